Context: an optimization exercise on an open-source flow, tuned for small area. The choices shown serve that exercise and are no tape-out recipe.
Only simulation tests tie the RTL to the original design; equivalence was not proved.
Runs are listed by start time; runs that overlapped did not see each other's results, and the first one shown may already differ from the original design.
The series may have gaps, and a smaller design here may also do less where the tests do not look.
Power figures rest on the tool's default switching activity, not on a simulated workload.

--- run.sh ---
#!/bin/bash
# synth_recipe.tcl (not shown) runs the flow's synth.tcl, then flattens the netlist and writes it again
# the make line also repeats each setting of config.mk as NAME=value (left out here)
make -C /OpenROAD-flow-scripts/flow DESIGN_CONFIG=/design/flow/config.mk WORK_HOME=/design/flow/orfs CLKGATE_MAP_FILE= SYNTH_SCRIPT=/design/flow/synth_recipe.tcl finish
--- config.mk ---
export PLATFORM = sky130hd
export DESIGN_NAME = sprite_bank
export DESIGN_NICKNAME = sprite_bank
export VERILOG_FILES = /design/flow/design.v
export SDC_FILE = /design/flow/constraint.sdc
export NUM_CORES = 4
export LEC_CHECK = 0
export ABC_AREA = 1
export CAP_MARGIN = 20
export CORE_MARGIN = 2
export CORE_UTILIZATION = 55
export SLEW_MARGIN = 20
export SYNTH_MEMORY_MAX_BITS = 65536
--- constraint.sdc ---
create_clock -name core_clock -period 12.0 [get_ports {clock}]
set_input_delay 2.4000 -clock core_clock [delete_from_list [all_inputs] [get_ports {clock}]]
set_output_delay 2.4000 -clock core_clock [all_outputs]
set_load 0.01 [all_outputs]
--- design.v ---
`timescale 1ns / 1ps
module Logo (
input enable,
input clock,
input [9:0] X, Y,
input [9:0] hcount,
input [9:0] vcount,
output reg[2:0] red,
output reg[2:0] green,
output reg[1:0] blue,
output reg imagen);
wire [10:0] dx = {1'b0, hcount} - {1'b0, X};
wire [10:0] dy = {1'b0, vcount} - {1'b0, Y};
wire inbox = ~dx[10] & ~dy[10] & (dx[9:0] < 10'd70) & (dy[9:0] < 10'd40);
wire op;
wire [7:0] col;
Logo_op u_op (.a({dy[5:0], dx[6:0]}), .q(op));
Logo_col u_col (.a({dy[5:0], dx[6:0]}), .q(col));
always @(posedge clock)
	if (enable) begin
		imagen <= inbox & op;
		{red, green, blue} <= col;
	end
endmodule
module Logo_op (input [12:0] a, output [0:0] q);
wire n0, n1, n2, n3, n4, n5, n6, n7, n8, n9, n10, n11, n12, n13, n14, n15, n16, n17, n18, n19, n20, n21, n22, n23, n24, n25, n26, n27, n28, n29, n30, n31, n32, n33, n34, n35, n36, n37, n38, n39, n40, n41, n42, n43, n44, n45, n46, n47, n48, n49, n50, n51, n52, n53, n54, n55, n56, n57, n58, n59, n60, n61, n62, n63, n64, n65, n66, n67, n68, n69, n70, n71, n72, n73, n74, n75, n76, n77, n78, n79, n80, n81, n82, n83, n84, n85, n86, n87, n88, n89, n90, n91, n92, n93, n94, n95, n96, n97, n98, n99, n100, n101, n102, n103, n104, n105, n106, n107, n108, n109, n110, n111, n112, n113, n114, n115, n116, n117, n118, n119, n120, n121, n122, n123, n124, n125, n126, n127, n128, n129, n130, n131, n132, n133, n134, n135, n136, n137, n138, n139, n140, n141, n142, n143, n144, n145, n146, n147, n148, n149, n150, n151, n152, n153, n154, n155, n156, n157, n158, n159, n160, n161, n162, n163, n164, n165, n166, n167, n168, n169, n170, n171, n172, n173, n174, n175, n176, n177, n178, n179, n180, n181, n182, n183, n184, n185, n186, n187, n188, n189;
assign n0 = (a[8] & a[10]);
assign n1 = (a[9] & a[10]);
assign n2 = (~n0 & ~n1);
assign n3 = (~a[11] & n2);
assign n4 = (a[9] & a[11]);
assign n5 = (n0 & n4);
assign n6 = (~a[3] & ~n5);
assign n7 = (~n3 & n6);
assign n8 = (~a[7] & ~a[9]);
assign n9 = (~n2 & ~n8);
assign n10 = (a[11] & ~n9);
assign n11 = (a[9] & ~a[11]);
assign n12 = (n0 & n11);
assign n13 = (a[7] & n12);
assign n14 = (~n10 & ~n13);
assign n15 = (~n7 & n14);
assign n16 = (~a[11] & ~n15);
assign n17 = (~a[1] & ~n16);
assign n18 = (a[11] & n2);
assign n19 = (~a[9] & a[10]);
assign n20 = (~a[7] & ~a[8]);
assign n21 = (a[7] & a[8]);
assign n22 = (~n20 & ~n21);
assign n23 = (n19 & n22);
assign n24 = (~a[3] & ~a[8]);
assign n25 = (n23 & n24);
assign n26 = (n18 & ~n25);
assign n27 = (~n18 & n25);
assign n28 = (~n26 & ~n27);
assign n29 = (n17 & n28);
assign n30 = (a[1] & ~n18);
assign n31 = (~n12 & n30);
assign n32 = (~a[11] & n9);
assign n33 = (~n23 & ~n32);
assign n34 = (a[0] & ~n7);
assign n35 = (~a[0] & ~a[3]);
assign n36 = (~a[11] & n35);
assign n37 = (n22 & n36);
assign n38 = (~n34 & ~n37);
assign n39 = (~n33 & ~n38);
assign n40 = (n31 & ~n39);
assign n41 = (a[2] & ~n40);
assign n42 = (~n29 & n41);
assign n43 = (a[4] & ~n42);
assign n44 = (~a[9] & n21);
assign n45 = (a[9] & ~n21);
assign n46 = (a[1] & ~n45);
assign n47 = (~n44 & n46);
assign n48 = (n10 & ~n47);
assign n49 = (~a[10] & n20);
assign n50 = (n18 & ~n49);
assign n51 = (~a[9] & a[11]);
assign n52 = (n14 & ~n51);
assign n53 = (~a[1] & ~n52);
assign n54 = (~n50 & ~n53);
assign n55 = (~n35 & ~n54);
assign n56 = (a[0] & ~a[7]);
assign n57 = (~n51 & ~n56);
assign n58 = (~n11 & ~n57);
assign n59 = (~n8 & n58);
assign n60 = (a[0] & ~a[11]);
assign n61 = (n8 & n60);
assign n62 = (a[3] & ~n61);
assign n63 = (~n59 & n62);
assign n64 = (~n55 & ~n63);
assign n65 = (~n48 & n64);
assign n66 = (~a[8] & a[11]);
assign n67 = (n1 & n66);
assign n68 = (~a[0] & a[10]);
assign n69 = (a[8] & ~a[9]);
assign n70 = (n68 & n69);
assign n71 = (a[1] & ~n70);
assign n72 = (~n67 & n71);
assign n73 = (~n3 & n72);
assign n74 = (~n65 & n73);
assign n75 = (n1 & ~n21);
assign n76 = (n52 & ~n75);
assign n77 = (a[3] & ~n23);
assign n78 = (~n76 & n77);
assign n79 = (a[10] & n20);
assign n80 = (~n4 & n79);
assign n81 = (a[9] & ~n20);
assign n82 = (n68 & ~n81);
assign n83 = (~n80 & ~n82);
assign n84 = (~a[0] & n80);
assign n85 = (~n83 & ~n84);
assign n86 = (a[10] & ~n81);
assign n87 = (~n85 & n86);
assign n88 = (~a[1] & ~n87);
assign n89 = (n78 & n88);
assign n90 = (~a[2] & ~n89);
assign n91 = (~n74 & n90);
assign n92 = (~n43 & ~n91);
assign n93 = (a[3] & n60);
assign n94 = (a[11] & ~n81);
assign n95 = (a[0] & ~a[3]);
assign n96 = (a[7] & ~a[8]);
assign n97 = (n95 & n96);
assign n98 = (n11 & ~n24);
assign n99 = (~n97 & ~n98);
assign n100 = (~n94 & n99);
assign n101 = (~n93 & n100);
assign n102 = (~n24 & ~n35);
assign n103 = (n32 & ~n102);
assign n104 = (~a[0] & a[3]);
assign n105 = (n66 & n104);
assign n106 = (n31 & ~n105);
assign n107 = (~n103 & n106);
assign n108 = (~n101 & n107);
assign n109 = (~a[2] & a[4]);
assign n110 = (~a[0] & ~a[11]);
assign n111 = (~a[1] & n8);
assign n112 = (n110 & n111);
assign n113 = (n109 & ~n112);
assign n114 = (~n15 & n113);
assign n115 = (~n108 & n114);
assign n116 = (~a[5] & ~n115);
assign n117 = (~n92 & n116);
assign n118 = (~n19 & ~n68);
assign n119 = (~a[3] & ~n118);
assign n120 = (~n100 & n119);
assign n121 = (~n10 & ~n120);
assign n122 = (n17 & n121);
assign n123 = (n22 & n93);
assign n124 = (~n35 & ~n123);
assign n125 = (~n33 & ~n124);
assign n126 = (n31 & ~n125);
assign n127 = (~a[4] & ~n126);
assign n128 = (~n122 & n127);
assign n129 = (~a[1] & ~n7);
assign n130 = (~n61 & ~n129);
assign n131 = (n78 & ~n85);
assign n132 = (~n130 & ~n131);
assign n133 = (~n94 & n107);
assign n134 = (a[4] & ~n133);
assign n135 = (~n132 & n134);
assign n136 = (~n128 & ~n135);
assign n137 = (a[2] & ~n136);
assign n138 = (~a[9] & a[12]);
assign n139 = (n49 & n138);
assign n140 = (~n9 & ~n139);
assign n141 = (~a[11] & n140);
assign n142 = (a[3] & ~n141);
assign n143 = (~n18 & ~n142);
assign n144 = (~n101 & ~n143);
assign n145 = (n68 & n78);
assign n146 = (~n29 & ~n145);
assign n147 = (~n144 & ~n146);
assign n148 = (a[9] & ~n66);
assign n149 = (~n110 & ~n148);
assign n150 = (~n140 & n149);
assign n151 = (n142 & ~n150);
assign n152 = (n75 & n95);
assign n153 = (n30 & ~n152);
assign n154 = (~n16 & n153);
assign n155 = (~n151 & n154);
assign n156 = (n56 & n67);
assign n157 = (n109 & ~n156);
assign n158 = (~n155 & n157);
assign n159 = (~n147 & n158);
assign n160 = (~a[3] & n58);
assign n161 = (n29 & ~n160);
assign n162 = (a[0] & ~n14);
assign n163 = (~a[0] & ~n30);
assign n164 = (~n7 & ~n163);
assign n165 = (~n162 & n164);
assign n166 = (~a[2] & ~a[4]);
assign n167 = (~n165 & n166);
assign n168 = (~n161 & n167);
assign n169 = (a[5] & ~n168);
assign n170 = (~n159 & n169);
assign n171 = (~n137 & n170);
assign n172 = (~n117 & ~n171);
assign n173 = (~a[6] & ~n172);
assign n174 = (~a[1] & ~n4);
assign n175 = (~n140 & n174);
assign n176 = (~n64 & n175);
assign n177 = (a[1] & n9);
assign n178 = (~n101 & n177);
assign n179 = (~n10 & ~n178);
assign n180 = (~n176 & n179);
assign n181 = (~a[6] & ~n180);
assign n182 = (~a[0] & ~n54);
assign n183 = (~a[3] & ~n48);
assign n184 = (~n182 & n183);
assign n185 = (~a[2] & ~n184);
assign n186 = (~a[4] & ~a[5]);
assign n187 = (~n185 & n186);
assign n188 = (~n181 & n187);
assign n189 = (~n173 & ~n188);
assign q[0] = n189;
endmodule
module Logo_col (input [12:0] a, output [7:0] q);
wire n0, n1, n2, n3, n4, n5, n6, n7, n8, n9, n10, n11, n12, n13, n14, n15, n16, n17, n18, n19, n20, n21, n22, n23, n24, n25, n26, n27, n28, n29, n30, n31, n32, n33, n34, n35, n36, n37, n38, n39, n40, n41, n42, n43, n44, n45, n46, n47, n48, n49, n50, n51, n52, n53, n54, n55, n56, n57, n58, n59, n60, n61, n62, n63, n64, n65, n66, n67, n68, n69, n70, n71, n72, n73, n74, n75, n76, n77, n78, n79, n80, n81, n82, n83, n84, n85, n86, n87, n88, n89, n90, n91, n92, n93, n94, n95, n96, n97, n98, n99, n100, n101, n102, n103, n104, n105, n106, n107, n108, n109, n110, n111, n112, n113, n114, n115, n116, n117, n118, n119, n120, n121, n122, n123, n124, n125, n126, n127, n128, n129, n130, n131, n132, n133, n134, n135, n136, n137, n138, n139, n140, n141, n142, n143, n144, n145, n146, n147, n148, n149, n150, n151, n152, n153, n154, n155, n156, n157, n158, n159, n160, n161, n162, n163, n164, n165, n166, n167, n168, n169, n170, n171, n172, n173, n174, n175, n176, n177, n178, n179, n180, n181, n182, n183, n184, n185, n186, n187, n188, n189, n190, n191, n192, n193, n194, n195, n196, n197, n198, n199, n200, n201, n202, n203, n204, n205, n206, n207, n208, n209, n210, n211, n212, n213, n214, n215, n216, n217, n218, n219, n220, n221, n222, n223, n224, n225, n226, n227, n228, n229, n230, n231, n232, n233, n234, n235, n236, n237, n238, n239, n240, n241, n242, n243, n244, n245, n246, n247, n248, n249, n250, n251, n252, n253, n254, n255, n256, n257, n258, n259, n260, n261, n262, n263, n264, n265, n266, n267, n268, n269, n270, n271, n272, n273, n274, n275, n276, n277, n278, n279, n280, n281, n282, n283, n284, n285, n286, n287, n288, n289, n290, n291, n292, n293, n294, n295, n296, n297, n298, n299, n300, n301, n302, n303, n304, n305, n306, n307, n308, n309, n310, n311, n312, n313, n314, n315, n316, n317, n318, n319, n320, n321, n322, n323, n324, n325, n326, n327, n328, n329, n330, n331, n332, n333, n334, n335, n336, n337, n338, n339, n340, n341, n342, n343, n344, n345, n346, n347, n348, n349, n350, n351, n352, n353, n354, n355, n356, n357, n358, n359, n360, n361, n362, n363, n364, n365, n366, n367, n368, n369, n370, n371, n372, n373, n374, n375, n376, n377, n378, n379, n380, n381, n382, n383, n384, n385, n386, n387, n388, n389, n390, n391, n392, n393, n394, n395, n396, n397, n398, n399, n400, n401, n402, n403, n404, n405, n406, n407, n408, n409, n410, n411, n412, n413, n414, n415, n416, n417, n418, n419, n420, n421, n422, n423, n424, n425, n426;
assign n0 = (a[10] & a[11]);
assign n1 = (a[8] & n0);
assign n2 = (~a[0] & ~a[5]);
assign n3 = (a[0] & a[5]);
assign n4 = (~n2 & ~n3);
assign n5 = (~a[4] & ~a[5]);
assign n6 = (a[4] & a[5]);
assign n7 = (~n5 & ~n6);
assign n8 = (~a[3] & a[5]);
assign n9 = (a[2] & ~n8);
assign n10 = (n7 & n9);
assign n11 = (~n4 & n10);
assign n12 = (a[1] & n11);
assign n13 = (~a[2] & a[5]);
assign n14 = (a[2] & ~a[5]);
assign n15 = (~n13 & ~n14);
assign n16 = (a[3] & ~a[5]);
assign n17 = (~n8 & ~n16);
assign n18 = (~a[0] & ~n17);
assign n19 = (n15 & n18);
assign n20 = (~a[1] & n19);
assign n21 = (a[1] & ~a[3]);
assign n22 = (~n15 & n21);
assign n23 = (~a[3] & ~a[5]);
assign n24 = (a[0] & n23);
assign n25 = (~a[2] & n24);
assign n26 = (~n22 & ~n25);
assign n27 = (~n20 & n26);
assign n28 = (a[4] & ~n27);
assign n29 = (~n12 & ~n28);
assign n30 = (a[1] & a[7]);
assign n31 = (n29 & ~n30);
assign n32 = (~a[1] & a[7]);
assign n33 = (a[0] & a[2]);
assign n34 = (~a[5] & n33);
assign n35 = (~a[0] & n13);
assign n36 = (~n34 & ~n35);
assign n37 = (~a[3] & ~n5);
assign n38 = (a[4] & n13);
assign n39 = (~n24 & ~n38);
assign n40 = (n37 & ~n39);
assign n41 = (~n11 & ~n40);
assign n42 = (~a[1] & a[4]);
assign n43 = (~n41 & n42);
assign n44 = (~n36 & n43);
assign n45 = (a[3] & a[4]);
assign n46 = (~a[0] & ~a[2]);
assign n47 = (~n33 & ~n46);
assign n48 = (~n4 & n47);
assign n49 = (n45 & n48);
assign n50 = (~n12 & ~n49);
assign n51 = (~n44 & n50);
assign n52 = (a[7] & ~n51);
assign n53 = (~n32 & ~n52);
assign n54 = (~n31 & ~n53);
assign n55 = (~a[9] & ~n54);
assign n56 = (~a[1] & n48);
assign n57 = (~n37 & n56);
assign n58 = (~n44 & ~n57);
assign n59 = (~a[7] & ~n58);
assign n60 = (~a[3] & n34);
assign n61 = (a[4] & n60);
assign n62 = (~a[0] & a[2]);
assign n63 = (n45 & n62);
assign n64 = (~n61 & ~n63);
assign n65 = (a[1] & ~n64);
assign n66 = (~a[1] & a[3]);
assign n67 = (~n36 & n66);
assign n68 = (~n65 & ~n67);
assign n69 = (a[7] & ~n68);
assign n70 = (a[9] & ~n69);
assign n71 = (~n59 & n70);
assign n72 = (~n55 & ~n71);
assign n73 = (n1 & n72);
assign n74 = (~a[3] & ~a[4]);
assign n75 = (~a[1] & a[5]);
assign n76 = (n74 & n75);
assign n77 = (n47 & n76);
assign n78 = (a[7] & n77);
assign n79 = (~n29 & ~n32);
assign n80 = (~n78 & ~n79);
assign n81 = (~a[8] & a[9]);
assign n82 = (n0 & n81);
assign n83 = (~n80 & n82);
assign n84 = (~n15 & n66);
assign n85 = (n50 & ~n84);
assign n86 = (~a[7] & ~n85);
assign n87 = (~n69 & ~n86);
assign n88 = (~a[9] & ~a[11]);
assign n89 = (~n87 & n88);
assign n90 = (~n83 & ~n89);
assign n91 = (~n73 & n90);
assign n92 = (~a[12] & ~n91);
assign n93 = (a[10] & ~a[11]);
assign n94 = (~a[8] & n93);
assign n95 = (~n72 & n94);
assign n96 = (a[8] & a[9]);
assign n97 = (~n80 & n96);
assign n98 = (n0 & ~n97);
assign n99 = (n54 & n81);
assign n100 = (a[1] & ~a[7]);
assign n101 = (a[1] & a[2]);
assign n102 = (n7 & n101);
assign n103 = (~n17 & n102);
assign n104 = (n4 & n103);
assign n105 = (a[4] & ~n104);
assign n106 = (n100 & ~n105);
assign n107 = (~n32 & ~n106);
assign n108 = (~n5 & ~n107);
assign n109 = (a[0] & ~a[2]);
assign n110 = (n74 & ~n109);
assign n111 = (~n103 & ~n110);
assign n112 = (a[2] & ~n3);
assign n113 = (~n32 & ~n112);
assign n114 = (~a[8] & ~a[9]);
assign n115 = (~n2 & n114);
assign n116 = (~n113 & n115);
assign n117 = (~n111 & n116);
assign n118 = (n108 & n117);
assign n119 = (a[3] & n20);
assign n120 = (a[1] & ~n60);
assign n121 = (n33 & n74);
assign n122 = (~n63 & ~n121);
assign n123 = (~a[2] & ~n8);
assign n124 = (~a[4] & ~n16);
assign n125 = (n123 & n124);
assign n126 = (n122 & ~n125);
assign n127 = (n120 & n126);
assign n128 = (~a[7] & ~n127);
assign n129 = (a[4] & n66);
assign n130 = (~n13 & n129);
assign n131 = (a[4] & ~n33);
assign n132 = (~a[1] & ~n123);
assign n133 = (n131 & n132);
assign n134 = (~n130 & ~n133);
assign n135 = (~n128 & n134);
assign n136 = (~n119 & n135);
assign n137 = (~a[1] & ~a[7]);
assign n138 = (~n77 & n137);
assign n139 = (~n43 & n138);
assign n140 = (a[8] & ~a[9]);
assign n141 = (~n139 & n140);
assign n142 = (~n136 & n141);
assign n143 = (~n118 & ~n142);
assign n144 = (~n99 & n143);
assign n145 = (n98 & n144);
assign n146 = (n66 & ~n131);
assign n147 = (a[2] & n2);
assign n148 = (n146 & n147);
assign n149 = (~n59 & ~n148);
assign n150 = (~a[9] & ~n149);
assign n151 = (a[9] & n78);
assign n152 = (a[8] & n93);
assign n153 = (~n151 & n152);
assign n154 = (~n150 & n153);
assign n155 = (~a[4] & ~n46);
assign n156 = (n146 & ~n155);
assign n157 = (n30 & ~n122);
assign n158 = (~n156 & ~n157);
assign n159 = (n96 & ~n158);
assign n160 = (~n7 & n159);
assign n161 = (n2 & n157);
assign n162 = (~a[7] & n76);
assign n163 = (n47 & n162);
assign n164 = (~n161 & ~n163);
assign n165 = (n114 & ~n164);
assign n166 = (~a[10] & a[11]);
assign n167 = (~a[7] & n7);
assign n168 = (n140 & n167);
assign n169 = (n156 & n168);
assign n170 = (n166 & ~n169);
assign n171 = (~n165 & n170);
assign n172 = (~n160 & n171);
assign n173 = (~a[12] & ~n172);
assign n174 = (~n154 & n173);
assign n175 = (~n145 & n174);
assign n176 = (~n95 & n175);
assign n177 = (~a[8] & a[11]);
assign n178 = (~n54 & ~n177);
assign n179 = (~a[3] & ~n177);
assign n180 = (n17 & ~n122);
assign n181 = (a[1] & n180);
assign n182 = (~n156 & ~n181);
assign n183 = (~n179 & n182);
assign n184 = (~n7 & ~n183);
assign n185 = (~n178 & n184);
assign n186 = (a[8] & ~a[11]);
assign n187 = (~a[9] & ~n186);
assign n188 = (~n185 & n187);
assign n189 = (~n52 & n186);
assign n190 = (n31 & n177);
assign n191 = (n68 & ~n177);
assign n192 = (~n3 & ~n23);
assign n193 = (~n25 & ~n192);
assign n194 = (n17 & n46);
assign n195 = (~n193 & ~n194);
assign n196 = (a[4] & ~n195);
assign n197 = (~n19 & ~n25);
assign n198 = (~a[4] & ~n197);
assign n199 = (~n196 & ~n198);
assign n200 = (n177 & ~n199);
assign n201 = (a[7] & ~n200);
assign n202 = (~n191 & ~n201);
assign n203 = (~n190 & n202);
assign n204 = (a[9] & ~n203);
assign n205 = (~n189 & ~n204);
assign n206 = (~n188 & n205);
assign n207 = (a[10] & ~n206);
assign n208 = (~n47 & n76);
assign n209 = (a[7] & n104);
assign n210 = (~n208 & ~n209);
assign n211 = (n114 & ~n210);
assign n212 = (n103 & n168);
assign n213 = (n166 & ~n212);
assign n214 = (~n211 & n213);
assign n215 = (~a[12] & ~n214);
assign n216 = (~n207 & n215);
assign n217 = (n5 & ~n68);
assign n218 = (a[1] & n63);
assign n219 = (~a[7] & ~n218);
assign n220 = (a[1] & ~a[4]);
assign n221 = (n193 & n220);
assign n222 = (~n61 & ~n221);
assign n223 = (n45 & n147);
assign n224 = (a[3] & n220);
assign n225 = (~n42 & ~n224);
assign n226 = (~n66 & n225);
assign n227 = (n35 & ~n226);
assign n228 = (~n223 & ~n227);
assign n229 = (n222 & n228);
assign n230 = (n219 & n229);
assign n231 = (a[7] & ~n77);
assign n232 = (n147 & n224);
assign n233 = (a[9] & ~n232);
assign n234 = (n231 & n233);
assign n235 = (~n230 & ~n234);
assign n236 = (~n217 & ~n235);
assign n237 = (a[7] & ~n41);
assign n238 = (~a[9] & ~n237);
assign n239 = (~n236 & ~n238);
assign n240 = (n1 & n239);
assign n241 = (~n89 & ~n240);
assign n242 = (~a[12] & ~n241);
assign n243 = (a[12] & ~n91);
assign n244 = (a[2] & n8);
assign n245 = (~n38 & ~n244);
assign n246 = (n108 & n245);
assign n247 = (~a[3] & n41);
assign n248 = (n246 & n247);
assign n249 = (~n36 & n220);
assign n250 = (~n244 & ~n249);
assign n251 = (n33 & ~n74);
assign n252 = (n100 & n251);
assign n253 = (n30 & n131);
assign n254 = (~a[4] & a[7]);
assign n255 = (~n21 & n254);
assign n256 = (~n253 & ~n255);
assign n257 = (~n252 & n256);
assign n258 = (~n250 & ~n257);
assign n259 = (~n77 & n96);
assign n260 = (~n258 & n259);
assign n261 = (~n248 & n260);
assign n262 = (~a[8] & ~n239);
assign n263 = (n32 & ~n229);
assign n264 = (n84 & n254);
assign n265 = (n140 & ~n264);
assign n266 = (~n86 & n265);
assign n267 = (~n263 & n266);
assign n268 = (~n262 & ~n267);
assign n269 = (~n261 & n268);
assign n270 = (a[10] & ~n269);
assign n271 = (~a[11] & ~n270);
assign n272 = (~n32 & ~n182);
assign n273 = (a[0] & n157);
assign n274 = (n84 & n167);
assign n275 = (a[8] & ~n274);
assign n276 = (~n273 & n275);
assign n277 = (~n272 & n276);
assign n278 = (~a[3] & n137);
assign n279 = (n7 & n278);
assign n280 = (a[7] & n156);
assign n281 = (~n279 & ~n280);
assign n282 = (n199 & ~n281);
assign n283 = (~a[7] & ~n34);
assign n284 = (n103 & ~n283);
assign n285 = (~a[9] & ~n284);
assign n286 = (~n282 & n285);
assign n287 = (~n277 & ~n286);
assign n288 = (~a[7] & ~n7);
assign n289 = (~a[3] & ~n33);
assign n290 = (~a[9] & ~n289);
assign n291 = (~n288 & n290);
assign n292 = (n277 & n291);
assign n293 = (~n287 & ~n292);
assign n294 = (n109 & n220);
assign n295 = (~n100 & ~n294);
assign n296 = (n17 & ~n35);
assign n297 = (~n295 & ~n296);
assign n298 = (n265 & ~n297);
assign n299 = (n3 & n156);
assign n300 = (a[7] & n299);
assign n301 = (n81 & ~n300);
assign n302 = (~n298 & ~n301);
assign n303 = (~n9 & ~n24);
assign n304 = (~n18 & n303);
assign n305 = (n4 & n288);
assign n306 = (n304 & n305);
assign n307 = (n229 & n306);
assign n308 = (~n302 & ~n307);
assign n309 = (~a[10] & ~n308);
assign n310 = (~n293 & n309);
assign n311 = (n33 & n162);
assign n312 = (n6 & n47);
assign n313 = (n278 & n312);
assign n314 = (n140 & ~n313);
assign n315 = (~n311 & n314);
assign n316 = (~n246 & n315);
assign n317 = (n87 & n96);
assign n318 = (~a[1] & n198);
assign n319 = (n42 & n193);
assign n320 = (n13 & ~n225);
assign n321 = (a[0] & n129);
assign n322 = (a[7] & ~n63);
assign n323 = (~n321 & n322);
assign n324 = (~n320 & n323);
assign n325 = (~n319 & n324);
assign n326 = (n222 & n325);
assign n327 = (~n318 & n326);
assign n328 = (n137 & ~n304);
assign n329 = (n81 & ~n328);
assign n330 = (~n327 & n329);
assign n331 = (n32 & n64);
assign n332 = (n46 & n76);
assign n333 = (n219 & ~n332);
assign n334 = (a[1] & ~n180);
assign n335 = (~n333 & ~n334);
assign n336 = (~n331 & n335);
assign n337 = (n114 & ~n336);
assign n338 = (n0 & ~n337);
assign n339 = (~n330 & n338);
assign n340 = (~n317 & n339);
assign n341 = (~n316 & n340);
assign n342 = (~n310 & ~n341);
assign n343 = (~n271 & n342);
assign n344 = (~a[12] & ~n343);
assign n345 = ~((~n243 & ~n344));
assign n346 = (~n119 & ~n137);
assign n347 = (n29 & n346);
assign n348 = (~n138 & ~n347);
assign n349 = (~a[9] & ~n348);
assign n350 = (~a[1] & ~n87);
assign n351 = (n7 & n21);
assign n352 = (n41 & n351);
assign n353 = (~n3 & n15);
assign n354 = (~a[2] & n100);
assign n355 = (~n4 & n354);
assign n356 = (~n353 & ~n355);
assign n357 = (n352 & n356);
assign n358 = (a[9] & ~n357);
assign n359 = (~n350 & n358);
assign n360 = (~n349 & ~n359);
assign n361 = (~a[8] & ~n360);
assign n362 = (n76 & ~n138);
assign n363 = (~a[7] & n232);
assign n364 = (n96 & ~n363);
assign n365 = (~n362 & n364);
assign n366 = (~n30 & ~n51);
assign n367 = (n265 & ~n366);
assign n368 = (~n365 & ~n367);
assign n369 = (~n361 & n368);
assign n370 = (n93 & ~n369);
assign n371 = (~a[1] & n199);
assign n372 = (~a[7] & ~n352);
assign n373 = (~n371 & n372);
assign n374 = (n30 & ~n304);
assign n375 = (n81 & ~n374);
assign n376 = (~n331 & n375);
assign n377 = (~n373 & n376);
assign n378 = (n41 & ~n333);
assign n379 = (~n43 & ~n181);
assign n380 = (~n378 & n379);
assign n381 = (n231 & ~n299);
assign n382 = (~n352 & n381);
assign n383 = (n140 & ~n382);
assign n384 = (~n380 & n383);
assign n385 = (~n104 & n231);
assign n386 = (~n181 & n385);
assign n387 = (a[5] & n121);
assign n388 = (n219 & ~n387);
assign n389 = (n114 & ~n388);
assign n390 = (~n386 & n389);
assign n391 = (~n384 & ~n390);
assign n392 = (~n377 & n391);
assign n393 = (n98 & n392);
assign n394 = (~n109 & n162);
assign n395 = (n103 & ~n128);
assign n396 = (~n394 & ~n395);
assign n397 = (n114 & ~n396);
assign n398 = (a[1] & n34);
assign n399 = (~n56 & ~n398);
assign n400 = (n168 & ~n399);
assign n401 = (~n32 & ~n355);
assign n402 = (~n7 & n81);
assign n403 = (~n356 & n402);
assign n404 = (~n401 & n403);
assign n405 = (~n400 & ~n404);
assign n406 = (a[3] & ~n405);
assign n407 = (n159 & ~n167);
assign n408 = (n166 & ~n407);
assign n409 = (~n406 & n408);
assign n410 = (~n397 & n409);
assign n411 = (~a[12] & ~n410);
assign n412 = (~n393 & n411);
assign n413 = (~n370 & n412);
assign n414 = (n1 & n360);
assign n415 = (~n34 & n212);
assign n416 = (~n169 & ~n415);
assign n417 = (~n211 & n416);
assign n418 = (n166 & ~n417);
assign n419 = (~n100 & n112);
assign n420 = (n0 & ~n419);
assign n421 = (n117 & n420);
assign n422 = (~n89 & ~n421);
assign n423 = (~n418 & n422);
assign n424 = (~n414 & n423);
assign n425 = (~a[12] & ~n424);
assign n426 = ~(1'b1);
assign q[0] = n92;
assign q[1] = n426;
assign q[2] = n176;
assign q[3] = n216;
assign q[4] = n242;
assign q[5] = n345;
assign q[6] = n413;
assign q[7] = n425;
endmodule
`timescale 1ns / 1ps
module Obs (
input enable,
input clock,
input [9:0] X, Y,
input [9:0] hcount,
input [9:0] vcount,
output reg[2:0] red,
output reg[2:0] green,
output reg[1:0] blue,
output reg imagen);
wire [10:0] dx = {1'b0, hcount} - {1'b0, X};
wire [10:0] dy = {1'b0, vcount} - {1'b0, Y};
wire inbox = ~dx[10] & ~dy[10] & (dx[9:0] < 10'd32) & (dy[9:0] < 10'd15);
wire op;
wire [7:0] col;
Obs_op u_op (.a({dy[3:0], dx[4:0]}), .q(op));
Obs_col u_col (.a({dy[3:0], dx[4:0]}), .q(col));
always @(posedge clock)
	if (enable) begin
		imagen <= inbox & op;
		{red, green, blue} <= col;
	end
endmodule
module Obs_op (input [8:0] a, output [0:0] q);
wire n0, n1, n2, n3, n4, n5, n6, n7, n8, n9, n10, n11, n12, n13, n14, n15, n16, n17, n18, n19, n20, n21, n22, n23, n24, n25, n26, n27, n28, n29, n30, n31, n32, n33, n34, n35, n36, n37, n38, n39, n40, n41, n42, n43, n44, n45, n46, n47, n48, n49, n50, n51, n52, n53, n54, n55, n56;
assign n0 = (~a[1] & ~a[6]);
assign n1 = (a[7] & ~n0);
assign n2 = (~a[0] & ~a[1]);
assign n3 = (a[6] & ~n2);
assign n4 = (a[0] & a[1]);
assign n5 = (~a[5] & ~n4);
assign n6 = (~n3 & n5);
assign n7 = (n1 & ~n6);
assign n8 = (a[5] & a[6]);
assign n9 = (~n4 & n8);
assign n10 = (~a[5] & ~a[6]);
assign n11 = (a[4] & ~n10);
assign n12 = (~a[7] & ~n11);
assign n13 = (~n9 & n12);
assign n14 = (a[3] & ~n13);
assign n15 = (~n7 & ~n14);
assign n16 = (a[8] & ~n15);
assign n17 = (~a[0] & a[6]);
assign n18 = (a[1] & ~n17);
assign n19 = (a[7] & ~n18);
assign n20 = (~n8 & ~n10);
assign n21 = (n2 & ~n20);
assign n22 = (a[0] & ~a[6]);
assign n23 = (a[5] & a[7]);
assign n24 = (~n22 & n23);
assign n25 = (~a[4] & ~a[8]);
assign n26 = (~n24 & n25);
assign n27 = (~n21 & n26);
assign n28 = (~n19 & n27);
assign n29 = (~a[7] & ~a[8]);
assign n30 = (n10 & n29);
assign n31 = (a[4] & ~n30);
assign n32 = (~a[3] & ~n31);
assign n33 = (~n28 & n32);
assign n34 = (~n16 & ~n33);
assign n35 = (~a[2] & ~n34);
assign n36 = (n3 & ~n5);
assign n37 = (~a[7] & ~n36);
assign n38 = (~a[3] & ~n37);
assign n39 = (a[3] & ~n19);
assign n40 = (~n2 & n10);
assign n41 = (~a[4] & ~n40);
assign n42 = (~n39 & n41);
assign n43 = (~n38 & ~n42);
assign n44 = (a[8] & ~n43);
assign n45 = (~n1 & ~n23);
assign n46 = (~n2 & ~n45);
assign n47 = (n4 & ~n20);
assign n48 = (a[4] & ~a[8]);
assign n49 = (~n47 & n48);
assign n50 = (~n46 & n49);
assign n51 = (~a[4] & ~n30);
assign n52 = (a[3] & ~n51);
assign n53 = (~n50 & n52);
assign n54 = (~n44 & ~n53);
assign n55 = (a[2] & ~n54);
assign n56 = (~n35 & ~n55);
assign q[0] = n56;
endmodule
module Obs_col (input [8:0] a, output [7:0] q);
wire n0, n1, n2, n3, n4, n5, n6, n7, n8, n9, n10, n11, n12, n13, n14, n15, n16, n17, n18, n19, n20, n21, n22, n23, n24, n25, n26, n27, n28, n29, n30, n31, n32, n33, n34, n35, n36, n37, n38, n39, n40, n41, n42, n43, n44, n45, n46, n47, n48, n49, n50, n51, n52, n53, n54, n55, n56, n57, n58, n59, n60, n61, n62, n63, n64, n65, n66, n67, n68, n69, n70, n71, n72, n73, n74, n75, n76, n77, n78, n79, n80, n81, n82, n83, n84, n85, n86, n87, n88, n89, n90, n91, n92, n93, n94, n95, n96, n97, n98, n99, n100, n101, n102, n103, n104, n105, n106, n107, n108, n109, n110, n111, n112, n113, n114, n115, n116, n117, n118, n119, n120, n121, n122, n123, n124, n125, n126, n127, n128, n129, n130, n131, n132, n133, n134, n135, n136, n137, n138, n139, n140, n141, n142, n143, n144, n145, n146, n147, n148, n149, n150, n151, n152, n153, n154, n155, n156, n157, n158, n159, n160, n161, n162, n163, n164, n165, n166, n167, n168, n169, n170, n171, n172, n173, n174, n175, n176, n177, n178, n179, n180, n181, n182, n183, n184, n185, n186, n187, n188, n189, n190, n191, n192, n193, n194, n195, n196, n197, n198, n199, n200, n201, n202, n203, n204, n205, n206, n207, n208, n209, n210, n211, n212, n213, n214, n215, n216, n217, n218, n219, n220, n221, n222, n223, n224, n225, n226, n227, n228, n229, n230, n231, n232, n233, n234, n235, n236, n237, n238, n239, n240, n241, n242, n243, n244, n245, n246, n247, n248, n249, n250, n251, n252, n253, n254, n255, n256, n257, n258, n259, n260, n261, n262, n263, n264, n265, n266, n267, n268, n269, n270, n271, n272, n273, n274, n275, n276, n277, n278, n279, n280, n281, n282, n283, n284, n285, n286, n287, n288, n289, n290, n291, n292, n293, n294, n295, n296, n297, n298, n299, n300, n301, n302, n303, n304, n305, n306, n307, n308, n309, n310, n311, n312, n313, n314, n315, n316, n317, n318, n319, n320, n321, n322, n323, n324, n325, n326, n327, n328, n329, n330, n331, n332, n333, n334, n335, n336, n337, n338, n339, n340, n341, n342, n343, n344, n345, n346, n347, n348, n349, n350, n351, n352, n353, n354, n355, n356, n357, n358, n359, n360, n361, n362, n363, n364, n365, n366, n367, n368, n369, n370, n371, n372, n373, n374, n375, n376, n377, n378, n379, n380, n381, n382, n383, n384, n385, n386, n387, n388, n389, n390;
assign n0 = (a[3] & a[8]);
assign n1 = (a[2] & ~a[3]);
assign n2 = (a[1] & ~n1);
assign n3 = (~n0 & n2);
assign n4 = (a[2] & a[3]);
assign n5 = (a[8] & ~n4);
assign n6 = (~a[1] & n5);
assign n7 = (~n3 & ~n6);
assign n8 = (~a[4] & n7);
assign n9 = (~a[3] & ~a[8]);
assign n10 = (~a[2] & n9);
assign n11 = (~a[1] & ~n10);
assign n12 = (~n0 & ~n9);
assign n13 = (~a[2] & n12);
assign n14 = (a[2] & ~n12);
assign n15 = (~n13 & ~n14);
assign n16 = (a[1] & ~a[3]);
assign n17 = (a[2] & ~a[8]);
assign n18 = (n16 & ~n17);
assign n19 = (~a[1] & ~n17);
assign n20 = (~n13 & n19);
assign n21 = (~n18 & ~n20);
assign n22 = (~n15 & n21);
assign n23 = (a[3] & ~n22);
assign n24 = (n11 & n23);
assign n25 = (a[4] & ~n3);
assign n26 = (~n24 & n25);
assign n27 = (a[0] & ~n26);
assign n28 = (~n8 & n27);
assign n29 = (a[2] & a[8]);
assign n30 = (n16 & n29);
assign n31 = (~a[1] & a[2]);
assign n32 = (~a[2] & ~a[3]);
assign n33 = (~n4 & ~n32);
assign n34 = (~a[1] & ~n33);
assign n35 = (~n31 & ~n34);
assign n36 = (~n5 & ~n35);
assign n37 = (~n30 & ~n36);
assign n38 = (~a[0] & ~n37);
assign n39 = (~a[5] & ~n38);
assign n40 = (~n28 & n39);
assign n41 = (~a[4] & ~n37);
assign n42 = (a[1] & ~a[2]);
assign n43 = (n15 & ~n42);
assign n44 = (a[3] & n42);
assign n45 = (~n43 & ~n44);
assign n46 = (a[4] & ~n45);
assign n47 = (~n41 & ~n46);
assign n48 = (a[0] & ~n47);
assign n49 = (a[4] & n7);
assign n50 = (~a[0] & ~n49);
assign n51 = (~n4 & ~n13);
assign n52 = (~a[1] & n51);
assign n53 = (a[1] & n15);
assign n54 = (~a[4] & ~n53);
assign n55 = (~n52 & n54);
assign n56 = (n50 & ~n55);
assign n57 = (a[5] & ~n56);
assign n58 = (~n48 & n57);
assign n59 = (~a[6] & ~n58);
assign n60 = (~n40 & n59);
assign n61 = (a[1] & ~n51);
assign n62 = (a[4] & ~n6);
assign n63 = (~n61 & n62);
assign n64 = (a[0] & ~n63);
assign n65 = (~a[4] & n21);
assign n66 = (n64 & ~n65);
assign n67 = (a[5] & ~n66);
assign n68 = (a[3] & ~a[8]);
assign n69 = (~n29 & ~n68);
assign n70 = (a[1] & ~n12);
assign n71 = (n69 & ~n70);
assign n72 = (a[8] & n33);
assign n73 = (~n31 & n72);
assign n74 = (~n71 & ~n73);
assign n75 = (~a[4] & ~n74);
assign n76 = (~a[0] & n75);
assign n77 = (n67 & ~n76);
assign n78 = (a[6] & ~n77);
assign n79 = (a[1] & n0);
assign n80 = (~a[4] & ~n79);
assign n81 = (~n52 & n80);
assign n82 = (~n63 & ~n81);
assign n83 = (~a[5] & ~n82);
assign n84 = (n78 & ~n83);
assign n85 = (~n60 & ~n84);
assign n86 = (a[7] & ~n85);
assign n87 = (~a[1] & ~n72);
assign n88 = (a[1] & n33);
assign n89 = (~n87 & ~n88);
assign n90 = (~n9 & ~n29);
assign n91 = (n89 & n90);
assign n92 = (~n24 & ~n91);
assign n93 = (~a[4] & ~n92);
assign n94 = (~n52 & ~n53);
assign n95 = (a[4] & ~n94);
assign n96 = (~a[0] & ~n95);
assign n97 = (~n93 & n96);
assign n98 = (a[4] & ~n10);
assign n99 = (~a[8] & ~n15);
assign n100 = (a[1] & ~n99);
assign n101 = (n98 & ~n100);
assign n102 = (a[0] & n101);
assign n103 = (a[0] & ~a[4]);
assign n104 = (n45 & n103);
assign n105 = (~a[6] & ~n104);
assign n106 = (~n102 & n105);
assign n107 = (~n97 & n106);
assign n108 = (~n34 & ~n73);
assign n109 = (a[4] & ~n108);
assign n110 = (~a[0] & ~n109);
assign n111 = (~n75 & n110);
assign n112 = (a[1] & ~n69);
assign n113 = (n0 & ~n42);
assign n114 = (~n112 & ~n113);
assign n115 = (a[4] & ~n114);
assign n116 = (~a[4] & n89);
assign n117 = (a[0] & ~n116);
assign n118 = (~n115 & n117);
assign n119 = (a[6] & ~n118);
assign n120 = (~n111 & n119);
assign n121 = (a[5] & ~n120);
assign n122 = (~n107 & n121);
assign n123 = (~n68 & n87);
assign n124 = (n101 & ~n123);
assign n125 = (~n9 & n31);
assign n126 = (~a[4] & ~n125);
assign n127 = (~n18 & n126);
assign n128 = (~a[0] & ~n127);
assign n129 = (~n124 & n128);
assign n130 = (~n9 & ~n33);
assign n131 = (~n70 & n130);
assign n132 = (~a[4] & ~n131);
assign n133 = (~a[1] & n15);
assign n134 = (~n61 & ~n133);
assign n135 = (n132 & n134);
assign n136 = (a[4] & ~n18);
assign n137 = (~n125 & n136);
assign n138 = (a[0] & ~n137);
assign n139 = (~n135 & n138);
assign n140 = (a[6] & ~n139);
assign n141 = (~n129 & n140);
assign n142 = (n5 & ~n42);
assign n143 = (~a[4] & ~n142);
assign n144 = (a[0] & ~n143);
assign n145 = (a[4] & ~n72);
assign n146 = (n144 & ~n145);
assign n147 = (a[4] & n74);
assign n148 = (~n72 & ~n147);
assign n149 = (~n53 & n98);
assign n150 = (~a[0] & ~n149);
assign n151 = (~n148 & n150);
assign n152 = (~n146 & ~n151);
assign n153 = (~a[6] & ~n152);
assign n154 = (~a[5] & ~n153);
assign n155 = (~n141 & n154);
assign n156 = (~a[7] & ~n155);
assign n157 = (~n122 & n156);
assign n158 = (~n86 & ~n157);
assign n159 = (~n37 & ~n114);
assign n160 = (a[4] & ~n159);
assign n161 = (~a[0] & ~n160);
assign n162 = (~n7 & n161);
assign n163 = (a[0] & a[4]);
assign n164 = (~n37 & n163);
assign n165 = (~a[6] & ~n164);
assign n166 = (~n162 & n165);
assign n167 = (a[4] & n21);
assign n168 = (~a[4] & ~n43);
assign n169 = (a[0] & ~n168);
assign n170 = (~n167 & n169);
assign n171 = (~n132 & n150);
assign n172 = (a[6] & ~n171);
assign n173 = (~n170 & n172);
assign n174 = (~a[5] & ~n173);
assign n175 = (~n166 & n174);
assign n176 = (n15 & n74);
assign n177 = (~a[4] & ~n22);
assign n178 = (~n176 & ~n177);
assign n179 = (a[0] & ~n178);
assign n180 = (~n133 & n136);
assign n181 = (n128 & ~n180);
assign n182 = (a[6] & ~n181);
assign n183 = (~n179 & n182);
assign n184 = (~a[4] & n114);
assign n185 = (n72 & n184);
assign n186 = (~a[1] & n12);
assign n187 = (a[4] & ~n16);
assign n188 = (~n13 & n187);
assign n189 = (~n186 & n188);
assign n190 = (~n185 & ~n189);
assign n191 = (~a[0] & ~n190);
assign n192 = (n72 & n114);
assign n193 = (a[4] & ~n192);
assign n194 = (~n11 & ~n70);
assign n195 = (~a[4] & ~n194);
assign n196 = (a[0] & ~n195);
assign n197 = (~n193 & n196);
assign n198 = (~a[6] & ~n197);
assign n199 = (~n191 & n198);
assign n200 = (a[5] & ~n199);
assign n201 = (~n183 & n200);
assign n202 = (~a[7] & ~n201);
assign n203 = (~n175 & n202);
assign n204 = (~n23 & ~n99);
assign n205 = (~a[4] & n204);
assign n206 = (a[4] & n142);
assign n207 = (~n205 & ~n206);
assign n208 = (a[5] & n207);
assign n209 = (a[4] & ~n89);
assign n210 = (~a[0] & ~n81);
assign n211 = (~n209 & n210);
assign n212 = (~a[4] & n108);
assign n213 = (n64 & ~n212);
assign n214 = (~a[5] & ~n213);
assign n215 = (~n211 & n214);
assign n216 = (~a[6] & ~n215);
assign n217 = (~n208 & n216);
assign n218 = (a[4] & n92);
assign n219 = (~n65 & ~n218);
assign n220 = (a[6] & n219);
assign n221 = (a[7] & ~n220);
assign n222 = (~n217 & n221);
assign n223 = (~n203 & ~n222);
assign n224 = (n210 & ~n218);
assign n225 = (n67 & ~n224);
assign n226 = (~n115 & ~n205);
assign n227 = (a[0] & ~n226);
assign n228 = (~a[0] & a[4]);
assign n229 = (n131 & n228);
assign n230 = (~n76 & ~n229);
assign n231 = (~n227 & n230);
assign n232 = (a[6] & ~n231);
assign n233 = (~a[6] & n219);
assign n234 = (~a[5] & ~n233);
assign n235 = (~n232 & n234);
assign n236 = (~n225 & ~n235);
assign n237 = (a[7] & ~n236);
assign n238 = (n161 & ~n168);
assign n239 = (n144 & ~n149);
assign n240 = (a[5] & ~n239);
assign n241 = (~n238 & n240);
assign n242 = (a[4] & ~n204);
assign n243 = (a[8] & ~n30);
assign n244 = (~n186 & n243);
assign n245 = (~a[4] & ~n244);
assign n246 = (~a[5] & ~n245);
assign n247 = (~n242 & n246);
assign n248 = (~a[6] & ~n247);
assign n249 = (~n241 & n248);
assign n250 = (~a[7] & ~n249);
assign n251 = (n81 & ~n186);
assign n252 = (~n15 & n65);
assign n253 = (~n251 & ~n252);
assign n254 = (~a[0] & n253);
assign n255 = (~n145 & n254);
assign n256 = (a[0] & ~n149);
assign n257 = (~n148 & n256);
assign n258 = (~a[5] & ~n257);
assign n259 = (~n255 & n258);
assign n260 = (a[4] & ~n244);
assign n261 = (a[0] & n253);
assign n262 = (~n260 & n261);
assign n263 = (~n53 & n193);
assign n264 = (~a[0] & ~n263);
assign n265 = (~a[4] & ~n159);
assign n266 = (n264 & ~n265);
assign n267 = (a[5] & ~n266);
assign n268 = (~n262 & n267);
assign n269 = (a[6] & ~n268);
assign n270 = (~n259 & n269);
assign n271 = (n250 & ~n270);
assign n272 = (~n237 & ~n271);
assign n273 = (~a[0] & ~n226);
assign n274 = (a[0] & n75);
assign n275 = (~a[5] & ~n274);
assign n276 = (~n273 & n275);
assign n277 = (n78 & ~n276);
assign n278 = (n27 & ~n54);
assign n279 = (~a[0] & ~n42);
assign n280 = (~n47 & n279);
assign n281 = (~a[5] & ~n280);
assign n282 = (~n278 & n281);
assign n283 = (~n37 & n103);
assign n284 = (~n3 & ~n113);
assign n285 = (n228 & ~n284);
assign n286 = (a[5] & ~n285);
assign n287 = (~n283 & n286);
assign n288 = (~a[6] & ~n287);
assign n289 = (~n282 & n288);
assign n290 = (a[7] & ~n289);
assign n291 = (~n277 & n290);
assign n292 = (~n160 & n254);
assign n293 = (~a[4] & ~n91);
assign n294 = (a[0] & ~n263);
assign n295 = (~n293 & n294);
assign n296 = (~n292 & ~n295);
assign n297 = (~a[6] & ~n296);
assign n298 = (~n184 & n256);
assign n299 = (~a[0] & ~n147);
assign n300 = (~n168 & n299);
assign n301 = (a[6] & ~n300);
assign n302 = (~n298 & n301);
assign n303 = (~n297 & ~n302);
assign n304 = (~a[5] & ~n303);
assign n305 = (~a[8] & ~n33);
assign n306 = (n35 & n163);
assign n307 = (~a[0] & ~a[4]);
assign n308 = (~n2 & n307);
assign n309 = (~n306 & ~n308);
assign n310 = (~n305 & ~n309);
assign n311 = (a[8] & ~n192);
assign n312 = (~n163 & ~n307);
assign n313 = (~n311 & n312);
assign n314 = (~n310 & ~n313);
assign n315 = (~a[6] & ~n314);
assign n316 = (~a[4] & ~n94);
assign n317 = (n110 & ~n316);
assign n318 = (~n46 & n117);
assign n319 = (a[6] & ~n318);
assign n320 = (~n317 & n319);
assign n321 = (~n315 & ~n320);
assign n322 = (a[5] & ~n321);
assign n323 = (~a[7] & ~n322);
assign n324 = (~n304 & n323);
assign n325 = ~((~n291 & ~n324));
assign n326 = (~n207 & ~n228);
assign n327 = (a[5] & ~n229);
assign n328 = (~n326 & n327);
assign n329 = (~a[0] & ~n131);
assign n330 = (n205 & n329);
assign n331 = (n215 & ~n330);
assign n332 = (~a[6] & ~n331);
assign n333 = (~n328 & n332);
assign n334 = (~n220 & ~n333);
assign n335 = (a[7] & ~n334);
assign n336 = (a[4] & ~n22);
assign n337 = (~a[0] & ~n336);
assign n338 = (n92 & n337);
assign n339 = (a[5] & ~n252);
assign n340 = (~n102 & n339);
assign n341 = (~n338 & n340);
assign n342 = (~a[1] & n305);
assign n343 = (n98 & ~n342);
assign n344 = (~n293 & ~n343);
assign n345 = (a[0] & ~n344);
assign n346 = (~n101 & n209);
assign n347 = (~a[4] & n176);
assign n348 = (~a[0] & ~n347);
assign n349 = (~n346 & n348);
assign n350 = (~a[5] & ~n349);
assign n351 = (~n345 & n350);
assign n352 = (a[6] & ~n351);
assign n353 = (~n341 & n352);
assign n354 = (n33 & n124);
assign n355 = (~n79 & n126);
assign n356 = (a[0] & ~n355);
assign n357 = (~n354 & n356);
assign n358 = (~n136 & ~n284);
assign n359 = (~a[1] & a[4]);
assign n360 = (~n358 & ~n359);
assign n361 = (n50 & ~n360);
assign n362 = (a[5] & ~n361);
assign n363 = (~n357 & n362);
assign n364 = (~n9 & n100);
assign n365 = (~a[1] & n32);
assign n366 = (~n29 & ~n365);
assign n367 = (~n364 & n366);
assign n368 = (~a[0] & ~n367);
assign n369 = (a[0] & n243);
assign n370 = (~a[5] & ~n369);
assign n371 = (~n368 & n370);
assign n372 = (~a[6] & ~n371);
assign n373 = (~n363 & n372);
assign n374 = (~a[7] & ~n373);
assign n375 = (~n353 & n374);
assign n376 = ~((~n335 & ~n375));
assign n377 = (a[5] & n218);
assign n378 = (~a[5] & n209);
assign n379 = (n261 & ~n378);
assign n380 = (~n377 & n379);
assign n381 = (~a[5] & n212);
assign n382 = (a[5] & n65);
assign n383 = (~n381 & ~n382);
assign n384 = (n264 & n383);
assign n385 = (~n380 & ~n384);
assign n386 = (a[6] & ~n385);
assign n387 = (n250 & ~n386);
assign n388 = (~n237 & ~n387);
assign n389 = ~(1'b1);
assign n390 = ~(1'b1);
assign q[0] = n389;
assign q[1] = n390;
assign q[2] = n158;
assign q[3] = n223;
assign q[4] = n272;
assign q[5] = n325;
assign q[6] = n376;
assign q[7] = n388;
endmodule
`timescale 1ns / 1ps
module Obs2 (
input enable,
input clock,
input [9:0] X, Y,
input [9:0] hcount,
input [9:0] vcount,
output reg[2:0] red,
output reg[2:0] green,
output reg[1:0] blue,
output reg imagen);
wire [10:0] dx = {1'b0, hcount} - {1'b0, X};
wire [10:0] dy = {1'b0, vcount} - {1'b0, Y};
wire inbox = ~dx[10] & ~dy[10] & (dx[9:0] < 10'd20) & (dy[9:0] < 10'd32);
wire op;
wire [7:0] col;
Obs2_op u_op (.a({dy[4:0], dx[4:0]}), .q(op));
Obs2_col u_col (.a({dy[4:0], dx[4:0]}), .q(col));
always @(posedge clock)
	if (enable) begin
		imagen <= inbox & op;
		{red, green, blue} <= col;
	end
endmodule
module Obs2_op (input [9:0] a, output [0:0] q);
wire n0, n1, n2, n3, n4, n5, n6, n7, n8, n9, n10, n11, n12, n13, n14, n15, n16, n17, n18, n19, n20, n21, n22, n23, n24, n25, n26, n27, n28, n29, n30, n31, n32, n33, n34, n35, n36, n37, n38, n39, n40, n41, n42, n43, n44, n45, n46, n47, n48, n49, n50, n51, n52, n53, n54, n55, n56, n57, n58, n59, n60, n61, n62, n63, n64, n65, n66, n67, n68, n69, n70, n71, n72, n73, n74, n75, n76, n77, n78, n79;
assign n0 = (~a[5] & ~a[9]);
assign n1 = (a[3] & a[9]);
assign n2 = (a[2] & n1);
assign n3 = (~a[2] & ~a[3]);
assign n4 = (~a[1] & n3);
assign n5 = (~a[0] & n4);
assign n6 = (~a[3] & a[9]);
assign n7 = (~a[1] & n6);
assign n8 = (a[8] & ~n7);
assign n9 = (~n5 & n8);
assign n10 = (~a[0] & n6);
assign n11 = (a[0] & a[1]);
assign n12 = (n1 & n11);
assign n13 = (~n4 & ~n12);
assign n14 = (~n10 & n13);
assign n15 = (a[5] & ~n14);
assign n16 = (n9 & ~n15);
assign n17 = (~a[6] & a[8]);
assign n18 = (~n16 & ~n17);
assign n19 = (~n2 & ~n18);
assign n20 = (~a[8] & ~n5);
assign n21 = (~a[2] & a[3]);
assign n22 = (a[6] & n21);
assign n23 = (~a[0] & a[1]);
assign n24 = (n0 & n23);
assign n25 = (n22 & n24);
assign n26 = (n20 & ~n25);
assign n27 = (~n19 & ~n26);
assign n28 = (n0 & n27);
assign n29 = (~a[0] & ~a[1]);
assign n30 = (a[2] & ~n29);
assign n31 = (a[3] & n30);
assign n32 = (~a[3] & ~n30);
assign n33 = (~n31 & ~n32);
assign n34 = (a[9] & ~n33);
assign n35 = (~n2 & ~n34);
assign n36 = (~a[5] & ~a[6]);
assign n37 = (~a[8] & ~n36);
assign n38 = (~n17 & ~n37);
assign n39 = (n11 & n31);
assign n40 = (~n4 & ~n39);
assign n41 = (~a[6] & n40);
assign n42 = (~n38 & ~n41);
assign n43 = (n35 & n42);
assign n44 = (~n28 & ~n43);
assign n45 = (a[4] & ~n44);
assign n46 = (~a[4] & ~n34);
assign n47 = (~n27 & n46);
assign n48 = (~n45 & ~n47);
assign n49 = (a[7] & ~n48);
assign n50 = (n3 & ~n11);
assign n51 = (~n12 & ~n50);
assign n52 = (~a[8] & ~n51);
assign n53 = (~a[6] & ~n9);
assign n54 = (~n52 & ~n53);
assign n55 = (~a[4] & ~n54);
assign n56 = (n35 & ~n55);
assign n57 = (a[5] & a[6]);
assign n58 = (~n34 & n57);
assign n59 = (a[1] & a[5]);
assign n60 = (n2 & n59);
assign n61 = (~a[9] & n3);
assign n62 = (~a[6] & ~n61);
assign n63 = (~n60 & n62);
assign n64 = (~n58 & ~n63);
assign n65 = (n0 & ~n33);
assign n66 = (~a[8] & n40);
assign n67 = (~n65 & n66);
assign n68 = (~n64 & n67);
assign n69 = (~n56 & ~n68);
assign n70 = (~n20 & n57);
assign n71 = (~n40 & n70);
assign n72 = (~n36 & ~n50);
assign n73 = (a[8] & ~n57);
assign n74 = (~n72 & n73);
assign n75 = (a[4] & ~n74);
assign n76 = (~n71 & n75);
assign n77 = (~a[7] & ~n76);
assign n78 = (~n69 & n77);
assign n79 = ~((~n49 & ~n78));
assign q[0] = n79;
endmodule
module Obs2_col (input [9:0] a, output [7:0] q);
wire n0, n1, n2, n3, n4, n5, n6, n7, n8, n9, n10, n11, n12, n13, n14, n15, n16, n17, n18, n19, n20, n21, n22, n23, n24, n25, n26, n27, n28, n29, n30, n31, n32, n33, n34, n35, n36, n37, n38, n39, n40, n41, n42, n43, n44, n45, n46, n47, n48, n49, n50, n51, n52, n53, n54, n55, n56, n57, n58, n59, n60, n61, n62, n63, n64, n65, n66, n67, n68, n69, n70, n71, n72, n73, n74, n75, n76, n77, n78, n79, n80, n81, n82, n83, n84, n85, n86, n87, n88, n89, n90, n91, n92, n93, n94, n95, n96, n97, n98, n99, n100, n101, n102, n103, n104, n105, n106, n107, n108, n109, n110, n111, n112, n113, n114, n115, n116, n117, n118, n119, n120, n121, n122, n123, n124, n125, n126, n127, n128, n129, n130, n131, n132, n133, n134, n135, n136, n137, n138, n139, n140, n141, n142, n143, n144, n145, n146, n147, n148, n149, n150, n151, n152, n153, n154, n155, n156, n157, n158, n159, n160, n161, n162, n163, n164, n165, n166, n167, n168, n169, n170, n171, n172, n173, n174, n175, n176, n177, n178, n179, n180, n181, n182, n183, n184, n185, n186, n187, n188, n189, n190, n191, n192, n193, n194, n195, n196, n197, n198, n199, n200, n201, n202, n203, n204, n205, n206, n207, n208, n209, n210, n211, n212, n213, n214, n215, n216, n217, n218, n219, n220, n221, n222, n223, n224, n225, n226, n227, n228, n229, n230, n231, n232, n233, n234, n235, n236, n237, n238, n239, n240, n241, n242, n243, n244, n245, n246, n247, n248, n249, n250, n251, n252, n253, n254, n255, n256, n257, n258, n259, n260, n261, n262, n263, n264, n265, n266, n267, n268, n269, n270, n271, n272, n273, n274, n275, n276, n277, n278, n279, n280, n281, n282, n283, n284, n285, n286, n287, n288, n289, n290, n291, n292, n293, n294, n295, n296, n297, n298, n299, n300, n301, n302, n303, n304, n305, n306, n307, n308, n309, n310, n311, n312, n313, n314, n315, n316, n317, n318, n319, n320, n321, n322, n323, n324, n325, n326, n327, n328, n329, n330, n331, n332, n333, n334, n335, n336, n337, n338, n339, n340, n341, n342, n343, n344, n345, n346, n347, n348, n349, n350, n351, n352, n353, n354, n355, n356, n357, n358, n359, n360, n361, n362, n363, n364, n365, n366, n367, n368, n369, n370, n371, n372, n373, n374, n375, n376, n377, n378, n379, n380, n381, n382, n383, n384, n385, n386, n387, n388, n389, n390, n391, n392, n393, n394, n395, n396, n397, n398, n399, n400, n401, n402, n403, n404, n405, n406, n407, n408, n409, n410, n411, n412, n413, n414, n415, n416, n417, n418, n419, n420, n421, n422, n423, n424, n425, n426, n427, n428, n429, n430, n431, n432, n433, n434, n435, n436, n437, n438, n439, n440, n441, n442, n443, n444, n445, n446, n447, n448, n449, n450, n451, n452, n453, n454, n455, n456, n457, n458, n459, n460, n461, n462, n463, n464, n465, n466, n467, n468, n469, n470, n471, n472, n473, n474, n475, n476, n477, n478, n479, n480, n481, n482, n483, n484, n485, n486, n487, n488, n489, n490, n491, n492, n493, n494, n495, n496, n497, n498, n499, n500, n501, n502, n503, n504, n505, n506, n507, n508, n509, n510, n511, n512, n513, n514, n515, n516, n517, n518, n519, n520, n521, n522, n523, n524, n525, n526, n527, n528, n529, n530, n531, n532, n533, n534;
assign n0 = (~a[7] & ~a[8]);
assign n1 = (a[9] & n0);
assign n2 = (~a[3] & ~a[6]);
assign n3 = (a[2] & a[3]);
assign n4 = (a[5] & n3);
assign n5 = (~n2 & ~n4);
assign n6 = (a[1] & a[5]);
assign n7 = (~a[0] & n6);
assign n8 = (~a[6] & ~n7);
assign n9 = (~a[2] & a[4]);
assign n10 = (~a[0] & n9);
assign n11 = (a[5] & n10);
assign n12 = (n8 & n11);
assign n13 = (~a[0] & a[2]);
assign n14 = (~a[2] & ~a[4]);
assign n15 = (a[0] & n14);
assign n16 = (~n13 & ~n15);
assign n17 = (~a[1] & ~a[5]);
assign n18 = (a[2] & n17);
assign n19 = (a[1] & ~a[5]);
assign n20 = (n14 & n19);
assign n21 = (~n18 & ~n20);
assign n22 = (~n16 & ~n21);
assign n23 = (a[0] & n17);
assign n24 = (~n6 & ~n23);
assign n25 = (a[6] & ~n24);
assign n26 = (~n22 & ~n25);
assign n27 = (~n12 & n26);
assign n28 = (~n5 & ~n27);
assign n29 = (~a[3] & a[6]);
assign n30 = (~a[1] & n15);
assign n31 = (a[1] & ~n14);
assign n32 = (~n30 & ~n31);
assign n33 = (n29 & ~n32);
assign n34 = (a[0] & a[1]);
assign n35 = (a[2] & n34);
assign n36 = (~a[1] & n9);
assign n37 = (~a[0] & n36);
assign n38 = (~n35 & ~n37);
assign n39 = (a[3] & a[5]);
assign n40 = (a[6] & ~n39);
assign n41 = (~n38 & n40);
assign n42 = (~n33 & n41);
assign n43 = (~n28 & ~n42);
assign n44 = (n1 & ~n43);
assign n45 = (a[7] & ~a[8]);
assign n46 = (a[3] & ~a[6]);
assign n47 = (~a[1] & a[5]);
assign n48 = (a[2] & n47);
assign n49 = (n46 & n48);
assign n50 = (~a[5] & n15);
assign n51 = (n13 & ~n47);
assign n52 = (a[0] & a[2]);
assign n53 = (a[5] & n52);
assign n54 = (a[3] & ~n53);
assign n55 = (~n51 & n54);
assign n56 = (~n50 & n55);
assign n57 = (n49 & n56);
assign n58 = (a[5] & ~n38);
assign n59 = (~a[0] & ~a[2]);
assign n60 = (n17 & n59);
assign n61 = (~n58 & ~n60);
assign n62 = (~a[3] & n61);
assign n63 = (a[6] & ~n56);
assign n64 = (~n62 & n63);
assign n65 = (~n57 & ~n64);
assign n66 = (n45 & ~n65);
assign n67 = (a[7] & a[8]);
assign n68 = (~a[6] & n67);
assign n69 = (~a[2] & ~a[5]);
assign n70 = (a[3] & ~n69);
assign n71 = (n68 & ~n70);
assign n72 = (~a[2] & n6);
assign n73 = (~n17 & ~n72);
assign n74 = (~a[4] & ~n73);
assign n75 = (~n6 & ~n14);
assign n76 = (~n36 & n75);
assign n77 = (~n74 & ~n76);
assign n78 = (a[0] & ~n77);
assign n79 = (n19 & n59);
assign n80 = (~a[3] & ~n79);
assign n81 = (~n78 & n80);
assign n82 = (n71 & ~n81);
assign n83 = (a[5] & n15);
assign n84 = (~a[1] & ~a[2]);
assign n85 = (a[0] & n47);
assign n86 = (~n79 & ~n85);
assign n87 = (~n84 & n86);
assign n88 = (~n83 & ~n87);
assign n89 = (n29 & n88);
assign n90 = (~a[0] & n19);
assign n91 = (~n14 & n90);
assign n92 = (n6 & n13);
assign n93 = (~n91 & ~n92);
assign n94 = (n2 & n93);
assign n95 = (~a[2] & a[5]);
assign n96 = (~n18 & ~n95);
assign n97 = (~n52 & ~n96);
assign n98 = (a[3] & a[6]);
assign n99 = (~n47 & n98);
assign n100 = (~n30 & n99);
assign n101 = (~n97 & n100);
assign n102 = (~a[7] & a[8]);
assign n103 = (a[2] & n19);
assign n104 = (n46 & ~n103);
assign n105 = (~n52 & n104);
assign n106 = (n102 & ~n105);
assign n107 = (~n101 & n106);
assign n108 = (~n94 & n107);
assign n109 = (~n89 & n108);
assign n110 = (~a[1] & n52);
assign n111 = (~n47 & ~n110);
assign n112 = (n29 & n67);
assign n113 = (~n111 & n112);
assign n114 = (~n109 & ~n113);
assign n115 = (~n82 & n114);
assign n116 = (~n66 & n115);
assign n117 = (~a[9] & ~n116);
assign n118 = ~((~n44 & ~n117));
assign n119 = (a[4] & a[6]);
assign n120 = (~a[5] & ~n119);
assign n121 = (n9 & ~n34);
assign n122 = (~a[0] & n84);
assign n123 = (~n121 & ~n122);
assign n124 = (~n120 & ~n123);
assign n125 = (~a[9] & n45);
assign n126 = (a[5] & n29);
assign n127 = (n125 & n126);
assign n128 = (n124 & n127);
assign n129 = (~a[5] & n9);
assign n130 = (~a[3] & n129);
assign n131 = (~n3 & ~n130);
assign n132 = (~a[1] & ~n131);
assign n133 = (~a[5] & n35);
assign n134 = (~a[3] & n60);
assign n135 = (~n133 & ~n134);
assign n136 = (~n132 & n135);
assign n137 = (a[3] & n13);
assign n138 = (n136 & ~n137);
assign n139 = (~a[6] & ~n138);
assign n140 = (~n30 & ~n52);
assign n141 = (a[5] & n140);
assign n142 = (~a[1] & n141);
assign n143 = (~n69 & ~n92);
assign n144 = (~n17 & n143);
assign n145 = (a[0] & n19);
assign n146 = (~n15 & ~n145);
assign n147 = (n144 & n146);
assign n148 = (~n142 & n147);
assign n149 = (n29 & n148);
assign n150 = (n14 & n34);
assign n151 = (n96 & ~n150);
assign n152 = (n98 & ~n151);
assign n153 = (~a[7] & ~n152);
assign n154 = (~n149 & n153);
assign n155 = (~n139 & n154);
assign n156 = (~a[1] & n13);
assign n157 = (~n150 & ~n156);
assign n158 = (n29 & ~n157);
assign n159 = (a[1] & n2);
assign n160 = (n59 & n159);
assign n161 = (a[7] & ~n160);
assign n162 = (~n158 & n161);
assign n163 = (a[8] & ~a[9]);
assign n164 = (~n162 & n163);
assign n165 = (~n155 & n164);
assign n166 = (~n72 & ~n83);
assign n167 = (n98 & n125);
assign n168 = (~n91 & n167);
assign n169 = (n166 & n168);
assign n170 = (~n165 & ~n169);
assign n171 = ~((~n128 & n170));
assign n172 = (~a[2] & n17);
assign n173 = (n6 & n15);
assign n174 = (~n103 & ~n156);
assign n175 = (~n173 & n174);
assign n176 = (~n172 & n175);
assign n177 = (n10 & n17);
assign n178 = (n21 & ~n177);
assign n179 = (~n176 & n178);
assign n180 = (~n110 & ~n179);
assign n181 = (n98 & ~n180);
assign n182 = (n46 & n176);
assign n183 = (n2 & ~n111);
assign n184 = (n45 & ~n183);
assign n185 = (~n182 & n184);
assign n186 = (~n149 & n185);
assign n187 = (~n181 & n186);
assign n188 = (~a[1] & ~n13);
assign n189 = (~n9 & n188);
assign n190 = (~a[5] & n189);
assign n191 = (n6 & n52);
assign n192 = (~n91 & ~n191);
assign n193 = (~n190 & n192);
assign n194 = (~n142 & n193);
assign n195 = (n46 & ~n194);
assign n196 = (n16 & ~n36);
assign n197 = (n9 & n47);
assign n198 = (~n90 & ~n197);
assign n199 = (~n196 & n198);
assign n200 = (n98 & ~n199);
assign n201 = (a[2] & ~n85);
assign n202 = (~n90 & n201);
assign n203 = (n29 & n202);
assign n204 = (n2 & ~n47);
assign n205 = (~n9 & n145);
assign n206 = (n204 & ~n205);
assign n207 = (~n203 & ~n206);
assign n208 = (~n200 & n207);
assign n209 = (~n195 & n208);
assign n210 = (n0 & ~n209);
assign n211 = (a[3] & n27);
assign n212 = (n2 & ~n176);
assign n213 = (~n211 & ~n212);
assign n214 = (n67 & ~n213);
assign n215 = (a[3] & ~n48);
assign n216 = (n175 & n215);
assign n217 = (a[6] & ~n216);
assign n218 = (~n81 & n217);
assign n219 = (n46 & ~n88);
assign n220 = (n2 & ~n93);
assign n221 = (n102 & ~n220);
assign n222 = (~n219 & n221);
assign n223 = (~n218 & n222);
assign n224 = (~n214 & ~n223);
assign n225 = (~n210 & n224);
assign n226 = (~n187 & n225);
assign n227 = (a[9] & ~n226);
assign n228 = (a[5] & n13);
assign n229 = (~a[1] & a[2]);
assign n230 = (~n228 & ~n229);
assign n231 = (~n22 & n230);
assign n232 = (~n11 & n231);
assign n233 = (~n47 & ~n232);
assign n234 = (n46 & ~n233);
assign n235 = (a[5] & n34);
assign n236 = (n17 & n52);
assign n237 = (~n95 & ~n236);
assign n238 = (~n235 & n237);
assign n239 = (n98 & ~n238);
assign n240 = (n45 & ~n239);
assign n241 = (n84 & ~n129);
assign n242 = (n29 & ~n236);
assign n243 = (~n241 & n242);
assign n244 = (n93 & n243);
assign n245 = (n86 & ~n189);
assign n246 = (n2 & n245);
assign n247 = (~n244 & ~n246);
assign n248 = (n240 & n247);
assign n249 = (~n234 & n248);
assign n250 = (~a[6] & ~n202);
assign n251 = (n0 & ~n204);
assign n252 = (~n250 & n251);
assign n253 = (~n249 & ~n252);
assign n254 = (~a[3] & n27);
assign n255 = (n13 & n19);
assign n256 = (a[3] & ~n255);
assign n257 = (n237 & n256);
assign n258 = (~n254 & ~n257);
assign n259 = (a[6] & ~a[7]);
assign n260 = (~n258 & n259);
assign n261 = (~n253 & ~n260);
assign n262 = (a[0] & ~n31);
assign n263 = (~n84 & n262);
assign n264 = (~n13 & n166);
assign n265 = (~n263 & n264);
assign n266 = (n98 & n265);
assign n267 = (n29 & n199);
assign n268 = (~n266 & ~n267);
assign n269 = (n67 & ~n268);
assign n270 = (~n7 & n98);
assign n271 = (~n205 & n270);
assign n272 = (~n97 & n271);
assign n273 = (~n15 & n143);
assign n274 = (n46 & ~n273);
assign n275 = (n102 & ~n274);
assign n276 = (~n272 & n275);
assign n277 = (~n13 & ~n235);
assign n278 = (n21 & n277);
assign n279 = (n198 & n278);
assign n280 = (n2 & ~n279);
assign n281 = (n14 & n47);
assign n282 = (~n228 & ~n281);
assign n283 = (n146 & n282);
assign n284 = (n178 & n283);
assign n285 = (n29 & ~n284);
assign n286 = (~n280 & ~n285);
assign n287 = (n276 & n286);
assign n288 = (a[3] & ~n17);
assign n289 = (~n131 & ~n288);
assign n290 = (a[3] & ~a[5]);
assign n291 = (~a[3] & ~a[4]);
assign n292 = (n84 & ~n291);
assign n293 = (a[1] & n59);
assign n294 = (~n90 & ~n293);
assign n295 = (~n292 & n294);
assign n296 = (~n290 & ~n295);
assign n297 = (~n289 & ~n296);
assign n298 = (n68 & ~n297);
assign n299 = (~a[9] & ~n298);
assign n300 = (~n287 & n299);
assign n301 = (~n269 & n300);
assign n302 = (~n261 & n301);
assign n303 = ~((~n227 & ~n302));
assign n304 = (n23 & n81);
assign n305 = (~n150 & ~n235);
assign n306 = (~n97 & n305);
assign n307 = (n98 & ~n306);
assign n308 = (n31 & ~n52);
assign n309 = (~a[3] & ~n53);
assign n310 = (~n308 & n309);
assign n311 = (~n3 & ~n310);
assign n312 = (n8 & ~n30);
assign n313 = (~n311 & n312);
assign n314 = (~n307 & ~n313);
assign n315 = (~n149 & n314);
assign n316 = (~n304 & n315);
assign n317 = (n102 & ~n316);
assign n318 = (n2 & ~n180);
assign n319 = (n144 & ~n263);
assign n320 = (n46 & ~n319);
assign n321 = (n0 & ~n320);
assign n322 = (n29 & n176);
assign n323 = (~n34 & ~n237);
assign n324 = (~n205 & ~n323);
assign n325 = (n98 & ~n324);
assign n326 = (~n322 & ~n325);
assign n327 = (n321 & n326);
assign n328 = (~n318 & n327);
assign n329 = (~a[5] & n13);
assign n330 = (n46 & ~n329);
assign n331 = (~n58 & n330);
assign n332 = (n2 & ~n293);
assign n333 = (~n11 & n332);
assign n334 = (a[5] & n156);
assign n335 = (~n72 & ~n334);
assign n336 = (n333 & n335);
assign n337 = (~n33 & ~n336);
assign n338 = (n240 & n337);
assign n339 = (~n331 & n338);
assign n340 = (~n35 & ~n121);
assign n341 = (~n30 & n340);
assign n342 = (~a[5] & n341);
assign n343 = (~n53 & n99);
assign n344 = (~n342 & n343);
assign n345 = (~n158 & ~n344);
assign n346 = (n67 & ~n345);
assign n347 = (n68 & ~n333);
assign n348 = (~n216 & n347);
assign n349 = (~a[9] & ~n348);
assign n350 = (~n346 & n349);
assign n351 = (~n339 & n350);
assign n352 = (~n328 & n351);
assign n353 = (~n317 & n352);
assign n354 = (n29 & n180);
assign n355 = (n99 & ~n205);
assign n356 = (~n354 & ~n355);
assign n357 = (~a[7] & ~n356);
assign n358 = (a[8] & ~n357);
assign n359 = (n29 & n194);
assign n360 = (~n61 & n98);
assign n361 = (n46 & ~n47);
assign n362 = (n279 & n361);
assign n363 = (a[2] & a[5]);
assign n364 = (~n50 & ~n363);
assign n365 = (n159 & ~n364);
assign n366 = (n0 & ~n365);
assign n367 = (~n362 & n366);
assign n368 = (~n360 & n367);
assign n369 = (~n359 & n368);
assign n370 = (n39 & n263);
assign n371 = (a[6] & ~n370);
assign n372 = (a[5] & n9);
assign n373 = (~n7 & ~n372);
assign n374 = (n19 & ~n59);
assign n375 = (n46 & ~n374);
assign n376 = (n373 & n375);
assign n377 = (~n371 & ~n376);
assign n378 = (~a[3] & ~n136);
assign n379 = (a[7] & ~n378);
assign n380 = (~n377 & n379);
assign n381 = (~n369 & ~n380);
assign n382 = (~n358 & n381);
assign n383 = (n141 & ~n148);
assign n384 = (n288 & ~n383);
assign n385 = (~a[3] & ~n373);
assign n386 = (~a[6] & ~n374);
assign n387 = (~n385 & n386);
assign n388 = (~n384 & n387);
assign n389 = (a[6] & n138);
assign n390 = (n67 & ~n389);
assign n391 = (~n388 & n390);
assign n392 = (a[9] & ~n391);
assign n393 = (~n382 & n392);
assign n394 = (~n353 & ~n393);
assign n395 = (~a[6] & ~n257);
assign n396 = (~n62 & n395);
assign n397 = (n98 & ~n231);
assign n398 = (n17 & n29);
assign n399 = (n16 & n398);
assign n400 = (n126 & n156);
assign n401 = (n0 & ~n400);
assign n402 = (~n399 & n401);
assign n403 = (~n397 & n402);
assign n404 = (~n396 & n403);
assign n405 = (n43 & n102);
assign n406 = (a[6] & ~n95);
assign n407 = (~n20 & ~n229);
assign n408 = (n406 & n407);
assign n409 = (~n91 & n408);
assign n410 = (n105 & ~n363);
assign n411 = (a[3] & ~n410);
assign n412 = (~n409 & n411);
assign n413 = (n10 & n333);
assign n414 = (n67 & ~n413);
assign n415 = (~n412 & n414);
assign n416 = (~a[6] & n150);
assign n417 = (~n361 & ~n416);
assign n418 = (~n410 & ~n417);
assign n419 = (n45 & ~n158);
assign n420 = (~n418 & n419);
assign n421 = (~a[9] & ~n420);
assign n422 = (~n415 & n421);
assign n423 = (~n405 & n422);
assign n424 = (~n404 & n423);
assign n425 = (n29 & n265);
assign n426 = (n98 & n279);
assign n427 = (n46 & ~n111);
assign n428 = (~n426 & ~n427);
assign n429 = (~n425 & n428);
assign n430 = (a[8] & ~n429);
assign n431 = (~a[7] & ~n430);
assign n432 = (n29 & n319);
assign n433 = (~a[8] & ~n220);
assign n434 = (~n432 & n433);
assign n435 = (~a[6] & n370);
assign n436 = (a[6] & n216);
assign n437 = (~n435 & ~n436);
assign n438 = (n434 & n437);
assign n439 = (n2 & n265);
assign n440 = (n98 & ~n176);
assign n441 = (n46 & ~n245);
assign n442 = (n67 & ~n441);
assign n443 = (~n440 & n442);
assign n444 = (~n439 & n443);
assign n445 = (a[9] & ~n444);
assign n446 = (~n438 & n445);
assign n447 = (~n431 & n446);
assign n448 = (n2 & ~n38);
assign n449 = (n105 & n335);
assign n450 = (n29 & n111);
assign n451 = (~n449 & ~n450);
assign n452 = (~n448 & n451);
assign n453 = (n1 & ~n452);
assign n454 = (~n447 & ~n453);
assign n455 = ~((~n424 & n454));
assign n456 = (~n53 & n70);
assign n457 = (~n6 & n98);
assign n458 = (~n456 & ~n457);
assign n459 = (~n173 & ~n458);
assign n460 = (~a[6] & ~n20);
assign n461 = (~n51 & n460);
assign n462 = (~n23 & n406);
assign n463 = (n335 & n462);
assign n464 = (~n461 & ~n463);
assign n465 = (~a[3] & ~n255);
assign n466 = (~n124 & n465);
assign n467 = (~n464 & n466);
assign n468 = (~n459 & ~n467);
assign n469 = (~a[7] & ~n468);
assign n470 = (n2 & ~n17);
assign n471 = (~n69 & n470);
assign n472 = (~n36 & n471);
assign n473 = (~n262 & n472);
assign n474 = (~n15 & ~n95);
assign n475 = (~n51 & n474);
assign n476 = (n29 & ~n475);
assign n477 = (~n410 & ~n476);
assign n478 = (~n473 & n477);
assign n479 = (a[7] & ~n478);
assign n480 = (~n469 & ~n479);
assign n481 = (~n52 & n98);
assign n482 = (~n92 & n481);
assign n483 = (~n50 & n482);
assign n484 = (n163 & ~n483);
assign n485 = (~n480 & n484);
assign n486 = (n39 & n88);
assign n487 = (n126 & ~n341);
assign n488 = (n51 & n104);
assign n489 = (n98 & ~n329);
assign n490 = (n474 & n489);
assign n491 = (~n488 & ~n490);
assign n492 = (~n487 & n491);
assign n493 = (~n486 & n492);
assign n494 = (n125 & ~n493);
assign n495 = (n105 & n493);
assign n496 = (a[6] & ~n156);
assign n497 = (~n34 & n69);
assign n498 = (~n4 & ~n497);
assign n499 = (n1 & ~n498);
assign n500 = (~n496 & n499);
assign n501 = (~n495 & n500);
assign n502 = (~n494 & ~n501);
assign n503 = (~n485 & n502);
assign n504 = (a[5] & n121);
assign n505 = (n46 & ~n504);
assign n506 = (~n94 & ~n505);
assign n507 = (~n191 & ~n506);
assign n508 = (a[5] & n16);
assign n509 = (~n10 & ~n172);
assign n510 = (~n508 & n509);
assign n511 = (n29 & ~n510);
assign n512 = (~a[1] & ~n364);
assign n513 = (n98 & ~n512);
assign n514 = (n102 & ~n513);
assign n515 = (~n511 & n514);
assign n516 = (~n507 & n515);
assign n517 = (~a[5] & ~n140);
assign n518 = (~a[3] & ~n48);
assign n519 = (~n173 & n518);
assign n520 = (~n517 & n519);
assign n521 = (n71 & ~n520);
assign n522 = (n16 & n113);
assign n523 = (n91 & n98);
assign n524 = (n10 & n398);
assign n525 = (~n49 & ~n524);
assign n526 = (~n523 & n525);
assign n527 = (n45 & ~n526);
assign n528 = (~n522 & ~n527);
assign n529 = (~n521 & n528);
assign n530 = (~n516 & n529);
assign n531 = (~a[9] & ~n530);
assign n532 = ~((~n44 & ~n531));
assign n533 = (n127 & ~n340);
assign n534 = ~((n170 & ~n533));
assign q[0] = n118;
assign q[1] = n171;
assign q[2] = n303;
assign q[3] = n394;
assign q[4] = n455;
assign q[5] = n503;
assign q[6] = n532;
assign q[7] = n534;
endmodule
`timescale 1ns / 1ps
module Over (
input enable,
input clock,
input [9:0] X, Y,
input [9:0] hcount,
input [9:0] vcount,
output reg[2:0] red,
output reg[2:0] green,
output reg[1:0] blue,
output reg imagen);
wire [10:0] dx = {1'b0, hcount} - {1'b0, X};
wire [10:0] dy = {1'b0, vcount} - {1'b0, Y};
wire inbox = ~dx[10] & ~dy[10] & (dx[9:0] < 10'd70) & (dy[9:0] < 10'd40);
wire op;
wire [7:0] col;
Over_op u_op (.a({dy[5:0], dx[6:0]}), .q(op));
Over_col u_col (.a({dy[5:0], dx[6:0]}), .q(col));
always @(posedge clock)
	if (enable) begin
		imagen <= inbox & op;
		{red, green, blue} <= col;
	end
endmodule
module Over_op (input [12:0] a, output [0:0] q);
wire n0, n1, n2, n3, n4, n5, n6, n7, n8, n9, n10, n11, n12, n13, n14, n15, n16, n17, n18, n19, n20, n21, n22, n23, n24, n25, n26, n27, n28, n29, n30, n31, n32, n33, n34, n35, n36, n37, n38, n39, n40, n41, n42, n43, n44, n45, n46, n47, n48, n49, n50, n51, n52, n53, n54, n55, n56, n57, n58, n59, n60, n61, n62, n63, n64, n65, n66, n67, n68, n69, n70, n71, n72, n73, n74, n75, n76, n77, n78, n79, n80, n81, n82, n83, n84, n85, n86, n87, n88, n89, n90, n91, n92, n93, n94, n95, n96, n97, n98, n99, n100, n101, n102, n103, n104, n105, n106, n107, n108, n109, n110, n111, n112, n113, n114, n115, n116, n117, n118, n119, n120, n121, n122, n123, n124, n125, n126, n127, n128, n129, n130, n131, n132, n133, n134, n135, n136, n137, n138, n139, n140, n141, n142, n143, n144, n145, n146, n147, n148, n149, n150, n151, n152, n153, n154, n155, n156, n157, n158, n159, n160, n161, n162, n163, n164, n165, n166, n167, n168, n169, n170, n171, n172, n173, n174, n175, n176, n177, n178, n179, n180, n181, n182, n183, n184, n185, n186, n187, n188, n189;
assign n0 = (~a[3] & a[5]);
assign n1 = (~a[0] & ~a[1]);
assign n2 = (a[2] & ~n1);
assign n3 = (a[0] & a[1]);
assign n4 = (~a[1] & ~a[7]);
assign n5 = (a[8] & ~n4);
assign n6 = (~n3 & ~n5);
assign n7 = (n2 & ~n6);
assign n8 = (n0 & ~n7);
assign n9 = (~a[2] & ~a[8]);
assign n10 = (~a[1] & ~a[3]);
assign n11 = (~n9 & n10);
assign n12 = (~n8 & ~n11);
assign n13 = (~a[1] & ~a[2]);
assign n14 = (a[0] & n13);
assign n15 = (~a[8] & n14);
assign n16 = (~a[0] & a[1]);
assign n17 = (n9 & n16);
assign n18 = (~a[7] & ~a[8]);
assign n19 = (a[9] & ~n18);
assign n20 = (~n17 & n19);
assign n21 = (~n15 & n20);
assign n22 = (~n12 & ~n21);
assign n23 = (a[1] & ~a[8]);
assign n24 = (~a[0] & ~n18);
assign n25 = (n23 & ~n24);
assign n26 = (a[9] & ~n25);
assign n27 = (~a[2] & ~a[3]);
assign n28 = (a[7] & a[8]);
assign n29 = (a[2] & a[3]);
assign n30 = (~n28 & n29);
assign n31 = (~n27 & ~n30);
assign n32 = (~n26 & ~n31);
assign n33 = (a[1] & a[2]);
assign n34 = (a[3] & n23);
assign n35 = (a[9] & ~n34);
assign n36 = (n33 & ~n35);
assign n37 = (~a[2] & a[3]);
assign n38 = (a[1] & n37);
assign n39 = (~a[0] & ~n37);
assign n40 = (~n19 & ~n39);
assign n41 = (~n38 & n40);
assign n42 = (~n36 & ~n41);
assign n43 = (~n32 & n42);
assign n44 = (~a[5] & ~n43);
assign n45 = (~n22 & ~n44);
assign n46 = (a[1] & a[7]);
assign n47 = (~n3 & ~n46);
assign n48 = (a[3] & ~n47);
assign n49 = (~a[9] & n18);
assign n50 = (n48 & n49);
assign n51 = (~a[4] & ~n50);
assign n52 = (~n45 & ~n51);
assign n53 = (a[3] & a[8]);
assign n54 = (n1 & n53);
assign n55 = (~a[9] & ~n54);
assign n56 = (~a[8] & n1);
assign n57 = (n35 & ~n56);
assign n58 = (~n55 & ~n57);
assign n59 = (a[3] & n3);
assign n60 = (n28 & n59);
assign n61 = (n19 & ~n23);
assign n62 = (~n27 & ~n61);
assign n63 = (~n60 & n62);
assign n64 = (~n58 & ~n63);
assign n65 = (~a[4] & a[5]);
assign n66 = (~a[2] & ~n3);
assign n67 = (~n13 & ~n18);
assign n68 = (n66 & ~n67);
assign n69 = (n58 & ~n68);
assign n70 = (n65 & ~n69);
assign n71 = (~n64 & n70);
assign n72 = (~a[10] & ~a[11]);
assign n73 = (a[12] & n72);
assign n74 = (~n71 & n73);
assign n75 = (~n52 & n74);
assign n76 = (~n19 & ~n26);
assign n77 = (a[2] & n3);
assign n78 = (~n66 & ~n77);
assign n79 = (~n5 & n78);
assign n80 = (n0 & ~n2);
assign n81 = (~n79 & n80);
assign n82 = (~n28 & n48);
assign n83 = (~a[5] & ~n29);
assign n84 = (~n82 & n83);
assign n85 = (~n10 & n28);
assign n86 = (~n54 & n66);
assign n87 = (~n85 & n86);
assign n88 = (n84 & ~n87);
assign n89 = (~n81 & ~n88);
assign n90 = (~n76 & ~n89);
assign n91 = (~a[5] & ~n90);
assign n92 = (~n3 & n90);
assign n93 = (~a[0] & a[8]);
assign n94 = (n36 & ~n93);
assign n95 = (~a[3] & ~n94);
assign n96 = (~n92 & ~n95);
assign n97 = (~n91 & n96);
assign n98 = (a[3] & ~n33);
assign n99 = (~n93 & n98);
assign n100 = (~n67 & ~n81);
assign n101 = (~n99 & ~n100);
assign n102 = (~a[9] & ~n28);
assign n103 = (a[0] & a[8]);
assign n104 = (~a[2] & n103);
assign n105 = (n102 & ~n104);
assign n106 = (~n101 & n105);
assign n107 = (~n97 & ~n106);
assign n108 = (~n2 & n18);
assign n109 = (a[1] & ~n28);
assign n110 = (~n78 & ~n109);
assign n111 = (~n108 & ~n110);
assign n112 = (a[3] & ~n21);
assign n113 = (~n111 & ~n112);
assign n114 = (a[5] & ~n113);
assign n115 = (~a[2] & ~n46);
assign n116 = (a[8] & ~n115);
assign n117 = (n98 & ~n116);
assign n118 = (~n14 & ~n16);
assign n119 = (n18 & ~n118);
assign n120 = (~n117 & ~n119);
assign n121 = (n13 & n18);
assign n122 = (n120 & n121);
assign n123 = (n3 & n29);
assign n124 = (~a[11] & ~n123);
assign n125 = (~n122 & n124);
assign n126 = (~n114 & n125);
assign n127 = (a[4] & ~n126);
assign n128 = (~n107 & n127);
assign n129 = (~n3 & n19);
assign n130 = (~n1 & ~n19);
assign n131 = (~n129 & ~n130);
assign n132 = (n27 & ~n102);
assign n133 = (~n131 & n132);
assign n134 = (a[7] & ~n43);
assign n135 = (~a[8] & ~a[9]);
assign n136 = (~n113 & n135);
assign n137 = (~n134 & n136);
assign n138 = (~n133 & ~n137);
assign n139 = (a[11] & ~n58);
assign n140 = (~n138 & n139);
assign n141 = (a[5] & ~n140);
assign n142 = (~a[9] & ~n103);
assign n143 = (a[1] & ~n142);
assign n144 = (~n64 & ~n143);
assign n145 = (a[11] & ~n131);
assign n146 = (n29 & ~n145);
assign n147 = (~n144 & n146);
assign n148 = (~a[4] & ~n147);
assign n149 = (~n141 & n148);
assign n150 = (~n128 & ~n149);
assign n151 = (a[10] & ~n150);
assign n152 = (a[4] & ~n132);
assign n153 = (~a[2] & n3);
assign n154 = (a[5] & n18);
assign n155 = (~n153 & n154);
assign n156 = (a[9] & ~n155);
assign n157 = (~n8 & n156);
assign n158 = (~n84 & ~n157);
assign n159 = (~n152 & ~n158);
assign n160 = (a[2] & n25);
assign n161 = (a[9] & ~n160);
assign n162 = (n91 & ~n161);
assign n163 = (~n2 & n116);
assign n164 = (~n29 & ~n163);
assign n165 = (~a[5] & n121);
assign n166 = (a[9] & ~n165);
assign n167 = (~a[3] & ~n28);
assign n168 = (n78 & ~n167);
assign n169 = (~n166 & ~n168);
assign n170 = (n164 & n169);
assign n171 = (a[4] & ~n170);
assign n172 = (~n162 & n171);
assign n173 = (~n159 & ~n172);
assign n174 = (~a[10] & ~n173);
assign n175 = (~n72 & ~n174);
assign n176 = (~n151 & n175);
assign n177 = (~a[3] & n33);
assign n178 = (a[9] & ~n177);
assign n179 = (~n14 & ~n178);
assign n180 = (n120 & ~n179);
assign n181 = (n11 & n24);
assign n182 = (~n180 & ~n181);
assign n183 = (n65 & ~n182);
assign n184 = (a[4] & n90);
assign n185 = (~n183 & ~n184);
assign n186 = (~a[11] & ~n185);
assign n187 = (~a[12] & ~n186);
assign n188 = (~n176 & n187);
assign n189 = (~n75 & ~n188);
assign q[0] = n189;
endmodule
module Over_col (input [12:0] a, output [7:0] q);
wire n0, n1, n2, n3, n4, n5, n6, n7, n8, n9, n10, n11, n12, n13, n14, n15, n16, n17, n18, n19, n20, n21, n22, n23, n24, n25, n26, n27, n28, n29, n30, n31, n32, n33, n34, n35, n36, n37, n38, n39, n40, n41, n42, n43, n44, n45, n46, n47, n48, n49, n50, n51, n52, n53, n54, n55, n56, n57, n58, n59, n60, n61, n62, n63, n64, n65, n66, n67, n68, n69, n70, n71, n72, n73, n74, n75, n76, n77, n78, n79, n80, n81, n82, n83, n84, n85, n86, n87, n88, n89, n90, n91, n92, n93, n94, n95, n96, n97, n98, n99, n100, n101, n102, n103, n104, n105, n106, n107, n108, n109, n110, n111, n112, n113, n114, n115, n116, n117, n118, n119, n120, n121, n122, n123, n124, n125, n126, n127, n128, n129, n130, n131, n132, n133, n134, n135, n136, n137, n138, n139, n140, n141, n142, n143, n144, n145, n146, n147, n148, n149, n150, n151, n152, n153, n154, n155, n156, n157, n158, n159, n160, n161, n162, n163, n164, n165, n166, n167, n168, n169, n170, n171, n172, n173, n174, n175, n176, n177, n178, n179, n180, n181, n182, n183, n184, n185, n186, n187, n188, n189, n190, n191, n192, n193, n194, n195, n196, n197, n198, n199, n200, n201, n202, n203, n204, n205, n206, n207, n208, n209, n210, n211, n212, n213, n214, n215, n216, n217, n218, n219, n220, n221, n222, n223, n224, n225, n226, n227, n228, n229, n230, n231, n232, n233, n234, n235, n236, n237, n238, n239, n240, n241, n242, n243, n244, n245, n246, n247, n248, n249, n250, n251, n252, n253, n254, n255, n256, n257, n258, n259, n260, n261, n262, n263, n264, n265, n266, n267, n268, n269, n270, n271, n272, n273, n274, n275, n276, n277, n278, n279, n280, n281, n282, n283, n284, n285, n286, n287, n288, n289, n290, n291, n292, n293, n294, n295, n296, n297, n298, n299, n300, n301, n302, n303, n304, n305, n306, n307, n308, n309, n310, n311, n312, n313, n314, n315, n316, n317, n318, n319, n320, n321, n322, n323, n324, n325, n326, n327, n328, n329, n330, n331, n332, n333, n334, n335, n336, n337, n338, n339, n340, n341, n342, n343, n344, n345, n346, n347, n348, n349, n350, n351, n352, n353, n354, n355, n356, n357, n358, n359, n360, n361, n362, n363, n364, n365, n366, n367, n368, n369, n370, n371, n372, n373, n374, n375, n376, n377, n378, n379, n380, n381, n382, n383, n384, n385, n386, n387, n388, n389, n390, n391, n392, n393, n394, n395, n396, n397, n398, n399, n400, n401, n402, n403, n404, n405, n406, n407, n408, n409, n410, n411, n412, n413, n414, n415, n416, n417, n418, n419, n420, n421, n422, n423, n424, n425, n426, n427, n428, n429, n430, n431, n432, n433, n434, n435, n436, n437, n438, n439, n440, n441, n442, n443, n444, n445, n446, n447, n448, n449, n450, n451, n452, n453, n454, n455, n456, n457, n458, n459, n460, n461, n462, n463, n464, n465, n466, n467, n468, n469, n470, n471, n472, n473, n474, n475, n476, n477, n478, n479, n480, n481, n482, n483, n484, n485, n486, n487, n488, n489, n490, n491, n492, n493, n494, n495, n496, n497, n498, n499, n500, n501, n502, n503, n504, n505, n506, n507, n508, n509, n510, n511, n512, n513, n514, n515, n516, n517, n518, n519, n520, n521, n522, n523, n524, n525, n526, n527, n528, n529, n530, n531, n532, n533, n534, n535, n536, n537, n538, n539, n540, n541, n542, n543, n544, n545, n546, n547, n548, n549, n550, n551, n552, n553, n554, n555, n556, n557, n558, n559, n560, n561, n562, n563, n564, n565, n566, n567, n568, n569, n570, n571, n572, n573, n574, n575, n576, n577, n578, n579, n580, n581, n582, n583, n584, n585, n586, n587, n588, n589, n590, n591, n592, n593, n594, n595, n596, n597, n598, n599, n600, n601, n602, n603, n604, n605, n606, n607, n608, n609, n610, n611, n612, n613, n614, n615, n616, n617, n618, n619, n620, n621, n622, n623, n624, n625, n626, n627, n628, n629, n630, n631, n632, n633, n634, n635, n636, n637, n638, n639, n640, n641, n642, n643, n644, n645, n646, n647, n648, n649, n650, n651, n652, n653, n654, n655, n656, n657, n658, n659, n660, n661, n662, n663, n664, n665, n666, n667, n668, n669, n670, n671, n672, n673, n674, n675, n676, n677, n678, n679, n680, n681, n682, n683, n684, n685, n686, n687, n688, n689, n690, n691, n692, n693, n694, n695, n696, n697, n698, n699, n700, n701, n702, n703, n704, n705, n706, n707, n708, n709, n710, n711, n712, n713, n714, n715, n716, n717, n718, n719, n720, n721, n722, n723, n724, n725, n726, n727, n728, n729, n730, n731, n732, n733, n734, n735, n736, n737, n738, n739, n740, n741, n742, n743, n744, n745, n746, n747, n748, n749, n750, n751, n752, n753, n754, n755, n756, n757, n758, n759, n760, n761, n762, n763, n764, n765, n766, n767, n768, n769, n770, n771, n772, n773, n774, n775, n776, n777, n778, n779, n780, n781, n782, n783, n784, n785, n786, n787, n788, n789, n790, n791, n792, n793, n794, n795, n796, n797, n798, n799, n800, n801, n802, n803, n804, n805, n806, n807, n808, n809, n810, n811, n812, n813, n814, n815, n816, n817, n818, n819, n820, n821, n822, n823, n824, n825, n826, n827, n828, n829, n830, n831, n832, n833, n834, n835, n836, n837, n838, n839, n840, n841, n842, n843, n844, n845, n846, n847, n848, n849, n850, n851, n852, n853, n854, n855, n856, n857, n858, n859, n860, n861, n862, n863, n864, n865, n866, n867, n868, n869, n870, n871, n872, n873, n874, n875, n876, n877, n878, n879, n880, n881, n882, n883, n884, n885, n886, n887, n888, n889, n890, n891, n892, n893, n894, n895, n896, n897, n898, n899, n900, n901, n902, n903, n904, n905, n906, n907, n908, n909, n910, n911, n912, n913, n914, n915, n916, n917, n918, n919, n920, n921, n922, n923, n924, n925, n926, n927, n928, n929, n930, n931, n932, n933, n934, n935, n936, n937, n938, n939, n940, n941, n942, n943, n944, n945, n946, n947, n948, n949, n950, n951, n952, n953, n954, n955, n956, n957, n958, n959, n960, n961, n962, n963, n964, n965, n966, n967, n968, n969, n970, n971, n972, n973, n974, n975, n976, n977, n978, n979, n980, n981, n982, n983, n984, n985, n986, n987, n988, n989, n990, n991, n992, n993, n994, n995, n996, n997, n998, n999, n1000, n1001, n1002, n1003, n1004, n1005, n1006, n1007, n1008, n1009, n1010, n1011, n1012, n1013, n1014, n1015, n1016, n1017, n1018, n1019, n1020, n1021, n1022, n1023, n1024, n1025, n1026, n1027, n1028, n1029, n1030, n1031, n1032, n1033, n1034, n1035, n1036, n1037, n1038, n1039, n1040, n1041, n1042, n1043, n1044, n1045, n1046, n1047, n1048, n1049, n1050, n1051, n1052, n1053, n1054, n1055, n1056, n1057, n1058, n1059, n1060, n1061, n1062, n1063, n1064, n1065, n1066, n1067, n1068, n1069, n1070, n1071, n1072, n1073, n1074, n1075, n1076, n1077, n1078, n1079, n1080, n1081, n1082, n1083, n1084, n1085, n1086, n1087, n1088, n1089, n1090, n1091, n1092, n1093, n1094, n1095, n1096, n1097, n1098, n1099, n1100, n1101, n1102, n1103, n1104, n1105, n1106, n1107, n1108, n1109, n1110, n1111, n1112, n1113, n1114, n1115, n1116, n1117, n1118, n1119, n1120, n1121, n1122, n1123, n1124, n1125, n1126, n1127, n1128, n1129, n1130, n1131, n1132, n1133, n1134, n1135, n1136, n1137, n1138, n1139, n1140, n1141, n1142, n1143, n1144, n1145, n1146, n1147, n1148, n1149, n1150, n1151, n1152, n1153, n1154, n1155, n1156, n1157, n1158, n1159, n1160, n1161, n1162, n1163, n1164, n1165, n1166, n1167, n1168, n1169, n1170, n1171, n1172, n1173, n1174, n1175, n1176, n1177, n1178, n1179, n1180, n1181, n1182, n1183, n1184, n1185, n1186, n1187, n1188, n1189, n1190, n1191, n1192, n1193, n1194, n1195, n1196, n1197, n1198, n1199, n1200, n1201, n1202, n1203, n1204, n1205, n1206, n1207, n1208, n1209, n1210, n1211, n1212, n1213, n1214, n1215, n1216, n1217, n1218, n1219, n1220, n1221, n1222, n1223, n1224, n1225, n1226, n1227, n1228, n1229, n1230, n1231, n1232, n1233, n1234, n1235, n1236, n1237, n1238, n1239, n1240, n1241, n1242, n1243, n1244, n1245, n1246, n1247, n1248, n1249, n1250, n1251, n1252, n1253, n1254, n1255, n1256, n1257, n1258, n1259, n1260, n1261, n1262, n1263, n1264, n1265, n1266, n1267, n1268, n1269, n1270, n1271, n1272, n1273, n1274, n1275, n1276, n1277, n1278, n1279, n1280, n1281, n1282, n1283, n1284, n1285, n1286, n1287, n1288, n1289, n1290, n1291, n1292, n1293, n1294, n1295, n1296, n1297, n1298, n1299, n1300, n1301, n1302, n1303, n1304, n1305, n1306, n1307, n1308, n1309, n1310, n1311, n1312, n1313, n1314, n1315, n1316, n1317, n1318, n1319, n1320, n1321, n1322, n1323, n1324, n1325, n1326, n1327, n1328, n1329, n1330, n1331, n1332, n1333, n1334, n1335, n1336, n1337, n1338, n1339, n1340, n1341, n1342, n1343, n1344, n1345, n1346, n1347, n1348, n1349, n1350, n1351, n1352, n1353, n1354, n1355, n1356, n1357, n1358, n1359, n1360, n1361, n1362, n1363, n1364, n1365, n1366, n1367, n1368, n1369, n1370, n1371, n1372, n1373, n1374, n1375, n1376, n1377, n1378, n1379, n1380, n1381, n1382, n1383, n1384, n1385, n1386, n1387, n1388, n1389, n1390, n1391, n1392, n1393, n1394, n1395, n1396, n1397, n1398, n1399, n1400, n1401, n1402, n1403, n1404, n1405, n1406, n1407, n1408, n1409, n1410, n1411, n1412, n1413, n1414, n1415, n1416, n1417, n1418, n1419, n1420, n1421, n1422, n1423, n1424, n1425, n1426, n1427, n1428, n1429, n1430, n1431, n1432, n1433, n1434, n1435, n1436, n1437, n1438, n1439, n1440, n1441, n1442, n1443, n1444, n1445, n1446, n1447, n1448, n1449, n1450, n1451, n1452, n1453, n1454, n1455, n1456, n1457, n1458, n1459, n1460, n1461, n1462, n1463, n1464, n1465, n1466, n1467, n1468, n1469, n1470, n1471, n1472, n1473, n1474, n1475, n1476, n1477, n1478, n1479, n1480, n1481, n1482, n1483, n1484, n1485, n1486, n1487, n1488, n1489, n1490, n1491, n1492, n1493, n1494, n1495, n1496, n1497, n1498, n1499, n1500, n1501, n1502, n1503, n1504, n1505, n1506, n1507, n1508, n1509, n1510, n1511, n1512, n1513, n1514, n1515, n1516, n1517, n1518, n1519, n1520, n1521, n1522, n1523, n1524, n1525, n1526, n1527, n1528, n1529, n1530, n1531, n1532;
assign n0 = (~a[2] & ~a[4]);
assign n1 = (~a[4] & a[5]);
assign n2 = (a[4] & ~a[5]);
assign n3 = (~n1 & ~n2);
assign n4 = (a[2] & ~n3);
assign n5 = (~n0 & ~n4);
assign n6 = (a[7] & n5);
assign n7 = (~a[2] & ~n3);
assign n8 = (~a[7] & n7);
assign n9 = (~n6 & ~n8);
assign n10 = (a[0] & ~n9);
assign n11 = (~a[2] & a[4]);
assign n12 = (a[7] & n11);
assign n13 = (a[2] & a[7]);
assign n14 = (~n3 & n13);
assign n15 = (~n12 & ~n14);
assign n16 = (~a[0] & ~n15);
assign n17 = (~n10 & ~n16);
assign n18 = (~a[8] & ~n17);
assign n19 = (~a[7] & n0);
assign n20 = (a[5] & n13);
assign n21 = (~a[0] & ~n20);
assign n22 = (~n19 & n21);
assign n23 = (a[2] & a[5]);
assign n24 = (a[7] & ~n23);
assign n25 = (~a[5] & n11);
assign n26 = (a[8] & ~n25);
assign n27 = (~n24 & n26);
assign n28 = (~n22 & n27);
assign n29 = (~a[10] & ~n28);
assign n30 = (~n18 & n29);
assign n31 = (~a[2] & n3);
assign n32 = (~a[5] & ~a[7]);
assign n33 = (n31 & ~n32);
assign n34 = (a[4] & a[7]);
assign n35 = (a[5] & n34);
assign n36 = (~n33 & ~n35);
assign n37 = (n3 & n36);
assign n38 = (~a[0] & n37);
assign n39 = (~a[7] & ~n23);
assign n40 = (n3 & n39);
assign n41 = (n36 & ~n40);
assign n42 = (~n38 & ~n41);
assign n43 = (a[8] & n42);
assign n44 = (a[2] & ~a[4]);
assign n45 = (~a[5] & n44);
assign n46 = (~a[7] & n45);
assign n47 = (~a[8] & n46);
assign n48 = (~n43 & ~n47);
assign n49 = (a[10] & n48);
assign n50 = (~n30 & ~n49);
assign n51 = (~a[3] & ~n50);
assign n52 = (~a[0] & ~a[8]);
assign n53 = (a[4] & ~a[7]);
assign n54 = (~n1 & n24);
assign n55 = (~n53 & ~n54);
assign n56 = (~a[4] & a[7]);
assign n57 = (~n11 & ~n44);
assign n58 = (a[5] & ~n57);
assign n59 = (~n56 & ~n58);
assign n60 = (~n55 & ~n59);
assign n61 = (n52 & n60);
assign n62 = (a[10] & n61);
assign n63 = (a[3] & ~n62);
assign n64 = (a[7] & n3);
assign n65 = (~n11 & n64);
assign n66 = (~n39 & ~n65);
assign n67 = (~a[0] & n66);
assign n68 = (~a[8] & ~n67);
assign n69 = (~n13 & ~n34);
assign n70 = (~n39 & n69);
assign n71 = (a[0] & ~n70);
assign n72 = (n68 & ~n71);
assign n73 = (a[2] & n2);
assign n74 = (a[7] & ~n73);
assign n75 = (a[2] & ~n1);
assign n76 = (~n2 & ~n75);
assign n77 = (n74 & ~n76);
assign n78 = (a[0] & a[7]);
assign n79 = (~n77 & ~n78);
assign n80 = (n5 & ~n79);
assign n81 = (a[8] & ~n80);
assign n82 = (~a[10] & ~n81);
assign n83 = (~n72 & n82);
assign n84 = (n63 & ~n83);
assign n85 = (a[9] & ~n84);
assign n86 = (~n51 & n85);
assign n87 = (~a[7] & n44);
assign n88 = (a[0] & a[8]);
assign n89 = (n87 & n88);
assign n90 = (~a[10] & ~n89);
assign n91 = (a[2] & n3);
assign n92 = (~n25 & ~n91);
assign n93 = (a[0] & n92);
assign n94 = (~n44 & n93);
assign n95 = (~a[0] & ~n0);
assign n96 = (~a[8] & ~n95);
assign n97 = (~n75 & n96);
assign n98 = (~n94 & n97);
assign n99 = (n90 & ~n98);
assign n100 = (n3 & ~n11);
assign n101 = (~n19 & ~n100);
assign n102 = (a[0] & n101);
assign n103 = (n68 & ~n102);
assign n104 = (~n46 & ~n103);
assign n105 = (a[10] & n104);
assign n106 = (a[3] & ~n105);
assign n107 = (~n99 & n106);
assign n108 = (~n4 & ~n31);
assign n109 = (a[7] & n108);
assign n110 = (n22 & ~n109);
assign n111 = (a[8] & n110);
assign n112 = (~a[7] & ~n57);
assign n113 = (n15 & ~n112);
assign n114 = (n52 & ~n113);
assign n115 = (a[0] & n44);
assign n116 = (~a[10] & ~n115);
assign n117 = (~n114 & n116);
assign n118 = (~n111 & n117);
assign n119 = (~a[8] & n87);
assign n120 = (a[10] & ~n119);
assign n121 = (a[2] & ~a[5]);
assign n122 = (a[0] & ~n121);
assign n123 = (a[8] & ~n122);
assign n124 = (n65 & n123);
assign n125 = (n120 & ~n124);
assign n126 = (~a[3] & ~n125);
assign n127 = (~n118 & n126);
assign n128 = (~n107 & ~n127);
assign n129 = (~a[9] & ~n128);
assign n130 = (a[1] & ~n129);
assign n131 = (~n86 & n130);
assign n132 = (a[12] & ~n131);
assign n133 = (a[3] & a[10]);
assign n134 = (a[2] & n1);
assign n135 = (~n25 & ~n134);
assign n136 = (~a[7] & n135);
assign n137 = (~n75 & ~n136);
assign n138 = (~a[0] & ~n137);
assign n139 = (a[0] & ~n66);
assign n140 = (~n138 & ~n139);
assign n141 = (~a[8] & ~n140);
assign n142 = (~a[0] & a[7]);
assign n143 = (~n53 & ~n56);
assign n144 = (~a[0] & ~n143);
assign n145 = (~n142 & ~n144);
assign n146 = (n45 & n145);
assign n147 = (~n141 & ~n146);
assign n148 = (n133 & n147);
assign n149 = (~a[3] & ~a[10]);
assign n150 = (~a[0] & a[8]);
assign n151 = (~a[5] & n12);
assign n152 = (~n19 & ~n151);
assign n153 = (n150 & ~n152);
assign n154 = (n149 & ~n153);
assign n155 = (~n98 & n154);
assign n156 = (~n2 & ~n34);
assign n157 = (a[0] & n156);
assign n158 = (~a[0] & ~n87);
assign n159 = (n92 & n158);
assign n160 = (~n157 & ~n159);
assign n161 = (~a[8] & ~n160);
assign n162 = (a[3] & ~a[10]);
assign n163 = (a[7] & ~n11);
assign n164 = (~n2 & ~n163);
assign n165 = (a[0] & ~n164);
assign n166 = (a[8] & ~n165);
assign n167 = (~n95 & n166);
assign n168 = (n162 & ~n167);
assign n169 = (~n161 & n168);
assign n170 = (~a[3] & n120);
assign n171 = (~n169 & ~n170);
assign n172 = (~n155 & n171);
assign n173 = (~n148 & n172);
assign n174 = (~a[9] & ~n173);
assign n175 = (a[7] & n57);
assign n176 = (a[0] & ~n175);
assign n177 = (a[2] & ~a[7]);
assign n178 = (n176 & ~n177);
assign n179 = (~a[0] & n70);
assign n180 = (~a[0] & n135);
assign n181 = (a[7] & n180);
assign n182 = (~n179 & ~n181);
assign n183 = (~n178 & n182);
assign n184 = (~a[8] & ~n183);
assign n185 = (~a[7] & ~n7);
assign n186 = (~a[2] & n35);
assign n187 = (a[0] & ~n186);
assign n188 = (~n185 & n187);
assign n189 = (~n112 & n180);
assign n190 = (a[8] & ~n189);
assign n191 = (~n188 & n190);
assign n192 = (~a[10] & ~n191);
assign n193 = (~n184 & n192);
assign n194 = (~a[3] & ~n193);
assign n195 = (~n49 & n194);
assign n196 = (n31 & ~n143);
assign n197 = (~a[8] & n196);
assign n198 = (~n124 & ~n197);
assign n199 = (~n61 & n198);
assign n200 = (a[10] & ~n199);
assign n201 = (~n3 & ~n13);
assign n202 = (~n24 & ~n201);
assign n203 = (~n77 & ~n202);
assign n204 = (a[0] & ~n203);
assign n205 = (~a[0] & n44);
assign n206 = (~a[8] & ~n205);
assign n207 = (~n204 & n206);
assign n208 = (n82 & ~n207);
assign n209 = (~n200 & ~n208);
assign n210 = (a[3] & ~n209);
assign n211 = (a[9] & ~n210);
assign n212 = (~n195 & n211);
assign n213 = (~n174 & ~n212);
assign n214 = (~a[1] & ~n213);
assign n215 = (n132 & ~n214);
assign n216 = (~a[2] & n53);
assign n217 = (a[0] & ~n20);
assign n218 = (~n216 & n217);
assign n219 = (~n32 & ~n163);
assign n220 = (n218 & n219);
assign n221 = (~n22 & ~n220);
assign n222 = (a[8] & ~n221);
assign n223 = (~n56 & ~n216);
assign n224 = (a[0] & ~n223);
assign n225 = (~a[0] & ~n37);
assign n226 = (~n224 & ~n225);
assign n227 = (~a[8] & ~n226);
assign n228 = (~n222 & ~n227);
assign n229 = (~a[10] & ~n228);
assign n230 = (a[0] & n137);
assign n231 = (~a[8] & a[10]);
assign n232 = (~a[5] & a[7]);
assign n233 = (~n163 & ~n232);
assign n234 = (~n112 & n233);
assign n235 = (~a[0] & ~n234);
assign n236 = (n231 & ~n235);
assign n237 = (~n230 & n236);
assign n238 = (a[3] & ~n237);
assign n239 = (~n229 & n238);
assign n240 = (~n4 & ~n64);
assign n241 = (~n216 & n240);
assign n242 = (a[0] & ~n25);
assign n243 = (~a[8] & ~n242);
assign n244 = (n241 & n243);
assign n245 = (~a[3] & a[10]);
assign n246 = (~a[7] & n25);
assign n247 = (n150 & n246);
assign n248 = (n245 & ~n247);
assign n249 = (~n244 & n248);
assign n250 = (~a[7] & ~n2);
assign n251 = (n57 & ~n250);
assign n252 = (~a[0] & ~n251);
assign n253 = (~n242 & ~n252);
assign n254 = (~a[8] & ~n253);
assign n255 = (~a[0] & ~n25);
assign n256 = (~n250 & n255);
assign n257 = (a[0] & ~n13);
assign n258 = (~n250 & n257);
assign n259 = (~n223 & n258);
assign n260 = (~n256 & ~n259);
assign n261 = (a[8] & n260);
assign n262 = (n149 & ~n261);
assign n263 = (~n254 & n262);
assign n264 = (~n249 & ~n263);
assign n265 = (~n239 & n264);
assign n266 = (~a[9] & ~n265);
assign n267 = (n2 & n177);
assign n268 = (~a[0] & ~n267);
assign n269 = (~n74 & n268);
assign n270 = (a[0] & ~n234);
assign n271 = (~n269 & ~n270);
assign n272 = (a[8] & ~n271);
assign n273 = (~n31 & ~n73);
assign n274 = (~a[7] & n273);
assign n275 = (n176 & ~n274);
assign n276 = (~a[0] & n5);
assign n277 = (~n275 & ~n276);
assign n278 = (~a[8] & ~n277);
assign n279 = (~a[10] & ~n278);
assign n280 = (~n272 & n279);
assign n281 = (a[3] & ~n280);
assign n282 = (a[8] & n38);
assign n283 = (~n146 & ~n282);
assign n284 = (a[10] & n283);
assign n285 = (n281 & ~n284);
assign n286 = (a[8] & a[10]);
assign n287 = (n80 & n286);
assign n288 = (~a[8] & n230);
assign n289 = (n52 & ~n164);
assign n290 = (~n89 & ~n289);
assign n291 = (~n288 & n290);
assign n292 = (~a[10] & ~n291);
assign n293 = (~n287 & ~n292);
assign n294 = (~a[3] & ~n293);
assign n295 = (a[9] & ~n294);
assign n296 = (~n285 & n295);
assign n297 = (~a[1] & ~n296);
assign n298 = (~n266 & n297);
assign n299 = (~a[12] & ~n298);
assign n300 = (~n215 & ~n299);
assign n301 = (a[1] & n213);
assign n302 = (~n132 & n301);
assign n303 = (~a[11] & ~n302);
assign n304 = (~n300 & n303);
assign n305 = (a[7] & n58);
assign n306 = (a[0] & ~n305);
assign n307 = (~a[0] & ~n151);
assign n308 = (~n306 & ~n307);
assign n309 = (a[8] & ~n308);
assign n310 = (~a[7] & n100);
assign n311 = (n122 & n310);
assign n312 = (~a[8] & ~n311);
assign n313 = (~a[10] & ~n312);
assign n314 = (~n309 & n313);
assign n315 = (~n305 & ~n310);
assign n316 = (~a[0] & n315);
assign n317 = (~n19 & n217);
assign n318 = (~n109 & n317);
assign n319 = (a[8] & ~n318);
assign n320 = (~n316 & n319);
assign n321 = (a[10] & ~n72);
assign n322 = (~n320 & n321);
assign n323 = (~n314 & ~n322);
assign n324 = (~a[3] & ~n323);
assign n325 = (n26 & ~n230);
assign n326 = (~n3 & n39);
assign n327 = (~n13 & ~n326);
assign n328 = (~n66 & n327);
assign n329 = (~a[0] & n328);
assign n330 = (~a[8] & ~n329);
assign n331 = (~n325 & ~n330);
assign n332 = (~a[10] & ~n331);
assign n333 = (~a[8] & ~n271);
assign n334 = (a[10] & ~n333);
assign n335 = (~n102 & ~n158);
assign n336 = (a[8] & ~n335);
assign n337 = (n334 & ~n336);
assign n338 = (a[3] & ~n337);
assign n339 = (~n332 & n338);
assign n340 = (~a[9] & ~n339);
assign n341 = (~n324 & n340);
assign n342 = (a[2] & ~n64);
assign n343 = (~a[0] & n342);
assign n344 = (a[10] & ~n343);
assign n345 = (~n76 & ~n175);
assign n346 = (a[0] & ~n345);
assign n347 = (a[8] & ~n0);
assign n348 = (~n346 & ~n347);
assign n349 = (n344 & n348);
assign n350 = (~a[10] & ~n147);
assign n351 = (a[3] & ~n350);
assign n352 = (~n349 & n351);
assign n353 = (~a[8] & ~n115);
assign n354 = (n135 & n353);
assign n355 = (~a[0] & n75);
assign n356 = (~n44 & ~n56);
assign n357 = (a[0] & n356);
assign n358 = (a[10] & ~n357);
assign n359 = (~n355 & n358);
assign n360 = (~n354 & n359);
assign n361 = (~a[3] & ~n360);
assign n362 = (~n118 & n361);
assign n363 = (a[9] & ~n362);
assign n364 = (~n352 & n363);
assign n365 = (a[1] & ~n364);
assign n366 = (~n341 & n365);
assign n367 = (a[11] & ~a[12]);
assign n368 = (a[0] & n164);
assign n369 = (a[8] & ~n368);
assign n370 = (~n22 & n369);
assign n371 = (~n44 & n327);
assign n372 = (~a[0] & ~n371);
assign n373 = (~n34 & ~n87);
assign n374 = (n242 & n373);
assign n375 = (~a[8] & ~n374);
assign n376 = (~n372 & n375);
assign n377 = (~n370 & ~n376);
assign n378 = (~a[10] & ~n377);
assign n379 = (a[3] & ~n378);
assign n380 = (a[10] & ~n0);
assign n381 = (n379 & ~n380);
assign n382 = (~n19 & ~n109);
assign n383 = (~n23 & ~n185);
assign n384 = (n382 & n383);
assign n385 = (a[0] & ~n384);
assign n386 = (~a[0] & n100);
assign n387 = (~a[8] & ~n386);
assign n388 = (~n385 & n387);
assign n389 = (~a[0] & n101);
assign n390 = (a[0] & ~n273);
assign n391 = (~n389 & ~n390);
assign n392 = (a[8] & ~n391);
assign n393 = (a[10] & ~n392);
assign n394 = (~n388 & n393);
assign n395 = (~n280 & ~n394);
assign n396 = (~a[3] & ~n395);
assign n397 = (~n381 & ~n396);
assign n398 = (a[9] & ~n397);
assign n399 = (~n2 & ~n134);
assign n400 = (~a[7] & ~n399);
assign n401 = (~n109 & ~n400);
assign n402 = (~a[0] & n401);
assign n403 = (a[0] & ~n0);
assign n404 = (a[8] & ~n403);
assign n405 = (~n402 & n404);
assign n406 = (~n333 & ~n405);
assign n407 = (a[10] & ~n406);
assign n408 = (~a[10] & n199);
assign n409 = (~a[3] & ~n408);
assign n410 = (~n407 & n409);
assign n411 = (a[0] & ~n401);
assign n412 = (n68 & ~n411);
assign n413 = (a[8] & ~n372);
assign n414 = (~n10 & n413);
assign n415 = (~n412 & ~n414);
assign n416 = (n133 & n415);
assign n417 = (~n151 & ~n267);
assign n418 = (n150 & ~n417);
assign n419 = (~a[8] & n328);
assign n420 = (~n418 & ~n419);
assign n421 = (n162 & ~n420);
assign n422 = (~a[9] & ~n421);
assign n423 = (~n416 & n422);
assign n424 = (~n410 & n423);
assign n425 = (~a[1] & ~n424);
assign n426 = (~n398 & n425);
assign n427 = (n367 & ~n426);
assign n428 = (~n366 & n427);
assign n429 = (~n304 & ~n428);
assign n430 = (a[0] & ~a[8]);
assign n431 = (n0 & n32);
assign n432 = (n430 & n431);
assign n433 = (~a[10] & ~n432);
assign n434 = (~n120 & ~n433);
assign n435 = (~a[3] & ~n434);
assign n436 = (a[0] & n53);
assign n437 = (~n25 & ~n436);
assign n438 = (n231 & ~n437);
assign n439 = (~a[10] & n88);
assign n440 = (n151 & n439);
assign n441 = (a[3] & ~n440);
assign n442 = (~n438 & n441);
assign n443 = (~n435 & ~n442);
assign n444 = (~a[9] & ~n443);
assign n445 = (~a[0] & ~n203);
assign n446 = (a[0] & n305);
assign n447 = (a[0] & ~a[7]);
assign n448 = (~n135 & n447);
assign n449 = (~n446 & ~n448);
assign n450 = (~n445 & n449);
assign n451 = (a[8] & ~n450);
assign n452 = (~n142 & ~n447);
assign n453 = (n25 & ~n452);
assign n454 = (~n451 & ~n453);
assign n455 = (n149 & ~n454);
assign n456 = (n69 & ~n274);
assign n457 = (~a[8] & ~n456);
assign n458 = (a[0] & n245);
assign n459 = (~n347 & n458);
assign n460 = (~n457 & n459);
assign n461 = (a[9] & ~n460);
assign n462 = (~n455 & n461);
assign n463 = (~n285 & n462);
assign n464 = (~n444 & ~n463);
assign n465 = (a[1] & n464);
assign n466 = (a[0] & n13);
assign n467 = (~a[4] & n466);
assign n468 = (a[5] & n11);
assign n469 = (~a[7] & n468);
assign n470 = (n430 & ~n469);
assign n471 = (~n467 & n470);
assign n472 = (~n25 & n52);
assign n473 = (n373 & n472);
assign n474 = (~n471 & ~n473);
assign n475 = (~n451 & n474);
assign n476 = (~a[10] & ~n475);
assign n477 = (~a[3] & ~n476);
assign n478 = (n257 & ~n400);
assign n479 = (~n108 & ~n274);
assign n480 = (~a[0] & ~n479);
assign n481 = (~n478 & ~n480);
assign n482 = (a[8] & n481);
assign n483 = (~a[10] & ~n482);
assign n484 = (n52 & n328);
assign n485 = (~n124 & ~n484);
assign n486 = (a[10] & ~n485);
assign n487 = (a[3] & ~n486);
assign n488 = (~n483 & n487);
assign n489 = (a[9] & ~n488);
assign n490 = (~n477 & n489);
assign n491 = (a[8] & n146);
assign n492 = (~a[0] & ~n73);
assign n493 = (~n31 & n492);
assign n494 = (~a[8] & ~n493);
assign n495 = (~n385 & n494);
assign n496 = (~n491 & ~n495);
assign n497 = (a[10] & ~n496);
assign n498 = (a[7] & ~n58);
assign n499 = (a[0] & ~n39);
assign n500 = (~n498 & n499);
assign n501 = (~n355 & ~n500);
assign n502 = (~a[8] & ~n501);
assign n503 = (n90 & ~n502);
assign n504 = (a[3] & ~n503);
assign n505 = (~n497 & n504);
assign n506 = (~a[10] & n283);
assign n507 = (~a[3] & ~n506);
assign n508 = (~a[9] & ~n507);
assign n509 = (~n505 & n508);
assign n510 = (~n490 & ~n509);
assign n511 = (~a[1] & n510);
assign n512 = (a[12] & ~n511);
assign n513 = (~n465 & n512);
assign n514 = (a[0] & n327);
assign n515 = (~n343 & ~n514);
assign n516 = (~n110 & n515);
assign n517 = (a[8] & n516);
assign n518 = (a[0] & n371);
assign n519 = (n96 & ~n518);
assign n520 = (~n517 & ~n519);
assign n521 = (~a[10] & ~n520);
assign n522 = (~a[8] & n146);
assign n523 = (a[10] & ~n522);
assign n524 = (n45 & n150);
assign n525 = (n523 & ~n524);
assign n526 = (~n521 & ~n525);
assign n527 = (~a[3] & n526);
assign n528 = (a[0] & n273);
assign n529 = (~a[8] & ~n528);
assign n530 = (~n180 & n529);
assign n531 = (~a[0] & ~n468);
assign n532 = (~n185 & n531);
assign n533 = (a[8] & ~n176);
assign n534 = (~n532 & n533);
assign n535 = (~n530 & ~n534);
assign n536 = (~a[10] & ~n535);
assign n537 = (n2 & n13);
assign n538 = (a[0] & ~n537);
assign n539 = (~n469 & n538);
assign n540 = (~a[8] & ~n539);
assign n541 = (~n268 & n540);
assign n542 = (~a[0] & ~n196);
assign n543 = (~n122 & n166);
assign n544 = (~n542 & n543);
assign n545 = (~n541 & ~n544);
assign n546 = (a[10] & ~n545);
assign n547 = (~n536 & ~n546);
assign n548 = (a[3] & ~n547);
assign n549 = (~a[9] & ~n548);
assign n550 = (~n527 & n549);
assign n551 = (a[7] & ~n25);
assign n552 = (~a[0] & ~n551);
assign n553 = (~n3 & n112);
assign n554 = (n552 & ~n553);
assign n555 = (~n218 & ~n554);
assign n556 = (~a[8] & n555);
assign n557 = (~n24 & ~n136);
assign n558 = (~n466 & n557);
assign n559 = (a[8] & ~n558);
assign n560 = (~n556 & ~n559);
assign n561 = (~a[10] & ~n560);
assign n562 = (n32 & n205);
assign n563 = (n523 & ~n562);
assign n564 = (~n561 & ~n563);
assign n565 = (~a[3] & n564);
assign n566 = (~n46 & ~n186);
assign n567 = (n52 & ~n566);
assign n568 = (n52 & ~n152);
assign n569 = (n29 & ~n568);
assign n570 = (~n567 & ~n569);
assign n571 = (a[3] & ~n570);
assign n572 = (a[9] & ~n571);
assign n573 = (~n565 & n572);
assign n574 = (~n550 & ~n573);
assign n575 = (a[1] & n574);
assign n576 = (n231 & n267);
assign n577 = (a[3] & ~n576);
assign n578 = (~a[10] & ~n415);
assign n579 = (n577 & ~n578);
assign n580 = (a[8] & ~n87);
assign n581 = (~n278 & ~n580);
assign n582 = (~a[10] & ~n581);
assign n583 = (n231 & n453);
assign n584 = (~a[3] & ~n583);
assign n585 = (~n582 & n584);
assign n586 = (~n579 & ~n585);
assign n587 = (~a[9] & ~n586);
assign n588 = (a[3] & n564);
assign n589 = (n241 & ~n242);
assign n590 = (a[8] & n589);
assign n591 = (a[0] & n417);
assign n592 = (~a[8] & ~n591);
assign n593 = (~n16 & n592);
assign n594 = (~n590 & ~n593);
assign n595 = (n149 & ~n594);
assign n596 = (a[9] & ~n595);
assign n597 = (~n588 & n596);
assign n598 = (~a[1] & ~n597);
assign n599 = (~n587 & n598);
assign n600 = (~a[12] & ~n599);
assign n601 = (~n575 & n600);
assign n602 = (~n513 & ~n601);
assign n603 = (~a[11] & ~n602);
assign n604 = (~a[8] & ~n390);
assign n605 = (~n38 & n604);
assign n606 = (~n56 & ~n274);
assign n607 = (a[0] & n606);
assign n608 = (a[8] & ~n151);
assign n609 = (~n607 & n608);
assign n610 = (~n605 & ~n609);
assign n611 = (~a[10] & ~n610);
assign n612 = (a[7] & n0);
assign n613 = (n88 & n612);
assign n614 = (a[10] & ~n613);
assign n615 = (~n611 & ~n614);
assign n616 = (~a[3] & ~n615);
assign n617 = (~n442 & ~n616);
assign n618 = (a[9] & ~n617);
assign n619 = (a[3] & n434);
assign n620 = (~a[9] & ~n619);
assign n621 = (~n460 & n620);
assign n622 = (a[1] & ~n621);
assign n623 = (~n618 & n622);
assign n624 = (~a[1] & n464);
assign n625 = (n367 & ~n624);
assign n626 = (~n623 & n625);
assign n627 = (~n603 & ~n626);
assign n628 = (~n76 & n142);
assign n629 = (n532 & ~n628);
assign n630 = (a[8] & ~n220);
assign n631 = (~n629 & n630);
assign n632 = (a[0] & n315);
assign n633 = (~n542 & ~n632);
assign n634 = (~a[8] & ~n633);
assign n635 = (n162 & ~n634);
assign n636 = (~n631 & n635);
assign n637 = (~n39 & n492);
assign n638 = (~n139 & ~n637);
assign n639 = (a[8] & ~n638);
assign n640 = (n133 & ~n278);
assign n641 = (~n639 & n640);
assign n642 = (~a[0] & ~n326);
assign n643 = (~n12 & n642);
assign n644 = (~n258 & ~n643);
assign n645 = (a[8] & ~n644);
assign n646 = (n474 & ~n645);
assign n647 = (n245 & ~n646);
assign n648 = (a[0] & n15);
assign n649 = (a[7] & ~n57);
assign n650 = (n268 & ~n649);
assign n651 = (~n648 & ~n650);
assign n652 = (a[8] & ~n651);
assign n653 = (~a[0] & n186);
assign n654 = (~a[8] & ~n246);
assign n655 = (a[0] & n25);
assign n656 = (n654 & ~n655);
assign n657 = (~n653 & n656);
assign n658 = (n149 & ~n657);
assign n659 = (~n652 & n658);
assign n660 = (~a[9] & ~n659);
assign n661 = (~n647 & n660);
assign n662 = (~n641 & n661);
assign n663 = (~n636 & n662);
assign n664 = (~n273 & n447);
assign n665 = (~n445 & ~n664);
assign n666 = (~a[8] & n665);
assign n667 = (~n167 & ~n666);
assign n668 = (~a[10] & ~n667);
assign n669 = (a[0] & ~n382);
assign n670 = (n231 & ~n276);
assign n671 = (~n669 & n670);
assign n672 = (n5 & n142);
assign n673 = (n92 & n286);
assign n674 = (~n672 & n673);
assign n675 = (~a[3] & ~n674);
assign n676 = (~n671 & n675);
assign n677 = (~n668 & n676);
assign n678 = (~a[2] & ~n34);
assign n679 = (a[8] & ~n678);
assign n680 = (~n357 & n679);
assign n681 = (~a[8] & n356);
assign n682 = (n133 & ~n681);
assign n683 = (~n680 & n682);
assign n684 = (a[9] & ~n683);
assign n685 = (~n677 & n684);
assign n686 = (~n663 & ~n685);
assign n687 = (a[1] & ~n686);
assign n688 = (a[8] & ~n255);
assign n689 = (~n539 & n688);
assign n690 = (~n250 & n430);
assign n691 = (~n57 & n690);
assign n692 = (a[10] & ~n691);
assign n693 = (~n689 & n692);
assign n694 = (~n9 & n604);
assign n695 = (n217 & ~n246);
assign n696 = (~a[0] & ~n678);
assign n697 = (a[8] & ~n696);
assign n698 = (~n695 & n697);
assign n699 = (~a[10] & ~n698);
assign n700 = (~n694 & n699);
assign n701 = (~n693 & ~n700);
assign n702 = (a[3] & ~n701);
assign n703 = (~a[7] & ~n76);
assign n704 = (~a[0] & ~n703);
assign n705 = (~n14 & n704);
assign n706 = (~n165 & ~n705);
assign n707 = (a[8] & ~n706);
assign n708 = (~n254 & ~n707);
assign n709 = (n149 & ~n708);
assign n710 = (~n87 & n93);
assign n711 = (~a[8] & ~n710);
assign n712 = (~a[0] & ~n44);
assign n713 = (~n201 & n712);
assign n714 = (n711 & ~n713);
assign n715 = (a[0] & n5);
assign n716 = (~n389 & ~n715);
assign n717 = (a[8] & ~n716);
assign n718 = (n245 & ~n717);
assign n719 = (~n714 & n718);
assign n720 = (a[9] & ~n719);
assign n721 = (~n709 & n720);
assign n722 = (~n702 & n721);
assign n723 = (~n58 & ~n612);
assign n724 = (a[0] & n723);
assign n725 = (~a[8] & ~n724);
assign n726 = (n58 & n142);
assign n727 = (n725 & ~n726);
assign n728 = (~n240 & n538);
assign n729 = (~a[0] & ~n723);
assign n730 = (~n728 & ~n729);
assign n731 = (a[8] & ~n730);
assign n732 = (a[10] & ~n731);
assign n733 = (~n727 & n732);
assign n734 = (~a[7] & n75);
assign n735 = (a[0] & ~n734);
assign n736 = (~a[8] & ~n735);
assign n737 = (~a[0] & ~n537);
assign n738 = (~a[7] & ~n92);
assign n739 = (n737 & ~n738);
assign n740 = (n736 & ~n739);
assign n741 = (n75 & n165);
assign n742 = (a[8] & n741);
assign n743 = (~a[10] & ~n742);
assign n744 = (~n740 & n743);
assign n745 = (~n733 & ~n744);
assign n746 = (~a[3] & ~n745);
assign n747 = (~n240 & n737);
assign n748 = (~n317 & ~n747);
assign n749 = (a[8] & ~n748);
assign n750 = (~n333 & ~n749);
assign n751 = (a[10] & ~n750);
assign n752 = (~n36 & n430);
assign n753 = (~n19 & n737);
assign n754 = (~n3 & ~n87);
assign n755 = (a[0] & ~n754);
assign n756 = (a[8] & ~n755);
assign n757 = (~n753 & n756);
assign n758 = (~n752 & ~n757);
assign n759 = (~a[10] & ~n758);
assign n760 = (a[3] & ~n759);
assign n761 = (~n751 & n760);
assign n762 = (~a[9] & ~n761);
assign n763 = (~n746 & n762);
assign n764 = (~a[1] & ~n763);
assign n765 = (~n722 & n764);
assign n766 = (~n687 & ~n765);
assign n767 = (n367 & ~n766);
assign n768 = (~a[8] & ~n252);
assign n769 = (~n188 & n768);
assign n770 = (n82 & ~n769);
assign n771 = (n63 & ~n770);
assign n772 = (a[8] & ~n665);
assign n773 = (n9 & n57);
assign n774 = (~n468 & ~n773);
assign n775 = (a[0] & ~n774);
assign n776 = (~a[7] & n5);
assign n777 = (~n20 & ~n776);
assign n778 = (~a[0] & ~n777);
assign n779 = (~a[8] & ~n778);
assign n780 = (~n775 & n779);
assign n781 = (~n772 & ~n780);
assign n782 = (~a[10] & ~n781);
assign n783 = (a[10] & ~n48);
assign n784 = (~a[3] & ~n783);
assign n785 = (~n782 & n784);
assign n786 = (~n771 & ~n785);
assign n787 = (a[9] & ~n786);
assign n788 = (~a[8] & ~n516);
assign n789 = (~a[10] & ~n222);
assign n790 = (~n788 & n789);
assign n791 = (n106 & ~n790);
assign n792 = (n243 & ~n342);
assign n793 = (~a[3] & ~n120);
assign n794 = (~n698 & n793);
assign n795 = (~n792 & n794);
assign n796 = (~a[9] & ~n795);
assign n797 = (~n791 & n796);
assign n798 = (~n787 & ~n797);
assign n799 = (a[1] & ~n798);
assign n800 = (a[8] & ~n65);
assign n801 = (~n386 & n800);
assign n802 = (n21 & n654);
assign n803 = (a[10] & ~n802);
assign n804 = (~n471 & n803);
assign n805 = (~n801 & n804);
assign n806 = (~n229 & ~n805);
assign n807 = (~a[3] & ~n806);
assign n808 = (~n235 & n529);
assign n809 = (a[8] & n46);
assign n810 = (a[10] & ~n809);
assign n811 = (~n808 & n810);
assign n812 = (a[3] & ~n811);
assign n813 = (a[0] & ~n479);
assign n814 = (~a[8] & ~n159);
assign n815 = (~n813 & n814);
assign n816 = (a[8] & ~n252);
assign n817 = (~n539 & n816);
assign n818 = (~a[10] & ~n817);
assign n819 = (~n815 & n818);
assign n820 = (n812 & ~n819);
assign n821 = (~n807 & ~n820);
assign n822 = (~a[9] & ~n821);
assign n823 = (a[10] & n42);
assign n824 = (a[8] & n555);
assign n825 = (~a[10] & ~n824);
assign n826 = (~n244 & n825);
assign n827 = (a[3] & ~n826);
assign n828 = (~n823 & n827);
assign n829 = (~n12 & n26);
assign n830 = (~n672 & n829);
assign n831 = (a[0] & ~n11);
assign n832 = (n3 & n831);
assign n833 = (~a[8] & ~n832);
assign n834 = (a[10] & ~n833);
assign n835 = (~n830 & n834);
assign n836 = (~a[3] & ~n835);
assign n837 = (~n216 & ~n551);
assign n838 = (a[0] & n837);
assign n839 = (n816 & ~n838);
assign n840 = (~a[0] & ~n305);
assign n841 = (~n734 & n840);
assign n842 = (~n87 & n187);
assign n843 = (~a[8] & ~n842);
assign n844 = (~n841 & n843);
assign n845 = (~a[10] & ~n844);
assign n846 = (~n839 & n845);
assign n847 = (n836 & ~n846);
assign n848 = (a[9] & ~n847);
assign n849 = (~n828 & n848);
assign n850 = (~n822 & ~n849);
assign n851 = (~a[1] & ~n850);
assign n852 = (~n799 & ~n851);
assign n853 = (a[12] & ~n852);
assign n854 = (~a[10] & ~n707);
assign n855 = (~a[8] & n481);
assign n856 = (n854 & ~n855);
assign n857 = (~n166 & ~n801);
assign n858 = (~n38 & ~n857);
assign n859 = (~a[7] & ~n58);
assign n860 = (~n24 & ~n859);
assign n861 = (n430 & ~n860);
assign n862 = (n803 & ~n861);
assign n863 = (~n858 & n862);
assign n864 = (~n856 & ~n863);
assign n865 = (~a[3] & ~n864);
assign n866 = (n52 & n557);
assign n867 = (~a[10] & ~n613);
assign n868 = (~n866 & n867);
assign n869 = (n812 & ~n868);
assign n870 = (~n865 & ~n869);
assign n871 = (~a[9] & ~n870);
assign n872 = (~n103 & n825);
assign n873 = (a[3] & ~n872);
assign n874 = (~n783 & n873);
assign n875 = (a[0] & ~n777);
assign n876 = (n142 & n399);
assign n877 = (~a[8] & ~n876);
assign n878 = (~n875 & n877);
assign n879 = (a[8] & ~n591);
assign n880 = (~n841 & n879);
assign n881 = (~n878 & ~n880);
assign n882 = (~a[10] & ~n881);
assign n883 = (n836 & ~n882);
assign n884 = (a[9] & ~n883);
assign n885 = (~n874 & n884);
assign n886 = (~n871 & ~n885);
assign n887 = (a[1] & n886);
assign n888 = (a[3] & ~n193);
assign n889 = (a[0] & n3);
assign n890 = (a[10] & ~n889);
assign n891 = (n41 & n890);
assign n892 = (n888 & ~n891);
assign n893 = (~n6 & ~n310);
assign n894 = (a[0] & ~n893);
assign n895 = (~a[0] & ~n92);
assign n896 = (~n894 & ~n895);
assign n897 = (~n672 & n896);
assign n898 = (a[8] & n245);
assign n899 = (~n897 & n898);
assign n900 = (~n77 & n158);
assign n901 = (~n8 & n900);
assign n902 = (~n318 & ~n901);
assign n903 = (a[8] & ~n902);
assign n904 = (~n205 & n903);
assign n905 = (~a[8] & ~n466);
assign n906 = (~n144 & n905);
assign n907 = (n149 & ~n906);
assign n908 = (~n904 & n907);
assign n909 = (~n899 & ~n908);
assign n910 = (~n892 & n909);
assign n911 = (a[9] & ~n910);
assign n912 = (~a[0] & n109);
assign n913 = (n353 & ~n912);
assign n914 = (~a[0] & n246);
assign n915 = (a[8] & ~n914);
assign n916 = (a[10] & ~n915);
assign n917 = (~n913 & n916);
assign n918 = (~n101 & n150);
assign n919 = (~n163 & ~n326);
assign n920 = (n88 & ~n919);
assign n921 = (~n741 & ~n920);
assign n922 = (~n918 & n921);
assign n923 = (~a[10] & ~n922);
assign n924 = (~a[3] & ~n923);
assign n925 = (~n917 & n924);
assign n926 = (~n134 & n250);
assign n927 = (n176 & ~n926);
assign n928 = (n26 & ~n927);
assign n929 = (~a[0] & ~n273);
assign n930 = (a[0] & ~n135);
assign n931 = (~a[8] & ~n930);
assign n932 = (~n929 & n931);
assign n933 = (~a[10] & ~n932);
assign n934 = (~n928 & n933);
assign n935 = (n180 & n231);
assign n936 = (n577 & ~n935);
assign n937 = (~n934 & n936);
assign n938 = (~a[9] & ~n937);
assign n939 = (~n925 & n938);
assign n940 = (~a[1] & ~n939);
assign n941 = (~n911 & n940);
assign n942 = (~a[12] & ~n941);
assign n943 = (~n887 & n942);
assign n944 = (~a[11] & ~n943);
assign n945 = (~n853 & n944);
assign n946 = (~n767 & ~n945);
assign n947 = (a[0] & ~n15);
assign n948 = (~a[0] & ~n152);
assign n949 = (~a[8] & ~n948);
assign n950 = (~n947 & n949);
assign n951 = (~n222 & ~n950);
assign n952 = (~a[10] & ~n951);
assign n953 = (~n811 & ~n952);
assign n954 = (a[3] & ~n953);
assign n955 = (~a[9] & ~n954);
assign n956 = (a[0] & n37);
assign n957 = (n915 & ~n956);
assign n958 = (a[10] & ~n957);
assign n959 = (a[0] & ~n77);
assign n960 = (~a[8] & n959);
assign n961 = (a[7] & n7);
assign n962 = (n52 & ~n310);
assign n963 = (~n961 & n962);
assign n964 = (~n960 & ~n963);
assign n965 = (n958 & n964);
assign n966 = (~a[10] & n646);
assign n967 = (~a[3] & ~n966);
assign n968 = (~n965 & n967);
assign n969 = (n955 & ~n968);
assign n970 = (a[10] & n146);
assign n971 = (a[8] & ~n553);
assign n972 = (~n446 & n971);
assign n973 = (~a[10] & ~n972);
assign n974 = (~n556 & n973);
assign n975 = (~n970 & ~n974);
assign n976 = (a[3] & n975);
assign n977 = (a[9] & ~n976);
assign n978 = (n286 & n628);
assign n979 = (n977 & n978);
assign n980 = (~n80 & ~n655);
assign n981 = (n286 & ~n980);
assign n982 = (~n74 & n831);
assign n983 = (~a[8] & ~n269);
assign n984 = (~n982 & n983);
assign n985 = (~n89 & ~n984);
assign n986 = (~a[10] & ~n985);
assign n987 = (~a[3] & ~n986);
assign n988 = (~n981 & n987);
assign n989 = (n977 & ~n988);
assign n990 = (~a[1] & ~n989);
assign n991 = (~n979 & n990);
assign n992 = (~n969 & n991);
assign n993 = (~n131 & ~n992);
assign n994 = (~a[12] & ~n993);
assign n995 = (a[9] & n586);
assign n996 = (~n266 & ~n995);
assign n997 = (a[1] & ~n996);
assign n998 = (~a[1] & n574);
assign n999 = (a[12] & ~n998);
assign n1000 = (~n997 & n999);
assign n1001 = (~n994 & ~n1000);
assign n1002 = (~a[11] & ~n1001);
assign n1003 = (a[8] & n17);
assign n1004 = (~a[10] & n1003);
assign n1005 = (~n60 & n88);
assign n1006 = (~n33 & n737);
assign n1007 = (~a[8] & ~n259);
assign n1008 = (~n1006 & n1007);
assign n1009 = (a[10] & ~n1008);
assign n1010 = (~n1005 & n1009);
assign n1011 = (~a[3] & ~n1010);
assign n1012 = (~n1004 & n1011);
assign n1013 = (~a[10] & n104);
assign n1014 = (~n255 & ~n528);
assign n1015 = (a[8] & ~n1014);
assign n1016 = (a[10] & ~n1015);
assign n1017 = (~a[8] & ~n25);
assign n1018 = (~n403 & n1017);
assign n1019 = (n1016 & ~n1018);
assign n1020 = (a[3] & ~n1019);
assign n1021 = (~n1013 & n1020);
assign n1022 = (~n1012 & ~n1021);
assign n1023 = (a[9] & ~n1022);
assign n1024 = (n26 & ~n649);
assign n1025 = (~n552 & n1024);
assign n1026 = (n133 & ~n1025);
assign n1027 = (~n98 & n1026);
assign n1028 = (~a[7] & ~n73);
assign n1029 = (~n54 & n150);
assign n1030 = (~n1028 & n1029);
assign n1031 = (~n197 & ~n1030);
assign n1032 = (n162 & ~n1031);
assign n1033 = (~a[9] & ~n1032);
assign n1034 = (~n1027 & n1033);
assign n1035 = (~a[10] & n545);
assign n1036 = (~a[8] & ~n224);
assign n1037 = (~n269 & n1036);
assign n1038 = (a[10] & ~n1037);
assign n1039 = (a[5] & ~a[7]);
assign n1040 = (~n232 & ~n1039);
assign n1041 = (a[4] & ~n1040);
assign n1042 = (~n926 & ~n1041);
assign n1043 = (a[0] & ~n1042);
assign n1044 = (a[8] & ~n1043);
assign n1045 = (~n179 & n1044);
assign n1046 = (n1038 & ~n1045);
assign n1047 = (~a[3] & ~n1046);
assign n1048 = (~n1035 & n1047);
assign n1049 = (n1034 & ~n1048);
assign n1050 = (~n1023 & ~n1049);
assign n1051 = (~a[1] & ~n1050);
assign n1052 = (~n41 & ~n956);
assign n1053 = (~a[8] & ~n1052);
assign n1054 = (n110 & ~n185);
assign n1055 = (a[7] & ~n7);
assign n1056 = (n499 & ~n1055);
assign n1057 = (a[8] & ~n1056);
assign n1058 = (~n1054 & n1057);
assign n1059 = (~n1053 & ~n1058);
assign n1060 = (~a[10] & ~n1059);
assign n1061 = (~a[0] & n371);
assign n1062 = (a[8] & ~n1061);
assign n1063 = (n73 & n447);
assign n1064 = (n1062 & ~n1063);
assign n1065 = (n334 & ~n1064);
assign n1066 = (a[3] & ~n1065);
assign n1067 = (~n1060 & n1066);
assign n1068 = (~a[8] & ~n37);
assign n1069 = (~n467 & ~n628);
assign n1070 = (a[8] & n1069);
assign n1071 = (~n1068 & ~n1070);
assign n1072 = (~a[10] & ~n1071);
assign n1073 = (~n56 & ~n859);
assign n1074 = (~a[0] & ~n1073);
assign n1075 = (n187 & ~n400);
assign n1076 = (a[8] & ~n1075);
assign n1077 = (~n1074 & n1076);
assign n1078 = (n1038 & ~n1077);
assign n1079 = (~a[3] & ~n1078);
assign n1080 = (~n1072 & n1079);
assign n1081 = (~n1067 & ~n1080);
assign n1082 = (~a[9] & ~n1081);
assign n1083 = (a[0] & ~n92);
assign n1084 = (a[10] & ~n1083);
assign n1085 = (a[8] & ~n138);
assign n1086 = (n1084 & n1085);
assign n1087 = (n93 & ~n961);
assign n1088 = (~a[0] & ~n3);
assign n1089 = (~n1087 & ~n1088);
assign n1090 = (n231 & ~n1089);
assign n1091 = (~n845 & ~n1090);
assign n1092 = (~n1086 & n1091);
assign n1093 = (~a[3] & ~n1092);
assign n1094 = (~n20 & ~n145);
assign n1095 = (n725 & ~n1094);
assign n1096 = (a[10] & ~n688);
assign n1097 = (~n1095 & n1096);
assign n1098 = (n52 & n606);
assign n1099 = (~n0 & ~n52);
assign n1100 = (~a[10] & ~n1099);
assign n1101 = (~n1098 & n1100);
assign n1102 = (~n1097 & ~n1101);
assign n1103 = (a[3] & ~n1102);
assign n1104 = (a[9] & ~n1103);
assign n1105 = (~n1093 & n1104);
assign n1106 = (a[1] & ~n1105);
assign n1107 = (~n1082 & n1106);
assign n1108 = (~n1051 & ~n1107);
assign n1109 = (n367 & ~n1108);
assign n1110 = (~n1002 & ~n1109);
assign n1111 = (a[1] & ~n510);
assign n1112 = (a[3] & n526);
assign n1113 = (~n837 & ~n840);
assign n1114 = (~a[8] & ~n1113);
assign n1115 = (~n589 & ~n1114);
assign n1116 = (n149 & ~n1115);
assign n1117 = (a[9] & ~n1116);
assign n1118 = (~n1112 & n1117);
assign n1119 = (~n453 & ~n948);
assign n1120 = (~a[8] & ~n1119);
assign n1121 = (~a[3] & ~n1120);
assign n1122 = (~n149 & ~n1121);
assign n1123 = (~n611 & ~n1122);
assign n1124 = (a[0] & n241);
assign n1125 = (a[8] & ~n22);
assign n1126 = (~n1124 & n1125);
assign n1127 = (~n519 & ~n1126);
assign n1128 = (~a[10] & ~n1127);
assign n1129 = (a[0] & n234);
assign n1130 = (n231 & n1129);
assign n1131 = (n577 & ~n1130);
assign n1132 = (~n1128 & n1131);
assign n1133 = (~n1123 & ~n1132);
assign n1134 = (~a[9] & ~n1133);
assign n1135 = (~a[1] & ~n1134);
assign n1136 = (~n1118 & n1135);
assign n1137 = (~n1111 & ~n1136);
assign n1138 = (~a[12] & ~n1137);
assign n1139 = (~n180 & ~n234);
assign n1140 = (~a[8] & ~n1139);
assign n1141 = (a[10] & ~n1140);
assign n1142 = (n281 & ~n1141);
assign n1143 = (~a[0] & n87);
assign n1144 = (~a[8] & ~n1143);
assign n1145 = (~n448 & n1144);
assign n1146 = (n149 & ~n1145);
assign n1147 = (~n392 & n1146);
assign n1148 = (~a[3] & ~n913);
assign n1149 = (n958 & n1148);
assign n1150 = (~n1147 & ~n1149);
assign n1151 = (~n1142 & n1150);
assign n1152 = (a[9] & ~n1151);
assign n1153 = (a[1] & ~n1152);
assign n1154 = (~n1134 & n1153);
assign n1155 = (a[9] & ~n954);
assign n1156 = (~n968 & n1155);
assign n1157 = (n940 & ~n1156);
assign n1158 = (a[12] & ~n1157);
assign n1159 = (~n1154 & n1158);
assign n1160 = (~a[11] & ~n1159);
assign n1161 = (~n1138 & n1160);
assign n1162 = (n88 & ~n135);
assign n1163 = (n344 & ~n1162);
assign n1164 = (n281 & ~n1163);
assign n1165 = (a[9] & ~n1164);
assign n1166 = (n279 & ~n451);
assign n1167 = (a[0] & n73);
assign n1168 = (a[10] & ~n1167);
assign n1169 = (n529 & ~n1006);
assign n1170 = (n1168 & ~n1169);
assign n1171 = (~a[3] & ~n1170);
assign n1172 = (~n1166 & n1171);
assign n1173 = (n1165 & ~n1172);
assign n1174 = (a[8] & ~n1129);
assign n1175 = (~n1054 & n1174);
assign n1176 = (n133 & ~n254);
assign n1177 = (~n1175 & n1176);
assign n1178 = (a[8] & n151);
assign n1179 = (~n47 & ~n1178);
assign n1180 = (n162 & ~n1179);
assign n1181 = (~a[9] & ~n1180);
assign n1182 = (~n1177 & n1181);
assign n1183 = (a[0] & ~n431);
assign n1184 = (~n1041 & n1183);
assign n1185 = (a[8] & ~n1184);
assign n1186 = (~n225 & n1185);
assign n1187 = (~n158 & n592);
assign n1188 = (~n1186 & ~n1187);
assign n1189 = (a[10] & n1188);
assign n1190 = (~a[10] & ~n61);
assign n1191 = (~a[3] & ~n1190);
assign n1192 = (~n1189 & n1191);
assign n1193 = (n1182 & ~n1192);
assign n1194 = (~a[1] & ~n1193);
assign n1195 = (~n1173 & n1194);
assign n1196 = (~a[10] & n1188);
assign n1197 = (~a[3] & ~n1196);
assign n1198 = (a[10] & ~n94);
assign n1199 = (~n231 & ~n1198);
assign n1200 = (~n492 & n529);
assign n1201 = (~n1199 & ~n1200);
assign n1202 = (n1197 & ~n1201);
assign n1203 = (a[8] & n343);
assign n1204 = (n59 & n430);
assign n1205 = (n52 & ~n156);
assign n1206 = (a[10] & ~n1205);
assign n1207 = (~n1204 & n1206);
assign n1208 = (~n1203 & n1207);
assign n1209 = (n888 & ~n1208);
assign n1210 = (a[9] & ~n1209);
assign n1211 = (~n1202 & n1210);
assign n1212 = (~n218 & ~n307);
assign n1213 = (a[8] & ~n1212);
assign n1214 = (n313 & ~n1213);
assign n1215 = (n286 & ~n1064);
assign n1216 = (~n1214 & ~n1215);
assign n1217 = (a[3] & ~n1216);
assign n1218 = (~n355 & n1036);
assign n1219 = (n245 & ~n1218);
assign n1220 = (~n642 & ~n927);
assign n1221 = (a[8] & ~n1220);
assign n1222 = (n1219 & ~n1221);
assign n1223 = (~a[9] & ~n1222);
assign n1224 = (~n1217 & n1223);
assign n1225 = (a[1] & ~n1224);
assign n1226 = (~n1211 & n1225);
assign n1227 = (n367 & ~n1226);
assign n1228 = (~n1195 & n1227);
assign n1229 = (~n1161 & ~n1228);
assign n1230 = (a[8] & ~n70);
assign n1231 = (n182 & n1230);
assign n1232 = (~n110 & n353);
assign n1233 = (~a[10] & ~n1232);
assign n1234 = (~n1231 & n1233);
assign n1235 = (n238 & ~n1234);
assign n1236 = (~n216 & n306);
assign n1237 = (~a[8] & ~n901);
assign n1238 = (~n1236 & n1237);
assign n1239 = (~n2 & n704);
assign n1240 = (n166 & ~n1239);
assign n1241 = (n149 & ~n1240);
assign n1242 = (~n1238 & n1241);
assign n1243 = (~a[0] & ~n612);
assign n1244 = (~n310 & n1243);
assign n1245 = (~a[8] & ~n959);
assign n1246 = (~n1244 & n1245);
assign n1247 = (n248 & ~n1246);
assign n1248 = (~a[9] & ~n1247);
assign n1249 = (~n1242 & n1248);
assign n1250 = (~n1235 & n1249);
assign n1251 = (~a[1] & ~n1250);
assign n1252 = (~n503 & n1121);
assign n1253 = (n577 & ~n1013);
assign n1254 = (~n1252 & ~n1253);
assign n1255 = (a[9] & n1254);
assign n1256 = (n1251 & ~n1255);
assign n1257 = (~a[3] & ~n701);
assign n1258 = (n955 & ~n1257);
assign n1259 = (a[1] & ~n1258);
assign n1260 = (~n787 & n1259);
assign n1261 = (~n1256 & ~n1260);
assign n1262 = (a[12] & ~n1261);
assign n1263 = (a[1] & ~n850);
assign n1264 = (n379 & ~n891);
assign n1265 = (~n628 & n896);
assign n1266 = (n898 & ~n1265);
assign n1267 = (~a[0] & n456);
assign n1268 = (n905 & ~n1267);
assign n1269 = (n149 & ~n903);
assign n1270 = (~n1268 & n1269);
assign n1271 = (~n1266 & ~n1270);
assign n1272 = (~n1264 & n1271);
assign n1273 = (a[9] & ~n1272);
assign n1274 = (~a[9] & ~n1151);
assign n1275 = (~n1273 & ~n1274);
assign n1276 = (~a[1] & ~n1275);
assign n1277 = (~a[12] & ~n1276);
assign n1278 = (~n1263 & n1277);
assign n1279 = (~n1262 & ~n1278);
assign n1280 = (~a[11] & ~n1279);
assign n1281 = (~a[0] & ~n629);
assign n1282 = (n711 & ~n1281);
assign n1283 = (~n57 & n1088);
assign n1284 = (~n715 & ~n1283);
assign n1285 = (a[8] & ~n1284);
assign n1286 = (~n1282 & ~n1285);
assign n1287 = (n245 & ~n1286);
assign n1288 = (~a[3] & ~n878);
assign n1289 = (n854 & n1288);
assign n1290 = (~n119 & n162);
assign n1291 = (n430 & ~n557);
assign n1292 = (n52 & ~n151);
assign n1293 = (n133 & ~n1292);
assign n1294 = (~n1291 & n1293);
assign n1295 = (~n1015 & n1294);
assign n1296 = (~n1290 & ~n1295);
assign n1297 = (~n1289 & n1296);
assign n1298 = (~n1287 & n1297);
assign n1299 = (a[9] & ~n1298);
assign n1300 = (~n53 & n492);
assign n1301 = (n736 & ~n1300);
assign n1302 = (~n742 & ~n1301);
assign n1303 = (~a[10] & ~n1302);
assign n1304 = (~a[0] & ~n356);
assign n1305 = (a[8] & ~n1304);
assign n1306 = (~n728 & n1305);
assign n1307 = (n1207 & ~n1306);
assign n1308 = (~a[3] & ~n1307);
assign n1309 = (~n1303 & n1308);
assign n1310 = (n762 & ~n1309);
assign n1311 = (~n1299 & ~n1310);
assign n1312 = (~a[1] & ~n1311);
assign n1313 = (~a[0] & ~n345);
assign n1314 = (a[8] & ~n1313);
assign n1315 = (~n1087 & n1314);
assign n1316 = (a[10] & ~n694);
assign n1317 = (~n1315 & n1316);
assign n1318 = (~n668 & ~n1317);
assign n1319 = (~a[3] & ~n1318);
assign n1320 = (~n204 & ~n696);
assign n1321 = (a[8] & ~n1320);
assign n1322 = (~a[8] & ~n179);
assign n1323 = (~n204 & n1322);
assign n1324 = (a[10] & ~n1323);
assign n1325 = (~n1321 & n1324);
assign n1326 = (a[0] & n113);
assign n1327 = (~a[0] & ~n241);
assign n1328 = (~a[8] & ~n1327);
assign n1329 = (~n1326 & n1328);
assign n1330 = (~a[10] & ~n1126);
assign n1331 = (~n1329 & n1330);
assign n1332 = (a[3] & ~n1331);
assign n1333 = (~n1325 & n1332);
assign n1334 = (~n1319 & ~n1333);
assign n1335 = (a[9] & ~n1334);
assign n1336 = (n533 & ~n637);
assign n1337 = (~a[8] & ~n260);
assign n1338 = (~n1336 & ~n1337);
assign n1339 = (a[10] & ~n1338);
assign n1340 = (a[3] & ~n1339);
assign n1341 = (~n186 & ~n738);
assign n1342 = (~a[0] & ~n1341);
assign n1343 = (n654 & ~n1342);
assign n1344 = (~a[10] & ~n652);
assign n1345 = (~n1343 & n1344);
assign n1346 = (~a[0] & ~n12);
assign n1347 = (~n859 & n1346);
assign n1348 = (a[8] & ~n655);
assign n1349 = (~n1347 & n1348);
assign n1350 = (~a[8] & ~n1069);
assign n1351 = (a[10] & ~n1350);
assign n1352 = (~n1349 & n1351);
assign n1353 = (~a[3] & ~n1352);
assign n1354 = (~n1345 & n1353);
assign n1355 = (~n1340 & ~n1354);
assign n1356 = (n55 & n158);
assign n1357 = (a[8] & ~n448);
assign n1358 = (~n1356 & n1357);
assign n1359 = (n635 & ~n1358);
assign n1360 = (~a[9] & ~n1359);
assign n1361 = (~n1355 & n1360);
assign n1362 = (a[1] & ~n1361);
assign n1363 = (~n1335 & n1362);
assign n1364 = (n367 & ~n1363);
assign n1365 = (~n1312 & n1364);
assign n1366 = (~n1280 & ~n1365);
assign n1367 = (~n989 & n1251);
assign n1368 = (~n799 & ~n1367);
assign n1369 = (~a[12] & ~n1368);
assign n1370 = (~a[1] & ~n886);
assign n1371 = (~a[0] & ~n649);
assign n1372 = (~n274 & n1371);
assign n1373 = (~a[8] & ~n655);
assign n1374 = (~n1372 & n1373);
assign n1375 = (~n261 & ~n1374);
assign n1376 = (n149 & ~n1375);
assign n1377 = (~a[9] & ~n1376);
assign n1378 = (~n381 & n1377);
assign n1379 = (~n995 & ~n1378);
assign n1380 = (a[1] & ~n1379);
assign n1381 = (a[12] & ~n1380);
assign n1382 = (~n1370 & n1381);
assign n1383 = (~n1369 & ~n1382);
assign n1384 = (~a[11] & ~n1383);
assign n1385 = (a[8] & n774);
assign n1386 = (~n88 & ~n877);
assign n1387 = (~n1385 & n1386);
assign n1388 = (n1084 & ~n1387);
assign n1389 = (~a[3] & ~n845);
assign n1390 = (~n1388 & n1389);
assign n1391 = (n52 & n164);
assign n1392 = (~n446 & ~n1391);
assign n1393 = (n1096 & n1392);
assign n1394 = (n351 & ~n1393);
assign n1395 = (a[9] & ~n1394);
assign n1396 = (~n1390 & n1395);
assign n1397 = (~n961 & n971);
assign n1398 = (~n150 & ~n1397);
assign n1399 = (~n1054 & ~n1398);
assign n1400 = (~n1053 & ~n1399);
assign n1401 = (n162 & ~n1400);
assign n1402 = (~n642 & ~n930);
assign n1403 = (a[8] & ~n1402);
assign n1404 = (~n56 & ~n78);
assign n1405 = (n1403 & n1404);
assign n1406 = (~n1037 & ~n1405);
assign n1407 = (a[10] & ~n1406);
assign n1408 = (n313 & ~n1070);
assign n1409 = (~a[3] & ~n1408);
assign n1410 = (~n1407 & n1409);
assign n1411 = (~n8 & n176);
assign n1412 = (n1062 & ~n1411);
assign n1413 = (a[10] & ~n1412);
assign n1414 = (a[3] & ~n184);
assign n1415 = (n1413 & n1414);
assign n1416 = (~n1410 & ~n1415);
assign n1417 = (~n1401 & n1416);
assign n1418 = (~a[9] & ~n1417);
assign n1419 = (a[1] & ~n1418);
assign n1420 = (~n1396 & n1419);
assign n1421 = (~n255 & ~n1124);
assign n1422 = (~a[8] & ~n1421);
assign n1423 = (n1016 & ~n1422);
assign n1424 = (~n1013 & ~n1423);
assign n1425 = (a[3] & ~n1424);
assign n1426 = (n279 & ~n1003);
assign n1427 = (a[5] & ~n919);
assign n1428 = (~n738 & ~n1427);
assign n1429 = (n52 & ~n1428);
assign n1430 = (a[0] & ~n60);
assign n1431 = (a[8] & ~n929);
assign n1432 = (~n1430 & n1431);
assign n1433 = (n678 & n690);
assign n1434 = (a[10] & ~n1433);
assign n1435 = (~n1432 & n1434);
assign n1436 = (~n1429 & n1435);
assign n1437 = (~a[3] & ~n1436);
assign n1438 = (~n1426 & n1437);
assign n1439 = (a[9] & ~n1438);
assign n1440 = (~n1425 & n1439);
assign n1441 = (n307 & n327);
assign n1442 = (n1044 & ~n1441);
assign n1443 = (~a[0] & ~n66);
assign n1444 = (n1036 & ~n1443);
assign n1445 = (a[10] & ~n1444);
assign n1446 = (~n1442 & n1445);
assign n1447 = (n150 & n328);
assign n1448 = (n540 & ~n542);
assign n1449 = (~a[10] & ~n1448);
assign n1450 = (~n1447 & n1449);
assign n1451 = (~a[3] & ~n1450);
assign n1452 = (~n1446 & n1451);
assign n1453 = (n1034 & ~n1452);
assign n1454 = (~a[1] & ~n1453);
assign n1455 = (~n1440 & n1454);
assign n1456 = (n367 & ~n1455);
assign n1457 = (~n1420 & n1456);
assign n1458 = (~n1384 & ~n1457);
assign n1459 = (~a[9] & ~n1254);
assign n1460 = (~n1118 & ~n1459);
assign n1461 = (~a[1] & ~n1460);
assign n1462 = (~a[3] & n975);
assign n1463 = (n489 & ~n1462);
assign n1464 = (a[1] & ~n509);
assign n1465 = (~n1463 & n1464);
assign n1466 = (~a[12] & ~n1465);
assign n1467 = (~n1461 & n1466);
assign n1468 = (~a[9] & ~n1333);
assign n1469 = (~n616 & n1468);
assign n1470 = (n1153 & ~n1469);
assign n1471 = (~a[3] & n209);
assign n1472 = (a[9] & ~n579);
assign n1473 = (~n1471 & n1472);
assign n1474 = (a[0] & n251);
assign n1475 = (~n159 & ~n1474);
assign n1476 = (~a[8] & ~n1475);
assign n1477 = (~n3 & n158);
assign n1478 = (n369 & ~n1477);
assign n1479 = (n149 & ~n1478);
assign n1480 = (~n1476 & n1479);
assign n1481 = (~a[9] & ~n1480);
assign n1482 = (~n1103 & n1481);
assign n1483 = (~a[1] & ~n1482);
assign n1484 = (~n1473 & n1483);
assign n1485 = (a[12] & ~n1484);
assign n1486 = (~n1470 & n1485);
assign n1487 = (~a[11] & ~n1486);
assign n1488 = (~n1467 & n1487);
assign n1489 = (~a[8] & ~n73);
assign n1490 = (~n136 & n1489);
assign n1491 = (~a[0] & ~n800);
assign n1492 = (~n1490 & n1491);
assign n1493 = (n1198 & ~n1492);
assign n1494 = (n1197 & ~n1493);
assign n1495 = (n95 & n1144);
assign n1496 = (~n471 & ~n1495);
assign n1497 = (~n1203 & n1496);
assign n1498 = (n133 & ~n1497);
assign n1499 = (a[9] & ~n1498);
assign n1500 = (~n1494 & n1499);
assign n1501 = (~n309 & ~n312);
assign n1502 = (~n227 & n1413);
assign n1503 = (~n1501 & ~n1502);
assign n1504 = (a[3] & ~n1503);
assign n1505 = (n1219 & ~n1403);
assign n1506 = (~a[9] & ~n1505);
assign n1507 = (~n1504 & n1506);
assign n1508 = (a[1] & ~n1507);
assign n1509 = (~n1500 & n1508);
assign n1510 = (n529 & n1428);
assign n1511 = (~n929 & n1168);
assign n1512 = (~n1510 & n1511);
assign n1513 = (~a[3] & ~n1512);
assign n1514 = (~n483 & n1513);
assign n1515 = (a[7] & n655);
assign n1516 = (n281 & n1515);
assign n1517 = (~n1514 & ~n1516);
assign n1518 = (n1165 & n1517);
assign n1519 = (n531 & ~n776);
assign n1520 = (n1185 & ~n1519);
assign n1521 = (~a[8] & n558);
assign n1522 = (a[10] & ~n1521);
assign n1523 = (~n1520 & n1522);
assign n1524 = (~a[10] & ~n567);
assign n1525 = (~a[3] & ~n1524);
assign n1526 = (~n1523 & n1525);
assign n1527 = (n1182 & ~n1526);
assign n1528 = (~a[1] & ~n1527);
assign n1529 = (~n1518 & n1528);
assign n1530 = (n367 & ~n1529);
assign n1531 = (~n1509 & n1530);
assign n1532 = (~n1488 & ~n1531);
assign q[0] = n429;
assign q[1] = n627;
assign q[2] = n946;
assign q[3] = n1110;
assign q[4] = n1229;
assign q[5] = n1366;
assign q[6] = n1458;
assign q[7] = n1532;
endmodule
`timescale 1ns / 1ps
module Personaje (
input enable,
input clock,
input [9:0] X, Y,
input [9:0] hcount,
input [9:0] vcount,
output reg[2:0] red,
output reg[2:0] green,
output reg[1:0] blue,
output reg imagen);
wire [10:0] dx = {1'b0, hcount} - {1'b0, X};
wire [10:0] dy = {1'b0, vcount} - {1'b0, Y};
wire inbox = ~dx[10] & ~dy[10] & (dx[9:0] < 10'd40) & (dy[9:0] < 10'd40);
wire op;
wire [7:0] col;
Personaje_op u_op (.a({dy[5:0], dx[5:0]}), .q(op));
Personaje_col u_col (.a({dy[5:0], dx[5:0]}), .q(col));
always @(posedge clock)
	if (enable) begin
		imagen <= inbox & op;
		{red, green, blue} <= col;
	end
endmodule
module Personaje_op (input [11:0] a, output [0:0] q);
wire n0, n1, n2, n3, n4, n5, n6, n7, n8, n9, n10, n11, n12, n13, n14, n15, n16, n17, n18, n19, n20, n21, n22, n23, n24, n25, n26, n27, n28, n29, n30, n31, n32, n33, n34, n35, n36, n37, n38, n39, n40, n41, n42, n43, n44, n45, n46, n47, n48, n49, n50, n51, n52, n53, n54, n55, n56, n57, n58, n59, n60, n61, n62, n63, n64, n65, n66, n67, n68, n69, n70, n71, n72, n73, n74, n75, n76, n77, n78, n79, n80, n81, n82, n83, n84, n85, n86, n87, n88, n89, n90, n91, n92, n93, n94, n95, n96, n97, n98, n99, n100, n101, n102, n103, n104, n105, n106, n107, n108, n109, n110, n111, n112, n113, n114, n115, n116, n117, n118, n119, n120, n121, n122, n123, n124, n125, n126, n127, n128, n129, n130, n131, n132, n133, n134, n135, n136, n137, n138, n139, n140, n141, n142, n143, n144, n145, n146, n147, n148, n149;
assign n0 = (~a[7] & ~a[8]);
assign n1 = (~a[9] & n0);
assign n2 = (a[7] & a[8]);
assign n3 = (~n0 & ~n2);
assign n4 = (~a[1] & ~n3);
assign n5 = (~a[2] & ~n4);
assign n6 = (a[1] & n3);
assign n7 = (~a[8] & ~a[9]);
assign n8 = (a[6] & a[7]);
assign n9 = (~a[8] & ~n8);
assign n10 = (a[7] & ~a[9]);
assign n11 = (~n9 & ~n10);
assign n12 = (~n7 & ~n11);
assign n13 = (n6 & n12);
assign n14 = (~n5 & ~n13);
assign n15 = (~a[0] & ~n14);
assign n16 = (~n1 & ~n15);
assign n17 = (a[0] & a[1]);
assign n18 = (~a[2] & ~n17);
assign n19 = (a[1] & n18);
assign n20 = (a[9] & n2);
assign n21 = (~a[0] & ~n8);
assign n22 = (n20 & ~n21);
assign n23 = (n19 & ~n22);
assign n24 = (~a[3] & ~n23);
assign n25 = (~n16 & n24);
assign n26 = (~a[6] & ~a[7]);
assign n27 = (~a[0] & ~a[1]);
assign n28 = (n9 & n27);
assign n29 = (~n26 & ~n28);
assign n30 = (n7 & ~n29);
assign n31 = (a[0] & ~a[1]);
assign n32 = (a[6] & n31);
assign n33 = (n0 & n32);
assign n34 = (~a[3] & ~n33);
assign n35 = (~n8 & ~n27);
assign n36 = (~n6 & ~n35);
assign n37 = (n20 & ~n36);
assign n38 = (~n12 & n17);
assign n39 = (~a[7] & a[9]);
assign n40 = (a[6] & n39);
assign n41 = (n6 & n40);
assign n42 = (~a[2] & ~n41);
assign n43 = (~n38 & n42);
assign n44 = (~n37 & n43);
assign n45 = (~n34 & ~n44);
assign n46 = (~n30 & ~n45);
assign n47 = (~n25 & n46);
assign n48 = (a[4] & n47);
assign n49 = (~n5 & n22);
assign n50 = (a[1] & ~a[4]);
assign n51 = (n49 & n50);
assign n52 = (~n47 & n51);
assign n53 = (~n48 & ~n52);
assign n54 = (~a[10] & ~a[11]);
assign n55 = (~n53 & n54);
assign n56 = (a[8] & n17);
assign n57 = (n39 & n56);
assign n58 = (~n10 & ~n39);
assign n59 = (~n2 & n27);
assign n60 = (n58 & n59);
assign n61 = (~n57 & ~n60);
assign n62 = (~a[6] & ~n61);
assign n63 = (~n5 & n62);
assign n64 = (n9 & n10);
assign n65 = (~n20 & ~n64);
assign n66 = (n19 & ~n65);
assign n67 = (~a[3] & ~n66);
assign n68 = (~n63 & n67);
assign n69 = (a[8] & ~n17);
assign n70 = (n62 & n69);
assign n71 = (a[1] & ~n21);
assign n72 = (~a[9] & ~n71);
assign n73 = (~a[1] & ~a[6]);
assign n74 = (n0 & n73);
assign n75 = (a[9] & ~n27);
assign n76 = (a[8] & ~n26);
assign n77 = (~n75 & ~n76);
assign n78 = (~n74 & ~n77);
assign n79 = (~n72 & n78);
assign n80 = (n31 & ~n40);
assign n81 = (n79 & n80);
assign n82 = (n1 & n17);
assign n83 = (~a[2] & a[3]);
assign n84 = (~n82 & n83);
assign n85 = (~n49 & n84);
assign n86 = (~n81 & n85);
assign n87 = (~n70 & n86);
assign n88 = (~n68 & ~n87);
assign n89 = (a[4] & ~n88);
assign n90 = (~a[0] & a[2]);
assign n91 = (n40 & n90);
assign n92 = (~a[4] & ~n28);
assign n93 = (~n91 & n92);
assign n94 = (~n36 & ~n69);
assign n95 = (a[2] & a[9]);
assign n96 = (~n94 & n95);
assign n97 = (~n93 & ~n96);
assign n98 = (a[2] & ~n56);
assign n99 = (~n79 & ~n98);
assign n100 = (a[3] & ~n99);
assign n101 = (~n97 & n100);
assign n102 = (~n89 & ~n101);
assign n103 = (a[10] & ~n102);
assign n104 = (n72 & n94);
assign n105 = (a[3] & ~n60);
assign n106 = (~a[1] & ~n9);
assign n107 = (n7 & ~n106);
assign n108 = (~a[3] & ~n18);
assign n109 = (~n107 & n108);
assign n110 = (~n99 & n109);
assign n111 = (~n105 & ~n110);
assign n112 = (~n104 & ~n111);
assign n113 = (~n17 & ~n27);
assign n114 = (~n30 & n113);
assign n115 = (~a[9] & n27);
assign n116 = (n9 & n17);
assign n117 = (~n115 & ~n116);
assign n118 = (~n114 & n117);
assign n119 = (~n7 & ~n73);
assign n120 = (~n3 & n119);
assign n121 = (~n118 & ~n120);
assign n122 = (~a[2] & ~n121);
assign n123 = (a[4] & ~n122);
assign n124 = (~n112 & n123);
assign n125 = (~a[9] & ~n106);
assign n126 = (~n31 & ~n125);
assign n127 = (~a[4] & ~n126);
assign n128 = (~n5 & ~n127);
assign n129 = (~a[6] & n17);
assign n130 = (~n32 & ~n129);
assign n131 = (a[4] & ~n58);
assign n132 = (~n130 & n131);
assign n133 = (a[7] & n17);
assign n134 = (n7 & ~n133);
assign n135 = (~a[2] & ~a[4]);
assign n136 = (~n134 & n135);
assign n137 = (~a[6] & n50);
assign n138 = (n2 & ~n137);
assign n139 = (~a[8] & n39);
assign n140 = (a[3] & ~n139);
assign n141 = (~n138 & n140);
assign n142 = (~n136 & n141);
assign n143 = (~n132 & n142);
assign n144 = (~n128 & n143);
assign n145 = (~a[10] & ~n144);
assign n146 = (~n124 & n145);
assign n147 = (a[11] & ~n146);
assign n148 = (~n103 & ~n147);
assign n149 = ~((~n55 & n148));
assign q[0] = n149;
endmodule
module Personaje_col (input [11:0] a, output [7:0] q);
wire n0, n1, n2, n3, n4, n5, n6, n7, n8, n9, n10, n11, n12, n13, n14, n15, n16, n17, n18, n19, n20, n21, n22, n23, n24, n25, n26, n27, n28, n29, n30, n31, n32, n33, n34, n35, n36, n37, n38, n39, n40, n41, n42, n43, n44, n45, n46, n47, n48, n49, n50, n51, n52, n53, n54, n55, n56, n57, n58, n59, n60, n61, n62, n63, n64, n65, n66, n67, n68, n69, n70, n71, n72, n73, n74, n75, n76, n77, n78, n79, n80, n81, n82, n83, n84, n85, n86, n87, n88, n89, n90, n91, n92, n93, n94, n95, n96, n97, n98, n99, n100, n101, n102, n103, n104, n105, n106, n107, n108, n109, n110, n111, n112, n113, n114, n115, n116, n117, n118, n119, n120, n121, n122, n123, n124, n125, n126, n127, n128, n129, n130, n131, n132, n133, n134, n135, n136, n137, n138, n139, n140, n141, n142, n143, n144, n145, n146, n147, n148, n149, n150, n151, n152, n153, n154, n155, n156, n157, n158, n159, n160, n161, n162, n163, n164, n165, n166, n167, n168, n169, n170, n171, n172, n173, n174, n175, n176, n177, n178, n179, n180, n181, n182, n183, n184, n185, n186, n187, n188, n189, n190, n191, n192, n193, n194, n195, n196, n197, n198, n199, n200, n201, n202, n203, n204, n205, n206, n207, n208, n209, n210, n211, n212, n213, n214, n215, n216, n217, n218, n219, n220, n221, n222, n223, n224, n225, n226, n227, n228, n229, n230, n231, n232, n233, n234, n235, n236, n237, n238, n239, n240, n241, n242, n243, n244, n245, n246, n247, n248, n249, n250, n251, n252, n253, n254, n255, n256, n257, n258, n259, n260, n261, n262, n263, n264, n265, n266, n267, n268, n269, n270, n271, n272, n273, n274, n275, n276, n277, n278, n279, n280, n281, n282, n283, n284, n285, n286, n287, n288, n289, n290, n291, n292, n293, n294, n295, n296, n297, n298, n299, n300, n301, n302, n303, n304, n305, n306, n307, n308, n309, n310, n311, n312, n313, n314, n315, n316, n317, n318, n319, n320, n321, n322, n323, n324, n325, n326, n327, n328, n329, n330, n331, n332, n333, n334, n335, n336, n337, n338, n339, n340, n341, n342, n343, n344, n345, n346, n347, n348, n349, n350, n351, n352, n353, n354, n355, n356, n357, n358, n359, n360, n361, n362, n363, n364, n365, n366, n367, n368, n369, n370, n371, n372, n373, n374, n375, n376, n377, n378, n379, n380, n381, n382, n383, n384, n385, n386, n387, n388, n389, n390, n391, n392, n393, n394, n395, n396, n397, n398, n399, n400, n401, n402, n403, n404, n405, n406, n407, n408, n409, n410, n411, n412, n413, n414, n415, n416, n417, n418, n419, n420, n421, n422, n423, n424, n425, n426, n427, n428, n429, n430, n431, n432, n433, n434, n435, n436, n437, n438, n439, n440, n441, n442, n443, n444, n445, n446, n447, n448, n449, n450, n451, n452, n453, n454, n455, n456, n457, n458, n459, n460, n461, n462, n463, n464, n465, n466;
assign n0 = (a[3] & ~a[11]);
assign n1 = (a[0] & ~n0);
assign n2 = (~a[2] & n0);
assign n3 = (a[3] & ~a[4]);
assign n4 = (~a[4] & ~a[11]);
assign n5 = (a[4] & a[11]);
assign n6 = (~n4 & ~n5);
assign n7 = (~a[3] & ~n6);
assign n8 = (a[2] & ~n7);
assign n9 = (~n3 & n8);
assign n10 = (~n2 & ~n9);
assign n11 = (~a[2] & n7);
assign n12 = (~n8 & ~n11);
assign n13 = (n10 & n12);
assign n14 = (a[0] & n13);
assign n15 = (~a[0] & a[3]);
assign n16 = (n6 & ~n15);
assign n17 = (~n14 & n16);
assign n18 = (a[11] & n7);
assign n19 = (~n4 & ~n18);
assign n20 = (a[0] & ~n19);
assign n21 = (~a[2] & n20);
assign n22 = (~n6 & n15);
assign n23 = (~n21 & ~n22);
assign n24 = (~n17 & n23);
assign n25 = (~a[0] & a[2]);
assign n26 = (n0 & n25);
assign n27 = (n24 & ~n26);
assign n28 = (~n1 & n27);
assign n29 = (~a[1] & ~n28);
assign n30 = (~a[6] & ~a[7]);
assign n31 = (a[2] & ~a[3]);
assign n32 = (n6 & n31);
assign n33 = (a[1] & ~n26);
assign n34 = (~n32 & n33);
assign n35 = (n30 & ~n34);
assign n36 = (~n29 & n35);
assign n37 = (~a[9] & ~n36);
assign n38 = (~a[0] & n13);
assign n39 = (~a[2] & ~n3);
assign n40 = (a[2] & n0);
assign n41 = (~n39 & ~n40);
assign n42 = (a[0] & ~n41);
assign n43 = (~n38 & ~n42);
assign n44 = (a[6] & a[7]);
assign n45 = (n43 & n44);
assign n46 = (~n30 & ~n34);
assign n47 = (~n45 & ~n46);
assign n48 = (~n10 & ~n25);
assign n49 = (~a[1] & ~n48);
assign n50 = (~n47 & ~n49);
assign n51 = (n37 & ~n50);
assign n52 = (a[8] & ~a[10]);
assign n53 = (~n51 & n52);
assign n54 = (a[0] & ~a[1]);
assign n55 = (~a[4] & n0);
assign n56 = (n6 & n9);
assign n57 = (~n55 & ~n56);
assign n58 = (a[0] & ~n57);
assign n59 = (a[6] & ~n58);
assign n60 = (~a[6] & n49);
assign n61 = (~n59 & ~n60);
assign n62 = (n54 & n61);
assign n63 = (a[1] & ~n48);
assign n64 = (~n57 & n63);
assign n65 = (~a[0] & ~a[1]);
assign n66 = (~n41 & n65);
assign n67 = (~a[6] & n66);
assign n68 = (~n64 & ~n67);
assign n69 = (~n62 & n68);
assign n70 = (~a[7] & ~n69);
assign n71 = (~a[1] & ~n14);
assign n72 = (n7 & ~n25);
assign n73 = (a[0] & a[1]);
assign n74 = (~n65 & ~n73);
assign n75 = (n72 & n74);
assign n76 = (a[1] & ~n75);
assign n77 = (~n71 & ~n76);
assign n78 = (n44 & n77);
assign n79 = (~a[6] & a[7]);
assign n80 = (~a[2] & a[3]);
assign n81 = (~n4 & ~n80);
assign n82 = (n3 & n81);
assign n83 = (~n3 & ~n81);
assign n84 = (~n82 & ~n83);
assign n85 = (~n18 & n84);
assign n86 = (~a[0] & ~n82);
assign n87 = (~n73 & ~n86);
assign n88 = (~n85 & n87);
assign n89 = (n79 & n88);
assign n90 = (~n78 & ~n89);
assign n91 = (a[9] & n90);
assign n92 = (~n70 & n91);
assign n93 = (n53 & ~n92);
assign n94 = (~a[8] & a[9]);
assign n95 = (~a[1] & ~n44);
assign n96 = (~n27 & n95);
assign n97 = (a[1] & a[7]);
assign n98 = (~n14 & n97);
assign n99 = (n25 & n55);
assign n100 = (n98 & ~n99);
assign n101 = (~a[1] & n44);
assign n102 = (n43 & n101);
assign n103 = (~n1 & n10);
assign n104 = (a[6] & ~a[7]);
assign n105 = (a[1] & n104);
assign n106 = (~n103 & n105);
assign n107 = (~n0 & n39);
assign n108 = (a[1] & n107);
assign n109 = (n30 & ~n108);
assign n110 = (a[9] & ~n109);
assign n111 = (~n106 & n110);
assign n112 = (~n102 & n111);
assign n113 = (~n100 & n112);
assign n114 = (~n96 & n113);
assign n115 = (~n94 & ~n114);
assign n116 = (~a[0] & a[1]);
assign n117 = (n13 & n116);
assign n118 = (~n30 & n117);
assign n119 = (~n2 & ~n32);
assign n120 = (~a[0] & ~n119);
assign n121 = (n101 & n120);
assign n122 = (~a[8] & ~n121);
assign n123 = (~n118 & n122);
assign n124 = (~n115 & ~n123);
assign n125 = (n54 & n55);
assign n126 = (~n64 & ~n125);
assign n127 = (a[8] & n30);
assign n128 = (~n126 & n127);
assign n129 = (n1 & n80);
assign n130 = (a[4] & n15);
assign n131 = (~n40 & n130);
assign n132 = (~n129 & ~n131);
assign n133 = (~n11 & n132);
assign n134 = (n101 & ~n133);
assign n135 = (~a[1] & ~n104);
assign n136 = (n38 & ~n135);
assign n137 = (a[1] & a[6]);
assign n138 = (a[0] & n137);
assign n139 = (n10 & n138);
assign n140 = (~a[1] & n31);
assign n141 = (~a[2] & ~a[3]);
assign n142 = (n116 & n141);
assign n143 = (~n26 & ~n142);
assign n144 = (~n140 & n143);
assign n145 = (n79 & ~n144);
assign n146 = (~n13 & n145);
assign n147 = (~n139 & ~n146);
assign n148 = (~n136 & n147);
assign n149 = (n123 & ~n148);
assign n150 = (~n134 & ~n149);
assign n151 = (~n128 & n150);
assign n152 = (~a[9] & ~n151);
assign n153 = (~n124 & ~n152);
assign n154 = (a[10] & ~n153);
assign n155 = (n28 & n137);
assign n156 = (~a[1] & ~n85);
assign n157 = (~n155 & ~n156);
assign n158 = (~a[7] & ~n157);
assign n159 = (a[1] & n30);
assign n160 = (n43 & n159);
assign n161 = (a[9] & ~n88);
assign n162 = (~n160 & n161);
assign n163 = (~n158 & n162);
assign n164 = (~n44 & n163);
assign n165 = (~a[8] & ~a[9]);
assign n166 = (~n30 & ~n101);
assign n167 = (a[0] & n55);
assign n168 = (a[1] & ~n167);
assign n169 = (~a[2] & ~n6);
assign n170 = (~n15 & n169);
assign n171 = (~a[1] & ~n170);
assign n172 = (~n168 & ~n171);
assign n173 = (~n166 & n172);
assign n174 = (n165 & ~n173);
assign n175 = (~a[8] & ~a[10]);
assign n176 = (~a[1] & ~n129);
assign n177 = (~n33 & ~n176);
assign n178 = (~n75 & ~n177);
assign n179 = (a[7] & a[9]);
assign n180 = (a[6] & n179);
assign n181 = (n178 & n180);
assign n182 = (n175 & ~n181);
assign n183 = (~n174 & n182);
assign n184 = (~n164 & n183);
assign n185 = (~n154 & ~n184);
assign n186 = ~((~n93 & n185));
assign n187 = (n14 & n137);
assign n188 = (~n85 & n101);
assign n189 = (a[1] & n79);
assign n190 = (n107 & n189);
assign n191 = (n94 & ~n190);
assign n192 = (~n188 & n191);
assign n193 = (~n187 & n192);
assign n194 = (a[10] & ~n193);
assign n195 = (~n174 & n194);
assign n196 = (a[9] & ~n90);
assign n197 = (a[8] & ~n196);
assign n198 = (n195 & ~n197);
assign n199 = (~n40 & n54);
assign n200 = (~n11 & n199);
assign n201 = (~a[0] & n169);
assign n202 = (n79 & ~n201);
assign n203 = (~n200 & n202);
assign n204 = (~a[0] & ~n24);
assign n205 = (~n8 & ~n204);
assign n206 = (~n25 & ~n205);
assign n207 = (~a[1] & n206);
assign n208 = (~n34 & n104);
assign n209 = (~n207 & n208);
assign n210 = (~n203 & ~n209);
assign n211 = (a[0] & n85);
assign n212 = (a[1] & ~n55);
assign n213 = (~n211 & n212);
assign n214 = (~n210 & ~n213);
assign n215 = (n49 & ~n57);
assign n216 = (n14 & ~n49);
assign n217 = (~n215 & ~n216);
assign n218 = (n30 & ~n217);
assign n219 = (~a[0] & n32);
assign n220 = (n0 & ~n25);
assign n221 = (n101 & ~n220);
assign n222 = (~n219 & n221);
assign n223 = (~n20 & n222);
assign n224 = (a[1] & n44);
assign n225 = (n170 & n224);
assign n226 = (a[9] & ~n225);
assign n227 = (~n223 & n226);
assign n228 = (~n218 & n227);
assign n229 = (~n214 & n228);
assign n230 = (a[8] & ~n229);
assign n231 = (~n41 & n74);
assign n232 = (n65 & n85);
assign n233 = (~n231 & ~n232);
assign n234 = (~n10 & n73);
assign n235 = (n233 & ~n234);
assign n236 = (n30 & n235);
assign n237 = (n74 & n104);
assign n238 = (n10 & n237);
assign n239 = (~a[9] & a[10]);
assign n240 = (~n238 & n239);
assign n241 = (~n236 & n240);
assign n242 = (n230 & n241);
assign n243 = (~n0 & ~n7);
assign n244 = (a[0] & ~n31);
assign n245 = (~a[6] & n244);
assign n246 = (n243 & ~n245);
assign n247 = (~n34 & n44);
assign n248 = (a[1] & ~n247);
assign n249 = (~n246 & n248);
assign n250 = (n41 & n54);
assign n251 = (n247 & ~n250);
assign n252 = (a[6] & ~n73);
assign n253 = (a[7] & ~n252);
assign n254 = (~n167 & n253);
assign n255 = (~n251 & ~n254);
assign n256 = (~n66 & ~n255);
assign n257 = (~n249 & n256);
assign n258 = (n242 & ~n257);
assign n259 = (~n29 & n58);
assign n260 = (n13 & n65);
assign n261 = (~n259 & ~n260);
assign n262 = (n104 & n261);
assign n263 = (~n13 & ~n22);
assign n264 = (~a[2] & n131);
assign n265 = (~a[6] & ~n264);
assign n266 = (~n263 & n265);
assign n267 = (n65 & ~n119);
assign n268 = (~n32 & ~n267);
assign n269 = (~a[1] & ~n268);
assign n270 = (a[7] & ~n269);
assign n271 = (~n266 & n270);
assign n272 = (~a[6] & ~n97);
assign n273 = (~n167 & n272);
assign n274 = (n94 & ~n273);
assign n275 = (~n271 & n274);
assign n276 = (~n262 & n275);
assign n277 = (~n74 & n243);
assign n278 = (~n88 & ~n277);
assign n279 = (n116 & n119);
assign n280 = (n278 & ~n279);
assign n281 = (n44 & ~n280);
assign n282 = (~a[1] & ~n10);
assign n283 = (~n65 & ~n108);
assign n284 = (~n282 & n283);
assign n285 = (n79 & ~n284);
assign n286 = (~n32 & n73);
assign n287 = (a[6] & ~n286);
assign n288 = (n178 & ~n287);
assign n289 = (~n107 & n252);
assign n290 = (~a[7] & ~n289);
assign n291 = (~n288 & n290);
assign n292 = (~n285 & ~n291);
assign n293 = (~n281 & n292);
assign n294 = (~a[9] & ~n293);
assign n295 = (a[10] & ~n294);
assign n296 = (~n276 & n295);
assign n297 = (~n230 & n296);
assign n298 = (n57 & n137);
assign n299 = (~n73 & n85);
assign n300 = (~n41 & n73);
assign n301 = (~a[6] & n300);
assign n302 = (~a[7] & a[9]);
assign n303 = (~n301 & n302);
assign n304 = (~n299 & n303);
assign n305 = (~n298 & n304);
assign n306 = (n175 & ~n305);
assign n307 = (~n0 & ~n25);
assign n308 = (~n244 & n307);
assign n309 = (n101 & ~n308);
assign n310 = (a[6] & ~n27);
assign n311 = (~a[1] & ~n133);
assign n312 = (a[7] & ~n311);
assign n313 = (~n310 & n312);
assign n314 = (~n309 & ~n313);
assign n315 = (~a[9] & ~n314);
assign n316 = (n30 & ~n88);
assign n317 = (~a[6] & n28);
assign n318 = (~n85 & n97);
assign n319 = (~n215 & ~n318);
assign n320 = (a[6] & ~n319);
assign n321 = (a[9] & ~n320);
assign n322 = (~n317 & n321);
assign n323 = (~n316 & ~n322);
assign n324 = (~n315 & n323);
assign n325 = (n306 & ~n324);
assign n326 = (n159 & ~n206);
assign n327 = (a[1] & n85);
assign n328 = (n104 & ~n327);
assign n329 = (~n223 & ~n328);
assign n330 = (~n267 & ~n329);
assign n331 = (~n86 & n318);
assign n332 = (~a[1] & n79);
assign n333 = (n107 & n332);
assign n334 = (~a[9] & ~n333);
assign n335 = (~n331 & n334);
assign n336 = (~n82 & ~n141);
assign n337 = (a[0] & ~n336);
assign n338 = (~n72 & ~n131);
assign n339 = (~n337 & n338);
assign n340 = (n35 & ~n339);
assign n341 = (n44 & n86);
assign n342 = (n10 & n341);
assign n343 = (~n340 & ~n342);
assign n344 = (n335 & n343);
assign n345 = (~n330 & n344);
assign n346 = (~n326 & n345);
assign n347 = (n52 & ~n346);
assign n348 = (~a[1] & n278);
assign n349 = (n79 & ~n117);
assign n350 = (~n348 & n349);
assign n351 = (n44 & ~n172);
assign n352 = (a[9] & ~n351);
assign n353 = (~n350 & n352);
assign n354 = (n347 & ~n353);
assign n355 = (~n325 & ~n354);
assign n356 = (~n297 & n355);
assign n357 = (n104 & n306);
assign n358 = (n178 & n357);
assign n359 = (~n63 & n104);
assign n360 = (n30 & ~n120);
assign n361 = (~n359 & ~n360);
assign n362 = (~n71 & ~n361);
assign n363 = (n347 & n362);
assign n364 = (~n358 & ~n363);
assign n365 = (n356 & n364);
assign n366 = (~n258 & n365);
assign n367 = (a[8] & a[9]);
assign n368 = (~a[7] & n367);
assign n369 = (~n103 & n189);
assign n370 = (a[6] & n331);
assign n371 = (n101 & n107);
assign n372 = (a[9] & ~n371);
assign n373 = (~n370 & n372);
assign n374 = (~n369 & n373);
assign n375 = (n53 & ~n374);
assign n376 = (n101 & n170);
assign n377 = (~n70 & ~n376);
assign n378 = (~a[9] & n377);
assign n379 = (~a[8] & ~n378);
assign n380 = (~n163 & n379);
assign n381 = (~a[10] & ~n380);
assign n382 = (~n375 & n381);
assign n383 = (~n368 & n382);
assign n384 = (n54 & n243);
assign n385 = (~n26 & n79);
assign n386 = (~n219 & n385);
assign n387 = (~n384 & n386);
assign n388 = (~n64 & n387);
assign n389 = (n44 & ~n235);
assign n390 = (~n2 & n65);
assign n391 = (n55 & n116);
assign n392 = (n104 & ~n391);
assign n393 = (~n390 & n392);
assign n394 = (~n300 & n393);
assign n395 = (~n109 & n165);
assign n396 = (~n394 & n395);
assign n397 = (~n389 & n396);
assign n398 = (~n388 & n397);
assign n399 = (a[10] & ~n398);
assign n400 = (~a[6] & n29);
assign n401 = (n114 & ~n400);
assign n402 = (n10 & n105);
assign n403 = (~n340 & n367);
assign n404 = (~n402 & n403);
assign n405 = (~n401 & n404);
assign n406 = (n30 & ~n178);
assign n407 = (n104 & n116);
assign n408 = (~n80 & n407);
assign n409 = (~n406 & ~n408);
assign n410 = (n123 & n409);
assign n411 = (~n165 & ~n410);
assign n412 = (~n405 & n411);
assign n413 = (n399 & ~n412);
assign n414 = (~n383 & ~n413);
assign n415 = (n37 & n399);
assign n416 = (n41 & n251);
assign n417 = (n79 & n311);
assign n418 = (~n416 & ~n417);
assign n419 = (n415 & n418);
assign n420 = (n43 & n137);
assign n421 = (~n34 & n61);
assign n422 = (~n420 & ~n421);
assign n423 = (n382 & n422);
assign n424 = (~n419 & ~n423);
assign n425 = (n414 & n424);
assign n426 = (n77 & n179);
assign n427 = (a[8] & ~n426);
assign n428 = (~a[9] & n44);
assign n429 = (~a[1] & n428);
assign n430 = (n233 & n429);
assign n431 = (n427 & ~n430);
assign n432 = (n195 & ~n431);
assign n433 = (~n199 & ~n390);
assign n434 = (~n9 & ~n433);
assign n435 = (n247 & ~n434);
assign n436 = (~n117 & ~n156);
assign n437 = (~a[6] & ~n436);
assign n438 = (n85 & n199);
assign n439 = (n268 & n438);
assign n440 = (~n437 & ~n439);
assign n441 = (a[7] & ~n440);
assign n442 = (~n435 & ~n441);
assign n443 = (n242 & n442);
assign n444 = (n104 & n284);
assign n445 = (~n63 & ~n348);
assign n446 = (n30 & ~n445);
assign n447 = (~n444 & ~n446);
assign n448 = (n347 & ~n447);
assign n449 = (~n77 & n357);
assign n450 = (~n448 & ~n449);
assign n451 = (n356 & n450);
assign n452 = (~n443 & n451);
assign n453 = (n261 & n382);
assign n454 = (n44 & ~n49);
assign n455 = (~n98 & n454);
assign n456 = (n79 & ~n268);
assign n457 = (~n455 & ~n456);
assign n458 = (n415 & n457);
assign n459 = (~n453 & ~n458);
assign n460 = (n414 & n459);
assign n461 = (~n268 & n428);
assign n462 = (n427 & ~n461);
assign n463 = (n195 & ~n462);
assign n464 = (~n194 & n367);
assign n465 = (~n377 & n464);
assign n466 = ~((~n463 & ~n465));
assign q[0] = n186;
assign q[1] = n198;
assign q[2] = n366;
assign q[3] = n425;
assign q[4] = n432;
assign q[5] = n452;
assign q[6] = n460;
assign q[7] = n466;
endmodule
`timescale 1ns / 1ps
module User (
input enable,
input clock,
input [9:0] X, Y,
input [9:0] hcount,
input [9:0] vcount,
output reg[2:0] red,
output reg[2:0] green,
output reg[1:0] blue,
output reg imagen);
wire [10:0] dx = {1'b0, hcount} - {1'b0, X};
wire [10:0] dy = {1'b0, vcount} - {1'b0, Y};
wire inbox = ~dx[10] & ~dy[10] & (dx[9:0] < 10'd72) & (dy[9:0] < 10'd25);
wire op;
wire [7:0] col;
User_op u_op (.a({dy[4:0], dx[6:0]}), .q(op));
User_col u_col (.a({dy[4:0], dx[6:0]}), .q(col));
always @(posedge clock)
	if (enable) begin
		imagen <= inbox & op;
		{red, green, blue} <= col;
	end
endmodule
module User_op (input [11:0] a, output [0:0] q);
wire n0;
assign n0 = 1'b1;
assign q[0] = n0;
endmodule
module User_col (input [11:0] a, output [7:0] q);
wire n0, n1, n2, n3, n4, n5, n6, n7, n8, n9, n10, n11, n12, n13, n14, n15, n16, n17, n18, n19, n20, n21, n22, n23, n24, n25, n26, n27, n28, n29, n30, n31, n32, n33, n34, n35, n36, n37, n38, n39, n40, n41, n42, n43, n44, n45, n46, n47, n48, n49, n50, n51, n52, n53, n54, n55, n56, n57, n58, n59, n60, n61, n62, n63, n64, n65, n66, n67, n68, n69, n70, n71, n72, n73, n74, n75, n76, n77, n78, n79, n80, n81, n82, n83, n84, n85, n86, n87, n88, n89, n90, n91, n92, n93, n94, n95, n96, n97, n98, n99, n100, n101, n102, n103, n104, n105, n106, n107, n108, n109, n110, n111, n112, n113, n114, n115, n116, n117, n118, n119, n120, n121, n122, n123, n124, n125, n126, n127, n128, n129, n130, n131, n132, n133, n134, n135, n136, n137, n138, n139, n140, n141, n142, n143, n144, n145, n146, n147, n148, n149, n150, n151, n152, n153, n154, n155, n156, n157, n158, n159, n160, n161, n162, n163, n164, n165, n166, n167, n168, n169, n170, n171, n172, n173, n174, n175, n176, n177, n178, n179, n180, n181, n182, n183, n184, n185, n186, n187, n188, n189, n190, n191, n192, n193, n194, n195, n196, n197, n198, n199, n200, n201, n202, n203, n204, n205, n206, n207, n208, n209, n210, n211, n212, n213, n214, n215, n216, n217, n218, n219, n220, n221, n222, n223, n224, n225, n226, n227, n228, n229, n230, n231, n232, n233, n234, n235, n236, n237, n238, n239, n240, n241, n242, n243, n244, n245, n246, n247, n248, n249, n250, n251, n252, n253, n254, n255, n256, n257, n258, n259, n260, n261, n262, n263, n264, n265, n266, n267, n268, n269, n270, n271, n272, n273, n274, n275, n276, n277, n278, n279, n280, n281, n282, n283, n284, n285, n286, n287, n288, n289, n290, n291, n292, n293, n294, n295, n296, n297, n298, n299, n300, n301, n302, n303, n304, n305, n306, n307, n308, n309, n310, n311, n312, n313, n314, n315, n316, n317, n318, n319, n320, n321, n322, n323, n324, n325, n326, n327, n328, n329, n330, n331, n332, n333, n334, n335, n336, n337, n338, n339, n340, n341, n342, n343, n344, n345, n346, n347, n348, n349, n350, n351, n352, n353, n354, n355, n356, n357, n358, n359, n360, n361, n362, n363, n364, n365, n366, n367, n368, n369, n370, n371, n372, n373, n374, n375, n376, n377, n378, n379, n380, n381, n382, n383, n384, n385, n386, n387, n388, n389, n390, n391, n392, n393, n394, n395, n396, n397, n398, n399, n400, n401, n402, n403, n404, n405, n406, n407, n408, n409, n410, n411, n412, n413, n414, n415, n416, n417, n418, n419, n420, n421, n422, n423, n424, n425, n426, n427, n428, n429, n430, n431, n432, n433, n434, n435, n436, n437, n438, n439, n440, n441, n442, n443, n444, n445, n446, n447, n448, n449, n450, n451, n452, n453, n454, n455, n456, n457, n458, n459, n460, n461, n462, n463, n464, n465, n466, n467, n468, n469, n470, n471, n472, n473, n474, n475, n476, n477, n478, n479, n480, n481, n482, n483, n484, n485, n486, n487, n488, n489, n490, n491, n492, n493, n494, n495, n496, n497, n498, n499, n500, n501, n502, n503, n504, n505, n506, n507, n508, n509, n510, n511, n512, n513, n514, n515, n516, n517, n518, n519, n520, n521, n522, n523, n524, n525, n526, n527, n528, n529, n530, n531, n532, n533, n534, n535, n536, n537, n538, n539, n540, n541, n542, n543, n544, n545, n546, n547, n548, n549, n550, n551, n552, n553, n554, n555, n556, n557, n558, n559, n560, n561, n562, n563, n564, n565, n566, n567, n568, n569, n570, n571, n572, n573, n574, n575, n576, n577, n578, n579, n580, n581, n582, n583, n584, n585, n586, n587, n588, n589, n590, n591, n592, n593, n594, n595, n596, n597, n598, n599, n600, n601, n602, n603, n604, n605, n606, n607, n608, n609, n610, n611, n612, n613, n614, n615, n616, n617, n618, n619, n620, n621, n622, n623, n624, n625, n626, n627, n628, n629, n630, n631, n632, n633, n634, n635, n636, n637, n638, n639, n640, n641, n642, n643, n644, n645, n646, n647, n648, n649, n650, n651, n652, n653, n654, n655, n656, n657, n658, n659, n660, n661, n662, n663, n664, n665, n666, n667, n668, n669, n670, n671, n672, n673, n674, n675, n676, n677, n678, n679, n680, n681, n682, n683, n684, n685, n686, n687, n688, n689, n690, n691, n692, n693, n694, n695, n696, n697, n698, n699, n700, n701, n702, n703, n704, n705, n706, n707, n708, n709, n710, n711, n712, n713, n714, n715, n716, n717, n718, n719, n720, n721, n722, n723, n724, n725, n726, n727, n728, n729, n730, n731, n732, n733, n734, n735, n736, n737, n738, n739, n740, n741, n742, n743, n744, n745, n746, n747, n748, n749, n750, n751, n752, n753, n754, n755, n756, n757, n758, n759, n760, n761, n762, n763, n764, n765, n766, n767, n768, n769, n770, n771, n772, n773, n774, n775, n776, n777, n778, n779, n780, n781, n782, n783, n784, n785, n786, n787, n788, n789, n790, n791, n792, n793, n794, n795, n796, n797, n798, n799, n800, n801, n802, n803, n804, n805, n806, n807, n808, n809, n810, n811, n812, n813, n814, n815, n816, n817, n818, n819, n820, n821, n822, n823, n824, n825, n826, n827, n828, n829, n830, n831, n832, n833, n834, n835, n836, n837, n838, n839, n840, n841, n842, n843, n844, n845, n846, n847, n848, n849, n850, n851, n852, n853, n854, n855, n856, n857, n858, n859, n860, n861, n862, n863, n864, n865, n866, n867, n868, n869, n870, n871, n872, n873, n874, n875, n876, n877, n878, n879, n880, n881, n882, n883, n884, n885, n886, n887, n888, n889, n890, n891, n892, n893, n894, n895, n896, n897, n898, n899, n900, n901, n902, n903, n904, n905, n906, n907, n908, n909, n910, n911, n912, n913, n914, n915, n916, n917, n918, n919, n920, n921, n922, n923, n924, n925, n926, n927, n928, n929, n930, n931, n932, n933, n934, n935, n936, n937, n938, n939, n940, n941, n942, n943, n944, n945, n946, n947, n948, n949;
assign n0 = (a[8] & a[9]);
assign n1 = (a[7] & n0);
assign n2 = (~a[2] & ~a[4]);
assign n3 = (a[6] & n2);
assign n4 = (a[3] & ~a[6]);
assign n5 = (a[4] & n4);
assign n6 = (a[2] & n5);
assign n7 = (~n3 & ~n6);
assign n8 = (~a[1] & ~n7);
assign n9 = (~a[0] & ~n8);
assign n10 = (~a[1] & ~a[4]);
assign n11 = (~a[2] & n10);
assign n12 = (a[6] & n11);
assign n13 = (~a[0] & n12);
assign n14 = (~a[2] & n4);
assign n15 = (a[1] & a[4]);
assign n16 = (n14 & n15);
assign n17 = (~n13 & ~n16);
assign n18 = (~a[1] & n6);
assign n19 = (n17 & ~n18);
assign n20 = (~a[5] & ~n19);
assign n21 = (~n9 & n20);
assign n22 = (~a[2] & a[4]);
assign n23 = (~a[2] & ~n4);
assign n24 = (~a[1] & ~n23);
assign n25 = (~n22 & n24);
assign n26 = (~a[4] & n4);
assign n27 = (~a[1] & ~n26);
assign n28 = (n4 & n22);
assign n29 = (~n3 & ~n28);
assign n30 = (a[4] & ~n4);
assign n31 = (~a[6] & ~n30);
assign n32 = (a[2] & n31);
assign n33 = (a[1] & ~n32);
assign n34 = (n29 & n33);
assign n35 = (~n27 & ~n34);
assign n36 = (~n25 & ~n35);
assign n37 = (~a[0] & ~n36);
assign n38 = (~a[3] & n31);
assign n39 = (a[2] & ~n38);
assign n40 = (~a[1] & ~n4);
assign n41 = (~n39 & n40);
assign n42 = (a[0] & ~n41);
assign n43 = (a[2] & a[4]);
assign n44 = (a[1] & n43);
assign n45 = (~n4 & n44);
assign n46 = (n42 & ~n45);
assign n47 = (a[5] & ~n46);
assign n48 = (~n37 & n47);
assign n49 = (~n21 & ~n48);
assign n50 = (n1 & ~n49);
assign n51 = (~a[0] & ~n35);
assign n52 = (a[1] & ~a[2]);
assign n53 = (n4 & n52);
assign n54 = (a[0] & ~n53);
assign n55 = (a[2] & ~a[4]);
assign n56 = (a[1] & n4);
assign n57 = (n55 & n56);
assign n58 = (n54 & ~n57);
assign n59 = (a[2] & ~n5);
assign n60 = (~a[1] & n59);
assign n61 = (~a[2] & ~n38);
assign n62 = (~a[1] & n61);
assign n63 = (~n60 & ~n62);
assign n64 = (~n5 & ~n55);
assign n65 = (~n63 & n64);
assign n66 = (n58 & ~n65);
assign n67 = (~n51 & ~n66);
assign n68 = (~a[5] & ~n67);
assign n69 = (a[0] & a[5]);
assign n70 = (~a[6] & n55);
assign n71 = (a[3] & n70);
assign n72 = (n24 & ~n71);
assign n73 = (a[1] & ~n4);
assign n74 = (~n70 & n73);
assign n75 = (a[5] & ~n74);
assign n76 = (~n72 & n75);
assign n77 = (~n69 & ~n76);
assign n78 = (a[2] & n27);
assign n79 = (~n62 & ~n78);
assign n80 = (a[2] & n56);
assign n81 = (a[0] & ~n80);
assign n82 = (a[2] & n38);
assign n83 = (~a[2] & ~n31);
assign n84 = (a[1] & n83);
assign n85 = (~n82 & ~n84);
assign n86 = (n81 & n85);
assign n87 = (n79 & n86);
assign n88 = (~n77 & ~n87);
assign n89 = (~n68 & ~n88);
assign n90 = (~a[7] & ~n89);
assign n91 = (a[1] & ~a[4]);
assign n92 = (~n70 & n91);
assign n93 = (a[0] & ~n92);
assign n94 = (a[5] & ~n93);
assign n95 = (a[1] & ~a[5]);
assign n96 = (n70 & n95);
assign n97 = (~n8 & ~n96);
assign n98 = (~n94 & n97);
assign n99 = (~a[1] & n71);
assign n100 = (~a[0] & ~n99);
assign n101 = (~n45 & n100);
assign n102 = (~n98 & ~n101);
assign n103 = (a[7] & ~n102);
assign n104 = (~a[8] & ~a[9]);
assign n105 = (~n103 & n104);
assign n106 = (~n90 & n105);
assign n107 = (~n50 & ~n106);
assign n108 = (a[10] & ~a[11]);
assign n109 = (~n107 & n108);
assign n110 = (a[1] & ~n38);
assign n111 = (~n59 & n110);
assign n112 = (a[2] & ~n4);
assign n113 = (~a[1] & ~n112);
assign n114 = (~n5 & n113);
assign n115 = (~n111 & ~n114);
assign n116 = (a[0] & ~n115);
assign n117 = (a[5] & ~n116);
assign n118 = (n29 & ~n30);
assign n119 = (a[1] & n118);
assign n120 = (~a[0] & ~n119);
assign n121 = (n79 & n120);
assign n122 = (n117 & ~n121);
assign n123 = (a[7] & ~n122);
assign n124 = (~n43 & ~n70);
assign n125 = (~n4 & ~n124);
assign n126 = (~n26 & ~n30);
assign n127 = (~a[2] & ~n126);
assign n128 = (~n125 & ~n127);
assign n129 = (~n43 & n128);
assign n130 = (a[1] & ~n14);
assign n131 = (a[0] & a[1]);
assign n132 = (~n130 & ~n131);
assign n133 = (~n129 & ~n132);
assign n134 = (~n3 & ~n125);
assign n135 = (~n26 & n134);
assign n136 = (~n14 & n135);
assign n137 = (~a[6] & n2);
assign n138 = (~a[1] & ~n137);
assign n139 = (~n100 & n138);
assign n140 = (~n136 & n139);
assign n141 = (~n133 & ~n140);
assign n142 = (~a[5] & ~n141);
assign n143 = (~a[1] & ~n2);
assign n144 = (~n129 & n143);
assign n145 = (~n57 & ~n73);
assign n146 = (~n144 & n145);
assign n147 = (a[0] & ~n146);
assign n148 = (~a[1] & n14);
assign n149 = (~a[0] & ~n148);
assign n150 = (~a[2] & n31);
assign n151 = (n110 & ~n150);
assign n152 = (n149 & ~n151);
assign n153 = (a[5] & ~n152);
assign n154 = (~n147 & n153);
assign n155 = (~n142 & ~n154);
assign n156 = (~a[7] & ~n155);
assign n157 = (~n123 & ~n156);
assign n158 = (a[1] & n29);
assign n159 = (~n125 & n158);
assign n160 = (~a[0] & ~n159);
assign n161 = (~n40 & ~n143);
assign n162 = (n160 & n161);
assign n163 = (~a[5] & a[7]);
assign n164 = (~n15 & ~n130);
assign n165 = (~n4 & n43);
assign n166 = (~n164 & ~n165);
assign n167 = (a[0] & ~n166);
assign n168 = (~a[1] & ~n83);
assign n169 = (~n125 & n168);
assign n170 = (n167 & ~n169);
assign n171 = (n163 & ~n170);
assign n172 = (~n162 & n171);
assign n173 = (~n157 & ~n172);
assign n174 = (a[8] & ~n173);
assign n175 = (~a[1] & ~n150);
assign n176 = (~n32 & ~n61);
assign n177 = (n175 & ~n176);
assign n178 = (~a[4] & ~n177);
assign n179 = (n29 & ~n32);
assign n180 = (~a[1] & a[4]);
assign n181 = (~n179 & n180);
assign n182 = (a[0] & ~n181);
assign n183 = (~n178 & n182);
assign n184 = (n30 & n52);
assign n185 = (n183 & ~n184);
assign n186 = (~a[1] & ~n22);
assign n187 = (~a[0] & ~n186);
assign n188 = (a[2] & n126);
assign n189 = (~n127 & ~n188);
assign n190 = (~n2 & n189);
assign n191 = (n187 & n190);
assign n192 = (~a[5] & ~n191);
assign n193 = (~n185 & n192);
assign n194 = (a[0] & ~n73);
assign n195 = (~n43 & n113);
assign n196 = (~n2 & n195);
assign n197 = (~n91 & ~n196);
assign n198 = (n194 & ~n197);
assign n199 = (~a[1] & ~n124);
assign n200 = (~a[0] & ~n199);
assign n201 = (~a[4] & ~n4);
assign n202 = (n195 & ~n201);
assign n203 = (n200 & ~n202);
assign n204 = (~n119 & n203);
assign n205 = (a[5] & ~n204);
assign n206 = (~n198 & n205);
assign n207 = (a[7] & ~n206);
assign n208 = (~n193 & n207);
assign n209 = (n138 & ~n188);
assign n210 = (~n14 & n209);
assign n211 = (n26 & n52);
assign n212 = (n43 & n56);
assign n213 = (a[0] & ~n212);
assign n214 = (~n211 & n213);
assign n215 = (~n210 & n214);
assign n216 = (a[1] & n38);
assign n217 = (a[2] & n216);
assign n218 = (~a[0] & ~n217);
assign n219 = (~n196 & n218);
assign n220 = (~n215 & ~n219);
assign n221 = (~a[5] & ~n220);
assign n222 = (~n10 & n23);
assign n223 = (a[0] & ~n222);
assign n224 = (n189 & n223);
assign n225 = (a[5] & ~n224);
assign n226 = (a[1] & ~n22);
assign n227 = (~n190 & n226);
assign n228 = (~a[0] & ~n24);
assign n229 = (~n227 & n228);
assign n230 = (n225 & ~n229);
assign n231 = (~a[7] & ~n230);
assign n232 = (~n221 & n231);
assign n233 = (~a[8] & ~n232);
assign n234 = (~n208 & n233);
assign n235 = (a[9] & ~n234);
assign n236 = (~n174 & n235);
assign n237 = (~a[11] & ~n236);
assign n238 = (a[8] & ~a[9]);
assign n239 = (~a[5] & ~n17);
assign n240 = (~a[0] & ~n45);
assign n241 = (n126 & n143);
assign n242 = (n240 & ~n241);
assign n243 = (a[0] & ~n16);
assign n244 = (~n78 & n243);
assign n245 = (a[5] & ~n244);
assign n246 = (~n242 & n245);
assign n247 = (~n239 & ~n246);
assign n248 = (a[7] & ~n247);
assign n249 = (n41 & ~n137);
assign n250 = (n15 & ~n112);
assign n251 = (~n249 & ~n250);
assign n252 = (a[0] & ~n251);
assign n253 = (~n6 & n168);
assign n254 = (~a[0] & ~n253);
assign n255 = (~n70 & n201);
assign n256 = (a[1] & ~n255);
assign n257 = (n254 & ~n256);
assign n258 = (a[5] & ~n257);
assign n259 = (~n252 & n258);
assign n260 = (a[1] & ~n7);
assign n261 = (~a[0] & n260);
assign n262 = (~a[5] & ~n261);
assign n263 = (~n12 & ~n212);
assign n264 = (n262 & n263);
assign n265 = (~a[7] & ~n264);
assign n266 = (~n259 & n265);
assign n267 = (~n248 & ~n266);
assign n268 = (n238 & ~n267);
assign n269 = (a[0] & ~a[1]);
assign n270 = (n82 & n269);
assign n271 = (n179 & n187);
assign n272 = (~n270 & ~n271);
assign n273 = (a[5] & ~n272);
assign n274 = (n4 & n15);
assign n275 = (a[0] & ~n274);
assign n276 = (~n12 & n275);
assign n277 = (~a[5] & ~n276);
assign n278 = (~a[0] & ~n260);
assign n279 = (n277 & ~n278);
assign n280 = (a[7] & ~n279);
assign n281 = (~n273 & n280);
assign n282 = (~a[5] & ~n16);
assign n283 = (~n166 & n200);
assign n284 = (n125 & n269);
assign n285 = (a[5] & ~n284);
assign n286 = (~n283 & n285);
assign n287 = (~n282 & ~n286);
assign n288 = (a[0] & ~a[5]);
assign n289 = (a[1] & ~n5);
assign n290 = (~a[1] & ~n3);
assign n291 = (~n6 & n290);
assign n292 = (~n289 & ~n291);
assign n293 = (n288 & n292);
assign n294 = (~a[7] & ~n293);
assign n295 = (~n287 & n294);
assign n296 = (n104 & ~n295);
assign n297 = (~n281 & n296);
assign n298 = (~a[8] & a[9]);
assign n299 = (n13 & n163);
assign n300 = (a[0] & ~n211);
assign n301 = (~a[0] & ~n82);
assign n302 = (~n300 & ~n301);
assign n303 = (a[5] & ~n302);
assign n304 = (a[0] & n12);
assign n305 = (~a[5] & ~n304);
assign n306 = (~a[7] & ~n305);
assign n307 = (~n303 & n306);
assign n308 = (~n299 & ~n307);
assign n309 = (n298 & ~n308);
assign n310 = (a[11] & ~n309);
assign n311 = (~n297 & n310);
assign n312 = (~n268 & n311);
assign n313 = (~a[10] & ~n312);
assign n314 = (~n237 & n313);
assign n315 = (~n109 & ~n314);
assign n316 = (~n136 & n195);
assign n317 = (~a[0] & ~n256);
assign n318 = (~n316 & n317);
assign n319 = (~n30 & ~n70);
assign n320 = (~n82 & n269);
assign n321 = (~n127 & n320);
assign n322 = (n319 & n321);
assign n323 = (a[0] & ~n43);
assign n324 = (~n164 & n323);
assign n325 = (~a[5] & ~n324);
assign n326 = (~n322 & n325);
assign n327 = (~n318 & n326);
assign n328 = (n79 & n160);
assign n329 = (~a[1] & n7);
assign n330 = (~n82 & n329);
assign n331 = (n81 & ~n274);
assign n332 = (~n330 & n331);
assign n333 = (a[5] & ~n332);
assign n334 = (~n328 & n333);
assign n335 = (a[7] & ~n334);
assign n336 = (~n327 & n335);
assign n337 = (~a[1] & ~n14);
assign n338 = (~n55 & n337);
assign n339 = (~n2 & ~n112);
assign n340 = (~a[1] & ~n339);
assign n341 = (~n338 & ~n340);
assign n342 = (~n14 & ~n341);
assign n343 = (~a[0] & ~n92);
assign n344 = (~n342 & n343);
assign n345 = (n126 & n134);
assign n346 = (~a[1] & n345);
assign n347 = (a[0] & ~n324);
assign n348 = (~n346 & n347);
assign n349 = (~n344 & ~n348);
assign n350 = (~a[5] & ~n349);
assign n351 = (~n82 & n130);
assign n352 = (n203 & ~n351);
assign n353 = (a[5] & ~n352);
assign n354 = (a[0] & ~n56);
assign n355 = (~n84 & n354);
assign n356 = (~n330 & n355);
assign n357 = (n353 & ~n356);
assign n358 = (~a[7] & ~n357);
assign n359 = (~n350 & n358);
assign n360 = (n104 & ~n359);
assign n361 = (~n336 & n360);
assign n362 = (~a[0] & n16);
assign n363 = (n305 & ~n362);
assign n364 = (~n9 & ~n275);
assign n365 = (n363 & ~n364);
assign n366 = (~a[0] & n211);
assign n367 = (~a[7] & ~n366);
assign n368 = (n0 & ~n367);
assign n369 = (~n365 & n368);
assign n370 = (~n55 & n110);
assign n371 = (n4 & n143);
assign n372 = (~a[1] & ~n371);
assign n373 = (~n370 & ~n372);
assign n374 = (a[0] & ~n373);
assign n375 = (~a[1] & n38);
assign n376 = (a[5] & ~n375);
assign n377 = (n33 & ~n201);
assign n378 = (n376 & ~n377);
assign n379 = (~n374 & n378);
assign n380 = (n369 & ~n379);
assign n381 = (~n361 & ~n380);
assign n382 = (n108 & ~n381);
assign n383 = (n40 & n43);
assign n384 = (~a[0] & ~n383);
assign n385 = (a[0] & ~n184);
assign n386 = (a[8] & n163);
assign n387 = (~n385 & n386);
assign n388 = (~n384 & n387);
assign n389 = (~a[9] & ~n388);
assign n390 = (~n38 & n195);
assign n391 = (~a[0] & ~n390);
assign n392 = (~n28 & ~n82);
assign n393 = (a[1] & ~n392);
assign n394 = (n391 & ~n393);
assign n395 = (n187 & ~n393);
assign n396 = (~n394 & ~n395);
assign n397 = (~n184 & ~n396);
assign n398 = (~a[5] & ~n397);
assign n399 = (n119 & ~n129);
assign n400 = (a[0] & ~n209);
assign n401 = (~n399 & n400);
assign n402 = (n398 & ~n401);
assign n403 = (~n62 & ~n82);
assign n404 = (~n260 & n403);
assign n405 = (~a[0] & ~n404);
assign n406 = (~a[1] & n129);
assign n407 = (n54 & ~n406);
assign n408 = (a[5] & ~n407);
assign n409 = (~n405 & n408);
assign n410 = (a[7] & ~n409);
assign n411 = (~n402 & n410);
assign n412 = (~n60 & n404);
assign n413 = (n100 & ~n412);
assign n414 = (~n195 & n331);
assign n415 = (a[5] & ~n414);
assign n416 = (~n413 & n415);
assign n417 = (n305 & ~n394);
assign n418 = (~n401 & n417);
assign n419 = (~a[7] & ~n418);
assign n420 = (~n416 & n419);
assign n421 = (a[8] & ~n420);
assign n422 = (~n411 & n421);
assign n423 = (~a[1] & ~n190);
assign n424 = (~n10 & n164);
assign n425 = (~n423 & n424);
assign n426 = (~n184 & n300);
assign n427 = (~n425 & n426);
assign n428 = (~n202 & n218);
assign n429 = (~a[5] & ~n428);
assign n430 = (~n427 & n429);
assign n431 = (~a[4] & n113);
assign n432 = (n275 & ~n431);
assign n433 = (~n10 & ~n15);
assign n434 = (~n70 & ~n433);
assign n435 = (~a[0] & ~n434);
assign n436 = (a[5] & ~n435);
assign n437 = (~n432 & n436);
assign n438 = (a[7] & ~n437);
assign n439 = (~n430 & n438);
assign n440 = (~a[1] & ~n136);
assign n441 = (a[1] & ~n6);
assign n442 = (~n201 & n441);
assign n443 = (a[0] & ~n442);
assign n444 = (~n440 & n443);
assign n445 = (~n6 & ~n127);
assign n446 = (n256 & n445);
assign n447 = (n391 & ~n446);
assign n448 = (~n165 & n447);
assign n449 = (~a[5] & ~n448);
assign n450 = (~n444 & n449);
assign n451 = (~n126 & n195);
assign n452 = (~n80 & n214);
assign n453 = (~n451 & n452);
assign n454 = (~a[0] & ~n431);
assign n455 = (~n110 & n454);
assign n456 = (a[5] & ~n455);
assign n457 = (~n453 & n456);
assign n458 = (~a[7] & ~n457);
assign n459 = (~n450 & n458);
assign n460 = (~a[8] & ~n459);
assign n461 = (~n439 & n460);
assign n462 = (a[9] & ~n461);
assign n463 = (~n422 & n462);
assign n464 = (~n389 & ~n463);
assign n465 = (~a[11] & ~n464);
assign n466 = (a[1] & n189);
assign n467 = (~a[0] & ~n18);
assign n468 = (~n451 & n467);
assign n469 = (~n466 & n468);
assign n470 = (~n74 & n469);
assign n471 = (~a[0] & ~n470);
assign n472 = (n69 & ~n338);
assign n473 = (~n216 & n472);
assign n474 = (~n277 & ~n473);
assign n475 = (~n471 & n474);
assign n476 = (~a[5] & n9);
assign n477 = (a[8] & ~n476);
assign n478 = (~n475 & n477);
assign n479 = (~n82 & ~n187);
assign n480 = (a[1] & ~n135);
assign n481 = (~n479 & ~n480);
assign n482 = (a[5] & ~n481);
assign n483 = (~n374 & n482);
assign n484 = (n282 & n467);
assign n485 = (~a[8] & ~n484);
assign n486 = (~a[5] & n12);
assign n487 = (n6 & n288);
assign n488 = (~n486 & ~n487);
assign n489 = (n288 & n488);
assign n490 = (n485 & ~n489);
assign n491 = (~n483 & n490);
assign n492 = (~n478 & ~n491);
assign n493 = (~a[7] & ~n492);
assign n494 = (~n216 & ~n346);
assign n495 = (a[0] & ~n494);
assign n496 = (a[1] & n392);
assign n497 = (~n112 & n180);
assign n498 = (~a[0] & ~n497);
assign n499 = (~n496 & n498);
assign n500 = (~a[8] & ~n499);
assign n501 = (~n495 & n500);
assign n502 = (a[0] & ~n377);
assign n503 = (~n372 & n502);
assign n504 = (~a[0] & ~n74);
assign n505 = (~a[1] & ~n125);
assign n506 = (n504 & ~n505);
assign n507 = (a[8] & ~n506);
assign n508 = (~n503 & n507);
assign n509 = (a[5] & ~n508);
assign n510 = (~n501 & n509);
assign n511 = (~a[5] & ~n292);
assign n512 = (~n484 & ~n511);
assign n513 = (a[7] & n512);
assign n514 = (~n510 & n513);
assign n515 = (~n493 & ~n514);
assign n516 = (~a[9] & ~n515);
assign n517 = (n69 & n260);
assign n518 = (a[7] & ~n517);
assign n519 = (n298 & ~n518);
assign n520 = (~n5 & n370);
assign n521 = (~a[0] & ~n346);
assign n522 = (~n520 & n521);
assign n523 = (n289 & n323);
assign n524 = (a[5] & ~n523);
assign n525 = (a[0] & n371);
assign n526 = (n524 & ~n525);
assign n527 = (~n522 & n526);
assign n528 = (~a[7] & ~n20);
assign n529 = (~n527 & n528);
assign n530 = (n519 & ~n529);
assign n531 = (a[11] & ~n530);
assign n532 = (~n516 & n531);
assign n533 = (~a[10] & ~n532);
assign n534 = (~n465 & n533);
assign n535 = (~n382 & ~n534);
assign n536 = (~a[0] & n28);
assign n537 = (~n59 & n131);
assign n538 = (~n150 & n537);
assign n539 = (~n536 & ~n538);
assign n540 = (a[5] & ~n539);
assign n541 = (n18 & n288);
assign n542 = (~n540 & ~n541);
assign n543 = (n1 & ~n542);
assign n544 = (~a[0] & ~n211);
assign n545 = (n61 & ~n433);
assign n546 = (n544 & ~n545);
assign n547 = (~a[5] & ~n546);
assign n548 = (n213 & ~n270);
assign n549 = (n547 & ~n548);
assign n550 = (n93 & ~n497);
assign n551 = (a[5] & ~n550);
assign n552 = (~n60 & n544);
assign n553 = (n194 & ~n339);
assign n554 = (~n552 & ~n553);
assign n555 = (n551 & n554);
assign n556 = (a[7] & ~n555);
assign n557 = (~n549 & n556);
assign n558 = (~a[1] & n189);
assign n559 = (n58 & ~n558);
assign n560 = (n278 & ~n451);
assign n561 = (a[5] & ~n560);
assign n562 = (~n559 & n561);
assign n563 = (~a[0] & n184);
assign n564 = (~n161 & ~n165);
assign n565 = (a[0] & ~n441);
assign n566 = (~n564 & n565);
assign n567 = (~n563 & ~n566);
assign n568 = (~a[5] & ~n567);
assign n569 = (~a[7] & ~n568);
assign n570 = (~n562 & n569);
assign n571 = (n104 & ~n570);
assign n572 = (~n557 & n571);
assign n573 = (~n543 & ~n572);
assign n574 = (n108 & ~n573);
assign n575 = (~n149 & ~n187);
assign n576 = (~a[1] & ~n59);
assign n577 = (~n38 & n576);
assign n578 = (~n351 & ~n577);
assign n579 = (~n61 & ~n578);
assign n580 = (~n575 & ~n579);
assign n581 = (~a[1] & n22);
assign n582 = (a[0] & ~n581);
assign n583 = (~n57 & n582);
assign n584 = (~n580 & ~n583);
assign n585 = (a[5] & ~n584);
assign n586 = (n73 & ~n124);
assign n587 = (n100 & ~n586);
assign n588 = (~n581 & n587);
assign n589 = (~a[1] & n70);
assign n590 = (n213 & ~n589);
assign n591 = (~n588 & ~n590);
assign n592 = (~a[5] & ~n591);
assign n593 = (a[8] & ~n592);
assign n594 = (~n585 & n593);
assign n595 = (a[0] & n145);
assign n596 = (~n177 & n595);
assign n597 = (~a[1] & n127);
assign n598 = (~n44 & ~n597);
assign n599 = (~a[0] & ~n598);
assign n600 = (a[5] & ~n599);
assign n601 = (~n596 & n600);
assign n602 = (~a[1] & ~n29);
assign n603 = (n452 & ~n602);
assign n604 = (~n57 & ~n383);
assign n605 = (n149 & n604);
assign n606 = (~n603 & ~n605);
assign n607 = (~a[5] & ~n606);
assign n608 = (~a[8] & ~n607);
assign n609 = (~n601 & n608);
assign n610 = (~a[7] & ~n609);
assign n611 = (~n594 & n610);
assign n612 = (~n23 & n226);
assign n613 = (~a[0] & ~n612);
assign n614 = (n63 & n613);
assign n615 = (n222 & n269);
assign n616 = (a[5] & ~n615);
assign n617 = (~n614 & n616);
assign n618 = (~n110 & ~n319);
assign n619 = (a[0] & ~n618);
assign n620 = (~n587 & ~n619);
assign n621 = (~a[5] & ~n620);
assign n622 = (a[8] & ~n621);
assign n623 = (~n617 & n622);
assign n624 = (~n44 & ~n575);
assign n625 = (n415 & ~n624);
assign n626 = (~a[5] & ~n320);
assign n627 = (~a[0] & ~n586);
assign n628 = (~n597 & n627);
assign n629 = (n131 & n445);
assign n630 = (~n628 & ~n629);
assign n631 = (n626 & n630);
assign n632 = (~n625 & ~n631);
assign n633 = (~a[8] & ~n632);
assign n634 = (a[7] & ~n633);
assign n635 = (~n623 & n634);
assign n636 = (a[9] & ~n635);
assign n637 = (~n611 & n636);
assign n638 = (~a[0] & n238);
assign n639 = (n163 & n638);
assign n640 = (n383 & n639);
assign n641 = (~a[11] & ~n640);
assign n642 = (~n637 & n641);
assign n643 = (a[0] & ~n249);
assign n644 = (~n78 & ~n161);
assign n645 = (~a[0] & ~n644);
assign n646 = (a[5] & ~n645);
assign n647 = (~n643 & n646);
assign n648 = (n488 & ~n647);
assign n649 = (a[7] & ~n648);
assign n650 = (~n71 & n226);
assign n651 = (~a[0] & ~n291);
assign n652 = (~n650 & n651);
assign n653 = (a[0] & ~n27);
assign n654 = (~n119 & n653);
assign n655 = (a[5] & ~n654);
assign n656 = (~n652 & n655);
assign n657 = (~n213 & ~n467);
assign n658 = (~a[5] & ~n657);
assign n659 = (~a[7] & ~n658);
assign n660 = (~n656 & n659);
assign n661 = (a[8] & ~n660);
assign n662 = (~n649 & n661);
assign n663 = (~n70 & n340);
assign n664 = (n385 & ~n663);
assign n665 = (n504 & ~n597);
assign n666 = (~n664 & ~n665);
assign n667 = (a[5] & ~n666);
assign n668 = (~a[7] & ~n282);
assign n669 = (~n667 & n668);
assign n670 = (~n6 & n262);
assign n671 = (~a[0] & ~n55);
assign n672 = (~n40 & n671);
assign n673 = (~n53 & n672);
assign n674 = (n22 & n673);
assign n675 = (a[0] & ~n126);
assign n676 = (~n337 & n675);
assign n677 = (a[5] & ~n676);
assign n678 = (~n674 & n677);
assign n679 = (a[7] & ~n678);
assign n680 = (~n670 & n679);
assign n681 = (~a[8] & ~n680);
assign n682 = (~n669 & n681);
assign n683 = (~a[9] & ~n682);
assign n684 = (~n662 & n683);
assign n685 = (n403 & n553);
assign n686 = (a[5] & ~n685);
assign n687 = (~n563 & n686);
assign n688 = (~a[5] & ~n13);
assign n689 = (~n362 & n688);
assign n690 = (~a[7] & n298);
assign n691 = (~n689 & n690);
assign n692 = (~n687 & n691);
assign n693 = (a[11] & ~n692);
assign n694 = (~n684 & n693);
assign n695 = (~a[10] & ~n694);
assign n696 = (~n642 & n695);
assign n697 = (~n574 & ~n696);
assign n698 = (~n30 & ~n83);
assign n699 = (a[1] & ~n698);
assign n700 = (n42 & ~n699);
assign n701 = (~n25 & ~n32);
assign n702 = (~a[0] & ~n701);
assign n703 = (a[5] & ~n702);
assign n704 = (~n700 & n703);
assign n705 = (~n21 & ~n704);
assign n706 = (n1 & ~n705);
assign n707 = (~a[1] & ~n698);
assign n708 = (n354 & ~n707);
assign n709 = (~n51 & ~n708);
assign n710 = (~a[5] & ~n709);
assign n711 = (n2 & n75);
assign n712 = (n77 & ~n711);
assign n713 = (a[1] & ~n176);
assign n714 = (a[0] & ~n423);
assign n715 = (~n713 & n714);
assign n716 = (~n712 & ~n715);
assign n717 = (~n710 & ~n716);
assign n718 = (~a[7] & ~n717);
assign n719 = (~n33 & ~n330);
assign n720 = (a[0] & ~n719);
assign n721 = (n547 & ~n720);
assign n722 = (~n45 & n552);
assign n723 = (n551 & ~n722);
assign n724 = (a[7] & ~n723);
assign n725 = (~n721 & n724);
assign n726 = (n104 & ~n725);
assign n727 = (~n718 & n726);
assign n728 = (~n706 & ~n727);
assign n729 = (n108 & ~n728);
assign n730 = (~n144 & n243);
assign n731 = (~n30 & n337);
assign n732 = (n240 & ~n731);
assign n733 = (a[5] & ~n732);
assign n734 = (~n730 & n733);
assign n735 = (a[7] & ~n239);
assign n736 = (~n734 & n735);
assign n737 = (a[2] & ~n433);
assign n738 = (~n451 & ~n737);
assign n739 = (n69 & ~n738);
assign n740 = (~a[7] & ~n486);
assign n741 = (~a[5] & n7);
assign n742 = (a[5] & ~n222);
assign n743 = (~a[0] & ~n742);
assign n744 = (~n741 & n743);
assign n745 = (n740 & ~n744);
assign n746 = (~n739 & n745);
assign n747 = (~a[9] & ~n746);
assign n748 = (~n736 & n747);
assign n749 = (~a[0] & ~n85);
assign n750 = (n686 & ~n749);
assign n751 = (~a[7] & ~n363);
assign n752 = (~n750 & n751);
assign n753 = (a[9] & ~n299);
assign n754 = (~n752 & n753);
assign n755 = (~a[8] & ~n754);
assign n756 = (~n748 & ~n755);
assign n757 = (~n355 & ~n595);
assign n758 = (~n270 & ~n757);
assign n759 = (~a[0] & ~n581);
assign n760 = (~n32 & n226);
assign n761 = (n759 & ~n760);
assign n762 = (~n758 & ~n761);
assign n763 = (a[5] & ~n762);
assign n764 = (n81 & n292);
assign n765 = (n262 & ~n764);
assign n766 = (a[7] & ~n765);
assign n767 = (~n763 & n766);
assign n768 = (~n166 & ~n175);
assign n769 = (~a[0] & ~n768);
assign n770 = (~n375 & n385);
assign n771 = (a[5] & ~n770);
assign n772 = (~n769 & n771);
assign n773 = (~n293 & ~n772);
assign n774 = (~a[7] & ~n773);
assign n775 = (n104 & ~n774);
assign n776 = (~n767 & n775);
assign n777 = (~n756 & ~n776);
assign n778 = (a[11] & ~n777);
assign n779 = (a[1] & ~n190);
assign n780 = (~a[0] & ~n337);
assign n781 = (~n779 & n780);
assign n782 = (~a[5] & ~n781);
assign n783 = (~n183 & n782);
assign n784 = (n194 & ~n199);
assign n785 = (n205 & ~n784);
assign n786 = (a[7] & ~n785);
assign n787 = (~n783 & n786);
assign n788 = (~n110 & ~n222);
assign n789 = (~n2 & ~n788);
assign n790 = (~n11 & ~n789);
assign n791 = (~a[0] & ~n790);
assign n792 = (n225 & ~n791);
assign n793 = (~n81 & ~n218);
assign n794 = (n143 & ~n188);
assign n795 = (~a[5] & ~n794);
assign n796 = (~n793 & n795);
assign n797 = (~a[7] & ~n796);
assign n798 = (~n792 & n797);
assign n799 = (~a[8] & ~n798);
assign n800 = (~n787 & n799);
assign n801 = (~n40 & n149);
assign n802 = (~n713 & n801);
assign n803 = (n117 & ~n802);
assign n804 = (n161 & ~n184);
assign n805 = (n120 & n804);
assign n806 = (~n125 & ~n164);
assign n807 = (~n70 & n290);
assign n808 = (a[0] & ~n807);
assign n809 = (~n806 & n808);
assign n810 = (~a[5] & ~n809);
assign n811 = (~n805 & n810);
assign n812 = (a[7] & ~n811);
assign n813 = (~n803 & n812);
assign n814 = (a[4] & n130);
assign n815 = (n759 & ~n814);
assign n816 = (~n125 & ~n602);
assign n817 = (n426 & n816);
assign n818 = (~n815 & ~n817);
assign n819 = (~a[5] & ~n818);
assign n820 = (~n56 & ~n114);
assign n821 = (a[0] & ~n820);
assign n822 = (a[5] & ~n673);
assign n823 = (~n821 & n822);
assign n824 = (~a[7] & ~n823);
assign n825 = (~n819 & n824);
assign n826 = (a[8] & ~n825);
assign n827 = (~n813 & n826);
assign n828 = (a[9] & ~n827);
assign n829 = (~n800 & n828);
assign n830 = (~a[11] & ~n829);
assign n831 = (~a[10] & ~n830);
assign n832 = (~n778 & n831);
assign n833 = (~n729 & ~n832);
assign n834 = (~n43 & n130);
assign n835 = (a[0] & ~n834);
assign n836 = (~n371 & n835);
assign n837 = (n376 & ~n520);
assign n838 = (~n69 & ~n837);
assign n839 = (~n836 & ~n838);
assign n840 = (n369 & ~n839);
assign n841 = (~n114 & n355);
assign n842 = (n353 & ~n841);
assign n843 = (n167 & ~n345);
assign n844 = (~n344 & ~n843);
assign n845 = (~a[5] & ~n844);
assign n846 = (~a[7] & ~n845);
assign n847 = (~n842 & n846);
assign n848 = (~n126 & n167);
assign n849 = (~n52 & n343);
assign n850 = (n341 & n849);
assign n851 = (~n848 & ~n850);
assign n852 = (~a[5] & ~n851);
assign n853 = (n186 & ~n188);
assign n854 = (n331 & ~n853);
assign n855 = (~n112 & n130);
assign n856 = (~a[0] & ~n855);
assign n857 = (~n577 & n856);
assign n858 = (a[5] & ~n857);
assign n859 = (~n854 & n858);
assign n860 = (a[7] & ~n859);
assign n861 = (~n852 & n860);
assign n862 = (n104 & ~n861);
assign n863 = (~n847 & n862);
assign n864 = (~n840 & ~n863);
assign n865 = (n108 & ~n864);
assign n866 = (~a[1] & ~n118);
assign n867 = (n214 & ~n866);
assign n868 = (n398 & ~n867);
assign n869 = (~n188 & ~n216);
assign n870 = (n79 & n869);
assign n871 = (n384 & ~n870);
assign n872 = (n408 & ~n871);
assign n873 = (a[7] & ~n872);
assign n874 = (~n868 & n873);
assign n875 = (~a[0] & ~n870);
assign n876 = (a[5] & ~n875);
assign n877 = (~n144 & ~n289);
assign n878 = (a[0] & ~n877);
assign n879 = (n876 & ~n878);
assign n880 = (~n395 & n418);
assign n881 = (~a[7] & ~n880);
assign n882 = (~n879 & n881);
assign n883 = (a[8] & ~n882);
assign n884 = (~n874 & n883);
assign n885 = (~n453 & n876);
assign n886 = (~a[1] & ~n135);
assign n887 = (n502 & ~n886);
assign n888 = (~a[5] & ~n447);
assign n889 = (~n887 & n888);
assign n890 = (~a[7] & ~n889);
assign n891 = (~n885 & n890);
assign n892 = (a[0] & ~n425);
assign n893 = (~a[5] & ~n219);
assign n894 = (~n892 & n893);
assign n895 = (a[0] & ~n99);
assign n896 = (n436 & ~n895);
assign n897 = (a[7] & ~n896);
assign n898 = (~n894 & n897);
assign n899 = (~a[8] & ~n898);
assign n900 = (~n891 & n899);
assign n901 = (a[9] & ~n900);
assign n902 = (~n884 & n901);
assign n903 = (~n389 & ~n902);
assign n904 = (~a[11] & ~n903);
assign n905 = (a[5] & n835);
assign n906 = (~n346 & n905);
assign n907 = (n254 & n392);
assign n908 = (~n277 & ~n907);
assign n909 = (~n906 & n908);
assign n910 = (a[7] & ~n909);
assign n911 = (~a[1] & n128);
assign n912 = (n835 & ~n911);
assign n913 = (n482 & ~n912);
assign n914 = (~a[7] & ~n489);
assign n915 = (~n913 & n914);
assign n916 = (~n910 & ~n915);
assign n917 = (n485 & ~n916);
assign n918 = (n504 & ~n577);
assign n919 = (~n340 & n502);
assign n920 = (~n918 & ~n919);
assign n921 = (a[5] & ~n920);
assign n922 = (n512 & ~n921);
assign n923 = (a[7] & ~n922);
assign n924 = (~a[1] & ~n392);
assign n925 = (n355 & ~n924);
assign n926 = (a[5] & ~n469);
assign n927 = (~n925 & n926);
assign n928 = (n274 & n288);
assign n929 = (n740 & ~n928);
assign n930 = (~n927 & n929);
assign n931 = (a[8] & ~n930);
assign n932 = (~n923 & n931);
assign n933 = (~n917 & ~n932);
assign n934 = (~a[9] & ~n933);
assign n935 = (~n211 & n240);
assign n936 = (~n346 & n935);
assign n937 = (~n321 & n524);
assign n938 = (~n936 & n937);
assign n939 = (~a[7] & ~n21);
assign n940 = (~n938 & n939);
assign n941 = (n519 & ~n940);
assign n942 = (a[11] & ~n941);
assign n943 = (~n934 & n942);
assign n944 = (~a[10] & ~n943);
assign n945 = (~n904 & n944);
assign n946 = (~n865 & ~n945);
assign n947 = (n697);
assign n948 = (n833);
assign n949 = (n946);
assign q[0] = n315;
assign q[1] = n535;
assign q[2] = n697;
assign q[3] = n833;
assign q[4] = n946;
assign q[5] = n947;
assign q[6] = n948;
assign q[7] = n949;
endmodule
`timescale 1ns / 1ps
module Boton_Start (
input enable,
input clock,
input [9:0] posx, posy,
input [9:0] hcount,
input [9:0] vcount,
output reg[2:0] red,
output reg[2:0] green,
output reg[1:0] blue,
output reg data);
wire [10:0] dx = {1'b0, hcount} - {1'b0, posx};
wire [10:0] dy = {1'b0, vcount} - {1'b0, posy};
wire inbox = ~dx[10] & ~dy[10] & (dx[9:0] < 10'd50) & (dy[9:0] < 10'd50);
wire op;
wire [7:0] col;
Boton_Start_op u_op (.a({dy[5:0], dx[5:0]}), .q(op));
Boton_Start_col u_col (.a({dy[5:0], dx[5:0]}), .q(col));
always @(posedge clock)
	if (enable) begin
		data <= inbox & op;
		{red, green, blue} <= col;
	end
endmodule
module Boton_Start_op (input [11:0] a, output [0:0] q);
wire n0, n1, n2, n3, n4, n5, n6, n7, n8, n9, n10, n11, n12, n13, n14, n15, n16, n17, n18, n19, n20, n21, n22, n23, n24, n25, n26, n27, n28, n29, n30, n31, n32, n33, n34, n35, n36, n37, n38, n39, n40, n41, n42, n43, n44, n45, n46, n47, n48, n49, n50, n51, n52, n53, n54, n55, n56, n57, n58, n59, n60, n61, n62, n63, n64, n65, n66, n67, n68, n69, n70, n71, n72, n73, n74, n75, n76, n77, n78, n79, n80, n81, n82, n83, n84, n85, n86, n87, n88, n89, n90, n91, n92, n93, n94, n95, n96, n97, n98, n99, n100, n101, n102, n103, n104;
assign n0 = (a[6] & a[7]);
assign n1 = (a[8] & ~n0);
assign n2 = (a[6] & ~a[7]);
assign n3 = (~a[1] & ~n2);
assign n4 = (~n1 & ~n3);
assign n5 = (a[7] & a[11]);
assign n6 = (~a[7] & ~a[11]);
assign n7 = (~n5 & ~n6);
assign n8 = (~a[6] & ~n7);
assign n9 = (~a[0] & ~n8);
assign n10 = (~n4 & n9);
assign n11 = (~a[7] & a[9]);
assign n12 = (~a[6] & ~a[7]);
assign n13 = (a[8] & a[9]);
assign n14 = (~a[8] & ~a[9]);
assign n15 = (~n13 & ~n14);
assign n16 = (~n12 & n15);
assign n17 = (~n11 & ~n16);
assign n18 = (~a[3] & ~n2);
assign n19 = (~n17 & n18);
assign n20 = (a[11] & n0);
assign n21 = (a[8] & ~n20);
assign n22 = (a[1] & ~n0);
assign n23 = (n21 & ~n22);
assign n24 = (a[11] & n14);
assign n25 = (~a[10] & ~n24);
assign n26 = (~n23 & n25);
assign n27 = (~n19 & n26);
assign n28 = (~n10 & n27);
assign n29 = (~a[9] & ~a[10]);
assign n30 = (~a[11] & ~n29);
assign n31 = (~a[10] & a[11]);
assign n32 = (~n13 & n31);
assign n33 = (~n30 & ~n32);
assign n34 = (~a[0] & ~n0);
assign n35 = (a[9] & n5);
assign n36 = (~n34 & n35);
assign n37 = (~n33 & ~n36);
assign n38 = (a[3] & ~n37);
assign n39 = (~a[2] & ~n38);
assign n40 = (~n28 & n39);
assign n41 = (~a[8] & ~a[10]);
assign n42 = (~a[7] & n41);
assign n43 = (~a[6] & n42);
assign n44 = (~a[9] & n43);
assign n45 = (~a[7] & n14);
assign n46 = (a[10] & ~a[11]);
assign n47 = (~n45 & n46);
assign n48 = (~n44 & ~n47);
assign n49 = (~n19 & n48);
assign n50 = (~n1 & n15);
assign n51 = (a[0] & ~n50);
assign n52 = (~a[1] & ~n51);
assign n53 = (~n49 & n52);
assign n54 = (~a[11] & n43);
assign n55 = (a[0] & n54);
assign n56 = (~a[3] & n37);
assign n57 = (~n55 & n56);
assign n58 = (~n53 & ~n57);
assign n59 = (~n40 & n58);
assign n60 = (~a[4] & ~n59);
assign n61 = (a[5] & ~n60);
assign n62 = (a[2] & a[3]);
assign n63 = (a[0] & a[1]);
assign n64 = (a[6] & ~n63);
assign n65 = (n62 & ~n64);
assign n66 = (a[1] & a[6]);
assign n67 = (~a[2] & ~n66);
assign n68 = (~a[1] & ~a[6]);
assign n69 = (~n67 & ~n68);
assign n70 = (~a[3] & ~n69);
assign n71 = (~n65 & ~n70);
assign n72 = (~a[10] & n21);
assign n73 = (~n71 & ~n72);
assign n74 = (a[0] & ~a[6]);
assign n75 = (~a[1] & ~n74);
assign n76 = (n1 & n75);
assign n77 = (n62 & ~n76);
assign n78 = (~n17 & n77);
assign n79 = (~a[4] & ~a[5]);
assign n80 = (~n78 & n79);
assign n81 = (a[6] & a[10]);
assign n82 = (~n42 & ~n81);
assign n83 = (~n80 & n82);
assign n84 = (~n73 & n83);
assign n85 = (n33 & ~n84);
assign n86 = (~n17 & ~n51);
assign n87 = (a[1] & ~n86);
assign n88 = (~n0 & n14);
assign n89 = (a[0] & n88);
assign n90 = (a[10] & ~n88);
assign n91 = (~n89 & ~n90);
assign n92 = (~n87 & n91);
assign n93 = (a[2] & ~n92);
assign n94 = (n7 & ~n34);
assign n95 = (a[9] & n41);
assign n96 = (~n22 & n95);
assign n97 = (~n94 & n96);
assign n98 = (~n54 & ~n97);
assign n99 = (~n63 & ~n98);
assign n100 = (a[3] & ~n99);
assign n101 = (n80 & ~n100);
assign n102 = (~n93 & n101);
assign n103 = (~n85 & ~n102);
assign n104 = (~n61 & n103);
assign q[0] = n104;
endmodule
module Boton_Start_col (input [11:0] a, output [7:0] q);
wire n0, n1, n2, n3, n4, n5, n6, n7, n8, n9, n10, n11, n12, n13, n14, n15, n16, n17, n18, n19, n20, n21, n22, n23, n24, n25, n26, n27, n28, n29, n30, n31, n32, n33, n34, n35, n36, n37, n38, n39, n40, n41, n42, n43, n44, n45, n46, n47, n48, n49, n50, n51, n52, n53, n54, n55, n56, n57, n58, n59, n60, n61, n62, n63, n64, n65, n66, n67, n68, n69, n70, n71, n72, n73, n74, n75, n76, n77, n78, n79, n80, n81, n82, n83, n84, n85, n86, n87, n88, n89, n90, n91, n92, n93, n94, n95, n96, n97, n98, n99, n100, n101, n102, n103, n104, n105, n106, n107, n108, n109, n110, n111, n112, n113, n114, n115, n116, n117, n118, n119, n120, n121, n122, n123, n124, n125, n126, n127, n128, n129, n130, n131, n132, n133, n134, n135, n136, n137, n138, n139, n140, n141, n142, n143, n144, n145, n146, n147, n148, n149, n150, n151, n152, n153, n154, n155, n156, n157, n158, n159, n160, n161, n162, n163, n164, n165, n166, n167, n168, n169, n170, n171, n172, n173, n174, n175, n176, n177, n178, n179, n180, n181, n182, n183, n184, n185, n186, n187, n188, n189, n190, n191, n192, n193, n194, n195, n196, n197, n198, n199, n200, n201, n202, n203, n204, n205, n206, n207, n208, n209, n210, n211, n212, n213, n214, n215, n216, n217, n218, n219, n220, n221, n222, n223, n224, n225, n226, n227, n228, n229, n230, n231, n232, n233, n234, n235, n236, n237, n238, n239, n240, n241, n242, n243, n244, n245, n246, n247, n248, n249, n250, n251, n252, n253, n254, n255, n256, n257, n258, n259, n260, n261, n262, n263, n264, n265, n266, n267, n268, n269, n270, n271, n272, n273, n274, n275, n276, n277, n278, n279, n280, n281, n282, n283, n284, n285, n286, n287, n288, n289, n290, n291, n292, n293, n294, n295, n296, n297, n298, n299, n300, n301, n302, n303, n304, n305, n306, n307, n308, n309, n310, n311, n312, n313, n314, n315, n316, n317, n318, n319, n320, n321, n322, n323, n324, n325, n326, n327, n328, n329, n330, n331, n332, n333, n334, n335, n336, n337, n338, n339, n340, n341, n342, n343, n344, n345, n346, n347, n348, n349, n350, n351, n352, n353, n354, n355, n356, n357, n358, n359, n360, n361, n362, n363, n364, n365, n366, n367, n368, n369, n370, n371, n372, n373, n374, n375, n376, n377, n378, n379, n380, n381, n382, n383, n384, n385, n386, n387, n388, n389, n390, n391, n392, n393, n394, n395, n396, n397, n398, n399, n400, n401, n402, n403, n404, n405, n406, n407, n408, n409, n410, n411, n412, n413, n414, n415, n416, n417, n418, n419, n420, n421, n422, n423, n424, n425, n426, n427, n428, n429, n430, n431, n432, n433, n434, n435, n436, n437, n438, n439, n440, n441, n442, n443, n444, n445, n446, n447, n448, n449, n450, n451, n452, n453, n454, n455, n456, n457, n458, n459, n460, n461, n462, n463, n464, n465, n466, n467, n468, n469, n470, n471, n472, n473, n474, n475, n476, n477, n478, n479, n480, n481, n482, n483, n484, n485, n486, n487, n488, n489, n490, n491, n492, n493, n494, n495, n496, n497, n498, n499, n500, n501, n502, n503, n504, n505, n506, n507, n508, n509, n510, n511, n512, n513, n514, n515, n516, n517, n518, n519, n520, n521, n522, n523, n524, n525, n526, n527, n528, n529, n530, n531, n532, n533, n534, n535, n536, n537, n538, n539, n540, n541, n542, n543, n544, n545, n546, n547, n548, n549, n550, n551, n552, n553, n554, n555, n556, n557, n558, n559, n560, n561, n562, n563, n564, n565, n566, n567, n568, n569, n570, n571, n572, n573, n574, n575, n576, n577, n578, n579, n580, n581, n582, n583, n584, n585, n586, n587, n588, n589, n590, n591, n592, n593, n594, n595, n596, n597, n598, n599, n600, n601, n602, n603, n604, n605, n606, n607, n608, n609, n610, n611, n612, n613, n614, n615, n616, n617, n618, n619, n620, n621, n622, n623, n624, n625, n626, n627, n628, n629, n630, n631, n632, n633, n634, n635, n636, n637, n638, n639, n640, n641, n642, n643, n644, n645, n646, n647, n648, n649, n650, n651, n652, n653, n654, n655, n656, n657, n658, n659, n660, n661, n662, n663, n664, n665, n666, n667, n668, n669, n670, n671, n672, n673, n674, n675, n676, n677, n678, n679, n680, n681, n682, n683, n684, n685, n686, n687, n688, n689, n690, n691, n692, n693, n694, n695, n696, n697, n698, n699, n700, n701, n702, n703, n704, n705, n706, n707, n708, n709, n710, n711, n712, n713, n714, n715, n716, n717, n718, n719, n720, n721, n722, n723, n724, n725, n726, n727, n728, n729, n730, n731, n732, n733, n734, n735, n736, n737, n738, n739, n740, n741, n742, n743, n744, n745, n746, n747, n748, n749, n750, n751, n752, n753, n754, n755, n756, n757, n758, n759, n760, n761, n762, n763, n764, n765, n766, n767, n768, n769, n770, n771, n772, n773, n774, n775, n776, n777, n778, n779, n780, n781, n782, n783, n784, n785, n786, n787, n788, n789, n790, n791, n792, n793, n794, n795, n796, n797, n798, n799, n800, n801, n802, n803, n804, n805, n806, n807, n808, n809, n810, n811, n812, n813, n814, n815, n816, n817, n818, n819, n820, n821, n822, n823, n824, n825, n826, n827, n828, n829, n830, n831, n832, n833, n834, n835, n836, n837, n838, n839, n840, n841, n842, n843, n844, n845, n846, n847, n848, n849, n850, n851, n852, n853, n854, n855, n856, n857, n858, n859, n860, n861, n862, n863, n864, n865, n866, n867, n868, n869, n870, n871, n872, n873, n874, n875, n876, n877, n878, n879, n880, n881, n882, n883, n884, n885, n886, n887, n888, n889, n890, n891, n892, n893, n894, n895, n896, n897, n898, n899, n900, n901, n902, n903, n904, n905, n906, n907, n908, n909, n910, n911, n912, n913, n914, n915, n916, n917, n918, n919, n920, n921, n922, n923, n924, n925, n926, n927, n928, n929, n930, n931, n932, n933, n934, n935, n936, n937, n938, n939, n940, n941, n942, n943, n944, n945, n946, n947, n948, n949, n950, n951, n952, n953, n954, n955, n956, n957, n958, n959, n960, n961, n962, n963, n964, n965, n966, n967, n968, n969, n970, n971, n972, n973, n974, n975, n976, n977, n978, n979, n980, n981, n982, n983, n984, n985, n986, n987, n988, n989, n990, n991, n992, n993, n994, n995, n996, n997, n998, n999, n1000, n1001, n1002, n1003, n1004, n1005, n1006, n1007, n1008, n1009, n1010, n1011, n1012, n1013, n1014, n1015, n1016, n1017, n1018, n1019, n1020, n1021, n1022, n1023, n1024, n1025, n1026, n1027, n1028, n1029, n1030, n1031, n1032, n1033, n1034, n1035, n1036, n1037, n1038, n1039, n1040, n1041, n1042, n1043, n1044, n1045, n1046, n1047, n1048, n1049, n1050, n1051, n1052, n1053, n1054, n1055, n1056, n1057, n1058, n1059, n1060, n1061, n1062, n1063, n1064, n1065, n1066, n1067, n1068, n1069, n1070, n1071, n1072, n1073, n1074, n1075, n1076, n1077, n1078, n1079, n1080, n1081, n1082, n1083, n1084, n1085, n1086, n1087, n1088, n1089, n1090, n1091, n1092, n1093, n1094, n1095, n1096, n1097, n1098, n1099, n1100, n1101, n1102, n1103, n1104, n1105, n1106, n1107, n1108, n1109, n1110, n1111, n1112, n1113, n1114, n1115, n1116, n1117, n1118, n1119, n1120, n1121, n1122, n1123, n1124, n1125, n1126, n1127, n1128, n1129, n1130, n1131, n1132, n1133, n1134, n1135, n1136, n1137, n1138, n1139, n1140, n1141, n1142, n1143, n1144, n1145, n1146, n1147, n1148, n1149, n1150, n1151, n1152, n1153, n1154, n1155, n1156, n1157, n1158, n1159, n1160, n1161, n1162, n1163, n1164, n1165, n1166, n1167, n1168, n1169, n1170, n1171, n1172, n1173, n1174, n1175, n1176, n1177, n1178, n1179, n1180, n1181, n1182, n1183, n1184, n1185, n1186, n1187, n1188, n1189, n1190, n1191, n1192, n1193, n1194, n1195, n1196, n1197, n1198, n1199, n1200, n1201, n1202, n1203, n1204, n1205, n1206, n1207, n1208, n1209, n1210, n1211, n1212, n1213, n1214, n1215, n1216, n1217, n1218, n1219, n1220, n1221, n1222, n1223, n1224, n1225, n1226, n1227, n1228, n1229, n1230, n1231, n1232, n1233, n1234, n1235, n1236, n1237, n1238, n1239, n1240, n1241, n1242, n1243, n1244, n1245, n1246, n1247, n1248, n1249, n1250, n1251, n1252, n1253, n1254, n1255, n1256, n1257, n1258, n1259, n1260, n1261, n1262, n1263, n1264, n1265, n1266, n1267, n1268, n1269, n1270, n1271, n1272, n1273, n1274, n1275, n1276, n1277, n1278, n1279, n1280, n1281, n1282, n1283, n1284, n1285, n1286, n1287, n1288, n1289, n1290, n1291, n1292, n1293, n1294, n1295, n1296, n1297, n1298, n1299, n1300, n1301, n1302, n1303, n1304, n1305, n1306, n1307, n1308, n1309, n1310, n1311, n1312, n1313, n1314, n1315, n1316, n1317, n1318, n1319, n1320, n1321, n1322, n1323, n1324, n1325, n1326, n1327, n1328, n1329, n1330, n1331, n1332, n1333, n1334, n1335, n1336, n1337, n1338, n1339, n1340, n1341, n1342, n1343, n1344, n1345, n1346, n1347, n1348, n1349, n1350, n1351, n1352, n1353, n1354, n1355, n1356, n1357, n1358, n1359, n1360, n1361, n1362, n1363, n1364, n1365, n1366, n1367, n1368, n1369, n1370, n1371, n1372, n1373, n1374, n1375, n1376, n1377, n1378, n1379, n1380, n1381, n1382, n1383, n1384, n1385, n1386, n1387, n1388, n1389, n1390, n1391, n1392, n1393, n1394, n1395, n1396, n1397, n1398, n1399, n1400, n1401, n1402, n1403, n1404, n1405, n1406, n1407, n1408, n1409, n1410, n1411, n1412, n1413, n1414, n1415, n1416, n1417, n1418, n1419, n1420, n1421, n1422, n1423, n1424, n1425, n1426, n1427, n1428, n1429, n1430, n1431, n1432, n1433, n1434, n1435, n1436, n1437, n1438, n1439, n1440, n1441, n1442, n1443, n1444, n1445, n1446, n1447, n1448, n1449, n1450, n1451, n1452, n1453, n1454, n1455, n1456, n1457, n1458, n1459, n1460, n1461, n1462, n1463, n1464, n1465, n1466, n1467, n1468, n1469, n1470, n1471, n1472, n1473, n1474, n1475, n1476, n1477, n1478, n1479, n1480, n1481, n1482, n1483, n1484, n1485, n1486, n1487, n1488, n1489, n1490, n1491, n1492, n1493, n1494, n1495, n1496, n1497, n1498, n1499, n1500, n1501, n1502, n1503, n1504, n1505, n1506, n1507, n1508, n1509, n1510, n1511, n1512, n1513, n1514, n1515, n1516, n1517, n1518, n1519, n1520, n1521, n1522, n1523, n1524, n1525, n1526, n1527, n1528, n1529, n1530, n1531, n1532, n1533, n1534, n1535, n1536, n1537, n1538, n1539, n1540, n1541, n1542, n1543, n1544, n1545, n1546, n1547, n1548, n1549, n1550, n1551, n1552, n1553, n1554, n1555, n1556, n1557, n1558, n1559, n1560, n1561, n1562, n1563, n1564, n1565, n1566, n1567, n1568, n1569, n1570, n1571, n1572, n1573, n1574, n1575, n1576, n1577, n1578, n1579, n1580, n1581, n1582, n1583, n1584, n1585, n1586, n1587, n1588, n1589, n1590, n1591, n1592, n1593, n1594, n1595, n1596, n1597, n1598, n1599, n1600, n1601, n1602, n1603, n1604, n1605, n1606, n1607, n1608, n1609, n1610, n1611, n1612, n1613, n1614, n1615, n1616, n1617, n1618, n1619, n1620, n1621, n1622, n1623, n1624, n1625, n1626, n1627, n1628, n1629, n1630, n1631, n1632, n1633, n1634, n1635, n1636, n1637, n1638, n1639, n1640, n1641, n1642, n1643, n1644, n1645, n1646, n1647, n1648, n1649, n1650, n1651, n1652, n1653, n1654, n1655, n1656, n1657, n1658, n1659, n1660, n1661, n1662, n1663, n1664, n1665, n1666, n1667, n1668, n1669, n1670, n1671, n1672, n1673, n1674, n1675, n1676, n1677, n1678, n1679, n1680, n1681, n1682, n1683, n1684, n1685, n1686, n1687, n1688, n1689, n1690, n1691, n1692, n1693, n1694, n1695, n1696, n1697, n1698, n1699, n1700, n1701, n1702, n1703, n1704, n1705, n1706, n1707, n1708, n1709, n1710, n1711, n1712, n1713, n1714, n1715, n1716, n1717, n1718, n1719, n1720, n1721, n1722, n1723, n1724, n1725, n1726, n1727, n1728, n1729, n1730, n1731, n1732, n1733, n1734, n1735, n1736, n1737, n1738, n1739, n1740, n1741, n1742, n1743, n1744, n1745, n1746, n1747, n1748, n1749, n1750, n1751, n1752, n1753, n1754, n1755, n1756, n1757, n1758, n1759, n1760, n1761, n1762, n1763, n1764, n1765, n1766, n1767, n1768, n1769, n1770, n1771, n1772, n1773, n1774, n1775, n1776, n1777, n1778, n1779, n1780, n1781, n1782, n1783, n1784, n1785, n1786, n1787, n1788, n1789, n1790, n1791, n1792, n1793, n1794, n1795, n1796, n1797, n1798, n1799, n1800, n1801, n1802, n1803, n1804, n1805, n1806, n1807, n1808, n1809, n1810, n1811, n1812, n1813, n1814, n1815, n1816, n1817, n1818, n1819, n1820, n1821, n1822, n1823, n1824, n1825, n1826, n1827, n1828, n1829, n1830, n1831, n1832, n1833, n1834, n1835, n1836, n1837, n1838, n1839, n1840, n1841, n1842, n1843, n1844, n1845, n1846, n1847, n1848, n1849, n1850, n1851, n1852, n1853, n1854, n1855, n1856, n1857, n1858, n1859, n1860, n1861, n1862, n1863, n1864, n1865, n1866, n1867, n1868, n1869, n1870, n1871, n1872, n1873, n1874, n1875, n1876, n1877, n1878, n1879, n1880, n1881, n1882, n1883, n1884, n1885, n1886, n1887, n1888, n1889, n1890, n1891, n1892, n1893, n1894, n1895, n1896, n1897, n1898, n1899, n1900, n1901, n1902, n1903, n1904, n1905, n1906, n1907, n1908, n1909, n1910, n1911, n1912, n1913, n1914, n1915, n1916, n1917, n1918;
assign n0 = (a[5] & ~a[11]);
assign n1 = (~a[5] & a[11]);
assign n2 = (~n0 & ~n1);
assign n3 = (~a[2] & ~a[3]);
assign n4 = (a[1] & ~a[7]);
assign n5 = (~a[6] & n4);
assign n6 = (~a[8] & ~n5);
assign n7 = (~a[0] & ~a[6]);
assign n8 = (~a[1] & a[7]);
assign n9 = (n7 & n8);
assign n10 = (a[8] & ~n9);
assign n11 = (~a[1] & a[6]);
assign n12 = (a[0] & a[7]);
assign n13 = (n11 & n12);
assign n14 = (n10 & ~n13);
assign n15 = (~a[9] & ~n14);
assign n16 = (~n6 & n15);
assign n17 = (a[0] & a[1]);
assign n18 = (a[6] & n17);
assign n19 = (a[8] & ~n5);
assign n20 = (~n18 & n19);
assign n21 = (~a[7] & ~a[8]);
assign n22 = (~n11 & n21);
assign n23 = (a[9] & ~n22);
assign n24 = (~n20 & n23);
assign n25 = (~n16 & ~n24);
assign n26 = (n3 & ~n25);
assign n27 = (~a[1] & a[8]);
assign n28 = (a[6] & ~a[7]);
assign n29 = (a[8] & ~n28);
assign n30 = (~n27 & ~n29);
assign n31 = (~a[6] & a[7]);
assign n32 = (a[1] & ~a[6]);
assign n33 = (a[0] & n32);
assign n34 = (~n31 & ~n33);
assign n35 = (~n30 & n34);
assign n36 = (~a[0] & a[7]);
assign n37 = (~a[1] & n36);
assign n38 = (a[6] & a[7]);
assign n39 = (~n17 & n38);
assign n40 = (~n37 & ~n39);
assign n41 = (~a[8] & ~n40);
assign n42 = (a[9] & ~n41);
assign n43 = (~n35 & n42);
assign n44 = (a[2] & ~a[3]);
assign n45 = (~a[6] & ~a[7]);
assign n46 = (~a[0] & ~a[1]);
assign n47 = (n45 & n46);
assign n48 = (~a[9] & ~n47);
assign n49 = (n44 & ~n48);
assign n50 = (a[8] & ~a[9]);
assign n51 = (n49 & ~n50);
assign n52 = (~n43 & n51);
assign n53 = (a[8] & a[9]);
assign n54 = (a[2] & n17);
assign n55 = (n38 & ~n54);
assign n56 = (a[7] & n32);
assign n57 = (a[2] & n56);
assign n58 = (~n55 & ~n57);
assign n59 = (n53 & ~n58);
assign n60 = (~a[8] & ~a[9]);
assign n61 = (~n17 & n45);
assign n62 = (n60 & n61);
assign n63 = (~n59 & ~n62);
assign n64 = (a[3] & ~n63);
assign n65 = (a[4] & ~a[10]);
assign n66 = (~n64 & n65);
assign n67 = (~n52 & n66);
assign n68 = (~n26 & n67);
assign n69 = (a[0] & ~a[1]);
assign n70 = (~a[0] & a[1]);
assign n71 = (~n69 & ~n70);
assign n72 = (~a[7] & ~n32);
assign n73 = (n71 & n72);
assign n74 = (~a[8] & n73);
assign n75 = (a[7] & a[8]);
assign n76 = (~n32 & n75);
assign n77 = (~n74 & ~n76);
assign n78 = (~a[9] & ~n77);
assign n79 = (a[0] & ~a[7]);
assign n80 = (a[1] & ~n36);
assign n81 = (~n79 & ~n80);
assign n82 = (n28 & n69);
assign n83 = (~n38 & ~n82);
assign n84 = (~a[8] & a[9]);
assign n85 = (n83 & n84);
assign n86 = (~n81 & n85);
assign n87 = (~n78 & ~n86);
assign n88 = (~a[2] & ~a[9]);
assign n89 = (n87 & n88);
assign n90 = (a[2] & ~n87);
assign n91 = (~a[3] & ~n90);
assign n92 = (~n89 & n91);
assign n93 = (~a[8] & ~n46);
assign n94 = (a[6] & ~n79);
assign n95 = (~n70 & n94);
assign n96 = (n93 & ~n95);
assign n97 = (~n38 & ~n45);
assign n98 = (n17 & ~n97);
assign n99 = (n28 & n70);
assign n100 = (~n98 & ~n99);
assign n101 = (a[8] & ~n100);
assign n102 = (~n96 & ~n101);
assign n103 = (~a[9] & ~n102);
assign n104 = (a[2] & ~n103);
assign n105 = (n45 & ~n46);
assign n106 = (~n9 & ~n105);
assign n107 = (a[6] & n80);
assign n108 = (a[8] & ~n107);
assign n109 = (n106 & n108);
assign n110 = (~a[6] & ~n8);
assign n111 = (n81 & ~n110);
assign n112 = (a[0] & n5);
assign n113 = (~a[8] & ~n112);
assign n114 = (~n111 & n113);
assign n115 = (~n109 & ~n114);
assign n116 = (a[9] & n115);
assign n117 = (n104 & ~n116);
assign n118 = (~a[1] & n94);
assign n119 = (a[8] & ~n118);
assign n120 = (~a[0] & ~a[7]);
assign n121 = (~a[6] & n71);
assign n122 = (~n120 & n121);
assign n123 = (n119 & ~n122);
assign n124 = (~a[0] & n38);
assign n125 = (n12 & n32);
assign n126 = (~n124 & ~n125);
assign n127 = (~a[8] & ~n126);
assign n128 = (a[9] & ~n127);
assign n129 = (~n123 & n128);
assign n130 = (a[8] & ~n111);
assign n131 = (a[6] & ~a[8]);
assign n132 = (n45 & n93);
assign n133 = (~n131 & ~n132);
assign n134 = (~a[9] & n133);
assign n135 = (~n130 & n134);
assign n136 = (~a[2] & ~n135);
assign n137 = (~n129 & n136);
assign n138 = (a[3] & ~n137);
assign n139 = (~n117 & n138);
assign n140 = (~n92 & ~n139);
assign n141 = (~a[10] & ~n140);
assign n142 = (a[1] & a[7]);
assign n143 = (a[6] & a[8]);
assign n144 = (n142 & n143);
assign n145 = (a[0] & n144);
assign n146 = (a[9] & ~n145);
assign n147 = (~a[6] & ~a[8]);
assign n148 = (~a[7] & n147);
assign n149 = (~a[8] & n46);
assign n150 = (~n148 & ~n149);
assign n151 = (~n38 & ~n150);
assign n152 = (n17 & n143);
assign n153 = (~n151 & ~n152);
assign n154 = (~n146 & ~n153);
assign n155 = (~a[2] & ~n154);
assign n156 = (~a[1] & n75);
assign n157 = (~a[6] & ~n37);
assign n158 = (n156 & ~n157);
assign n159 = (a[0] & n142);
assign n160 = (a[9] & ~n159);
assign n161 = (~n53 & ~n160);
assign n162 = (~n158 & ~n161);
assign n163 = (~a[0] & a[8]);
assign n164 = (n11 & n163);
assign n165 = (~a[9] & ~n164);
assign n166 = (~n156 & n165);
assign n167 = (~n22 & n166);
assign n168 = (~n162 & ~n167);
assign n169 = (a[2] & ~n168);
assign n170 = (~n155 & ~n169);
assign n171 = (~a[3] & ~n170);
assign n172 = (a[8] & ~n46);
assign n173 = (n38 & n163);
assign n174 = (~n172 & ~n173);
assign n175 = (n6 & ~n17);
assign n176 = (n174 & ~n175);
assign n177 = (~a[9] & ~n176);
assign n178 = (n8 & n163);
assign n179 = (a[9] & ~n178);
assign n180 = (n28 & n46);
assign n181 = (~a[8] & n180);
assign n182 = (n179 & ~n181);
assign n183 = (~a[2] & ~n182);
assign n184 = (~n177 & n183);
assign n185 = (~a[0] & n142);
assign n186 = (~a[8] & ~n185);
assign n187 = (~n131 & ~n186);
assign n188 = (n17 & n28);
assign n189 = (~n187 & ~n188);
assign n190 = (a[8] & ~n159);
assign n191 = (a[9] & ~n190);
assign n192 = (~n189 & n191);
assign n193 = (~a[9] & n17);
assign n194 = (~n21 & n193);
assign n195 = (~n29 & n194);
assign n196 = (a[2] & ~n195);
assign n197 = (~n192 & n196);
assign n198 = (~n184 & ~n197);
assign n199 = (a[3] & ~n198);
assign n200 = (a[10] & ~n199);
assign n201 = (~n171 & n200);
assign n202 = (~n141 & ~n201);
assign n203 = (~a[4] & ~n202);
assign n204 = (~n68 & ~n203);
assign n205 = (~n2 & ~n204);
assign n206 = (~n11 & ~n28);
assign n207 = (~a[6] & ~n17);
assign n208 = (~a[8] & ~n207);
assign n209 = (n206 & n208);
assign n210 = (~a[9] & ~n209);
assign n211 = (~a[1] & ~n12);
assign n212 = (a[8] & ~n211);
assign n213 = (~n22 & ~n212);
assign n214 = (n210 & n213);
assign n215 = (n71 & ~n98);
assign n216 = (a[8] & n71);
assign n217 = (~n215 & ~n216);
assign n218 = (a[9] & ~n217);
assign n219 = (a[2] & ~n218);
assign n220 = (~n214 & n219);
assign n221 = (~n148 & n166);
assign n222 = (a[1] & a[9]);
assign n223 = (~a[2] & ~n222);
assign n224 = (~n221 & n223);
assign n225 = (~a[3] & ~n224);
assign n226 = (~n220 & n225);
assign n227 = (a[0] & n4);
assign n228 = (n131 & n227);
assign n229 = (a[9] & ~n228);
assign n230 = (~a[6] & ~n159);
assign n231 = (a[8] & ~n230);
assign n232 = (n142 & n231);
assign n233 = (n229 & ~n232);
assign n234 = (n48 & n150);
assign n235 = (~a[2] & ~n234);
assign n236 = (~n233 & n235);
assign n237 = (~a[6] & ~n142);
assign n238 = (~a[8] & ~n237);
assign n239 = (n17 & ~n38);
assign n240 = (~n238 & ~n239);
assign n241 = (a[6] & ~n80);
assign n242 = (~n240 & ~n241);
assign n243 = (a[9] & ~n242);
assign n244 = (a[8] & ~n80);
assign n245 = (a[2] & ~n244);
assign n246 = (~n45 & n46);
assign n247 = (n245 & ~n246);
assign n248 = (~n243 & n247);
assign n249 = (a[3] & ~n248);
assign n250 = (~n236 & n249);
assign n251 = (~n226 & ~n250);
assign n252 = (a[10] & ~n251);
assign n253 = (a[2] & ~n60);
assign n254 = (n7 & ~n142);
assign n255 = (~a[1] & ~a[7]);
assign n256 = (~a[8] & ~n255);
assign n257 = (~n254 & n256);
assign n258 = (a[8] & n45);
assign n259 = (~n17 & n258);
assign n260 = (~n257 & ~n259);
assign n261 = (~a[9] & ~n260);
assign n262 = (~a[2] & ~n261);
assign n263 = (~n253 & ~n262);
assign n264 = (~a[3] & ~n263);
assign n265 = (a[3] & a[9]);
assign n266 = (~a[9] & n19);
assign n267 = (a[9] & ~n144);
assign n268 = (a[2] & ~n267);
assign n269 = (~n266 & n268);
assign n270 = (a[3] & ~n60);
assign n271 = (~n269 & n270);
assign n272 = (~a[10] & ~n271);
assign n273 = (~n265 & n272);
assign n274 = (~n264 & n273);
assign n275 = (a[4] & ~n274);
assign n276 = (~n252 & n275);
assign n277 = (~a[1] & n60);
assign n278 = (n45 & n277);
assign n279 = (~a[2] & n278);
assign n280 = (a[8] & ~n73);
assign n281 = (~n120 & n211);
assign n282 = (~a[8] & ~n281);
assign n283 = (~n159 & n282);
assign n284 = (~n280 & ~n283);
assign n285 = (~a[9] & ~n284);
assign n286 = (n33 & n75);
assign n287 = (n229 & ~n286);
assign n288 = (~n285 & ~n287);
assign n289 = (n279 & ~n288);
assign n290 = (a[2] & n288);
assign n291 = (~n289 & ~n290);
assign n292 = (~a[3] & ~n291);
assign n293 = (a[7] & n69);
assign n294 = (n147 & n293);
assign n295 = (~a[0] & a[6]);
assign n296 = (a[0] & ~a[6]);
assign n297 = (~n295 & ~n296);
assign n298 = (~a[8] & n211);
assign n299 = (n297 & n298);
assign n300 = (~n294 & ~n299);
assign n301 = (~n47 & ~n227);
assign n302 = (a[8] & ~n301);
assign n303 = (n300 & ~n302);
assign n304 = (a[9] & ~n303);
assign n305 = (~a[8] & ~n11);
assign n306 = (n46 & ~n97);
assign n307 = (a[8] & n306);
assign n308 = (~n305 & ~n307);
assign n309 = (~n12 & ~n70);
assign n310 = (~a[9] & n309);
assign n311 = (~n308 & n310);
assign n312 = (~n304 & ~n311);
assign n313 = (~a[2] & ~n312);
assign n314 = (a[6] & ~n17);
assign n315 = (a[1] & n21);
assign n316 = (~n314 & n315);
assign n317 = (a[9] & ~n316);
assign n318 = (~n115 & n317);
assign n319 = (~n8 & n186);
assign n320 = (~n11 & n319);
assign n321 = (~n120 & n212);
assign n322 = (~n320 & ~n321);
assign n323 = (a[2] & ~n322);
assign n324 = (~n318 & n323);
assign n325 = (a[3] & ~n324);
assign n326 = (~n313 & n325);
assign n327 = (~n292 & ~n326);
assign n328 = (a[10] & ~n327);
assign n329 = (~n142 & ~n255);
assign n330 = (a[0] & n329);
assign n331 = (a[6] & n330);
assign n332 = (a[0] & n28);
assign n333 = (n255 & ~n332);
assign n334 = (n38 & n70);
assign n335 = (~n333 & ~n334);
assign n336 = (~n331 & n335);
assign n337 = (n53 & n336);
assign n338 = (~a[2] & ~n62);
assign n339 = (~n337 & n338);
assign n340 = (n53 & ~n159);
assign n341 = (~n281 & n340);
assign n342 = (a[2] & ~n341);
assign n343 = (n60 & n105);
assign n344 = (a[9] & n257);
assign n345 = (~n343 & ~n344);
assign n346 = (n342 & n345);
assign n347 = (~a[3] & ~n346);
assign n348 = (~n339 & n347);
assign n349 = (a[8] & ~n336);
assign n350 = (~a[8] & ~n17);
assign n351 = (a[6] & n142);
assign n352 = (n350 & ~n351);
assign n353 = (~n349 & ~n352);
assign n354 = (~a[9] & ~n353);
assign n355 = (~n120 & ~n293);
assign n356 = (~a[6] & ~n355);
assign n357 = (~n188 & ~n356);
assign n358 = (a[8] & ~n357);
assign n359 = (a[6] & ~n255);
assign n360 = (~n142 & n359);
assign n361 = (a[0] & ~n110);
assign n362 = (~n360 & n361);
assign n363 = (n45 & ~n69);
assign n364 = (~n99 & ~n363);
assign n365 = (n8 & n295);
assign n366 = (n364 & ~n365);
assign n367 = (~n362 & n366);
assign n368 = (~a[8] & ~n367);
assign n369 = (a[9] & ~n368);
assign n370 = (~n358 & n369);
assign n371 = (~n354 & ~n370);
assign n372 = (~a[2] & ~n371);
assign n373 = (~a[8] & ~n98);
assign n374 = (~n12 & ~n142);
assign n375 = (~n207 & ~n374);
assign n376 = (~a[1] & n120);
assign n377 = (a[8] & ~n376);
assign n378 = (~n375 & n377);
assign n379 = (~n373 & ~n378);
assign n380 = (~a[9] & ~n379);
assign n381 = (n37 & n147);
assign n382 = (a[2] & ~n381);
assign n383 = (~n380 & n382);
assign n384 = (a[3] & ~n383);
assign n385 = (~n372 & n384);
assign n386 = (~n348 & ~n385);
assign n387 = (~a[10] & ~n386);
assign n388 = (~a[4] & ~n387);
assign n389 = (~n328 & n388);
assign n390 = (~n276 & ~n389);
assign n391 = (n2 & ~n390);
assign n392 = (~n205 & ~n391);
assign n393 = (~a[3] & n343);
assign n394 = (n291 & ~n393);
assign n395 = (~n292 & ~n394);
assign n396 = (~a[10] & ~n395);
assign n397 = (a[8] & n246);
assign n398 = (~a[9] & ~n397);
assign n399 = (~a[8] & ~n8);
assign n400 = (~n38 & n399);
assign n401 = (~n185 & n400);
assign n402 = (n398 & ~n401);
assign n403 = (n131 & n159);
assign n404 = (a[6] & a[9]);
assign n405 = (n21 & n46);
assign n406 = (a[9] & ~n405);
assign n407 = (~n404 & ~n406);
assign n408 = (~n403 & ~n407);
assign n409 = (a[6] & ~n46);
assign n410 = (n157 & ~n227);
assign n411 = (a[8] & ~n410);
assign n412 = (~n409 & n411);
assign n413 = (n408 & ~n412);
assign n414 = (~n402 & ~n413);
assign n415 = (a[2] & ~n414);
assign n416 = (a[9] & ~n93);
assign n417 = (n215 & n416);
assign n418 = (~n125 & n172);
assign n419 = (a[6] & n46);
assign n420 = (a[7] & ~a[8]);
assign n421 = (~n419 & n420);
assign n422 = (~a[9] & ~n421);
assign n423 = (~n418 & n422);
assign n424 = (~a[2] & ~n423);
assign n425 = (~n417 & n424);
assign n426 = (~n415 & ~n425);
assign n427 = (~a[3] & ~n426);
assign n428 = (~a[9] & ~n27);
assign n429 = (~a[6] & ~n4);
assign n430 = (~n36 & ~n69);
assign n431 = (n429 & n430);
assign n432 = (~n18 & ~n431);
assign n433 = (~a[8] & n432);
assign n434 = (n428 & ~n433);
assign n435 = (~n173 & n222);
assign n436 = (a[2] & ~n435);
assign n437 = (~n434 & n436);
assign n438 = (n47 & n84);
assign n439 = (a[8] & n365);
assign n440 = (~a[2] & ~n439);
assign n441 = (~n438 & n440);
assign n442 = (~n437 & ~n441);
assign n443 = (a[3] & n442);
assign n444 = (a[10] & ~n443);
assign n445 = (~n427 & n444);
assign n446 = (~n396 & ~n445);
assign n447 = (a[5] & ~n446);
assign n448 = (~n21 & ~n147);
assign n449 = (~n46 & n448);
assign n450 = (~n56 & ~n449);
assign n451 = (~a[9] & n450);
assign n452 = (~n45 & n172);
assign n453 = (n80 & n147);
assign n454 = (a[9] & ~n315);
assign n455 = (~n453 & n454);
assign n456 = (~n452 & n455);
assign n457 = (~a[2] & ~n456);
assign n458 = (~n451 & n457);
assign n459 = (~a[9] & ~n439);
assign n460 = (a[8] & ~n61);
assign n461 = (~n319 & ~n460);
assign n462 = (n459 & ~n461);
assign n463 = (a[9] & ~n175);
assign n464 = (~n47 & n190);
assign n465 = (n463 & ~n464);
assign n466 = (a[2] & ~n465);
assign n467 = (~n462 & n466);
assign n468 = (~n458 & ~n467);
assign n469 = (a[3] & a[10]);
assign n470 = (~n468 & n469);
assign n471 = (~a[2] & ~n343);
assign n472 = (a[2] & ~n278);
assign n473 = (a[3] & ~a[10]);
assign n474 = (~n472 & n473);
assign n475 = (~n471 & n474);
assign n476 = (~a[5] & ~n475);
assign n477 = (~n470 & n476);
assign n478 = (~n447 & ~n477);
assign n479 = (~a[4] & ~n478);
assign n480 = (~n143 & ~n321);
assign n481 = (~n46 & ~n480);
assign n482 = (~n319 & ~n481);
assign n483 = (~a[9] & ~n482);
assign n484 = (a[9] & ~n46);
assign n485 = (~n145 & n484);
assign n486 = (~n483 & ~n485);
assign n487 = (a[2] & ~n486);
assign n488 = (n27 & ~n45);
assign n489 = (~a[9] & ~n488);
assign n490 = (~n21 & n489);
assign n491 = (n223 & ~n490);
assign n492 = (~a[3] & ~n491);
assign n493 = (~n487 & n492);
assign n494 = (~n17 & ~n428);
assign n495 = (~n453 & n494);
assign n496 = (a[2] & ~n495);
assign n497 = (~n8 & n496);
assign n498 = (~a[8] & n239);
assign n499 = (~n145 & ~n498);
assign n500 = (a[9] & ~n499);
assign n501 = (a[3] & ~n500);
assign n502 = (n88 & ~n172);
assign n503 = (n374 & n502);
assign n504 = (n501 & ~n503);
assign n505 = (~n497 & n504);
assign n506 = (~n493 & ~n505);
assign n507 = (a[10] & ~n506);
assign n508 = (~a[9] & n148);
assign n509 = (a[2] & ~n71);
assign n510 = (n508 & n509);
assign n511 = (~n279 & ~n510);
assign n512 = (~a[3] & ~n511);
assign n513 = (a[3] & n511);
assign n514 = (~a[3] & ~n508);
assign n515 = (~a[10] & ~n514);
assign n516 = (~n513 & n515);
assign n517 = (~n512 & n516);
assign n518 = (a[4] & ~a[5]);
assign n519 = (~n517 & n518);
assign n520 = (~n507 & n519);
assign n521 = (~n479 & ~n520);
assign n522 = (~a[7] & ~n71);
assign n523 = (a[6] & ~n522);
assign n524 = (~n36 & n523);
assign n525 = (a[8] & ~n524);
assign n526 = (~a[8] & ~n365);
assign n527 = (n45 & n69);
assign n528 = (n526 & ~n527);
assign n529 = (a[2] & ~n528);
assign n530 = (~n525 & n529);
assign n531 = (~a[0] & n31);
assign n532 = (~a[8] & ~n531);
assign n533 = (~n331 & n532);
assign n534 = (~a[0] & n4);
assign n535 = (a[6] & ~n12);
assign n536 = (~n534 & n535);
assign n537 = (a[8] & ~n536);
assign n538 = (~n37 & n207);
assign n539 = (n537 & ~n538);
assign n540 = (~n533 & ~n539);
assign n541 = (~a[2] & ~n540);
assign n542 = (a[9] & ~n541);
assign n543 = (~n530 & n542);
assign n544 = (~a[0] & ~n329);
assign n545 = (~n330 & ~n544);
assign n546 = (~a[6] & n545);
assign n547 = (a[8] & ~n11);
assign n548 = (~n38 & n547);
assign n549 = (~n173 & ~n548);
assign n550 = (~n546 & ~n549);
assign n551 = (~a[1] & n79);
assign n552 = (~n351 & ~n551);
assign n553 = (n7 & n329);
assign n554 = (~a[8] & ~n553);
assign n555 = (n552 & n554);
assign n556 = (~n550 & ~n555);
assign n557 = (a[2] & ~n556);
assign n558 = (a[8] & n367);
assign n559 = (a[6] & ~n69);
assign n560 = (~n120 & n559);
assign n561 = (n31 & ~n70);
assign n562 = (~a[8] & ~n561);
assign n563 = (~n560 & n562);
assign n564 = (~a[2] & ~n563);
assign n565 = (~n558 & n564);
assign n566 = (~a[9] & ~n565);
assign n567 = (~n557 & n566);
assign n568 = (a[3] & ~n567);
assign n569 = (~n543 & n568);
assign n570 = (~a[2] & ~n379);
assign n571 = (a[9] & ~n570);
assign n572 = (~n557 & n571);
assign n573 = (a[1] & ~n120);
assign n574 = (~n12 & ~n573);
assign n575 = (~a[6] & ~n574);
assign n576 = (~n211 & n314);
assign n577 = (a[8] & ~n576);
assign n578 = (~n575 & n577);
assign n579 = (n21 & n32);
assign n580 = (~n381 & ~n579);
assign n581 = (a[7] & n532);
assign n582 = (a[2] & ~n581);
assign n583 = (n580 & n582);
assign n584 = (~n578 & n583);
assign n585 = (n11 & ~n12);
assign n586 = (n106 & ~n585);
assign n587 = (~a[8] & ~n586);
assign n588 = (n45 & n163);
assign n589 = (~a[1] & n588);
assign n590 = (~a[2] & ~n589);
assign n591 = (~n587 & n590);
assign n592 = (~a[9] & ~n591);
assign n593 = (~n584 & n592);
assign n594 = (~a[3] & ~n593);
assign n595 = (~n572 & n594);
assign n596 = (~n569 & ~n595);
assign n597 = (~a[10] & ~n596);
assign n598 = (n71 & n258);
assign n599 = (~n452 & ~n598);
assign n600 = (a[7] & ~n71);
assign n601 = (~n376 & ~n448);
assign n602 = (~n600 & n601);
assign n603 = (n599 & ~n602);
assign n604 = (a[9] & ~n603);
assign n605 = (~n121 & n450);
assign n606 = (n398 & ~n605);
assign n607 = (~a[2] & ~n606);
assign n608 = (~n604 & n607);
assign n609 = (a[8] & ~n56);
assign n610 = (a[6] & ~n545);
assign n611 = (n609 & ~n610);
assign n612 = (n17 & n38);
assign n613 = (~a[8] & ~n612);
assign n614 = (a[9] & ~n613);
assign n615 = (a[2] & ~n160);
assign n616 = (~a[8] & ~n80);
assign n617 = (~n228 & ~n616);
assign n618 = (n615 & n617);
assign n619 = (~n614 & n618);
assign n620 = (~n611 & n619);
assign n621 = (a[3] & ~n620);
assign n622 = (~n608 & n621);
assign n623 = (a[9] & ~n232);
assign n624 = (a[1] & ~n12);
assign n625 = (~a[8] & ~n94);
assign n626 = (n624 & n625);
assign n627 = (n623 & ~n626);
assign n628 = (~n356 & ~n576);
assign n629 = (n60 & ~n628);
assign n630 = (a[6] & ~n8);
assign n631 = (~n522 & n630);
assign n632 = (~n120 & ~n142);
assign n633 = (~a[6] & ~n632);
assign n634 = (n50 & ~n633);
assign n635 = (~n631 & n634);
assign n636 = (~n629 & ~n635);
assign n637 = (~n627 & n636);
assign n638 = (n44 & ~n637);
assign n639 = (a[10] & ~n638);
assign n640 = (~n622 & n639);
assign n641 = (~a[4] & ~n640);
assign n642 = (~n597 & n641);
assign n643 = (~n33 & n119);
assign n644 = (~a[8] & ~n336);
assign n645 = (~a[9] & ~n644);
assign n646 = (~n643 & n645);
assign n647 = (a[8] & ~n531);
assign n648 = (~n33 & n647);
assign n649 = (~a[7] & n559);
assign n650 = (n648 & ~n649);
assign n651 = (a[9] & ~n579);
assign n652 = (~n650 & n651);
assign n653 = (~a[3] & ~n652);
assign n654 = (~n646 & n653);
assign n655 = (n28 & n71);
assign n656 = (a[8] & ~n655);
assign n657 = (~a[9] & ~n257);
assign n658 = (~n656 & n657);
assign n659 = (a[9] & ~n148);
assign n660 = (a[3] & ~n659);
assign n661 = (~n658 & n660);
assign n662 = (~a[2] & ~n661);
assign n663 = (~n654 & n662);
assign n664 = (~n32 & n532);
assign n665 = (~n159 & n359);
assign n666 = (n664 & ~n665);
assign n667 = (~n206 & n377);
assign n668 = (~n12 & n207);
assign n669 = (a[8] & ~n668);
assign n670 = (~n667 & n669);
assign n671 = (~n666 & ~n670);
assign n672 = (a[9] & ~n671);
assign n673 = (~a[9] & ~n400);
assign n674 = (n72 & ~n332);
assign n675 = (n673 & ~n674);
assign n676 = (~n672 & ~n675);
assign n677 = (~a[3] & ~n676);
assign n678 = (~n17 & ~n429);
assign n679 = (n377 & n678);
assign n680 = (~a[9] & ~n127);
assign n681 = (~n679 & n680);
assign n682 = (n21 & ~n314);
assign n683 = (n267 & ~n682);
assign n684 = (a[3] & ~n683);
assign n685 = (~n681 & n684);
assign n686 = (a[2] & ~n685);
assign n687 = (~n677 & n686);
assign n688 = (~a[10] & ~n687);
assign n689 = (~n663 & n688);
assign n690 = (a[1] & a[8]);
assign n691 = (~n295 & n690);
assign n692 = (~n534 & n630);
assign n693 = (n31 & ~n46);
assign n694 = (~n692 & ~n693);
assign n695 = (~a[8] & ~n694);
assign n696 = (~n691 & ~n695);
assign n697 = (~a[9] & ~n696);
assign n698 = (a[8] & ~n125);
assign n699 = (~n7 & n80);
assign n700 = (a[9] & n699);
assign n701 = (~n698 & n700);
assign n702 = (~n697 & ~n701);
assign n703 = (a[3] & ~n702);
assign n704 = (~n142 & n207);
assign n705 = (a[8] & ~n704);
assign n706 = (~n4 & n535);
assign n707 = (n705 & ~n706);
assign n708 = (~n124 & n305);
assign n709 = (~n81 & n708);
assign n710 = (~a[9] & ~n709);
assign n711 = (~n707 & n710);
assign n712 = (~n27 & ~n143);
assign n713 = (~a[1] & ~n79);
assign n714 = (n314 & ~n713);
assign n715 = (~n712 & ~n714);
assign n716 = (~n32 & ~n374);
assign n717 = (n6 & ~n716);
assign n718 = (~n715 & ~n717);
assign n719 = (a[9] & ~n718);
assign n720 = (~a[3] & ~n719);
assign n721 = (~n711 & n720);
assign n722 = (a[2] & ~n721);
assign n723 = (~n703 & n722);
assign n724 = (~n8 & n559);
assign n725 = (n664 & ~n724);
assign n726 = (n27 & ~n31);
assign n727 = (a[9] & ~n726);
assign n728 = (~n725 & n727);
assign n729 = (~a[9] & ~n178);
assign n730 = (n21 & ~n559);
assign n731 = (n729 & ~n730);
assign n732 = (~a[3] & ~n731);
assign n733 = (~n728 & n732);
assign n734 = (~a[6] & ~n534);
assign n735 = (n315 & ~n734);
assign n736 = (n165 & ~n735);
assign n737 = (~n228 & n267);
assign n738 = (a[3] & ~n737);
assign n739 = (~n736 & n738);
assign n740 = (~a[2] & ~n739);
assign n741 = (~n733 & n740);
assign n742 = (a[10] & ~n741);
assign n743 = (~n723 & n742);
assign n744 = (a[4] & ~n743);
assign n745 = (~n689 & n744);
assign n746 = (n2 & ~n745);
assign n747 = (~n642 & n746);
assign n748 = (~a[2] & a[3]);
assign n749 = (~a[0] & n399);
assign n750 = (a[9] & ~n749);
assign n751 = (~n185 & n359);
assign n752 = (a[8] & ~n121);
assign n753 = (~n751 & n752);
assign n754 = (n750 & ~n753);
assign n755 = (~n37 & ~n80);
assign n756 = (n708 & ~n755);
assign n757 = (~n110 & n244);
assign n758 = (~a[9] & ~n757);
assign n759 = (~n756 & n758);
assign n760 = (~n754 & ~n759);
assign n761 = (n748 & ~n760);
assign n762 = (~n28 & n149);
assign n763 = (~a[9] & ~n762);
assign n764 = (a[8] & ~n79);
assign n765 = (n71 & n764);
assign n766 = (~n148 & ~n765);
assign n767 = (n763 & n766);
assign n768 = (~n31 & n46);
assign n769 = (a[9] & ~n149);
assign n770 = (~n768 & n769);
assign n771 = (~n767 & ~n770);
assign n772 = (n3 & ~n771);
assign n773 = (a[6] & ~n376);
assign n774 = (~n207 & ~n773);
assign n775 = (n340 & n774);
assign n776 = (n21 & ~n419);
assign n777 = (n729 & ~n776);
assign n778 = (n407 & ~n777);
assign n779 = (n44 & ~n778);
assign n780 = (~n775 & n779);
assign n781 = (~n772 & ~n780);
assign n782 = (~n761 & n781);
assign n783 = (a[10] & ~n782);
assign n784 = (~n131 & ~n749);
assign n785 = (n94 & ~n142);
assign n786 = (~n784 & ~n785);
assign n787 = (a[8] & n432);
assign n788 = (~n786 & ~n787);
assign n789 = (a[9] & ~n788);
assign n790 = (~a[8] & ~n239);
assign n791 = (n15 & ~n790);
assign n792 = (~n789 & ~n791);
assign n793 = (a[2] & ~n792);
assign n794 = (~a[8] & ~n665);
assign n795 = (~n546 & n794);
assign n796 = (a[8] & ~n17);
assign n797 = (~n255 & n796);
assign n798 = (~n75 & ~n797);
assign n799 = (~n230 & ~n798);
assign n800 = (a[9] & ~n799);
assign n801 = (~n795 & n800);
assign n802 = (~a[9] & ~n115);
assign n803 = (~a[2] & ~n802);
assign n804 = (~n801 & n803);
assign n805 = (~n793 & ~n804);
assign n806 = (~a[3] & ~n805);
assign n807 = (n71 & n429);
assign n808 = (n708 & ~n807);
assign n809 = (~n124 & n690);
assign n810 = (n75 & ~n809);
assign n811 = (~n808 & ~n810);
assign n812 = (a[9] & n811);
assign n813 = (n60 & ~n553);
assign n814 = (~n581 & n813);
assign n815 = (~n812 & ~n814);
assign n816 = (a[2] & ~n815);
assign n817 = (~a[8] & ~n807);
assign n818 = (~n37 & ~n82);
assign n819 = (a[8] & ~n818);
assign n820 = (a[9] & ~n819);
assign n821 = (~n817 & n820);
assign n822 = (~a[9] & ~n132);
assign n823 = (~n46 & n535);
assign n824 = (~n712 & ~n823);
assign n825 = (n822 & ~n824);
assign n826 = (~a[2] & ~n825);
assign n827 = (~n821 & n826);
assign n828 = (a[3] & ~n827);
assign n829 = (~n816 & n828);
assign n830 = (~a[10] & ~n829);
assign n831 = (~n806 & n830);
assign n832 = (~n783 & ~n831);
assign n833 = (~a[4] & ~n832);
assign n834 = (a[0] & n110);
assign n835 = (~n13 & ~n834);
assign n836 = (~a[6] & n81);
assign n837 = (~n29 & ~n836);
assign n838 = (n835 & n837);
assign n839 = (a[8] & n836);
assign n840 = (a[9] & ~n839);
assign n841 = (~n838 & n840);
assign n842 = (~n152 & n841);
assign n843 = (~n633 & ~n823);
assign n844 = (a[8] & ~n843);
assign n845 = (a[6] & ~n37);
assign n846 = (n420 & ~n845);
assign n847 = (~n7 & n315);
assign n848 = (~a[9] & ~n847);
assign n849 = (~n846 & n848);
assign n850 = (~n844 & n849);
assign n851 = (~a[2] & ~n850);
assign n852 = (~n842 & n851);
assign n853 = (a[8] & ~n120);
assign n854 = (~n29 & ~n853);
assign n855 = (~n39 & ~n834);
assign n856 = (~n854 & n855);
assign n857 = (~n41 & ~n856);
assign n858 = (a[9] & ~n857);
assign n859 = (a[8] & ~n124);
assign n860 = (~n120 & n374);
assign n861 = (n859 & ~n860);
assign n862 = (n237 & ~n376);
assign n863 = (a[6] & n70);
assign n864 = (~a[8] & ~n863);
assign n865 = (~n862 & n864);
assign n866 = (~a[9] & ~n865);
assign n867 = (~n861 & n866);
assign n868 = (a[2] & ~n867);
assign n869 = (~n858 & n868);
assign n870 = (~n852 & ~n869);
assign n871 = (a[3] & ~n870);
assign n872 = (a[9] & ~n113);
assign n873 = (n8 & n404);
assign n874 = (~n872 & ~n873);
assign n875 = (~a[1] & n45);
assign n876 = (n4 & ~n297);
assign n877 = (~n875 & ~n876);
assign n878 = (~n612 & n877);
assign n879 = (a[8] & ~n878);
assign n880 = (~n874 & ~n879);
assign n881 = (~n534 & n845);
assign n882 = (~a[6] & ~n551);
assign n883 = (~n159 & n882);
assign n884 = (~a[8] & ~n883);
assign n885 = (~n881 & n884);
assign n886 = (~n17 & n609);
assign n887 = (~a[9] & ~n886);
assign n888 = (~n885 & n887);
assign n889 = (~n880 & ~n888);
assign n890 = (~a[2] & ~n889);
assign n891 = (a[8] & ~n38);
assign n892 = (a[8] & n211);
assign n893 = (~n891 & ~n892);
assign n894 = (~a[1] & n31);
assign n895 = (~n893 & ~n894);
assign n896 = (n6 & ~n863);
assign n897 = (~n895 & ~n896);
assign n898 = (a[9] & ~n897);
assign n899 = (n19 & ~n365);
assign n900 = (~n69 & ~n142);
assign n901 = (n864 & n900);
assign n902 = (~a[9] & ~n901);
assign n903 = (~n899 & n902);
assign n904 = (a[2] & ~n903);
assign n905 = (~n898 & n904);
assign n906 = (~a[3] & ~n905);
assign n907 = (~n890 & n906);
assign n908 = (n65 & ~n907);
assign n909 = (~n871 & n908);
assign n910 = (~n2 & ~n909);
assign n911 = (~n833 & n910);
assign n912 = (~n747 & ~n911);
assign n913 = (a[2] & a[3]);
assign n914 = (~a[6] & ~n430);
assign n915 = (n656 & ~n914);
assign n916 = (a[9] & ~n365);
assign n917 = (~n612 & n916);
assign n918 = (~n915 & n917);
assign n919 = (a[6] & ~n281);
assign n920 = (~n69 & n734);
assign n921 = (~n919 & ~n920);
assign n922 = (n60 & ~n921);
assign n923 = (~a[9] & ~n376);
assign n924 = (n460 & n923);
assign n925 = (~n922 & ~n924);
assign n926 = (~n918 & n925);
assign n927 = (n913 & ~n926);
assign n928 = (n429 & ~n713);
assign n929 = (~n560 & ~n928);
assign n930 = (~a[8] & ~n929);
assign n931 = (~n216 & n712);
assign n932 = (~n534 & ~n931);
assign n933 = (~a[9] & ~n932);
assign n934 = (~n930 & n933);
assign n935 = (a[8] & ~n47);
assign n936 = (~n107 & n935);
assign n937 = (n872 & ~n936);
assign n938 = (n3 & ~n937);
assign n939 = (~n934 & n938);
assign n940 = (n230 & ~n376);
assign n941 = (~n612 & ~n940);
assign n942 = (n53 & ~n941);
assign n943 = (~n293 & n734);
assign n944 = (~n12 & n559);
assign n945 = (n50 & ~n944);
assign n946 = (~n943 & n945);
assign n947 = (n120 & ~n429);
assign n948 = (~a[8] & ~n947);
assign n949 = (a[9] & n948);
assign n950 = (a[3] & n338);
assign n951 = (~n949 & n950);
assign n952 = (~n946 & n951);
assign n953 = (~n942 & n952);
assign n954 = (~a[8] & ~n774);
assign n955 = (~n365 & n609);
assign n956 = (a[9] & ~n955);
assign n957 = (~n954 & n956);
assign n958 = (~a[3] & n472);
assign n959 = (~n957 & n958);
assign n960 = (~n953 & ~n959);
assign n961 = (~n939 & n960);
assign n962 = (~n927 & n961);
assign n963 = (n65 & ~n962);
assign n964 = (~n37 & ~n95);
assign n965 = (a[8] & ~n964);
assign n966 = (~a[8] & n431);
assign n967 = (~n405 & ~n966);
assign n968 = (~n965 & n967);
assign n969 = (~a[9] & n968);
assign n970 = (~a[8] & ~n111);
assign n971 = (a[9] & ~n970);
assign n972 = (a[2] & ~n971);
assign n973 = (~n969 & n972);
assign n974 = (a[9] & ~n99);
assign n975 = (~a[2] & ~n974);
assign n976 = (n811 & n975);
assign n977 = (~a[3] & ~n976);
assign n978 = (~n973 & n977);
assign n979 = (~n419 & n814);
assign n980 = (~n181 & ~n294);
assign n981 = (~n158 & n980);
assign n982 = (a[9] & ~n981);
assign n983 = (n913 & ~n982);
assign n984 = (~n979 & n983);
assign n985 = (~a[8] & ~n118);
assign n986 = (~n122 & n985);
assign n987 = (n179 & ~n986);
assign n988 = (~n334 & n935);
assign n989 = (~a[9] & ~n988);
assign n990 = (~a[8] & ~n105);
assign n991 = (n989 & ~n990);
assign n992 = (n748 & ~n991);
assign n993 = (~n987 & n992);
assign n994 = (~a[10] & ~n993);
assign n995 = (~n984 & n994);
assign n996 = (~n978 & n995);
assign n997 = (~a[9] & n21);
assign n998 = (~n94 & n997);
assign n999 = (~n110 & ~n409);
assign n1000 = (n50 & n999);
assign n1001 = (~n998 & ~n1000);
assign n1002 = (~n775 & n1001);
assign n1003 = (a[2] & ~n1002);
assign n1004 = (~n46 & n230);
assign n1005 = (n216 & ~n1004);
assign n1006 = (n150 & ~n1005);
assign n1007 = (~n655 & n770);
assign n1008 = (~a[2] & ~n1007);
assign n1009 = (~n1006 & n1008);
assign n1010 = (~n1003 & ~n1009);
assign n1011 = (~a[3] & ~n1010);
assign n1012 = (~n616 & n989);
assign n1013 = (~n53 & ~n222);
assign n1014 = (~n17 & ~n47);
assign n1015 = (~n1013 & n1014);
assign n1016 = (n748 & ~n1015);
assign n1017 = (~n1012 & n1016);
assign n1018 = (a[10] & ~n1017);
assign n1019 = (~n1011 & n1018);
assign n1020 = (~a[4] & ~n1019);
assign n1021 = (~n996 & n1020);
assign n1022 = (~n963 & ~n1021);
assign n1023 = (~n2 & ~n1022);
assign n1024 = (n53 & ~n431);
assign n1025 = (~n575 & ~n631);
assign n1026 = (n50 & ~n1025);
assign n1027 = (~a[9] & n682);
assign n1028 = (~n463 & ~n1027);
assign n1029 = (~n1026 & n1028);
assign n1030 = (~n1024 & ~n1029);
assign n1031 = (n913 & ~n1030);
assign n1032 = (~n309 & n532);
assign n1033 = (n632 & ~n712);
assign n1034 = (~a[9] & ~n1033);
assign n1035 = (~n1032 & n1034);
assign n1036 = (a[1] & ~n332);
assign n1037 = (~n531 & n1036);
assign n1038 = (~a[8] & ~n1037);
assign n1039 = (a[8] & ~n624);
assign n1040 = (a[9] & ~n1039);
assign n1041 = (~n1038 & n1040);
assign n1042 = (~n1035 & ~n1041);
assign n1043 = (n44 & ~n1042);
assign n1044 = (a[6] & ~n574);
assign n1045 = (~n943 & ~n1044);
assign n1046 = (~a[8] & ~n1045);
assign n1047 = (n10 & ~n180);
assign n1048 = (~a[9] & ~n1047);
assign n1049 = (~n1046 & n1048);
assign n1050 = (~n71 & n429);
assign n1051 = (~a[8] & ~n1050);
assign n1052 = (~n4 & n94);
assign n1053 = (n1051 & ~n1052);
assign n1054 = (a[9] & n599);
assign n1055 = (~n1053 & n1054);
assign n1056 = (n748 & ~n1055);
assign n1057 = (~n1049 & n1056);
assign n1058 = (a[10] & ~n1057);
assign n1059 = (~n1043 & n1058);
assign n1060 = (~n1031 & n1059);
assign n1061 = (~n36 & n429);
assign n1062 = (a[8] & ~n585);
assign n1063 = (~n1061 & n1062);
assign n1064 = (~n524 & n532);
assign n1065 = (~n1063 & ~n1064);
assign n1066 = (a[9] & ~n1065);
assign n1067 = (~a[6] & ~n281);
assign n1068 = (a[8] & ~n1067);
assign n1069 = (a[6] & ~n544);
assign n1070 = (n1068 & ~n1069);
assign n1071 = (~a[8] & ~n692);
assign n1072 = (~n1061 & n1071);
assign n1073 = (~a[9] & ~n1072);
assign n1074 = (~n1070 & n1073);
assign n1075 = (~a[2] & ~n1074);
assign n1076 = (~n1066 & n1075);
assign n1077 = (~a[0] & n359);
assign n1078 = (n764 & ~n1077);
assign n1079 = (n11 & n1078);
assign n1080 = (n37 & n350);
assign n1081 = (~n1079 & ~n1080);
assign n1082 = (a[9] & ~n1081);
assign n1083 = (a[2] & ~n380);
assign n1084 = (~n1082 & n1083);
assign n1085 = (a[3] & ~n1084);
assign n1086 = (~n1076 & n1085);
assign n1087 = (n537 & ~n546);
assign n1088 = (~a[8] & ~n363);
assign n1089 = (~n45 & ~n46);
assign n1090 = (n1088 & ~n1089);
assign n1091 = (~a[9] & ~n1090);
assign n1092 = (~n1087 & n1091);
assign n1093 = (~n82 & n84);
assign n1094 = (~n254 & n1093);
assign n1095 = (n342 & ~n1094);
assign n1096 = (~n1092 & n1095);
assign n1097 = (~a[2] & ~n508);
assign n1098 = (~n337 & n1097);
assign n1099 = (~a[3] & ~n1098);
assign n1100 = (~n1096 & n1099);
assign n1101 = (~a[10] & ~n1100);
assign n1102 = (~n1086 & n1101);
assign n1103 = (~n1060 & ~n1102);
assign n1104 = (~a[4] & ~n1103);
assign n1105 = (~a[2] & ~n623);
assign n1106 = (~a[9] & ~n307);
assign n1107 = (~n22 & ~n149);
assign n1108 = (n1106 & n1107);
assign n1109 = (n1105 & ~n1108);
assign n1110 = (a[9] & ~n699);
assign n1111 = (a[8] & ~n105);
assign n1112 = (a[9] & ~n227);
assign n1113 = (n1111 & n1112);
assign n1114 = (~n1110 & ~n1113);
assign n1115 = (n245 & n818);
assign n1116 = (n1114 & n1115);
assign n1117 = (a[3] & ~n1116);
assign n1118 = (~n1109 & n1117);
assign n1119 = (~n314 & n319);
assign n1120 = (~n11 & ~n674);
assign n1121 = (n647 & n1120);
assign n1122 = (~a[9] & ~n1121);
assign n1123 = (~n1119 & n1122);
assign n1124 = (~n56 & n71);
assign n1125 = (n1062 & ~n1124);
assign n1126 = (~n32 & ~n551);
assign n1127 = (n616 & ~n1126);
assign n1128 = (a[9] & ~n1127);
assign n1129 = (~n1125 & n1128);
assign n1130 = (a[2] & ~n1129);
assign n1131 = (~n1123 & n1130);
assign n1132 = (a[9] & ~n76);
assign n1133 = (~n404 & ~n1132);
assign n1134 = (~n38 & n149);
assign n1135 = (~n1133 & ~n1134);
assign n1136 = (n166 & ~n730);
assign n1137 = (~a[2] & ~n1136);
assign n1138 = (~n1135 & n1137);
assign n1139 = (~a[3] & ~n1138);
assign n1140 = (~n1131 & n1139);
assign n1141 = (~n1118 & ~n1140);
assign n1142 = (a[10] & ~n1141);
assign n1143 = (~n107 & ~n118);
assign n1144 = (~a[6] & ~n600);
assign n1145 = (n1143 & ~n1144);
assign n1146 = (a[8] & ~n1145);
assign n1147 = (~a[9] & ~n1146);
assign n1148 = (n156 & n296);
assign n1149 = (a[2] & ~n1148);
assign n1150 = (~n1147 & n1149);
assign n1151 = (~n262 & ~n1150);
assign n1152 = (~a[3] & ~n1151);
assign n1153 = (n272 & ~n1152);
assign n1154 = (a[4] & ~n1153);
assign n1155 = (~n1142 & n1154);
assign n1156 = (~n1104 & ~n1155);
assign n1157 = (n2 & ~n1156);
assign n1158 = (~n1023 & ~n1157);
assign n1159 = (~n178 & n408);
assign n1160 = (~n82 & ~n402);
assign n1161 = (~n1159 & n1160);
assign n1162 = (a[2] & ~n1161);
assign n1163 = (n178 & ~n536);
assign n1164 = (a[9] & n1163);
assign n1165 = (~a[2] & ~n997);
assign n1166 = (~n1164 & n1165);
assign n1167 = (~n1162 & ~n1166);
assign n1168 = (~a[3] & ~n1167);
assign n1169 = (n406 & ~n439);
assign n1170 = (~a[2] & ~n398);
assign n1171 = (~n1169 & n1170);
assign n1172 = (a[10] & ~n1171);
assign n1173 = (~n1168 & n1172);
assign n1174 = (~n12 & n573);
assign n1175 = (~a[6] & ~n1174);
assign n1176 = (n60 & ~n1052);
assign n1177 = (~n1175 & n1176);
assign n1178 = (n913 & ~n1177);
assign n1179 = (~n971 & n1178);
assign n1180 = (n60 & ~n301);
assign n1181 = (n44 & n1180);
assign n1182 = (~a[9] & n748);
assign n1183 = (n81 & ~n712);
assign n1184 = (n1182 & ~n1183);
assign n1185 = (~a[10] & ~n1184);
assign n1186 = (~n1181 & n1185);
assign n1187 = (~n1179 & n1186);
assign n1188 = (~a[4] & ~n1187);
assign n1189 = (~n1173 & n1188);
assign n1190 = (~n18 & n319);
assign n1191 = (a[9] & ~n75);
assign n1192 = (~n1190 & n1191);
assign n1193 = (n121 & n997);
assign n1194 = (~n1192 & ~n1193);
assign n1195 = (a[2] & ~n1194);
assign n1196 = (~a[8] & n227);
assign n1197 = (~a[6] & n1196);
assign n1198 = (a[9] & ~n1197);
assign n1199 = (~n1111 & n1198);
assign n1200 = (~n105 & n526);
assign n1201 = (~a[9] & ~n809);
assign n1202 = (~n1200 & n1201);
assign n1203 = (~n1199 & ~n1202);
assign n1204 = (~a[2] & ~n1203);
assign n1205 = (~a[3] & ~n1204);
assign n1206 = (~n1195 & n1205);
assign n1207 = (n29 & ~n376);
assign n1208 = (a[9] & ~n1207);
assign n1209 = (~n948 & n1208);
assign n1210 = (a[1] & n535);
assign n1211 = (n609 & ~n1210);
assign n1212 = (~a[8] & ~n875);
assign n1213 = (~a[9] & ~n1212);
assign n1214 = (~n1211 & n1213);
assign n1215 = (n748 & ~n1214);
assign n1216 = (~n1209 & n1215);
assign n1217 = (~n98 & n773);
assign n1218 = (n53 & ~n882);
assign n1219 = (~n1217 & n1218);
assign n1220 = (n13 & n60);
assign n1221 = (~n62 & n913);
assign n1222 = (~n1220 & n1221);
assign n1223 = (~n1219 & n1222);
assign n1224 = (n65 & ~n1223);
assign n1225 = (~n1216 & n1224);
assign n1226 = (~n1206 & n1225);
assign n1227 = (~n2 & ~n1226);
assign n1228 = (~n1189 & n1227);
assign n1229 = (n484 & ~n765);
assign n1230 = (~n483 & ~n1229);
assign n1231 = (a[2] & ~n1230);
assign n1232 = (~n83 & n489);
assign n1233 = (n491 & ~n1232);
assign n1234 = (~a[3] & ~n1233);
assign n1235 = (~n1231 & n1234);
assign n1236 = (~n419 & n497);
assign n1237 = (~n45 & ~n211);
assign n1238 = (n88 & n174);
assign n1239 = (~n1237 & n1238);
assign n1240 = (n501 & ~n1239);
assign n1241 = (~n1236 & n1240);
assign n1242 = (~n1235 & ~n1241);
assign n1243 = (a[4] & ~n1242);
assign n1244 = (~n299 & ~n598);
assign n1245 = (a[9] & ~n1244);
assign n1246 = (~a[2] & ~n311);
assign n1247 = (~n1245 & n1246);
assign n1248 = (~n145 & n317);
assign n1249 = (~n164 & ~n461);
assign n1250 = (~n1248 & n1249);
assign n1251 = (a[2] & ~n1250);
assign n1252 = (a[3] & ~n1251);
assign n1253 = (~n1247 & n1252);
assign n1254 = (~a[3] & ~n198);
assign n1255 = (~a[4] & ~n1254);
assign n1256 = (~n1253 & n1255);
assign n1257 = (~n1243 & ~n1256);
assign n1258 = (a[10] & ~n1257);
assign n1259 = (a[6] & ~n293);
assign n1260 = (~n534 & n1259);
assign n1261 = (a[8] & ~n1260);
assign n1262 = (~a[6] & ~n330);
assign n1263 = (~n185 & n1262);
assign n1264 = (n1261 & ~n1263);
assign n1265 = (n822 & ~n1264);
assign n1266 = (~a[3] & ~n471);
assign n1267 = (n407 & n1266);
assign n1268 = (~n1265 & n1267);
assign n1269 = (a[9] & ~n403);
assign n1270 = (~n1148 & n1269);
assign n1271 = (n748 & ~n763);
assign n1272 = (~n1270 & n1271);
assign n1273 = (~n1268 & ~n1272);
assign n1274 = (~a[4] & ~a[10]);
assign n1275 = (~n1273 & n1274);
assign n1276 = (n2 & ~n1275);
assign n1277 = (~n1258 & n1276);
assign n1278 = (~n1228 & ~n1277);
assign n1279 = (~n120 & n535);
assign n1280 = (~n1004 & ~n1279);
assign n1281 = (n53 & ~n1280);
assign n1282 = (~a[2] & ~n166);
assign n1283 = (~n1281 & n1282);
assign n1284 = (a[2] & a[9]);
assign n1285 = (n81 & ~n157);
assign n1286 = (~a[8] & ~n1285);
assign n1287 = (a[8] & ~n45);
assign n1288 = (~n665 & n1287);
assign n1289 = (~n1286 & ~n1288);
assign n1290 = (n1284 & n1289);
assign n1291 = (a[3] & ~n1290);
assign n1292 = (~n1283 & n1291);
assign n1293 = (~n36 & ~n1217);
assign n1294 = (n50 & ~n1293);
assign n1295 = (n157 & ~n159);
assign n1296 = (~a[8] & ~n1260);
assign n1297 = (~n1295 & n1296);
assign n1298 = (~n12 & n734);
assign n1299 = (~n159 & n409);
assign n1300 = (n29 & ~n1299);
assign n1301 = (~n1298 & n1300);
assign n1302 = (a[9] & ~n1301);
assign n1303 = (~n1297 & n1302);
assign n1304 = (~n1294 & ~n1303);
assign n1305 = (n3 & ~n1304);
assign n1306 = (~n882 & n1261);
assign n1307 = (~a[9] & ~n498);
assign n1308 = (~n1306 & n1307);
assign n1309 = (~a[8] & n297);
assign n1310 = (~n755 & n1309);
assign n1311 = (a[9] & ~n588);
assign n1312 = (~n1310 & n1311);
assign n1313 = (n44 & ~n1312);
assign n1314 = (~n1308 & n1313);
assign n1315 = (~a[10] & ~n1314);
assign n1316 = (~n1305 & n1315);
assign n1317 = (~n1292 & n1316);
assign n1318 = (n400 & ~n1174);
assign n1319 = (~a[9] & ~n1163);
assign n1320 = (~n1318 & n1319);
assign n1321 = (a[2] & ~n408);
assign n1322 = (~n1320 & n1321);
assign n1323 = (~a[2] & ~n484);
assign n1324 = (~n767 & n1323);
assign n1325 = (~a[3] & ~n1324);
assign n1326 = (~n1322 & n1325);
assign n1327 = (n230 & ~n522);
assign n1328 = (~n142 & n409);
assign n1329 = (n60 & ~n1328);
assign n1330 = (~n1327 & n1329);
assign n1331 = (~a[2] & ~n1330);
assign n1332 = (~a[8] & ~n47);
assign n1333 = (~n600 & n1332);
assign n1334 = (~n4 & ~n11);
assign n1335 = (n764 & n1334);
assign n1336 = (a[9] & ~n1335);
assign n1337 = (~n1333 & n1336);
assign n1338 = (a[7] & ~n70);
assign n1339 = (n882 & ~n1338);
assign n1340 = (n50 & ~n576);
assign n1341 = (~n1339 & n1340);
assign n1342 = (~n1337 & ~n1341);
assign n1343 = (n1331 & n1342);
assign n1344 = (a[2] & ~n261);
assign n1345 = (a[3] & ~n1344);
assign n1346 = (~n1343 & n1345);
assign n1347 = (a[10] & ~n1346);
assign n1348 = (~n1326 & n1347);
assign n1349 = (~a[4] & ~n1348);
assign n1350 = (~n1317 & n1349);
assign n1351 = (n734 & ~n1338);
assign n1352 = (n84 & n835);
assign n1353 = (~n1351 & n1352);
assign n1354 = (~n9 & ~n17);
assign n1355 = (~n724 & n1354);
assign n1356 = (n613 & ~n1355);
assign n1357 = (~n535 & ~n693);
assign n1358 = (n853 & n1357);
assign n1359 = (~a[9] & ~n1358);
assign n1360 = (~n1356 & n1359);
assign n1361 = (~n72 & ~n125);
assign n1362 = (n53 & ~n1361);
assign n1363 = (~n1360 & ~n1362);
assign n1364 = (~n1353 & n1363);
assign n1365 = (~a[2] & ~n1364);
assign n1366 = (n429 & ~n600);
assign n1367 = (n38 & ~n71);
assign n1368 = (~a[8] & ~n1367);
assign n1369 = (~n1366 & n1368);
assign n1370 = (~n527 & ~n854);
assign n1371 = (a[9] & ~n1370);
assign n1372 = (~n1369 & n1371);
assign n1373 = (~n281 & n314);
assign n1374 = (n990 & ~n1373);
assign n1375 = (~a[9] & ~n1078);
assign n1376 = (~n1374 & n1375);
assign n1377 = (~n1372 & ~n1376);
assign n1378 = (a[2] & ~n1377);
assign n1379 = (a[3] & ~n1378);
assign n1380 = (~n1365 & n1379);
assign n1381 = (~a[8] & ~n877);
assign n1382 = (n31 & n69);
assign n1383 = (n75 & ~n1382);
assign n1384 = (a[9] & ~n1383);
assign n1385 = (~n1381 & n1384);
assign n1386 = (~a[8] & n70);
assign n1387 = (~n238 & ~n1386);
assign n1388 = (n1143 & ~n1387);
assign n1389 = (n459 & ~n1388);
assign n1390 = (n44 & ~n1389);
assign n1391 = (~n1385 & n1390);
assign n1392 = (~n258 & n872);
assign n1393 = (~n612 & ~n931);
assign n1394 = (~a[9] & ~n186);
assign n1395 = (~n1393 & n1394);
assign n1396 = (~n1392 & ~n1395);
assign n1397 = (n3 & ~n1396);
assign n1398 = (n65 & ~n1397);
assign n1399 = (~n1391 & n1398);
assign n1400 = (~n1380 & n1399);
assign n1401 = (~n2 & ~n1400);
assign n1402 = (~n1350 & n1401);
assign n1403 = (~n159 & n523);
assign n1404 = (n411 & ~n1403);
assign n1405 = (~n644 & ~n1404);
assign n1406 = (~a[9] & ~n1405);
assign n1407 = (~a[7] & n314);
assign n1408 = (~n125 & ~n1407);
assign n1409 = (n84 & ~n1408);
assign n1410 = (~n1406 & ~n1409);
assign n1411 = (a[3] & ~n1410);
assign n1412 = (~a[0] & ~n246);
assign n1413 = (n552 & ~n1412);
assign n1414 = (~a[8] & ~n1413);
assign n1415 = (a[8] & ~n875);
assign n1416 = (~n531 & ~n1210);
assign n1417 = (n1415 & n1416);
assign n1418 = (a[9] & ~n1417);
assign n1419 = (~n1414 & n1418);
assign n1420 = (~n13 & ~n28);
assign n1421 = (n764 & n1420);
assign n1422 = (n673 & ~n1421);
assign n1423 = (~a[3] & ~n1422);
assign n1424 = (~n1419 & n1423);
assign n1425 = (a[2] & ~n1424);
assign n1426 = (~n1411 & n1425);
assign n1427 = (n29 & ~n704);
assign n1428 = (n134 & ~n1427);
assign n1429 = (n84 & ~n118);
assign n1430 = (n106 & n1429);
assign n1431 = (n484 & n1415);
assign n1432 = (n748 & ~n1431);
assign n1433 = (~n1430 & n1432);
assign n1434 = (~n1428 & n1433);
assign n1435 = (~n37 & ~n296);
assign n1436 = (n6 & n1435);
assign n1437 = (~n38 & n1415);
assign n1438 = (a[9] & ~n1437);
assign n1439 = (~n1436 & n1438);
assign n1440 = (~n142 & n560);
assign n1441 = (n50 & ~n693);
assign n1442 = (~n1440 & n1441);
assign n1443 = (n3 & ~n1442);
assign n1444 = (~n1439 & n1443);
assign n1445 = (~n1434 & ~n1444);
assign n1446 = (~n1426 & n1445);
assign n1447 = (~a[10] & ~n1446);
assign n1448 = (a[6] & ~n70);
assign n1449 = (n84 & ~n1448);
assign n1450 = (~n1263 & n1449);
assign n1451 = (~a[9] & ~n163);
assign n1452 = (~n420 & n1451);
assign n1453 = (~n281 & n1452);
assign n1454 = (n53 & ~n835);
assign n1455 = (~n1453 & ~n1454);
assign n1456 = (~n1450 & n1455);
assign n1457 = (~a[3] & ~n1456);
assign n1458 = (a[9] & ~n286);
assign n1459 = (~n847 & n1458);
assign n1460 = (a[0] & n45);
assign n1461 = (n93 & ~n1460);
assign n1462 = (~n785 & n1461);
assign n1463 = (~n120 & n691);
assign n1464 = (~a[9] & ~n1463);
assign n1465 = (~n1462 & n1464);
assign n1466 = (a[3] & ~n1465);
assign n1467 = (~n1459 & n1466);
assign n1468 = (~n1457 & ~n1467);
assign n1469 = (a[2] & ~n1468);
assign n1470 = (n21 & ~n523);
assign n1471 = (n398 & ~n1470);
assign n1472 = (~n359 & n892);
assign n1473 = (n350 & n632);
assign n1474 = (a[9] & ~n1473);
assign n1475 = (~n1472 & n1474);
assign n1476 = (~n1471 & ~n1475);
assign n1477 = (~a[3] & ~n1476);
assign n1478 = (n165 & n580);
assign n1479 = (n143 & n185);
assign n1480 = (n229 & ~n1479);
assign n1481 = (~n1478 & ~n1480);
assign n1482 = (a[3] & ~n1481);
assign n1483 = (~a[2] & ~n1482);
assign n1484 = (~n1477 & n1483);
assign n1485 = (a[10] & ~n1484);
assign n1486 = (~n1469 & n1485);
assign n1487 = (~n1447 & ~n1486);
assign n1488 = (a[4] & ~n1487);
assign n1489 = (n859 & ~n928);
assign n1490 = (~n331 & n1489);
assign n1491 = (a[9] & ~n966);
assign n1492 = (~n1490 & n1491);
assign n1493 = (n104 & ~n1492);
assign n1494 = (a[9] & ~n555);
assign n1495 = (~n8 & n1039);
assign n1496 = (~n1217 & n1495);
assign n1497 = (n1494 & ~n1496);
assign n1498 = (~a[2] & ~n277);
assign n1499 = (~n1497 & n1498);
assign n1500 = (a[3] & ~n1499);
assign n1501 = (~n1493 & n1500);
assign n1502 = (a[9] & ~n968);
assign n1503 = (n106 & ~n612);
assign n1504 = (n282 & n1503);
assign n1505 = (n216 & ~n329);
assign n1506 = (~a[9] & ~n1505);
assign n1507 = (~n1504 & n1506);
assign n1508 = (a[2] & ~n1507);
assign n1509 = (~n1502 & n1508);
assign n1510 = (a[9] & ~n122);
assign n1511 = (n377 & ~n612);
assign n1512 = (~n211 & n238);
assign n1513 = (~n1511 & ~n1512);
assign n1514 = (~n1510 & n1513);
assign n1515 = (n590 & ~n1514);
assign n1516 = (~a[3] & ~n1515);
assign n1517 = (~n1509 & n1516);
assign n1518 = (~a[10] & ~n1517);
assign n1519 = (~n1501 & n1518);
assign n1520 = (n547 & ~n836);
assign n1521 = (~n585 & ~n612);
assign n1522 = (~n1387 & n1521);
assign n1523 = (a[9] & ~n1522);
assign n1524 = (~n1520 & n1523);
assign n1525 = (~n480 & n1521);
assign n1526 = (n210 & ~n1525);
assign n1527 = (n44 & ~n1526);
assign n1528 = (~n1524 & n1527);
assign n1529 = (n94 & ~n255);
assign n1530 = (n231 & ~n1529);
assign n1531 = (~n81 & ~n133);
assign n1532 = (~n1530 & ~n1531);
assign n1533 = (~n94 & n305);
assign n1534 = (~n734 & n1533);
assign n1535 = (a[9] & ~n1534);
assign n1536 = (a[2] & ~n1535);
assign n1537 = (~n1532 & n1536);
assign n1538 = (n459 & ~n1196);
assign n1539 = (~a[2] & n407);
assign n1540 = (~n1538 & n1539);
assign n1541 = (a[3] & ~n1540);
assign n1542 = (~n1537 & n1541);
assign n1543 = (a[10] & ~n1542);
assign n1544 = (~n1528 & n1543);
assign n1545 = (~a[4] & ~n1544);
assign n1546 = (~n1519 & n1545);
assign n1547 = (n2 & ~n1546);
assign n1548 = (~n1488 & n1547);
assign n1549 = (~n1402 & ~n1548);
assign n1550 = (n860 & n1533);
assign n1551 = (n1106 & ~n1550);
assign n1552 = (a[9] & ~n598);
assign n1553 = (n300 & n1552);
assign n1554 = (~a[2] & ~n1553);
assign n1555 = (~n1551 & n1554);
assign n1556 = (n648 & ~n692);
assign n1557 = (~n82 & n1088);
assign n1558 = (n913 & ~n1557);
assign n1559 = (~n1198 & n1558);
assign n1560 = (~n1556 & n1559);
assign n1561 = (~n823 & n1051);
assign n1562 = (n143 & n1174);
assign n1563 = (~n191 & ~n1562);
assign n1564 = (~n1561 & ~n1563);
assign n1565 = (n60 & n206);
assign n1566 = (n573 & n1565);
assign n1567 = (~a[3] & ~n1566);
assign n1568 = (~n1564 & n1567);
assign n1569 = (a[10] & ~n3);
assign n1570 = (~n1568 & n1569);
assign n1571 = (~n1560 & n1570);
assign n1572 = (~n1555 & n1571);
assign n1573 = (~n44 & ~n514);
assign n1574 = (n1068 & ~n1299);
assign n1575 = (~n82 & ~n612);
assign n1576 = (n6 & n1575);
assign n1577 = (~n1574 & ~n1576);
assign n1578 = (~a[9] & ~n1577);
assign n1579 = (a[2] & ~n1169);
assign n1580 = (~n1578 & n1579);
assign n1581 = (~n1573 & ~n1580);
assign n1582 = (~n1175 & ~n1259);
assign n1583 = (a[8] & ~n1582);
assign n1584 = (~a[8] & n106);
assign n1585 = (~n1407 & n1584);
assign n1586 = (~n1583 & ~n1585);
assign n1587 = (a[9] & ~n1586);
assign n1588 = (~n1074 & ~n1587);
assign n1589 = (n913 & ~n1588);
assign n1590 = (~n705 & ~n1505);
assign n1591 = (~n293 & ~n1590);
assign n1592 = (n1494 & ~n1591);
assign n1593 = (~n37 & ~n704);
assign n1594 = (n60 & ~n1593);
assign n1595 = (n748 & ~n1594);
assign n1596 = (~n1592 & n1595);
assign n1597 = (~a[10] & ~n1596);
assign n1598 = (~n1589 & n1597);
assign n1599 = (~n1581 & n1598);
assign n1600 = (~n1572 & ~n1599);
assign n1601 = (~a[4] & ~n1600);
assign n1602 = (~n893 & ~n1262);
assign n1603 = (n133 & ~n1602);
assign n1604 = (~a[9] & ~n1603);
assign n1605 = (~n46 & n659);
assign n1606 = (~a[2] & ~n1605);
assign n1607 = (~n1604 & n1606);
assign n1608 = (~n70 & n630);
assign n1609 = (a[8] & ~n1608);
assign n1610 = (~n1175 & n1609);
assign n1611 = (n645 & ~n1610);
assign n1612 = (n400 & ~n682);
assign n1613 = (~n1479 & ~n1612);
assign n1614 = (a[9] & ~n1613);
assign n1615 = (a[2] & ~n1614);
assign n1616 = (~n1611 & n1615);
assign n1617 = (~n1607 & ~n1616);
assign n1618 = (a[3] & ~n1617);
assign n1619 = (a[8] & n1145);
assign n1620 = (n673 & ~n1619);
assign n1621 = (a[8] & ~n724);
assign n1622 = (~n943 & n1621);
assign n1623 = (a[9] & ~n1386);
assign n1624 = (~n1622 & n1623);
assign n1625 = (~n1620 & ~n1624);
assign n1626 = (a[2] & ~n1625);
assign n1627 = (~a[9] & ~n981);
assign n1628 = (~n105 & ~n531);
assign n1629 = (n84 & n1628);
assign n1630 = (~n919 & n1629);
assign n1631 = (~a[2] & ~n1630);
assign n1632 = (~n1627 & n1631);
assign n1633 = (~a[3] & ~n1632);
assign n1634 = (~n1626 & n1633);
assign n1635 = (~a[10] & ~n1634);
assign n1636 = (~n1618 & n1635);
assign n1637 = (~a[1] & ~n281);
assign n1638 = (~a[6] & ~n1637);
assign n1639 = (~n823 & ~n1638);
assign n1640 = (~n149 & ~n891);
assign n1641 = (n1639 & ~n1640);
assign n1642 = (a[9] & ~n1641);
assign n1643 = (~a[9] & ~n156);
assign n1644 = (~n1470 & n1643);
assign n1645 = (~a[2] & ~n1644);
assign n1646 = (~n1642 & n1645);
assign n1647 = (n884 & ~n1052);
assign n1648 = (~n46 & n764);
assign n1649 = (~n1448 & n1648);
assign n1650 = (a[9] & ~n1649);
assign n1651 = (~n1647 & n1650);
assign n1652 = (n314 & ~n376);
assign n1653 = (~a[8] & ~n1652);
assign n1654 = (~n836 & n1653);
assign n1655 = (~a[0] & n97);
assign n1656 = (n690 & ~n1655);
assign n1657 = (~a[9] & ~n1656);
assign n1658 = (~n1654 & n1657);
assign n1659 = (a[2] & ~n1658);
assign n1660 = (~n1651 & n1659);
assign n1661 = (~a[3] & ~n1660);
assign n1662 = (~n1646 & n1661);
assign n1663 = (~n133 & ~n1237);
assign n1664 = (n1106 & ~n1663);
assign n1665 = (n1105 & ~n1664);
assign n1666 = (~n573 & ~n1628);
assign n1667 = (n282 & ~n1666);
assign n1668 = (a[8] & n80);
assign n1669 = (~n1667 & ~n1668);
assign n1670 = (a[2] & n1114);
assign n1671 = (~n1669 & n1670);
assign n1672 = (a[3] & ~n1671);
assign n1673 = (~n1665 & n1672);
assign n1674 = (a[10] & ~n1673);
assign n1675 = (~n1662 & n1674);
assign n1676 = (a[4] & ~n1675);
assign n1677 = (~n1636 & n1676);
assign n1678 = (n2 & ~n1677);
assign n1679 = (~n1601 & n1678);
assign n1680 = (n81 & ~n297);
assign n1681 = (~n18 & ~n1680);
assign n1682 = (~a[8] & ~n1681);
assign n1683 = (a[9] & ~n5);
assign n1684 = (~n796 & n1683);
assign n1685 = (~n1682 & n1684);
assign n1686 = (~n13 & ~n430);
assign n1687 = (~n107 & ~n1686);
assign n1688 = (n60 & n1687);
assign n1689 = (n50 & n306);
assign n1690 = (n44 & ~n1689);
assign n1691 = (~n1688 & n1690);
assign n1692 = (~n1685 & n1691);
assign n1693 = (~n159 & n1067);
assign n1694 = (n1071 & ~n1693);
assign n1695 = (n237 & ~n522);
assign n1696 = (~n854 & ~n1695);
assign n1697 = (a[9] & ~n1696);
assign n1698 = (~n1694 & n1697);
assign n1699 = (~n1308 & ~n1698);
assign n1700 = (~a[3] & ~n1699);
assign n1701 = (n60 & n876);
assign n1702 = (~a[8] & ~n964);
assign n1703 = (~n690 & ~n891);
assign n1704 = (~n1702 & n1703);
assign n1705 = (a[9] & ~n1704);
assign n1706 = (~n1701 & ~n1705);
assign n1707 = (a[3] & ~n1706);
assign n1708 = (a[2] & ~n1707);
assign n1709 = (~n1700 & ~n1708);
assign n1710 = (~n1692 & ~n1709);
assign n1711 = (n53 & ~n1687);
assign n1712 = (n84 & ~n306);
assign n1713 = (~a[1] & n50);
assign n1714 = (~n157 & n1713);
assign n1715 = (n748 & ~n1714);
assign n1716 = (~n1712 & n1715);
assign n1717 = (~n1711 & n1716);
assign n1718 = (~a[10] & ~n1717);
assign n1719 = (~n1710 & n1718);
assign n1720 = (~n1006 & n1323);
assign n1721 = (n319 & ~n1529);
assign n1722 = (n459 & ~n1721);
assign n1723 = (~n28 & n853);
assign n1724 = (n900 & n1723);
assign n1725 = (n1269 & ~n1724);
assign n1726 = (a[2] & ~n1725);
assign n1727 = (~n1722 & n1726);
assign n1728 = (~a[3] & ~n1727);
assign n1729 = (~n1720 & n1728);
assign n1730 = (a[0] & ~n45);
assign n1731 = (n1088 & ~n1730);
assign n1732 = (a[8] & n69);
assign n1733 = (~n1731 & ~n1732);
assign n1734 = (~a[9] & ~n1733);
assign n1735 = (~n255 & n1062);
assign n1736 = (n750 & ~n1735);
assign n1737 = (~n1734 & ~n1736);
assign n1738 = (n748 & ~n1737);
assign n1739 = (a[10] & ~n1738);
assign n1740 = (~n1729 & n1739);
assign n1741 = (~a[4] & ~n1740);
assign n1742 = (~n1719 & n1741);
assign n1743 = (n50 & n1639);
assign n1744 = (n34 & ~n1069);
assign n1745 = (n60 & ~n1744);
assign n1746 = (~n841 & ~n1745);
assign n1747 = (~n1743 & n1746);
assign n1748 = (a[3] & ~n1747);
assign n1749 = (a[8] & n364);
assign n1750 = (n1198 & ~n1749);
assign n1751 = (n6 & n17);
assign n1752 = (n573 & n891);
assign n1753 = (~a[9] & ~n1752);
assign n1754 = (~n1751 & n1753);
assign n1755 = (~a[3] & ~n1754);
assign n1756 = (~n1750 & n1755);
assign n1757 = (~a[2] & ~n1756);
assign n1758 = (~n1748 & n1757);
assign n1759 = (n157 & ~n522);
assign n1760 = (~n559 & ~n1759);
assign n1761 = (~a[8] & ~n1760);
assign n1762 = (~n254 & n377);
assign n1763 = (~a[9] & ~n1762);
assign n1764 = (~n1761 & n1763);
assign n1765 = (~n854 & ~n1460);
assign n1766 = (n614 & ~n1765);
assign n1767 = (a[3] & ~n1766);
assign n1768 = (~n1764 & n1767);
assign n1769 = (n625 & ~n1338);
assign n1770 = (n1132 & ~n1769);
assign n1771 = (n514 & ~n1770);
assign n1772 = (a[2] & ~n1771);
assign n1773 = (~n1768 & n1772);
assign n1774 = (~n1758 & ~n1773);
assign n1775 = (n65 & ~n1774);
assign n1776 = (~n2 & ~n1775);
assign n1777 = (~n1742 & n1776);
assign n1778 = (~n1679 & ~n1777);
assign n1779 = (~n255 & n460);
assign n1780 = (a[9] & ~n1779);
assign n1781 = (~a[8] & ~n360);
assign n1782 = (~n546 & n1781);
assign n1783 = (n1780 & ~n1782);
assign n1784 = (~a[9] & n1704);
assign n1785 = (~a[2] & ~n1784);
assign n1786 = (~n1783 & n1785);
assign n1787 = (n84 & n999);
assign n1788 = (a[2] & ~n1180);
assign n1789 = (~n1787 & n1788);
assign n1790 = (~a[3] & ~n1789);
assign n1791 = (~n1786 & n1790);
assign n1792 = (~a[9] & n1183);
assign n1793 = (n21 & n121);
assign n1794 = (n179 & ~n1793);
assign n1795 = (~n1792 & ~n1794);
assign n1796 = (~a[2] & ~n1795);
assign n1797 = (~n124 & n399);
assign n1798 = (n1284 & ~n1797);
assign n1799 = (a[3] & ~n1798);
assign n1800 = (~n1796 & n1799);
assign n1801 = (~a[10] & ~n1800);
assign n1802 = (~n1791 & n1801);
assign n1803 = (~a[8] & ~n559);
assign n1804 = (~n1638 & n1803);
assign n1805 = (n1451 & ~n1804);
assign n1806 = (n750 & ~n797);
assign n1807 = (n748 & ~n1806);
assign n1808 = (~n1805 & n1807);
assign n1809 = (~n22 & ~n397);
assign n1810 = (n407 & ~n1809);
assign n1811 = (n44 & ~n1810);
assign n1812 = (n3 & ~n997);
assign n1813 = (a[10] & ~n1812);
assign n1814 = (~n1811 & n1813);
assign n1815 = (~n1808 & n1814);
assign n1816 = (~a[4] & ~n1815);
assign n1817 = (~n1802 & n1816);
assign n1818 = (~n17 & ~n630);
assign n1819 = (n532 & n1818);
assign n1820 = (~n527 & ~n1819);
assign n1821 = (~a[9] & ~n1820);
assign n1822 = (~n526 & n1780);
assign n1823 = (a[2] & ~n1822);
assign n1824 = (~n1821 & n1823);
assign n1825 = (n131 & n355);
assign n1826 = (n1191 & ~n1825);
assign n1827 = (n50 & n1237);
assign n1828 = (~a[2] & ~n278);
assign n1829 = (~n1827 & n1828);
assign n1830 = (~n1826 & n1829);
assign n1831 = (~n1824 & ~n1830);
assign n1832 = (a[3] & ~n1831);
assign n1833 = (a[1] & n6);
assign n1834 = (~n1668 & ~n1833);
assign n1835 = (~a[9] & ~n1834);
assign n1836 = (~a[2] & ~n1113);
assign n1837 = (~n1835 & n1836);
assign n1838 = (n1191 & ~n1318);
assign n1839 = (~n1193 & ~n1838);
assign n1840 = (a[2] & ~n1839);
assign n1841 = (~a[3] & ~n1840);
assign n1842 = (~n1837 & n1841);
assign n1843 = (n65 & ~n1842);
assign n1844 = (~n1832 & n1843);
assign n1845 = (~n2 & ~n1844);
assign n1846 = (~n1817 & n1845);
assign n1847 = (n496 & ~n713);
assign n1848 = (n501 & ~n1847);
assign n1849 = (~n4 & n409);
assign n1850 = (~a[8] & ~n1849);
assign n1851 = (~n765 & ~n1850);
assign n1852 = (~n1004 & ~n1851);
assign n1853 = (n1284 & ~n1852);
assign n1854 = (~n69 & n179);
assign n1855 = (~n1134 & n1854);
assign n1856 = (~n405 & n489);
assign n1857 = (~n682 & n1856);
assign n1858 = (~a[2] & ~n1857);
assign n1859 = (~n1855 & n1858);
assign n1860 = (~a[3] & ~n1859);
assign n1861 = (~n1853 & n1860);
assign n1862 = (~n1848 & ~n1861);
assign n1863 = (n44 & ~n419);
assign n1864 = (n483 & n1863);
assign n1865 = (n46 & ~n173);
assign n1866 = (n1182 & n1865);
assign n1867 = (a[4] & ~n1866);
assign n1868 = (~n1864 & n1867);
assign n1869 = (~n1862 & n1868);
assign n1870 = (~a[3] & ~n442);
assign n1871 = (~n211 & ~n480);
assign n1872 = (~n709 & ~n1871);
assign n1873 = (~n317 & n913);
assign n1874 = (~n1872 & n1873);
assign n1875 = (~a[4] & ~n1874);
assign n1876 = (~n1870 & n1875);
assign n1877 = (~n1869 & ~n1876);
assign n1878 = (a[10] & ~n1877);
assign n1879 = (~a[9] & ~n1289);
assign n1880 = (n146 & ~n682);
assign n1881 = (a[2] & ~n1880);
assign n1882 = (~n1879 & n1881);
assign n1883 = (~n28 & ~n1382);
assign n1884 = (n50 & ~n1883);
assign n1885 = (n1606 & ~n1884);
assign n1886 = (a[3] & ~n1885);
assign n1887 = (~n1882 & n1886);
assign n1888 = (n298 & ~n773);
assign n1889 = (a[9] & ~n1888);
assign n1890 = (n3 & ~n459);
assign n1891 = (~n1889 & n1890);
assign n1892 = (a[4] & ~n1891);
assign n1893 = (~n1887 & n1892);
assign n1894 = (~n232 & ~n298);
assign n1895 = (~n148 & ~n1894);
assign n1896 = (n49 & n1894);
assign n1897 = (n1266 & ~n1896);
assign n1898 = (~n1895 & n1897);
assign n1899 = (a[9] & ~n574);
assign n1900 = (n705 & n1899);
assign n1901 = (~a[9] & ~n145);
assign n1902 = (~a[8] & n333);
assign n1903 = (n913 & ~n1902);
assign n1904 = (~n1901 & n1903);
assign n1905 = (~n1900 & n1904);
assign n1906 = (n160 & ~n212);
assign n1907 = (~n667 & n1906);
assign n1908 = (n48 & ~n298);
assign n1909 = (n748 & ~n1908);
assign n1910 = (~n1907 & n1909);
assign n1911 = (~a[4] & ~n1910);
assign n1912 = (~n1905 & n1911);
assign n1913 = (~n1898 & n1912);
assign n1914 = (~a[10] & ~n1913);
assign n1915 = (~n1893 & n1914);
assign n1916 = (n2 & ~n1915);
assign n1917 = (~n1878 & n1916);
assign n1918 = (~n1846 & ~n1917);
assign q[0] = n392;
assign q[1] = n521;
assign q[2] = n912;
assign q[3] = n1158;
assign q[4] = n1278;
assign q[5] = n1549;
assign q[6] = n1778;
assign q[7] = n1918;
endmodule
`timescale 1ns / 1ps
module Boton_Exit (
input enable,
input clock,
input [9:0] posx, posy,
input [9:0] hcount,
input [9:0] vcount,
output reg[2:0] red,
output reg[2:0] green,
output reg[1:0] blue,
output reg data);
wire [10:0] dx = {1'b0, hcount} - {1'b0, posx};
wire [10:0] dy = {1'b0, vcount} - {1'b0, posy};
wire inbox = ~dx[10] & ~dy[10] & (dx[9:0] < 10'd50) & (dy[9:0] < 10'd50);
wire op;
wire [7:0] col;
Boton_Exit_op u_op (.a({dy[5:0], dx[5:0]}), .q(op));
Boton_Exit_col u_col (.a({dy[5:0], dx[5:0]}), .q(col));
always @(posedge clock)
	if (enable) begin
		data <= inbox & op;
		{red, green, blue} <= col;
	end
endmodule
module Boton_Exit_op (input [11:0] a, output [0:0] q);
wire n0, n1, n2, n3, n4, n5, n6, n7, n8, n9, n10, n11, n12, n13, n14, n15, n16, n17, n18, n19, n20, n21, n22, n23, n24, n25, n26, n27, n28, n29, n30, n31, n32, n33, n34, n35, n36, n37, n38, n39, n40, n41, n42, n43, n44, n45, n46, n47, n48, n49, n50, n51, n52, n53, n54, n55, n56, n57, n58, n59, n60, n61, n62, n63, n64, n65, n66, n67, n68, n69, n70, n71, n72, n73, n74, n75, n76, n77, n78, n79, n80, n81, n82, n83, n84, n85, n86, n87, n88, n89, n90, n91, n92, n93, n94, n95, n96, n97, n98, n99, n100, n101, n102, n103, n104, n105, n106, n107, n108, n109, n110, n111, n112, n113, n114, n115, n116, n117, n118, n119, n120;
assign n0 = (a[10] & a[11]);
assign n1 = (a[9] & ~a[11]);
assign n2 = (~a[9] & a[11]);
assign n3 = (~n1 & ~n2);
assign n4 = (~a[10] & n3);
assign n5 = (~n0 & ~n4);
assign n6 = (~a[6] & ~a[7]);
assign n7 = (~a[1] & ~n6);
assign n8 = (a[6] & a[7]);
assign n9 = (a[7] & ~a[8]);
assign n10 = (a[11] & ~n9);
assign n11 = (n8 & n10);
assign n12 = (~a[8] & ~a[11]);
assign n13 = (~n8 & n12);
assign n14 = (~n0 & ~n13);
assign n15 = (~n11 & n14);
assign n16 = (~n7 & ~n15);
assign n17 = (a[8] & ~a[9]);
assign n18 = (~a[8] & a[9]);
assign n19 = (~a[7] & a[8]);
assign n20 = (~n18 & ~n19);
assign n21 = (~n17 & n20);
assign n22 = (~a[10] & ~n21);
assign n23 = (a[0] & a[1]);
assign n24 = (a[7] & n23);
assign n25 = (n22 & n24);
assign n26 = (~a[2] & ~n25);
assign n27 = (~n16 & n26);
assign n28 = (~a[10] & ~n6);
assign n29 = (a[0] & n28);
assign n30 = (~a[1] & ~n29);
assign n31 = (~n22 & n30);
assign n32 = (~n27 & ~n31);
assign n33 = (n5 & ~n32);
assign n34 = (~a[0] & a[7]);
assign n35 = (a[1] & ~n34);
assign n36 = (a[8] & ~n6);
assign n37 = (~a[9] & n36);
assign n38 = (~n35 & n37);
assign n39 = (a[1] & n8);
assign n40 = (n18 & ~n39);
assign n41 = (~n38 & ~n40);
assign n42 = (~a[0] & a[6]);
assign n43 = (n9 & n42);
assign n44 = (~n19 & ~n43);
assign n45 = (~n10 & ~n12);
assign n46 = (n44 & ~n45);
assign n47 = (~a[2] & ~n46);
assign n48 = (n41 & ~n47);
assign n49 = (~a[10] & ~n48);
assign n50 = (a[8] & ~n8);
assign n51 = (~n9 & ~n42);
assign n52 = (~n50 & n51);
assign n53 = (n22 & n52);
assign n54 = (~n5 & ~n53);
assign n55 = (~n49 & n54);
assign n56 = (~a[0] & ~a[1]);
assign n57 = (~a[2] & n56);
assign n58 = (n46 & n57);
assign n59 = (a[3] & ~n58);
assign n60 = (~n55 & ~n59);
assign n61 = (~n5 & ~n15);
assign n62 = (a[9] & ~n36);
assign n63 = (a[2] & ~n17);
assign n64 = (~n62 & n63);
assign n65 = (~a[1] & ~a[3]);
assign n66 = (~a[10] & ~n65);
assign n67 = (a[0] & a[2]);
assign n68 = (~n66 & ~n67);
assign n69 = (~n64 & n68);
assign n70 = (~n61 & n69);
assign n71 = (~n60 & ~n70);
assign n72 = (~n33 & n71);
assign n73 = (a[3] & ~n56);
assign n74 = (~a[1] & a[11]);
assign n75 = (a[2] & ~n74);
assign n76 = (~n73 & n75);
assign n77 = (a[11] & n23);
assign n78 = (~a[2] & a[3]);
assign n79 = (~n77 & n78);
assign n80 = (~n76 & ~n79);
assign n81 = (n28 & ~n80);
assign n82 = (a[7] & ~a[11]);
assign n83 = (~n56 & n82);
assign n84 = (n61 & ~n83);
assign n85 = (~n81 & n84);
assign n86 = (a[4] & ~n85);
assign n87 = (~n37 & ~n62);
assign n88 = (~a[8] & a[10]);
assign n89 = (n6 & n88);
assign n90 = (a[0] & ~n28);
assign n91 = (~n89 & n90);
assign n92 = (n87 & ~n91);
assign n93 = (a[1] & ~n92);
assign n94 = (~a[2] & ~n93);
assign n95 = (~n22 & ~n94);
assign n96 = (n41 & n67);
assign n97 = (~n93 & n96);
assign n98 = (~a[5] & ~n97);
assign n99 = (~n95 & n98);
assign n100 = (~n86 & ~n99);
assign n101 = (~n72 & n100);
assign n102 = (n56 & n87);
assign n103 = (a[1] & n44);
assign n104 = (~a[2] & ~n103);
assign n105 = (n22 & ~n104);
assign n106 = (~n102 & n105);
assign n107 = (n54 & ~n106);
assign n108 = (a[3] & ~n107);
assign n109 = (n5 & n15);
assign n110 = (~a[3] & n3);
assign n111 = (a[0] & ~n6);
assign n112 = (~n110 & n111);
assign n113 = (~n109 & ~n112);
assign n114 = (a[1] & a[2]);
assign n115 = (~n61 & n114);
assign n116 = (~n113 & n115);
assign n117 = (~n86 & ~n116);
assign n118 = (~n108 & n117);
assign n119 = (~a[5] & ~n118);
assign n120 = ~((~n101 & ~n119));
assign q[0] = n120;
endmodule
module Boton_Exit_col (input [11:0] a, output [7:0] q);
wire n0, n1, n2, n3, n4, n5, n6, n7, n8, n9, n10, n11, n12, n13, n14, n15, n16, n17, n18, n19, n20, n21, n22, n23, n24, n25, n26, n27, n28, n29, n30, n31, n32, n33, n34, n35, n36, n37, n38, n39, n40, n41, n42, n43, n44, n45, n46, n47, n48, n49, n50, n51, n52, n53, n54, n55, n56, n57, n58, n59, n60, n61, n62, n63, n64, n65, n66, n67, n68, n69, n70, n71, n72, n73, n74, n75, n76, n77, n78, n79, n80, n81, n82, n83, n84, n85, n86, n87, n88, n89, n90, n91, n92, n93, n94, n95, n96, n97, n98, n99, n100, n101, n102, n103, n104, n105, n106, n107, n108, n109, n110, n111, n112, n113, n114, n115, n116, n117, n118, n119, n120, n121, n122, n123, n124, n125, n126, n127, n128, n129, n130, n131, n132, n133, n134, n135, n136, n137, n138, n139, n140, n141, n142, n143, n144, n145, n146, n147, n148, n149, n150, n151, n152, n153, n154, n155, n156, n157, n158, n159, n160, n161, n162, n163, n164, n165, n166, n167, n168, n169, n170, n171, n172, n173, n174, n175, n176, n177, n178, n179, n180, n181, n182, n183, n184, n185, n186, n187, n188, n189, n190, n191, n192, n193, n194, n195, n196, n197, n198, n199, n200, n201, n202, n203, n204, n205, n206, n207, n208, n209, n210, n211, n212, n213, n214, n215, n216, n217, n218, n219, n220, n221, n222, n223, n224, n225, n226, n227, n228, n229, n230, n231, n232, n233, n234, n235, n236, n237, n238, n239, n240, n241, n242, n243, n244, n245, n246, n247, n248, n249, n250, n251, n252, n253, n254, n255, n256, n257, n258, n259, n260, n261, n262, n263, n264, n265, n266, n267, n268, n269, n270, n271, n272, n273, n274, n275, n276, n277, n278, n279, n280, n281, n282, n283, n284, n285, n286, n287, n288, n289, n290, n291, n292, n293, n294, n295, n296, n297, n298, n299, n300, n301, n302, n303, n304, n305, n306, n307, n308, n309, n310, n311, n312, n313, n314, n315, n316, n317, n318, n319, n320, n321, n322, n323, n324, n325, n326, n327, n328, n329, n330, n331, n332, n333, n334, n335, n336, n337, n338, n339, n340, n341, n342, n343, n344, n345, n346, n347, n348, n349, n350, n351, n352, n353, n354, n355, n356, n357, n358, n359, n360, n361, n362, n363, n364, n365, n366, n367, n368, n369, n370, n371, n372, n373, n374, n375, n376, n377, n378, n379, n380, n381, n382, n383, n384, n385, n386, n387, n388, n389, n390, n391, n392, n393, n394, n395, n396, n397, n398, n399, n400, n401, n402, n403, n404, n405, n406, n407, n408, n409, n410, n411, n412, n413, n414, n415, n416, n417, n418, n419, n420, n421, n422, n423, n424, n425, n426, n427, n428, n429, n430, n431, n432, n433, n434, n435, n436, n437, n438, n439, n440, n441, n442, n443, n444, n445, n446, n447, n448, n449, n450, n451, n452, n453, n454, n455, n456, n457, n458, n459, n460, n461, n462, n463, n464, n465, n466, n467, n468, n469, n470, n471, n472, n473, n474, n475, n476, n477, n478, n479, n480, n481, n482, n483, n484, n485, n486, n487, n488, n489, n490, n491, n492, n493, n494, n495, n496, n497, n498, n499, n500, n501, n502, n503, n504, n505, n506, n507, n508, n509, n510, n511, n512, n513, n514, n515, n516, n517, n518, n519, n520, n521, n522, n523, n524, n525, n526, n527, n528, n529, n530, n531, n532, n533, n534, n535, n536, n537, n538, n539, n540, n541, n542, n543, n544, n545, n546, n547, n548, n549, n550, n551, n552, n553, n554, n555, n556, n557, n558, n559, n560, n561, n562, n563, n564, n565, n566, n567, n568, n569, n570, n571, n572, n573, n574, n575, n576, n577, n578, n579, n580, n581, n582, n583, n584, n585, n586, n587, n588, n589, n590, n591, n592, n593, n594, n595, n596, n597, n598, n599, n600, n601, n602, n603, n604, n605, n606, n607, n608, n609, n610, n611, n612, n613, n614, n615, n616, n617, n618, n619, n620, n621, n622, n623, n624, n625, n626, n627, n628, n629, n630, n631, n632, n633, n634, n635, n636, n637, n638, n639, n640, n641, n642, n643, n644, n645, n646, n647, n648, n649, n650, n651, n652, n653, n654, n655, n656, n657, n658, n659, n660, n661, n662, n663, n664, n665, n666, n667, n668, n669, n670, n671, n672, n673, n674, n675, n676, n677, n678, n679, n680, n681, n682, n683, n684, n685, n686, n687, n688, n689, n690, n691, n692, n693, n694, n695, n696, n697, n698, n699, n700, n701, n702, n703, n704, n705, n706, n707, n708, n709, n710, n711, n712, n713, n714, n715, n716, n717, n718, n719, n720, n721, n722, n723, n724, n725, n726, n727, n728, n729, n730, n731, n732, n733, n734, n735, n736, n737, n738, n739, n740, n741, n742, n743, n744, n745, n746, n747, n748, n749, n750, n751, n752, n753, n754, n755, n756, n757, n758, n759, n760, n761, n762, n763, n764, n765, n766, n767, n768, n769, n770, n771, n772, n773, n774, n775, n776, n777, n778, n779, n780, n781, n782, n783, n784, n785, n786, n787, n788, n789, n790, n791, n792, n793, n794, n795, n796, n797, n798, n799, n800, n801, n802, n803, n804, n805, n806, n807, n808, n809, n810, n811, n812, n813, n814, n815, n816, n817, n818, n819, n820, n821, n822, n823, n824, n825, n826, n827, n828, n829, n830, n831, n832, n833, n834, n835, n836, n837, n838, n839, n840, n841, n842, n843, n844, n845, n846, n847, n848, n849, n850, n851, n852, n853, n854, n855, n856, n857, n858, n859, n860, n861, n862, n863, n864, n865, n866, n867, n868, n869, n870, n871, n872, n873, n874, n875, n876, n877, n878, n879, n880, n881, n882, n883, n884, n885, n886, n887, n888, n889, n890, n891, n892, n893, n894, n895, n896, n897, n898, n899, n900, n901, n902, n903, n904, n905, n906, n907, n908, n909, n910, n911, n912, n913, n914, n915, n916, n917, n918, n919, n920, n921, n922, n923, n924, n925, n926, n927, n928, n929, n930, n931, n932, n933, n934, n935, n936, n937, n938, n939, n940, n941, n942, n943, n944, n945, n946, n947, n948, n949, n950, n951, n952, n953, n954, n955, n956, n957, n958, n959, n960, n961, n962, n963, n964, n965, n966, n967, n968, n969, n970, n971, n972, n973, n974, n975, n976, n977, n978, n979, n980, n981, n982, n983, n984, n985, n986, n987, n988, n989, n990, n991, n992, n993, n994, n995, n996, n997, n998, n999, n1000, n1001, n1002, n1003, n1004, n1005, n1006, n1007, n1008, n1009, n1010, n1011, n1012, n1013, n1014, n1015, n1016, n1017, n1018, n1019, n1020, n1021, n1022, n1023, n1024, n1025, n1026, n1027, n1028, n1029, n1030, n1031, n1032, n1033, n1034, n1035, n1036, n1037, n1038, n1039, n1040, n1041, n1042, n1043, n1044, n1045, n1046, n1047, n1048, n1049, n1050, n1051, n1052, n1053, n1054, n1055, n1056, n1057, n1058, n1059, n1060, n1061, n1062, n1063, n1064, n1065, n1066, n1067, n1068, n1069, n1070, n1071, n1072, n1073, n1074, n1075, n1076, n1077, n1078, n1079, n1080, n1081, n1082, n1083, n1084, n1085, n1086, n1087, n1088, n1089, n1090, n1091, n1092, n1093, n1094, n1095, n1096, n1097, n1098, n1099, n1100, n1101, n1102, n1103, n1104, n1105, n1106, n1107, n1108, n1109, n1110, n1111, n1112, n1113, n1114, n1115, n1116, n1117, n1118, n1119, n1120, n1121, n1122, n1123, n1124, n1125, n1126, n1127, n1128, n1129, n1130, n1131, n1132, n1133, n1134, n1135, n1136, n1137, n1138, n1139, n1140, n1141, n1142, n1143, n1144, n1145, n1146, n1147, n1148, n1149, n1150, n1151, n1152, n1153, n1154, n1155, n1156, n1157, n1158, n1159, n1160, n1161, n1162, n1163, n1164, n1165, n1166, n1167, n1168, n1169, n1170, n1171, n1172, n1173, n1174, n1175, n1176, n1177, n1178, n1179, n1180, n1181, n1182, n1183, n1184, n1185, n1186, n1187, n1188, n1189, n1190, n1191, n1192, n1193, n1194, n1195, n1196, n1197, n1198, n1199, n1200, n1201, n1202, n1203, n1204, n1205, n1206, n1207, n1208, n1209, n1210, n1211, n1212, n1213, n1214, n1215, n1216, n1217, n1218, n1219, n1220, n1221, n1222, n1223, n1224, n1225, n1226, n1227, n1228, n1229, n1230, n1231, n1232, n1233, n1234, n1235, n1236, n1237, n1238, n1239, n1240, n1241, n1242, n1243, n1244, n1245, n1246, n1247, n1248, n1249, n1250, n1251, n1252, n1253, n1254, n1255, n1256, n1257, n1258, n1259, n1260, n1261, n1262, n1263, n1264, n1265, n1266, n1267, n1268, n1269, n1270, n1271, n1272, n1273, n1274, n1275, n1276, n1277, n1278, n1279, n1280, n1281, n1282, n1283, n1284, n1285, n1286, n1287, n1288, n1289, n1290, n1291, n1292, n1293, n1294, n1295, n1296, n1297, n1298, n1299, n1300, n1301, n1302, n1303, n1304, n1305, n1306, n1307, n1308, n1309, n1310, n1311, n1312, n1313, n1314, n1315, n1316, n1317, n1318, n1319, n1320, n1321, n1322, n1323, n1324, n1325, n1326, n1327, n1328, n1329, n1330, n1331, n1332, n1333, n1334, n1335, n1336, n1337, n1338, n1339, n1340, n1341, n1342, n1343, n1344, n1345, n1346, n1347, n1348, n1349, n1350, n1351, n1352, n1353, n1354, n1355, n1356, n1357, n1358, n1359, n1360, n1361, n1362, n1363, n1364, n1365, n1366, n1367, n1368, n1369, n1370, n1371, n1372, n1373, n1374, n1375, n1376, n1377, n1378, n1379, n1380, n1381, n1382, n1383, n1384, n1385, n1386, n1387, n1388, n1389, n1390, n1391, n1392, n1393, n1394, n1395, n1396, n1397, n1398, n1399, n1400, n1401, n1402, n1403, n1404, n1405, n1406, n1407, n1408, n1409, n1410, n1411, n1412, n1413, n1414, n1415, n1416, n1417, n1418, n1419, n1420, n1421, n1422, n1423, n1424, n1425, n1426, n1427, n1428, n1429, n1430, n1431, n1432, n1433, n1434, n1435, n1436, n1437, n1438, n1439, n1440, n1441, n1442, n1443, n1444, n1445, n1446, n1447, n1448, n1449, n1450, n1451, n1452, n1453, n1454, n1455, n1456, n1457, n1458, n1459, n1460, n1461, n1462, n1463, n1464, n1465, n1466, n1467, n1468, n1469, n1470, n1471, n1472, n1473, n1474, n1475, n1476, n1477, n1478, n1479, n1480, n1481, n1482, n1483, n1484, n1485, n1486, n1487, n1488, n1489, n1490, n1491, n1492, n1493, n1494, n1495, n1496, n1497, n1498, n1499, n1500, n1501, n1502, n1503, n1504, n1505, n1506, n1507, n1508, n1509, n1510, n1511, n1512, n1513, n1514, n1515, n1516, n1517, n1518, n1519, n1520, n1521, n1522, n1523, n1524, n1525, n1526, n1527, n1528, n1529, n1530, n1531, n1532, n1533, n1534, n1535, n1536, n1537, n1538, n1539, n1540, n1541, n1542, n1543, n1544, n1545, n1546, n1547, n1548, n1549, n1550, n1551, n1552, n1553, n1554, n1555, n1556, n1557, n1558, n1559, n1560, n1561, n1562, n1563, n1564, n1565, n1566, n1567, n1568, n1569, n1570, n1571, n1572, n1573, n1574, n1575, n1576, n1577, n1578, n1579, n1580, n1581, n1582, n1583, n1584, n1585, n1586, n1587, n1588, n1589, n1590, n1591, n1592, n1593, n1594, n1595, n1596, n1597, n1598, n1599, n1600, n1601, n1602, n1603, n1604, n1605, n1606, n1607, n1608, n1609, n1610, n1611, n1612, n1613, n1614, n1615, n1616, n1617, n1618, n1619, n1620, n1621, n1622, n1623, n1624, n1625, n1626, n1627, n1628, n1629, n1630, n1631, n1632, n1633, n1634, n1635, n1636, n1637, n1638, n1639, n1640, n1641, n1642, n1643, n1644, n1645, n1646, n1647, n1648, n1649, n1650, n1651, n1652, n1653, n1654, n1655, n1656, n1657, n1658, n1659, n1660, n1661, n1662, n1663, n1664, n1665, n1666, n1667, n1668, n1669, n1670, n1671, n1672, n1673, n1674, n1675, n1676, n1677, n1678, n1679, n1680, n1681, n1682, n1683, n1684, n1685, n1686, n1687, n1688, n1689, n1690, n1691, n1692, n1693, n1694, n1695, n1696, n1697, n1698, n1699, n1700, n1701, n1702, n1703, n1704, n1705, n1706, n1707, n1708, n1709, n1710, n1711, n1712, n1713, n1714, n1715, n1716, n1717, n1718, n1719, n1720, n1721, n1722, n1723, n1724, n1725, n1726, n1727, n1728, n1729, n1730, n1731, n1732, n1733, n1734, n1735, n1736, n1737, n1738, n1739, n1740, n1741, n1742, n1743, n1744, n1745, n1746, n1747, n1748, n1749, n1750, n1751, n1752, n1753, n1754, n1755, n1756, n1757, n1758, n1759, n1760, n1761, n1762, n1763, n1764, n1765, n1766, n1767, n1768, n1769, n1770, n1771, n1772, n1773, n1774, n1775, n1776, n1777, n1778, n1779, n1780, n1781, n1782, n1783, n1784, n1785, n1786, n1787, n1788, n1789, n1790, n1791, n1792, n1793, n1794, n1795, n1796, n1797, n1798, n1799, n1800, n1801, n1802, n1803, n1804, n1805, n1806, n1807, n1808, n1809, n1810, n1811, n1812, n1813, n1814, n1815, n1816, n1817, n1818, n1819, n1820, n1821, n1822, n1823, n1824, n1825, n1826, n1827, n1828, n1829, n1830, n1831, n1832, n1833, n1834, n1835, n1836, n1837, n1838, n1839, n1840, n1841;
assign n0 = (a[5] & ~a[11]);
assign n1 = (~a[5] & a[11]);
assign n2 = (~n0 & ~n1);
assign n3 = (~a[4] & a[10]);
assign n4 = (~a[0] & a[6]);
assign n5 = (a[1] & ~a[7]);
assign n6 = (~n4 & n5);
assign n7 = (a[8] & ~n6);
assign n8 = (a[2] & ~n7);
assign n9 = (~a[1] & a[7]);
assign n10 = (n4 & n9);
assign n11 = (n8 & ~n10);
assign n12 = (~a[0] & ~a[6]);
assign n13 = (a[1] & ~n12);
assign n14 = (~a[7] & ~n13);
assign n15 = (~a[1] & ~a[6]);
assign n16 = (~a[0] & n15);
assign n17 = (a[8] & ~n16);
assign n18 = (~n14 & n17);
assign n19 = (~a[2] & ~n18);
assign n20 = (a[1] & a[7]);
assign n21 = (~n4 & n20);
assign n22 = (n19 & ~n21);
assign n23 = (~n11 & ~n22);
assign n24 = (~a[3] & ~a[9]);
assign n25 = (~n23 & n24);
assign n26 = (~a[1] & ~a[8]);
assign n27 = (~a[0] & n26);
assign n28 = (a[2] & ~n27);
assign n29 = (~n13 & ~n20);
assign n30 = (~a[1] & ~a[7]);
assign n31 = (n12 & n30);
assign n32 = (n29 & ~n31);
assign n33 = (a[8] & ~n32);
assign n34 = (n28 & ~n33);
assign n35 = (a[9] & ~n34);
assign n36 = (~a[0] & a[1]);
assign n37 = (~a[6] & n36);
assign n38 = (a[7] & ~n37);
assign n39 = (a[8] & ~n38);
assign n40 = (a[1] & n39);
assign n41 = (a[0] & ~a[7]);
assign n42 = (~n20 & ~n41);
assign n43 = (~a[0] & ~a[1]);
assign n44 = (~a[8] & ~n43);
assign n45 = (~a[1] & a[6]);
assign n46 = (a[0] & n45);
assign n47 = (~n37 & ~n46);
assign n48 = (n44 & n47);
assign n49 = (~n42 & n48);
assign n50 = (~n40 & ~n49);
assign n51 = (~a[2] & ~n50);
assign n52 = (n35 & ~n51);
assign n53 = (~a[2] & ~a[9]);
assign n54 = (a[1] & a[6]);
assign n55 = (~a[0] & n54);
assign n56 = (a[0] & a[1]);
assign n57 = (~a[6] & n56);
assign n58 = (~a[7] & ~n57);
assign n59 = (~n55 & n58);
assign n60 = (~n4 & n9);
assign n61 = (a[0] & a[7]);
assign n62 = (a[8] & ~n61);
assign n63 = (~n60 & n62);
assign n64 = (~n59 & n63);
assign n65 = (a[0] & ~a[1]);
assign n66 = (~n36 & ~n65);
assign n67 = (~a[6] & ~n66);
assign n68 = (a[0] & a[6]);
assign n69 = (~n67 & ~n68);
assign n70 = (~a[7] & n69);
assign n71 = (~a[0] & a[7]);
assign n72 = (a[0] & ~a[6]);
assign n73 = (n9 & ~n72);
assign n74 = (~n71 & ~n73);
assign n75 = (~a[8] & n74);
assign n76 = (~n70 & n75);
assign n77 = (~n64 & ~n76);
assign n78 = (n53 & ~n77);
assign n79 = (a[2] & ~a[9]);
assign n80 = (a[6] & a[7]);
assign n81 = (~a[6] & ~a[7]);
assign n82 = (~n80 & ~n81);
assign n83 = (~a[8] & n36);
assign n84 = (n82 & n83);
assign n85 = (n43 & ~n81);
assign n86 = (n56 & n81);
assign n87 = (~n85 & ~n86);
assign n88 = (a[8] & ~n87);
assign n89 = (~n84 & ~n88);
assign n90 = (n79 & ~n89);
assign n91 = (~n78 & ~n90);
assign n92 = (~n52 & n91);
assign n93 = (a[3] & n92);
assign n94 = (~n25 & ~n93);
assign n95 = (n3 & ~n94);
assign n96 = (~a[7] & ~n45);
assign n97 = (a[8] & ~n57);
assign n98 = (~n96 & n97);
assign n99 = (~a[2] & ~n98);
assign n100 = (~n9 & ~n80);
assign n101 = (~n14 & n100);
assign n102 = (~a[8] & n101);
assign n103 = (~a[7] & a[8]);
assign n104 = (~n15 & ~n54);
assign n105 = (a[0] & n104);
assign n106 = (~a[7] & ~n16);
assign n107 = (~n105 & n106);
assign n108 = (n103 & ~n107);
assign n109 = (a[2] & ~n108);
assign n110 = (~n102 & n109);
assign n111 = (~n99 & ~n110);
assign n112 = (~a[9] & ~n111);
assign n113 = (~a[1] & n72);
assign n114 = (~a[8] & ~n55);
assign n115 = (~n113 & n114);
assign n116 = (a[7] & ~a[8]);
assign n117 = (~n115 & ~n116);
assign n118 = (~n21 & ~n117);
assign n119 = (a[8] & ~n86);
assign n120 = (~n118 & ~n119);
assign n121 = (a[6] & n56);
assign n122 = (~a[7] & ~n121);
assign n123 = (~a[1] & ~n68);
assign n124 = (a[8] & ~n123);
assign n125 = (~n122 & n124);
assign n126 = (~a[2] & ~n125);
assign n127 = (a[9] & ~n126);
assign n128 = (~n120 & n127);
assign n129 = (~a[3] & ~n128);
assign n130 = (~n112 & n129);
assign n131 = (a[6] & ~a[7]);
assign n132 = (n43 & n131);
assign n133 = (a[7] & n54);
assign n134 = (a[0] & n80);
assign n135 = (~n86 & ~n134);
assign n136 = (~n133 & n135);
assign n137 = (~n132 & n136);
assign n138 = (a[8] & ~n137);
assign n139 = (a[2] & ~n138);
assign n140 = (~n4 & ~n67);
assign n141 = (~a[7] & ~n140);
assign n142 = (~a[8] & ~n141);
assign n143 = (~n73 & n142);
assign n144 = (n139 & ~n143);
assign n145 = (n71 & ~n104);
assign n146 = (~a[1] & n131);
assign n147 = (a[8] & ~n146);
assign n148 = (~n145 & n147);
assign n149 = (~a[8] & ~n10);
assign n150 = (~n86 & n149);
assign n151 = (~n148 & ~n150);
assign n152 = (~a[2] & ~n151);
assign n153 = (~n144 & ~n152);
assign n154 = (a[9] & ~n153);
assign n155 = (~a[2] & ~a[8]);
assign n156 = (~a[6] & a[7]);
assign n157 = (~n36 & n156);
assign n158 = (~n65 & n157);
assign n159 = (~n121 & ~n158);
assign n160 = (n155 & n159);
assign n161 = (~a[2] & a[8]);
assign n162 = (~a[0] & n156);
assign n163 = (~a[1] & n80);
assign n164 = (~n86 & ~n163);
assign n165 = (~n162 & n164);
assign n166 = (n161 & n165);
assign n167 = (a[1] & ~a[8]);
assign n168 = (a[0] & n167);
assign n169 = (n81 & n168);
assign n170 = (~a[9] & ~n169);
assign n171 = (~n166 & n170);
assign n172 = (~n160 & n171);
assign n173 = (a[3] & ~n172);
assign n174 = (~n154 & n173);
assign n175 = (~n130 & ~n174);
assign n176 = (~a[4] & ~n175);
assign n177 = (~a[2] & a[9]);
assign n178 = (a[7] & a[8]);
assign n179 = (n55 & n178);
assign n180 = (n177 & n179);
assign n181 = (n122 & ~n123);
assign n182 = (n9 & n12);
assign n183 = (~a[8] & ~n182);
assign n184 = (~n181 & n183);
assign n185 = (~n4 & ~n45);
assign n186 = (n103 & n185);
assign n187 = (a[2] & ~n186);
assign n188 = (~n184 & n187);
assign n189 = (~a[6] & ~n56);
assign n190 = (n5 & n68);
assign n191 = (~a[8] & ~n190);
assign n192 = (~n189 & n191);
assign n193 = (~a[6] & n103);
assign n194 = (a[1] & n193);
assign n195 = (~a[2] & ~n194);
assign n196 = (~n192 & n195);
assign n197 = (~a[9] & ~n196);
assign n198 = (~n188 & n197);
assign n199 = (~n180 & ~n198);
assign n200 = (a[3] & ~n199);
assign n201 = (n103 & ~n189);
assign n202 = (~n178 & ~n201);
assign n203 = (~n65 & n80);
assign n204 = (~n36 & n203);
assign n205 = (~a[8] & ~n204);
assign n206 = (~a[7] & n68);
assign n207 = (~n37 & ~n206);
assign n208 = (n205 & n207);
assign n209 = (n202 & ~n208);
assign n210 = (n79 & ~n209);
assign n211 = (~a[7] & ~n4);
assign n212 = (~a[1] & ~n211);
assign n213 = (n161 & n212);
assign n214 = (n20 & n68);
assign n215 = (a[8] & n214);
assign n216 = (a[9] & ~n215);
assign n217 = (~n177 & ~n216);
assign n218 = (~n213 & ~n217);
assign n219 = (n12 & n20);
assign n220 = (~n80 & ~n219);
assign n221 = (~n54 & n62);
assign n222 = (n220 & n221);
assign n223 = (~a[8] & ~n96);
assign n224 = (n53 & ~n223);
assign n225 = (~n222 & n224);
assign n226 = (~a[3] & ~n225);
assign n227 = (~n218 & n226);
assign n228 = (~n210 & n227);
assign n229 = (a[4] & ~n228);
assign n230 = (~n200 & n229);
assign n231 = (~a[10] & ~n230);
assign n232 = (~n176 & n231);
assign n233 = (~n95 & ~n232);
assign n234 = (~n2 & ~n233);
assign n235 = (a[7] & ~n140);
assign n236 = (~a[8] & ~n36);
assign n237 = (~n235 & n236);
assign n238 = (~n56 & n96);
assign n239 = (a[7] & ~n56);
assign n240 = (~n123 & n239);
assign n241 = (a[8] & ~n240);
assign n242 = (~n238 & n241);
assign n243 = (~n237 & ~n242);
assign n244 = (n79 & ~n243);
assign n245 = (a[6] & ~n36);
assign n246 = (a[7] & ~n245);
assign n247 = (a[8] & ~n246);
assign n248 = (~n59 & n247);
assign n249 = (~n20 & ~n80);
assign n250 = (~n54 & ~n249);
assign n251 = (~a[8] & ~n250);
assign n252 = (~n30 & n251);
assign n253 = (~a[2] & ~n252);
assign n254 = (~n248 & n253);
assign n255 = (~n12 & ~n68);
assign n256 = (~a[1] & ~n255);
assign n257 = (n178 & n256);
assign n258 = (~a[7] & n26);
assign n259 = (a[2] & ~n258);
assign n260 = (~n28 & ~n259);
assign n261 = (~n257 & ~n260);
assign n262 = (a[9] & ~n261);
assign n263 = (~n254 & n262);
assign n264 = (a[8] & n101);
assign n265 = (~a[8] & n14);
assign n266 = (n53 & ~n265);
assign n267 = (~n264 & n266);
assign n268 = (~n263 & ~n267);
assign n269 = (~n244 & n268);
assign n270 = (a[3] & ~n269);
assign n271 = (a[8] & ~n65);
assign n272 = (~a[7] & n56);
assign n273 = (~n156 & ~n272);
assign n274 = (n271 & ~n273);
assign n275 = (n5 & ~n68);
assign n276 = (~a[8] & ~n80);
assign n277 = (~n9 & n276);
assign n278 = (~n275 & n277);
assign n279 = (a[2] & ~n278);
assign n280 = (~n274 & n279);
assign n281 = (n41 & ~n54);
assign n282 = (~n30 & ~n281);
assign n283 = (~a[0] & n131);
assign n284 = (n282 & ~n283);
assign n285 = (~n239 & n284);
assign n286 = (n56 & n156);
assign n287 = (a[8] & ~n286);
assign n288 = (~a[2] & ~n287);
assign n289 = (n285 & n288);
assign n290 = (a[9] & ~n289);
assign n291 = (~n280 & n290);
assign n292 = (a[2] & a[8]);
assign n293 = (~a[7] & ~n54);
assign n294 = (~n67 & n293);
assign n295 = (~n133 & ~n294);
assign n296 = (n292 & ~n295);
assign n297 = (a[2] & n116);
assign n298 = (~n256 & n297);
assign n299 = (a[6] & n43);
assign n300 = (n178 & n299);
assign n301 = (~a[1] & ~a[2]);
assign n302 = (~n300 & n301);
assign n303 = (~a[9] & ~n302);
assign n304 = (~n298 & n303);
assign n305 = (~n296 & n304);
assign n306 = (~a[3] & ~n305);
assign n307 = (~n291 & n306);
assign n308 = (a[4] & ~n307);
assign n309 = (~n270 & n308);
assign n310 = (a[7] & ~n12);
assign n311 = (~n43 & n80);
assign n312 = (n310 & ~n311);
assign n313 = (~a[7] & ~n43);
assign n314 = (~n45 & n313);
assign n315 = (~n21 & ~n314);
assign n316 = (~n312 & n315);
assign n317 = (a[8] & ~n316);
assign n318 = (~n149 & ~n317);
assign n319 = (~a[2] & ~n318);
assign n320 = (a[7] & n66);
assign n321 = (~n72 & n320);
assign n322 = (~n141 & ~n321);
assign n323 = (n292 & ~n322);
assign n324 = (a[2] & ~a[8]);
assign n325 = (~n240 & ~n281);
assign n326 = (n324 & ~n325);
assign n327 = (a[9] & ~n326);
assign n328 = (~n323 & n327);
assign n329 = (~n319 & n328);
assign n330 = (a[8] & ~n31);
assign n331 = (~n56 & n330);
assign n332 = (~a[8] & ~n133);
assign n333 = (~n71 & n332);
assign n334 = (n282 & n333);
assign n335 = (~n331 & ~n334);
assign n336 = (n79 & ~n335);
assign n337 = (~n56 & n313);
assign n338 = (n9 & ~n12);
assign n339 = (~n337 & ~n338);
assign n340 = (~a[8] & ~n339);
assign n341 = (n43 & n103);
assign n342 = (~n340 & ~n341);
assign n343 = (n53 & ~n342);
assign n344 = (~n336 & ~n343);
assign n345 = (~n329 & n344);
assign n346 = (~a[3] & n345);
assign n347 = (a[3] & ~a[9]);
assign n348 = (n8 & ~n338);
assign n349 = (~n19 & ~n348);
assign n350 = (n347 & ~n349);
assign n351 = (~n19 & n219);
assign n352 = (n350 & ~n351);
assign n353 = (~a[4] & ~n352);
assign n354 = (~n346 & n353);
assign n355 = (a[10] & ~n354);
assign n356 = (~n309 & n355);
assign n357 = (a[7] & n56);
assign n358 = (n30 & n72);
assign n359 = (~n54 & ~n358);
assign n360 = (~n357 & n359);
assign n361 = (n149 & n360);
assign n362 = (~a[2] & ~n361);
assign n363 = (n15 & n103);
assign n364 = (n362 & ~n363);
assign n365 = (a[2] & ~n125);
assign n366 = (~a[9] & ~n365);
assign n367 = (~n364 & n366);
assign n368 = (~a[1] & a[8]);
assign n369 = (~n61 & ~n131);
assign n370 = (n368 & n369);
assign n371 = (~a[2] & ~n370);
assign n372 = (~n67 & ~n299);
assign n373 = (a[7] & n372);
assign n374 = (~a[8] & ~n373);
assign n375 = (~n59 & n374);
assign n376 = (n371 & ~n375);
assign n377 = (a[2] & ~n314);
assign n378 = (n44 & ~n255);
assign n379 = (~n57 & ~n378);
assign n380 = (n377 & n379);
assign n381 = (a[9] & ~n380);
assign n382 = (~n376 & n381);
assign n383 = (~n367 & ~n382);
assign n384 = (a[3] & ~a[4]);
assign n385 = (~n383 & n384);
assign n386 = (n113 & n178);
assign n387 = (a[8] & ~n386);
assign n388 = (~n132 & n387);
assign n389 = (a[2] & ~n265);
assign n390 = (~n388 & n389);
assign n391 = (a[8] & ~n131);
assign n392 = (~a[2] & ~n391);
assign n393 = (~n37 & ~n82);
assign n394 = (n392 & ~n393);
assign n395 = (~a[9] & ~n394);
assign n396 = (~n390 & n395);
assign n397 = (a[8] & ~n4);
assign n398 = (~n43 & n397);
assign n399 = (n74 & n398);
assign n400 = (n177 & ~n399);
assign n401 = (a[2] & a[9]);
assign n402 = (~n368 & n401);
assign n403 = (n65 & n80);
assign n404 = (n402 & ~n403);
assign n405 = (a[3] & ~n404);
assign n406 = (~n400 & n405);
assign n407 = (~n396 & n406);
assign n408 = (~n204 & n330);
assign n409 = (~n265 & ~n408);
assign n410 = (n53 & n409);
assign n411 = (n60 & n402);
assign n412 = (~n410 & ~n411);
assign n413 = (~a[3] & ~n412);
assign n414 = (a[6] & n313);
assign n415 = (n387 & ~n414);
assign n416 = (~a[3] & n79);
assign n417 = (n137 & n416);
assign n418 = (~n415 & n417);
assign n419 = (a[4] & ~n418);
assign n420 = (~n413 & n419);
assign n421 = (~n407 & n420);
assign n422 = (~n71 & ~n250);
assign n423 = (~a[7] & ~n72);
assign n424 = (n66 & n423);
assign n425 = (~a[8] & ~n424);
assign n426 = (n422 & n425);
assign n427 = (~a[2] & ~n426);
assign n428 = (~n317 & n427);
assign n429 = (~n36 & n80);
assign n430 = (~n56 & n156);
assign n431 = (~n429 & ~n430);
assign n432 = (~n122 & n292);
assign n433 = (n431 & n432);
assign n434 = (~n56 & n324);
assign n435 = (n211 & n434);
assign n436 = (a[9] & ~n435);
assign n437 = (~n433 & n436);
assign n438 = (~n428 & n437);
assign n439 = (~a[3] & ~a[4]);
assign n440 = (~a[8] & ~n212);
assign n441 = (n30 & ~n68);
assign n442 = (a[8] & ~n441);
assign n443 = (~n162 & n442);
assign n444 = (~n440 & ~n443);
assign n445 = (a[2] & ~n444);
assign n446 = (~a[8] & n31);
assign n447 = (~a[9] & ~n300);
assign n448 = (~n446 & n447);
assign n449 = (~n445 & n448);
assign n450 = (n439 & ~n449);
assign n451 = (~n438 & n450);
assign n452 = (~a[10] & ~n451);
assign n453 = (~n421 & n452);
assign n454 = (~n385 & n453);
assign n455 = (~n356 & ~n454);
assign n456 = (n2 & ~n455);
assign n457 = (~n234 & ~n456);
assign n458 = (~n6 & ~n56);
assign n459 = (~a[8] & n79);
assign n460 = (~n458 & n459);
assign n461 = (~a[3] & ~n460);
assign n462 = (~a[4] & ~n461);
assign n463 = (n26 & n71);
assign n464 = (~n320 & ~n429);
assign n465 = (a[8] & ~n314);
assign n466 = (~n283 & n465);
assign n467 = (n464 & n466);
assign n468 = (~n463 & ~n467);
assign n469 = (n53 & ~n468);
assign n470 = (a[7] & n65);
assign n471 = (n330 & ~n470);
assign n472 = (~a[8] & ~n86);
assign n473 = (n177 & ~n472);
assign n474 = (~n471 & n473);
assign n475 = (n27 & n131);
assign n476 = (n401 & n475);
assign n477 = (a[3] & ~n476);
assign n478 = (~n474 & n477);
assign n479 = (~n469 & n478);
assign n480 = (n462 & ~n479);
assign n481 = (a[2] & n179);
assign n482 = (n16 & n178);
assign n483 = (~a[2] & n482);
assign n484 = (a[9] & ~n483);
assign n485 = (~n481 & n484);
assign n486 = (~a[7] & n155);
assign n487 = (~n57 & n185);
assign n488 = (n486 & ~n487);
assign n489 = (~n178 & ~n488);
assign n490 = (a[3] & ~n489);
assign n491 = (a[7] & ~n123);
assign n492 = (a[2] & ~n103);
assign n493 = (~n491 & ~n492);
assign n494 = (n6 & ~n72);
assign n495 = (~a[8] & ~n494);
assign n496 = (n24 & ~n495);
assign n497 = (~n493 & n496);
assign n498 = (~n490 & ~n497);
assign n499 = (~n485 & n498);
assign n500 = (a[4] & ~n499);
assign n501 = (~a[10] & ~n500);
assign n502 = (~n480 & n501);
assign n503 = (n83 & ~n285);
assign n504 = (a[8] & n285);
assign n505 = (~a[9] & ~n504);
assign n506 = (~n503 & n505);
assign n507 = (~n5 & ~n36);
assign n508 = (~n332 & ~n507);
assign n509 = (a[9] & ~n168);
assign n510 = (~n508 & n509);
assign n511 = (~a[2] & a[3]);
assign n512 = (~n510 & n511);
assign n513 = (~n506 & n512);
assign n514 = (n3 & ~n513);
assign n515 = (~n2 & ~n514);
assign n516 = (~n502 & n515);
assign n517 = (~a[8] & ~n423);
assign n518 = (~n507 & n517);
assign n519 = (n79 & n518);
assign n520 = (~n343 & ~n519);
assign n521 = (n26 & n134);
assign n522 = (a[8] & n132);
assign n523 = (~n521 & ~n522);
assign n524 = (n177 & ~n523);
assign n525 = (~n14 & n324);
assign n526 = (a[9] & ~n320);
assign n527 = (n525 & n526);
assign n528 = (~n524 & ~n527);
assign n529 = (n520 & n528);
assign n530 = (a[3] & ~n529);
assign n531 = (~n26 & ~n441);
assign n532 = (~a[8] & n441);
assign n533 = (~n12 & n532);
assign n534 = (a[2] & ~n533);
assign n535 = (~n531 & ~n534);
assign n536 = (~n217 & ~n535);
assign n537 = (a[8] & n53);
assign n538 = (n10 & n537);
assign n539 = (~a[9] & ~n538);
assign n540 = (a[7] & ~n68);
assign n541 = (~n206 & ~n540);
assign n542 = (a[1] & n292);
assign n543 = (~n541 & n542);
assign n544 = (n539 & ~n543);
assign n545 = (~a[3] & ~n544);
assign n546 = (~n536 & n545);
assign n547 = (~n530 & ~n546);
assign n548 = (~a[4] & ~n547);
assign n549 = (a[6] & n103);
assign n550 = (a[7] & n43);
assign n551 = (a[2] & ~n341);
assign n552 = (~n550 & n551);
assign n553 = (~a[9] & ~n552);
assign n554 = (n549 & n553);
assign n555 = (a[3] & ~n554);
assign n556 = (~n149 & n177);
assign n557 = (~a[1] & ~n134);
assign n558 = (n556 & n557);
assign n559 = (n555 & ~n558);
assign n560 = (~a[3] & a[9]);
assign n561 = (~a[2] & ~n446);
assign n562 = (~n215 & n561);
assign n563 = (n43 & ~n178);
assign n564 = (~n276 & ~n563);
assign n565 = (a[2] & ~n564);
assign n566 = (~n562 & ~n565);
assign n567 = (n560 & ~n566);
assign n568 = (a[4] & ~n567);
assign n569 = (n80 & n368);
assign n570 = (~n475 & ~n569);
assign n571 = (~a[2] & ~n570);
assign n572 = (n24 & ~n571);
assign n573 = (~a[1] & n156);
assign n574 = (~n414 & ~n573);
assign n575 = (n292 & ~n574);
assign n576 = (n572 & ~n575);
assign n577 = (n568 & ~n576);
assign n578 = (~n559 & n577);
assign n579 = (~a[10] & ~n578);
assign n580 = (~n548 & n579);
assign n581 = (~n66 & n81);
assign n582 = (a[8] & ~n581);
assign n583 = (~n36 & ~n133);
assign n584 = (n582 & n583);
assign n585 = (~a[8] & ~n65);
assign n586 = (~n116 & ~n585);
assign n587 = (~n240 & ~n586);
assign n588 = (n401 & ~n587);
assign n589 = (~n584 & n588);
assign n590 = (n520 & ~n589);
assign n591 = (n439 & ~n590);
assign n592 = (a[2] & n482);
assign n593 = (n119 & ~n429);
assign n594 = (~a[2] & ~n332);
assign n595 = (~n593 & n594);
assign n596 = (~n592 & ~n595);
assign n597 = (a[9] & ~n596);
assign n598 = (n79 & n521);
assign n599 = (a[3] & ~n598);
assign n600 = (~n597 & n599);
assign n601 = (n56 & n155);
assign n602 = (n560 & ~n601);
assign n603 = (~a[6] & n20);
assign n604 = (a[8] & ~n603);
assign n605 = (~n550 & n604);
assign n606 = (~n116 & ~n605);
assign n607 = (a[2] & ~n101);
assign n608 = (~n606 & n607);
assign n609 = (n602 & ~n608);
assign n610 = (~n10 & ~n81);
assign n611 = (n324 & ~n610);
assign n612 = (~a[2] & n56);
assign n613 = (~n549 & n612);
assign n614 = (n24 & ~n613);
assign n615 = (~n611 & n614);
assign n616 = (a[4] & ~n615);
assign n617 = (~n609 & n616);
assign n618 = (~n600 & n617);
assign n619 = (a[10] & ~n618);
assign n620 = (~n591 & n619);
assign n621 = (n2 & ~n620);
assign n622 = (~n580 & n621);
assign n623 = ~((~n516 & ~n622));
assign n624 = (~n189 & n313);
assign n625 = (~n121 & n624);
assign n626 = (n205 & ~n625);
assign n627 = (n47 & n423);
assign n628 = (~n54 & n271);
assign n629 = (~n103 & ~n628);
assign n630 = (~n627 & ~n629);
assign n631 = (~n626 & ~n630);
assign n632 = (a[2] & ~n631);
assign n633 = (a[8] & ~n30);
assign n634 = (~n41 & n633);
assign n635 = (n165 & n634);
assign n636 = (~a[8] & ~n165);
assign n637 = (~a[2] & ~n636);
assign n638 = (~n635 & n637);
assign n639 = (a[9] & ~n638);
assign n640 = (~n632 & n639);
assign n641 = (~a[3] & n640);
assign n642 = (~n20 & ~n61);
assign n643 = (~n45 & ~n642);
assign n644 = (~n15 & n122);
assign n645 = (~n643 & ~n644);
assign n646 = (a[8] & ~n645);
assign n647 = (n239 & ~n299);
assign n648 = (~a[8] & ~n647);
assign n649 = (~n494 & n648);
assign n650 = (~n646 & ~n649);
assign n651 = (~a[2] & ~n650);
assign n652 = (a[8] & n16);
assign n653 = (~n124 & ~n652);
assign n654 = (~n141 & ~n653);
assign n655 = (n534 & ~n654);
assign n656 = (~a[9] & ~n655);
assign n657 = (~n651 & n656);
assign n658 = (~n107 & n115);
assign n659 = (a[6] & n66);
assign n660 = (n423 & ~n659);
assign n661 = (n17 & ~n660);
assign n662 = (~a[2] & ~n661);
assign n663 = (~n658 & n662);
assign n664 = (a[3] & a[9]);
assign n665 = (~n57 & n643);
assign n666 = (~n202 & ~n665);
assign n667 = (~n65 & ~n80);
assign n668 = (~n6 & n667);
assign n669 = (~a[8] & ~n668);
assign n670 = (a[2] & ~n669);
assign n671 = (~n666 & n670);
assign n672 = (n664 & ~n671);
assign n673 = (~n663 & n672);
assign n674 = (~a[10] & ~n673);
assign n675 = (~n657 & n674);
assign n676 = (~n641 & n675);
assign n677 = (~n20 & n44);
assign n678 = (n401 & ~n677);
assign n679 = (~n12 & n368);
assign n680 = (~n178 & ~n679);
assign n681 = (~n15 & n239);
assign n682 = (~n680 & ~n681);
assign n683 = (n678 & ~n682);
assign n684 = (~a[3] & ~n683);
assign n685 = (~a[8] & n131);
assign n686 = (~a[8] & ~n313);
assign n687 = (~n45 & n686);
assign n688 = (~n685 & ~n687);
assign n689 = (~n43 & ~n80);
assign n690 = (~n81 & ~n689);
assign n691 = (~n134 & n690);
assign n692 = (~n688 & ~n691);
assign n693 = (~a[2] & ~n482);
assign n694 = (~n47 & n103);
assign n695 = (n693 & ~n694);
assign n696 = (~n692 & n695);
assign n697 = (~n57 & n96);
assign n698 = (~a[8] & ~n16);
assign n699 = (n697 & n698);
assign n700 = (n116 & ~n338);
assign n701 = (n36 & n81);
assign n702 = (a[2] & ~n701);
assign n703 = (~n700 & n702);
assign n704 = (~n699 & n703);
assign n705 = (~a[9] & ~n704);
assign n706 = (~n696 & n705);
assign n707 = (~n684 & ~n706);
assign n708 = (n30 & ~n45);
assign n709 = (a[8] & ~n708);
assign n710 = (~n283 & n709);
assign n711 = (~n43 & n540);
assign n712 = (~n338 & ~n711);
assign n713 = (n710 & n712);
assign n714 = (~n426 & ~n713);
assign n715 = (~a[2] & n714);
assign n716 = (~n55 & ~n220);
assign n717 = (n686 & ~n716);
assign n718 = (a[8] & ~n81);
assign n719 = (n66 & n718);
assign n720 = (a[2] & ~n719);
assign n721 = (~n717 & n720);
assign n722 = (n24 & ~n721);
assign n723 = (~n715 & n722);
assign n724 = (~n299 & n423);
assign n725 = (~n240 & ~n724);
assign n726 = (a[8] & ~n725);
assign n727 = (~n340 & ~n726);
assign n728 = (n177 & n727);
assign n729 = (a[10] & ~n728);
assign n730 = (~n723 & n729);
assign n731 = (~n707 & n730);
assign n732 = (~a[4] & ~n731);
assign n733 = (~n676 & n732);
assign n734 = (~n157 & ~n424);
assign n735 = (~a[8] & ~n734);
assign n736 = (n140 & n178);
assign n737 = (a[2] & ~n736);
assign n738 = (~n735 & n737);
assign n739 = (~a[0] & ~n104);
assign n740 = (~n57 & ~n739);
assign n741 = (n116 & ~n740);
assign n742 = (~a[8] & n423);
assign n743 = (~n659 & n742);
assign n744 = (~n4 & n30);
assign n745 = (~n281 & ~n744);
assign n746 = (n604 & n745);
assign n747 = (~n743 & ~n746);
assign n748 = (~n741 & n747);
assign n749 = (~a[2] & ~n748);
assign n750 = (~a[9] & ~n749);
assign n751 = (~n738 & n750);
assign n752 = (n38 & ~n45);
assign n753 = (n115 & ~n752);
assign n754 = (~n204 & ~n430);
assign n755 = (n391 & n754);
assign n756 = (~a[2] & ~n755);
assign n757 = (~n753 & n756);
assign n758 = (~n4 & n239);
assign n759 = (~n66 & ~n517);
assign n760 = (~n758 & ~n759);
assign n761 = (a[2] & ~n271);
assign n762 = (~n760 & n761);
assign n763 = (a[9] & ~n762);
assign n764 = (~n757 & n763);
assign n765 = (~n751 & ~n764);
assign n766 = (a[3] & ~n765);
assign n767 = (~a[8] & ~n337);
assign n768 = (~n430 & n767);
assign n769 = (a[1] & ~n4);
assign n770 = (~n96 & ~n769);
assign n771 = (a[8] & ~n72);
assign n772 = (~n770 & n771);
assign n773 = (~n768 & ~n772);
assign n774 = (~a[2] & ~n773);
assign n775 = (a[8] & ~n203);
assign n776 = (~n337 & n775);
assign n777 = (~n43 & n156);
assign n778 = (~a[8] & ~n132);
assign n779 = (~n777 & n778);
assign n780 = (a[2] & ~n779);
assign n781 = (~n776 & n780);
assign n782 = (~a[9] & ~n781);
assign n783 = (~n774 & n782);
assign n784 = (~n100 & ~n659);
assign n785 = (~n65 & n211);
assign n786 = (~a[8] & ~n785);
assign n787 = (~n784 & n786);
assign n788 = (~n310 & ~n653);
assign n789 = (a[2] & ~n788);
assign n790 = (~n787 & n789);
assign n791 = (~a[8] & ~n701);
assign n792 = (~a[2] & ~n97);
assign n793 = (~n791 & n792);
assign n794 = (a[9] & ~n793);
assign n795 = (~n790 & n794);
assign n796 = (~n783 & ~n795);
assign n797 = (~a[3] & ~n796);
assign n798 = (a[10] & ~n797);
assign n799 = (~n766 & n798);
assign n800 = (~a[8] & ~n316);
assign n801 = (~a[7] & ~n739);
assign n802 = (n605 & ~n801);
assign n803 = (~a[2] & ~n802);
assign n804 = (~n800 & n803);
assign n805 = (n425 & ~n491);
assign n806 = (n39 & ~n96);
assign n807 = (a[2] & ~n806);
assign n808 = (~n805 & n807);
assign n809 = (n24 & ~n808);
assign n810 = (~n804 & n809);
assign n811 = (n425 & ~n752);
assign n812 = (~n652 & ~n811);
assign n813 = (a[2] & ~n812);
assign n814 = (~n57 & ~n299);
assign n815 = (n178 & ~n814);
assign n816 = (~a[2] & ~n532);
assign n817 = (~n815 & n816);
assign n818 = (n560 & ~n817);
assign n819 = (~n813 & n818);
assign n820 = (~n624 & ~n711);
assign n821 = (n161 & ~n820);
assign n822 = (a[8] & ~n769);
assign n823 = (~n85 & ~n283);
assign n824 = (n822 & n823);
assign n825 = (n45 & n116);
assign n826 = (a[2] & ~n825);
assign n827 = (~n824 & n826);
assign n828 = (~n13 & ~n211);
assign n829 = (n155 & ~n828);
assign n830 = (n664 & ~n829);
assign n831 = (~n827 & n830);
assign n832 = (~n821 & n831);
assign n833 = (n295 & n324);
assign n834 = (~n121 & ~n249);
assign n835 = (n155 & ~n834);
assign n836 = (~n272 & ~n711);
assign n837 = (n292 & ~n836);
assign n838 = (~n835 & ~n837);
assign n839 = (~n833 & n838);
assign n840 = (n347 & ~n839);
assign n841 = (~n832 & ~n840);
assign n842 = (~n819 & n841);
assign n843 = (~n810 & n842);
assign n844 = (~a[10] & ~n843);
assign n845 = (a[4] & ~n844);
assign n846 = (~n799 & n845);
assign n847 = (~n733 & ~n846);
assign n848 = (~a[11] & ~n847);
assign n849 = (n161 & n701);
assign n850 = (n55 & n116);
assign n851 = (~n849 & ~n850);
assign n852 = (~a[9] & ~n851);
assign n853 = (~n68 & ~n507);
assign n854 = (n161 & n853);
assign n855 = (a[2] & n56);
assign n856 = (~n718 & n855);
assign n857 = (~n854 & ~n856);
assign n858 = (a[9] & ~n857);
assign n859 = (~n852 & ~n858);
assign n860 = (a[3] & ~n859);
assign n861 = (n3 & ~n860);
assign n862 = (~a[0] & ~a[7]);
assign n863 = (~n54 & n862);
assign n864 = (~a[8] & ~n863);
assign n865 = (~n65 & n81);
assign n866 = (n431 & ~n865);
assign n867 = (n864 & n866);
assign n868 = (~n190 & ~n867);
assign n869 = (n416 & ~n868);
assign n870 = (~n141 & n333);
assign n871 = (n139 & ~n870);
assign n872 = (~a[2] & ~n386);
assign n873 = (a[9] & ~n872);
assign n874 = (~n871 & n873);
assign n875 = (~a[6] & ~n20);
assign n876 = (n767 & ~n875);
assign n877 = (a[8] & ~n313);
assign n878 = (n754 & n877);
assign n879 = (n79 & ~n878);
assign n880 = (~n876 & n879);
assign n881 = (n159 & n205);
assign n882 = (~n16 & ~n121);
assign n883 = (n634 & n882);
assign n884 = (n53 & ~n883);
assign n885 = (~n881 & n884);
assign n886 = (~n880 & ~n885);
assign n887 = (~n874 & n886);
assign n888 = (a[3] & ~n887);
assign n889 = (~n869 & ~n888);
assign n890 = (~a[4] & ~n889);
assign n891 = (~n45 & n320);
assign n892 = (~a[8] & ~n891);
assign n893 = (n30 & n255);
assign n894 = (n293 & ~n893);
assign n895 = (n892 & ~n894);
assign n896 = (a[8] & n82);
assign n897 = (~n56 & n896);
assign n898 = (~n215 & ~n897);
assign n899 = (~n895 & n898);
assign n900 = (~a[9] & ~n899);
assign n901 = (~a[7] & ~n882);
assign n902 = (a[8] & ~n901);
assign n903 = (n65 & n131);
assign n904 = (n149 & ~n903);
assign n905 = (a[9] & ~n904);
assign n906 = (~n902 & n905);
assign n907 = (a[2] & ~n906);
assign n908 = (~n900 & n907);
assign n909 = (a[6] & ~n66);
assign n910 = (~n239 & ~n909);
assign n911 = (~a[8] & ~n203);
assign n912 = (~n910 & n911);
assign n913 = (n178 & ~n667);
assign n914 = (n177 & ~n913);
assign n915 = (~n912 & n914);
assign n916 = (n191 & ~n219);
assign n917 = (n82 & n633);
assign n918 = (n53 & ~n917);
assign n919 = (~n916 & n918);
assign n920 = (a[3] & ~n919);
assign n921 = (~n915 & n920);
assign n922 = (~n908 & n921);
assign n923 = (~n4 & ~n422);
assign n924 = (a[8] & ~n627);
assign n925 = (~n923 & n924);
assign n926 = (~a[2] & n925);
assign n927 = (~a[8] & ~n283);
assign n928 = (~n784 & n927);
assign n929 = (a[8] & ~n393);
assign n930 = (a[2] & ~n929);
assign n931 = (~n928 & n930);
assign n932 = (~n57 & ~n642);
assign n933 = (~n96 & ~n932);
assign n934 = (n155 & ~n933);
assign n935 = (~n931 & ~n934);
assign n936 = (~n926 & n935);
assign n937 = (~a[9] & ~n936);
assign n938 = (~n311 & ~n701);
assign n939 = (a[8] & ~n938);
assign n940 = (n276 & ~n865);
assign n941 = (n910 & n940);
assign n942 = (~n939 & ~n941);
assign n943 = (a[2] & ~n942);
assign n944 = (~n20 & ~n30);
assign n945 = (~n54 & n944);
assign n946 = (~a[2] & n66);
assign n947 = (~n330 & n946);
assign n948 = (~n945 & n947);
assign n949 = (a[9] & ~n948);
assign n950 = (~n943 & n949);
assign n951 = (~a[3] & ~n950);
assign n952 = (~n937 & n951);
assign n953 = (~n922 & ~n952);
assign n954 = (a[4] & ~n953);
assign n955 = (~a[10] & ~n954);
assign n956 = (~n890 & n955);
assign n957 = (~n861 & ~n956);
assign n958 = (a[11] & ~n957);
assign n959 = (~a[5] & ~n958);
assign n960 = (~n848 & n959);
assign n961 = (a[3] & ~n640);
assign n962 = (~n657 & n961);
assign n963 = (n103 & ~n181);
assign n964 = (n38 & n585);
assign n965 = (~n742 & ~n964);
assign n966 = (~n963 & n965);
assign n967 = (a[2] & ~n966);
assign n968 = (n38 & ~n46);
assign n969 = (~n122 & n161);
assign n970 = (~n968 & n969);
assign n971 = (~n967 & ~n970);
assign n972 = (n560 & ~n971);
assign n973 = (n59 & ~n739);
assign n974 = (a[8] & n220);
assign n975 = (~n973 & n974);
assign n976 = (n362 & ~n975);
assign n977 = (a[2] & ~n714);
assign n978 = (n24 & ~n977);
assign n979 = (~n976 & n978);
assign n980 = (~a[10] & ~n979);
assign n981 = (~n972 & n980);
assign n982 = (~n962 & n981);
assign n983 = (a[2] & n727);
assign n984 = (a[0] & n82);
assign n985 = (~a[0] & ~n689);
assign n986 = (~a[8] & ~n985);
assign n987 = (~n984 & n986);
assign n988 = (~n12 & n239);
assign n989 = (a[8] & ~n863);
assign n990 = (~n988 & n989);
assign n991 = (~a[2] & ~n990);
assign n992 = (~n987 & n991);
assign n993 = (~a[9] & ~n992);
assign n994 = (~n983 & n993);
assign n995 = (a[8] & ~n325);
assign n996 = (n42 & n995);
assign n997 = (~n42 & ~n995);
assign n998 = (~a[2] & ~n997);
assign n999 = (~n996 & n998);
assign n1000 = (a[8] & ~n214);
assign n1001 = (~n744 & n1000);
assign n1002 = (a[2] & ~n167);
assign n1003 = (~n1001 & n1002);
assign n1004 = (a[9] & ~n1003);
assign n1005 = (~n999 & n1004);
assign n1006 = (~n994 & ~n1005);
assign n1007 = (a[3] & ~n1006);
assign n1008 = (~n249 & ~n255);
assign n1009 = (~n697 & ~n1008);
assign n1010 = (~a[8] & ~n1009);
assign n1011 = (a[2] & ~n494);
assign n1012 = (~n1010 & n1011);
assign n1013 = (~a[2] & ~n694);
assign n1014 = (~n470 & ~n659);
assign n1015 = (n791 & n1014);
assign n1016 = (n1013 & ~n1015);
assign n1017 = (n24 & ~n1016);
assign n1018 = (~n1012 & n1017);
assign n1019 = (a[10] & ~n1018);
assign n1020 = (~n1007 & n1019);
assign n1021 = (~n982 & ~n1020);
assign n1022 = (~a[4] & ~a[11]);
assign n1023 = (~n1021 & n1022);
assign n1024 = (~a[10] & a[11]);
assign n1025 = (~a[4] & n1024);
assign n1026 = (n131 & n167);
assign n1027 = (~n45 & n178);
assign n1028 = (a[0] & ~n1027);
assign n1029 = (~n1026 & n1028);
assign n1030 = (~a[2] & ~n1029);
assign n1031 = (~n16 & n122);
assign n1032 = (a[8] & ~n1031);
assign n1033 = (n9 & ~n68);
assign n1034 = (n1032 & ~n1033);
assign n1035 = (a[2] & ~n741);
assign n1036 = (~n1034 & n1035);
assign n1037 = (~n1030 & ~n1036);
assign n1038 = (n560 & ~n1037);
assign n1039 = (~n16 & ~n414);
assign n1040 = (~a[8] & ~n1039);
assign n1041 = (~n491 & n822);
assign n1042 = (~a[2] & ~n1041);
assign n1043 = (~n1040 & n1042);
assign n1044 = (a[2] & ~n724);
assign n1045 = (~n629 & n1044);
assign n1046 = (~a[1] & ~n369);
assign n1047 = (n324 & n1046);
assign n1048 = (n24 & ~n1047);
assign n1049 = (~n1045 & n1048);
assign n1050 = (~n1043 & n1049);
assign n1051 = (~n1038 & ~n1050);
assign n1052 = (~n962 & n1051);
assign n1053 = (n1025 & ~n1052);
assign n1054 = (a[5] & ~n1053);
assign n1055 = (~n1023 & n1054);
assign n1056 = ~((~n960 & ~n1055));
assign n1057 = (n136 & n778);
assign n1058 = (~n30 & n82);
assign n1059 = (~n20 & n1058);
assign n1060 = (a[2] & ~n1059);
assign n1061 = (~n1057 & n1060);
assign n1062 = (~n246 & ~n801);
assign n1063 = (n161 & ~n1062);
assign n1064 = (~a[9] & ~n1063);
assign n1065 = (~n1061 & n1064);
assign n1066 = (~n60 & n425);
assign n1067 = (~n204 & n561);
assign n1068 = (a[9] & ~n341);
assign n1069 = (~n1067 & n1068);
assign n1070 = (~n1066 & n1069);
assign n1071 = (~n1065 & ~n1070);
assign n1072 = (~a[3] & ~n1071);
assign n1073 = (~a[7] & n814);
assign n1074 = (n292 & n464);
assign n1075 = (~n1073 & n1074);
assign n1076 = (~n82 & ~n769);
assign n1077 = (n392 & ~n1076);
assign n1078 = (~a[9] & ~n525);
assign n1079 = (~n1077 & n1078);
assign n1080 = (~n1075 & n1079);
assign n1081 = (~n240 & n710);
assign n1082 = (n177 & ~n475);
assign n1083 = (~n1081 & n1082);
assign n1084 = (n405 & ~n1083);
assign n1085 = (~n1080 & n1084);
assign n1086 = (~n1072 & ~n1085);
assign n1087 = (a[4] & ~n1086);
assign n1088 = (n374 & ~n973);
assign n1089 = (n371 & ~n1088);
assign n1090 = (~n13 & n313);
assign n1091 = (~n357 & ~n1090);
assign n1092 = (n205 & n1091);
assign n1093 = (n97 & ~n313);
assign n1094 = (~n1092 & ~n1093);
assign n1095 = (a[2] & ~n1094);
assign n1096 = (~n1089 & ~n1095);
assign n1097 = (a[9] & ~n1096);
assign n1098 = (~a[9] & ~n1037);
assign n1099 = (a[3] & ~n1098);
assign n1100 = (~n1097 & n1099);
assign n1101 = (~a[4] & ~n451);
assign n1102 = (~n1100 & n1101);
assign n1103 = (~n1087 & ~n1102);
assign n1104 = (~a[11] & ~n1103);
assign n1105 = (~a[3] & n92);
assign n1106 = (n142 & ~n429);
assign n1107 = (~n507 & ~n862);
assign n1108 = (a[2] & ~n1107);
assign n1109 = (~n1106 & n1108);
assign n1110 = (n284 & ~n643);
assign n1111 = (n155 & ~n1110);
assign n1112 = (~n283 & n633);
assign n1113 = (~n932 & n1112);
assign n1114 = (~a[2] & n1113);
assign n1115 = (a[9] & ~n1114);
assign n1116 = (~n1111 & n1115);
assign n1117 = (~n1109 & n1116);
assign n1118 = (~n62 & ~n386);
assign n1119 = (~n141 & ~n1118);
assign n1120 = (~n122 & n648);
assign n1121 = (n53 & ~n1120);
assign n1122 = (~n1119 & n1121);
assign n1123 = (a[3] & ~n1122);
assign n1124 = (~n1117 & n1123);
assign n1125 = (~a[4] & ~n1124);
assign n1126 = (~n1105 & n1125);
assign n1127 = (~a[8] & ~n131);
assign n1128 = (n185 & n1127);
assign n1129 = (~a[2] & ~n1128);
assign n1130 = (~n4 & n643);
assign n1131 = (a[7] & ~n1130);
assign n1132 = (n582 & ~n1131);
assign n1133 = (n1129 & ~n1132);
assign n1134 = (a[9] & ~n1133);
assign n1135 = (n698 & ~n894);
assign n1136 = (~n391 & ~n1135);
assign n1137 = (a[2] & ~n1136);
assign n1138 = (~n4 & ~n57);
assign n1139 = (n276 & n1138);
assign n1140 = (n103 & ~n104);
assign n1141 = (n53 & ~n1140);
assign n1142 = (~n1139 & n1141);
assign n1143 = (~n1137 & ~n1142);
assign n1144 = (~n1134 & n1143);
assign n1145 = (~a[8] & ~n550);
assign n1146 = (~n287 & n401);
assign n1147 = (~n1145 & n1146);
assign n1148 = (a[3] & ~n1147);
assign n1149 = (~n1144 & n1148);
assign n1150 = (n205 & ~n219);
assign n1151 = (~n660 & n1150);
assign n1152 = (a[2] & ~n201);
assign n1153 = (~n1151 & n1152);
assign n1154 = (a[8] & ~n46);
assign n1155 = (~n414 & n1154);
assign n1156 = (~n223 & ~n1155);
assign n1157 = (~a[2] & ~n1156);
assign n1158 = (~a[9] & ~n1157);
assign n1159 = (~n1153 & n1158);
assign n1160 = (~n54 & n71);
assign n1161 = (~n4 & n96);
assign n1162 = (~n1160 & ~n1161);
assign n1163 = (~a[8] & ~n1162);
assign n1164 = (a[8] & ~n1076);
assign n1165 = (n401 & ~n1164);
assign n1166 = (~n1163 & n1165);
assign n1167 = (~n182 & ~n903);
assign n1168 = (a[8] & n177);
assign n1169 = (~n1167 & n1168);
assign n1170 = (~a[3] & ~n1169);
assign n1171 = (~n1166 & n1170);
assign n1172 = (~n1159 & n1171);
assign n1173 = (a[4] & ~n1172);
assign n1174 = (~n1149 & n1173);
assign n1175 = (a[11] & ~n1174);
assign n1176 = (~n1126 & n1175);
assign n1177 = (~n1104 & ~n1176);
assign n1178 = (~a[10] & ~n1177);
assign n1179 = (~a[2] & ~n251);
assign n1180 = (n301 & n423);
assign n1181 = (~n1179 & ~n1180);
assign n1182 = (~n57 & ~n311);
assign n1183 = (~n238 & n1182);
assign n1184 = (a[8] & ~n1183);
assign n1185 = (~n1181 & ~n1184);
assign n1186 = (~n43 & ~n569);
assign n1187 = (~n685 & ~n1186);
assign n1188 = (a[2] & ~n1187);
assign n1189 = (a[9] & ~n1188);
assign n1190 = (~n1185 & n1189);
assign n1191 = (n236 & ~n338);
assign n1192 = (~n16 & n242);
assign n1193 = (~n1191 & ~n1192);
assign n1194 = (n79 & ~n1193);
assign n1195 = (~n14 & n39);
assign n1196 = (~a[9] & n816);
assign n1197 = (~n1195 & n1196);
assign n1198 = (a[3] & ~n1197);
assign n1199 = (~n1194 & n1198);
assign n1200 = (~n1190 & n1199);
assign n1201 = (a[8] & ~n865);
assign n1202 = (~n98 & n1201);
assign n1203 = (a[1] & ~n540);
assign n1204 = (n440 & ~n1203);
assign n1205 = (a[2] & ~n1204);
assign n1206 = (~n1202 & n1205);
assign n1207 = (n288 & ~n458);
assign n1208 = (n560 & ~n1207);
assign n1209 = (~n1206 & n1208);
assign n1210 = (n604 & ~n697);
assign n1211 = (~n1127 & ~n1210);
assign n1212 = (~n73 & ~n1211);
assign n1213 = (n4 & n116);
assign n1214 = (~n1212 & ~n1213);
assign n1215 = (a[2] & ~n1214);
assign n1216 = (~a[2] & ~n36);
assign n1217 = (~n190 & n1216);
assign n1218 = (~n300 & n1217);
assign n1219 = (n24 & ~n1218);
assign n1220 = (~n1215 & n1219);
assign n1221 = (~n1209 & ~n1220);
assign n1222 = (~n1200 & n1221);
assign n1223 = (a[4] & ~n1222);
assign n1224 = (~n30 & ~n43);
assign n1225 = (n332 & n1224);
assign n1226 = (~n331 & ~n1225);
assign n1227 = (n79 & ~n1226);
assign n1228 = (~n709 & n1107);
assign n1229 = (~a[0] & n709);
assign n1230 = (n401 & ~n1229);
assign n1231 = (~n1228 & n1230);
assign n1232 = (~a[3] & ~n1231);
assign n1233 = (~n1227 & n1232);
assign n1234 = (~a[4] & ~n350);
assign n1235 = (~n1233 & n1234);
assign n1236 = (a[10] & ~a[11]);
assign n1237 = (~n1235 & n1236);
assign n1238 = (~n1223 & n1237);
assign n1239 = (~n1178 & ~n1238);
assign n1240 = (~a[5] & ~n1239);
assign n1241 = (n19 & ~n214);
assign n1242 = (~n11 & ~n1241);
assign n1243 = (n24 & ~n1242);
assign n1244 = (a[8] & ~n853);
assign n1245 = (~a[2] & n586);
assign n1246 = (~n1244 & n1245);
assign n1247 = (n35 & ~n1246);
assign n1248 = (~n414 & n767);
assign n1249 = (~n1130 & n1248);
assign n1250 = (a[8] & ~n10);
assign n1251 = (n29 & n1250);
assign n1252 = (n53 & ~n1251);
assign n1253 = (~n1249 & n1252);
assign n1254 = (a[3] & ~n90);
assign n1255 = (~n1253 & n1254);
assign n1256 = (~n1247 & n1255);
assign n1257 = (~n1243 & ~n1256);
assign n1258 = (a[10] & ~n1257);
assign n1259 = (a[3] & ~n345);
assign n1260 = (~a[8] & ~n9);
assign n1261 = (~n86 & n1260);
assign n1262 = (n99 & ~n1261);
assign n1263 = (a[7] & ~n121);
assign n1264 = (~n97 & n1263);
assign n1265 = (a[2] & ~n215);
assign n1266 = (~a[7] & ~n299);
assign n1267 = (n1265 & ~n1266);
assign n1268 = (~n1264 & n1267);
assign n1269 = (~n1262 & ~n1268);
assign n1270 = (~a[9] & ~n1269);
assign n1271 = (n129 & ~n1270);
assign n1272 = (~a[10] & ~n1271);
assign n1273 = (~n1259 & n1272);
assign n1274 = (~n1258 & ~n1273);
assign n1275 = (~a[4] & ~n1274);
assign n1276 = (~a[11] & ~n1275);
assign n1277 = (n69 & n178);
assign n1278 = (n26 & ~n81);
assign n1279 = (~n963 & ~n1278);
assign n1280 = (~n1277 & n1279);
assign n1281 = (a[2] & ~n1280);
assign n1282 = (~n446 & n693);
assign n1283 = (~a[9] & ~n1282);
assign n1284 = (~n1281 & n1283);
assign n1285 = (~n426 & ~n1001);
assign n1286 = (~a[2] & ~n1285);
assign n1287 = (~n4 & ~n54);
assign n1288 = (n742 & n1287);
assign n1289 = (n1265 & ~n1288);
assign n1290 = (a[9] & ~n1289);
assign n1291 = (~n1286 & n1290);
assign n1292 = (~a[3] & ~n1291);
assign n1293 = (~n1284 & n1292);
assign n1294 = (a[7] & ~n189);
assign n1295 = (n1248 & ~n1294);
assign n1296 = (n103 & n113);
assign n1297 = (~n1295 & ~n1296);
assign n1298 = (n53 & ~n1297);
assign n1299 = (a[3] & n528);
assign n1300 = (~n1298 & n1299);
assign n1301 = (~a[4] & ~n1300);
assign n1302 = (~n1293 & n1301);
assign n1303 = (~n314 & ~n491);
assign n1304 = (n556 & n1303);
assign n1305 = (n555 & ~n1304);
assign n1306 = (n292 & n1059);
assign n1307 = (n572 & ~n1306);
assign n1308 = (n568 & ~n1307);
assign n1309 = (~n1305 & n1308);
assign n1310 = (~a[10] & ~n1309);
assign n1311 = (~n1302 & n1310);
assign n1312 = (a[9] & ~n552);
assign n1313 = (n391 & ~n430);
assign n1314 = (~a[2] & ~n133);
assign n1315 = (~n1313 & n1314);
assign n1316 = (n1312 & ~n1315);
assign n1317 = (a[8] & n156);
assign n1318 = (n612 & n1317);
assign n1319 = (a[3] & ~n1318);
assign n1320 = (~n1316 & n1319);
assign n1321 = (a[8] & ~n293);
assign n1322 = (a[7] & n814);
assign n1323 = (n1321 & ~n1322);
assign n1324 = (n277 & ~n299);
assign n1325 = (a[2] & ~n1324);
assign n1326 = (~n1323 & n1325);
assign n1327 = (n602 & ~n1326);
assign n1328 = (a[2] & n386);
assign n1329 = (n615 & ~n1328);
assign n1330 = (a[4] & ~n1329);
assign n1331 = (~n1327 & n1330);
assign n1332 = (~n1320 & n1331);
assign n1333 = (n36 & n678);
assign n1334 = (~n852 & ~n1333);
assign n1335 = (n439 & ~n1334);
assign n1336 = (a[10] & ~n1335);
assign n1337 = (~n1332 & n1336);
assign n1338 = (~n1311 & ~n1337);
assign n1339 = (a[11] & n1338);
assign n1340 = (a[5] & ~n1339);
assign n1341 = (~n1276 & n1340);
assign n1342 = (~n1240 & ~n1341);
assign n1343 = (~a[11] & ~n1338);
assign n1344 = (~a[8] & ~n429);
assign n1345 = (n469 & ~n1344);
assign n1346 = (a[9] & ~n1269);
assign n1347 = (a[3] & ~n1346);
assign n1348 = (~n1345 & n1347);
assign n1349 = (n462 & ~n1348);
assign n1350 = (n422 & n877);
assign n1351 = (~n27 & ~n1350);
assign n1352 = (~a[2] & ~n1351);
assign n1353 = (n216 & ~n463);
assign n1354 = (~n1352 & n1353);
assign n1355 = (~a[3] & a[4]);
assign n1356 = (~n72 & n372);
assign n1357 = (~a[2] & n178);
assign n1358 = (~n1356 & n1357);
assign n1359 = (n167 & n423);
assign n1360 = (~n1317 & ~n1359);
assign n1361 = (a[2] & ~n1360);
assign n1362 = (~a[9] & ~n1361);
assign n1363 = (~n1358 & n1362);
assign n1364 = (n1355 & ~n1363);
assign n1365 = (~n1354 & n1364);
assign n1366 = (a[2] & ~n570);
assign n1367 = (n80 & n161);
assign n1368 = (a[9] & ~n1367);
assign n1369 = (~n1366 & n1368);
assign n1370 = (a[3] & a[4]);
assign n1371 = (~a[9] & ~n1317);
assign n1372 = (~n488 & n1371);
assign n1373 = (~a[2] & n146);
assign n1374 = (n1372 & ~n1373);
assign n1375 = (n1370 & ~n1374);
assign n1376 = (~n1369 & n1375);
assign n1377 = (n1024 & ~n1376);
assign n1378 = (~n1365 & n1377);
assign n1379 = (~n1349 & n1378);
assign n1380 = (~a[5] & ~n1379);
assign n1381 = (~n1343 & n1380);
assign n1382 = (~a[11] & ~n957);
assign n1383 = (n14 & ~n16);
assign n1384 = (n97 & ~n1383);
assign n1385 = (~a[8] & ~n214);
assign n1386 = (~n893 & n1385);
assign n1387 = (a[2] & ~n1386);
assign n1388 = (~n1384 & n1387);
assign n1389 = (a[8] & ~n893);
assign n1390 = (n422 & n1389);
assign n1391 = (~a[2] & ~n585);
assign n1392 = (~n1390 & n1391);
assign n1393 = (~n1388 & ~n1392);
assign n1394 = (a[9] & n1393);
assign n1395 = (~n433 & n539);
assign n1396 = (~a[3] & ~n1395);
assign n1397 = (~n1394 & n1396);
assign n1398 = (n1025 & ~n1397);
assign n1399 = (~n1259 & n1398);
assign n1400 = (a[5] & ~n1399);
assign n1401 = (~n1382 & n1400);
assign n1402 = ~((~n1381 & ~n1401));
assign n1403 = (n30 & ~n255);
assign n1404 = (a[8] & ~n1403);
assign n1405 = (~n665 & n1404);
assign n1406 = (~a[8] & ~n321);
assign n1407 = (a[2] & ~n1406);
assign n1408 = (~n1405 & n1407);
assign n1409 = (~n13 & ~n893);
assign n1410 = (~n275 & ~n1409);
assign n1411 = (~a[8] & ~n1410);
assign n1412 = (~n181 & n387);
assign n1413 = (~a[2] & ~n1412);
assign n1414 = (~n1411 & n1413);
assign n1415 = (a[9] & ~n1414);
assign n1416 = (~n1408 & n1415);
assign n1417 = (~a[9] & n1393);
assign n1418 = (a[3] & ~n1417);
assign n1419 = (~n1416 & n1418);
assign n1420 = (~n1105 & ~n1419);
assign n1421 = (~a[4] & ~n1420);
assign n1422 = (a[8] & ~n1266);
assign n1423 = (n712 & n1422);
assign n1424 = (~n16 & n265);
assign n1425 = (~a[2] & ~n1424);
assign n1426 = (~n1423 & n1425);
assign n1427 = (~n299 & n442);
assign n1428 = (~n191 & ~n1427);
assign n1429 = (a[2] & ~n1428);
assign n1430 = (a[9] & ~n1429);
assign n1431 = (~n1426 & n1430);
assign n1432 = (~a[2] & ~n179);
assign n1433 = (~n685 & n1432);
assign n1434 = (a[2] & ~n300);
assign n1435 = (~n1128 & n1434);
assign n1436 = (~a[9] & ~n1435);
assign n1437 = (~n1433 & n1436);
assign n1438 = (a[3] & ~n1437);
assign n1439 = (~n1431 & n1438);
assign n1440 = (~a[2] & ~n182);
assign n1441 = (~n1057 & n1440);
assign n1442 = (~a[8] & n1059);
assign n1443 = (a[2] & ~n363);
assign n1444 = (~n1442 & n1443);
assign n1445 = (~n1441 & ~n1444);
assign n1446 = (n24 & ~n1445);
assign n1447 = (n155 & n573);
assign n1448 = (a[0] & n1447);
assign n1449 = (~n155 & ~n292);
assign n1450 = (n358 & n1449);
assign n1451 = (n560 & ~n1450);
assign n1452 = (~n1448 & n1451);
assign n1453 = (a[4] & ~n1452);
assign n1454 = (~n1446 & n1453);
assign n1455 = (~n1439 & n1454);
assign n1456 = (~a[10] & ~n1455);
assign n1457 = (~n1421 & n1456);
assign n1458 = (n17 & ~n294);
assign n1459 = (~a[8] & ~n1033);
assign n1460 = (a[2] & ~n1459);
assign n1461 = (~n1458 & n1460);
assign n1462 = (n202 & n220);
assign n1463 = (n1432 & ~n1462);
assign n1464 = (a[9] & ~n1463);
assign n1465 = (~n1461 & n1464);
assign n1466 = (~n103 & ~n426);
assign n1467 = (a[2] & ~n12);
assign n1468 = (n66 & n1467);
assign n1469 = (~n1466 & n1468);
assign n1470 = (n20 & ~n72);
assign n1471 = (a[8] & ~n121);
assign n1472 = (~n1470 & n1471);
assign n1473 = (n114 & ~n286);
assign n1474 = (~a[2] & ~n1473);
assign n1475 = (~n1472 & n1474);
assign n1476 = (~a[9] & ~n1475);
assign n1477 = (~n1469 & n1476);
assign n1478 = (a[3] & ~n1477);
assign n1479 = (~n1465 & n1478);
assign n1480 = (a[4] & a[10]);
assign n1481 = (~a[8] & n624);
assign n1482 = (~n113 & n633);
assign n1483 = (~a[2] & ~n700);
assign n1484 = (~n1482 & n1483);
assign n1485 = (~n1481 & n1484);
assign n1486 = (n62 & ~n250);
assign n1487 = (n377 & n1486);
assign n1488 = (n21 & n324);
assign n1489 = (~a[9] & ~n1488);
assign n1490 = (~n1487 & n1489);
assign n1491 = (~n1485 & n1490);
assign n1492 = (n39 & ~n1090);
assign n1493 = (~n46 & ~n71);
assign n1494 = (n277 & n1493);
assign n1495 = (~n1492 & ~n1494);
assign n1496 = (n401 & ~n1495);
assign n1497 = (~a[7] & ~n659);
assign n1498 = (~n491 & ~n1250);
assign n1499 = (~n1497 & n1498);
assign n1500 = (n177 & ~n1499);
assign n1501 = (~a[3] & ~n1500);
assign n1502 = (~n1496 & n1501);
assign n1503 = (~n1491 & n1502);
assign n1504 = (n1480 & ~n1503);
assign n1505 = (~n1479 & n1504);
assign n1506 = (~n57 & n292);
assign n1507 = (~n133 & ~n146);
assign n1508 = (~n182 & n1507);
assign n1509 = (n1506 & n1508);
assign n1510 = (n434 & ~n1058);
assign n1511 = (~n1509 & ~n1510);
assign n1512 = (n155 & n185);
assign n1513 = (n712 & n1512);
assign n1514 = (~n158 & n161);
assign n1515 = (~n627 & n1514);
assign n1516 = (~n1513 & ~n1515);
assign n1517 = (n1511 & n1516);
assign n1518 = (a[9] & ~n1517);
assign n1519 = (n698 & n910);
assign n1520 = (~n338 & ~n603);
assign n1521 = (a[8] & ~n423);
assign n1522 = (n1520 & n1521);
assign n1523 = (n79 & ~n1522);
assign n1524 = (~n1519 & n1523);
assign n1525 = (n43 & n82);
assign n1526 = (a[1] & ~n82);
assign n1527 = (a[0] & n81);
assign n1528 = (~a[8] & ~n1527);
assign n1529 = (~n1526 & n1528);
assign n1530 = (~n1525 & n1529);
assign n1531 = (~n104 & n862);
assign n1532 = (n53 & ~n777);
assign n1533 = (~n1531 & n1532);
assign n1534 = (~n1530 & n1533);
assign n1535 = (a[3] & ~n1534);
assign n1536 = (~n1524 & n1535);
assign n1537 = (~n1518 & n1536);
assign n1538 = (~a[2] & ~n1495);
assign n1539 = (n85 & n292);
assign n1540 = (a[9] & ~n1539);
assign n1541 = (~n1538 & n1540);
assign n1542 = (~n28 & n89);
assign n1543 = (n56 & n549);
assign n1544 = (~a[9] & ~n1543);
assign n1545 = (~n1542 & n1544);
assign n1546 = (~a[3] & ~n1545);
assign n1547 = (~n1541 & n1546);
assign n1548 = (n3 & ~n1547);
assign n1549 = (~n1537 & n1548);
assign n1550 = (~n1505 & ~n1549);
assign n1551 = (~n1457 & n1550);
assign n1552 = (~a[11] & ~n1551);
assign n1553 = (~n667 & n1344);
assign n1554 = (~n1113 & ~n1553);
assign n1555 = (n416 & ~n1554);
assign n1556 = (~n67 & n122);
assign n1557 = (~a[8] & ~n1470);
assign n1558 = (~n1556 & n1557);
assign n1559 = (n195 & ~n1558);
assign n1560 = (~n337 & n709);
assign n1561 = (n464 & n1560);
assign n1562 = (~n30 & n236);
assign n1563 = (~n711 & n1562);
assign n1564 = (a[2] & ~n1563);
assign n1565 = (~n1561 & n1564);
assign n1566 = (~n1559 & ~n1565);
assign n1567 = (a[9] & ~n1566);
assign n1568 = (n69 & n877);
assign n1569 = (~n15 & n116);
assign n1570 = (a[2] & ~n1569);
assign n1571 = (~n1568 & n1570);
assign n1572 = (a[0] & ~n104);
assign n1573 = (n486 & n1572);
assign n1574 = (n73 & n161);
assign n1575 = (~a[9] & ~n1574);
assign n1576 = (~n1573 & n1575);
assign n1577 = (~n1571 & n1576);
assign n1578 = (a[3] & ~n1577);
assign n1579 = (~n1567 & n1578);
assign n1580 = (~n1555 & ~n1579);
assign n1581 = (~a[4] & ~n1580);
assign n1582 = (~n891 & n1032);
assign n1583 = (~n286 & ~n446);
assign n1584 = (n1128 & n1583);
assign n1585 = (~a[2] & ~n1584);
assign n1586 = (~n1582 & n1585);
assign n1587 = (~n16 & ~n68);
assign n1588 = (n103 & ~n1587);
assign n1589 = (n259 & ~n1588);
assign n1590 = (a[9] & ~n1589);
assign n1591 = (~n1586 & n1590);
assign n1592 = (n284 & n892);
assign n1593 = (n7 & ~n1076);
assign n1594 = (a[2] & ~n1593);
assign n1595 = (~n1592 & n1594);
assign n1596 = (~n310 & n1260);
assign n1597 = (~a[2] & ~n896);
assign n1598 = (~n1596 & n1597);
assign n1599 = (~a[9] & ~n1598);
assign n1600 = (~n1595 & n1599);
assign n1601 = (a[3] & ~n1600);
assign n1602 = (~n1591 & n1601);
assign n1603 = (n100 & ~n1161);
assign n1604 = (n1145 & ~n1603);
assign n1605 = (~a[2] & ~n1604);
assign n1606 = (~n925 & n1605);
assign n1607 = (~n6 & n251);
assign n1608 = (~n156 & n391);
assign n1609 = (a[2] & ~n1608);
assign n1610 = (~n1607 & n1609);
assign n1611 = (n24 & ~n1610);
assign n1612 = (~n1606 & n1611);
assign n1613 = (~n43 & n881);
assign n1614 = (n1013 & ~n1201);
assign n1615 = (~n1613 & n1614);
assign n1616 = (n48 & ~n59);
assign n1617 = (a[8] & ~n20);
assign n1618 = (~n37 & n1617);
assign n1619 = (a[2] & ~n1618);
assign n1620 = (~n1616 & n1619);
assign n1621 = (n560 & ~n1620);
assign n1622 = (~n1615 & n1621);
assign n1623 = (a[4] & ~n1622);
assign n1624 = (~n1612 & n1623);
assign n1625 = (~n1602 & n1624);
assign n1626 = (n1024 & ~n1625);
assign n1627 = (~n1581 & n1626);
assign n1628 = (~a[5] & ~n1627);
assign n1629 = (~n1552 & n1628);
assign n1630 = (~n239 & ~n627);
assign n1631 = (a[8] & ~n1630);
assign n1632 = (~a[7] & ~n372);
assign n1633 = (n332 & ~n1632);
assign n1634 = (~n1631 & ~n1633);
assign n1635 = (a[2] & ~n1634);
assign n1636 = (~n834 & n1260);
assign n1637 = (n372 & n1636);
assign n1638 = (n7 & ~n157);
assign n1639 = (~a[2] & ~n1638);
assign n1640 = (~n1637 & n1639);
assign n1641 = (~n1635 & ~n1640);
assign n1642 = (a[9] & ~n1641);
assign n1643 = (~a[8] & ~n37);
assign n1644 = (~n697 & n1643);
assign n1645 = (~n1572 & n1644);
assign n1646 = (a[8] & ~n690);
assign n1647 = (a[2] & ~n1646);
assign n1648 = (~n1645 & n1647);
assign n1649 = (~n105 & n161);
assign n1650 = (~n945 & n1649);
assign n1651 = (n155 & n875);
assign n1652 = (~a[9] & ~n1651);
assign n1653 = (~n1650 & n1652);
assign n1654 = (~n1648 & n1653);
assign n1655 = (~a[3] & ~n1654);
assign n1656 = (~n1642 & n1655);
assign n1657 = (~a[8] & n1303);
assign n1658 = (a[8] & n339);
assign n1659 = (a[2] & ~n1658);
assign n1660 = (~n1657 & n1659);
assign n1661 = (~n330 & ~n1260);
assign n1662 = (~n10 & ~n1661);
assign n1663 = (n1179 & ~n1662);
assign n1664 = (a[9] & ~n1663);
assign n1665 = (~n1660 & n1664);
assign n1666 = (n301 & n397);
assign n1667 = (~n1574 & n1666);
assign n1668 = (~n60 & ~n132);
assign n1669 = (n155 & ~n1668);
assign n1670 = (~n1667 & ~n1669);
assign n1671 = (n553 & n1670);
assign n1672 = (a[3] & ~n1671);
assign n1673 = (~n1665 & n1672);
assign n1674 = (a[10] & ~n1673);
assign n1675 = (~n1656 & n1674);
assign n1676 = (~n86 & ~n909);
assign n1677 = (n927 & ~n1676);
assign n1678 = (a[8] & n910);
assign n1679 = (a[2] & ~n1678);
assign n1680 = (~n1677 & n1679);
assign n1681 = (n12 & ~n944);
assign n1682 = (~n414 & ~n1681);
assign n1683 = (a[8] & ~n1682);
assign n1684 = (n659 & n686);
assign n1685 = (~a[2] & ~n1684);
assign n1686 = (~n1683 & n1685);
assign n1687 = (n560 & ~n1686);
assign n1688 = (~n1680 & n1687);
assign n1689 = (n24 & n1566);
assign n1690 = (~a[10] & ~n1689);
assign n1691 = (~n1688 & n1690);
assign n1692 = (~n1124 & n1691);
assign n1693 = (~n1675 & ~n1692);
assign n1694 = (n1022 & ~n1693);
assign n1695 = (~n12 & ~n634);
assign n1696 = (~n482 & ~n1695);
assign n1697 = (~n214 & ~n586);
assign n1698 = (~n1696 & ~n1697);
assign n1699 = (~a[2] & ~n1698);
assign n1700 = (n560 & ~n632);
assign n1701 = (~n1699 & n1700);
assign n1702 = (~n312 & n864);
assign n1703 = (~n341 & n1000);
assign n1704 = (~n1702 & ~n1703);
assign n1705 = (a[2] & ~n1704);
assign n1706 = (~a[2] & ~n6);
assign n1707 = (~n834 & n1706);
assign n1708 = (~n184 & n1707);
assign n1709 = (n24 & ~n1708);
assign n1710 = (~n1705 & n1709);
assign n1711 = (~n73 & ~n337);
assign n1712 = (~n414 & n1711);
assign n1713 = (a[8] & ~n1712);
assign n1714 = (~a[8] & ~n1266);
assign n1715 = (n754 & n1714);
assign n1716 = (~a[2] & ~n1715);
assign n1717 = (~n1713 & n1716);
assign n1718 = (a[2] & n409);
assign n1719 = (n347 & ~n1718);
assign n1720 = (~n1717 & n1719);
assign n1721 = (n1025 & ~n1720);
assign n1722 = (~n1710 & n1721);
assign n1723 = (~n1701 & n1722);
assign n1724 = (a[5] & ~n1723);
assign n1725 = (~n1694 & n1724);
assign n1726 = ~((~n1629 & ~n1725));
assign n1727 = (a[4] & n79);
assign n1728 = (n265 & n1727);
assign n1729 = (n177 & n384);
assign n1730 = (n446 & n1729);
assign n1731 = (~n1728 & ~n1730);
assign n1732 = (~a[10] & ~n1731);
assign n1733 = (~a[9] & n292);
assign n1734 = (n219 & n1733);
assign n1735 = (~n157 & n628);
assign n1736 = (n401 & ~n648);
assign n1737 = (~n1735 & n1736);
assign n1738 = (~n1734 & ~n1737);
assign n1739 = (~a[3] & ~n1738);
assign n1740 = (~n60 & n1127);
assign n1741 = (a[2] & ~n531);
assign n1742 = (~n1740 & n1741);
assign n1743 = (a[8] & ~n245);
assign n1744 = (~n430 & n1743);
assign n1745 = (n594 & ~n1744);
assign n1746 = (a[9] & ~n1745);
assign n1747 = (~n1742 & n1746);
assign n1748 = (~a[9] & ~n592);
assign n1749 = (a[3] & ~n1748);
assign n1750 = (~n1747 & n1749);
assign n1751 = (~n1739 & ~n1750);
assign n1752 = (n1480 & ~n1751);
assign n1753 = (~n1732 & ~n1752);
assign n1754 = (~a[11] & ~n1753);
assign n1755 = (~a[8] & n38);
assign n1756 = (~a[2] & ~n39);
assign n1757 = (~n1755 & n1756);
assign n1758 = (n85 & n324);
assign n1759 = (n286 & n292);
assign n1760 = (a[9] & ~n1759);
assign n1761 = (~n1758 & n1760);
assign n1762 = (~n81 & n97);
assign n1763 = (~n446 & ~n1762);
assign n1764 = (~n1761 & n1763);
assign n1765 = (~n1757 & n1764);
assign n1766 = (~n182 & n582);
assign n1767 = (n1129 & n1761);
assign n1768 = (~n1766 & n1767);
assign n1769 = (n1370 & ~n1768);
assign n1770 = (~n1765 & n1769);
assign n1771 = (a[2] & ~n193);
assign n1772 = (~n20 & ~n414);
assign n1773 = (a[8] & ~n1772);
assign n1774 = (~n1771 & ~n1773);
assign n1775 = (~a[8] & ~n6);
assign n1776 = (~n57 & n1775);
assign n1777 = (~n1774 & ~n1776);
assign n1778 = (~a[9] & ~n1777);
assign n1779 = (n927 & ~n968);
assign n1780 = (~n214 & n709);
assign n1781 = (n401 & ~n1780);
assign n1782 = (~n1779 & n1781);
assign n1783 = (n1355 & ~n1782);
assign n1784 = (n1046 & n1168);
assign n1785 = (n1783 & ~n1784);
assign n1786 = (~n1778 & n1785);
assign n1787 = (a[3] & ~n858);
assign n1788 = (n177 & ~n531);
assign n1789 = (~a[3] & ~n538);
assign n1790 = (~n1788 & n1789);
assign n1791 = (~a[4] & ~n1790);
assign n1792 = (~n1787 & n1791);
assign n1793 = (~a[10] & ~n1792);
assign n1794 = (~n1786 & n1793);
assign n1795 = (~n1770 & n1794);
assign n1796 = (a[11] & ~n1795);
assign n1797 = (~n1754 & ~n1796);
assign n1798 = (~a[5] & ~n1797);
assign n1799 = (~n1133 & n1761);
assign n1800 = (n1372 & ~n1447);
assign n1801 = (a[4] & ~n1800);
assign n1802 = (~n1799 & n1801);
assign n1803 = (a[3] & ~n1802);
assign n1804 = (n422 & n465);
assign n1805 = (~n27 & ~n1804);
assign n1806 = (n177 & ~n1805);
assign n1807 = (~n699 & ~n1317);
assign n1808 = (n79 & ~n1807);
assign n1809 = (n537 & ~n1520);
assign n1810 = (~n1808 & ~n1809);
assign n1811 = (n1783 & n1810);
assign n1812 = (~n1806 & n1811);
assign n1813 = (~a[4] & a[11]);
assign n1814 = (~n483 & n1813);
assign n1815 = (~n1169 & n1814);
assign n1816 = (~n1812 & ~n1815);
assign n1817 = (~n1803 & n1816);
assign n1818 = (~a[10] & ~n1817);
assign n1819 = (~n932 & n1321);
assign n1820 = (n401 & ~n1324);
assign n1821 = (~n1819 & n1820);
assign n1822 = (~a[3] & ~n1328);
assign n1823 = (~n1821 & n1822);
assign n1824 = (a[4] & ~n1823);
assign n1825 = (a[10] & ~n1824);
assign n1826 = (n357 & n1312);
assign n1827 = (n1320 & ~n1826);
assign n1828 = (~a[2] & n518);
assign n1829 = (~n1003 & ~n1828);
assign n1830 = (~a[4] & ~a[9]);
assign n1831 = (~n1829 & n1830);
assign n1832 = (~a[10] & ~n1831);
assign n1833 = (~n1827 & ~n1832);
assign n1834 = (~n1825 & n1833);
assign n1835 = (~a[11] & ~n1834);
assign n1836 = (~n1818 & ~n1835);
assign n1837 = (a[5] & n1836);
assign n1838 = ~((~n1798 & ~n1837));
assign n1839 = (a[5] & ~n1796);
assign n1840 = (~a[5] & ~n1836);
assign n1841 = (~n1839 & ~n1840);
assign q[0] = n457;
assign q[1] = n623;
assign q[2] = n1056;
assign q[3] = n1342;
assign q[4] = n1402;
assign q[5] = n1726;
assign q[6] = n1838;
assign q[7] = n1841;
endmodule
`timescale 1ns / 1ps
module sprite_bank (
    input         clock,
    input  [9:0]  hcount,
    input  [9:0]  vcount,
    input  [7:0]  en,
    input  [79:0] pos_x,
    input  [79:0] pos_y,
    output [63:0] rgb,
    output [7:0]  vis
);
Logo u_logo (
    .enable(en[0]), .clock(clock), .X(pos_x[9:0]), .Y(pos_y[9:0]),
    .hcount(hcount), .vcount(vcount),
    .red(rgb[7:5]), .green(rgb[4:2]), .blue(rgb[1:0]), .imagen(vis[0]));
Obs u_obs (
    .enable(en[1]), .clock(clock), .X(pos_x[19:10]), .Y(pos_y[19:10]),
    .hcount(hcount), .vcount(vcount),
    .red(rgb[15:13]), .green(rgb[12:10]), .blue(rgb[9:8]), .imagen(vis[1]));
Obs2 u_obs2 (
    .enable(en[2]), .clock(clock), .X(pos_x[29:20]), .Y(pos_y[29:20]),
    .hcount(hcount), .vcount(vcount),
    .red(rgb[23:21]), .green(rgb[20:18]), .blue(rgb[17:16]), .imagen(vis[2]));
Over u_over (
    .enable(en[3]), .clock(clock), .X(pos_x[39:30]), .Y(pos_y[39:30]),
    .hcount(hcount), .vcount(vcount),
    .red(rgb[31:29]), .green(rgb[28:26]), .blue(rgb[25:24]), .imagen(vis[3]));
Personaje u_personaje (
    .enable(en[4]), .clock(clock), .X(pos_x[49:40]), .Y(pos_y[49:40]),
    .hcount(hcount), .vcount(vcount),
    .red(rgb[39:37]), .green(rgb[36:34]), .blue(rgb[33:32]), .imagen(vis[4]));
User u_user (
    .enable(en[5]), .clock(clock), .X(pos_x[59:50]), .Y(pos_y[59:50]),
    .hcount(hcount), .vcount(vcount),
    .red(rgb[47:45]), .green(rgb[44:42]), .blue(rgb[41:40]), .imagen(vis[5]));
Boton_Start u_boton_start (
    .enable(en[6]), .clock(clock), .posx(pos_x[69:60]), .posy(pos_y[69:60]),
    .hcount(hcount), .vcount(vcount),
    .red(rgb[55:53]), .green(rgb[52:50]), .blue(rgb[49:48]), .data(vis[6]));
Boton_Exit u_boton_exit (
    .enable(en[7]), .clock(clock), .posx(pos_x[79:70]), .posy(pos_y[79:70]),
    .hcount(hcount), .vcount(vcount),
    .red(rgb[63:61]), .green(rgb[60:58]), .blue(rgb[57:56]), .data(vis[7]));
endmodule
==> results.cfg, run 1 <==
[status]
stop_stage = 5_1_grt
error = [ERROR GRT-0116] Global routing finished with congestion. Check the congestion regions in the DRC Viewer.
outcome = aborted with a tool error

[place]
pre_cts_slack_ps = 3660
dpl.hpwl_mm = 191
gp_congestion = 1.50
io_buffers = 257

[clock_network]
numCtsBuffers = 9
root_buffer = clkbuf_16
clock-sinks = 66
cts-resized-gates = 0
cts_buffer_depth = 2
hold_buffers = 0
htreeDepth = 3
postCtsSetupBuffers = 0

[synthesis]
ys.flop_type = edfxtp_1
synth_cell_types = 76
yosys_warnings = 8
synth_edf_count = 66
synth-seq-cells = 66
netlist_area_um2 = 41600
syn_inst = 8058
ys_seq_area_share_pct = 4.77
synth-async-reset-ratio_pct = 0
avgSynthCellArea_um2 = 5.16

[floorplanning]
io_pins = 261
die_y_um = 279
die_w_um = 279
num_rows = 100
floorplan.initialDensity_pct = 55.7

[grt]
grt_max_degree = 69
[power by group through the flow]
stage | Combinational [mW] | Sequential, mW | Clock, mW
CTS | 5.19 | 0.356 | 0.285
floorplan | 3.33 | 0.378 | 0
detailed placement | 5.17 | 0.360 | 0
global placement | 5.24 | 0.358 | 0
[cells by family after synthesis]
logic type / share of synthesized area (%)
compound gates: 28.8
xor+xnor: 1.37
fa+ha+maj: 9.31
buf+inv: 13.6
flops: 4.77
other cells: 0.00902
simple gates: 42.1
[how the worst max path moves through the flow]
stage / from / endpoint / slack (ps) / cells past startpoint
floorplan: hcount[0] / u_boton_start.red[1]$_DFFE_PP_ / 5920 / 25
global placement: vcount[0] / u_boton_start.red[0]$_DFFE_PP_ / 3520 / 20
detailed placement: vcount[0] / u_boton_start.red[0]$_DFFE_PP_ / 3660 / 20
CTS: vcount[0] / u_boton_start.red[0]$_DFFE_PP_ / 4070 / 20
[metrics by stage]
stage                     instances  utilization, %  power, mW  area, um^2
after CTS                      9013            59.9       5.83       44700
after detailed placement       8997            59.5       5.53       44500
after global placement         8997            59.5       5.60       44500
after floorplan                8060               -       3.71       41600
[cells in the mapped netlist, drive strengths merged, types with 10 or more instances]
library cell / n / area share, %
o2111ai: 42 / 0.88
clkinv: 26 / 0.23
o32ai: 11 / 0.23
a22oi: 17 / 0.31
o21a: 10 / 0.18
nand4: 111 / 1.7
o31ai: 51 / 0.92
nand2: 2064 / 19
a21oi: 609 / 7.4
nor4: 12 / 0.18
nor3: 136 / 1.6
o221ai: 44 / 0.93
o21ai: 743 / 9.0
o22ai: 56 / 0.84
clkbuf: 188 / 1.7
xnor2: 15 / 0.38
o21bai: 19 / 0.34
edfxtp: 66 / 4.8
a211oi: 37 / 0.68
or2: 27 / 0.41
a21boi: 11 / 0.20
o211ai: 137 / 2.5
inv: 1029 / 9.3
nand3b: 25 / 0.45
o311ai: 46 / 0.97
xor2: 46 / 0.99
nand3: 790 / 9.5
fa: 19 / 0.91
a31oi: 125 / 1.9
nor2: 979 / 9.1
buf: 200 / 2.4
ha: 279 / 8.4
a221oi: 11 / 0.23
==> inputs of run 2 (changes only) <==
--- a/config.mk
+++ b/config.mk
@@ -10,3 +10,3 @@
 export CORE_MARGIN = 2
-export CORE_UTILIZATION = 55
+export CORE_UTILIZATION = 35
 export SLEW_MARGIN = 20
==> run 2 against run 1 <==
Against the previous run: now clean on timing, DRC and antenna; synthesized area did not move; synthesized cell count did not move.
==> results.cfg, run 2 <==
[clock_network]
root_buffer = clkbuf_16
cts_tree = done
htreeDepth = 3
hold_buffers = 0
cts-resized-gates = 0
cts_buffer_depth = 2
numCtsBuffers = 9
postCtsSetupBuffers = 0
clk_pin_slew_ps = 80
clock-sinks = 66

[sta]
fin_tns_setup_ps = 0
setup_violations = 0
rsz0062_at_grt = false
hold_violations = 0
finalCriticalPeriod_ps = 8620
final.period_utilization_pct = 71.8
timing.hold.ws_ps = 2760
fmax_ghz = 0.116
slew_viol_final = 0
relSlewSlack_pct = 12.5
worst_pin_slew_ps = 1310

[flow_run]
maxCapViolCount = 0

[power_and_ir_drop]
p_switching_mw = 5.17
p_sw_share_pct = 71.6
p_int_mw = 2.06
p_seq_share_pct = 5.0
p_leak_nw = 22.3
clkPwrFrac_pct = 5.3
vdd_drop_max_mv = 0.122
comb_power_share_pct = 89.8
cellPowerDensity_nw_per_um2 = 157

[status]
outcome = no timing/DRC/antenna violations

[synthesis]
synth.most_common_cell = nand2_1
synth_commonest_cells = nand2_1 (2033), inv_1 (1010), nor2_1 (946)
synth_top_area_share_pct = 18.4
synthXorXnorAreaFrac_pct = 1.37
ys_seq_area_share_pct = 4.77
syn_inst = 8058
avgSynthCellArea_um2 = 5.16
synth_area_leaders = nand2_1 (18%), nand3_1 (9.5%), inv_1 (9.1%)
synth-compound-area-share_pct = 28.8
ys.flop_type = edfxtp_1
muxShareOfSynthArea_pct = 0
synth-seq-cells = 66
synth_edf_count = 66
netlist_area_um2 = 41600
synth_top_family_by_area = simple AND/OR/NAND/NOR gates
synth_top_area_cell = nand2_1
synth-async-reset-ratio_pct = 0
synth-simple-area-share_pct = 42.1
synth_cell_types = 76
yosys_warnings = 8
synthAdderAreaFrac_pct = 9.31

[hold_path]
hold_depth = 1
hold_start = en[5]
min_to = u_user.blue[0]$_DFFE_PP_
worstHoldPathType = in -> reg

[cells_and_area]
layout.nets = 8594
fin_cells = 9681
seq_area_um2 = 1980
multi_input_area_um2 = 34000
fill_cells = 13400
syn_to_final_growth_pct = 11.0
final_common_cell = nand2_1
layout_common_cells = nand2_1 (2032), inv_1 (1006), nor2_1 (940)
drive_gt1_share_pct = 4.09

[place]
dpl.hpwl_mm = 258
gp_congestion = 1.22
dp_cells = 9632
io_buffers = 257

[grt]
grt_max_degree = 104
grt_pass1_vias = 63400
grt_pass1_wl_mm = 475
grtUsageTotal_pct = 54.2
overflow = 0
antenna_found_initial = 51

[critical_path]
max_stage_delay_ps = 800
cpMostUsedCell = inv_1
worstPathCellList = clkdlybuf4s50_1 > inv_1 > buf_4 > ha_2 > inv_1 > fa_1 > buf_4 > ha_1 > buf_4 > inv_1 > nand2_1 > nor2_1 > nor2_1 > o21ai_0 > nand2_1 > nor2_1 > o311ai_0 > nand3_1 > nand3_1 > o211ai_1 > nand2_1 > inv_1
worstPathRequired_ps = 12220
cp_top_family = buffers and inverters
cp.buffers_inverters = 8
cp_max_fo = 26
crit_slowest_cell = o311ai_0
end_kind = register
start_kind = input pin
critical_path_class = in -> reg
crit_arrival_ps = 8830

[detailed_routing]
routed_wirelength_mm = 345
viasPerCell = 7.11
drtPass1Iterations = 15
routedWlPerCell_um = 35.6
num_vias = 68800
drc = 0
drt-initial-drc-count = 14600
ant_nets = 0

[floorplanning]
coreArea_um2 = 118000
io_pins = 261
dieArea_um2 = 122000
num_rows = 126
die_w_um = 349
floorplan.initialDensity_pct = 35.3
die_y_um = 349
## run 2: layout make-up
| type | instances | area share, % |
|---|---|---|
| Clock inverter | 7 | 0.217 |
| Multi-Input combinational cell | 6551 | 73.7 |
| Inverter | 1055 | 8.58 |
| Antenna cell | 33 | 0.179 |
| Clock buffer | 9 | 0.488 |
| Timing Repair Buffer | 424 | 8.35 |
| Tap cell | 1536 | 4.16 |
| Sequential cell | 66 | 4.29 |
## run 2: cells by family (layout without fill, tap and decap cells)
logic type      after synthesis  count (layout)
simple gates               4157            4157
compound gates             2032            2032
buf+inv                    1443            1495
fa+ha+maj                   298             298
flops                        66              66
xor+xnor                     61              61
other cells                   1              36
## run 2: worst max-delay path by stage
| stage | from | slack (ps) | to | depth (start not counted) |
|---|---|---|---|---|
| after floorplan | hcount[0] | 5920 | u_boton_start.red[1]$_DFFE_PP_ | 25 |
| after global routing | hcount[0] | 3310 | u_over.red[2]$_DFFE_PP_ | 26 |
| final | hcount[0] | 3380 | u_boton_start.green[0]$_DFFE_PP_ | 22 |
| after detailed placement | hcount[0] | 3630 | u_over.blue[1]$_DFFE_PP_ | 23 |
| after CTS | hcount[0] | 4140 | u_over.blue[1]$_DFFE_PP_ | 23 |
| after global placement | hcount[0] | 3630 | u_boton_start.green[0]$_DFFE_PP_ | 22 |
## run 2: per-stage QoR
stage                     setup slack (ps)  total power [mW]  utilization (%)  area, um^2
after floorplan                       5920              3.71                -       41600
final                                 3380              7.23             39.1       46200
after CTS                             4140              6.56             39.1       46100
after global placement                3630              6.31             38.8       45700
after global routing                  3310              7.27             39.1       46100
after detailed placement              3630              6.15             38.8       45700
## run 2: routing by layer
layer	vias up	routed length (um)	global-route usage, %	share of wire, %
li1	27500	-	-	-
met1	31100	115000	60.3	33
met2	7665	130000	74.0	38
met3	2516	60700	29.8	18
met4	40	38500	46.1	11
met5	-	659	2.88	0.19
## run 2: power by group through the flow
stage          Sequential, mW  Combinational (mW)  Clock [mW]
2_1_floorplan           0.378                3.33           0
3_5_place_dp            0.360                5.79           0
3_3_place_gp            0.360                5.95           0
5_1_grt                 0.361                6.53       0.380
6_report                0.359                6.49       0.381
4_1_cts                 0.357                5.82       0.379

## re-timing with driven ports
No port has a modelled driver above. Below, the same layout with a new extraction and two added sets of constraints.
Step 1, drivers: a clkbuf_16 drives clock and a buf_2 each remaining input, both assumed.
Step 2 also shifts input and output timing later by t, the mid clock arrival at the registers, as if the neighbouring blocks saw the same clock.
a / b / c = ideal ports / drivers / drivers and shift; a / b = the first two.
run: run 2
t, ns: 0.549
setup WS [ns]: 3.382 / 3.442 / 2.893
clock arrival spread, ns: 0.041 / 0.040
worst data-port slew with drivers (ns): 0.18
After both steps run 2 still meets setup and hold. For run 2, drivers alone change the setup slack by +0.060 ns; drivers and shift together by -0.489 ns.
